What follows belongs to an exercise in optimizing a design on an open flow for small area and a short achievable clock period; a production flow would make more cautious choices.
RTL that was checked went through simulation tests only; none was proved equivalent to the original.
Runs are listed by start time; runs that overlapped did not see each other's results, and the first one shown may already differ from the original design.
Some runs may be left out. An edit can pass the tests and still lose a function that they never use.
Only the layout flow was run in runs 2 to 5, 8 to 10, 17, 19 to 21, 34 to 37, 40, 41, 43, 44, 47, 50 and 51; the RTL was not checked for function there.
Power is estimated from default activity; no workload was simulated.

==> design/flow/design.v <==
`timescale 1ns / 1ps
module mod3_1(
input clk,
input reset_n,
input  signed [22:0]a,     
input  signed [22:0]b,     
input signed [16:0]c,     
output signed [39:0]y
    );
    reg signed [22:0] a1;
    reg signed [22:0] b1;
    reg signed [16:0] c1;
    reg signed [23:0] sum;
    reg signed [39:0]result;
    always@(posedge clk)
    begin
             if(!reset_n)
             begin
             a1<=0;
             b1<=0;
             c1<=0;
             sum <= 0;
             result <=0;
             end
             else begin
             a1<=a;
             b1<=b;
             c1<=c;
             sum <= a1-b1;
            result <= sum * c1;
             end
    end
  assign y = result;
endmodule
==> design/flow/run.sh <==
#!/bin/bash
# synth_recipe.tcl (not shown) runs the flow's synth.tcl, then flattens the netlist and writes it again
# the make line also repeats each setting of config.mk as NAME=value (left out here)
make -C /OpenROAD-flow-scripts/flow DESIGN_CONFIG=/design/flow/config.mk WORK_HOME=/design/flow/orfs CLKGATE_MAP_FILE= SYNTH_SCRIPT=/design/flow/synth_recipe.tcl finish
==> design/flow/config.mk <==
export PLATFORM = sky130hd
export DESIGN_NAME = mod3_1
export DESIGN_NICKNAME = mod3_1
export VERILOG_FILES = /design/flow/design.v
export SDC_FILE = /design/flow/constraint.sdc
export NUM_CORES = 4
export LEC_CHECK = 0
export CAP_MARGIN = 20
export CORE_MARGIN = 2
export CORE_UTILIZATION = 40
export SLEW_MARGIN = 20
==> design/flow/constraint.sdc <==
create_clock -name core_clock -period 7.0 [get_ports {clk}]
set_input_delay 1.4000 -clock core_clock [delete_from_list [all_inputs] [get_ports {clk}]]
set_output_delay 1.4000 -clock core_clock [all_outputs]
set_load 0.01 [all_outputs]
==> flow_summary.yaml, run 1 <==
run_status:
  status: "timing/DRC/antenna clean"
run:
  maxCapViolCount: 0
synth:
  synth_edf_count: 0
  yosysUniqueCellTypes: 59
  avgSynthCellArea_um2: 9.31
  ys_ff_latch: 127
  netlist_area_um2: 18500
  synthTopCellsByCount: "inv_1, fa_1, and2_1"
  synth_area_leaders: "fa_1, dfxtp_1, inv_1"
  synth.most_common_cell: "inv_1"
  synth_async_sr_flop_share: 0
  yosysWarningCount: 1
  ys.flop_type: "dfxtp_1"
  syn_nets: 2573
  syn_inst: 1992
  synth_top_area_frac: 0.428
  yosys.area.top_type: "fa_1"
  yosysSeqAreaShare: 0.137
route:
  wl_um: 46000
  drcViolationCount: 0
  post_drt_via_cell_ratio: 4.87
  drt-wirelength-per-cell_um: 17.0
  first_pass_iters: 5
  first_iter_violations: 668
  via_count: 13200
  final_antenna_net_count: 0
global_routing:
  grt_pass1_wl_um: 77400
  grt_max_degree: 79
  first_global_vias: 14900
  antenna_found_initial: 0
  grt_remaining_overflow: 0
  grt_usage: 0.209
power_and_ir_drop:
  p_clk_frac: 0.139
  p_switching_mw: 3.27
  switching_share: 0.484
  peakVddDrop_mv: 0.282
  p_int_mw: 3.49
  p_leak_nw: 10.4
  combPwrFrac: 0.714
  pwr_density_cell_nw_per_um2: 320
  seqPwrFrac: 0.148
hold_path:
  hp-class: "reg2reg"
floorplan:
  io_pins: 105
  die_x_um: 219
  floorplan.die_area_um2: 48100
  row_count: 78
  start_util: 0.407
  core_um2: 45600
  fp.dieH_um: 219
clocking:
  h-tree-depth: 4
  cts_tree: "yes"
  clock-sinks: 127
  cts.clk_slew.worst_paths_ps: 80
  clock_latency_ps: 470
  clk_root_buffer_cell: "clkbuf_16"
  ctsLongestPathBuffers: 2
  cts_buffers: 17
place:
  dp_hpwl_um: 38100
  gp_congestion: 0.885
  dpl.cell_count: 2680
  portBuffers: 104
  preCtsSetupSlack_ps: -313
sta:
  hold_viol: 0
  final_max_slew_viol_count: 0
  fin_ws_ps: 347
  rsz0062_at_grt: "false"
  timing.fmax_mhz: 150
  layout_min_cycle_time_ps: 6650
  finalSetupTns_ps: 0
  slew_headroom: 0.441
  period_share: 0.950
  max_slew.worst_pin.slew_ps: 837
  setup-violations-final: 0
  skew_ps: 23.5
cells_and_area:
  synthToLayoutAreaGrowth_pct: 14.1
  layout.cells.non_filler: 2712
  diodes: 0
  num-fill-cells: 4358
  drive_gt1_frac: 0.0554
  nets: 2680
setup_path:
  crit_type: "reg2reg"
  critPathRequiredTime_ps: 7360
  endpoint_kind: "flop"
  critPathArrivalTime_ps: 7010
  start_kind: "flop"
  cp_max_fo: 20
what timing repair did:
action | in CTS | in global routing
pin swaps | 0 | 0
hold buffers | 0 | 0
hold endpoints to repair | 0 | 0
buffers inserted | 0 | 0
endpoints found under the setup margin | 5 | 8
gates resized for setup | 7 | 12
cell type report:
type | count | area (um2) | area share
clock buffer | 17 | 425 | 0.0201
clock inverter | 15 | 191 | 0.00905
inverter | 443 | 1660 | 0.0787
multi-input combinational | 1350 | 14100 | 0.666
sequential | 127 | 2560 | 0.121
tap | 600 | 751 | 0.0355
timing repair buffer | 160 | 1480 | 0.0700
power by group through the flow:
stage | clock network, mW | registers (mW) | logic, mW
after floorplan | 0 | 0.974 | 3.36
after global placement | 0 | 1.01 | 4.70
after detailed placement | 0 | 1.01 | 4.82
after CTS | 0.965 | 0.998 | 4.85
after global routing | 0.990 | 1.01 | 5.54
final | 0.938 | 0.999 | 4.83
per-stage QoR:
stage          total power [mW]  area [um2]   util  hold WS (ps)
4_1_cts                    6.81       21100  0.464           533
3_3_place_gp               5.72       20500  0.450           518
3_5_place_dp               5.83       20500  0.450           517
6_report                   6.76       21200  0.464           524
2_1_floorplan              4.33       18500      -           478
5_1_grt                    7.54       21200  0.464           561
path summary, 6_finish.rpt:
path	from	endpoint	slack, ps	cells after the start
worst max-delay path	c1[5]	result[37]	350	22
worst min-delay path	b1[0]	sum[0]	520	2
worst max register to register	c1[5]	result[37]	350	22
worst min register to register	b1[0]	sum[0]	520	2
layer usage:
| layer | track usage | up-vias | share of wire |
|---|---|---|---|
| met2 | 0.358 | 338 | 0.48 |
| met5 | 0 | - | 0 |
| met1 | 0.267 | 6696 | 0.44 |
| met3 | 0.0292 | 79 | 0.044 |
| li1 | - | 6094 | - |
| met4 | 0.0797 | 0 | 0.036 |
sequential cells by signal (all words and copies together), names as in the netlist:
register / flops
a1: 23
b1: 23
c1: 17
result: 40
sum: 24
worst max-delay path: stages, from the launching register on:
cell       delay, ps
dfxtp_2          450
buf_4            210
and2_1           160
fa_1             540
inv_1             50
fa_1             450
fa_1             590
inv_1             70
fa_1             460
fa_1             520
inv_1             50
fa_1             470
inv_1             40
ha_1             390
nand4_1          190
nor3_4           330
nand4_1          320
nand3_2          260
a21oi_2          120
a21oi_2          250
and2_1           190
o21ai_1           60
a2111oi_1        340
cell usage in the layout, fill, tap and decap left out, types with 4 or more instances in the layout:
| master | Yosys | routed |
|---|---|---|
| buf_4 | 0 | 54 |
| o211ai_1 | 4 | 4 |
| fa_1 | 396 | 396 |
| dfxtp_2 | 0 | 14 |
| and3_1 | 8 | 8 |
| o21bai_1 | 4 | 4 |
| inv_1 | 441 | 441 |
| nand2_1 | 230 | 230 |
| and2_1 | 249 | 249 |
| nor2_1 | 83 | 83 |
| clkbuf_16 | 0 | 17 |
| dfxtp_1 | 127 | 113 |
| clkinv_8 | 0 | 4 |
| o21a_1 | 15 | 15 |
| ha_1 | 120 | 120 |
| inv_8 | 0 | 4 |
| o21ai_1 | 5 | 5 |
| xnor2_1 | 32 | 32 |
| or3_1 | 5 | 5 |
| a31oi_1 | 4 | 4 |
| nand4_1 | 5 | 5 |
| nand2b_1 | 14 | 14 |
| a21oi_1 | 35 | 34 |
| xor2_1 | 19 | 19 |
| nor2b_1 | 7 | 7 |
| nor3_1 | 21 | 20 |
| a21o_1 | 15 | 15 |
| clkdlybuf4s50_1 | 0 | 103 |
| o21ai_0 | 28 | 28 |
| a211oi_1 | 5 | 5 |
cell families (layout without fill, tap and decap cells):
group           count (synthesis)  in the layout  synth area share
buf+inv                       515            635             0.104
mux                             1              1          0.000540
simple gates                  638            638             0.173
compound gates                144            144            0.0526
flops                         127            127             0.137
fa+ha+maj                     516            516             0.509
xor+xnor                       51             51            0.0241
--- run 2: outline of the changes from run 1 ---
design/flow/design.v: 34 -> 1846 lines; modules unchanged: 0
  mod3_1: edited, 33 -> 1846 lines, shown in part
  code outside the modules changed too, not shown
==> module mod3_1, changes in run 2, first 48 of 1878 lines <==
@@ -1,33 +1,1846 @@
 module mod3_1(
-input clk,
-input reset_n,
-input  signed [22:0]a,     
-input  signed [22:0]b,     
-input signed [16:0]c,     
-output signed [39:0]y
-    );
-    reg signed [22:0] a1;
-    reg signed [22:0] b1;
-    reg signed [16:0] c1;
-    reg signed [23:0] sum;
-    reg signed [39:0]result;
-    always@(posedge clk)
-    begin
-             if(!reset_n)
-             begin
-             a1<=0;
-             b1<=0;
-             c1<=0;
-             sum <= 0;
-             result <=0;
-             end
-             else begin
-             a1<=a;
-             b1<=b;
-             c1<=c;
-             sum <= a1-b1;
-            result <= sum * c1;
-             end
-    end
-  assign y = result;
+  input clk,
+  input reset_n,
+  input signed [22:0] a,
+  input signed [22:0] b,
+  input signed [16:0] c,
+  output signed [39:0] y
+);
+  reg [23:0] d1, d2;
+  reg r1q, f1q;
+  reg [16:0] c1;
+  reg [39:0] r0;
+  reg [39:0] r1;
+  wire kill = ~reset_n | f1q;
+  wire [8:0] one_w, two_w, neg_w;
+  assign one_w[0] = c1[0] ^ 1'b0;
==> run 2 against run 1 <==
Against the previous run: global-route usage up 3.0 points; final cell count increased by 3.7%; utilization is 1.4 points lower; sequential power increased by about 20%; synthesized cell count grew 15%; sequential share of layout area up 2.9 points; largest cell class unchanged.
==> flow_summary.yaml, run 2 <==
clocking:
  cts.clk_slew.worst_paths_ps: 60
  clock-sinks: 145
  cts_buffers: 17
  hold_buffers: 0
  h-tree-depth: 4
  ctsLongestPathBuffers: 2
  clock_latency_ps: 470
  cts_tree: "yes"
  cts_setup_buffers: 0
  clk_root_buffer_cell: "clkbuf_16"
  cts_resized: 0
place:
  gp_congestion: 0.940
  preCtsSetupSlack_ps: 1790
  portBuffers: 104
  dp_hpwl_um: 38200
synth:
  synth_area_leaders: "fa_1, dfxtp_1, a21oi_1"
  yosysSeqAreaShare: 0.165
  netlist_area_um2: 17600
  yosysWarningCount: 1
  synth_top_area_frac: 0.185
  synth_edf_count: 0
  synth_async_sr_flop_share: 0
  ys.flop_type: "dfxtp_1"
  yosysUniqueCellTypes: 66
  syn_inst: 2287
  yosys.area.top_type: "fa_1"
  synthTopCellsByCount: "a21oi_1, clkbuf_1, inv_1"
  syn_nets: 2618
  synth.most_common_cell: "a21oi_1"
  ys_ff_latch: 145
  avgSynthCellArea_um2: 7.68
hold_path:
  hp-class: "reg2reg"
route:
  first_pass_iters: 6
  drcViolationCount: 0
  via_count: 16500
  final_antenna_net_count: 0
  drt-wirelength-per-cell_um: 19.0
  first_iter_violations: 1958
  post_drt_via_cell_ratio: 5.88
  wl_um: 53500
cells_and_area:
  final_common_cell: "a21oi_1"
  largest_reg_flops: 40
  nets: 2546
  diodes: 0
  top_regs: "r0 (40), r1 (38)"
  final-seq-area_um2: 2920
  synthToLayoutAreaGrowth_pct: 10.9
  layout_common_cells: "a21oi_1, inv_1, nor2_1, fa_1, nand2_1"
  fin_util: 0.450
  top_register: "r0"
  num-fill-cells: 4322
  drive_gt1_frac: 0.0548
  multi_input_area_um2: 13000
setup_path:
  critical_path.cell_chain: "buf_4, clkinv_1, o311a_1, o22ai_1, fa_1, fa_1, fa_1, fa_1, inv_1, ha_1, ha_1, and2_1"
  crit_family: "adder cells"
  critPathRequiredTime_ps: 7350
  slowest_delay_ps: 780
  path_common_cell: "fa_1"
  crit_type: "reg2reg"
  critPathArrivalTime_ps: 5700
  cp_max_fo: 45
  start_kind: "flop"
  endpoint_kind: "flop"
  path_buf_inv: 3
  crit_slowest_cell: "clkinv_1"
  reg2reg_slack_ps: 1660
sta:
  finalSetupTns_ps: 0
  fin_ws_ps: 1660
  layout_min_cycle_time_ps: 5340
  skew_ps: 16.7
  timing.fmax_mhz: 187
  rsz0062_at_grt: "false"
  holdWs_ps: 325
  max_slew.worst_pin.slew_ps: 1160
  slew_headroom: 0.227
  setup-violations-final: 0
  final_max_slew_viol_count: 0
  period_share: 0.763
  hold_viol: 0
floorplan:
  fp.dieH_um: 214
  start_util: 0.406
  row_count: 76
  io_pins: 105
  core_um2: 43300
  floorplan.die_area_um2: 45600
  die_x_um: 214
power_and_ir_drop:
  p_leak_nw: 8.08
  peakVddDrop_mv: 0.195
  pwr_density_cell_nw_per_um2: 396
run:
  maxCapViolCount: 0
global_routing:
  grt_max_degree: 77
  grt_pass1_wl_um: 84800
  grt_remaining_overflow: 0
  first_global_vias: 15100
  grt_usage: 0.239
  antenna_found_initial: 0
run_status:
  status: "timing/DRC/antenna clean"
run 2: logic make-up after synthesis:
group,Yosys count,share of synthesized area
AO/OA/AOI/OAI,766,0.273
XOR/XNOR,87,0.0434
adder cells (fa/ha/maj),296,0.276
buffers and inverters,451,0.0965
flip-flops,145,0.165
multiplexers,17,0.00975
AND/OR/NAND/NOR,525,0.137
run 2: final timing paths:
| path | from | to | cells after the start |
|---|---|---|---|
| max reg2reg | c1[4] | r0[26] | 12 |
| max | c1[4] | r0[26] | 12 |
| min | d1[17] | d2[17] | 0 |
| min reg2reg | d1[17] | d2[17] | 0 |
run 2: metrics by stage:
stage	cell area [um2]	power, mW	instances
6_report	19500	7.72	2813
5_1_grt	19500	8.93	2813
4_1_cts	19500	7.84	2813
3_5_place_dp	18900	6.78	2781
3_3_place_gp	18900	6.70	2781
2_1_floorplan	17600	5.14	2287
run 2: cell type report:
| type | instances | area share |
|---|---|---|
| Multi-Input combinational cell | 1691 | 0.667 |
| Sequential cell | 145 | 0.150 |
| Timing Repair Buffer | 160 | 0.0756 |
| Inverter | 200 | 0.0385 |
| Tap cell | 585 | 0.0376 |
| Clock buffer | 17 | 0.0218 |
| Clock inverter | 15 | 0.0101 |
run 2: worst register-to-register path: cells and delay by family, from the launching register on:
family / cells / cell delay [ps]
AO/OA/AOI/OAI: 2 / 910
adder cells (fa/ha/maj): 6 / 2630
buffers and inverters: 3 / 1240
AND/OR/NAND/NOR: 1 / 130
flip-flops: 1 / 310
run 2: metal layers:
layer	part of all wire	GRT usage	vias to the layer above	wire length, um
met3	0.099	0.0464	93	5300
li1	-	-	7741	-
met4	0.032	0.0979	0	1700
met1	0.43	0.336	7789	23300
met2	0.43	0.359	910	23200
met5	0	0	-	0
run 2: power breakdown:
| part | leakage [nW] | switching (mW) | internal, mW |
|---|---|---|---|
| sequential | 1.20 | 0.198 | 1.01 |
| clock | 0.301 | 0.400 | 0.571 |
| combinational | 6.58 | 3.05 | 2.50 |
| total | 8.08 | 3.65 | 4.07 |
==> run 3, diff against run 2 <==
--- a/design/flow/design.v
+++ b/design/flow/design.v
@@ -9,8 +9,7 @@
   reg [23:0] d1, d2;
   reg r1q, f1q;
   reg [16:0] c1;
-  reg [39:0] r0;
-  reg [39:0] r1;
+  reg [39:0] res;
   wire kill = ~reset_n | f1q;
   wire [8:0] one_w, two_w, neg_w;
   assign one_w[0] = c1[0] ^ 1'b0;
@@ -1511,210 +1510,212 @@
   assign co629 = s626 & co623;
   assign s630 = ci233 ^ co627;
   assign co631 = ci233 & co627;
-  wire [39:0] r0_d, r1_d;
-  assign r0_d[0] = (pp1 ^ neg0) & ~kill;
-  assign r1_d[0] = (pp1 & neg0) & ~kill;
-  assign r0_d[1] = (pp2) & ~kill;
+  wire [39:0] r0_d, r1_d, prod;
+  assign r0_d[0] = pp1;
+  assign r1_d[0] = neg0;
+  assign r0_d[1] = pp2;
   assign r1_d[1] = 1'b0;
-  assign r0_d[2] = (pp26 ^ s234) & ~kill;
-  assign r1_d[2] = (pp26 & s234) & ~kill;
-  assign r0_d[3] = (co235 ^ s236) & ~kill;
-  assign r1_d[3] = (co235 & s236) & ~kill;
-  assign r0_d[4] = (s238 ^ s240) & ~kill;
-  assign r1_d[4] = (s238 & s240) & ~kill;
-  assign r0_d[5] = (s242 ^ s244) & ~kill;
-  assign r1_d[5] = (s242 & s244) & ~kill;
-  assign r0_d[6] = (s248 ^ s250) & ~kill;
-  assign r1_d[6] = (s248 & s250) & ~kill;
-  assign r0_d[7] = (s254 ^ s256) & ~kill;
-  assign r1_d[7] = (s254 & s256) & ~kill;
-  assign r0_d[8] = (co257 ^ s264) & ~kill;
-  assign r1_d[8] = (co257 & s264) & ~kill;
-  assign r0_d[9] = (s270 ^ s272) & ~kill;
-  assign r1_d[9] = (s270 & s272) & ~kill;
-  assign r0_d[10] = (s280 ^ s282) & ~kill;
-  assign r1_d[10] = (s280 & s282) & ~kill;
-  assign r0_d[11] = (co283 ^ s292) & ~kill;
-  assign r1_d[11] = (co283 & s292) & ~kill;
-  assign r0_d[12] = (co293 ^ s304) & ~kill;
-  assign r1_d[12] = (co293 & s304) & ~kill;
-  assign r0_d[13] = (s314 ^ s316) & ~kill;
-  assign r1_d[13] = (s314 & s316) & ~kill;
-  assign r0_d[14] = (co317 ^ s330) & ~kill;
-  assign r1_d[14] = (co317 & s330) & ~kill;
-  assign r0_d[15] = (co331 ^ s344) & ~kill;
-  assign r1_d[15] = (co331 & s344) & ~kill;
-  assign r0_d[16] = (co345 ^ s360) & ~kill;
-  assign r1_d[16] = (co345 & s360) & ~kill;
-  assign r0_d[17] = (co361 ^ s376) & ~kill;
-  assign r1_d[17] = (co361 & s376) & ~kill;
-  assign r0_d[18] = (co377 ^ s392) & ~kill;
-  assign r1_d[18] = (co377 & s392) & ~kill;
-  assign r0_d[19] = (co393 ^ s408) & ~kill;
-  assign r1_d[19] = (co393 & s408) & ~kill;
-  assign r0_d[20] = (co409 ^ s424) & ~kill;
-  assign r1_d[20] = (co409 & s424) & ~kill;
-  assign r0_d[21] = (co425 ^ s440) & ~kill;
-  assign r1_d[21] = (co425 & s440) & ~kill;
-  assign r0_d[22] = (co441 ^ s456) & ~kill;
-  assign r1_d[22] = (co441 & s456) & ~kill;
-  assign r0_d[23] = (co457 ^ s472) & ~kill;
-  assign r1_d[23] = (co457 & s472) & ~kill;
-  assign r0_d[24] = (co473 ^ s488) & ~kill;
-  assign r1_d[24] = (co473 & s488) & ~kill;
-  assign r0_d[25] = (co489 ^ s504) & ~kill;
-  assign r1_d[25] = (co489 & s504) & ~kill;
-  assign r0_d[26] = (co505 ^ s520) & ~kill;
-  assign r1_d[26] = (co505 & s520) & ~kill;
-  assign r0_d[27] = (co521 ^ s534) & ~kill;
-  assign r1_d[27] = (co521 & s534) & ~kill;
-  assign r0_d[28] = (co535 ^ s548) & ~kill;
-  assign r1_d[28] = (co535 & s548) & ~kill;
-  assign r0_d[29] = (co549 ^ s560) & ~kill;
-  assign r1_d[29] = (co549 & s560) & ~kill;
-  assign r0_d[30] = (co561 ^ s572) & ~kill;
-  assign r1_d[30] = (co561 & s572) & ~kill;
-  assign r0_d[31] = (co573 ^ s582) & ~kill;
-  assign r1_d[31] = (co573 & s582) & ~kill;
-  assign r0_d[32] = (co583 ^ s592) & ~kill;
-  assign r1_d[32] = (co583 & s592) & ~kill;
-  assign r0_d[33] = (co593 ^ s600) & ~kill;
-  assign r1_d[33] = (co593 & s600) & ~kill;
-  assign r0_d[34] = (co601 ^ s608) & ~kill;
-  assign r1_d[34] = (co601 & s608) & ~kill;
-  assign r0_d[35] = (co609 ^ s614) & ~kill;
-  assign r1_d[35] = (co609 & s614) & ~kill;
-  assign r0_d[36] = (co615 ^ s620) & ~kill;
-  assign r1_d[36] = (co615 & s620) & ~kill;
-  assign r0_d[37] = (co621 ^ s624) & ~kill;
-  assign r1_d[37] = (co621 & s624) & ~kill;
-  assign r0_d[38] = (co625 ^ s628) & ~kill;
-  assign r1_d[38] = (co625 & s628) & ~kill;
-  assign r0_d[39] = (co629 ^ s630) & ~kill;
-  assign r1_d[39] = (co629 & s630) & ~kill;
-  wire [39:0] sum;
-  assign pg632 = r1[1] | (r0[1] & r1[0]);
-  assign pp633 = r0[1] & r0[0];
-  assign pg634 = r1[3] | (r0[3] & r1[2]);
-  assign pp635 = r0[3] & r0[2];
-  assign pg636 = r1[5] | (r0[5] & r1[4]);
-  assign pp637 = r0[5] & r0[4];
-  assign pg638 = r1[7] | (r0[7] & r1[6]);
-  assign pp639 = r0[7] & r0[6];
-  assign pg640 = r1[9] | (r0[9] & r1[8]);
-  assign pp641 = r0[9] & r0[8];
-  assign pg642 = r1[11] | (r0[11] & r1[10]);
-  assign pp643 = r0[11] & r0[10];
-  assign pg644 = r1[13] | (r0[13] & r1[12]);
-  assign pp645 = r0[13] & r0[12];
-  assign pg646 = r1[15] | (r0[15] & r1[14]);
-  assign pp647 = r0[15] & r0[14];
-  assign pg648 = r1[17] | (r0[17] & r1[16]);
-  assign pp649 = r0[17] & r0[16];
-  assign pg650 = r1[19] | (r0[19] & r1[18]);
-  assign pp651 = r0[19] & r0[18];
-  assign pg652 = r1[21] | (r0[21] & r1[20]);
-  assign pp653 = r0[21] & r0[20];
-  assign pg654 = r1[23] | (r0[23] & r1[22]);
-  assign pp655 = r0[23] & r0[22];
-  assign pg656 = r1[25] | (r0[25] & r1[24]);
-  assign pp657 = r0[25] & r0[24];
-  assign pg658 = r1[27] | (r0[27] & r1[26]);
-  assign pp659 = r0[27] & r0[26];
-  assign pg660 = r1[29] | (r0[29] & r1[28]);
-  assign pp661 = r0[29] & r0[28];
-  assign pg662 = r1[31] | (r0[31] & r1[30]);
-  assign pp663 = r0[31] & r0[30];
-  assign pg664 = r1[33] | (r0[33] & r1[32]);
-  assign pp665 = r0[33] & r0[32];
-  assign pg666 = r1[35] | (r0[35] & r1[34]);
-  assign pp667 = r0[35] & r0[34];
-  assign pg668 = r1[37] | (r0[37] & r1[36]);
-  assign pp669 = r0[37] & r0[36];
-  assign pg670 = r1[39] | (r0[39] & r1[38]);
-  assign pp671 = r0[39] & r0[38];
-  assign pg672 = r1[2] | (r0[2] & pg632);
-  assign pp673 = r0[2] & pp633;
+  assign r0_d[2] = pp26;
+  assign r1_d[2] = s234;
+  assign r0_d[3] = co235;
+  assign r1_d[3] = s236;
+  assign r0_d[4] = s238;
+  assign r1_d[4] = s240;
+  assign r0_d[5] = s242;
+  assign r1_d[5] = s244;
+  assign r0_d[6] = s248;
+  assign r1_d[6] = s250;
+  assign r0_d[7] = s254;
+  assign r1_d[7] = s256;
+  assign r0_d[8] = co257;
+  assign r1_d[8] = s264;
+  assign r0_d[9] = s270;
+  assign r1_d[9] = s272;
+  assign r0_d[10] = s280;
+  assign r1_d[10] = s282;
+  assign r0_d[11] = co283;
+  assign r1_d[11] = s292;
+  assign r0_d[12] = co293;
+  assign r1_d[12] = s304;
+  assign r0_d[13] = s314;
+  assign r1_d[13] = s316;
+  assign r0_d[14] = co317;
+  assign r1_d[14] = s330;
+  assign r0_d[15] = co331;
+  assign r1_d[15] = s344;
+  assign r0_d[16] = co345;
+  assign r1_d[16] = s360;
+  assign r0_d[17] = co361;
+  assign r1_d[17] = s376;
+  assign r0_d[18] = co377;
+  assign r1_d[18] = s392;
+  assign r0_d[19] = co393;
+  assign r1_d[19] = s408;
+  assign r0_d[20] = co409;
+  assign r1_d[20] = s424;
+  assign r0_d[21] = co425;
+  assign r1_d[21] = s440;
+  assign r0_d[22] = co441;
+  assign r1_d[22] = s456;
+  assign r0_d[23] = co457;
+  assign r1_d[23] = s472;
+  assign r0_d[24] = co473;
+  assign r1_d[24] = s488;
+  assign r0_d[25] = co489;
+  assign r1_d[25] = s504;
+  assign r0_d[26] = co505;
+  assign r1_d[26] = s520;
+  assign r0_d[27] = co521;
+  assign r1_d[27] = s534;
+  assign r0_d[28] = co535;
+  assign r1_d[28] = s548;
+  assign r0_d[29] = co549;
+  assign r1_d[29] = s560;
+  assign r0_d[30] = co561;
+  assign r1_d[30] = s572;
+  assign r0_d[31] = co573;
+  assign r1_d[31] = s582;
+  assign r0_d[32] = co583;
+  assign r1_d[32] = s592;
+  assign r0_d[33] = co593;
+  assign r1_d[33] = s600;
+  assign r0_d[34] = co601;
+  assign r1_d[34] = s608;
+  assign r0_d[35] = co609;
+  assign r1_d[35] = s614;
+  assign r0_d[36] = co615;
+  assign r1_d[36] = s620;
+  assign r0_d[37] = co621;
+  assign r1_d[37] = s624;
+  assign r0_d[38] = co625;
+  assign r1_d[38] = s628;
+  assign r0_d[39] = co629;
+  assign r1_d[39] = s630;
+  wire [39:0] fp, fg;
+  assign fp = r0_d ^ r1_d;
+  assign fg = r0_d & r1_d;
+  assign pg632 = fg[1] | (fp[1] & fg[0]);
+  assign pp633 = fp[1] & fp[0];
+  assign pg634 = fg[3] | (fp[3] & fg[2]);
+  assign pp635 = fp[3] & fp[2];
+  assign pg636 = fg[5] | (fp[5] & fg[4]);
+  assign pp637 = fp[5] & fp[4];
+  assign pg638 = fg[7] | (fp[7] & fg[6]);
+  assign pp639 = fp[7] & fp[6];
+  assign pg640 = fg[9] | (fp[9] & fg[8]);
+  assign pp641 = fp[9] & fp[8];
+  assign pg642 = fg[11] | (fp[11] & fg[10]);
+  assign pp643 = fp[11] & fp[10];
+  assign pg644 = fg[13] | (fp[13] & fg[12]);
+  assign pp645 = fp[13] & fp[12];
+  assign pg646 = fg[15] | (fp[15] & fg[14]);
+  assign pp647 = fp[15] & fp[14];
+  assign pg648 = fg[17] | (fp[17] & fg[16]);
+  assign pp649 = fp[17] & fp[16];
+  assign pg650 = fg[19] | (fp[19] & fg[18]);
+  assign pp651 = fp[19] & fp[18];
+  assign pg652 = fg[21] | (fp[21] & fg[20]);
+  assign pp653 = fp[21] & fp[20];
+  assign pg654 = fg[23] | (fp[23] & fg[22]);
+  assign pp655 = fp[23] & fp[22];
+  assign pg656 = fg[25] | (fp[25] & fg[24]);
+  assign pp657 = fp[25] & fp[24];
+  assign pg658 = fg[27] | (fp[27] & fg[26]);
+  assign pp659 = fp[27] & fp[26];
+  assign pg660 = fg[29] | (fp[29] & fg[28]);
+  assign pp661 = fp[29] & fp[28];
+  assign pg662 = fg[31] | (fp[31] & fg[30]);
+  assign pp663 = fp[31] & fp[30];
+  assign pg664 = fg[33] | (fp[33] & fg[32]);
+  assign pp665 = fp[33] & fp[32];
+  assign pg666 = fg[35] | (fp[35] & fg[34]);
+  assign pp667 = fp[35] & fp[34];
+  assign pg668 = fg[37] | (fp[37] & fg[36]);
+  assign pp669 = fp[37] & fp[36];
+  assign pg670 = fg[39] | (fp[39] & fg[38]);
+  assign pp671 = fp[39] & fp[38];
+  assign pg672 = fg[2] | (fp[2] & pg632);
+  assign pp673 = fp[2] & pp633;
   assign pg674 = pg634 | (pp635 & pg632);
   assign pp675 = pp635 & pp633;
-  assign pg676 = r1[6] | (r0[6] & pg636);
-  assign pp677 = r0[6] & pp637;
+  assign pg676 = fg[6] | (fp[6] & pg636);
+  assign pp677 = fp[6] & pp637;
   assign pg678 = pg638 | (pp639 & pg636);
   assign pp679 = pp639 & pp637;
-  assign pg680 = r1[10] | (r0[10] & pg640);
-  assign pp681 = r0[10] & pp641;
+  assign pg680 = fg[10] | (fp[10] & pg640);
+  assign pp681 = fp[10] & pp641;
   assign pg682 = pg642 | (pp643 & pg640);
   assign pp683 = pp643 & pp641;
-  assign pg684 = r1[14] | (r0[14] & pg644);
-  assign pp685 = r0[14] & pp645;
+  assign pg684 = fg[14] | (fp[14] & pg644);
+  assign pp685 = fp[14] & pp645;
   assign pg686 = pg646 | (pp647 & pg644);
   assign pp687 = pp647 & pp645;
-  assign pg688 = r1[18] | (r0[18] & pg648);
-  assign pp689 = r0[18] & pp649;
+  assign pg688 = fg[18] | (fp[18] & pg648);
+  assign pp689 = fp[18] & pp649;
   assign pg690 = pg650 | (pp651 & pg648);
   assign pp691 = pp651 & pp649;
-  assign pg692 = r1[22] | (r0[22] & pg652);
-  assign pp693 = r0[22] & pp653;
+  assign pg692 = fg[22] | (fp[22] & pg652);
+  assign pp693 = fp[22] & pp653;
   assign pg694 = pg654 | (pp655 & pg652);
   assign pp695 = pp655 & pp653;
-  assign pg696 = r1[26] | (r0[26] & pg656);
-  assign pp697 = r0[26] & pp657;
+  assign pg696 = fg[26] | (fp[26] & pg656);
+  assign pp697 = fp[26] & pp657;
   assign pg698 = pg658 | (pp659 & pg656);
   assign pp699 = pp659 & pp657;
-  assign pg700 = r1[30] | (r0[30] & pg660);
-  assign pp701 = r0[30] & pp661;
+  assign pg700 = fg[30] | (fp[30] & pg660);
+  assign pp701 = fp[30] & pp661;
   assign pg702 = pg662 | (pp663 & pg660);
   assign pp703 = pp663 & pp661;
-  assign pg704 = r1[34] | (r0[34] & pg664);
-  assign pp705 = r0[34] & pp665;
+  assign pg704 = fg[34] | (fp[34] & pg664);
+  assign pp705 = fp[34] & pp665;
   assign pg706 = pg666 | (pp667 & pg664);
   assign pp707 = pp667 & pp665;
-  assign pg708 = r1[38] | (r0[38] & pg668);
-  assign pp709 = r0[38] & pp669;
+  assign pg708 = fg[38] | (fp[38] & pg668);
+  assign pp709 = fp[38] & pp669;
   assign pg710 = pg670 | (pp671 & pg668);
   assign pp711 = pp671 & pp669;
-  assign pg712 = r1[4] | (r0[4] & pg674);
-  assign pp713 = r0[4] & pp675;
+  assign pg712 = fg[4] | (fp[4] & pg674);
+  assign pp713 = fp[4] & pp675;
   assign pg714 = pg636 | (pp637 & pg674);
   assign pp715 = pp637 & pp675;
   assign pg716 = pg676 | (pp677 & pg674);
   assign pp717 = pp677 & pp675;
   assign pg718 = pg678 | (pp679 & pg674);
   assign pp719 = pp679 & pp675;
-  assign pg720 = r1[12] | (r0[12] & pg682);
-  assign pp721 = r0[12] & pp683;
+  assign pg720 = fg[12] | (fp[12] & pg682);
+  assign pp721 = fp[12] & pp683;
   assign pg722 = pg644 | (pp645 & pg682);
   assign pp723 = pp645 & pp683;
   assign pg724 = pg684 | (pp685 & pg682);
   assign pp725 = pp685 & pp683;
   assign pg726 = pg686 | (pp687 & pg682);
   assign pp727 = pp687 & pp683;
-  assign pg728 = r1[20] | (r0[20] & pg690);
-  assign pp729 = r0[20] & pp691;
+  assign pg728 = fg[20] | (fp[20] & pg690);
+  assign pp729 = fp[20] & pp691;
   assign pg730 = pg652 | (pp653 & pg690);
   assign pp731 = pp653 & pp691;
   assign pg732 = pg692 | (pp693 & pg690);
   assign pp733 = pp693 & pp691;
   assign pg734 = pg694 | (pp695 & pg690);
   assign pp735 = pp695 & pp691;
-  assign pg736 = r1[28] | (r0[28] & pg698);
-  assign pp737 = r0[28] & pp699;
+  assign pg736 = fg[28] | (fp[28] & pg698);
+  assign pp737 = fp[28] & pp699;
   assign pg738 = pg660 | (pp661 & pg698);
   assign pp739 = pp661 & pp699;
   assign pg740 = pg700 | (pp701 & pg698);
   assign pp741 = pp701 & pp699;
   assign pg742 = pg702 | (pp703 & pg698);
   assign pp743 = pp703 & pp699;
-  assign pg744 = r1[36] | (r0[36] & pg706);
-  assign pp745 = r0[36] & pp707;
+  assign pg744 = fg[36] | (fp[36] & pg706);
+  assign pp745 = fp[36] & pp707;
   assign pg746 = pg668 | (pp669 & pg706);
   assign pp747 = pp669 & pp707;
   assign pg748 = pg708 | (pp709 & pg706);
   assign pp749 = pp709 & pp707;
   assign pg750 = pg710 | (pp711 & pg706);
   assign pp751 = pp711 & pp707;
-  assign pg752 = r1[8] | (r0[8] & pg718);
-  assign pp753 = r0[8] & pp719;
+  assign pg752 = fg[8] | (fp[8] & pg718);
+  assign pp753 = fp[8] & pp719;
   assign pg754 = pg640 | (pp641 & pg718);
   assign pp755 = pp641 & pp719;
   assign pg756 = pg680 | (pp681 & pg718);
@@ -1729,8 +1730,8 @@
   assign pp765 = pp725 & pp719;
   assign pg766 = pg726 | (pp727 & pg718);
   assign pp767 = pp727 & pp719;
-  assign pg768 = r1[24] | (r0[24] & pg734);
-  assign pp769 = r0[24] & pp735;
+  assign pg768 = fg[24] | (fp[24] & pg734);
+  assign pp769 = fp[24] & pp735;
   assign pg770 = pg656 | (pp657 & pg734);
   assign pp771 = pp657 & pp735;
   assign pg772 = pg696 | (pp697 & pg734);
@@ -1745,8 +1746,8 @@
   assign pp781 = pp741 & pp735;
   assign pg782 = pg742 | (pp743 & pg734);
   assign pp783 = pp743 & pp735;
-  assign pg784 = r1[16] | (r0[16] & pg766);
-  assign pp785 = r0[16] & pp767;
+  assign pg784 = fg[16] | (fp[16] & pg766);
+  assign pp785 = fp[16] & pp767;
   assign pg786 = pg648 | (pp649 & pg766);
   assign pp787 = pp649 & pp767;
   assign pg788 = pg688 | (pp689 & pg766);
@@ -1777,8 +1778,8 @@
   assign pp813 = pp781 & pp767;
   assign pg814 = pg782 | (pp783 & pg766);
   assign pp815 = pp783 & pp767;
-  assign pg816 = r1[32] | (r0[32] & pg814);
-  assign pp817 = r0[32] & pp815;
+  assign pg816 = fg[32] | (fp[32] & pg814);
+  assign pp817 = fp[32] & pp815;
   assign pg818 = pg664 | (pp665 & pg814);
   assign pp819 = pp665 & pp815;
   assign pg820 = pg704 | (pp705 & pg814);
@@ -1793,54 +1794,53 @@
   assign pp829 = pp749 & pp815;
   assign pg830 = pg750 | (pp751 & pg814);
   assign pp831 = pp751 & pp815;
-  assign sum[0] = r0[0];
-  assign sum[1] = r0[1] ^ r1[0];
-  assign sum[2] = r0[2] ^ pg632;
-  assign sum[3] = r0[3] ^ pg672;
-  assign sum[4] = r0[4] ^ pg674;
-  assign sum[5] = r0[5] ^ pg712;
-  assign sum[6] = r0[6] ^ pg714;
-  assign sum[7] = r0[7] ^ pg716;
-  assign sum[8] = r0[8] ^ pg718;
-  assign sum[9] = r0[9] ^ pg752;
-  assign sum[10] = r0[10] ^ pg754;
-  assign sum[11] = r0[11] ^ pg756;
-  assign sum[12] = r0[12] ^ pg758;
-  assign sum[13] = r0[13] ^ pg760;
-  assign sum[14] = r0[14] ^ pg762;
-  assign sum[15] = r0[15] ^ pg764;
-  assign sum[16] = r0[16] ^ pg766;
-  assign sum[17] = r0[17] ^ pg784;
-  assign sum[18] = r0[18] ^ pg786;
-  assign sum[19] = r0[19] ^ pg788;
-  assign sum[20] = r0[20] ^ pg790;
-  assign sum[21] = r0[21] ^ pg792;
-  assign sum[22] = r0[22] ^ pg794;
-  assign sum[23] = r0[23] ^ pg796;
-  assign sum[24] = r0[24] ^ pg798;
-  assign sum[25] = r0[25] ^ pg800;
-  assign sum[26] = r0[26] ^ pg802;
-  assign sum[27] = r0[27] ^ pg804;
-  assign sum[28] = r0[28] ^ pg806;
-  assign sum[29] = r0[29] ^ pg808;
-  assign sum[30] = r0[30] ^ pg810;
-  assign sum[31] = r0[31] ^ pg812;
-  assign sum[32] = r0[32] ^ pg814;
-  assign sum[33] = r0[33] ^ pg816;
-  assign sum[34] = r0[34] ^ pg818;
-  assign sum[35] = r0[35] ^ pg820;
-  assign sum[36] = r0[36] ^ pg822;
-  assign sum[37] = r0[37] ^ pg824;
-  assign sum[38] = r0[38] ^ pg826;
-  assign sum[39] = r0[39] ^ pg828;
-  assign y = sum;
+  assign prod[0] = fp[0];
+  assign prod[1] = fp[1] ^ fg[0];
+  assign prod[2] = fp[2] ^ pg632;
+  assign prod[3] = fp[3] ^ pg672;
+  assign prod[4] = fp[4] ^ pg674;
+  assign prod[5] = fp[5] ^ pg712;
+  assign prod[6] = fp[6] ^ pg714;
+  assign prod[7] = fp[7] ^ pg716;
+  assign prod[8] = fp[8] ^ pg718;
+  assign prod[9] = fp[9] ^ pg752;
+  assign prod[10] = fp[10] ^ pg754;
+  assign prod[11] = fp[11] ^ pg756;
+  assign prod[12] = fp[12] ^ pg758;
+  assign prod[13] = fp[13] ^ pg760;
+  assign prod[14] = fp[14] ^ pg762;
+  assign prod[15] = fp[15] ^ pg764;
+  assign prod[16] = fp[16] ^ pg766;
+  assign prod[17] = fp[17] ^ pg784;
+  assign prod[18] = fp[18] ^ pg786;
+  assign prod[19] = fp[19] ^ pg788;
+  assign prod[20] = fp[20] ^ pg790;
+  assign prod[21] = fp[21] ^ pg792;
+  assign prod[22] = fp[22] ^ pg794;
+  assign prod[23] = fp[23] ^ pg796;
+  assign prod[24] = fp[24] ^ pg798;
+  assign prod[25] = fp[25] ^ pg800;
+  assign prod[26] = fp[26] ^ pg802;
+  assign prod[27] = fp[27] ^ pg804;
+  assign prod[28] = fp[28] ^ pg806;
+  assign prod[29] = fp[29] ^ pg808;
+  assign prod[30] = fp[30] ^ pg810;
+  assign prod[31] = fp[31] ^ pg812;
+  assign prod[32] = fp[32] ^ pg814;
+  assign prod[33] = fp[33] ^ pg816;
+  assign prod[34] = fp[34] ^ pg818;
+  assign prod[35] = fp[35] ^ pg820;
+  assign prod[36] = fp[36] ^ pg822;
+  assign prod[37] = fp[37] ^ pg824;
+  assign prod[38] = fp[38] ^ pg826;
+  assign prod[39] = fp[39] ^ pg828;
+  assign y = res;
   always @(posedge clk) begin
     d1 <= {a[22], a} - {b[22], b};
     r1q <= ~reset_n;
     d2 <= d1;
     f1q <= ~reset_n | r1q;
     c1 <= c;
-    r0 <= r0_d;
-    r1 <= r1_d;
+    res <= prod & {40{~kill}};
   end
 endmodule
==> run 3 against run 2 <==
Against the previous run: fmax shrank 17%; final cell count shrank 2.6%; largest cell class unchanged; die area shrank 5.0%; area after synthesis shrank 5.0%; flip-flop and latch count shrank 38; critical path depth grew 11; utilization shrank 0.17 points; worst setup slack lost 1100 ps; synthesized cell count shrank 1.5%; register-to-register slack lost 1100 ps; worst hold slack lost 15 ps; via count shrank 6.8%.
==> flow_summary.yaml, run 3 <==
route:
  drt-wirelength-per-cell_um: 17.4
  final_antenna_net_count: 0
  drcViolationCount: 0
  via_count: 15400
  post_drt_via_cell_ratio: 5.63
  wl_um: 47700
  first_pass_iters: 8
  first_iter_violations: 1680
global_routing:
  grt_max_degree: 112
  grt_usage: 0.221
  antenna_found_initial: 0
  grt_pass1_wl_um: 77300
  grt_remaining_overflow: 0
  first_global_vias: 14400
synth:
  syn_inst: 2252
  avgSynthCellArea_um2: 7.41
  yosysUniqueCellTypes: 62
  netlist_area_um2: 16700
  ys_ff_latch: 107
  synthTopCellsByCount: "inv_1, nor2_1, a21oi_1"
  synth_edf_count: 0
  yosysWarningCount: 1
  yosys.area.top_type: "fa_1"
  yosysSeqAreaShare: 0.128
  syn_nets: 2583
  synth_async_sr_flop_share: 0
  ys.flop_type: "dfxtp_1"
  synth.most_common_cell: "inv_1"
  synth_area_leaders: "fa_1, dfxtp_1, ha_1"
  synth_top_area_frac: 0.200
cells_and_area:
  largest_reg_flops: 40
  synthToLayoutAreaGrowth_pct: 10.3
  top_register: "res"
  final_common_cell: "inv_1"
  top_regs: "res (40), d1 (24), d2 (24)"
  nets: 2533
  diodes: 0
  drive_gt1_frac: 0.0548
  layout_common_cells: "inv_1, nor2_1, a21oi_1, nand2_1, fa_1"
sta:
  slew_headroom: 0.260
  rsz0062_at_grt: "false"
  timing.fmax_mhz: 155
  finalSetupTns_ps: 0
  hold_viol: 0
  period_share: 0.922
  layout_min_cycle_time_ps: 6460
  setup-violations-final: 0
  max_slew.worst_pin.slew_ps: 1110
  final_max_slew_viol_count: 0
  skew_ps: 21.4
clocking:
  cts_tree: "yes"
  cts_setup_buffers: 0
  h-tree-depth: 3
  cts_resized: 0
  cts_buffers: 9
  cts.clk_slew.worst_paths_ps: 100
  clock-sinks: 107
  ctsLongestPathBuffers: 2
  hold_buffers: 0
  clock_latency_ps: 410
  clk_root_buffer_cell: "clkbuf_16"
setup_path:
  cp_max_fo: 22
  start_kind: "flop"
  endpoint_kind: "flop"
  critPathArrivalTime_ps: 6810
  crit_type: "reg2reg"
  critPathRequiredTime_ps: 7360
run:
  maxCapViolCount: 0
floorplan:
  row_count: 74
  fp.dieH_um: 208
  core_um2: 41000
  start_util: 0.407
  die_x_um: 208
  io_pins: 105
  floorplan.die_area_um2: 43400
place:
  gp_congestion: 0.875
  portBuffers: 104
  dp_hpwl_um: 36600
hold_path:
  hp-class: "reg2reg"
run_status:
  status: "timing/DRC/antenna clean"
==> run 3: cell type report <==
cell class	instances	area, um2
Multi-Input combinational cell	1634	12600
Timing Repair Buffer	181	1640
Fill cell	4134	22600
Clock buffer	9	225
Clock inverter	7	68.8
Sequential cell	107	2160
Tap cell	532	666
Inverter	269	1010
==> run 3: worst paths after layout <==
check,from,depth (start not counted),end,slack (ps)
hold reg to reg,d1[19],0,d2[19],310
setup / recovery,c1[9],23,res[38],540
hold / removal,d1[19],0,d2[19],310
setup reg to reg,c1[9],23,res[38],540
==> run 3: cells by family (layout without fill, tap and decap cells) <==
group,count (synthesis),in the layout,synth area share
XOR/XNOR,67,67,0.0352
flip-flops,107,107,0.128
AND/OR/NAND/NOR,542,542,0.138
multiplexers,44,44,0.0269
buffers and inverters,511,466,0.115
adder cells (fa/ha/maj),314,314,0.303
AO/OA/AOI/OAI,667,667,0.253
==> run 3: metal layers <==
layer | vias up | global-route usage | routed length (um)
met5 | - | 0 | 0
met3 | 46 | 0.0409 | 4580
li1 | 7486 | - | -
met2 | 649 | 0.333 | 20600
met1 | 7228 | 0.320 | 21800
met4 | 0 | 0.0615 | 670
==> run 3: critical path: stages, from the launching register on <==
cell      delay, ps
dfxtp_2         440
buf_4           260
nand2_1         390
o22ai_1         160
nor2_1          140
nor2_1           40
a221oi_1        410
fa_1            520
fa_1            460
fa_1            560
inv_1            60
fa_1            520
inv_1            40
ha_1            290
ha_1            360
a21o_1          170
a21o_1          170
a21oi_1         190
o21ai_0         170
a21oi_1         190
o21a_2          250
o31ai_2         110
or4_1           410
nand3_1          90
==> run 3: per-stage QoR <==
step	hold WS (ps)	util	instance area [um2]	cells	worst slack (ps)
floorplan	310	-	16700	2252	1050
global placement	314	0.442	18100	2723	700
detailed placement	312	0.442	18100	2723	616
CTS	313	0.449	18400	2739	582
global route	334	0.449	18400	2739	89.9
finish	310	0.449	18400	2739	545
Power of run 3 is left out: the tool's default activity adds up to more than one toggle a clock period on the data nets, which glitch-free logic cannot reach.
==> run 4, diff against run 3 <==
==> design/flow/design.v: back to that of run 2 <==
--- a/design/flow/config.mk
+++ b/design/flow/config.mk
@@ -5,6 +5,7 @@
 export SDC_FILE = /design/flow/constraint.sdc
 export NUM_CORES = 4
 export LEC_CHECK = 0
+export ABC_AREA = 1
 export CAP_MARGIN = 20
 export CORE_MARGIN = 2
 export CORE_UTILIZATION = 40
==> run 4 against run 3 <==
Against the previous run: still clean; critical path depth is 8 lower; worst hold slack better by 2.5 ps; clock skew down 9.5 ps; worst setup slack better by 1000 ps; synthesized cell count shrank 17%; final area is 7.3% lower; flip-flop and latch count grew 38; clock-buffer cell count up 10; area after synthesis down 9.8%; sequential share of layout area grew 5.3 points; utilization up 0.77 points; critical endpoint is now r0[26]; largest cell class unchanged.
==> flow_summary.yaml, run 4 <==
global_routing:
  grt_pass1_wl_um: 63900
  grt_max_degree: 55
  grt_remaining_overflow: 0
  first_global_vias: 12300
  grt_usage: 0.209
  antenna_found_initial: 0
synth:
  synth_area_leaders: "fa_1, dfxtp_1, xor2_1"
  avgSynthCellArea_um2: 8.07
  yosysUniqueCellTypes: 38
  yosysWarningCount: 1
  yosys.area.top_type: "fa_1"
  synthTopCellsByCount: "inv_1, nand2_1, xor2_1"
  synth_edf_count: 0
  syn_inst: 1864
  synth.most_common_cell: "inv_1"
  syn_nets: 2195
  ys_ff_latch: 145
  netlist_area_um2: 15000
  yosysSeqAreaShare: 0.193
  synth_top_area_frac: 0.216
  ys.flop_type: "dfxtp_1"
  synth_async_sr_flop_share: 0
sta:
  timing.fmax_mhz: 185
  final_max_slew_viol_count: 0
  hold_viol: 0
  finalSetupTns_ps: 0
  skew_ps: 11.9
  setup-violations-final: 0
  layout_min_cycle_time_ps: 5420
  period_share: 0.774
  slew_headroom: 0.194
  rsz0062_at_grt: "false"
  max_slew.worst_pin.slew_ps: 1210
clocking:
  ctsLongestPathBuffers: 2
  h-tree-depth: 4
  cts_buffers: 17
  clk_root_buffer_cell: "clkbuf_16"
  cts.clk_slew.worst_paths_ps: 70
  clock-sinks: 145
  clock_latency_ps: 440
  cts_tree: "yes"
  hold_buffers: 0
  cts_setup_buffers: 0
  cts_resized: 0
cells_and_area:
  largest_reg_flops: 40
  top_regs: "r0 (40), r1 (38)"
  synthToLayoutAreaGrowth_pct: 13.4
  final_common_cell: "inv_1"
  drive_gt1_frac: 0.0565
  layout.cells.non_filler: 2441
  fin_util: 0.456
  layout_common_cells: "inv_1, nand2_1, xor2_1, o22ai_1, fa_1"
  nets: 2248
  fin_area_um2: 17100
  diodes: 0
  top_register: "r0"
setup_path:
  endpoint_kind: "flop"
  critPathArrivalTime_ps: 5740
  crit_type: "reg2reg"
  reg2reg_slack_ps: 1580
  critPathRequiredTime_ps: 7320
  start_kind: "flop"
  cp_max_fo: 20
place:
  dpl-instance-area_um2: 16400
  dp_hpwl_um: 30100
  gp_congestion: 0.934
  portBuffers: 104
  dpl.cell_count: 2409
floorplan:
  io_pins: 105
  row_count: 71
  floorplan.die_area_um2: 39200
  fp.dieH_um: 198
  core_um2: 37400
  start_util: 0.402
  die_x_um: 198
route:
  first_pass_iters: 5
  drcViolationCount: 0
  via_count: 12200
  drt-wirelength-per-cell_um: 16.2
  first_iter_violations: 906
  wl_um: 39600
  final_antenna_net_count: 0
  post_drt_via_cell_ratio: 4.98
hold_path:
  hp-class: "reg2reg"
run_status:
  status: "timing/DRC/antenna clean"
run:
  maxCapViolCount: 0
==> run 4: cell count changes after synthesis, moves of 35 or more <==
cell      previous run  this run
a21oi_1            211        53
maj3_1              48         0
a22oi_1             55         0
o21ai_0            109        44
xor2_1              28       210
buf_2                0        45
a221oi_1            65         1
nor2_1             226       140
nor2b_1             35         0
dfxtp_1            107       145
o22ai_1            103       182
mux2i_1             37         0
inv_1              267       364
clkbuf_1           200        31
==> run 4: through the flow <==
step,worst slack (ps),hold WS [ps]
finish,1580,313
global route,1290,321
CTS,1610,315
detailed placement,1610,312
global placement,1670,310
floorplan,2850,310
==> run 4: per-layer routing <==
layer	wire [um]	GRT usage	vias up
li1	-	-	5955
met1	17700	0.279	5663
met2	17700	0.333	454
met3	2910	0.0365	90
met4	1320	0.0880	0
met5	0	0	-
==> run 4: final timing paths <==
kind / start / to / cells past startpoint
max: c1[15] / r0[26] / 15
min: d1[23] / d2[23] / 0
max reg2reg: c1[15] / r0[26] / 15
min reg2reg: d1[23] / d2[23] / 0
==> run 4: area by class of cell <==
type | count | area [um2]
Fill cell | 3748 | 20300
Multi-Input combinational cell | 1251 | 10300
Sequential cell | 145 | 2900
Clock inverter | 13 | 175
Timing Repair Buffer | 127 | 1210
Inverter | 375 | 1410
Tap cell | 511 | 639
Clock buffer | 19 | 443
==> run 4: cells by family (layout without fill, tap and decap cells) <==
family,after synthesis,after routing,share of synthesized area
buf+inv,468,534,0.124
compound gates,312,312,0.126
xor+xnor,225,225,0.131
flops,145,145,0.193
fa+ha+maj,266,266,0.302
simple gates,448,448,0.124
==> run 4: worst max-delay path, stage by stage (launching register included) <==
cell and delay [ps]:
dfxtp_1 970, inv_2 320, o21ai_2 510, buf_4 290
o22ai_1 100, xor2_1 200, fa_1 560, inv_1 60
fa_1 500, fa_1 520, fa_1 550, inv_1 40
ha_1 290, ha_1 290, inv_1 60, nor2_1 40
Power of run 4 is not shown: the default activity estimate is doubtful for this run.
## Run 5: large edit since run 4, in outline
design/flow/design.v: 1846 -> 1736 lines; modules unchanged: 0
  mod3_1: edited, 1846 -> 1736 lines, shown in part
==> module mod3_1, changes in run 5, first 68 of 594 lines <==
@@ -11,6 +11,7 @@
   reg [16:0] c1;
   reg [39:0] r0;
   reg [39:0] r1;
+  reg kq;
   wire kill = ~reset_n | f1q;
   wire [8:0] one_w, two_w, neg_w;
   assign one_w[0] = c1[0] ^ 1'b0;
@@ -824,62 +825,6 @@
   wire pp773;
   wire pg774;
   wire pp775;
-  wire pg776;
-  wire pp777;
-  wire pg778;
-  wire pp779;
-  wire pg780;
-  wire pp781;
-  wire pg782;
-  wire pp783;
-  wire pg784;
-  wire pp785;
-  wire pg786;
-  wire pp787;
-  wire pg788;
-  wire pp789;
-  wire pg790;
-  wire pp791;
-  wire pg792;
-  wire pp793;
-  wire pg794;
-  wire pp795;
-  wire pg796;
-  wire pp797;
-  wire pg798;
-  wire pp799;
-  wire pg800;
-  wire pp801;
-  wire pg802;
-  wire pp803;
-  wire pg804;
-  wire pp805;
-  wire pg806;
-  wire pp807;
-  wire pg808;
-  wire pp809;
-  wire pg810;
-  wire pp811;
-  wire pg812;
-  wire pp813;
-  wire pg814;
-  wire pp815;
-  wire pg816;
-  wire pp817;
-  wire pg818;
-  wire pp819;
-  wire pg820;
-  wire pp821;
-  wire pg822;
-  wire pp823;
-  wire pg824;
-  wire pp825;
-  wire pg826;
-  wire pp827;
-  wire pg828;
-  wire pp829;
-  wire pg830;
-  wire pp831;
==> run 5 against run 4 <==
Against the previous run: clock-buffer cell count decreased by 2; die area fell by 2.2%; clock skew down 1.5 ps; worst hold slack better by 14 ps; critical path type unchanged; highest routed layer unchanged.
==> flow_summary.yaml, run 5 <==
place:
  gp_congestion: 0.941
  preCtsSetupSlack_ps: 1790
  dp_hpwl_um: 29100
  portBuffers: 104
cells_and_area:
  drive_gt1_frac: 0.0861
  diodes: 0
  top_register: "r0"
  largest_reg_flops: 40
  nets: 2074
  top_regs: "r0 (40), r1 (38)"
  layout_common_cells: "inv_1, xor2_1, nand2_1, fa_1, o22ai_1"
  synthToLayoutAreaGrowth_pct: 13.2
  final_common_cell: "inv_1"
  num-fill-cells: 3540
global_routing:
  grt_usage: 0.205
  grt_max_degree: 41
  grt_pass1_wl_um: 61400
  antenna_found_initial: 0
  first_global_vias: 11700
  grt_remaining_overflow: 0
route:
  via_count: 11500
  first_pass_iters: 6
  drcViolationCount: 0
  final_antenna_net_count: 0
  post_drt_via_cell_ratio: 5.21
  wl_um: 38300
  first_iter_violations: 766
  drt-wirelength-per-cell_um: 17.3
setup_path:
  critPathArrivalTime_ps: 5310
  crit_slowest_cell: "o21ai_2"
  cp_max_fo: 15
  start_kind: "flop"
  critical_path.cell_chain: "buf_8, inv_2, o21ai_2, buf_4, o22ai_2, xor2_1, fa_1, inv_1, fa_1, inv_1, fa_1, fa_1, inv_1, ha_1, ha_1"
  path_common_cell: "fa_1"
  critPathLaunch: "c1[15]"
  crit_type: "reg2reg"
  endpoint_kind: "flop"
  critPathRequiredTime_ps: 7320
  crit_family: "adder cells"
  slowest_delay_ps: 790
  path_buf_inv: 6
  rr_startpoint: "c1[15]"
clocking:
  clk_root_buffer_cell: "clkbuf_16"
  hold_buffers: 0
  cts.clk_slew.worst_paths_ps: 70
  cts_resized: 0
  cts_tree: "yes"
  h-tree-depth: 4
  clock_latency_ps: 440
  cts_setup_buffers: 0
  clock-sinks: 146
  cts_buffers: 17
  ctsLongestPathBuffers: 2
sta:
  timing.fmax_mhz: 200
  setup-violations-final: 0
  hold_viol: 0
  slew_headroom: 0.263
  skew_ps: 10.4
  max_slew.worst_pin.slew_ps: 1110
  period_share: 0.713
  final_max_slew_viol_count: 0
  fin_ws_ps: 2010
  rsz0062_at_grt: "false"
  layout_min_cycle_time_ps: 4990
  finalSetupTns_ps: 0
synth:
  syn_nets: 2017
  synth_async_sr_flop_share: 0
  synthTopCellsByCount: "inv_1, xor2_1, nand2_1"
  avgSynthCellArea_um2: 8.80
  synth.most_common_cell: "inv_1"
  synth_area_leaders: "fa_1, dfxtp_1, xor2_1"
  yosysWarningCount: 1
  yosysSeqAreaShare: 0.199
  syn_inst: 1672
  netlist_area_um2: 14700
  ys.flop_type: "dfxtp_1"
  synth_edf_count: 0
  yosys.area.top_type: "fa_1"
  synth_top_area_frac: 0.220
  yosysUniqueCellTypes: 41
  ys_ff_latch: 146
run:
  maxCapViolCount: 0
floorplan:
  io_pins: 105
  row_count: 70
  fp.dieH_um: 196
  floorplan.die_area_um2: 38300
  die_x_um: 196
  core_um2: 36400
  start_util: 0.404
hold_path:
  hp-class: "reg2reg"
  worstHoldStart: "d1[0]"
run_status:
  status: "timing/DRC/antenna clean"
==> run 5: path summary, 6_finish.rpt <==
| check | to | slack, ps | cells past startpoint |
|---|---|---|---|
| hold / removal | d2[0] | 330 | 0 |
| setup reg to reg | r0[29] | 2010 | 15 |
| setup / recovery | r0[29] | 2010 | 15 |
| hold reg to reg | d2[0] | 330 | 0 |
==> run 5: worst reg2reg max path: stages (launching register included) <==
cell and delay [ps]:
dfxtp_1 650, buf_8 240, inv_2 60, o21ai_2 790
buf_4 360, o22ai_2 100, xor2_1 190, fa_1 500
inv_1 50, fa_1 350, inv_1 80, fa_1 420
fa_1 490, inv_1 40, ha_1 280, ha_1 270
==> run 5: kinds of logic (layout without fill, tap and decap cells) <==
family,count (synthesis),count (layout),share of synthesized area
buf+inv,384,454,0.107
simple gates,348,348,0.104
compound gates,303,303,0.144
fa+ha+maj,280,280,0.321
xor+xnor,211,211,0.126
flops,146,146,0.199
==> run 5: routing by layer <==
metal	routed length (um)	global-route usage	vias to the layer above	share of wire
li1	-	-	5502	-
met1	16100	0.263	5444	0.42
met2	17800	0.336	489	0.46
met3	3120	0.0425	84	0.081
met4	1310	0.0873	0	0.034
met5	0	0	-	0
==> run 5: final cells by class <==
cell class	instances	area [um2]	share of cell area
Tap cell	468	586	0.0352
Clock buffer	17	425	0.0255
Inverter	297	1110	0.0669
Sequential cell	146	2920	0.176
Timing Repair Buffer	125	1210	0.0724
Multi-Input combinational cell	1142	10200	0.613
Clock inverter	15	189	0.0113
==> run 5: stage by stage <==
| stage | hold slack, ps | std cells | utilization | area, um2 |
|---|---|---|---|---|
| floorplan | 310 | 1672 | - | 14700 |
| global placement | 311 | 2177 | 0.440 | 16000 |
| detailed placement | 312 | 2177 | 0.440 | 16000 |
| CTS | 327 | 2209 | 0.457 | 16600 |
| global route | 330 | 2210 | 0.457 | 16700 |
| finish | 327 | 2210 | 0.457 | 16700 |
Power of run 5 is not shown: the default activity estimate is doubtful for this run.
## Run 6: large edit since run 5, in outline
design/flow/design.v: 1736 -> 1681 lines; modules unchanged: 0
  mod3_1: edited, 1736 -> 1681 lines, shown in part
==> module mod3_1, changes in run 6, first 28 of 1478 lines <==
@@ -8,12 +8,13 @@
 );
   reg [23:0] d1, d2;
   reg r1q, f1q;
-  reg [16:0] c1;
+  reg [8:0] one_q, two_q, neg_q;
   reg [39:0] r0;
   reg [39:0] r1;
   reg kq;
   wire kill = ~reset_n | f1q;
   wire [8:0] one_w, two_w, neg_w;
+  wire [16:0] c1 = c;
   assign one_w[0] = c1[0] ^ 1'b0;
   assign two_w[0] = (c1[1] & ~c1[0] & ~1'b0) | (~c1[1] & c1[0] & 1'b0);
   assign neg_w[0] = c1[1];
@@ -41,15 +42,16 @@
   assign one_w[8] = c1[16] ^ c1[15];
   assign two_w[8] = (c1[16] & ~c1[16] & ~c1[15]) | (~c1[16] & c1[16] & c1[15]);
   assign neg_w[8] = c1[16];
-  wire one0 = one_w[0], two0 = two_w[0], neg0 = neg_w[0];
-  wire one1 = one_w[1], two1 = two_w[1], neg1 = neg_w[1];
-  wire one2 = one_w[2], two2 = two_w[2], neg2 = neg_w[2];
-  wire one3 = one_w[3], two3 = two_w[3], neg3 = neg_w[3];
-  wire one4 = one_w[4], two4 = two_w[4], neg4 = neg_w[4];
-  wire one5 = one_w[5], two5 = two_w[5], neg5 = neg_w[5];
-  wire one6 = one_w[6], two6 = two_w[6], neg6 = neg_w[6];
-  wire one7 = one_w[7], two7 = two_w[7], neg7 = neg_w[7];
-  wire one8 = one_w[8], two8 = two_w[8], neg8 = neg_w[8];
==> run 6 against run 5 <==
Against the previous run: register-to-register slack better by 980 ps; fmax up 11%; via count up 12%; final cell count up 14%; non-clock buffer count down 12; area after synthesis up 6.0%; utilization about the same; wire length up 17%; first-iteration DRC count up 14%; flip-flop and latch count up 10; clock skew up 7.3 ps; global-route usage up 1.8 points; critical endpoint is now y[33].
==> flow_summary.yaml, run 6 <==
run_status:
  status: "timing/DRC/antenna clean"
setup_path:
  cp_max_fo: 5
  reg2reg_slack_ps: 2990
  r2r_cells: 10
  crit_type: "reg2out"
  critPathLaunch: "r0[21]"
  crit_family: "simple AND/OR/NAND/NOR gates"
  r2r-end: "r1[17]"
  crit_slowest_cell: "clkdlybuf4s50_1"
  critPathArrivalTime_ps: 3110
  path_buf_inv: 1
  slowest_delay_ps: 540
  rr_startpoint: "one_q[0]"
  endpoint_kind: "output pin"
  critical_path.cell_chain: "ha_1, nand2_1, nor2_1, nand2_1, nor2_1, nand4_1, nand4_1, nand2_1, nor2_1, clkdlybuf4s50_1"
  start_kind: "flop"
  critPathRequiredTime_ps: 5600
hold_path:
  worstHoldStart: "d1[17]"
  holdPathEnd: "d2[17]"
  whs_path_depth: 0
  hp-class: "reg2reg"
clocking:
  clk_root_buffer_cell: "clkbuf_16"
  cts_setup_buffers: 0
  clock-sinks: 156
  cts_buffers: 17
  ctsLongestPathBuffers: 2
  cts_resized: 0
  cts.clk_slew.worst_paths_ps: 70
  hold_buffers: 0
  h-tree-depth: 4
  clock_latency_ps: 450
  cts_tree: "yes"
floorplan:
  io_pins: 105
  core_um2: 38600
  fp.dieH_um: 201
  start_util: 0.404
  die_x_um: 201
  floorplan.die_area_um2: 40600
  row_count: 72
sta:
  period_share: 0.645
  max_slew.worst_pin.slew_ps: 1090
  hold_viol: 0
  skew_ps: 17.7
  timing.fmax_mhz: 222
  final_max_slew_viol_count: 0
  slew_headroom: 0.274
  layout_min_cycle_time_ps: 4510
  rsz0062_at_grt: "false"
  finalSetupTns_ps: 0
  holdWs_ps: 322
  setup-violations-final: 0
route:
  via_count: 12800
  wl_um: 44800
  post_drt_via_cell_ratio: 5.11
  route.met2.wl_um: 19900
  first_pass_iters: 5
  first_iter_violations: 870
  final_antenna_net_count: 0
  drcViolationCount: 0
  drt-wirelength-per-cell_um: 17.8
  topRoutingLayerUsed: "met4"
  wl_met3_um: 3590
  m1WireLength_um: 19500
global_routing:
  grt_max_degree: 37
  antenna_found_initial: 0
  grt_usage: 0.223
  first_global_vias: 13100
  grt_pass1_wl_um: 70700
  grt_remaining_overflow: 0
cells_and_area:
  diodes: 0
  top_register: "r0"
  synthToLayoutAreaGrowth_pct: 13.1
  drive_gt1_frac: 0.0426
  top_regs: "r0 (40), r1 (39)"
  final_common_cell: "inv_1"
  largest_reg_flops: 40
  nets: 2318
  layout_common_cells: "inv_1, nand2_1, xor2_1, o22ai_1, fa_1"
place:
  dp_hpwl_um: 34100
  gp_congestion: 0.926
  portBuffers: 104
run:
  maxCapViolCount: 0
synth:
  synth_area_leaders: "fa_1, dfxtp_1, xor2_1"
  avgSynthCellArea_um2: 8.07
  netlist_area_um2: 15600
  synth.most_common_cell: "inv_1"
  ys.flop_type: "dfxtp_1"
  ys_ff_latch: 156
  synth_edf_count: 0
  yosysSeqAreaShare: 0.200
  yosys.area.top_type: "fa_1"
  yosysUniqueCellTypes: 38
  synthTopCellsByCount: "inv_1, nand2_1, xor2_1"
  synth_top_area_frac: 0.221
  yosysWarningCount: 1
  syn_inst: 1931
  syn_nets: 2267
  synth_async_sr_flop_share: 0
run 6: cell count changes after synthesis, moves of 36 or more:
cell,previous run,this run
clkbuf_1,22,58
o22ai_1,146,184
inv_1,284,380
nor2_1,65,111
nor3_1,43,7
o22ai_2,37,0
nand2_1,173,288
run 6: worst reg2reg max path: cells and delay by family, from the launching register on:
family	cells	cell delay, ps
fa+ha+maj	5	2410
compound gates	1	230
xor+xnor	1	190
flops	1	310
buf+inv	3	760
run 6: worst max-delay path by stage:
stage	endpoint	slack, ps	depth (start not counted)
2_1_floorplan	r1[17]	3550	11
3_3_place_gp	d1[22]	2850	16
3_5_place_dp	d1[22]	2810	16
4_1_cts	y[33]	2460	10
5_1_grt	y[33]	2390	10
6_report	y[33]	2490	10
run 6: metrics by stage:
stage                     cell area [um2]  setup slack, ps   util  instances
after global placement              17000             2850  0.441       2480
after global routing                17600             2390  0.457       2512
after detailed placement            17000             2810  0.441       2480
final                               17600             2490  0.457       2512
after floorplan                     15600             3550      -       1931
after CTS                           17600             2460  0.457       2511
run 6: kinds of logic after synthesis:
group	share of synthesized area
flops	0.200
mux	0.00506
fa+ha+maj	0.300
xor+xnor	0.135
simple gates	0.128
buf+inv	0.116
compound gates	0.115
run 6: metal layers:
layer | GRT usage | up-vias
met5 | 0 | -
met4 | 0.103 | 0
met1 | 0.290 | 6029
li1 | - | 6148
met2 | 0.355 | 561
met3 | 0.0460 | 107
run 6: area by class of cell:
type | count | area, um2
fillers | 3931 | 20900
well taps | 518 | 648
flip-flops and latches | 156 | 3120
multi-input cells | 1303 | 10700
inverters | 391 | 1470
clock buffers | 18 | 439
repair buffers | 113 | 1130
clock inverters | 13 | 155
Power of run 6 is not shown: the default activity estimate is doubtful for this run.
==> run 7, diff against run 6 <==
--- a/design/flow/config.mk
+++ b/design/flow/config.mk
@@ -9,4 +9,5 @@
 export CAP_MARGIN = 20
 export CORE_MARGIN = 2
 export CORE_UTILIZATION = 40
+export SETUP_SLACK_MARGIN = 2.5
 export SLEW_MARGIN = 20
==> run 7 against run 6 <==
Against the previous run: still clean on timing, DRC and antenna; fmax up 4.3%; via count up 0.60%; worst hold slack about the same; highest routed layer unchanged.
==> flow_summary.yaml, run 7 <==
hold_path:
  whs_path_depth: 0
  hp-class: "reg2reg"
  holdPathEnd: "d2[11]"
  worstHoldStart: "d1[11]"
setup_path:
  start_kind: "flop"
  r2r_cells: 10
  r2r-end: "r1[17]"
  critPathRequiredTime_ps: 5600
  cp_max_fo: 5
  rr_startpoint: "one_q[0]"
  critPathArrivalTime_ps: 2930
  crit_type: "reg2out"
  endpoint_kind: "output pin"
  reg2reg_slack_ps: 2980
synth:
  ys.flop_type: "dfxtp_1"
  syn_nets: 2267
  synth_top_area_frac: 0.221
  ys_ff_latch: 156
  avgSynthCellArea_um2: 8.07
  synth_async_sr_flop_share: 0
  yosysUniqueCellTypes: 38
  synth.most_common_cell: "inv_1"
  synth_area_leaders: "fa_1, dfxtp_1, xor2_1"
  yosys.area.top_type: "fa_1"
  yosysWarningCount: 1
  yosysSeqAreaShare: 0.200
  netlist_area_um2: 15600
  synth_edf_count: 0
  syn_inst: 1931
  synthTopCellsByCount: "inv_1, nand2_1, xor2_1"
cells_and_area:
  layout_common_cells: "inv_1, nand2_1, xor2_1, o22ai_1, fa_1"
  nets: 2319
  final_common_cell: "inv_1"
  synthToLayoutAreaGrowth_pct: 13.1
  top_register: "r0"
  diodes: 0
  largest_reg_flops: 40
  drive_gt1_frac: 0.0436
  num-fill-cells: 3932
  top_regs: "r0 (40), r1 (39)"
route:
  via_count: 12900
  drcViolationCount: 0
  first_pass_iters: 5
  post_drt_via_cell_ratio: 5.14
  final_antenna_net_count: 0
  drt-wirelength-per-cell_um: 17.8
  wl_um: 44800
  first_iter_violations: 887
global_routing:
  first_global_vias: 13100
  grt_pass1_wl_um: 70700
  grt_usage: 0.223
  grt_remaining_overflow: 0
  antenna_found_initial: 0
  grt_max_degree: 37
sta:
  holdWs_ps: 323
  skew_ps: 17.9
  setup-violations-final: 0
  finalSetupTns_ps: 0
  period_share: 0.618
  rsz0062_at_grt: "false"
  hold_viol: 0
  layout_min_cycle_time_ps: 4330
  final_max_slew_viol_count: 0
  max_slew.worst_pin.slew_ps: 1080
  timing.fmax_mhz: 231
  slew_headroom: 0.278
floorplan:
  die_x_um: 201
  row_count: 72
  io_pins: 105
  floorplan.die_area_um2: 40600
  core_um2: 38600
  start_util: 0.404
  fp.dieH_um: 201
run:
  maxCapViolCount: 0
place:
  gp_congestion: 0.926
  portBuffers: 104
  dp_hpwl_um: 34100
clocking:
  clock-sinks: 156
  cts.clk_slew.worst_paths_ps: 60
  h-tree-depth: 4
  clock_latency_ps: 450
  cts_tree: "yes"
  cts_buffers: 17
  clk_root_buffer_cell: "clkbuf_16"
  ctsLongestPathBuffers: 2
run_status:
  status: "timing/DRC/antenna clean"
[run 7: cell counts after synthesis]
Identical to the previous run, type by type.
[run 7: final cells by class]
cell class / instances / area [um2] / share of cell area
clock inverters: 13 / 155 / 0.00880
inverters: 391 / 1470 / 0.0832
flip-flops and latches: 156 / 3120 / 0.177
well taps: 518 / 648 / 0.0367
repair buffers: 114 / 1130 / 0.0643
multi-input cells: 1303 / 10700 / 0.605
clock buffers: 18 / 439 / 0.0249
[run 7: layer usage]
| layer | up-vias | global-route usage | wire (um) |
|---|---|---|---|
| met5 | - | 0 | 0 |
| met4 | 0 | 0.103 | 1810 |
| met3 | 110 | 0.0460 | 3710 |
| met2 | 584 | 0.355 | 19800 |
| met1 | 6080 | 0.290 | 19500 |
| li1 | 6148 | - | - |
[run 7: critical path, stage by stage, from the launching register on]
cell and delay, ps:
dfxtp_1 300, ha_1 380, nand2_1 120, nor2_1 210, nand2_1 150, nor2_1 270
nand4_1 120, buf_4 180, nand4_1 80, nand2_1 50, nor2_1 80, clkdlybuf4s50_1 540
[run 7: cell families (layout without fill, tap and decap cells)]
logic type	count (synthesis)	after routing	share of synthesized area
adder cells (fa/ha/maj)	271	271	0.300
XOR/XNOR	241	241	0.135
multiplexers	7	7	0.00506
AND/OR/NAND/NOR	478	478	0.128
flip-flops	156	156	0.200
AO/OA/AOI/OAI	306	306	0.115
buffers and inverters	472	536	0.116
[run 7: what timing repair did]
action	CTS	global route
gates resized for setup	0	1
pin swaps	1	0
hold endpoints to repair	0	0
hold buffers	0	0
buffers inserted	1	0
endpoints found under the setup margin	1	1
[run 7: through the flow]
step	instances	util	instance area [um2]	worst slack [ps]
after floorplan	1931	-	15600	3550
after global placement	2480	0.441	17000	2850
after detailed placement	2480	0.441	17000	2810
after CTS	2512	0.457	17600	2590
after global routing	2513	0.457	17600	2510
final	2513	0.457	17600	2670
[run 7: worst max path at each step]
| stage | from | endpoint | slack [ps] |
|---|---|---|---|
| final | r0[29] | y[33] | 2670 |
| after global routing | r1[9] | y[34] | 2510 |
| after CTS | r0[21] | y[33] | 2590 |
| after detailed placement | a[0] | d1[22] | 2810 |
| after global placement | a[0] | d1[22] | 2850 |
| after floorplan | d2[15] | r1[17] | 3550 |
Power of run 7 is not shown: the default activity estimate is doubtful for this run.
## Run 8: large edit since run 7, in outline
design/flow/design.v: 1681 -> 1681 lines; modules unchanged: 0
  mod3_1: edited, 1681 -> 1681 lines, not shown
removed: design/flow/run.sh
==> design/flow/flow/run.sh (new file) <==
#!/bin/bash
# Layout flow: the standard layout (standard.sh) with two changes:
#  1. synthesis runs Yosys's synth with -noabc, so the generic "abc -fast" pass does not
#     restructure the design's adder cells before extract_fa; everything else in the
#     synthesis script (synth_recipe.tcl and ORFS synth.tcl) is unchanged.
#  2. the port buffers that place inserts are sky130_fd_sc_hd__buf_1 (buffer_ports
#     -buffer_cell) instead of the cell buffer_ports picks by default.
set -euo pipefail
work=$PWD
sed 's/synth -nofsm -noshare {\*}\$args/synth -nofsm -noshare -noabc {*}$args/' \
  synth_recipe.tcl > flow_synth.tcl
grep -q -- '-noabc' flow_synth.tcl
bash standard.sh "SYNTH_SCRIPT=$work/flow_synth.tcl" \
  "BUFFER_PORTS_ARGS=-buffer_cell ${PORT_BUF:-sky130_fd_sc_hd__buf_1}" finish \
  > flow_make.log 2>&1
==> design/flow/standard.sh (new file) <==
#!/bin/bash
# synth_recipe.tcl (not shown) runs the flow's synth.tcl, then flattens the netlist and writes it again
# the make line also repeats each setting of config.mk as NAME=value (left out here)
make -C /OpenROAD-flow-scripts/flow DESIGN_CONFIG=/design/flow/config.mk WORK_HOME=/design/flow/orfs CLKGATE_MAP_FILE= SYNTH_SCRIPT=/design/flow/synth_recipe.tcl "${@:-finish}"
--- a/design/flow/config.mk
+++ b/design/flow/config.mk
@@ -9,5 +9,4 @@
 export CAP_MARGIN = 20
 export CORE_MARGIN = 2
 export CORE_UTILIZATION = 40
-export SETUP_SLACK_MARGIN = 2.5
 export SLEW_MARGIN = 20
==> run 8 against run 7 <==
Against the previous run: still clean on timing, DRC and antenna; wire length is 11% lower; final area is 8.5% lower; critical path depth is 2 lower; die area is 3.7% lower; clock-buffer cell count is 1 higher; critical endpoint unchanged; worst hold slack worse by 2.3 ps; flip-flop and latch count stayed put; first-iteration DRC count is 20% higher; worst setup slack better by 390 ps.
==> flow_summary.yaml, run 8 <==
global_routing:
  first_global_vias: 12000
  grt_remaining_overflow: 0
  antenna_found_initial: 0
  grt_pass1_wl_um: 64100
  grt_usage: 0.209
  grt_max_degree: 32
synth:
  synth_edf_count: 0
  synth.most_common_cell: "nand2_1"
  synth_async_sr_flop_share: 0
  synth_top_area_frac: 0.231
  ys_ff_latch: 156
  synthTopCellsByCount: "nand2_1, xor2_1, inv_1"
  yosysSeqAreaShare: 0.208
  syn_nets: 2124
  avgSynthCellArea_um2: 8.39
  synth_area_leaders: "fa_1, dfxtp_1, xor2_1"
  yosys.area.top_type: "fa_1"
  syn_inst: 1788
  ys.flop_type: "dfxtp_1"
  yosysUniqueCellTypes: 33
  netlist_area_um2: 15000
  yosysWarningCount: 1
hold_path:
  worstHoldStart: "d1n[7]"
  hp-class: "reg2reg"
  holdPathEnd: "d2n[7]"
  whs_path_depth: 0
clocking:
  ctsLongestPathBuffers: 2
  cts_resized: 0
  cts.clk_slew.worst_paths_ps: 70
  h-tree-depth: 4
  clock-sinks: 156
  hold_buffers: 0
  clock_latency_ps: 440
  cts_tree: "yes"
  clk_root_buffer_cell: "clkbuf_16"
  cts_setup_buffers: 0
  cts_buffers: 17
cells_and_area:
  final-seq-area_um2: 3120
  num-fill-cells: 3664
  top_regs: "r0 (40), r1 (39)"
  drive_gt1_frac: 0.0381
  top_register: "r0"
  nets: 2135
  multi_input_area_um2: 10600
  final_common_cell: "nand2_1"
  diodes: 0
  synthToLayoutAreaGrowth_pct: 7.60
  layout_common_cells: "nand2_1, xor2_1, inv_1, o22ai_1, fa_1"
  largest_reg_flops: 40
setup_path:
  endpoint_kind: "output pin"
  start_kind: "flop"
  cp_max_fo: 5
  reg2reg_slack_ps: 3230
  critPathRequiredTime_ps: 5600
  rr_startpoint: "twon_q[1]"
  r2r_cells: 7
  critPathArrivalTime_ps: 2540
  r2r-end: "r1[19]"
  crit_type: "reg2out"
sta:
  setup-violations-final: 0
  max_slew.worst_pin.slew_ps: 1170
  hold_viol: 0
  period_share: 0.562
  timing.fmax_mhz: 254
  slew_headroom: 0.221
  layout_min_cycle_time_ps: 3940
  final_max_slew_viol_count: 0
  finalSetupTns_ps: 0
  rsz0062_at_grt: "false"
  skew_ps: 16.0
route:
  first_iter_violations: 1061
  first_pass_iters: 5
  via_count: 11900
  post_drt_via_cell_ratio: 5.23
  final_antenna_net_count: 0
  drcViolationCount: 0
  wl_um: 39900
  drt-wirelength-per-cell_um: 17.5
place:
  gp_congestion: 0.905
  dp_hpwl_um: 30000
  portBuffers: 104
floorplan:
  die_x_um: 198
  fp.dieH_um: 198
  floorplan.die_area_um2: 39100
  start_util: 0.408
  row_count: 70
  io_pins: 105
  core_um2: 36800
run_status:
  status: "timing/DRC/antenna clean"
run:
  maxCapViolCount: 0
[run 8: worst max-delay path, stage by stage (launching register included)]
cell     delay (ps)
dfxtp_1         300
ha_1            360
nand2_1         150
nor2_2          200
nor3b_1         300
nand4_1         250
nand4_1         160
nand2_1          50
nor2_1          150
buf_1           180
[run 8: worst max path at each step]
| stage | start | cells after the start | to | slack (ps) |
|---|---|---|---|---|
| floorplan | d2n[21] | 11 | r1[26] | 3660 |
| global placement | a[0] | 16 | d1n[21] | 3230 |
| detailed placement | a[0] | 16 | d1n[21] | 3210 |
| CTS | r0[8] | 9 | y[33] | 3060 |
| global route | r0[24] | 10 | y[33] | 2880 |
| finish | r0[7] | 9 | y[33] | 3060 |
[run 8: stage by stage]
stage               hold WS [ps]  instance area, um2  instances  setup slack, ps  utilization
global placement             312               15600       2248             3230        0.423
floorplan                    310               15000       1788             3660            -
detailed placement           312               15600       2248             3210        0.423
finish                       320               16100       2277             3060        0.439
global route                 329               16100       2277             2880        0.439
CTS                          325               16100       2277             3060        0.439
[run 8: area by class of cell]
class,count,share of cell area
multi-input combinational,1289,0.655
timing repair buffer,113,0.0284
clock inverter,10,0.00884
tap,468,0.0363
clock buffer,19,0.0268
sequential,156,0.193
inverter,222,0.0516
[run 8: logic make-up after synthesis]
| family | Yosys count | synth area share |
|---|---|---|
| adder cells (fa/ha/maj) | 271 | 0.313 |
| multiplexers | 2 | 0.00150 |
| AND/OR/NAND/NOR | 466 | 0.128 |
| XOR/XNOR | 238 | 0.139 |
| buffers and inverters | 343 | 0.0875 |
| flip-flops | 156 | 0.208 |
| AO/OA/AOI/OAI | 312 | 0.123 |
[run 8: routing by layer]
layer,GRT usage,part of all wire,vias up
li1,-,-,5749
met1,0.292,0.45,5579
met2,0.319,0.43,518
met3,0.0514,0.095,57
met4,0.0638,0.019,0
met5,0,0,-
Power of run 8 is not shown: the default activity estimate is doubtful for this run.
--- run 9: outline of the changes from run 8 ---
design/flow/design.v: 1681 -> 2168 lines; modules unchanged: 0
  mod3_1: edited, 1681 -> 2168 lines, shown in part
==> module mod3_1, changes in run 9, first 68 of 1147 lines <==
@@ -9,8 +9,8 @@
   reg [23:0] d1n, d2n;
   reg r1q, f1q;
   reg [8:0] one_q, two_q, neg_q, onen_q, twon_q;
-  reg [39:0] r0;
-  reg [39:0] r1;
+  reg [39:0] h0;
+  reg [39:0] h1;
   reg kq;
   wire kill = ~reset_n | f1q;
   wire [8:0] one_w, two_w, neg_w;
@@ -683,86 +683,86 @@
   wire co629;
   wire s630;
   wire co631;
-  wire sp632;
-  wire sg633;
-  wire sp634;
-  wire sg635;
-  wire sp636;
-  wire sg637;
-  wire sp638;
-  wire sg639;
-  wire sp640;
-  wire sg641;
-  wire sp642;
-  wire sg643;
-  wire sp644;
-  wire sg645;
-  wire sp646;
-  wire sg647;
-  wire sp648;
-  wire sg649;
-  wire sp650;
-  wire sg651;
-  wire sp652;
-  wire sg653;
-  wire sp654;
-  wire sg655;
-  wire sp656;
-  wire sg657;
-  wire sp658;
-  wire sg659;
-  wire sp660;
-  wire sg661;
-  wire sp662;
-  wire sg663;
-  wire sp664;
-  wire sg665;
-  wire sp666;
-  wire sg667;
-  wire sp668;
-  wire sg669;
-  wire sp670;
-  wire sg671;
-  wire sp672;
-  wire sg673;
-  wire sp674;
-  wire sg675;
-  wire sp676;
-  wire sg677;
-  wire sp678;
-  wire sg679;
-  wire pg680;
-  wire pp681;
-  wire pg682;
-  wire pp683;
-  wire pg684;
==> run 9 against run 8 <==
Against the previous run: via count shrank 18%; register-to-register slack improved by 150 ps; clock skew fell by 3.9 ps; first-iteration DRC count fell by 36%; global-route usage down 1.5 points; sequential share of layout area is 1.5 points higher; clock-buffer cell count fell by 2; die area shrank 8.0%; fmax down 15%; worst setup slack lost 720 ps; non-clock buffer count increased by 9; critical path depth is 10 higher.
==> flow_summary.yaml, run 9 <==
global_routing:
  grt_remaining_overflow: 0
  antenna_found_initial: 0
  grt_use_met3: 0.0480
  grt_pass1_wl_um: 55000
  grt_use_met2: 0.318
  grt_busiest_layer: "met2"
  met1_usage: 0.254
  grt_max_degree: 41
  first_global_vias: 10400
  grt_usage: 0.194
synth:
  yosysWarningCount: 1
  syn_nets: 1753
  syn_inst: 1399
  ys.flop_type: "dfxtp_1"
  yosysSeqAreaShare: 0.227
  synth_top_area_frac: 0.279
  avgSynthCellArea_um2: 9.84
  synthTopCellsByCount: "xor2_1, fa_1, o22ai_1"
  yosys.area.top_type: "fa_1"
  ys_ff_latch: 156
  synth_edf_count: 0
  netlist_area_um2: 13800
  yosysUniqueCellTypes: 31
  synth_area_leaders: "fa_1, dfxtp_1, xor2_1"
  synth_async_sr_flop_share: 0
  synth.most_common_cell: "xor2_1"
cells_and_area:
  fin_util: 0.445
  nets: 1773
  drive_gt1_frac: 0.0573
  top_regs: "h0 (40), h1 (39)"
  layout.cells.non_filler: 1880
  fin_area_um2: 15000
  layout_common_cells: "xor2_1, fa_1, o22ai_1, dfxtp_1, inv_1"
  num-fill-cells: 3277
  synthToLayoutAreaGrowth_pct: 8.84
  final_common_cell: "xor2_1"
  largest_reg_flops: 40
  top_register: "h0"
  diodes: 0
hold_path:
  worstHoldStart: "d1n[2]"
  whs_path_depth: 0
  hp-class: "reg2reg"
  holdPathEnd: "d2n[2]"
setup_path:
  path_buf_inv: 1
  slowest_delay_ps: 370
  crit_type: "reg2out"
  cp_max_fo: 5
  start_kind: "flop"
  r2r_cells: 7
  reg2reg_slack_ps: 3380
  r2r-end: "h1[31]"
  critical_path.cell_chain: "ha_1, ha_1, nand3_1, nand3_2, nand2_2, nand2_2, nand2_1, nand2_4, nand2_2, nand2_2, nand2_2, nand2_2, nand2_1, nand2_1, fa_1, xor2_1, nor2_1, nor3b_1, buf_1"
  endpoint_kind: "output pin"
  critPathArrivalTime_ps: 3260
  critPathRequiredTime_ps: 5600
  crit_slowest_cell: "fa_1"
  rr_startpoint: "twon_q[5]"
  path_common_cell: "nand2_2"
  crit_family: "simple AND/OR/NAND/NOR gates"
route:
  first_pass_iters: 5
  final_antenna_net_count: 0
  drt-wirelength-per-cell_um: 17.7
  post_drt_via_cell_ratio: 5.18
  drcViolationCount: 0
  via_count: 9734
  wl_um: 33300
  first_iter_violations: 684
floorplan:
  fp.dieH_um: 190
  row_count: 67
  floorplan.die_area_um2: 35900
  die_x_um: 190
  start_util: 0.409
  io_pins: 105
  core_um2: 33700
clocking:
  ctsLongestPathBuffers: 2
  clk_root_buffer_cell: "clkbuf_16"
  hold_buffers: 0
  cts_setup_buffers: 0
  clock-sinks: 156
  cts_tree: "yes"
  h-tree-depth: 4
  cts_buffers: 17
  clock_latency_ps: 440
  cts.clk_slew.worst_paths_ps: 70
  cts_resized: 0
place:
  dp_hpwl_um: 23400
  preCtsSetupSlack_ps: 2740
  gp_congestion: 0.856
  portBuffers: 104
  dpl-instance-area_um2: 14400
  dpl.cell_count: 1848
sta:
  slew_headroom: 0.215
  fin_ws_ps: 2340
  skew_ps: 12.1
  layout_min_cycle_time_ps: 4660
  max_slew.worst_pin.slew_ps: 1180
  timing.fmax_mhz: 215
  rsz0062_at_grt: "false"
  hold_viol: 0
  final_max_slew_viol_count: 0
  period_share: 0.665
  finalSetupTns_ps: 0
  holdWs_ps: 323
  setup-violations-final: 0
power_and_ir_drop:
  power_mw: 7.48
  pwr_density_cell_nw_per_um2: 499
  p_leak_nw: 6.65
  peakVddDrop_mv: 0.209
run:
  maxCapViolCount: 0
run_status:
  status: "timing/DRC/antenna clean"
==> run 9: cell type report <==
class | count | area [um2] | area share
sequential | 156 | 3130 | 0.209
clock buffer | 17 | 425 | 0.0284
tap | 448 | 561 | 0.0374
inverter | 129 | 484 | 0.0323
clock inverter | 15 | 195 | 0.0130
multi-input combinational | 993 | 9670 | 0.645
timing repair buffer | 122 | 526 | 0.0351
==> run 9: worst max path at each step <==
stage               slack [ps]  cells past startpoint  endpoint  startpoint
finish                    2340                     19     y[39]       h0[0]
detailed placement        2740                     19     y[39]       h0[0]
global route              2040                     19     y[39]       h0[0]
CTS                       2270                     19     y[39]       h0[0]
floorplan                 3190                     18     y[39]       h0[0]
global placement          2800                     19     y[39]       h0[0]
==> run 9: logic make-up after synthesis <==
logic type,count (synthesis),share of synthesized area
buffers and inverters,250,0.0709
and+or+nand+nor,211,0.0645
AOI/OAI and AO/OA,232,0.104
muxes,2,0.00164
DFF,156,0.227
adders and majority gates,289,0.367
xor gates and xnor gates,259,0.165
==> run 9: power breakdown <==
part	total [mW]	switching (mW)	leakage (nW)	internal, mW
logic	4.82	2.60	5.04	2.22
clock network	0.968	0.423	0.294	0.545
registers	1.68	0.370	1.31	1.31
==> run 9: layer usage <==
layer | part of all wire | vias to the layer above
met1 | 0.44 | 4742
met5 | 0 | -
li1 | - | 4566
met4 | 0.016 | 0
met2 | 0.47 | 382
met3 | 0.077 | 44
## Run 10: large edit since run 9, in outline
design/flow/design.v: 2168 -> 1801 lines; modules unchanged: 0
  mod3_1: edited, 2168 -> 1801 lines, shown in part
==> module mod3_1, changes in run 10, first 68 of 1307 lines <==
@@ -9,8 +9,10 @@
   reg [23:0] d1n, d2n;
   reg r1q, f1q;
   reg [8:0] one_q, two_q, neg_q, onen_q, twon_q;
-  reg [39:0] h0;
-  reg [39:0] h1;
+  reg [7:0] ylo;
+  reg cyq;
+  reg [31:0] h0;
+  reg [31:0] h1;
   reg kq;
   wire kill = ~reset_n | f1q;
   wire [8:0] one_w, two_w, neg_w;
@@ -699,336 +701,152 @@
   wire fg645;
   wire fp646;
   wire fg647;
-  wire fp648;
-  wire fg649;
-  wire fp650;
-  wire fg651;
-  wire fp652;
-  wire fg653;
-  wire fp654;
-  wire fg655;
-  wire fp656;
-  wire fg657;
-  wire fp658;
-  wire fg659;
-  wire fp660;
-  wire fg661;
-  wire fp662;
-  wire fg663;
-  wire fp664;
-  wire fg665;
-  wire fp666;
-  wire fg667;
-  wire fp668;
-  wire fg669;
-  wire fp670;
-  wire fg671;
-  wire fp672;
-  wire fg673;
-  wire fp674;
-  wire fg675;
-  wire fp676;
-  wire fg677;
-  wire fp678;
-  wire fg679;
-  wire fp680;
-  wire fg681;
-  wire fp682;
-  wire fg683;
-  wire fp684;
-  wire fg685;
-  wire fp686;
-  wire fg687;
-  wire fp688;
-  wire fg689;
-  wire fp690;
-  wire fg691;
-  wire fp692;
-  wire fg693;
-  wire fp694;
-  wire fg695;
-  wire fp696;
-  wire fg697;
-  wire fp698;
==> run 10 against run 9 <==
Against the previous run: worst hold slack about the same; final area increased by 5.6%; utilization is 0.95 points lower; non-clock buffer count decreased by 9; clock-buffer cell count did not move; fmax up 12%; via count is 17% higher; sequential share of layout area is 1.8 points lower; register-to-register slack got worse by 140 ps; largest cell class unchanged; highest routed layer unchanged.
==> flow_summary.yaml, run 10 <==
clocking:
  hold_buffers: 0
  cts_buffers: 17
  cts.clk_slew.worst_paths_ps: 70
  clock-sinks: 150
  cts_resized: 0
  ctsLongestPathBuffers: 2
  clk_root_buffer_cell: "clkbuf_16"
  cts_tree: "yes"
  h-tree-depth: 4
  cts_setup_buffers: 0
  clock_latency_ps: 440
global_routing:
  grt_pass1_wl_um: 61800
  grt_max_degree: 30
  grt_remaining_overflow: 0
  grt_usage: 0.204
  antenna_found_initial: 0
  first_global_vias: 11400
cells_and_area:
  nets: 2046
  synthToLayoutAreaGrowth_pct: 8.02
  final_common_cell: "nand2_1"
  layout_common_cells: "nand2_1, xor2_1, inv_1, o22ai_1, fa_1"
  drive_gt1_frac: 0.0489
  diodes: 0
  top_regs: "h0 (32), h1 (32)"
  num-fill-cells: 3582
run_status:
  status: "timing/DRC/antenna clean"
synth:
  avgSynthCellArea_um2: 8.64
  yosysUniqueCellTypes: 30
  synthTopCellsByCount: "nand2_1, xor2_1, inv_1"
  synth.most_common_cell: "nand2_1"
  synth_top_area_frac: 0.242
  syn_inst: 1695
  yosysWarningCount: 1
  netlist_area_um2: 14600
  ys_ff_latch: 150
  synth_area_leaders: "fa_1, dfxtp_1, xor2_1"
  ys.flop_type: "dfxtp_1"
  yosys.area.top_type: "fa_1"
  yosysSeqAreaShare: 0.205
  syn_nets: 2035
  synth_edf_count: 0
  synth_async_sr_flop_share: 0
hold_path:
  hp-class: "reg2reg"
route:
  drcViolationCount: 0
  wl_um: 37800
  final_antenna_net_count: 0
  drt-wirelength-per-cell_um: 17.3
  first_pass_iters: 5
  post_drt_via_cell_ratio: 5.21
  via_count: 11400
  first_iter_violations: 1029
sta:
  period_share: 0.595
  final_max_slew_viol_count: 0
  rsz0062_at_grt: "false"
  hold_viol: 0
  skew_ps: 9.55
  layout_min_cycle_time_ps: 4170
  max_slew.worst_pin.slew_ps: 1200
  finalSetupTns_ps: 0
  slew_headroom: 0.199
  setup-violations-final: 0
  timing.fmax_mhz: 240
  holdWs_ps: 323
place:
  dp_hpwl_um: 28300
  portBuffers: 104
  gp_congestion: 0.909
run:
  maxCapViolCount: 0
setup_path:
  start_kind: "flop"
  crit_type: "reg2out"
  critPathRequiredTime_ps: 5600
  critPathArrivalTime_ps: 2770
  endpoint_kind: "output pin"
  cp_max_fo: 4
floorplan:
  start_util: 0.403
  floorplan.die_area_um2: 38200
  core_um2: 36300
  die_x_um: 195
  io_pins: 105
  row_count: 70
  fp.dieH_um: 195
[run 10: final cells by class]
type                       instances  area (um2)  share of cell area
multi-input combinational       1224       10400               0.656
sequential                       150        3010               0.190
inverter                         200         751              0.0474
tap                              468         586              0.0370
timing repair buffer             113         458              0.0289
clock buffer                      17         425              0.0269
clock inverter                    15         216              0.0137
[run 10: cells by family after synthesis]
family,synth area share
AND/OR/NAND/NOR,0.120
buffers and inverters,0.0864
AO/OA/AOI/OAI,0.114
adder cells (fa/ha/maj),0.326
XOR/XNOR,0.148
flip-flops,0.205
multiplexers,0.000769
[run 10: worst paths after layout]
check / startpoint / endpoint / slack, ps / depth (start not counted)
hold reg to reg: d1n[10] / d2n[10] / 320 / 0
setup reg to reg: twon_q[2] / h1[18] / 3240 / 9
hold / removal: d1n[10] / d2n[10] / 320 / 0
setup / recovery: cyq / y[28] / 2830 / 12
[run 10: metrics by stage]
stage / utilization / area, um2 / cells / setup slack [ps]
after floorplan: - / 14600 / 1695 / 3620
after global placement: 0.418 / 15200 / 2155 / 3300
after detailed placement: 0.418 / 15200 / 2155 / 3270
after CTS: 0.435 / 15800 / 2187 / 2790
after global routing: 0.435 / 15800 / 2187 / 2570
final: 0.435 / 15800 / 2187 / 2830
[run 10: routing by layer]
metal / global-route usage / wire length (um) / up-vias / share of wire
li1: - / - / 5448 / -
met1: 0.295 / 17600 / 5438 / 0.47
met2: 0.312 / 16500 / 469 / 0.44
met3: 0.0380 / 3220 / 37 / 0.085
met4: 0.0568 / 490 / 0 / 0.013
met5: 0 / 0 / - / 0
[run 10: critical path, stage by stage (launching register included)]
cell	delay [ps]
dfxtp_1	310
fa_1	490
fa_1	470
nand3_1	120
nand3_1	150
nand3_1	110
nand3_1	150
nand2_1	100
nand2_1	70
nand2_1	60
nand2_1	50
nor2_1	110
buf_1	160
Power of run 10 is not shown: the default activity estimate is doubtful for this run.
--- run 11: outline of the changes from run 10 ---
design/flow/design.v: 1801 -> 1845 lines; modules unchanged: 0
  mod3_1: edited, 1801 -> 1845 lines, shown in part
==> module mod3_1, changes in run 11, first 54 of 786 lines <==
@@ -9,10 +9,10 @@
   reg [23:0] d1n, d2n;
   reg r1q, f1q;
   reg [8:0] one_q, two_q, neg_q, onen_q, twon_q;
-  reg [7:0] ylo;
+  reg [11:0] ylo;
   reg cyq;
-  reg [31:0] h0;
-  reg [31:0] h1;
+  reg [27:0] h0;
+  reg [27:0] h1;
   reg kq;
   wire kill = ~reset_n | f1q;
   wire [8:0] one_w, two_w, neg_w;
@@ -701,14 +701,14 @@
   wire fg645;
   wire fp646;
   wire fg647;
-  wire pg648;
-  wire pp649;
-  wire pg650;
-  wire pp651;
-  wire pg652;
-  wire pp653;
-  wire pg654;
-  wire pp655;
+  wire fp648;
+  wire fg649;
+  wire fp650;
+  wire fg651;
+  wire fp652;
+  wire fg653;
+  wire fp654;
+  wire fg655;
   wire pg656;
   wire pp657;
   wire pg658;
@@ -725,30 +725,30 @@
   wire pp669;
   wire pg670;
   wire pp671;
-  wire sp675;
-  wire sg676;
-  wire sp677;
-  wire sg678;
-  wire sp679;
-  wire sg680;
-  wire sp681;
-  wire sg682;
-  wire sp683;
-  wire sg684;
-  wire sp685;
-  wire sg686;
-  wire sp687;
--- a/design/flow/config.mk
+++ b/design/flow/config.mk
@@ -9,4 +9,5 @@
 export CAP_MARGIN = 20
 export CORE_MARGIN = 2
 export CORE_UTILIZATION = 40
+export SETUP_SLACK_MARGIN = 4.0
 export SLEW_MARGIN = 20
==> run 11 against run 10 <==
Against the previous run: still clean on timing, DRC and antenna; area after synthesis decreased by 1.6%; register-to-register slack improved by 490 ps; clock skew increased by 4.7 ps; synthesized cell count decreased by 1.8%; sequential share of layout area decreased by 2.8 points.
==> flow_summary.yaml, run 11 <==
run_status:
  status: "timing/DRC/antenna clean"
floorplan:
  die_x_um: 194
  start_util: 0.405
  core_um2: 35600
  row_count: 69
  io_pins: 105
  fp.dieH_um: 194
  floorplan.die_area_um2: 37600
setup_path:
  path_buf_inv: 3
  crit_family: "adder cells"
  critPathRequiredTime_ps: 5600
  cp_max_fo: 3
  crit_slowest_cell: "fa_2"
  slowest_delay_ps: 400
  critical_path.cell_chain: "fa_2, buf_4, buf_6, nand3_2, nand3_4, a21oi_2, nand2_1, nand2_1, nor2_1, buf_2"
  start_kind: "flop"
  critPathArrivalTime_ps: 2130
  path_common_cell: "nand2_1"
  endpoint_kind: "output pin"
  crit_type: "reg2out"
place:
  dpl-instance-area_um2: 15100
  portBuffers: 104
  dp_hpwl_um: 27500
  gp_congestion: 0.906
synth:
  synth_async_sr_flop_share: 0
  synthTopCellsByCount: "nand2_1, xor2_1, inv_1"
  avgSynthCellArea_um2: 8.67
  ys.flop_type: "dfxtp_1"
  syn_inst: 1664
  syn_nets: 2005
  yosys.area.top_type: "fa_1"
  yosysUniqueCellTypes: 28
  synth_top_area_frac: 0.246
  synth.most_common_cell: "nand2_1"
  synth_edf_count: 0
  synth_area_leaders: "fa_1, dfxtp_1, xor2_1"
  netlist_area_um2: 14400
  yosysSeqAreaShare: 0.203
  ys_ff_latch: 146
  yosysWarningCount: 1
clocking:
  ctsLongestPathBuffers: 2
  cts_tree: "yes"
  h-tree-depth: 4
  clk_root_buffer_cell: "clkbuf_16"
  cts.clk_slew.worst_paths_ps: 70
  clock_latency_ps: 450
  cts_buffers: 17
  clock-sinks: 146
cells_and_area:
  num-fill-cells: 3094
  synthToLayoutAreaGrowth_pct: 33.9
  top_regs: "h0 (28), h1 (28)"
  fin_area_um2: 19300
  final_common_cell: "xor2_1"
  nets: 2175
  multi_input_area_um2: 12100
  final-seq-area_um2: 3130
  layout_common_cells: "xor2_1, inv_1, nand2_1, o22ai_1, buf_4"
  fin_util: 0.543
  drive_gt1_frac: 0.363
  diodes: 0
sta:
  period_share: 0.504
  setup-violations-final: 0
  slew_headroom: 0.677
  skew_ps: 14.3
  holdWs_ps: 320
  layout_min_cycle_time_ps: 3530
  max_slew.worst_pin.slew_ps: 485
  hold_viol: 0
  finalSetupTns_ps: 0
  rsz0062_at_grt: "true"
  timing.fmax_mhz: 283
  final_max_slew_viol_count: 0
global_routing:
  grt_usage: 0.223
  antenna_found_initial: 0
  grt_remaining_overflow: 0
  first_global_vias: 12500
  grt_pass1_wl_um: 66600
  grt_max_degree: 27
route:
  wl_um: 46000
  first_iter_violations: 1085
  first_pass_iters: 7
  drcViolationCount: 0
  post_drt_via_cell_ratio: 5.46
  via_count: 12600
  final_antenna_net_count: 0
  drt-wirelength-per-cell_um: 19.9
run:
  maxCapViolCount: 0
hold_path:
  hp-class: "reg2reg"
[run 11: final cells by class]
class                           count  share of cell area
Inverter                          191              0.0381
Tap cell                          461              0.0299
Multi-Input combinational cell   1206               0.625
Timing Repair inverter              1            0.000389
Clock inverter                     15             0.00972
Timing Repair Buffer              271               0.113
Clock buffer                       17              0.0220
Sequential cell                   146               0.162
[run 11: layer usage]
layer,vias to the layer above,track usage,wire length [um],part of all wire
li1,5663,-,-,-
met1,6014,0.294,18300,0.40
met2,726,0.354,21000,0.46
met3,193,0.0477,4130,0.090
met4,0,0.0962,2540,0.055
met5,-,0,0,0
[run 11: stage by stage]
step	setup slack (ps)	std cells
floorplan	3800	1664
global placement	3280	2118
detailed placement	3260	2118
CTS	3520	2244
global route	3380	2308
finish	3470	2308
[run 11: logic make-up (layout without fill, tap and decap cells)]
family          count (synthesis)  in the layout  share of synthesized area
mux                             2              2                    0.00156
simple gates                  418            418                      0.119
xor+xnor                      244            244                      0.148
flops                         146            146                      0.203
compound gates                266            266                      0.110
fa+ha+maj                     276            276                      0.332
buf+inv                       312            495                     0.0867
[run 11: what timing repair did]
action,4_1_cts,5_1_grt
pin swaps,81,127
gates cloned,5,2
buffers inserted,89,62
hold buffers,0,0
gates resized for setup,338,263
endpoints found under the setup margin,95,79
[run 11: worst paths after layout]
check             startpoint      to  slack (ps)  depth (start not counted)
setup / recovery       h1[0]   y[29]        3470                         10
setup reg to reg   twon_q[1]  h1[12]        3730                          9
hold reg to reg       d1n[1]  d2n[1]         320                          0
hold / removal        d1n[1]  d2n[1]         320                          0
Power of run 11 is not shown: the default activity estimate is doubtful for this run.
==> run 12, diff against run 11 <==
--- a/design/flow/config.mk
+++ b/design/flow/config.mk
@@ -9,5 +9,4 @@
 export CAP_MARGIN = 20
 export CORE_MARGIN = 2
 export CORE_UTILIZATION = 40
-export SETUP_SLACK_MARGIN = 4.0
-export SLEW_MARGIN = 20
+export SLEW_MARGIN = 70
==> run 12 against run 11 <==
Against the previous run: die area stayed put; clock skew is 3.1 ps lower; wire length fell by 21%; sequential share of layout area rose by 3.0 points; still clean; critical path depth rose by 1; largest cell class unchanged; highest routed layer unchanged; critical path type unchanged; synthesized cell count did not move; via count shrank 11%.
==> flow_summary.yaml, run 12 <==
run_status:
  status: "timing/DRC/antenna clean"
synth:
  ys_ff_latch: 146
  yosysUniqueCellTypes: 28
  yosysWarningCount: 1
  netlist_area_um2: 14400
  synth_top_area_frac: 0.246
  ys.flop_type: "dfxtp_1"
  syn_inst: 1664
  avgSynthCellArea_um2: 8.67
  synth.most_common_cell: "nand2_1"
  syn_nets: 2005
  yosys.area.top_type: "fa_1"
  yosysSeqAreaShare: 0.203
  synth_async_sr_flop_share: 0
  synth_area_leaders: "fa_1, dfxtp_1, xor2_1"
  synth_edf_count: 0
  synthTopCellsByCount: "nand2_1, xor2_1, inv_1"
cells_and_area:
  fin_area_um2: 15800
  final_common_cell: "nand2_1"
  drive_gt1_frac: 0.0715
  top_regs: "h0 (28), h1 (28)"
  diodes: 0
  layout_common_cells: "nand2_1, xor2_1, inv_1, o22ai_1, fa_1"
  num-fill-cells: 3481
  synthToLayoutAreaGrowth_pct: 9.52
  nets: 2021
clocking:
  cts_tree: "yes"
  cts.clk_slew.worst_paths_ps: 70
  clock-sinks: 146
  cts_setup_buffers: 0
  clk_root_buffer_cell: "clkbuf_16"
  clock_latency_ps: 440
  ctsLongestPathBuffers: 2
  cts_buffers: 17
  cts_resized: 0
  hold_buffers: 0
  h-tree-depth: 4
global_routing:
  grt_remaining_overflow: 0
  first_global_vias: 11300
  antenna_found_initial: 0
  grt_max_degree: 27
  grt_pass1_wl_um: 59900
  grt_usage: 0.198
sta:
  timing.fmax_mhz: 269
  layout_min_cycle_time_ps: 3720
  final_max_slew_viol_count: 0
  skew_ps: 11.1
  hold_viol: 0
  finalSetupTns_ps: 0
  rsz0062_at_grt: "false"
  period_share: 0.531
  max_slew.worst_pin.slew_ps: 436
  setup-violations-final: 0
  holdWs_ps: 320
  slew_headroom: 0.707
  fin_ws_ps: 3280
route:
  via_count: 11200
  final_antenna_net_count: 0
  drcViolationCount: 0
  wl_um: 36400
  post_drt_via_cell_ratio: 5.21
  first_pass_iters: 5
  first_iter_violations: 1050
  drt-wirelength-per-cell_um: 16.9
floorplan:
  start_util: 0.405
  die_x_um: 194
  io_pins: 105
  row_count: 69
  fp.dieH_um: 194
  core_um2: 35600
  floorplan.die_area_um2: 37600
setup_path:
  critPathRequiredTime_ps: 5600
  critPathArrivalTime_ps: 2320
  start_kind: "flop"
  cp_max_fo: 5
  crit_type: "reg2out"
  endpoint_kind: "output pin"
hold_path:
  hp-class: "reg2reg"
place:
  preCtsSetupSlack_ps: 3300
  portBuffers: 104
  dpl-instance-area_um2: 15100
  gp_congestion: 0.889
  dp_hpwl_um: 27600
run:
  maxCapViolCount: 0
[run 12: cell types whose count changed in the layout (fill, tap and decap cells not counted), moves of 26 or more]
cell	change
ha_1	+36
ha_4	-32
nand2_1	+68
fa_2	-74
buf_4	-103
nor2_1	+27
o22ai_1	+56
o22ai_2	-40
buf_6	-26
fa_1	+74
dfxtp_1	+38
buf_2	-27
nand2_2	-51
buf_1	+30
[run 12: logic make-up after synthesis]
kind of cell	count (synthesis)	synth area share
AO/OA/AOI/OAI	266	0.110
XOR/XNOR	244	0.148
adder cells (fa/ha/maj)	276	0.332
buffers and inverters	312	0.0867
flip-flops	146	0.203
multiplexers	2	0.00156
AND/OR/NAND/NOR	418	0.119
[run 12: layout make-up]
cell class	count	area (um2)	share of cell area
Clock inverter	10	106	0.00673
Inverter	191	718	0.0455
Timing Repair Buffer	118	587	0.0372
Multi-Input combinational cell	1206	10300	0.649
Clock buffer	22	518	0.0328
Sequential cell	146	3030	0.192
Tap cell	461	577	0.0365
[run 12: per-layer routing]
layer / GRT usage / wire [um] / vias up
met1: 0.276 / 16800 / 5344
met5: 0 / 0 / -
met2: 0.312 / 16400 / 467
met3: 0.0390 / 2630 / 50
met4: 0.0567 / 589 / 0
li1: - / - / 5360
[run 12: worst paths after layout]
check / start / endpoint / slack (ps) / cells after the start
min: d1n[9] / d2n[9] / 320 / 0
min reg2reg: d1n[9] / d2n[9] / 320 / 0
max: cyq / y[33] / 3280 / 11
max reg2reg: d2n[6] / ylo[9] / 3610 / 10
[run 12: stage by stage]
| step | cells | util |
|---|---|---|
| global placement | 2118 | 0.420 |
| finish | 2154 | 0.444 |
| global route | 2154 | 0.444 |
| floorplan | 1664 | - |
| detailed placement | 2122 | 0.425 |
| CTS | 2154 | 0.443 |
[run 12: worst max-delay path, cell delays in order, from the launching register on]
cell,delay [ps]
dfxtp_1,370
fa_1,510
nand3_1,110
nand3_2,130
nand2_1,110
nand2_1,90
nand2_1,70
nand3_1,120
nand2_1,80
nand2_1,50
nor2_1,90
buf_1,160
Power of run 12 is not shown: the default activity estimate is doubtful for this run.
==> run 13, diff against run 12 <==
--- a/design/flow/config.mk
+++ b/design/flow/config.mk
@@ -9,4 +9,4 @@
 export CAP_MARGIN = 20
 export CORE_MARGIN = 2
 export CORE_UTILIZATION = 40
-export SLEW_MARGIN = 70
+export SLEW_MARGIN = 20
==> run 13 against run 12 <==
Against the previous run: sequential share of layout area decreased by 0.40 points; still clean; synthesized cell count unchanged; critical path depth decreased by 1; worst hold slack got worse by 5.6 ps; flip-flop and latch count unchanged; clock-buffer cell count decreased by 4; utilization decreased by 0.65 points; global-route usage decreased by 0.17 points; worst setup slack got worse by 36 ps; final cell count decreased by 0.19%; first-iteration DRC count decreased by 9.8%; critical path type is now reg2reg.
==> flow_summary.yaml, run 13 <==
run_status:
  status: "timing/DRC/antenna clean"
clocking:
  cts_buffers: 17
  cts.clk_slew.worst_paths_ps: 70
  h-tree-depth: 4
  cts_setup_buffers: 0
  ctsLongestPathBuffers: 2
  hold_buffers: 0
  clock-sinks: 146
  clk_root_buffer_cell: "clkbuf_16"
  cts_resized: 0
  cts_tree: "yes"
  clock_latency_ps: 450
cells_and_area:
  drive_gt1_frac: 0.0456
  top_regs: "h0 (28), h1 (28)"
  num-fill-cells: 3573
  layout_common_cells: "nand2_1, xor2_1, inv_1, o22ai_1, fa_1"
  final_common_cell: "nand2_1"
  diodes: 0
  synthToLayoutAreaGrowth_pct: 7.91
  nets: 2018
global_routing:
  grt_usage: 0.196
  antenna_found_initial: 0
  grt_max_degree: 27
  first_global_vias: 11100
  grt_remaining_overflow: 0
  grt_pass1_wl_um: 59100
route:
  post_drt_via_cell_ratio: 5.15
  drt-wirelength-per-cell_um: 16.9
  drcViolationCount: 0
  wl_um: 36300
  via_count: 11100
  first_pass_iters: 5
  first_iter_violations: 947
  final_antenna_net_count: 0
sta:
  skew_ps: 18.3
  final_max_slew_viol_count: 0
  max_slew.worst_pin.slew_ps: 1160
  period_share: 0.536
  hold_viol: 0
  timing.fmax_mhz: 267
  finalSetupTns_ps: 0
  setup-violations-final: 0
  rsz0062_at_grt: "false"
  layout_min_cycle_time_ps: 3750
  fin_ws_ps: 3250
  slew_headroom: 0.226
synth:
  syn_inst: 1664
  netlist_area_um2: 14400
  yosys.area.top_type: "fa_1"
  yosysWarningCount: 1
  synthTopCellsByCount: "nand2_1, xor2_1, inv_1"
  synth_top_area_frac: 0.246
  synth_async_sr_flop_share: 0
  synth_edf_count: 0
  ys_ff_latch: 146
  ys.flop_type: "dfxtp_1"
  synth_area_leaders: "fa_1, dfxtp_1, xor2_1"
  yosysSeqAreaShare: 0.203
  synth.most_common_cell: "nand2_1"
  syn_nets: 2005
  yosysUniqueCellTypes: 28
  avgSynthCellArea_um2: 8.67
place:
  preCtsSetupSlack_ps: 3280
  dp_hpwl_um: 27400
  gp_congestion: 0.889
  portBuffers: 104
setup_path:
  rr_startpoint: "twon_q[0]"
  path_common_cell: "fa_1"
  r2r_cells: 10
  r2r-end: "ylo[9]"
  path_depth: 10
  crit_end: "ylo[9]"
  endpoint_kind: "flop"
  critPathLaunch: "twon_q[0]"
  critPathRequiredTime_ps: 7320
  path_buf_inv: 0
  crit_family: "adder cells"
  start_kind: "flop"
  crit_type: "reg2reg"
  slowest_delay_ps: 880
  critPathArrivalTime_ps: 4080
  crit_slowest_cell: "dfxtp_1"
  critical_path.cell_chain: "o22ai_1, xor2_1, ha_1, fa_1, fa_1, ha_1, a21oi_1, nand3_1, fa_1, xor2_1"
  reg2reg_slack_ps: 3250
  cp_max_fo: 24
floorplan:
  floorplan.die_area_um2: 37600
  fp.dieH_um: 194
  die_x_um: 194
  io_pins: 105
  start_util: 0.405
  core_um2: 35600
  row_count: 69
hold_path:
  hp-class: "reg2reg"
run:
  maxCapViolCount: 0
## run 13: kinds of logic after synthesis
kind of cell	after synthesis	share of synthesized area
compound gates	266	0.110
xor+xnor	244	0.148
fa+ha+maj	276	0.332
buf+inv	312	0.0867
flops	146	0.203
mux	2	0.00156
simple gates	418	0.119
## run 13: stage by stage
stage                     instance area [um2]  utilization  std cells  hold slack [ps]
final                                   15600        0.437       2150              314
after global routing                    15600        0.437       2150              317
after CTS                               15500        0.437       2149              318
after detailed placement                14900        0.420       2118              312
after global placement                  14900        0.420       2118              313
after floorplan                         14400            -       1664              310
## run 13: layout make-up
cell class | count | area (um2) | area share
clock buffers | 18 | 439 | 0.0282
clock inverters | 13 | 175 | 0.0113
inverters | 191 | 717 | 0.0461
multi-input cells | 1206 | 10200 | 0.658
flip-flops and latches | 146 | 2930 | 0.188
well taps | 461 | 577 | 0.0371
repair buffers | 115 | 480 | 0.0309
## run 13: metal layers
metal / global-route usage / routed length, um / up-vias
met2: 0.303 / 16100 / 428
met3: 0.0409 / 2660 / 48
met4: 0.0595 / 602 / 0
met1: 0.276 / 16900 / 5233
met5: 0 / 0 / -
li1: - / - / 5353
## run 13: worst min-delay path by stage
stage	startpoint	end	slack (ps)	depth (start not counted)
after CTS	d1n[6]	d2n[6]	320	0
after detailed placement	d1n[15]	d2n[15]	310	0
after global routing	d1n[6]	d2n[6]	320	0
after floorplan	d1n[0]	d2n[0]	310	0
after global placement	d1n[9]	d2n[9]	310	0
final	d1n[6]	d2n[6]	310	0
## run 13: worst reg2reg max path, delay by kind of cell, from the launching register on
family,cells,cell delay (ps)
AO/OA/AOI/OAI,2,350
adder cells (fa/ha/maj),5,1900
XOR/XNOR,2,340
flip-flops,1,880
AND/OR/NAND/NOR,1,160
Power of run 13 is not shown: the default activity estimate is doubtful for this run.
==> run 14, diff against run 13 <==
==> design/flow/flow/run.sh (replaced) <==
#!/bin/bash
# Layout flow: the standard layout (standard.sh, ORFS make) with these changes:
#  1. synthesis runs Yosys's synth with -noabc, so the generic "abc -fast" pass does not
#     restructure the adder logic before extract_fa; the rest of synth_recipe.tcl and of ORFS's
#     synth.tcl is unchanged (same registers and names).
#  2. the final ABC mapping uses flow/abc.script (area mapping, no buffering or gate sizing;
#     OpenROAD's repair steps buffer and size the netlist after placement instead).
#  3. the port buffers that placement inserts are sky130_fd_sc_hd__buf_1.
# Each tool's output goes to ORFS's own logs (orfs/logs/...), and make's output to flow_make.log.
set -euo pipefail
work=$PWD
sed 's/synth -nofsm -noshare {\*}\$args/synth -nofsm -noshare -noabc {*}$args/' \
  synth_recipe.tcl > flow_synth.tcl
grep -q -- '-noabc' flow_synth.tcl
# ORFS scripts, with the ABC area script replaced
rm -rf flow_scripts
cp -r "$FLOW_HOME/scripts" flow_scripts
cp flow/abc.script flow_scripts/abc_area.script
bash standard.sh "SYNTH_SCRIPT=$work/flow_synth.tcl" "SCRIPTS_DIR=$work/flow_scripts" \
  "BUFFER_PORTS_ARGS=-buffer_cell sky130_fd_sc_hd__buf_1" finish \
  > flow_make.log 2>&1
==> design/flow/flow/abc.script (new file) <==
strash
dch
map -a
topo
==> run 14 against run 13 <==
Against the previous run: critical endpoint is now y[38]; first-iteration DRC count down 13%; global-route usage increased by 2.1 points; still clean; worst setup slack got worse by 570 ps; final cell count decreased by 10%; utilization up 2.0 points; critical path depth is 2 higher; clock skew decreased by 9.4 ps; synthesized cell count is 20% lower.
==> flow_summary.yaml, run 14 <==
run_status:
  status: "timing/DRC/antenna clean"
route:
  final_antenna_net_count: 0
  first_iter_violations: 820
  via_count: 10500
  drcViolationCount: 0
  wl_um: 35400
  first_pass_iters: 7
  post_drt_via_cell_ratio: 5.46
  drt-wirelength-per-cell_um: 18.4
clocking:
  cts_resized: 0
  cts_buffers: 17
  cts_setup_buffers: 0
  cts.clk_slew.worst_paths_ps: 60
  cts_tree: "yes"
  ctsLongestPathBuffers: 2
  hold_buffers: 0
  clock-sinks: 146
  h-tree-depth: 4
  clock_latency_ps: 440
  clk_root_buffer_cell: "clkbuf_16"
floorplan:
  fp.dieH_um: 186
  die_x_um: 186
  row_count: 66
  start_util: 0.406
  core_um2: 32500
  io_pins: 105
  floorplan.die_area_um2: 34400
sta:
  final_max_slew_viol_count: 0
  setup-violations-final: 0
  layout_min_cycle_time_ps: 4320
  skew_ps: 8.87
  timing.fmax_mhz: 231
  slew_headroom: 0.186
  period_share: 0.617
  finalSetupTns_ps: 0
  rsz0062_at_grt: "false"
  hold_viol: 0
  max_slew.worst_pin.slew_ps: 1220
place:
  portBuffers: 104
  dp_hpwl_um: 24900
  gp_congestion: 0.897
synth:
  synth.most_common_cell: "xor2_1"
  synth_top_area_frac: 0.269
  synthTopCellsByCount: "xor2_1, o22ai_1, fa_1"
  avgSynthCellArea_um2: 9.87
  synth_area_leaders: "fa_1, dfxtp_1, xor2_1"
  synth_async_sr_flop_share: 0
  yosys.area.top_type: "fa_1"
  syn_inst: 1335
  ys.flop_type: "dfxtp_1"
  yosysUniqueCellTypes: 28
  ys_ff_latch: 146
  syn_nets: 1676
  synth_edf_count: 0
  yosysWarningCount: 1
  netlist_area_um2: 13200
  yosysSeqAreaShare: 0.222
setup_path:
  crit_type: "reg2out"
  crit_slowest_cell: "ha_1"
  critPathArrivalTime_ps: 2920
  critical_path.cell_chain: "ha_1, a21oi_1, and2_2, nor3_1, nor2_1, clkinv_1, a21oi_1, clkinv_1, a41oi_1, o21ai_0, a21oi_1, buf_1"
  slowest_delay_ps: 350
  critPathRequiredTime_ps: 5600
  endpoint_kind: "output pin"
  path_common_cell: "a21oi_1"
  cp_max_fo: 5
  start_kind: "flop"
cells_and_area:
  nets: 1811
  diodes: 0
  final-seq-area_um2: 2930
  layout_common_cells: "xor2_1, o22ai_1, fa_1, dfxtp_1, clkinv_1"
  num-fill-cells: 3147
  final_common_cell: "xor2_1"
  top_regs: "h0 (28), h1 (28)"
  drive_gt1_frac: 0.0398
  synthToLayoutAreaGrowth_pct: 12.6
  multi_input_area_um2: 9760
global_routing:
  first_global_vias: 10900
  grt_max_degree: 27
  grt_pass1_wl_um: 58200
  antenna_found_initial: 0
  grt_remaining_overflow: 0
  grt_usage: 0.217
hold_path:
  hp-class: "reg2reg"
run:
  maxCapViolCount: 0
[run 14: cell types whose count changed after synthesis, moves of 37 or more]
cell      previous run  this run
inv_1              191         0
nand2_1            241        62
clkinv_1             0       133
buf_2               60         0
clkbuf_1            60         0
o21ai_0             19        56
[run 14: worst paths after layout]
kind | start | to | slack, ps | cells after the start
max | h0[1] | y[38] | 2680 | 12
min | d1n[4] | d2n[4] | 330 | 0
max reg2reg | twon_q[0] | ylo[8] | 2950 | 9
min reg2reg | d1n[4] | d2n[4] | 330 | 0
[run 14: cell type report]
class | instances | area share
timing repair buffer | 116 | 0.0324
tap | 442 | 0.0373
clock inverter | 12 | 0.0114
multi-input combinational | 1056 | 0.657
clock buffer | 20 | 0.0308
inverter | 133 | 0.0336
sequential | 146 | 0.197
[run 14: logic make-up after synthesis]
logic type               after synthesis  synth area share
buffers and inverters                133            0.0379
flip-flops                           146             0.222
adder cells (fa/ha/maj)              276             0.363
XOR/XNOR                             248             0.165
AND/OR/NAND/NOR                      179            0.0551
multiplexers                           2           0.00171
AO/OA/AOI/OAI                        351             0.156
[run 14: metal layers]
metal	global-route usage	wire length, um	vias to the layer above
met5	0	0	-
met4	0.0670	486	0
met3	0.0558	3130	43
met2	0.335	15700	464
met1	0.299	16100	5115
li1	-	-	4882
[run 14: metrics by stage]
| stage | instances | hold WS (ps) | worst slack [ps] | util | instance area [um2] |
|---|---|---|---|---|---|
| floorplan | 1335 | 310 | 3150 | - | 13200 |
| detailed placement | 1893 | 312 | 2450 | 0.438 | 14200 |
| global placement | 1893 | 312 | 2480 | 0.438 | 14200 |
| global route | 1925 | 332 | 2340 | 0.457 | 14800 |
| CTS | 1925 | 326 | 2690 | 0.457 | 14800 |
| finish | 1925 | 326 | 2680 | 0.457 | 14800 |
[run 14: worst max-delay path: cells and delay by family, from the launching register on]
kind                       cells  cell delay, ps
AOI/OAI and AO/OA              5             890
buffers and inverters          3             520
DFF                            1             300
adders and majority gates      1             350
and+or+nand+nor                3             430
Power of run 14 is not shown: the default activity estimate is doubtful for this run.
==> run 15, diff against run 14 <==
==> design/flow/flow/abc.script (replaced) <==
strash
dch
map -B 0.9
topo
==> run 15 against run 14 <==
Against the previous run: fmax is 10% higher; wire length is 2.0% higher; non-clock buffer count is 1 higher; via count is 5.8% higher; still clean; critical path depth is 2 lower; critical endpoint is now ylo[9]; critical path type is now reg2reg.
==> flow_summary.yaml, run 15 <==
run_status:
  status: "timing/DRC/antenna clean"
synth:
  syn_inst: 1543
  yosysSeqAreaShare: 0.212
  yosysWarningCount: 1
  yosysUniqueCellTypes: 22
  synth-adder-area-share: 0.346
  synth_mux_area_frac: 0.00163
  ys.flop_type: "dfxtp_1"
  synth_top_area_frac: 0.256
  synth_compound_area_frac: 0.115
  avgSynthCellArea_um2: 8.95
  synth_top_family_by_area: "adder cells"
  synth_async_sr_flop_share: 0
  synth_area_leaders: "fa_1, dfxtp_1, xor2_1"
  synthTopCellsByCount: "nand2_1, xor2_1, clkinv_1"
  syn_nets: 1884
  ys_ff_latch: 146
  yosys.area.top_type: "fa_1"
  netlist_area_um2: 13800
  synthXorXnorAreaFrac: 0.155
  synth-simple-area-share: 0.119
  synth.most_common_cell: "nand2_1"
  synth_edf_count: 0
global_routing:
  grt_remaining_overflow: 0
  grt_usage: 0.209
  grt_max_degree: 27
  antenna_found_initial: 0
  grt_pass1_wl_um: 59800
  first_global_vias: 11300
floorplan:
  core_um2: 34300
  fp.dieH_um: 190
  io_pins: 105
  die_x_um: 190
  floorplan.die_area_um2: 36000
  start_util: 0.403
  row_count: 68
sta:
  slew_headroom: 0.199
  finalSetupTns_ps: 0
  rsz0062_at_grt: "false"
  timing.fmax_mhz: 255
  skew_ps: 14.9
  fin_ws_ps: 3080
  period_share: 0.560
  hold_viol: 0
  final_max_slew_viol_count: 0
  holdWs_ps: 326
  setup-violations-final: 0
  max_slew.worst_pin.slew_ps: 1200
  layout_min_cycle_time_ps: 3920
place:
  dpl-instance-area_um2: 14900
  dp_hpwl_um: 26800
  preCtsSetupSlack_ps: 3080
  portBuffers: 104
  gp_congestion: 0.889
route:
  via_count: 11100
  post_drt_via_cell_ratio: 5.18
  wl_um: 36100
  drcViolationCount: 0
  drt-wirelength-per-cell_um: 16.8
  final_antenna_net_count: 0
  first_pass_iters: 5
  first_iter_violations: 857
clocking:
  h-tree-depth: 4
  clk_root_buffer_cell: "clkbuf_16"
  clock-sinks: 146
  cts_resized: 0
  cts.clk_slew.worst_paths_ps: 60
  cts_setup_buffers: 0
  hold_buffers: 0
  clock_latency_ps: 430
  cts_tree: "yes"
  ctsLongestPathBuffers: 2
  cts_buffers: 17
setup_path:
  critPathRequiredTime_ps: 7310
  cp_max_fo: 24
  critPathArrivalTime_ps: 4230
  endpoint_kind: "flop"
  crit_type: "reg2reg"
  r2r_cells: 10
  start_kind: "flop"
cells_and_area:
  diodes: 0
  fin_area_um2: 15500
  layout_common_cells: "nand2_1, xor2_1, clkinv_1, o22ai_1, fa_1"
  top_regs: "h0 (28), h1 (28)"
  synthToLayoutAreaGrowth_pct: 12.0
  final_common_cell: "nand2_1"
  nets: 2020
  drive_gt1_frac: 0.0367
hold_path:
  whs_path_depth: 0
  hp-class: "reg2reg"
run:
  maxCapViolCount: 0
## run 15: cell count changes in the layout (fill, tap and decap cells not counted), moves of 4 or more
| cell | before | now |
|---|---|---|
| a21o_2 | 2 | 6 |
| a21oi_1 | 87 | 52 |
| a41oi_1 | 4 | 0 |
| clkinv_1 | 133 | 191 |
| nand2_1 | 62 | 247 |
| nand3_1 | 13 | 29 |
| nor2_1 | 89 | 127 |
| o21ai_0 | 56 | 19 |
| o31ai_1 | 4 | 0 |
| or2_2 | 4 | 8 |
| xor2_1 | 239 | 232 |
## run 15: routing by layer
layer / share of wire / up-vias / global-route usage
met5: 0 / - / 0
met4: 0.011 / 0 / 0.0519
met3: 0.080 / 28 / 0.0465
met2: 0.45 / 394 / 0.331
met1: 0.46 / 5339 / 0.289
li1: - / 5355 / -
## run 15: logic make-up (layout without fill, tap and decap cells)
logic type | count (synthesis) | after routing
xor gates and xnor gates | 244 | 244
adders and majority gates | 276 | 276
DFF | 146 | 146
buffers and inverters | 191 | 339
AOI/OAI and AO/OA | 266 | 266
muxes | 2 | 2
and+or+nand+nor | 418 | 418
## run 15: layout make-up
type / count / area [um2]
Sequential cell: 146 / 2930
Timing Repair Buffer: 117 / 503
Fill cell: 3369 / 18800
Inverter: 191 / 717
Clock inverter: 11 / 129
Multi-Input combinational cell: 1206 / 10200
Tap cell: 455 / 569
Clock buffer: 20 / 457
## run 15: worst paths after layout
path,endpoint,startpoint,slack (ps)
worst max-delay path,ylo[9],twon_q[0],3080
worst min-delay path,d2n[22],d1n[22],330
worst max register to register,ylo[9],twon_q[0],3080
worst min register to register,d2n[22],d1n[22],330
## run 15: stage by stage
step,cells,utilization
floorplan,1543,-
global placement,2113,0.433
detailed placement,2113,0.433
CTS,2144,0.450
global route,2146,0.451
finish,2146,0.451
## run 15: critical path, cell delays in order (launching register included)
cell     delay (ps)
dfxtp_1         980
o22ai_1         190
xor2_1          200
ha_1            230
fa_1            510
fa_1            420
ha_1            350
a21oi_1         160
nand3_1         200
fa_1            420
xor2_1          150
Power of run 15 is not shown: the default activity estimate is doubtful for this run.
==> run 16, diff against run 15 <==
--- a/design/flow/config.mk
+++ b/design/flow/config.mk
@@ -9,4 +9,4 @@
 export CAP_MARGIN = 20
 export CORE_MARGIN = 2
 export CORE_UTILIZATION = 40
-export SLEW_MARGIN = 20
+export SLEW_MARGIN = 70
==> run 16 against run 15 <==
Against the previous run: first-iteration DRC count down 17%; global-route usage down 0.053 points; final cell count unchanged; sequential share of layout area up 0.51 points; utilization up 0.29 points; final area up 0.65%; critical path depth up 1; flip-flop and latch count unchanged; fmax up 2.4%.
==> flow_summary.yaml, run 16 <==
run_status:
  status: "timing/DRC/antenna clean"
setup_path:
  reg2reg_slack_ps: 3570
  critPathArrivalTime_ps: 2430
  r2r_cells: 10
  endpoint_kind: "output pin"
  r2r-end: "ylo[9]"
  start_kind: "flop"
  rr_startpoint: "d2n[5]"
  cp_max_fo: 5
  crit_type: "reg2out"
  critPathRequiredTime_ps: 5600
floorplan:
  io_pins: 105
  core_um2: 34300
  fp.dieH_um: 190
  start_util: 0.403
  die_x_um: 190
  floorplan.die_area_um2: 36000
  row_count: 68
synth:
  yosys.area.top_type: "fa_1"
  synth_top_area_frac: 0.256
  synth.most_common_cell: "nand2_1"
  ys.flop_type: "dfxtp_1"
  ys_ff_latch: 146
  synthXorXnorAreaFrac: 0.155
  syn_inst: 1543
  syn_nets: 1884
  synth_async_sr_flop_share: 0
  avgSynthCellArea_um2: 8.95
  netlist_area_um2: 13800
  synth_area_leaders: "fa_1, dfxtp_1, xor2_1"
  synth-adder-area-share: 0.346
  yosysSeqAreaShare: 0.212
  synth_edf_count: 0
  synth_compound_area_frac: 0.115
  yosysUniqueCellTypes: 22
  synth_mux_area_frac: 0.00163
  synth_top_family_by_area: "adder cells"
  yosysWarningCount: 1
  synth-simple-area-share: 0.119
  synthTopCellsByCount: "nand2_1, xor2_1, clkinv_1"
place:
  dp_hpwl_um: 27000
  gp_congestion: 0.889
  preCtsSetupSlack_ps: 3080
  portBuffers: 104
  dpl-instance-area_um2: 15000
cells_and_area:
  top_regs: "h0 (28), h1 (28)"
  num-fill-cells: 3330
  final_common_cell: "nand2_1"
  diodes: 0
  synthToLayoutAreaGrowth_pct: 12.7
  nets: 2019
  layout_common_cells: "nand2_1, xor2_1, clkinv_1, o22ai_1, fa_1"
  final-seq-area_um2: 3020
  drive_gt1_frac: 0.0597
  fin_area_um2: 15600
  multi_input_area_um2: 10200
route:
  drt-wirelength-per-cell_um: 16.8
  drcViolationCount: 0
  first_pass_iters: 5
  via_count: 11200
  wl_um: 36000
  final_antenna_net_count: 0
  post_drt_via_cell_ratio: 5.20
  first_iter_violations: 715
global_routing:
  grt_pass1_wl_um: 59600
  grt_use_met2: 0.331
  antenna_found_initial: 0
  grt_max_degree: 27
  first_global_vias: 11400
  grt_busiest_layer: "met2"
  grt_use_met3: 0.0494
  met1_usage: 0.288
  grt_remaining_overflow: 0
  grt_usage: 0.208
sta:
  skew_ps: 6.71
  holdWs_ps: 324
  period_share: 0.547
  max_slew.worst_pin.slew_ps: 452
  rsz0062_at_grt: "false"
  fin_ws_ps: 3170
  layout_min_cycle_time_ps: 3830
  hold_viol: 0
  slew_headroom: 0.698
  final_max_slew_viol_count: 0
  timing.fmax_mhz: 261
  finalSetupTns_ps: 0
  setup-violations-final: 0
clocking:
  clk_root_buffer_cell: "clkbuf_16"
  cts_resized: 0
  h-tree-depth: 4
  clock_latency_ps: 430
  cts.clk_slew.worst_paths_ps: 60
  hold_buffers: 0
  ctsLongestPathBuffers: 2
  cts_tree: "yes"
  clock-sinks: 146
  cts_buffers: 17
  cts_setup_buffers: 0
hold_path:
  holdPathEnd: "d2n[3]"
  hp-class: "reg2reg"
  whs_path_depth: 0
  worstHoldStart: "d1n[3]"
run:
  maxCapViolCount: 0
run 16: layer usage:
layer | share of wire | up-vias
met4 | 0.011 | 0
met3 | 0.076 | 33
met1 | 0.46 | 5403
met5 | 0 | -
met2 | 0.45 | 376
li1 | - | 5357
run 16: how the worst max path moves through the flow:
stage	start	to	slack, ps	cells past startpoint
6_report	cyq	y[33]	3170	11
5_1_grt	cyq	y[31]	2890	11
4_1_cts	cyq	y[31]	3110	11
3_5_place_dp	a[0]	d1n[19]	3080	14
3_3_place_gp	a[0]	d1n[19]	3130	14
2_1_floorplan	neg_q[4]	h1[19]	3360	7
run 16: kinds of logic after synthesis:
logic type	count (synthesis)
compound gates	266
buf+inv	191
mux	2
simple gates	418
xor+xnor	244
flops	146
fa+ha+maj	276
run 16: area by class of cell:
| type | instances | area share |
|---|---|---|
| Multi-Input combinational cell | 1206 | 0.653 |
| Sequential cell | 146 | 0.194 |
| Inverter | 191 | 0.0461 |
| Tap cell | 455 | 0.0365 |
| Timing Repair Buffer | 116 | 0.0341 |
| Clock buffer | 18 | 0.0276 |
| Clock inverter | 14 | 0.00835 |
run 16: stage by stage:
step	instances	utilization
2_1_floorplan	1543	-
3_3_place_gp	2113	0.433
3_5_place_dp	2114	0.437
4_1_cts	2146	0.454
5_1_grt	2146	0.454
6_report	2146	0.454
run 16: worst max-delay path, stage by stage (launching register included):
cell	delay, ps
dfxtp_1	360
fa_1	500
nand3_1	90
nand3_1	160
nand2_1	150
nand2_1	110
nand2_1	70
nand3_1	120
nand2_1	90
nand2_1	50
nor2_1	130
buf_1	160
Power of run 16 is not shown: the default activity estimate is doubtful for this run.
==> run 17, diff against run 16 <==
--- a/design/flow/design.v
+++ b/design/flow/design.v
@@ -13,7 +13,6 @@
   reg cyq;
   reg [27:0] h0;
   reg [27:0] h1;
-  reg kq;
   wire kill = ~reset_n | f1q;
   wire [8:0] one_w, two_w, neg_w;
   wire [16:0] c1 = c;
@@ -1713,75 +1712,75 @@
   assign pg694 = pg678 | (pp679 & pg686);
   assign pp695 = pp679 & pp687;
   wire [11:0] ylo_d;
-  assign ylo_d[0] = fp632;
-  assign ylo_d[1] = fp634 ^ fg633;
-  assign ylo_d[2] = fp636 ^ pg656;
-  assign ylo_d[3] = fp638 ^ pg668;
-  assign ylo_d[4] = fp640 ^ pg670;
-  assign ylo_d[5] = fp642 ^ pg680;
-  assign ylo_d[6] = fp644 ^ pg682;
-  assign ylo_d[7] = fp646 ^ pg684;
-  assign ylo_d[8] = fp648 ^ pg686;
-  assign ylo_d[9] = fp650 ^ pg688;
-  assign ylo_d[10] = fp652 ^ pg690;
-  assign ylo_d[11] = fp654 ^ pg692;
+  assign ylo_d[0] = (fp632) & ~kill;
+  assign ylo_d[1] = (fp634 ^ fg633) & ~kill;
+  assign ylo_d[2] = (fp636 ^ pg656) & ~kill;
+  assign ylo_d[3] = (fp638 ^ pg668) & ~kill;
+  assign ylo_d[4] = (fp640 ^ pg670) & ~kill;
+  assign ylo_d[5] = (fp642 ^ pg680) & ~kill;
+  assign ylo_d[6] = (fp644 ^ pg682) & ~kill;
+  assign ylo_d[7] = (fp646 ^ pg684) & ~kill;
+  assign ylo_d[8] = (fp648 ^ pg686) & ~kill;
+  assign ylo_d[9] = (fp650 ^ pg688) & ~kill;
+  assign ylo_d[10] = (fp652 ^ pg690) & ~kill;
+  assign ylo_d[11] = (fp654 ^ pg692) & ~kill;
   wire [27:0] h0_d, h1_d;
-  assign h0_d[0] = co575;
-  assign h1_d[0] = s576;
-  assign h0_d[1] = co577;
-  assign h1_d[1] = s578;
-  assign h0_d[2] = co579;
-  assign h1_d[2] = s580;
-  assign h0_d[3] = co581;
-  assign h1_d[3] = s582;
-  assign h0_d[4] = co583;
-  assign h1_d[4] = s584;
-  assign h0_d[5] = co585;
-  assign h1_d[5] = s586;
-  assign h0_d[6] = co587;
-  assign h1_d[6] = s588;
-  assign h0_d[7] = co589;
-  assign h1_d[7] = s590;
-  assign h0_d[8] = co591;
-  assign h1_d[8] = s592;
-  assign h0_d[9] = co593;
-  assign h1_d[9] = s594;
-  assign h0_d[10] = co595;
-  assign h1_d[10] = s596;
-  assign h0_d[11] = co597;
-  assign h1_d[11] = s598;
-  assign h0_d[12] = co599;
-  assign h1_d[12] = s600;
-  assign h0_d[13] = co601;
-  assign h1_d[13] = s602;
-  assign h0_d[14] = co603;
-  assign h1_d[14] = s604;
-  assign h0_d[15] = co605;
-  assign h1_d[15] = s606;
-  assign h0_d[16] = co607;
-  assign h1_d[16] = s608;
-  assign h0_d[17] = co609;
-  assign h1_d[17] = s610;
-  assign h0_d[18] = co611;
-  assign h1_d[18] = s612;
-  assign h0_d[19] = co613;
-  assign h1_d[19] = s614;
-  assign h0_d[20] = co615;
-  assign h1_d[20] = s616;
-  assign h0_d[21] = co617;
-  assign h1_d[21] = s618;
-  assign h0_d[22] = co619;
-  assign h1_d[22] = s620;
-  assign h0_d[23] = co621;
-  assign h1_d[23] = s622;
-  assign h0_d[24] = co623;
-  assign h1_d[24] = s624;
-  assign h0_d[25] = co625;
-  assign h1_d[25] = s626;
-  assign h0_d[26] = co627;
-  assign h1_d[26] = s628;
-  assign h0_d[27] = co629;
-  assign h1_d[27] = s630;
+  assign h0_d[0] = (co575) & ~kill;
+  assign h1_d[0] = (s576) & ~kill;
+  assign h0_d[1] = (co577) & ~kill;
+  assign h1_d[1] = (s578) & ~kill;
+  assign h0_d[2] = (co579) & ~kill;
+  assign h1_d[2] = (s580) & ~kill;
+  assign h0_d[3] = (co581) & ~kill;
+  assign h1_d[3] = (s582) & ~kill;
+  assign h0_d[4] = (co583) & ~kill;
+  assign h1_d[4] = (s584) & ~kill;
+  assign h0_d[5] = (co585) & ~kill;
+  assign h1_d[5] = (s586) & ~kill;
+  assign h0_d[6] = (co587) & ~kill;
+  assign h1_d[6] = (s588) & ~kill;
+  assign h0_d[7] = (co589) & ~kill;
+  assign h1_d[7] = (s590) & ~kill;
+  assign h0_d[8] = (co591) & ~kill;
+  assign h1_d[8] = (s592) & ~kill;
+  assign h0_d[9] = (co593) & ~kill;
+  assign h1_d[9] = (s594) & ~kill;
+  assign h0_d[10] = (co595) & ~kill;
+  assign h1_d[10] = (s596) & ~kill;
+  assign h0_d[11] = (co597) & ~kill;
+  assign h1_d[11] = (s598) & ~kill;
+  assign h0_d[12] = (co599) & ~kill;
+  assign h1_d[12] = (s600) & ~kill;
+  assign h0_d[13] = (co601) & ~kill;
+  assign h1_d[13] = (s602) & ~kill;
+  assign h0_d[14] = (co603) & ~kill;
+  assign h1_d[14] = (s604) & ~kill;
+  assign h0_d[15] = (co605) & ~kill;
+  assign h1_d[15] = (s606) & ~kill;
+  assign h0_d[16] = (co607) & ~kill;
+  assign h1_d[16] = (s608) & ~kill;
+  assign h0_d[17] = (co609) & ~kill;
+  assign h1_d[17] = (s610) & ~kill;
+  assign h0_d[18] = (co611) & ~kill;
+  assign h1_d[18] = (s612) & ~kill;
+  assign h0_d[19] = (co613) & ~kill;
+  assign h1_d[19] = (s614) & ~kill;
+  assign h0_d[20] = (co615) & ~kill;
+  assign h1_d[20] = (s616) & ~kill;
+  assign h0_d[21] = (co617) & ~kill;
+  assign h1_d[21] = (s618) & ~kill;
+  assign h0_d[22] = (co619) & ~kill;
+  assign h1_d[22] = (s620) & ~kill;
+  assign h0_d[23] = (co621) & ~kill;
+  assign h1_d[23] = (s622) & ~kill;
+  assign h0_d[24] = (co623) & ~kill;
+  assign h1_d[24] = (s624) & ~kill;
+  assign h0_d[25] = (co625) & ~kill;
+  assign h1_d[25] = (s626) & ~kill;
+  assign h0_d[26] = (co627) & ~kill;
+  assign h1_d[26] = (s628) & ~kill;
+  assign h0_d[27] = (co629) & ~kill;
+  assign h1_d[27] = (s630) & ~kill;
   wire [29:0] ax696, bx697, sm698;
   assign ax696 = {1'b0, h0[27], h0[26], h0[25], h0[24], h0[23], h0[22], h0[21], h0[20], h0[19], h0[18], h0[17], h0[16], h0[15], h0[14], h0[13], h0[12], h0[11], h0[10], h0[9], h0[8], h0[7], h0[6], h0[5], h0[4], h0[3], h0[2], h0[1], h0[0], 1'b1};
   assign bx697 = {1'b0, h1[27], h1[26], h1[25], h1[24], h1[23], h1[22], h1[21], h1[20], h1[19], h1[18], h1[17], h1[16], h1[15], h1[14], h1[13], h1[12], h1[11], h1[10], h1[9], h1[8], h1[7], h1[6], h1[5], h1[4], h1[3], h1[2], h1[1], h1[0], cyq};
@@ -1827,7 +1826,7 @@
   assign sum[37] = sm698[26];
   assign sum[38] = sm698[27];
   assign sum[39] = sm698[28];
-  assign y = sum & {40{~kq}};
+  assign y = sum;
   always @(posedge clk) begin
     d1n <= ~dsub;
     r1q <= ~reset_n;
@@ -1837,9 +1836,8 @@
     twon_q <= ~two_w;
     neg_q <= neg_w;
     ylo <= ylo_d;
-    cyq <= pg694;
+    cyq <= (pg694) & ~kill;
     h0 <= h0_d;
     h1 <= h1_d;
-    kq <= kill;
   end
 endmodule
==> design/flow/flow/run.sh (replaced) <==
#!/bin/bash
# Layout flow: the standard layout (standard.sh) with two changes:
#  1. synthesis runs Yosys's synth with -noabc, so the generic "abc -fast" pass does not
#     restructure the design's adder cells before extract_fa; everything else in the
#     synthesis script (synth_recipe.tcl and ORFS synth.tcl) is unchanged.
#  2. the port buffers that place inserts are sky130_fd_sc_hd__buf_1 (buffer_ports
#     -buffer_cell) instead of the cell buffer_ports picks by default.
set -euo pipefail
work=$PWD
sed 's/synth -nofsm -noshare {\*}\$args/synth -nofsm -noshare -noabc {*}$args/' \
  synth_recipe.tcl > flow_synth.tcl
grep -q -- '-noabc' flow_synth.tcl
bash standard.sh "SYNTH_SCRIPT=$work/flow_synth.tcl" \
  "BUFFER_PORTS_ARGS=-buffer_cell ${PORT_BUF:-sky130_fd_sc_hd__buf_1}" finish \
  > flow_make.log 2>&1
removed: design/flow/flow/abc.script
==> run 17 against run 16 <==
Against the previous run: still clean on timing, DRC and antenna; final cell count up 3.4%; first-iteration DRC count up 26%; clock skew up 6.7 ps; critical endpoint is now y[39]; largest cell class unchanged.
==> flow_summary.yaml, run 17 <==
sta:
  setup-violations-final: 0
  final_max_slew_viol_count: 0
  hold_viol: 0
  period_share: 0.543
  finalSetupTns_ps: 0
  timing.fmax_mhz: 263
  layout_min_cycle_time_ps: 3800
  slew_headroom: 0.710
  skew_ps: 13.4
  rsz0062_at_grt: "false"
  max_slew.worst_pin.slew_ps: 433
global_routing:
  grt_max_degree: 65
  antenna_found_initial: 0
  grt_pass1_wl_um: 60300
  first_global_vias: 11500
  grt_remaining_overflow: 0
  grt_usage: 0.198
clocking:
  cts_resized: 0
  ctsLongestPathBuffers: 2
  hold_buffers: 0
  cts.clk_slew.worst_paths_ps: 60
  h-tree-depth: 4
  cts_setup_buffers: 0
  cts_tree: "yes"
  cts_buffers: 17
  clk_root_buffer_cell: "clkbuf_16"
  clock_latency_ps: 440
  clock-sinks: 145
synth:
  synth_async_sr_flop_share: 0
  synth_area_leaders: "fa_1, dfxtp_1, xor2_1"
  yosysUniqueCellTypes: 30
  ys_ff_latch: 145
  synthTopCellsByCount: "xor2_1, inv_1, nand2_1"
  syn_inst: 1726
  yosysWarningCount: 1
  synth_edf_count: 0
  avgSynthCellArea_um2: 8.51
  yosys.area.top_type: "fa_1"
  syn_nets: 2067
  ys.flop_type: "dfxtp_1"
  synth_top_area_frac: 0.241
  yosysSeqAreaShare: 0.198
  netlist_area_um2: 14700
  synth.most_common_cell: "xor2_1"
hold_path:
  whs_path_depth: 0
  holdPathEnd: "d2n[0]"
  hp-class: "reg2reg"
  worstHoldStart: "d1n[0]"
run:
  maxCapViolCount: 0
setup_path:
  r2r_cells: 12
  crit_type: "reg2out"
  critPathRequiredTime_ps: 5600
  cp_max_fo: 4
  r2r-end: "ylo[8]"
  reg2reg_slack_ps: 3490
  critPathArrivalTime_ps: 2400
  rr_startpoint: "d2n[5]"
  start_kind: "flop"
  endpoint_kind: "output pin"
route:
  first_iter_violations: 902
  post_drt_via_cell_ratio: 5.06
  drcViolationCount: 0
  final_antenna_net_count: 0
  via_count: 11200
  drt-wirelength-per-cell_um: 16.7
  first_pass_iters: 5
  wl_um: 37100
floorplan:
  io_pins: 105
  floorplan.die_area_um2: 38300
  row_count: 70
  fp.dieH_um: 196
  core_um2: 36300
  start_util: 0.404
  die_x_um: 196
power_and_ir_drop:
  pwr_density_cell_nw_per_um2: 456
  power_mw: 7.30
  p_leak_nw: 7.65
  peakVddDrop_mv: 0.200
cells_and_area:
  drive_gt1_frac: 0.0662
  nets: 2080
  final-seq-area_um2: 3000
  layout.cells.non_filler: 2220
  layout_common_cells: "xor2_1, inv_1, nand2_1, o22ai_1, fa_1"
  multi_input_area_um2: 10400
  top_regs: "h0 (28), h1 (28)"
  num-fill-cells: 3613
  synthToLayoutAreaGrowth_pct: 8.98
  final_common_cell: "xor2_1"
  diodes: 0
  fin_util: 0.440
place:
  gp_congestion: 0.871
  portBuffers: 104
  dp_hpwl_um: 28100
  dpl.cell_count: 2187
run_status:
  status: "timing/DRC/antenna clean"
[run 17: cell types whose count changed in the layout (fill, tap and decap cells not counted), sizes merged, moves of 4 or more]
cell / change
nand4: +4
nand3: +7
a21oi: -5
clkinv: -194
xor2: +10
nand2: -13
o21bai: +5
inv: +232
clkbuf: +4
nor2: +14
o21ai: -7
[run 17: worst max path at each step]
stage / start / end / slack, ps / cells after the start
global placement: twon_q[1] / ylo[8] / 3230 / 11
global route: cyq / y[39] / 2970 / 9
finish: cyq / y[39] / 3200 / 9
detailed placement: a[0] / d1n[19] / 3270 / 15
floorplan: onen_q[0] / ylo[8] / 3510 / 14
CTS: cyq / y[39] / 3120 / 9
[run 17: where the power goes]
| group | internal, mW | leakage (nW) | switching (mW) | total (mW) |
|---|---|---|---|---|
| Combinational | 2.23 | 6.15 | 2.83 | 5.06 |
| Clock | 0.568 | 0.289 | 0.371 | 0.939 |
| Sequential | 1.01 | 1.21 | 0.285 | 1.30 |
| Total | 3.81 | 7.65 | 3.48 | 7.30 |
[run 17: cell families after synthesis]
kind of cell,after synthesis,share of synthesized area
adder cells (fa/ha/maj),276,0.326
flip-flops,145,0.198
XOR/XNOR,255,0.152
buffers and inverters,358,0.0966
multiplexers,3,0.00230
AND/OR/NAND/NOR,433,0.121
AO/OA/AOI/OAI,256,0.105
[run 17: cell type report]
cell class | count | share of cell area
timing repair buffer | 117 | 0.0342
inverter | 235 | 0.0556
clock buffer | 22 | 0.0303
multi-input combinational | 1223 | 0.648
sequential | 145 | 0.188
tap | 468 | 0.0366
clock inverter | 10 | 0.00766
[run 17: critical path, cell delays in order (launching register included)]
cell and delay (ps):
dfxtp_1 380, fa_1 510, nand3_1 110, nand3_1 180
nand3_1 120, nand3_1 190, nand2_1 150, nand3_1 80
nand2_1 80, buf_1 160
[run 17: layer usage]
layer  vias up  share of wire  global-route usage
met1      5304           0.47               0.277
li1       5487              -                   -
met5         -              0                   0
met2       400           0.44               0.309
met4         0          0.019              0.0633
met3        42          0.067              0.0377
[run 17: metrics by stage]
stage / hold slack, ps / area, um2 / worst slack [ps]
2_1_floorplan: 310 / 14700 / 3510
3_3_place_gp: 311 / 15200 / 3230
3_5_place_dp: 312 / 15300 / 3270
4_1_cts: 325 / 16000 / 3120
5_1_grt: 329 / 16000 / 2970
6_report: 323 / 16000 / 3200
==> run 18, diff against run 17 <==
==> design/flow/design.v: back to that of run 11 <==
--- a/design/flow/config.mk
+++ b/design/flow/config.mk
@@ -9,4 +9,5 @@
 export CAP_MARGIN = 20
 export CORE_MARGIN = 2
 export CORE_UTILIZATION = 40
+export CTS_BUF_LIST = sky130_fd_sc_hd__clkbuf_8
 export SLEW_MARGIN = 70
==> run 18 against run 17 <==
Against the previous run: flip-flop and latch count up 1; clock-buffer cell count down 4; final cell count down 3.0%; critical path type unchanged; non-clock buffer count up 1; largest cell class unchanged; worst hold slack worse by 3.5 ps; via count down 0.57%; area after synthesis down 1.8%; synthesized cell count down 3.6%.
==> flow_summary.yaml, run 18 <==
floorplan:
  die_x_um: 194
  io_pins: 105
  core_um2: 35600
  floorplan.die_area_um2: 37600
  fp.dieH_um: 194
  start_util: 0.405
  row_count: 69
place:
  dpl.cell_count: 2122
  gp_congestion: 0.889
  portBuffers: 104
  dp_hpwl_um: 27600
  dpl-instance-area_um2: 15100
  preCtsSetupSlack_ps: 3300
global_routing:
  grt_pass1_wl_um: 59600
  first_global_vias: 11300
  antenna_found_initial: 0
  grt_max_degree: 27
  grt_usage: 0.197
  grt_remaining_overflow: 0
synth:
  synth_async_sr_flop_share: 0
  netlist_area_um2: 14400
  synth_top_area_frac: 0.246
  yosysWarningCount: 1
  ys_ff_latch: 146
  synth.most_common_cell: "nand2_1"
  yosysSeqAreaShare: 0.203
  syn_nets: 2005
  syn_inst: 1664
  yosysUniqueCellTypes: 28
  synth_edf_count: 0
  synthTopCellsByCount: "nand2_1, xor2_1, inv_1"
  synth_area_leaders: "fa_1, dfxtp_1, xor2_1"
  avgSynthCellArea_um2: 8.67
  ys.flop_type: "dfxtp_1"
  yosys.area.top_type: "fa_1"
route:
  post_drt_via_cell_ratio: 5.19
  first_pass_iters: 5
  via_count: 11200
  drt-wirelength-per-cell_um: 16.9
  first_iter_violations: 991
  drcViolationCount: 0
  final_antenna_net_count: 0
  wl_um: 36300
clocking:
  ctsLongestPathBuffers: 2
  cts_setup_buffers: 0
  cts_resized: 0
  clk_root_buffer_cell: "clkbuf_8"
  cts_buffers: 17
  hold_buffers: 0
  cts_tree: "yes"
  clock_latency_ps: 460
  cts.clk_slew.worst_paths_ps: 90
  h-tree-depth: 4
  clock-sinks: 146
sta:
  setup-violations-final: 0
  rsz0062_at_grt: "false"
  layout_min_cycle_time_ps: 3750
  finalSetupTns_ps: 0
  slew_headroom: 0.709
  final_max_slew_viol_count: 0
  period_share: 0.536
  skew_ps: 12.6
  fin_ws_ps: 3250
  timing.fmax_mhz: 267
  max_slew.worst_pin.slew_ps: 433
  hold_viol: 0
setup_path:
  critPathArrivalTime_ps: 2350
  critical_path.cell_chain: "fa_1, nand3_1, nand3_2, nand2_1, nand2_1, nand2_1, nand3_1, nand2_1, nand2_1, nor2_1, buf_1"
  start_kind: "flop"
  path_buf_inv: 1
  endpoint_kind: "output pin"
  slowest_delay_ps: 510
  path_common_cell: "nand2_1"
  crit_slowest_cell: "fa_1"
  crit_family: "simple AND/OR/NAND/NOR gates"
  cp_max_fo: 5
  crit_type: "reg2out"
  critPathRequiredTime_ps: 5600
run:
  maxCapViolCount: 0
cells_and_area:
  drive_gt1_frac: 0.0715
  nets: 2021
  synthToLayoutAreaGrowth_pct: 8.31
  final_common_cell: "nand2_1"
  layout.cells.non_filler: 2154
  fin_area_um2: 15600
  top_regs: "h0 (28), h1 (28)"
  layout_common_cells: "nand2_1, xor2_1, inv_1, o22ai_1, fa_1"
  diodes: 0
run_status:
  status: "timing/DRC/antenna clean"
hold_path:
  hp-class: "reg2reg"
run 18: through the flow:
stage / hold slack (ps) / util
after CTS: 319 / 0.438
after global routing: 327 / 0.439
final: 320 / 0.439
after detailed placement: 312 / 0.425
after floorplan: 310 / -
after global placement: 313 / 0.420
run 18: cells by family (layout without fill, tap and decap cells):
logic type               count (synthesis)  count (layout)  share of synthesized area
XOR/XNOR                               244             244                      0.148
flip-flops                             146             146                      0.203
multiplexers                             2               2                    0.00156
AND/OR/NAND/NOR                        418             418                      0.119
adder cells (fa/ha/maj)                276             276                      0.332
AO/OA/AOI/OAI                          266             266                      0.110
buffers and inverters                  312             341                     0.0867
run 18: per-layer routing:
metal	vias up	track usage	routed length [um]
met5	-	0	0
met4	0	0.0589	616
met3	62	0.0381	2720
met2	450	0.309	16400
met1	5296	0.276	16600
li1	5361	-	-
run 18: final timing paths:
path | start | slack (ps) | to | cells past startpoint
min reg2reg | d1n[11] | 320 | d2n[11] | 0
max reg2reg | d2n[8] | 3600 | ylo[11] | 12
max | cyq | 3250 | y[33] | 11
min | d1n[11] | 320 | d2n[11] | 0
run 18: final cells by class:
cell class                 count  area, um2
sequential                   146       3030
tap                          461        577
inverter                     191        718
clock buffer                  18        248
fill                        3502      20000
timing repair buffer         118        587
clock inverter                14        200
multi-input combinational   1206      10300
Power of run 18 is not shown: the default activity estimate is doubtful for this run.
--- run 19: outline of the changes from run 18 ---
design/flow/design.v: 1845 -> 1843 lines; modules unchanged: 0
  mod3_1: edited, 1845 -> 1843 lines, not shown
==> run 19 against run 18 <==
Against the previous run: still clean on timing, DRC and antenna; critical path depth is 1 lower; synthesized cell count up 1.9%; final cell count is 1.2% higher; wire length increased by 1.3%; non-clock buffer count decreased by 5; fmax decreased by 1.5%; via count increased by 0.44%; critical path type unchanged.
==> flow_summary.yaml, run 19 <==
power_and_ir_drop:
  p_clk_frac: 0.083
  p_int_mw: 3.76
  pwr_density_cell_nw_per_um2: 481
  switching_share: 0.501
  peakVddDrop_mv: 0.246
  p_switching_mw: 3.79
  combPwrFrac: 0.748
  seqPwrFrac: 0.170
  p_leak_nw: 7.37
floorplan:
  row_count: 69
  die_x_um: 195
  fp.dieH_um: 195
  core_um2: 35700
  io_pins: 105
  floorplan.die_area_um2: 38100
  start_util: 0.409
route:
  drcViolationCount: 0
  first_iter_violations: 1010
  final_antenna_net_count: 0
  wl_um: 36800
  first_pass_iters: 5
  post_drt_via_cell_ratio: 5.15
  via_count: 11200
  drt-wirelength-per-cell_um: 16.9
sta:
  rsz0062_at_grt: "false"
  skew_ps: 16.3
  layout_min_cycle_time_ps: 3810
  setup-violations-final: 0
  timing.fmax_mhz: 263
  finalSetupTns_ps: 0
  final_max_slew_viol_count: 0
  period_share: 0.544
  holdWs_ps: 325
  slew_headroom: 0.705
  hold_viol: 0
  max_slew.worst_pin.slew_ps: 443
  fin_ws_ps: 3190
clocking:
  cts_resized: 0
  clock-sinks: 144
  cts.clk_slew.worst_paths_ps: 90
  h-tree-depth: 4
  ctsLongestPathBuffers: 2
  clock_latency_ps: 470
  cts_tree: "yes"
  cts_buffers: 17
  clk_root_buffer_cell: "clkbuf_8"
  cts_setup_buffers: 0
  hold_buffers: 0
synth:
  ys.flop_type: "dfxtp_1"
  avgSynthCellArea_um2: 8.62
  synth.most_common_cell: "xor2_1"
  synth_async_sr_flop_share: 0
  yosysSeqAreaShare: 0.197
  ys_ff_latch: 144
  synthTopCellsByCount: "xor2_1, inv_1, nand2_1"
  netlist_area_um2: 14600
  synth_edf_count: 0
  yosys.area.top_type: "fa_1"
  syn_nets: 2035
  synth_top_area_frac: 0.244
  yosysUniqueCellTypes: 35
  yosysWarningCount: 1
  synth_area_leaders: "fa_1, dfxtp_1, xor2_1"
  syn_inst: 1695
setup_path:
  critical_path.cell_chain: "ha_1, fa_1, nand2_1, nand3_1, nand3_2, nand2_2, nand3_1, nand4_1, nand2_1, buf_1"
  rr_startpoint: "neg_q[8]"
  crit_slowest_cell: "fa_1"
  start_kind: "flop"
  crit_type: "reg2out"
  critPathArrivalTime_ps: 2410
  cp_max_fo: 4
  slowest_delay_ps: 500
  critPathLaunch: "h0[0]"
  crit_family: "adder cells"
  critPathRequiredTime_ps: 5600
  endpoint_kind: "output pin"
  path_buf_inv: 1
global_routing:
  first_global_vias: 11700
  antenna_found_initial: 0
  grt_pass1_wl_um: 60500
  grt_usage: 0.199
  grt_max_degree: 64
  grt_remaining_overflow: 0
cells_and_area:
  diodes: 0
  layout_common_cells: "xor2_1, inv_1, nand2_1, o22ai_1, fa_1"
  top_regs: "h0 (28), h1 (28)"
  final_common_cell: "xor2_1"
  fin_area_um2: 15700
  nets: 2045
  synthToLayoutAreaGrowth_pct: 7.40
  fin_util: 0.439
  drive_gt1_frac: 0.0774
place:
  gp_congestion: 0.894
  dpl-instance-area_um2: 15300
  dp_hpwl_um: 27200
  preCtsSetupSlack_ps: 3320
  portBuffers: 104
hold_path:
  hp-class: "reg2reg"
  worstHoldStart: "d1n[0]"
run:
  maxCapViolCount: 0
run_status:
  status: "timing/DRC/antenna clean"
## run 19: cell types whose count changed in the layout (fill, tap and decap cells not counted), moves of 8 or more
cell	previous run	this run
nand2_1	241	211
inv_1	191	220
xor2_1	231	247
o21ai_0	19	6
dfxtp_4	24	32
nand2_2	6	14
nor2_1	118	126
## run 19: final timing paths
check,endpoint,slack (ps),depth (start not counted)
max,y[36],3190,10
min,d2n[0],330,0
max reg2reg,h1[14],3320,11
min reg2reg,d2n[0],330,0
## run 19: cell type report
class,count,area [um2]
clock inverter,15,129
tap,461,577
sequential,144,3020
multi-input combinational,1203,10400
fill,3617,20100
clock buffer,17,234
inverter,226,856
timing repair buffer,113,517
## run 19: logic make-up after synthesis
| kind of cell | synth area share |
|---|---|
| xor gates and xnor gates | 0.152 |
| buffers and inverters | 0.0945 |
| muxes | 0.00308 |
| AOI/OAI and AO/OA | 0.105 |
| adders and majority gates | 0.327 |
| DFF | 0.197 |
| and+or+nand+nor | 0.121 |
## run 19: power by group through the flow
| stage | combinational, mW | clock [mW] | sequential (mW) |
|---|---|---|---|
| after floorplan | 4.51 | 0 | 1.03 |
| after global placement | 5.54 | 0 | 1.28 |
| after detailed placement | 5.64 | 0 | 1.28 |
| after CTS | 5.70 | 0.650 | 1.27 |
| after global routing | 6.68 | 0.684 | 1.30 |
| final | 5.64 | 0.623 | 1.28 |
## run 19: stage by stage
stage               power [mW]  cells
CTS                       7.61   2179
finish                    7.55   2179
floorplan                 5.54   1695
global route              8.67   2179
detailed placement        6.93   2147
global placement          6.81   2145
## run 19: routing by layer
metal / track usage / wire [um] / vias up
met2: 0.316 / 16100 / 510
li1: - / - / 5401
met3: 0.0482 / 3660 / 50
met4: 0.0622 / 604 / 0
met5: 0 / 0 / -
met1: 0.268 / 16400 / 5257
## Run 20: large edit since run 19, in outline
design/flow/design.v: 1843 -> 1817 lines; modules unchanged: 0
  mod3_1: edited, 1843 -> 1817 lines, shown in part
==> module mod3_1, changes in run 20, first 68 of 1608 lines <==
@@ -9,9 +9,9 @@
   reg [23:0] d1n, d2n;
   reg r1q, f1q;
   reg [8:0] one_q, two_q, neg_q, onen_q, twon_q;
-  reg [11:0] ylo;
-  reg [27:0] h0;
-  reg [27:0] h1;
+  reg [9:0] ylo;
+  reg [29:0] h0;
+  reg [29:0] h1;
   wire kill = ~reset_n | f1q;
   wire [8:0] one_w, two_w, neg_w;
   wire [16:0] c1 = c;
@@ -325,91 +325,91 @@
   wire co271;
   wire s272;
   wire co273;
-  wire s274;
-  wire co275;
-  wire s276;
-  wire co277;
-  wire s278;
-  wire co279;
-  wire s280;
-  wire co281;
-  wire s282;
-  wire co283;
-  wire s284;
-  wire co285;
-  wire s286;
-  wire co287;
-  wire s288;
-  wire co289;
-  wire s290;
-  wire co291;
-  wire s292;
-  wire co293;
-  wire fp294;
-  wire fg295;
-  wire fp296;
-  wire fg297;
-  wire fp298;
-  wire fg299;
-  wire fp300;
-  wire fg301;
-  wire fp302;
-  wire fg303;
-  wire fp304;
-  wire fg305;
-  wire fp306;
-  wire fg307;
-  wire fp308;
-  wire fg309;
-  wire fp310;
-  wire fg311;
-  wire fp312;
-  wire fg313;
-  wire fp314;
-  wire fg315;
-  wire fp316;
-  wire fg317;
+  wire fp274;
+  wire fg275;
+  wire fp276;
+  wire fg277;
+  wire fp278;
+  wire fg279;
+  wire fp280;
==> run 20 against run 19 <==
Against the previous run: sequential power hardly changed; sequential share of layout area down 0.093 points; clock power up 4.2%; largest cell class unchanged; critical path type unchanged; worst setup slack worse by 26 ps; power up 0.21%; register-to-register slack worse by 100 ps; final area is 1.4% higher; first-iteration DRC count grew 2.3%; via count up 0.97%; die area rose by 0.98%; final cell count increased by 2.5%.
==> flow_summary.yaml, run 20 <==
run_status:
  status: "timing/DRC/antenna clean"
sta:
  skew_ps: 13.7
  max_slew.worst_pin.slew_ps: 447
  final_max_slew_viol_count: 0
  layout_min_cycle_time_ps: 3830
  setup-violations-final: 0
  timing.fmax_mhz: 261
  finalSetupTns_ps: 0
  fin_ws_ps: 3170
  hold_viol: 0
  period_share: 0.548
  rsz0062_at_grt: "false"
  slew_headroom: 0.702
  holdWs_ps: 324
cells_and_area:
  final_common_cell: "xor2_1"
  diodes: 0
  synthToLayoutAreaGrowth_pct: 7.80
  num-fill-cells: 3593
  layout.cells.non_filler: 2234
  fin_util: 0.436
  fin_area_um2: 15900
  top_regs: "h0 (30), h1 (30)"
  layout_common_cells: "xor2_1, inv_1, nand2_1, o22ai_1, fa_1"
  drive_gt1_frac: 0.0691
  nets: 2093
synth:
  synth_area_leaders: "fa_1, dfxtp_1, xor2_1"
  yosys.area.top_type: "fa_1"
  ys_ff_latch: 146
  avgSynthCellArea_um2: 8.47
  syn_nets: 2081
  yosysSeqAreaShare: 0.198
  yosysWarningCount: 1
  ys.flop_type: "dfxtp_1"
  synth.most_common_cell: "xor2_1"
  synthTopCellsByCount: "xor2_1, inv_1, nand2_1"
  netlist_area_um2: 14700
  synth_top_area_frac: 0.242
  synth_async_sr_flop_share: 0
  yosysUniqueCellTypes: 34
  synth_edf_count: 0
  syn_inst: 1741
global_routing:
  grt_pass1_wl_um: 58900
  first_global_vias: 11300
  antenna_found_initial: 0
  grt_usage: 0.192
  grt_max_degree: 69
  grt_remaining_overflow: 0
route:
  drt-wirelength-per-cell_um: 16.2
  final_antenna_net_count: 0
  via_count: 11300
  post_drt_via_cell_ratio: 5.07
  wl_um: 36200
  first_iter_violations: 1033
  first_pass_iters: 5
  drcViolationCount: 0
setup_path:
  crit_type: "reg2out"
  cp_max_fo: 4
  critPathArrivalTime_ps: 2430
  endpoint_kind: "output pin"
  start_kind: "flop"
  critPathRequiredTime_ps: 5600
place:
  dpl.cell_count: 2200
  gp_congestion: 0.919
  preCtsSetupSlack_ps: 3250
  dp_hpwl_um: 27500
  dpl-instance-area_um2: 15400
  portBuffers: 104
power_and_ir_drop:
  p_leak_nw: 7.59
  peakVddDrop_mv: 0.253
  power_mw: 7.57
  pwr_density_cell_nw_per_um2: 476
floorplan:
  fp.dieH_um: 196
  io_pins: 105
  floorplan.die_area_um2: 38400
  core_um2: 36400
  start_util: 0.405
  row_count: 70
  die_x_um: 196
clocking:
  cts_setup_buffers: 0
  clock-sinks: 146
  cts_resized: 0
  hold_buffers: 0
  h-tree-depth: 4
  clock_latency_ps: 480
  cts_tree: "yes"
  ctsLongestPathBuffers: 2
  cts_buffers: 17
  cts.clk_slew.worst_paths_ps: 90
  clk_root_buffer_cell: "clkbuf_8"
run:
  maxCapViolCount: 0
hold_path:
  hp-class: "reg2reg"
## run 20: cell types whose count changed after synthesis, sizes merged, moves of 3 or more
cell,delta
or2,-4
a21oi,-4
nand4,-3
nand3,+5
clkbuf,-6
mux2,-3
nor2,+12
buf,+7
o21ai,+6
nand2,+19
o21bai,-5
inv,+20
## run 20: power by group
part / switching, mW / internal (mW)
Clock: 0.377 / 0.273
Combinational: 3.09 / 2.53
Sequential: 0.288 / 1.01
## run 20: per-layer routing
layer / vias to the layer above / wire [um] / GRT usage
met1: 5318 / 16600 / 0.266
met3: 45 / 2710 / 0.0401
li1: 5521 / - / -
met2: 443 / 16400 / 0.302
met5: - / 0 / 0
met4: 0 / 561 / 0.0589
## run 20: logic make-up after synthesis
| logic type | count (synthesis) | share of synthesized area |
|---|---|---|
| mux | 1 | 0.000763 |
| buf+inv | 369 | 0.0992 |
| fa+ha+maj | 275 | 0.324 |
| simple gates | 445 | 0.124 |
| flops | 146 | 0.198 |
| compound gates | 250 | 0.102 |
| xor+xnor | 255 | 0.151 |
## run 20: final cells by class
cell class | count | area, um2 | share of cell area
clock buffer | 18 | 248 | 0.0156
clock inverter | 14 | 139 | 0.00874
inverter | 246 | 931 | 0.0586
multi-input combinational | 1226 | 10400 | 0.653
sequential | 146 | 3040 | 0.191
tap | 468 | 586 | 0.0368
timing repair buffer | 116 | 567 | 0.0357
## run 20: path summary, 6_finish.rpt
path | from | end | slack (ps) | cells past startpoint
max | h0[0] | y[38] | 3170 | 10
min | d1n[21] | d2n[21] | 320 | 0
max reg2reg | neg_q[8] | h1[17] | 3220 | 11
min reg2reg | d1n[21] | d2n[21] | 320 | 0
## run 20: critical path: stages, from the launching register on
cell     delay [ps]
dfxtp_1         310
ha_1            290
fa_1            470
nand3_1         120
nand3_2         120
nand3_1         110
nand3_2         120
nand2_1         120
nand3_1          80
nand2_1          80
buf_1           150
## Run 21: large edit since run 20, in outline
design/flow/design.v: 1817 -> 2279 lines; modules unchanged: 0
  mod3_1: edited, 1817 -> 2279 lines, shown in part
==> module mod3_1, changes in run 21, first 67 of 2970 lines <==
@@ -9,9 +9,11 @@
   reg [23:0] d1n, d2n;
   reg r1q, f1q;
   reg [8:0] one_q, two_q, neg_q, onen_q, twon_q;
-  reg [9:0] ylo;
-  reg [29:0] h0;
-  reg [29:0] h1;
+  reg [11:0] ylo;
+  reg cyq;
+  reg [27:0] h0;
+  reg [27:0] h1;
+  reg kq;
   wire kill = ~reset_n | f1q;
   wire [8:0] one_w, two_w, neg_w;
   wire [16:0] c1 = c;
@@ -325,537 +327,769 @@
   wire co271;
   wire s272;
   wire co273;
-  wire fp274;
-  wire fg275;
-  wire fp276;
-  wire fg277;
-  wire fp278;
-  wire fg279;
-  wire fp280;
-  wire fg281;
-  wire fp282;
-  wire fg283;
-  wire fp284;
-  wire fg285;
-  wire fp286;
-  wire fg287;
-  wire fp288;
-  wire fg289;
-  wire fp290;
-  wire fg291;
-  wire fp292;
-  wire fg293;
-  wire pg294;
-  wire pp295;
-  wire pg296;
-  wire pp297;
-  wire pg298;
-  wire pp299;
-  wire pg300;
-  wire pp301;
-  wire pg302;
-  wire pp303;
-  wire pg304;
-  wire pp305;
-  wire pg306;
-  wire pp307;
-  wire pg308;
-  wire pp309;
-  wire pg310;
-  wire pp311;
-  wire pg312;
-  wire pp313;
-  wire pg314;
-  wire pp315;
-  wire pg316;
-  wire pp317;
-  wire pg318;
-  wire pp319;
-  wire pg320;
-  wire pp321;
==> run 21 against run 20 <==
Against the previous run: still clean on timing, DRC and antenna; flip-flop and latch count fell by 1; fmax is 2.7% lower; utilization rose by 0.31 points; synthesized cell count decreased by 4.8%; non-clock buffer count increased by 3; first-iteration DRC count is 26% lower; register-to-register slack improved by 220 ps; final cell count shrank 3.8%; sequential share of layout area increased by 0.094 points; die area is 1.9% lower; worst setup slack worse by 110 ps; highest routed layer unchanged.
==> flow_summary.yaml, run 21 <==
sta:
  final_max_slew_viol_count: 0
  rsz0062_at_grt: "false"
  finalSetupTns_ps: 0
  skew_ps: 13.9
  layout_min_cycle_time_ps: 3940
  max_slew.worst_pin.slew_ps: 433
  period_share: 0.563
  slew_headroom: 0.711
  timing.fmax_mhz: 254
  hold_viol: 0
  setup-violations-final: 0
clocking:
  cts_tree: "yes"
  cts.clk_slew.worst_paths_ps: 90
  clock_latency_ps: 470
  cts_setup_buffers: 0
  clock-sinks: 145
  cts_resized: 0
  cts_buffers: 17
  ctsLongestPathBuffers: 2
  hold_buffers: 0
  h-tree-depth: 4
  clk_root_buffer_cell: "clkbuf_8"
cells_and_area:
  nets: 2017
  diodes: 0
  synthToLayoutAreaGrowth_pct: 8.12
  top_regs: "h0 (28), h1 (27)"
  fin_util: 0.439
  largest_reg_flops: 28
  top_register: "h0"
  fin_area_um2: 15600
  final_common_cell: "xor2_1"
  layout_common_cells: "xor2_1, nand2_1, inv_1, o22ai_1, fa_1"
  drive_gt1_frac: 0.0841
  num-fill-cells: 3533
place:
  dpl-instance-area_um2: 15100
  dp_hpwl_um: 27000
  portBuffers: 104
  gp_congestion: 0.881
synth:
  synth_async_sr_flop_share: 0
  netlist_area_um2: 14500
  ys.flop_type: "dfxtp_1"
  syn_inst: 1658
  synth.most_common_cell: "xor2_1"
  syn_nets: 2000
  avgSynthCellArea_um2: 8.72
  yosys.area.top_type: "fa_1"
  yosysWarningCount: 1
  synth_area_leaders: "fa_1, dfxtp_1, xor2_1"
  yosysSeqAreaShare: 0.201
  ys_ff_latch: 145
  synth_top_area_frac: 0.244
  synthTopCellsByCount: "xor2_1, nand2_1, inv_1"
  yosysUniqueCellTypes: 35
  synth_edf_count: 0
setup_path:
  critical_path.cell_chain: "ha_1, inv_1, nand2_1, ha_1, inv_1, nand2_1, nand2_1, nand2_2, nand2_1, nand2_2, nand2_1, nand3_1, nand2_1, nand2_1, nor2_1, buf_1"
  crit_slowest_cell: "dfxtp_1"
  critPathRequiredTime_ps: 5600
  slowest_delay_ps: 310
  critPathArrivalTime_ps: 2540
  start_kind: "flop"
  cp_max_fo: 6
  endpoint_kind: "output pin"
  crit_type: "reg2out"
  path_common_cell: "nand2_1"
run:
  maxCapViolCount: 0
route:
  first_pass_iters: 5
  via_count: 11100
  drcViolationCount: 0
  final_antenna_net_count: 0
  drt-wirelength-per-cell_um: 16.5
  first_iter_violations: 761
  post_drt_via_cell_ratio: 5.15
  wl_um: 35500
global_routing:
  grt_max_degree: 27
  grt_pass1_wl_um: 58200
  first_global_vias: 11200
  grt_usage: 0.191
  antenna_found_initial: 0
  grt_remaining_overflow: 0
floorplan:
  core_um2: 35600
  io_pins: 105
  fp.dieH_um: 194
  start_util: 0.406
  floorplan.die_area_um2: 37700
  die_x_um: 194
  row_count: 69
run_status:
  status: "timing/DRC/antenna clean"
hold_path:
  hp-class: "reg2reg"
[run 21: per-stage QoR]
step	hold slack, ps	setup WS, ps	instances
final	322	3060	2149
after global routing	327	2720	2149
after CTS	325	2980	2148
after detailed placement	313	3270	2116
after global placement	311	3180	2114
after floorplan	310	3510	1658
[run 21: final timing paths]
path	start	end	slack, ps	cells after the start
worst min register to register	d1n[21]	d2n[21]	320	0
worst min-delay path	d1n[21]	d2n[21]	320	0
worst max register to register	d2n[21]	h0[14]	3440	10
worst max-delay path	cyq	y[36]	3060	16
[run 21: area by class of cell]
type	count	area, um2	share of cell area
clock buffers	17	234	0.0150
well taps	461	577	0.0369
multi-input cells	1193	10300	0.659
inverters	199	747	0.0478
flip-flops and latches	145	3010	0.192
repair buffers	119	578	0.0370
clock inverters	15	195	0.0125
[run 21: critical path: cells and delay by family (launching register included)]
| kind | cells | cell delay, ps |
|---|---|---|
| adders and majority gates | 2 | 400 |
| DFF | 1 | 310 |
| and+or+nand+nor | 11 | 1080 |
| buffers and inverters | 3 | 270 |
[run 21: cells by family (layout without fill, tap and decap cells)]
family          count (synthesis)  in the layout  share of synthesized area
simple gates                  400            400                      0.118
mux                             2              2                    0.00156
compound gates                270            270                      0.112
buf+inv                       320            350                     0.0883
xor+xnor                      244            244                      0.148
flops                         145            145                      0.201
fa+ha+maj                     277            277                      0.331
[run 21: routing by layer]
| layer | share of wire | vias to the layer above | track usage |
|---|---|---|---|
| met1 | 0.47 | 5334 | 0.265 |
| met2 | 0.45 | 372 | 0.304 |
| met3 | 0.066 | 37 | 0.0405 |
| met5 | 0 | - | 0 |
| li1 | - | 5322 | - |
| met4 | 0.013 | 0 | 0.0452 |
Power of run 21 is not shown: the default activity estimate is doubtful for this run.
==> run 22, diff against run 21 <==
==> design/flow/design.v: back to that of run 11 <==
--- a/design/flow/config.mk
+++ b/design/flow/config.mk
@@ -10,4 +10,5 @@
 export CORE_MARGIN = 2
 export CORE_UTILIZATION = 40
 export CTS_BUF_LIST = sky130_fd_sc_hd__clkbuf_8
+export SETUP_SLACK_MARGIN = 3.4
 export SLEW_MARGIN = 70
==> run 22 against run 21 <==
Against the previous run: wire length grew 4.1%; fmax grew 11%; worst hold slack lost 4.1 ps; clock-buffer cell count grew 1; register-to-register slack gained 170 ps; die area shrank 0.26%; worst setup slack gained 400 ps.
==> flow_summary.yaml, run 22 <==
floorplan:
  io_pins: 105
  fp.dieH_um: 194
  row_count: 69
  die_x_um: 194
  start_util: 0.405
  core_um2: 35600
  floorplan.die_area_um2: 37600
synth:
  syn_nets: 2005
  synthTopCellsByCount: "nand2_1, xor2_1, inv_1"
  yosys.area.top_type: "fa_1"
  syn_inst: 1664
  synth_async_sr_flop_share: 0
  synth_edf_count: 0
  avgSynthCellArea_um2: 8.67
  synth_top_area_frac: 0.246
  netlist_area_um2: 14400
  synth.most_common_cell: "nand2_1"
  yosysWarningCount: 1
  yosysSeqAreaShare: 0.203
  synth_area_leaders: "fa_1, dfxtp_1, xor2_1"
  ys_ff_latch: 146
  ys.flop_type: "dfxtp_1"
  yosysUniqueCellTypes: 28
global_routing:
  grt_remaining_overflow: 0
  grt_usage: 0.197
  grt_pass1_wl_um: 59800
  grt_max_degree: 27
  antenna_found_initial: 0
  first_global_vias: 11300
clocking:
  ctsLongestPathBuffers: 2
  hold_buffers: 0
  h-tree-depth: 4
  clock_latency_ps: 460
  clock-sinks: 146
  cts.clk_slew.worst_paths_ps: 90
  cts_tree: "yes"
  cts_buffers: 17
  clk_root_buffer_cell: "clkbuf_8"
setup_path:
  crit_family: "simple AND/OR/NAND/NOR gates"
  critPathArrivalTime_ps: 2140
  path_buf_inv: 1
  endpoint_kind: "output pin"
  crit_type: "reg2out"
  slowest_delay_ps: 340
  cp_max_fo: 5
  crit_slowest_cell: "dfxtp_2"
  critPathRequiredTime_ps: 5600
  start_kind: "flop"
  path_common_cell: "nand2_1"
  critical_path.cell_chain: "ha_1, nand3_1, nand3_4, nand2_2, nand2_2, nand2_1, nand3_2, nand2_1, nand2_1, nor2_1, buf_2"
cells_and_area:
  diodes: 0
  layout.cells.non_filler: 2162
  synthToLayoutAreaGrowth_pct: 13.1
  top_regs: "h0 (28), h1 (28)"
  final_common_cell: "xor2_1"
  drive_gt1_frac: 0.142
  nets: 2029
  num-fill-cells: 3446
  fin_util: 0.459
  layout_common_cells: "xor2_1, nand2_1, inv_1, o22ai_1, fa_1"
place:
  dpl.cell_count: 2122
  dp_hpwl_um: 27600
  portBuffers: 104
  gp_congestion: 0.889
run:
  maxCapViolCount: 0
route:
  drt-wirelength-per-cell_um: 17.1
  via_count: 11300
  final_antenna_net_count: 0
  wl_um: 37000
  first_iter_violations: 938
  post_drt_via_cell_ratio: 5.24
  drcViolationCount: 0
  first_pass_iters: 7
sta:
  layout_min_cycle_time_ps: 3540
  holdWs_ps: 318
  timing.fmax_mhz: 283
  period_share: 0.505
  skew_ps: 14.0
  slew_headroom: 0.703
  hold_viol: 0
  finalSetupTns_ps: 0
  setup-violations-final: 0
  rsz0062_at_grt: "true"
  max_slew.worst_pin.slew_ps: 442
  final_max_slew_viol_count: 0
run_status:
  status: "timing/DRC/antenna clean"
hold_path:
  hp-class: "reg2reg"
run 22: cell types whose count changed in the layout (fill, tap and decap cells not counted), sizes merged, moves of 2 or more:
cell    before  now
inv        208  196
o21a         5    2
clkbuf      17   22
ha         101   99
nor2       120  127
buf        119  122
nand3       25   29
nand2      240  247
clkinv       1    4
run 22: metrics by stage:
step           setup WS [ps]  cell area, um2
6_report                3460           16300
5_1_grt                 3330           16300
4_1_cts                 3380           15800
3_5_place_dp            3300           15100
3_3_place_gp            3340           14900
2_1_floorplan           3650           14400
run 22: final timing paths:
check	from	to	slack, ps	cells after the start
setup / recovery	h0[0]	y[32]	3460	11
hold / removal	d1n[11]	d2n[11]	320	0
setup reg to reg	d2n[8]	ylo[11]	3610	12
hold reg to reg	d1n[11]	d2n[11]	320	0
run 22: area by class of cell:
class | instances | area [um2] | share of cell area
clock buffer | 18 | 248 | 0.0152
inverter | 191 | 718 | 0.0440
multi-input combinational | 1206 | 10900 | 0.665
clock inverter | 14 | 200 | 0.0123
tap | 461 | 577 | 0.0354
sequential | 146 | 3050 | 0.187
timing repair buffer | 126 | 666 | 0.0408
run 22: cells by family (layout without fill, tap and decap cells):
logic type                 count (synthesis)  count (layout)  share of synthesized area
muxes                                      2               2                    0.00156
DFF                                      146             146                      0.203
and+or+nand+nor                          418             418                      0.119
adders and majority gates                276             276                      0.332
xor gates and xnor gates                 244             244                      0.148
AOI/OAI and AO/OA                        266             266                      0.110
buffers and inverters                    312             349                     0.0867
run 22: metal layers:
| layer | vias up | part of all wire | global-route usage |
|---|---|---|---|
| met5 | - | 0 | 0 |
| met4 | 0 | 0.017 | 0.0589 |
| met3 | 65 | 0.074 | 0.0381 |
| met2 | 461 | 0.46 | 0.309 |
| met1 | 5435 | 0.45 | 0.277 |
| li1 | 5375 | - | - |
run 22: worst register-to-register path: stages, from the launching register on:
cell     delay, ps
dfxtp_2        600
o22ai_1        180
xor2_1         190
fa_1           440
fa_1           560
fa_1           410
ha_1           330
a21oi_1        230
nor2_1          70
nor2_1         120
nand2_1         70
nand2_1         50
nand2_1         40
run 22: timing repair:
item / in CTS / in global routing
resized for setup: 46 / 105
buffers inserted: 2 / 6
endpoints found under the setup margin: 21 / 21
pin swaps: 3 / 16
Power of run 22 is not shown: the default activity estimate is doubtful for this run.
==> run 23, diff against run 22 <==
--- a/design/flow/config.mk
+++ b/design/flow/config.mk
@@ -10,5 +10,5 @@
 export CORE_MARGIN = 2
 export CORE_UTILIZATION = 40
 export CTS_BUF_LIST = sky130_fd_sc_hd__clkbuf_8
-export SETUP_SLACK_MARGIN = 3.4
+export SETUP_SLACK_MARGIN = 3.6
 export SLEW_MARGIN = 70
==> run 23 against run 22 <==
Against the previous run: still clean; wire length increased by 1.2%; synthesized cell count did not move; sequential share of layout area down 0.29 points; final cell count grew 0.88%; non-clock buffer count increased by 19; clock skew hardly changed; die area did not move; flip-flop and latch count unchanged; critical path depth is the same; critical path type unchanged; highest routed layer unchanged.
==> flow_summary.yaml, run 23 <==
sta:
  rsz0062_at_grt: "true"
  max_slew.worst_pin.slew_ps: 442
  hold_viol: 0
  skew_ps: 13.8
  final_max_slew_viol_count: 0
  slew_headroom: 0.703
  layout_min_cycle_time_ps: 3490
  period_share: 0.499
  finalSetupTns_ps: 0
  setup-violations-final: 0
  timing.fmax_mhz: 286
synth:
  ys.flop_type: "dfxtp_1"
  synth_compound_area_frac: 0.110
  yosysUniqueCellTypes: 28
  synth_top_family_by_area: "adder cells"
  synth-simple-area-share: 0.119
  yosys.area.top_type: "fa_1"
  yosysWarningCount: 1
  syn_inst: 1664
  avgSynthCellArea_um2: 8.67
  synthTopCellsByCount: "nand2_1, xor2_1, inv_1"
  ys_ff_latch: 146
  synth_edf_count: 0
  syn_nets: 2005
  synth_mux_area_frac: 0.00156
  synth.most_common_cell: "nand2_1"
  netlist_area_um2: 14400
  synth-adder-area-share: 0.332
  synthXorXnorAreaFrac: 0.148
  synth_top_area_frac: 0.246
  synth_area_leaders: "fa_1, dfxtp_1, xor2_1"
  yosysSeqAreaShare: 0.203
  synth_async_sr_flop_share: 0
cells_and_area:
  layout_common_cells: "xor2_1, nand2_1, inv_1, o22ai_1, fa_1"
  nets: 2048
  final_common_cell: "xor2_1"
  top_regs: "h0 (28), h1 (28)"
  diodes: 0
  synthToLayoutAreaGrowth_pct: 16.3
  num-fill-cells: 3407
  drive_gt1_frac: 0.190
floorplan:
  die_x_um: 194
  row_count: 69
  io_pins: 105
  fp.dieH_um: 194
  floorplan.die_area_um2: 37600
  start_util: 0.405
  core_um2: 35600
clocking:
  clk_root_buffer_cell: "clkbuf_8"
  clock_latency_ps: 470
  clock-sinks: 146
  cts_tree: "yes"
  ctsLongestPathBuffers: 2
  cts.clk_slew.worst_paths_ps: 90
  h-tree-depth: 4
  hold_buffers: 0
  cts_buffers: 17
place:
  gp_congestion: 0.889
  portBuffers: 104
  dp_hpwl_um: 27600
hold_path:
  hp-class: "reg2reg"
global_routing:
  antenna_found_initial: 0
  grt_pass1_wl_um: 60800
  first_global_vias: 11500
  grt_max_degree: 27
  grt_remaining_overflow: 0
  grt_usage: 0.201
setup_path:
  reg2reg_slack_ps: 3710
  r2r-end: "ylo[9]"
  critPathArrivalTime_ps: 2090
  r2r_cells: 10
  start_kind: "flop"
  critPathRequiredTime_ps: 5600
  crit_type: "reg2out"
  endpoint_kind: "output pin"
  critPathLaunch: "h0[0]"
  cp_max_fo: 4
  rr_startpoint: "twon_q[0]"
  crit_end: "y[35]"
route:
  first_iter_violations: 953
  via_count: 11500
  wl_um: 37400
  drcViolationCount: 0
  final_antenna_net_count: 0
  post_drt_via_cell_ratio: 5.25
  first_pass_iters: 5
  drt-wirelength-per-cell_um: 17.2
run_status:
  status: "timing/DRC/antenna clean"
run:
  maxCapViolCount: 0
## run 23: what timing repair did
item / CTS / global route
pin swaps: 28 / 32
gates resized for setup: 181 / 76
setup buffers: 14 / 13
setup endpoints to repair: 27 / 33
## run 23: cell families (layout without fill, tap and decap cells)
group,after synthesis,in the layout
adders and majority gates,276,276
buffers and inverters,312,368
and+or+nand+nor,418,418
AOI/OAI and AO/OA,266,266
DFF,146,146
muxes,2,2
xor gates and xnor gates,244,244
## run 23: through the flow
step | cells | worst slack [ps] | hold slack [ps] | instance area, um2 | utilization
2_1_floorplan | 1664 | 3650 | 310 | 14400 | -
3_3_place_gp | 2118 | 3340 | 313 | 14900 | 0.420
3_5_place_dp | 2122 | 3300 | 312 | 15100 | 0.425
4_1_cts | 2168 | 3460 | 319 | 16400 | 0.460
5_1_grt | 2181 | 3350 | 327 | 16800 | 0.471
6_report | 2181 | 3510 | 318 | 16800 | 0.471
## run 23: final cells by class
class | count | area, um2 | area share
Inverter | 191 | 718 | 0.0428
Tap cell | 461 | 577 | 0.0344
Timing Repair Buffer | 145 | 832 | 0.0496
Clock inverter | 14 | 200 | 0.0119
Clock buffer | 18 | 248 | 0.0148
Sequential cell | 146 | 3090 | 0.184
Multi-Input combinational cell | 1206 | 11100 | 0.662
## run 23: routing by layer
metal | up-vias | track usage | wire (um)
met3 | 59 | 0.0377 | 2480
met4 | 0 | 0.0589 | 566
met1 | 5524 | 0.280 | 17000
li1 | 5409 | - | -
met5 | - | 0 | 0
met2 | 463 | 0.317 | 17300
## run 23: how the worst min path moves through the flow
stage             from       to  cells after the start
2_1_floorplan   d1n[0]   d2n[0]                      0
3_3_place_gp    d1n[9]   d2n[9]                      0
3_5_place_dp   d1n[15]  d2n[15]                      0
4_1_cts         d1n[9]   d2n[9]                      0
5_1_grt        d1n[11]  d2n[11]                      0
6_report       d1n[11]  d2n[11]                      0
## run 23: worst max-delay path, cell delays in order (launching register included)
cell,delay [ps]
dfxtp_2,340
fa_2,410
nand3_2,90
nand3_4,110
nand2_2,110
nand2_4,80
nand2_2,70
nand3_2,80
nand2_1,70
nand2_1,40
nor2_1,100
buf_2,140
Power of run 23 is not shown: the default activity estimate is doubtful for this run.
==> run 24, diff against run 23 <==
--- a/design/flow/config.mk
+++ b/design/flow/config.mk
@@ -10,5 +10,5 @@
 export CORE_MARGIN = 2
 export CORE_UTILIZATION = 40
 export CTS_BUF_LIST = sky130_fd_sc_hd__clkbuf_8
-export SETUP_SLACK_MARGIN = 3.6
+export SETUP_SLACK_MARGIN = 3.8
 export SLEW_MARGIN = 70
==> run 24 against run 23 <==
Against the previous run: synthesized cell count unchanged; sequential share of layout area decreased by 0.25 points; clock skew decreased by 3.4 ps; utilization increased by 1.1 points; final cell count increased by 1.3%; wire length increased by 2.9%; via count increased by 1.3%; non-clock buffer count increased by 29.
==> flow_summary.yaml, run 24 <==
route:
  final_antenna_net_count: 0
  first_pass_iters: 5
  drcViolationCount: 0
  first_iter_violations: 1044
  via_count: 11600
  drt-wirelength-per-cell_um: 17.4
  post_drt_via_cell_ratio: 5.25
  wl_um: 38500
cells_and_area:
  drive_gt1_frac: 0.227
  top_regs: "h0 (28), h1 (28)"
  multi_input_area_um2: 11200
  num-fill-cells: 3373
  nets: 2077
  synthToLayoutAreaGrowth_pct: 19.1
  final_common_cell: "xor2_1"
  layout_common_cells: "xor2_1, nand2_1, inv_1, o22ai_1, fa_1"
  diodes: 0
  final-seq-area_um2: 3120
synth:
  synth_top_area_frac: 0.246
  syn_nets: 2005
  yosysWarningCount: 1
  syn_inst: 1664
  avgSynthCellArea_um2: 8.67
  synth_async_sr_flop_share: 0
  ys_ff_latch: 146
  synth_area_leaders: "fa_1, dfxtp_1, xor2_1"
  ys.flop_type: "dfxtp_1"
  synth.most_common_cell: "nand2_1"
  yosys.area.top_type: "fa_1"
  yosysSeqAreaShare: 0.203
  synth_edf_count: 0
  yosysUniqueCellTypes: 28
  synthTopCellsByCount: "nand2_1, xor2_1, inv_1"
  netlist_area_um2: 14400
floorplan:
  core_um2: 35600
  start_util: 0.405
  io_pins: 105
  die_x_um: 194
  fp.dieH_um: 194
  floorplan.die_area_um2: 37600
  row_count: 69
clocking:
  ctsLongestPathBuffers: 2
  cts_tree: "yes"
  clock-sinks: 146
  clk_root_buffer_cell: "clkbuf_8"
  h-tree-depth: 4
  cts.clk_slew.worst_paths_ps: 90
  hold_buffers: 0
  clock_latency_ps: 480
  cts_buffers: 17
run_status:
  status: "timing/DRC/antenna clean"
sta:
  max_slew.worst_pin.slew_ps: 435
  rsz0062_at_grt: "true"
  skew_ps: 10.5
  finalSetupTns_ps: 0
  slew_headroom: 0.709
  hold_viol: 0
  layout_min_cycle_time_ps: 3510
  final_max_slew_viol_count: 0
  period_share: 0.501
  timing.fmax_mhz: 285
  setup-violations-final: 0
setup_path:
  crit_type: "reg2out"
  critPathRequiredTime_ps: 5600
  critical_path.cell_chain: "ha_4, nand2_2, inv_1, a21oi_2, nor2_1, nor2_1, nand3_2, nand2_1, nand2_1, nor2_2, buf_2"
  start_kind: "flop"
  crit_slowest_cell: "dfxtp_1"
  path_buf_inv: 2
  endpoint_kind: "output pin"
  cp_max_fo: 5
  slowest_delay_ps: 370
  critPathArrivalTime_ps: 2110
  crit_family: "simple AND/OR/NAND/NOR gates"
place:
  portBuffers: 104
  dp_hpwl_um: 27500
  gp_congestion: 0.879
global_routing:
  grt_max_degree: 27
  grt_remaining_overflow: 0
  antenna_found_initial: 0
  grt_usage: 0.202
  grt_pass1_wl_um: 61400
  first_global_vias: 11700
hold_path:
  hp-class: "reg2reg"
run:
  maxCapViolCount: 0
[run 24: cell counts after synthesis]
No cell type changed its count.
[run 24: worst paths after layout]
check             startpoint      end  slack (ps)  cells past startpoint
setup / recovery      h0[14]    y[32]        3490                     11
hold / removal       d1n[11]  d2n[11]         320                      0
setup reg to reg   twon_q[0]    h1[5]        3850                      7
hold reg to reg      d1n[11]  d2n[11]         320                      0
[run 24: area by class of cell]
type,instances,share of cell area
Tap cell,461,0.0336
Multi-Input combinational cell,1206,0.652
Clock inverter,14,0.0131
Sequential cell,146,0.181
Inverter,191,0.0426
Timing Repair Buffer,174,0.0633
Clock buffer,18,0.0144
[run 24: layer usage]
layer,GRT usage,wire length (um)
met1,0.283,17400
met2,0.318,17400
met3,0.0357,2810
met4,0.0668,917
met5,0,0
[run 24: per-stage QoR]
step	hold slack, ps	utilization	instance area [um2]	instances	worst slack [ps]
floorplan	310	-	14500	1664	3770
global placement	312	0.420	14900	2116	3280
detailed placement	312	0.425	15100	2119	3240
CTS	324	0.467	16600	2180	3460
global route	330	0.483	17200	2210	3340
finish	323	0.483	17200	2210	3490
[run 24: what timing repair did]
item | 4_1_cts | 5_1_grt
buffers inserted | 29 | 30
gates cloned | 0 | 0
pin swaps | 39 | 36
setup endpoints to repair | 53 | 52
resized for setup | 210 | 88
[run 24: cells by family after synthesis]
logic type / after synthesis / synth area share
compound gates: 266 / 0.110
xor+xnor: 244 / 0.148
fa+ha+maj: 276 / 0.332
buf+inv: 312 / 0.0867
flops: 146 / 0.203
mux: 2 / 0.00156
simple gates: 418 / 0.119
Power of run 24 is not shown: the default activity estimate is doubtful for this run.
==> run 25, diff against run 24 <==
--- a/design/flow/config.mk
+++ b/design/flow/config.mk
@@ -8,7 +8,8 @@
 export ABC_AREA = 1
 export CAP_MARGIN = 20
 export CORE_MARGIN = 2
-export CORE_UTILIZATION = 40
+export CORE_UTILIZATION = 55
 export CTS_BUF_LIST = sky130_fd_sc_hd__clkbuf_8
-export SETUP_SLACK_MARGIN = 3.8
+export PLACE_DENSITY = 0.75
+export SETUP_SLACK_MARGIN = 3.4
 export SLEW_MARGIN = 70
==> run 25 against run 24 <==
Against the previous run: still clean; worst setup slack got worse by 33 ps; final area down 7.1%; via count decreased by 0.90%; clock-buffer cell count fell by 1; global-route usage up 5.8 points; final cell count fell by 8.1%; worst hold slack lost 2.2 ps; critical path type unchanged; critical endpoint is now y[36].
==> flow_summary.yaml, run 25 <==
cells_and_area:
  diodes: 0
  final_common_cell: "xor2_1"
  synthToLayoutAreaGrowth_pct: 10.6
  top_regs: "h0 (28), h1 (28)"
  layout_common_cells: "xor2_1, nand2_1, inv_1, o22ai_1, fa_1"
  nets: 2024
  drive_gt1_frac: 0.131
place:
  portBuffers: 104
  gp_congestion: 0.931
  dp_hpwl_um: 26100
synth:
  yosysWarningCount: 1
  synth_top_area_frac: 0.246
  synth_async_sr_flop_share: 0
  synthTopCellsByCount: "nand2_1, xor2_1, inv_1"
  yosys.area.top_type: "fa_1"
  synth_area_leaders: "fa_1, dfxtp_1, xor2_1"
  synth.most_common_cell: "nand2_1"
  ys_ff_latch: 146
  syn_inst: 1664
  ys.flop_type: "dfxtp_1"
  synth_edf_count: 0
  syn_nets: 2005
  avgSynthCellArea_um2: 8.67
  netlist_area_um2: 14400
  yosysUniqueCellTypes: 28
  yosysSeqAreaShare: 0.203
route:
  final_antenna_net_count: 0
  topRoutingLayerUsed: "met4"
  via_count: 11500
  wl_met3_um: 2740
  route.met2.wl_um: 16800
  post_drt_via_cell_ratio: 5.66
  first_iter_violations: 1143
  wl_um: 35900
  drcViolationCount: 0
  drt-wirelength-per-cell_um: 17.7
  first_pass_iters: 5
  m1WireLength_um: 15400
floorplan:
  start_util: 0.556
  core_um2: 25900
  fp.dieH_um: 166
  floorplan.die_area_um2: 27500
  io_pins: 105
  die_x_um: 166
  row_count: 59
global_routing:
  grt_remaining_overflow: 0
  grt_pass1_wl_um: 58200
  antenna_found_initial: 0
  grt_max_degree: 27
  first_global_vias: 11600
  grt_usage: 0.261
setup_path:
  critical_path.cell_chain: "ha_4, nand2_1, nor2_1, nand3_1, nand3_4, nand2_1, nand3_1, nand2_1, nor2_1, clkbuf_2"
  crit_slowest_cell: "dfxtp_1"
  crit_family: "simple AND/OR/NAND/NOR gates"
  path_buf_inv: 1
  slowest_delay_ps: 340
  crit_type: "reg2out"
  endpoint_kind: "output pin"
  cp_max_fo: 6
  path_common_cell: "nand2_1"
  critPathArrivalTime_ps: 2140
  start_kind: "flop"
  critPathRequiredTime_ps: 5600
sta:
  setup-violations-final: 0
  rsz0062_at_grt: "true"
  finalSetupTns_ps: 0
  period_share: 0.506
  slew_headroom: 0.699
  skew_ps: 18.0
  final_max_slew_viol_count: 0
  timing.fmax_mhz: 283
  layout_min_cycle_time_ps: 3540
  max_slew.worst_pin.slew_ps: 452
  hold_viol: 0
clocking:
  h-tree-depth: 4
  cts_tree: "yes"
  clock_latency_ps: 470
  clock-sinks: 146
  ctsLongestPathBuffers: 2
  cts_buffers: 17
  clk_root_buffer_cell: "clkbuf_8"
  cts.clk_slew.worst_paths_ps: 80
run:
  maxCapViolCount: 0
hold_path:
  hp-class: "reg2reg"
run_status:
  status: "timing/DRC/antenna clean"
==> run 25: final cells by class <==
type                       count  area [um2]
multi-input combinational   1206       10800
fill                        2234        9960
sequential                   146        3040
inverter                     191         718
timing repair buffer         121         608
tap                          335         419
clock buffer                  17         234
clock inverter                15         145
==> run 25: final timing paths <==
| check | endpoint | slack (ps) | cells after the start | startpoint |
|---|---|---|---|---|
| worst max-delay path | y[36] | 3460 | 10 | h0[2] |
| worst min-delay path | d2n[2] | 320 | 0 | d1n[2] |
| worst max register to register | cyq | 3610 | 9 | d2n[10] |
| worst min register to register | d2n[2] | 320 | 0 | d1n[2] |
==> run 25: repair_timing <==
item | 4_1_cts | 5_1_grt
setup buffers | 1 | 2
hold buffers | 0 | 0
pin swaps | 2 | 11
resized for setup | 28 | 105
endpoints found under the setup margin | 16 | 24
==> run 25: per-stage QoR <==
step | cell area (um2) | worst slack (ps) | utilization | hold WS (ps) | std cells
4_1_cts | 15500 | 3400 | 0.597 | 323 | 2029
3_5_place_dp | 14900 | 3280 | 0.577 | 312 | 1996
5_1_grt | 16000 | 3330 | 0.616 | 331 | 2031
3_3_place_gp | 14800 | 3350 | 0.570 | 310 | 1992
2_1_floorplan | 14400 | 3650 | - | 310 | 1664
6_report | 16000 | 3460 | 0.616 | 321 | 2031
==> run 25: per-layer routing <==
layer  GRT usage  vias to the layer above
met5           0                        -
met4       0.103                        0
met3      0.0372                       89
met2       0.426                      538
met1       0.351                     5513
li1            -                     5360
==> run 25: cell families after synthesis <==
logic type,count (synthesis),synth area share
AOI/OAI and AO/OA,266,0.110
and+or+nand+nor,418,0.119
xor gates and xnor gates,244,0.148
muxes,2,0.00156
DFF,146,0.203
buffers and inverters,312,0.0867
adders and majority gates,276,0.332
==> run 25: worst register-to-register path: stages (launching register included) <==
cell and delay, ps:
dfxtp_2 600, o22ai_1 180, xor2_1 260, ha_1 290
fa_1 400, fa_1 530, fa_1 430, ha_1 340
a21oi_1 140, nand2_1 100
Power of run 25 is not shown: the default activity estimate is doubtful for this run.
==> run 26, diff against run 25 <==
--- a/design/flow/config.mk
+++ b/design/flow/config.mk
@@ -8,8 +8,7 @@
 export ABC_AREA = 1
 export CAP_MARGIN = 20
 export CORE_MARGIN = 2
-export CORE_UTILIZATION = 55
+export CORE_UTILIZATION = 85
 export CTS_BUF_LIST = sky130_fd_sc_hd__clkbuf_8
-export PLACE_DENSITY = 0.75
 export SETUP_SLACK_MARGIN = 3.4
 export SLEW_MARGIN = 70
==> run 26 against run 25 <==
Against the previous run: the run now fails in global routing; synthesized cell count unchanged; area after synthesis unchanged.
==> flow_summary.yaml, run 26 <==
run_status:
  status: "stopped before the end"
  stop_stage: "global routing"
  tool.error: "[ERROR GRT-0232] Routing congestion too high. Check the congestion heatmap in the GUI."
place:
  dp_hpwl_um: 30200
  portBuffers: 104
  gp_congestion: 0.948
synth:
  synth.most_common_cell: "nand2_1"
  synth-simple-area-share: 0.119
  yosysSeqAreaShare: 0.203
  synthTopCellsByCount: "nand2_1, xor2_1, inv_1"
  synth_async_sr_flop_share: 0
  syn_nets: 2005
  synth_edf_count: 0
  syn_inst: 1664
  yosysUniqueCellTypes: 28
  yosys.area.top_type: "fa_1"
  synth_top_area_frac: 0.246
  synth-adder-area-share: 0.332
  synthXorXnorAreaFrac: 0.148
  synth_mux_area_frac: 0.00156
  ys.flop_type: "dfxtp_1"
  synth_compound_area_frac: 0.110
  ys_ff_latch: 146
  yosysWarningCount: 1
  netlist_area_um2: 14400
  avgSynthCellArea_um2: 8.67
  synth_area_leaders: "fa_1, dfxtp_1, xor2_1"
  synth_top_family_by_area: "adder cells"
clocking:
  cts_buffers: 17
  hold_buffers: 0
  h-tree-depth: 4
  clock-sinks: 146
  clk_root_buffer_cell: "clkbuf_8"
  ctsLongestPathBuffers: 2
global_routing:
  grt_max_degree: 27
  grt_usage: 0.818
  grt_remaining_overflow: 178
floorplan:
  fp.dieH_um: 134
  row_count: 47
  die_x_um: 134
  start_util: 0.869
  io_pins: 105
sta:
  endpoint_type: "primary output"
  postGrtWorstEndpoint: "y[31]"
run 26: cell counts after synthesis:
No cell type changed its count.
run 26: per-layer routing:
| metal | GRT overflow | track usage |
|---|---|---|
| met5 | 0 | 0.167 |
| met4 | 59 | 0.894 |
| met3 | 5 | 0.659 |
| met2 | 111 | 0.989 |
| met1 | 3 | 0.798 |
run 26: logic make-up after synthesis:
family / after synthesis
buffers and inverters: 312
XOR/XNOR: 244
multiplexers: 2
AO/OA/AOI/OAI: 266
adder cells (fa/ha/maj): 276
flip-flops: 146
AND/OR/NAND/NOR: 418
run 26: how the worst max path moves through the flow:
stage | start | endpoint | slack (ps) | depth (start not counted)
floorplan | onen_q[0] | ylo[11] | 3650 | 14
global placement | twon_q[0] | ylo[11] | 3400 | 12
detailed placement | a[0] | d1n[21] | 3220 | 15
CTS | h0[6] | y[35] | 3380 | 13
run 26: timing repair:
| item | 4_1_cts |
|---|---|
| gates resized for setup | 23 |
| setup endpoints to repair | 17 |
| pin swaps | 1 |
| endpoints found under the hold margin | 0 |
| buffers inserted | 2 |
run 26: through the flow:
stage	util	instances	setup WS, ps	cell area [um2]
3_3_place_gp	0.883	1878	3400	14600
3_5_place_dp	0.890	1880	3220	14800
4_1_cts	0.919	1914	3380	15200
2_1_floorplan	-	1664	3650	14400
==> run 27, diff against run 26 <==
--- a/design/flow/config.mk
+++ b/design/flow/config.mk
@@ -8,7 +8,7 @@
 export ABC_AREA = 1
 export CAP_MARGIN = 20
 export CORE_MARGIN = 2
-export CORE_UTILIZATION = 85
+export CORE_UTILIZATION = 75
 export CTS_BUF_LIST = sky130_fd_sc_hd__clkbuf_8
 export SETUP_SLACK_MARGIN = 3.4
 export SLEW_MARGIN = 70
==> run 27 against run 26 <==
Against the previous run: synthesized cell count is the same; the run now finishes clean; area after synthesis stayed put.
==> flow_summary.yaml, run 27 <==
floorplan:
  io_pins: 105
  fp.dieH_um: 143
  start_util: 0.768
  core_um2: 18800
  floorplan.die_area_um2: 20400
  row_count: 50
  die_x_um: 143
synth:
  ys_ff_latch: 146
  avgSynthCellArea_um2: 8.67
  synthTopCellsByCount: "nand2_1, xor2_1, inv_1"
  yosys.area.top_type: "fa_1"
  synth_edf_count: 0
  yosysSeqAreaShare: 0.203
  netlist_area_um2: 14400
  synth_top_area_frac: 0.246
  ys.flop_type: "dfxtp_1"
  yosysWarningCount: 1
  syn_nets: 2005
  synth.most_common_cell: "nand2_1"
  yosysUniqueCellTypes: 28
  syn_inst: 1664
  synth_area_leaders: "fa_1, dfxtp_1, xor2_1"
  synth_async_sr_flop_share: 0
setup_path:
  crit_type: "reg2out"
  critPathRequiredTime_ps: 5600
  rr_startpoint: "d2n[15]"
  critPathArrivalTime_ps: 2220
  critPathLaunch: "cyq"
  crit_end: "y[35]"
  start_kind: "flop"
  crit_slowest_cell: "fa_2"
  path_buf_inv: 1
  r2r-end: "h1[6]"
  reg2reg_slack_ps: 3570
  crit_family: "simple AND/OR/NAND/NOR gates"
  endpoint_kind: "output pin"
  critical_path.cell_chain: "fa_2, nand3_2, nand3_4, nand2_4, nand2_4, nand2_2, nand3_2, nand2_1, nand2_1, nor2_1, buf_2"
  cp_max_fo: 5
  slowest_delay_ps: 400
  path_depth: 11
  r2r_cells: 7
sta:
  timing.fmax_mhz: 276
  final_max_slew_viol_count: 0
  setup-violations-final: 0
  slew_headroom: 0.692
  rsz0062_at_grt: "true"
  period_share: 0.517
  finalSetupTns_ps: 0
  skew_ps: 30.4
  fin_ws_ps: 3380
  layout_min_cycle_time_ps: 3620
  max_slew.worst_pin.slew_ps: 462
  hold_viol: 0
global_routing:
  grt_pass1_wl_um: 59800
  first_global_vias: 11800
  grt_usage: 0.381
  antenna_found_initial: 1
  grt_max_degree: 27
  grt_remaining_overflow: 0
route:
  wl_um: 39100
  post_drt_via_cell_ratio: 6.28
  drt-wirelength-per-cell_um: 20.3
  first_pass_iters: 9
  drcViolationCount: 0
  via_count: 12100
  final_antenna_net_count: 0
  first_iter_violations: 1617
cells_and_area:
  synthToLayoutAreaGrowth_pct: 9.96
  diodes: 0
  fin_area_um2: 15900
  top_regs: "h0 (28), h1 (28)"
  layout_common_cells: "xor2_1, nand2_1, inv_1, o22ai_1, fa_1"
  final_common_cell: "xor2_1"
  final-seq-area_um2: 3040
  num-fill-cells: 1105
  nets: 2021
  drive_gt1_frac: 0.129
  layout.cells.non_filler: 1927
  multi_input_area_um2: 10800
hold_path:
  worstHoldStart: "d1n[14]"
  hp-class: "reg2reg"
clocking:
  clock-sinks: 146
  cts_tree: "yes"
  clock_latency_ps: 490
  cts.clk_slew.worst_paths_ps: 110
  hold_buffers: 0
  h-tree-depth: 4
  ctsLongestPathBuffers: 2
  cts_buffers: 17
  clk_root_buffer_cell: "clkbuf_8"
run:
  maxCapViolCount: 0
place:
  portBuffers: 104
  preCtsSetupSlack_ps: 3310
  dpl.cell_count: 1892
  dpl-instance-area_um2: 14800
  gp_congestion: 0.947
  dp_hpwl_um: 26800
run_status:
  status: "timing/DRC/antenna clean"
## run 27: cell counts after synthesis
No cell type changed its count.
## run 27: layout make-up
| type | instances | area share |
|---|---|---|
| tap | 234 | 0.0185 |
| clock buffer | 18 | 0.0156 |
| inverter | 191 | 0.0452 |
| timing repair buffer | 118 | 0.0352 |
| clock inverter | 14 | 0.0113 |
| multi-input combinational | 1206 | 0.683 |
| sequential | 146 | 0.191 |
## run 27: logic make-up (layout without fill, tap and decap cells)
group | count (synthesis) | count (layout) | synth area share
compound gates | 266 | 266 | 0.110
buf+inv | 312 | 341 | 0.0867
simple gates | 418 | 418 | 0.119
xor+xnor | 244 | 244 | 0.148
fa+ha+maj | 276 | 276 | 0.332
mux | 2 | 2 | 0.00156
flops | 146 | 146 | 0.203
## run 27: how the worst min path moves through the flow
stage | end | slack (ps) | depth (start not counted)
floorplan | d2n[0] | 310 | 0
CTS | d2n[17] | 320 | 0
global route | d2n[14] | 320 | 0
detailed placement | d2n[15] | 310 | 0
global placement | d2n[16] | 310 | 0
finish | d2n[14] | 320 | 0
## run 27: per-stage QoR
stage,util,hold WS (ps)
detailed placement,0.787,312
finish,0.845,319
floorplan,-,310
CTS,0.815,322
global route,0.845,322
global placement,0.780,310
## run 27: repair_timing
item,in CTS,in global routing
setup buffers,1,2
resized for setup,18,124
endpoints found under the hold margin,0,0
gates cloned,0,0
endpoints found under the setup margin,14,23
pin swaps,1,19
## run 27: routing by layer
metal | GRT usage | wire (um) | vias up
met4 | 0.146 | 1820 | 2
met1 | 0.492 | 14400 | 5660
met2 | 0.628 | 18100 | 884
met5 | 0 | 13 | -
met3 | 0.0892 | 4660 | 182
li1 | - | - | 5364
Power of run 27 is not shown: the default activity estimate is doubtful for this run.
==> run 28, diff against run 27 <==
--- a/design/flow/config.mk
+++ b/design/flow/config.mk
@@ -8,7 +8,7 @@
 export ABC_AREA = 1
 export CAP_MARGIN = 20
 export CORE_MARGIN = 2
-export CORE_UTILIZATION = 75
+export CORE_UTILIZATION = 65
 export CTS_BUF_LIST = sky130_fd_sc_hd__clkbuf_8
 export SETUP_SLACK_MARGIN = 3.4
 export SLEW_MARGIN = 70
==> run 28 against run 27 <==
Against the previous run: still clean on timing, DRC and antenna; wire length decreased by 9.9%; global-route usage is 7.1 points lower; worst hold slack better by 1.6 ps; sequential share of layout area up 0.073 points; highest routed layer is now met4.
==> flow_summary.yaml, run 28 <==
run_status:
  status: "timing/DRC/antenna clean"
floorplan:
  fp.dieH_um: 153
  start_util: 0.661
  core_um2: 21800
  io_pins: 105
  row_count: 54
  die_x_um: 153
  floorplan.die_area_um2: 23400
synth:
  syn_inst: 1664
  yosysWarningCount: 1
  synthXorXnorAreaFrac: 0.148
  synthTopCellsByCount: "nand2_1, xor2_1, inv_1"
  synth_top_family_by_area: "adder cells"
  avgSynthCellArea_um2: 8.67
  synth-simple-area-share: 0.119
  synth_async_sr_flop_share: 0
  synth_top_area_frac: 0.246
  ys_ff_latch: 146
  synth_compound_area_frac: 0.110
  synth_area_leaders: "fa_1, dfxtp_1, xor2_1"
  yosysUniqueCellTypes: 28
  syn_nets: 2005
  synth_edf_count: 0
  yosys.area.top_type: "fa_1"
  synth_mux_area_frac: 0.00156
  synth-adder-area-share: 0.332
  ys.flop_type: "dfxtp_1"
  yosysSeqAreaShare: 0.203
  synth.most_common_cell: "nand2_1"
  netlist_area_um2: 14400
global_routing:
  grt_pass1_wl_um: 58000
  grt_remaining_overflow: 0
  first_global_vias: 11500
  grt_use_met2: 0.491
  antenna_found_initial: 0
  grt_max_degree: 27
  grt_busiest_layer: "met2"
  grt_usage: 0.310
  met1_usage: 0.431
  grt_use_met3: 0.0621
clocking:
  ctsLongestPathBuffers: 2
  clock-sinks: 146
  hold_buffers: 0
  cts_tree: "yes"
  clk_root_buffer_cell: "clkbuf_8"
  h-tree-depth: 4
  cts_buffers: 17
  cts.clk_slew.worst_paths_ps: 100
  clock_latency_ps: 460
cells_and_area:
  layout_common_cells: "xor2_1, nand2_1, inv_1, o22ai_1, fa_1"
  top_regs: "h0 (28), h1 (28)"
  final_common_cell: "xor2_1"
  diodes: 0
  nets: 2021
  final-seq-area_um2: 3030
  synthToLayoutAreaGrowth_pct: 9.41
  drive_gt1_frac: 0.127
  multi_input_area_um2: 10700
  num-fill-cells: 1731
route:
  via_count: 11400
  first_iter_violations: 942
  post_drt_via_cell_ratio: 5.77
  wl_um: 35200
  final_antenna_net_count: 0
  first_pass_iters: 5
  drt-wirelength-per-cell_um: 17.8
  drcViolationCount: 0
sta:
  setup-violations-final: 0
  layout_min_cycle_time_ps: 3510
  final_max_slew_viol_count: 0
  hold_viol: 0
  max_slew.worst_pin.slew_ps: 446
  rsz0062_at_grt: "true"
  finalSetupTns_ps: 0
  period_share: 0.502
  timing.fmax_mhz: 285
  skew_ps: 26.9
  slew_headroom: 0.703
setup_path:
  crit_type: "reg2out"
  start_kind: "flop"
  critPathArrivalTime_ps: 2110
  critPathRequiredTime_ps: 5600
  endpoint_kind: "output pin"
  cp_max_fo: 5
place:
  portBuffers: 104
  dp_hpwl_um: 26000
  gp_congestion: 0.911
run:
  maxCapViolCount: 0
hold_path:
  hp-class: "reg2reg"
run 28: worst paths after layout:
kind | from | slack (ps) | end | cells after the start
max | h1[0] | 3490 | y[33] | 11
min | d1n[9] | 320 | d2n[9] | 0
max reg2reg | d2n[6] | 3560 | ylo[9] | 10
min reg2reg | d1n[9] | 320 | d2n[9] | 0
run 28: area by class of cell:
type | instances | area share
clock buffer | 18 | 0.0157
clock inverter | 14 | 0.00872
inverter | 191 | 0.0455
multi-input combinational | 1206 | 0.681
sequential | 146 | 0.192
tap | 280 | 0.0222
timing repair buffer | 118 | 0.0346
run 28: timing repair:
item                                    CTS  global route
resized for setup                        11           113
gates cloned                              0             0
setup buffers                             1             1
pin swaps                                 1             7
endpoints found under the setup margin   11            24
endpoints found under the hold margin     0             0
run 28: cells by family (layout without fill, tap and decap cells):
family	after synthesis	in the layout
adder cells (fa/ha/maj)	276	276
flip-flops	146	146
AND/OR/NAND/NOR	418	418
AO/OA/AOI/OAI	266	266
multiplexers	2	2
XOR/XNOR	244	244
buffers and inverters	312	341
run 28: metal layers:
layer | up-vias | share of wire
met5 | - | 0
met4 | 0 | 0.027
met3 | 90 | 0.095
met2 | 559 | 0.45
met1 | 5379 | 0.42
li1 | 5348 | -
run 28: critical path: stages, from the launching register on:
cell and delay [ps]:
dfxtp_2 340, fa_2 410, nand3_2 90, nand3_4 110, nand2_2 80, nand2_1 90, nand2_1 90, nand3_2 100
nand2_1 70, nand2_1 50, nor2_1 90, buf_2 130
run 28: per-stage QoR:
step | std cells | worst slack (ps) | hold slack, ps | instance area, um2 | util
after floorplan | 1664 | 3650 | 310 | 14400 | -
final | 1973 | 3490 | 321 | 15800 | 0.723
after global routing | 1973 | 3330 | 324 | 15800 | 0.723
after CTS | 1971 | 3390 | 322 | 15300 | 0.699
after detailed placement | 1938 | 3340 | 312 | 14800 | 0.679
after global placement | 1938 | 3370 | 310 | 14700 | 0.674
Power of run 28 is not shown: the default activity estimate is doubtful for this run.
==> run 29, diff against run 28 <==
==> design/flow/flow/run.sh (replaced) <==
#!/bin/bash
# Layout flow: the standard layout (standard.sh, ORFS make) with these changes:
#  1. synthesis runs Yosys's synth with -noabc, so the generic "abc -fast" pass does not
#     restructure the adder logic before extract_fa; the rest of synth_recipe.tcl and of ORFS's
#     synth.tcl is unchanged (same registers and names).
#  2. the final ABC mapping uses flow/abc.script (area mapping, no buffering or gate sizing;
#     OpenROAD's repair steps buffer and size the netlist after placement instead).
#  3. the port buffers that placement inserts are sky130_fd_sc_hd__buf_1.
# Each tool's output goes to ORFS's own logs (orfs/logs/...), and make's output to flow_make.log.
set -euo pipefail
work=$PWD
sed 's/synth -nofsm -noshare {\*}\$args/synth -nofsm -noshare -noabc {*}$args/' \
  synth_recipe.tcl > flow_synth.tcl
grep -q -- '-noabc' flow_synth.tcl
# ORFS scripts, with the ABC area script replaced
rm -rf flow_scripts
cp -r "$FLOW_HOME/scripts" flow_scripts
cp flow/abc.script flow_scripts/abc_area.script
bash standard.sh "SYNTH_SCRIPT=$work/flow_synth.tcl" "SCRIPTS_DIR=$work/flow_scripts" \
  "BUFFER_PORTS_ARGS=-buffer_cell sky130_fd_sc_hd__buf_1" finish \
  > flow_make.log 2>&1
==> design/flow/flow/abc.script (new file) <==
strash
dch
map -B 0.9
topo
stime -c
buffer -c
dnsize -c
==> run 29 against run 28 <==
Against the previous run: wire length grew 0.48%; first-iteration DRC count grew 38%; critical endpoint is now y[35]; worst hold slack gained 2.7 ps; die area shrank 0.91%; sequential share of layout area shrank 0.13 points; fmax shrank 1.3%; still clean on timing, DRC and antenna; final area grew 0.53%; highest routed layer unchanged; synthesized cell count is the same; clock skew grew 7.4 ps; global-route usage shrank 0.45 points; via count shrank 0.63%.
==> flow_summary.yaml, run 29 <==
run_status:
  status: "timing/DRC/antenna clean"
setup_path:
  critPathArrivalTime_ps: 2160
  slowest_delay_ps: 400
  start_kind: "flop"
  critical_path.cell_chain: "fa_2, nand3_2, nand3_4, nand2_2, nand2_4, nand2_1, nand3_2, nand2_1, nand2_1, nor2_1, buf_2"
  crit_slowest_cell: "fa_2"
  critPathRequiredTime_ps: 5600
  cp_max_fo: 4
  crit_type: "reg2out"
  endpoint_kind: "output pin"
  rr_startpoint: "d2n[5]"
  critPathLaunch: "cyq"
  path_common_cell: "nand2_1"
clocking:
  cts.clk_slew.worst_paths_ps: 110
  cts_tree: "yes"
  cts_buffers: 17
  h-tree-depth: 4
  clock-sinks: 146
  clk_root_buffer_cell: "clkbuf_8"
  clock_latency_ps: 480
  hold_buffers: 0
  ctsLongestPathBuffers: 2
cells_and_area:
  multi_input_area_um2: 10800
  layout_common_cells: "xor2_1, nand2_1, inv_1, o22ai_1, fa_1"
  num-fill-cells: 1692
  final-seq-area_um2: 3030
  final_common_cell: "xor2_1"
  top_regs: "h0 (28), h1 (28)"
  synthToLayoutAreaGrowth_pct: 11.0
  nets: 2026
  drive_gt1_frac: 0.128
  diodes: 0
  layout.cells.non_filler: 1978
global_routing:
  antenna_found_initial: 0
  first_global_vias: 11100
  grt_remaining_overflow: 0
  grt_max_degree: 27
  grt_usage: 0.305
  grt_pass1_wl_um: 56700
sta:
  period_share: 0.508
  hold_viol: 0
  slew_headroom: 0.700
  setup-violations-final: 0
  skew_ps: 34.3
  rsz0062_at_grt: "true"
  timing.fmax_mhz: 281
  max_slew.worst_pin.slew_ps: 450
  final_max_slew_viol_count: 0
  layout_min_cycle_time_ps: 3560
  finalSetupTns_ps: 0
hold_path:
  worstHoldStart: "d1n[21]"
  hp-class: "reg2reg"
route:
  via_count: 11300
  drt-wirelength-per-cell_um: 17.9
  wl_um: 35400
  final_antenna_net_count: 0
  post_drt_via_cell_ratio: 5.71
  first_iter_violations: 1303
  first_pass_iters: 6
  drcViolationCount: 0
floorplan:
  die_x_um: 152
  row_count: 54
  io_pins: 105
  core_um2: 21700
  floorplan.die_area_um2: 23200
  fp.dieH_um: 152
  start_util: 0.659
synth:
  yosys.area.top_type: "fa_1"
  synthTopCellsByCount: "nand2_1, xor2_1, inv_1"
  synth.most_common_cell: "nand2_1"
  yosysUniqueCellTypes: 25
  avgSynthCellArea_um2: 8.58
  ys_ff_latch: 146
  yosysWarningCount: 1
  synth_async_sr_flop_share: 0
  synth_area_leaders: "fa_1, dfxtp_1, xor2_1"
  yosysSeqAreaShare: 0.205
  netlist_area_um2: 14300
  syn_nets: 2005
  syn_inst: 1664
  synth_top_area_frac: 0.248
  synth_edf_count: 0
  ys.flop_type: "dfxtp_1"
place:
  gp_congestion: 0.871
  portBuffers: 104
  dp_hpwl_um: 25600
  dpl.cell_count: 1940
run:
  maxCapViolCount: 0
==> run 29: changes by cell type in the layout (fill, tap and decap cells not counted), sizes merged <==
cell and delta:
buf +3, bufinv +1, clkbuf +1, clkinv +2, clkinvlp +2, inv -4
==> run 29: critical path: cells and delay by family, from the launching register on <==
kind	cells	cell delay [ps]
AND/OR/NAND/NOR	9	770
adder cells (fa/ha/maj)	1	400
flip-flops	1	370
buffers and inverters	1	130
==> run 29: cell families after synthesis <==
family / share of synthesized area
flops: 0.205
compound gates: 0.111
simple gates: 0.115
buf+inv: 0.0836
fa+ha+maj: 0.335
xor+xnor: 0.150
mux: 0.00158
==> run 29: area by class of cell <==
type,count,share of cell area
Tap cell,280,0.0221
Inverter,191,0.0453
Sequential cell,146,0.191
Clock inverter,15,0.0109
Clock buffer,17,0.0148
Multi-Input combinational cell,1206,0.680
Timing Repair Buffer,123,0.0364
==> run 29: repair_timing <==
item,4_1_cts,5_1_grt
endpoints found under the setup margin,21,20
setup buffers,1,5
resized for setup,28,123
gates cloned,0,0
pin swaps,2,13
==> run 29: metal layers <==
metal	part of all wire	GRT usage	vias to the layer above
met2	0.45	0.484	533
met3	0.090	0.0631	65
met1	0.44	0.423	5341
met5	0	0	-
met4	0.021	0.0988	0
li1	-	-	5365
==> run 29: path summary, 6_finish.rpt <==
check | cells past startpoint | slack (ps) | to
worst max register to register | 10 | 3540 | ylo[9]
worst max-delay path | 11 | 3440 | y[35]
worst min register to register | 0 | 320 | d2n[21]
worst min-delay path | 0 | 320 | d2n[21]
==> run 29: stage by stage <==
step	instance area (um2)	hold slack (ps)	setup slack (ps)	utilization
4_1_cts	15300	328	3380	0.705
3_3_place_gp	14600	311	3370	0.675
3_5_place_dp	14700	312	3320	0.679
2_1_floorplan	14300	310	3590	-
6_report	15900	323	3440	0.731
5_1_grt	15900	328	3310	0.731
Power of run 29 is not shown: the default activity estimate is doubtful for this run.
==> run 30, diff against run 29 <==
==> design/flow/flow/run.sh (replaced) <==
#!/bin/bash
# Layout flow: the standard layout (standard.sh, ORFS make) with these changes:
#  1. synthesis runs Yosys's synth with -noabc, so the generic "abc -fast" pass does not
#     restructure the adder logic before extract_fa; the rest of synth_recipe.tcl is unchanged
#     (same registers and names).
#  2. a copy of ORFS's scripts is used in which synth.tcl extracts only full adders
#     (extract_fa -fa): half adders are left to ABC as plain gates.
#  3. the port buffers that placement inserts are sky130_fd_sc_hd__buf_1.
# Each tool's output goes to ORFS's own logs (orfs/logs/...), and make's output to flow_make.log.
set -euo pipefail
work=$PWD
sed 's/synth -nofsm -noshare {\*}\$args/synth -nofsm -noshare -noabc {*}$args/' \
  synth_recipe.tcl > flow_synth.tcl
grep -q -- '-noabc' flow_synth.tcl
rm -rf flow_scripts
cp -r "$FLOW_HOME/scripts" flow_scripts
sed -i 's/^  extract_fa {\*}\[dont_use_extract_fa_args\]$/  extract_fa -fa/' flow_scripts/synth.tcl
grep -q '^  extract_fa -fa$' flow_scripts/synth.tcl
bash standard.sh "SYNTH_SCRIPT=$work/flow_synth.tcl" "SCRIPTS_DIR=$work/flow_scripts" \
  "BUFFER_PORTS_ARGS=-buffer_cell sky130_fd_sc_hd__buf_1" finish \
  > flow_make.log 2>&1
--- a/design/flow/config.mk
+++ b/design/flow/config.mk
@@ -10,5 +10,4 @@
 export CORE_MARGIN = 2
 export CORE_UTILIZATION = 65
 export CTS_BUF_LIST = sky130_fd_sc_hd__clkbuf_8
-export SETUP_SLACK_MARGIN = 3.4
 export SLEW_MARGIN = 70
removed: design/flow/flow/abc.script
==> run 30 against run 29 <==
Against the previous run: global-route usage grew 2.8 points; final cell count grew 3.2%; synthesized cell count up 4.3%; critical path depth up 3; first-iteration DRC count shrank 20%; area after synthesis is 0.88% lower; final area fell by 5.0%; die area is 0.85% lower; register-to-register slack worse by 70 ps; worst setup slack worse by 600 ps; flip-flop and latch count did not move; worst hold slack improved by 2.1 ps; critical endpoint is now y[36].
==> flow_summary.yaml, run 30 <==
sta:
  final_max_slew_viol_count: 0
  period_share: 0.593
  slew_headroom: 0.693
  rsz0062_at_grt: "false"
  setup-violations-final: 0
  timing.fmax_mhz: 241
  skew_ps: 18.2
  layout_min_cycle_time_ps: 4150
  finalSetupTns_ps: 0
  max_slew.worst_pin.slew_ps: 459
  hold_viol: 0
cells_and_area:
  synthToLayoutAreaGrowth_pct: 6.38
  layout.cells.non_filler: 2042
  nets: 1996
  top_regs: "h0 (28), h1 (28)"
  layout_common_cells: "xor2_1, nand2_1, nor2_1, o22ai_1, fa_1"
  num-fill-cells: 1728
  final_common_cell: "xor2_1"
  diodes: 0
  drive_gt1_frac: 0.0826
synth:
  synthTopCellsByCount: "xor2_1, nand2_1, nor2_1"
  avgSynthCellArea_um2: 8.16
  syn_inst: 1735
  yosys.area.top_type: "fa_1"
  syn_nets: 1977
  synth.most_common_cell: "xor2_1"
  ys_ff_latch: 146
  yosysUniqueCellTypes: 44
  synth_edf_count: 0
  yosysSeqAreaShare: 0.206
  netlist_area_um2: 14200
  synth_top_area_frac: 0.250
  synth_area_leaders: "fa_1, dfxtp_1, xor2_1"
  ys.flop_type: "dfxtp_1"
  synth_async_sr_flop_share: 0
  yosysWarningCount: 1
run_status:
  status: "timing/DRC/antenna clean"
global_routing:
  first_global_vias: 11700
  grt_usage: 0.333
  antenna_found_initial: 0
  grt_max_degree: 26
  grt_pass1_wl_um: 58700
  grt_remaining_overflow: 0
route:
  drt-wirelength-per-cell_um: 17.8
  via_count: 12000
  first_iter_violations: 1047
  wl_um: 36300
  post_drt_via_cell_ratio: 5.87
  drcViolationCount: 0
  final_antenna_net_count: 0
  first_pass_iters: 6
setup_path:
  crit_family: "simple AND/OR/NAND/NOR gates"
  endpoint_kind: "output pin"
  path_buf_inv: 4
  crit_type: "reg2out"
  start_kind: "flop"
  critical_path.cell_chain: "nand2_1, inv_1, nor2_1, inv_1, nor2_1, nand2_1, nor3_1, nand2_1, clkinv_1, nand2_1, nand4_1, nand2_1, nor2_1, buf_1"
  crit_slowest_cell: "nor3_1"
  critPathRequiredTime_ps: 5600
  cp_max_fo: 3
  slowest_delay_ps: 350
  critPathArrivalTime_ps: 2750
  path_common_cell: "nand2_1"
clocking:
  h-tree-depth: 4
  clk_root_buffer_cell: "clkbuf_8"
  ctsLongestPathBuffers: 2
  cts_setup_buffers: 0
  hold_buffers: 0
  clock-sinks: 146
  cts_buffers: 17
  clock_latency_ps: 470
  cts_resized: 0
  cts.clk_slew.worst_paths_ps: 100
  cts_tree: "yes"
run:
  maxCapViolCount: 0
floorplan:
  floorplan.die_area_um2: 23000
  fp.dieH_um: 152
  core_um2: 21200
  die_x_um: 152
  io_pins: 105
  start_util: 0.667
  row_count: 53
place:
  dp_hpwl_um: 27500
  dpl.cell_count: 2009
  portBuffers: 104
  gp_congestion: 0.930
power_and_ir_drop:
  pwr_density_cell_nw_per_um2: 501
  peakVddDrop_mv: 0.225
  p_leak_nw: 6.72
hold_path:
  hp-class: "reg2reg"
## run 30: cell count changes after synthesis, moves of 10 or more
cell and delta:
clkbuf_1 -10, o21ai_0 +22, inv_2 +12, xor2_1 +27, nand3_1 +12, nor2_1 +76, nand2_1 -27, a21oi_1 +26
xnor2_1 +12, inv_1 -40, ha_1 -99
## run 30: final timing paths
path	to	slack, ps	cells after the start	startpoint
worst max-delay path	y[36]	2850	14	h1[16]
worst min-delay path	d2n[18]	330	0	d1n[18]
worst max register to register	h1[14]	3470	9	neg_q[2]
worst min register to register	d2n[18]	330	0	d1n[18]
## run 30: layout make-up
class                           instances  area [um2]  share of cell area
Clock buffer                           17         234              0.0155
Clock inverter                         15         139             0.00922
Inverter                              169         637              0.0423
Multi-Input combinational cell       1306       10200               0.677
Sequential cell                       146        3030               0.201
Tap cell                              275         344              0.0228
Timing Repair Buffer                  114         485              0.0322
## run 30: report_power, final
part	total (mW)	switching (mW)	internal, mW
combinational	5.30	3.13	2.17
clock	0.648	0.386	0.262
sequential	1.61	0.368	1.24
## run 30: per-stage QoR
step	total power [mW]	area, um2	utilization	hold slack (ps)	setup slack (ps)
2_1_floorplan	5.51	14200	-	310	3360
3_3_place_gp	6.71	14500	0.683	311	3230
3_5_place_dp	6.90	14600	0.689	312	3220
4_1_cts	7.56	15000	0.707	326	2940
5_1_grt	8.53	15100	0.710	334	2690
6_report	7.55	15100	0.710	326	2850
## run 30: logic make-up after synthesis
family	count (synthesis)	share of synthesized area
and+or+nand+nor	516	0.151
AOI/OAI and AO/OA	326	0.135
xor gates and xnor gates	285	0.177
buffers and inverters	283	0.0779
adders and majority gates	177	0.250
DFF	146	0.206
muxes	2	0.00159
## run 30: metal layers
metal,routed length [um],share of wire,track usage,up-vias
li1,-,-,-,5597
met4,1550,0.043,0.152,0
met2,16500,0.45,0.526,618
met1,15100,0.41,0.440,5663
met3,3200,0.088,0.0734,115
met5,0,0,0,-
==> run 31, diff against run 30 <==
--- a/design/flow/config.mk
+++ b/design/flow/config.mk
@@ -10,4 +10,5 @@
 export CORE_MARGIN = 2
 export CORE_UTILIZATION = 65
 export CTS_BUF_LIST = sky130_fd_sc_hd__clkbuf_8
+export SETUP_SLACK_MARGIN = 3.4
 export SLEW_MARGIN = 70
==> run 31 against run 30 <==
Against the previous run: worst setup slack gained 570 ps; final cell count up 1.6%; clock skew increased by 1.6 ps; critical path depth is 2 lower; fmax increased by 16%; die area unchanged; synthesized cell count unchanged; wire length is 4.8% higher; sequential share of layout area decreased by 0.94 points.
==> flow_summary.yaml, run 31 <==
synth:
  ys_ff_latch: 146
  syn_inst: 1735
  synth_top_area_frac: 0.250
  synthTopCellsByCount: "xor2_1, nand2_1, nor2_1"
  yosysSeqAreaShare: 0.206
  syn_nets: 1977
  netlist_area_um2: 14200
  synth_area_leaders: "fa_1, dfxtp_1, xor2_1"
  yosysWarningCount: 1
  synth.most_common_cell: "xor2_1"
  yosys.area.top_type: "fa_1"
  synth_async_sr_flop_share: 0
  avgSynthCellArea_um2: 8.16
  ys.flop_type: "dfxtp_1"
  yosysUniqueCellTypes: 44
  synth_edf_count: 0
sta:
  timing.fmax_mhz: 279
  max_slew.worst_pin.slew_ps: 469
  finalSetupTns_ps: 0
  layout_min_cycle_time_ps: 3590
  setup-violations-final: 0
  rsz0062_at_grt: "true"
  period_share: 0.512
  hold_viol: 0
  skew_ps: 19.9
  final_max_slew_viol_count: 0
  slew_headroom: 0.688
cells_and_area:
  diodes: 0
  top_regs: "h0 (28), h1 (28)"
  nets: 2028
  layout_common_cells: "xor2_1, o22ai_1, fa_1, nand2_1, nor2_1"
  num-fill-cells: 1619
  drive_gt1_frac: 0.205
  final_common_cell: "xor2_1"
  synthToLayoutAreaGrowth_pct: 14.2
floorplan:
  io_pins: 105
  die_x_um: 152
  start_util: 0.667
  core_um2: 21200
  floorplan.die_area_um2: 23000
  fp.dieH_um: 152
  row_count: 53
clocking:
  clk_root_buffer_cell: "clkbuf_8"
  h-tree-depth: 4
  cts_buffers: 17
  clock_latency_ps: 470
  ctsLongestPathBuffers: 2
  cts_tree: "yes"
  cts.clk_slew.worst_paths_ps: 100
  clock-sinks: 146
setup_path:
  slowest_delay_ps: 350
  path_common_cell: "nor2_4"
  reg2reg_slack_ps: 3510
  critPathRequiredTime_ps: 5600
  crit_family: "simple AND/OR/NAND/NOR gates"
  r2r-end: "h1[5]"
  start_kind: "flop"
  rr_startpoint: "neg_q[8]"
  critical_path.cell_chain: "nand2_2, inv_2, nor2_4, inv_4, nor2_4, nand2_4, o21ai_2, a21oi_1, nand3_1, nand2_1, nor2_1, buf_2"
  crit_type: "reg2out"
  crit_slowest_cell: "dfxtp_2"
  path_buf_inv: 3
  endpoint_kind: "output pin"
  cp_max_fo: 3
  r2r_cells: 7
  critPathArrivalTime_ps: 2190
hold_path:
  whs_path_depth: 0
  worstHoldStart: "d1n[1]"
  holdPathEnd: "d2n[1]"
  hp-class: "reg2reg"
global_routing:
  first_global_vias: 11800
  antenna_found_initial: 0
  grt_pass1_wl_um: 59900
  grt_max_degree: 26
  grt_usage: 0.339
  grt_remaining_overflow: 0
route:
  first_pass_iters: 6
  post_drt_via_cell_ratio: 5.95
  drcViolationCount: 0
  via_count: 12300
  final_antenna_net_count: 0
  first_iter_violations: 1209
  wl_met3_um: 3490
  route.met2.wl_um: 18100
  topRoutingLayerUsed: "met4"
  drt-wirelength-per-cell_um: 18.4
  m1WireLength_um: 15000
  wl_um: 38100
run:
  maxCapViolCount: 0
place:
  dp_hpwl_um: 27900
  gp_congestion: 0.939
  portBuffers: 104
run_status:
  status: "timing/DRC/antenna clean"
## run 31: worst max path at each step
stage / startpoint / endpoint / slack (ps) / cells past startpoint
6_report: h0[16] / y[38] / 3410 / 12
3_5_place_dp: b[0] / d1n[22] / 3210 / 13
2_1_floorplan: onen_q[2] / ylo[8] / 3430 / 17
4_1_cts: h1[3] / y[29] / 3390 / 13
3_3_place_gp: twon_q[2] / ylo[8] / 3230 / 14
5_1_grt: h0[14] / y[27] / 3260 / 8
## run 31: layer usage
metal  track usage  up-vias
li1              -     5679
met1         0.452     5841
met2         0.548      685
met3        0.0560      130
met4         0.152        0
met5             0        -
## run 31: cell families (layout without fill, tap and decap cells)
family | count (synthesis) | count (layout) | share of synthesized area
compound gates | 326 | 326 | 0.135
xor+xnor | 285 | 285 | 0.177
fa+ha+maj | 177 | 177 | 0.250
buf+inv | 283 | 347 | 0.0779
flops | 146 | 146 | 0.206
mux | 2 | 2 | 0.00159
simple gates | 516 | 516 | 0.151
## run 31: timing repair
action,CTS,global route
pin swaps,28,51
cloned,0,0
hold buffers,0,0
resized for setup,107,182
setup endpoints to repair,21,30
buffers inserted,11,23
## run 31: final cells by class
| type | instances | area, um2 | share of cell area |
|---|---|---|---|
| multi-input cells | 1306 | 11000 | 0.678 |
| flip-flops and latches | 146 | 3100 | 0.192 |
| repair buffers | 146 | 746 | 0.0461 |
| inverters | 169 | 653 | 0.0404 |
| well taps | 275 | 344 | 0.0213 |
| clock buffers | 17 | 234 | 0.0145 |
| clock inverters | 15 | 121 | 0.00750 |
## run 31: through the flow
step | hold slack, ps | std cells | setup slack [ps] | util | instance area [um2]
5_1_grt | 335 | 2074 | 3260 | 0.762 | 16200
4_1_cts | 329 | 2051 | 3390 | 0.724 | 15400
6_report | 324 | 2074 | 3410 | 0.762 | 16200
3_5_place_dp | 312 | 2008 | 3210 | 0.688 | 14600
3_3_place_gp | 310 | 2008 | 3230 | 0.683 | 14500
2_1_floorplan | 310 | 1735 | 3430 | - | 14200
Power of run 31 is not shown: the default activity estimate is doubtful for this run.
==> run 32, diff against run 31 <==
==> design/flow/flow/run.sh (replaced) <==
#!/bin/bash
# Layout flow: the standard layout (standard.sh) with two changes:
#  1. synthesis runs Yosys's synth with -noabc, so the generic "abc -fast" pass does not
#     restructure the design's adder cells before extract_fa; everything else in the
#     synthesis script (synth_recipe.tcl and ORFS synth.tcl) is unchanged.
#  2. the port buffers that place inserts are sky130_fd_sc_hd__buf_1 (buffer_ports
#     -buffer_cell) instead of the cell buffer_ports picks by default.
set -euo pipefail
work=$PWD
sed 's/synth -nofsm -noshare {\*}\$args/synth -nofsm -noshare -noabc {*}$args/' \
  synth_recipe.tcl > flow_synth.tcl
grep -q -- '-noabc' flow_synth.tcl
bash standard.sh "SYNTH_SCRIPT=$work/flow_synth.tcl" \
  "BUFFER_PORTS_ARGS=-buffer_cell ${PORT_BUF:-sky130_fd_sc_hd__buf_1}" finish \
  > flow_make.log 2>&1
--- a/design/flow/config.mk
+++ b/design/flow/config.mk
@@ -10,5 +10,6 @@
 export CORE_MARGIN = 2
 export CORE_UTILIZATION = 65
 export CTS_BUF_LIST = sky130_fd_sc_hd__clkbuf_8
+export PLACE_DENSITY = 0.8
 export SETUP_SLACK_MARGIN = 3.4
 export SLEW_MARGIN = 70
==> run 32 against run 31 <==
Against the previous run: final cell count shrank 4.8%; flip-flop and latch count is the same; utilization decreased by 3.7 points; critical path depth is 3 lower; first-iteration DRC count rose by 9.5%; die area increased by 1.8%; fmax increased by 0.65%; global-route usage shrank 3.2 points; worst setup slack better by 23 ps; critical path type unchanged; critical endpoint is now y[34]; highest routed layer unchanged.
==> flow_summary.yaml, run 32 <==
setup_path:
  critPathLaunch: "h0[21]"
  r2r-end: "ylo[9]"
  reg2reg_slack_ps: 3650
  start_kind: "flop"
  cp_max_fo: 5
  slowest_delay_ps: 360
  r2r_cells: 10
  endpoint_kind: "output pin"
  crit_slowest_cell: "dfxtp_1"
  rr_startpoint: "d2n[6]"
  critPathArrivalTime_ps: 2160
  critical_path.cell_chain: "ha_2, a21oi_1, nand2_1, a21oi_1, nand3_2, nand2_1, nand2_1, nor2_1, clkbuf_2"
  path_common_cell: "nand2_1"
  crit_type: "reg2out"
  critPathRequiredTime_ps: 5600
floorplan:
  fp.dieH_um: 153
  row_count: 54
  core_um2: 21800
  io_pins: 105
  start_util: 0.661
  floorplan.die_area_um2: 23400
  die_x_um: 153
route:
  drcViolationCount: 0
  first_iter_violations: 1324
  post_drt_via_cell_ratio: 5.88
  via_count: 11600
  wl_um: 36200
  final_antenna_net_count: 0
  drt-wirelength-per-cell_um: 18.3
  first_pass_iters: 6
synth:
  yosysSeqAreaShare: 0.203
  synth_top_family_by_area: "adder cells"
  synthXorXnorAreaFrac: 0.148
  synth_edf_count: 0
  synth.most_common_cell: "nand2_1"
  syn_nets: 2005
  ys_ff_latch: 146
  synth-adder-area-share: 0.332
  syn_inst: 1664
  synthTopCellsByCount: "nand2_1, xor2_1, inv_1"
  netlist_area_um2: 14400
  yosys.area.top_type: "fa_1"
  synth_area_leaders: "fa_1, dfxtp_1, xor2_1"
  yosysWarningCount: 1
  avgSynthCellArea_um2: 8.67
  ys.flop_type: "dfxtp_1"
  synth_compound_area_frac: 0.110
  synth_async_sr_flop_share: 0
  synth_mux_area_frac: 0.00156
  synth-simple-area-share: 0.119
  synth_top_area_frac: 0.246
  yosysUniqueCellTypes: 28
sta:
  timing.fmax_mhz: 281
  period_share: 0.509
  rsz0062_at_grt: "true"
  setup-violations-final: 0
  fin_ws_ps: 3440
  finalSetupTns_ps: 0
  slew_headroom: 0.707
  hold_viol: 0
  max_slew.worst_pin.slew_ps: 440
  layout_min_cycle_time_ps: 3560
  final_max_slew_viol_count: 0
  holdWs_ps: 320
  skew_ps: 18.9
cells_and_area:
  final_common_cell: "xor2_1"
  layout_common_cells: "xor2_1, nand2_1, inv_1, o22ai_1, fa_1"
  top_regs: "h0 (28), h1 (28)"
  drive_gt1_frac: 0.128
  diodes: 0
  synthToLayoutAreaGrowth_pct: 9.68
  nets: 2022
place:
  portBuffers: 104
  gp_congestion: 0.958
  dp_hpwl_um: 25400
  preCtsSetupSlack_ps: 3330
clocking:
  clock-sinks: 146
  h-tree-depth: 4
  cts_tree: "yes"
  cts_buffers: 17
  ctsLongestPathBuffers: 2
  cts.clk_slew.worst_paths_ps: 90
  clk_root_buffer_cell: "clkbuf_8"
  hold_buffers: 0
  clock_latency_ps: 480
hold_path:
  worstHoldStart: "d1n[3]"
  whs_path_depth: 0
  holdPathEnd: "d2n[3]"
  hp-class: "reg2reg"
global_routing:
  grt_max_degree: 27
  grt_usage: 0.308
  grt_remaining_overflow: 0
  first_global_vias: 11500
  antenna_found_initial: 0
  grt_pass1_wl_um: 57800
run:
  maxCapViolCount: 0
run_status:
  status: "timing/DRC/antenna clean"
## run 32: changes by cell type after synthesis, sizes merged, moves of 26 or more
cell	delta
ha	+99
nor2	-84
buf	+33
o21ai	-31
inv	+28
xor2	-28
a21oi	-26
clkbuf	-26
## run 32: cells by family after synthesis
family | after synthesis
AO/OA/AOI/OAI | 266
flip-flops | 146
buffers and inverters | 312
XOR/XNOR | 244
adder cells (fa/ha/maj) | 276
multiplexers | 2
AND/OR/NAND/NOR | 418
## run 32: what timing repair did
item,4_1_cts,5_1_grt
resized for setup,26,91
hold endpoints to repair,0,0
endpoints found under the setup margin,16,20
buffers inserted,2,2
pin swaps,7,7
## run 32: stage by stage
stage / std cells / util / cell area, um2
final: 1974 / 0.725 / 15800
after global routing: 1974 / 0.725 / 15800
after CTS: 1972 / 0.706 / 15400
after detailed placement: 1938 / 0.680 / 14800
after global placement: 1937 / 0.674 / 14700
after floorplan: 1664 / - / 14400
## run 32: layout make-up
type	instances	area, um2
clock buffers	17	234
clock inverters	15	188
fillers	1609	6010
inverters	191	718
multi-input cells	1206	10700
flip-flops and latches	146	3030
well taps	280	350
repair buffers	119	561
## run 32: worst max-delay path by stage
stage	endpoint	slack, ps	cells past startpoint
after floorplan	ylo[11]	3650	14
after global placement	d1n[19]	3400	14
after detailed placement	d1n[19]	3330	14
after CTS	y[29]	3380	11
after global routing	y[36]	3330	10
final	y[34]	3440	9
## run 32: worst max-delay path, delay by kind of cell, from the launching register on
kind / cells / cell delay (ps)
flip-flops: 1 / 360
AND/OR/NAND/NOR: 5 / 430
AO/OA/AOI/OAI: 2 / 440
adder cells (fa/ha/maj): 1 / 320
buffers and inverters: 1 / 130
## run 32: routing by layer
layer / up-vias / part of all wire / GRT usage
li1: 5362 / - / -
met1: 5515 / 0.40 / 0.413
met5: - / 0 / 0
met3: 78 / 0.097 / 0.0576
met4: 0 / 0.023 / 0.111
met2: 654 / 0.48 / 0.502
Power of run 32 is not shown: the default activity estimate is doubtful for this run.
==> run 33, diff against run 32 <==
--- a/design/flow/config.mk
+++ b/design/flow/config.mk
@@ -10,6 +10,5 @@
 export CORE_MARGIN = 2
 export CORE_UTILIZATION = 65
 export CTS_BUF_LIST = sky130_fd_sc_hd__clkbuf_8
-export PLACE_DENSITY = 0.8
-export SETUP_SLACK_MARGIN = 3.4
+export SETUP_SLACK_MARGIN = 3.3
 export SLEW_MARGIN = 70
==> run 33 against run 32 <==
Against the previous run: via count fell by 2.5%; final area fell by 2.3%; worst hold slack improved by 1.6 ps; highest routed layer unchanged; die area did not move; critical endpoint is now y[33]; sequential share of layout area rose by 0.38 points.
==> flow_summary.yaml, run 33 <==
run_status:
  status: "timing/DRC/antenna clean"
sta:
  setup-violations-final: 0
  slew_headroom: 0.709
  timing.fmax_mhz: 279
  rsz0062_at_grt: "true"
  finalSetupTns_ps: 0
  period_share: 0.512
  layout_min_cycle_time_ps: 3590
  final_max_slew_viol_count: 0
  skew_ps: 27.9
  max_slew.worst_pin.slew_ps: 436
  hold_viol: 0
setup_path:
  critPathLaunch: "h0[0]"
  rr_startpoint: "d2n[7]"
  crit_type: "reg2out"
  start_kind: "flop"
  reg2reg_slack_ps: 3580
  r2r-end: "ylo[11]"
  cp_max_fo: 5
  critPathArrivalTime_ps: 2190
  critPathRequiredTime_ps: 5600
  r2r_cells: 12
  endpoint_kind: "output pin"
synth:
  syn_inst: 1664
  synth_top_area_frac: 0.246
  synthTopCellsByCount: "nand2_1, xor2_1, inv_1"
  ys_ff_latch: 146
  netlist_area_um2: 14400
  avgSynthCellArea_um2: 8.67
  synth_area_leaders: "fa_1, dfxtp_1, xor2_1"
  synth_edf_count: 0
  ys.flop_type: "dfxtp_1"
  syn_nets: 2005
  yosysUniqueCellTypes: 28
  yosysWarningCount: 1
  synth.most_common_cell: "nand2_1"
  yosysSeqAreaShare: 0.203
  synth_async_sr_flop_share: 0
  yosys.area.top_type: "fa_1"
clocking:
  cts_tree: "yes"
  h-tree-depth: 4
  ctsLongestPathBuffers: 2
  clock-sinks: 146
  cts.clk_slew.worst_paths_ps: 90
  cts_buffers: 17
  clock_latency_ps: 460
  clk_root_buffer_cell: "clkbuf_8"
place:
  dp_hpwl_um: 26000
  gp_congestion: 0.911
  portBuffers: 104
cells_and_area:
  final_common_cell: "nand2_1"
  synthToLayoutAreaGrowth_pct: 7.17
  nets: 2021
  layout_common_cells: "nand2_1, xor2_1, inv_1, o22ai_1, fa_1"
  top_regs: "h0 (28), h1 (28)"
  num-fill-cells: 1798
  diodes: 0
  drive_gt1_frac: 0.102
route:
  drcViolationCount: 0
  first_pass_iters: 6
  drt-wirelength-per-cell_um: 17.6
  first_iter_violations: 880
  post_drt_via_cell_ratio: 5.74
  wl_um: 34800
  via_count: 11300
  final_antenna_net_count: 0
hold_path:
  hp-class: "reg2reg"
  worstHoldStart: "d1n[17]"
  holdPathEnd: "d2n[17]"
  whs_path_depth: 0
global_routing:
  grt_max_degree: 27
  antenna_found_initial: 0
  grt_remaining_overflow: 0
  grt_pass1_wl_um: 57900
  grt_usage: 0.309
  first_global_vias: 11500
floorplan:
  row_count: 54
  floorplan.die_area_um2: 23400
  io_pins: 105
  die_x_um: 153
  fp.dieH_um: 153
  core_um2: 21800
  start_util: 0.661
run:
  maxCapViolCount: 0
[run 33: per-stage QoR]
stage          area [um2]  setup slack, ps  hold slack (ps)  std cells  utilization
6_report            15500             3410              321       1973        0.708
4_1_cts             15200             3310              322       1970        0.697
3_5_place_dp        14800             3340              312       1938        0.679
2_1_floorplan       14400             3650              310       1664            -
3_3_place_gp        14700             3370              310       1938        0.674
5_1_grt             15500             3270              324       1973        0.708
[run 33: worst max path at each step]
stage,depth (start not counted),end,slack (ps)
floorplan,14,ylo[11],3650
global placement,12,ylo[11],3370
detailed placement,14,d1n[19],3340
CTS,11,y[33],3310
global route,10,y[38],3270
finish,11,y[33],3410
[run 33: repair_timing]
action                     4_1_cts  5_1_grt
pin swaps                        1        1
buffers inserted                 0        2
hold buffers                     0        0
gates resized for setup          1       54
setup endpoints to repair        6       18
[run 33: logic make-up (layout without fill, tap and decap cells)]
kind of cell,after synthesis,count (layout),share of synthesized area
flip-flops,146,146,0.203
buffers and inverters,312,341,0.0867
AO/OA/AOI/OAI,266,266,0.110
XOR/XNOR,244,244,0.148
adder cells (fa/ha/maj),276,276,0.332
AND/OR/NAND/NOR,418,418,0.119
multiplexers,2,2,0.00156
[run 33: metal layers]
metal,global-route usage,wire (um),part of all wire,up-vias
li1,-,-,-,5345
met4,0.0966,854,0.025,0
met5,0,0,0,-
met3,0.0618,3170,0.091,72
met2,0.491,15800,0.45,539
met1,0.430,15000,0.43,5361
[run 33: critical path, cell delays in order (launching register included)]
cell	delay, ps
dfxtp_2	340
fa_2	420
nand3_2	90
nand3_4	100
nand2_1	100
nand2_1	90
nand2_1	80
nand3_1	130
nand2_1	90
nand2_1	50
nor2_1	90
buf_1	150
[run 33: cell type report]
| class | instances | area [um2] | area share |
|---|---|---|---|
| sequential | 146 | 3020 | 0.196 |
| inverter | 191 | 718 | 0.0465 |
| clock inverter | 14 | 138 | 0.00891 |
| multi-input combinational | 1206 | 10400 | 0.676 |
| tap | 280 | 350 | 0.0227 |
| clock buffer | 18 | 248 | 0.0160 |
| timing repair buffer | 118 | 534 | 0.0346 |
Power of run 33 is not shown: the default activity estimate is doubtful for this run.
--- run 34: outline of the changes from run 33 ---
design/flow/design.v: 1845 -> 2445 lines; modules unchanged: 0
  mod3_1: edited, 1845 -> 2445 lines, shown in part
==> module mod3_1, changes in run 34, first 59 of 1228 lines <==
@@ -749,128 +749,430 @@
   wire pp693;
   wire pg694;
   wire pp695;
-  wire sp699;
-  wire sg700;
-  wire sp701;
-  wire sg702;
-  wire sp703;
-  wire sg704;
-  wire sp705;
-  wire sg706;
-  wire sp707;
-  wire sg708;
-  wire sp709;
-  wire sg710;
-  wire sp711;
-  wire sg712;
-  wire sp713;
-  wire sg714;
-  wire sp715;
-  wire sg716;
-  wire sp717;
-  wire sg718;
-  wire sp719;
-  wire sg720;
-  wire sp721;
-  wire sg722;
-  wire sp723;
-  wire sg724;
-  wire sp725;
-  wire sg726;
-  wire sp727;
-  wire sg728;
-  wire sp729;
-  wire sg730;
-  wire sp731;
-  wire sg732;
-  wire sp733;
-  wire sg734;
-  wire sp735;
-  wire sg736;
-  wire sp737;
-  wire sg738;
-  wire sp739;
-  wire sg740;
-  wire sp741;
-  wire sg742;
-  wire sp743;
-  wire sg744;
-  wire sp745;
-  wire sg746;
-  wire pg747;
-  wire pp748;
-  wire pg749;
-  wire pp750;
-  wire pg751;
-  wire pp752;
-  wire pg753;
--- a/design/flow/config.mk
+++ b/design/flow/config.mk
@@ -10,5 +10,4 @@
 export CORE_MARGIN = 2
 export CORE_UTILIZATION = 65
 export CTS_BUF_LIST = sky130_fd_sc_hd__clkbuf_8
-export SETUP_SLACK_MARGIN = 3.3
 export SLEW_MARGIN = 70
==> run 34 against run 33 <==
Against the previous run: clock skew fell by 5.4 ps; worst hold slack improved by 1.3 ps; global-route usage decreased by 0.98 points; wire length fell by 1.0%; synthesized cell count shrank 1.9%; die area decreased by 0.25%; register-to-register slack worse by 40 ps; fmax fell by 5.8%.
==> flow_summary.yaml, run 34 <==
global_routing:
  grt_pass1_wl_um: 56200
  grt_remaining_overflow: 0
  antenna_found_initial: 0
  grt_usage: 0.299
  grt_max_degree: 27
  first_global_vias: 11000
synth:
  ys_ff_latch: 146
  yosys.area.top_type: "fa_1"
  synthTopCellsByCount: "xor2_1, nand2_1, o22ai_1"
  syn_nets: 1974
  yosysSeqAreaShare: 0.203
  yosysWarningCount: 1
  synth_area_leaders: "fa_1, dfxtp_1, xor2_1"
  syn_inst: 1633
  synth_top_area_frac: 0.246
  ys.flop_type: "dfxtp_1"
  avgSynthCellArea_um2: 8.81
  synth_edf_count: 0
  netlist_area_um2: 14400
  synth.most_common_cell: "xor2_1"
  synth_async_sr_flop_share: 0
  yosysUniqueCellTypes: 41
route:
  first_pass_iters: 5
  via_count: 11100
  drcViolationCount: 0
  final_antenna_net_count: 0
  first_iter_violations: 911
  drt-wirelength-per-cell_um: 17.7
  post_drt_via_cell_ratio: 5.74
  wl_um: 34500
sta:
  slew_headroom: 0.705
  rsz0062_at_grt: "false"
  final_max_slew_viol_count: 0
  max_slew.worst_pin.slew_ps: 443
  holdWs_ps: 323
  timing.fmax_mhz: 263
  finalSetupTns_ps: 0
  layout_min_cycle_time_ps: 3800
  setup-violations-final: 0
  hold_viol: 0
  skew_ps: 22.5
  fin_ws_ps: 3200
  period_share: 0.544
cells_and_area:
  layout_common_cells: "xor2_1, nand2_1, o22ai_1, fa_1, inv_1"
  drive_gt1_frac: 0.0789
  final_common_cell: "xor2_1"
  top_regs: "h0 (28), h1 (28)"
  num-fill-cells: 1769
  synthToLayoutAreaGrowth_pct: 6.34
  nets: 1989
  diodes: 0
clocking:
  cts_resized: 0
  cts.clk_slew.worst_paths_ps: 110
  cts_buffers: 17
  hold_buffers: 0
  clock_latency_ps: 480
  clock-sinks: 146
  clk_root_buffer_cell: "clkbuf_8"
  ctsLongestPathBuffers: 2
  h-tree-depth: 4
  cts_setup_buffers: 0
  cts_tree: "yes"
place:
  portBuffers: 104
  preCtsSetupSlack_ps: 3210
  gp_congestion: 0.928
  dp_hpwl_um: 25900
setup_path:
  critPathRequiredTime_ps: 5600
  crit_type: "reg2out"
  start_kind: "flop"
  endpoint_kind: "output pin"
  critPathArrivalTime_ps: 2400
  cp_max_fo: 6
floorplan:
  core_um2: 21800
  die_x_um: 153
  floorplan.die_area_um2: 23300
  start_util: 0.661
  fp.dieH_um: 153
  row_count: 54
  io_pins: 105
run:
  maxCapViolCount: 0
run_status:
  status: "timing/DRC/antenna clean"
hold_path:
  hp-class: "reg2reg"
## run 34: per-stage QoR
stage	instances	instance area [um2]	util
final	1941	15300	0.703
after global routing	1941	15300	0.703
after CTS	1941	15300	0.701
after detailed placement	1909	14800	0.682
after global placement	1908	14700	0.677
after floorplan	1633	14400	-
## run 34: path summary, 6_finish.rpt
path | depth (start not counted) | from | end | slack [ps]
worst max-delay path | 10 | h0[1] | y[35] | 3200
worst max register to register | 12 | d2n[8] | ylo[11] | 3540
worst min-delay path | 0 | d1n[22] | d2n[22] | 320
worst min register to register | 0 | d1n[22] | d2n[22] | 320
## run 34: cell families after synthesis
kind of cell	after synthesis	synth area share
AND/OR/NAND/NOR	393	0.118
flip-flops	146	0.203
AO/OA/AOI/OAI	276	0.116
buffers and inverters	294	0.0792
adder cells (fa/ha/maj)	276	0.332
multiplexers	1	0.000783
XOR/XNOR	247	0.150
## run 34: routing by layer
metal / GRT usage / part of all wire / vias up
met3: 0.0501 / 0.085 / 68
met1: 0.418 / 0.44 / 5234
met4: 0.101 / 0.024 / 0
met2: 0.477 / 0.46 / 519
met5: 0 / 0 / -
li1: - / - / 5311
## run 34: final cells by class
cell class                      instances  area, um2  area share
Clock buffer                           17        234      0.0153
Multi-Input combinational cell       1193      10300       0.676
Tap cell                              280        350      0.0229
Clock inverter                         15        180      0.0118
Inverter                              173        649      0.0425
Timing Repair Buffer                  117        531      0.0347
Sequential cell                       146       3010       0.197
## run 34: critical path, cell delays in order (launching register included)
cell     delay (ps)
dfxtp_1         320
ha_1            430
nand2_2          90
nor2_1          300
nand3_1         140
nand3_2         140
nand4_1         120
nand3_1         100
nand2_1          50
nor2_1          100
buf_1           150
Power of run 34 is not shown: the default activity estimate is doubtful for this run.
==> run 35, diff against run 34 <==
--- a/design/flow/config.mk
+++ b/design/flow/config.mk
@@ -10,4 +10,5 @@
 export CORE_MARGIN = 2
 export CORE_UTILIZATION = 65
 export CTS_BUF_LIST = sky130_fd_sc_hd__clkbuf_8
+export SETUP_SLACK_MARGIN = 3.4
 export SLEW_MARGIN = 70
==> run 35 against run 34 <==
Against the previous run: flip-flop and latch count did not move; worst hold slack worse by 0.61 ps; final area increased by 5.6%; fmax is 6.1% higher; die area unchanged; synthesized cell count unchanged; final cell count up 0.72%; utilization rose by 3.9 points; clock-buffer cell count unchanged; clock skew increased by 2.4 ps.
==> flow_summary.yaml, run 35 <==
setup_path:
  path_common_cell: "nand2_1"
  crit_slowest_cell: "dfxtp_2"
  slowest_delay_ps: 340
  critPathRequiredTime_ps: 5600
  path_buf_inv: 2
  critPathArrivalTime_ps: 2190
  crit_type: "reg2out"
  crit_family: "simple AND/OR/NAND/NOR gates"
  endpoint_kind: "output pin"
  cp_max_fo: 4
  reg2reg_slack_ps: 3660
  start_kind: "flop"
  critical_path.cell_chain: "ha_4, nand2_2, inv_1, nand2_1, nand2_1, nor2_1, nand2_1, nand3_4, nand2_2, nand3_1, nand2_1, nor2_1, clkbuf_2"
global_routing:
  grt_busiest_layer: "met2"
  first_global_vias: 11200
  grt_use_met2: 0.489
  met1_usage: 0.424
  grt_max_degree: 27
  grt_pass1_wl_um: 57300
  grt_usage: 0.305
  antenna_found_initial: 0
  grt_use_met3: 0.0503
  grt_remaining_overflow: 0
sta:
  fin_ws_ps: 3410
  skew_ps: 24.9
  timing.fmax_mhz: 279
  hold_viol: 0
  period_share: 0.512
  setup-violations-final: 0
  max_slew.worst_pin.slew_ps: 444
  rsz0062_at_grt: "true"
  final_max_slew_viol_count: 0
  slew_headroom: 0.704
  holdWs_ps: 322
  finalSetupTns_ps: 0
  layout_min_cycle_time_ps: 3590
synth:
  syn_nets: 1974
  yosysUniqueCellTypes: 41
  yosysWarningCount: 1
  synth.most_common_cell: "xor2_1"
  synth_async_sr_flop_share: 0
  synthTopCellsByCount: "xor2_1, nand2_1, o22ai_1"
  synth_top_area_frac: 0.246
  yosysSeqAreaShare: 0.203
  ys_ff_latch: 146
  netlist_area_um2: 14400
  synth_edf_count: 0
  avgSynthCellArea_um2: 8.81
  yosys.area.top_type: "fa_1"
  ys.flop_type: "dfxtp_1"
  syn_inst: 1633
  synth_area_leaders: "fa_1, dfxtp_1, xor2_1"
clocking:
  clk_root_buffer_cell: "clkbuf_8"
  cts_buffers: 17
  clock-sinks: 146
  hold_buffers: 0
  cts_tree: "yes"
  cts.clk_slew.worst_paths_ps: 110
  h-tree-depth: 4
  clock_latency_ps: 470
  ctsLongestPathBuffers: 2
place:
  dp_hpwl_um: 25900
  dpl-instance-area_um2: 14800
  gp_congestion: 0.928
  portBuffers: 104
  preCtsSetupSlack_ps: 3210
cells_and_area:
  layout_common_cells: "xor2_1, o22ai_1, fa_1, nand2_1, inv_1"
  fin_area_um2: 16100
  diodes: 0
  nets: 2003
  final_common_cell: "xor2_1"
  top_regs: "h0 (28), h1 (28)"
  synthToLayoutAreaGrowth_pct: 12.2
  drive_gt1_frac: 0.167
run_status:
  status: "timing/DRC/antenna clean"
floorplan:
  die_x_um: 153
  io_pins: 105
  core_um2: 21800
  floorplan.die_area_um2: 23300
  start_util: 0.661
  fp.dieH_um: 153
  row_count: 54
route:
  drcViolationCount: 0
  first_iter_violations: 1034
  final_antenna_net_count: 0
  wl_um: 35800
  post_drt_via_cell_ratio: 5.81
  via_count: 11400
  drt-wirelength-per-cell_um: 18.3
  first_pass_iters: 5
run:
  maxCapViolCount: 0
hold_path:
  hp-class: "reg2reg"
run 35: final timing paths:
| check | cells after the start | start | endpoint |
|---|---|---|---|
| worst max register to register | 7 | d2n[21] | h1[12] |
| worst min register to register | 0 | d1n[22] | d2n[22] |
| worst min-delay path | 0 | d1n[22] | d2n[22] |
| worst max-delay path | 13 | h1[8] | y[38] |
run 35: kinds of logic (layout without fill, tap and decap cells):
logic type                 after synthesis  after routing  share of synthesized area
AOI/OAI and AO/OA                      276            276                      0.116
xor gates and xnor gates               247            247                      0.150
and+or+nand+nor                        393            393                      0.118
buffers and inverters                  294            336                     0.0792
DFF                                    146            146                      0.203
muxes                                    1              1                   0.000783
adders and majority gates              276            276                      0.332
run 35: final cells by class:
| type | instances | area, um2 |
|---|---|---|
| repair buffers | 131 | 664 |
| well taps | 280 | 350 |
| clock inverters | 15 | 180 |
| fillers | 1637 | 5610 |
| flip-flops and latches | 146 | 3060 |
| clock buffers | 17 | 234 |
| inverters | 173 | 652 |
| multi-input cells | 1193 | 11000 |
run 35: worst register-to-register path, cell delays in order (launching register included):
cell and delay (ps):
dfxtp_2 620, o22ai_1 190, xor2_1 180, ha_1 320
fa_1 470, fa_1 410, fa_1 580, fa_1 430
run 35: timing repair:
action	CTS	global route
resized for setup	55	126
endpoints found under the setup margin	18	20
cloned	0	0
setup buffers	0	14
pin swaps	6	48
run 35: metal layers:
layer | vias up | part of all wire
met3 | 72 | 0.077
li1 | 5332 | -
met4 | 0 | 0.026
met1 | 5436 | 0.44
met5 | - | 0
met2 | 527 | 0.46
run 35: through the flow:
| stage | instances | util |
|---|---|---|
| CTS | 1941 | 0.717 |
| detailed placement | 1909 | 0.682 |
| floorplan | 1633 | - |
| global placement | 1908 | 0.677 |
| global route | 1955 | 0.742 |
| finish | 1955 | 0.742 |
Power of run 35 is not shown: the default activity estimate is doubtful for this run.
==> run 36: too many edits to list; what changed since run 35 <==
design/flow/design.v: 2445 -> 1819 lines; modules unchanged: 0
  mod3_1: edited, 2445 -> 1819 lines, shown in part
==> module mod3_1, changes in run 36, first 67 of 1498 lines <==
@@ -9,10 +9,10 @@
   reg [23:0] d1n, d2n;
   reg r1q, f1q;
   reg [8:0] one_q, two_q, neg_q, onen_q, twon_q;
-  reg [11:0] ylo;
+  reg [9:0] ylo;
   reg cyq;
-  reg [27:0] h0;
-  reg [27:0] h1;
+  reg [29:0] h0;
+  reg [29:0] h1;
   reg kq;
   wire kill = ~reset_n | f1q;
   wire [8:0] one_w, two_w, neg_w;
@@ -705,10 +705,10 @@
   wire fg649;
   wire fp650;
   wire fg651;
-  wire fp652;
-  wire fg653;
-  wire fp654;
-  wire fg655;
+  wire pg652;
+  wire pp653;
+  wire pg654;
+  wire pp655;
   wire pg656;
   wire pp657;
   wire pg658;
@@ -735,444 +735,128 @@
   wire pp679;
   wire pg680;
   wire pp681;
-  wire pg682;
-  wire pp683;
-  wire pg684;
-  wire pp685;
-  wire pg686;
-  wire pp687;
-  wire pg688;
-  wire pp689;
-  wire pg690;
-  wire pp691;
-  wire pg692;
-  wire pp693;
-  wire pg694;
-  wire pp695;
-  wire fp696;
-  wire fg697;
-  wire fp698;
-  wire fg699;
-  wire fp700;
-  wire fg701;
-  wire fp702;
-  wire fg703;
-  wire fp704;
-  wire fg705;
-  wire fp706;
-  wire fg707;
-  wire fp708;
-  wire fg709;
-  wire fp710;
-  wire fg711;
-  wire fp712;
-  wire fg713;
-  wire fp714;
-  wire fg715;
==> run 36 against run 35 <==
Against the previous run: wire length increased by 2.0%; highest routed layer is now met5; final cell count grew 2.0%; clock-buffer cell count unchanged; clock skew is 0.56 ps higher; still clean on timing, DRC and antenna; worst hold slack worse by 1.5 ps; final area increased by 1.1%; die area grew 0.66%; register-to-register slack improved by 30 ps; synthesized cell count up 2.1%; worst setup slack better by 15 ps.
==> flow_summary.yaml, run 36 <==
sta:
  fin_ws_ps: 3430
  rsz0062_at_grt: "true"
  setup-violations-final: 0
  hold_viol: 0
  max_slew.worst_pin.slew_ps: 438
  slew_headroom: 0.708
  final_max_slew_viol_count: 0
  skew_ps: 25.5
  period_share: 0.510
  layout_min_cycle_time_ps: 3570
  timing.fmax_mhz: 280
  finalSetupTns_ps: 0
place:
  preCtsSetupSlack_ps: 3310
  portBuffers: 104
  dpl-instance-area_um2: 14900
  gp_congestion: 0.914
  dp_hpwl_um: 25800
global_routing:
  grt_max_degree: 29
  first_global_vias: 11700
  grt_pass1_wl_um: 58500
  grt_usage: 0.309
  antenna_found_initial: 0
  grt_remaining_overflow: 0
hold_path:
  holdPathEnd: "d2n[19]"
  hp-class: "reg2reg"
  worstHoldStart: "d1n[19]"
  whs_path_depth: 0
synth:
  yosysSeqAreaShare: 0.205
  synth_top_area_frac: 0.245
  synth_edf_count: 0
  synth_area_leaders: "fa_1, dfxtp_1, xor2_1"
  netlist_area_um2: 14500
  syn_nets: 2009
  yosysUniqueCellTypes: 35
  synth_async_sr_flop_share: 0
  ys_ff_latch: 148
  ys.flop_type: "dfxtp_1"
  avgSynthCellArea_um2: 8.68
  synthTopCellsByCount: "nand2_1, xor2_1, inv_1"
  yosysWarningCount: 1
  synth.most_common_cell: "nand2_1"
  syn_inst: 1668
  yosys.area.top_type: "fa_1"
route:
  first_pass_iters: 6
  first_iter_violations: 1118
  post_drt_via_cell_ratio: 5.81
  wl_um: 36600
  drcViolationCount: 0
  final_antenna_net_count: 0
  drt-wirelength-per-cell_um: 18.3
  via_count: 11600
floorplan:
  core_um2: 21800
  io_pins: 105
  die_x_um: 153
  floorplan.die_area_um2: 23500
  start_util: 0.663
  row_count: 54
  fp.dieH_um: 153
setup_path:
  endpoint_kind: "output pin"
  r2r-end: "h1[16]"
  reg2reg_slack_ps: 3690
  r2r_cells: 9
  critPathRequiredTime_ps: 5600
  critPathArrivalTime_ps: 2170
  rr_startpoint: "d2n[18]"
  crit_type: "reg2out"
  cp_max_fo: 4
  start_kind: "flop"
clocking:
  clock-sinks: 148
  cts_buffers: 17
  clock_latency_ps: 470
  h-tree-depth: 4
  cts_tree: "yes"
  ctsLongestPathBuffers: 2
  cts.clk_slew.worst_paths_ps: 110
  clk_root_buffer_cell: "clkbuf_8"
  hold_buffers: 0
run_status:
  status: "timing/DRC/antenna clean"
run:
  maxCapViolCount: 0
cells_and_area:
  nets: 2042
  final_common_cell: "xor2_1"
  drive_gt1_frac: 0.163
  fin_area_um2: 16300
  fin_util: 0.748
  synthToLayoutAreaGrowth_pct: 12.7
  layout_common_cells: "xor2_1, nand2_1, o22ai_1, inv_1, fa_1"
  top_regs: "h0 (30), h1 (30)"
  diodes: 0
run 36: metrics by stage:
step	std cells	hold WS (ps)
after CTS	1977	328
after global routing	1994	330
final	1994	321
after floorplan	1668	310
after detailed placement	1941	312
after global placement	1941	311
run 36: critical path, cell delays in order (launching register included):
cell,delay [ps]
dfxtp_4,370
fa_2,430
nand3_2,100
nand3_4,100
nand3_4,90
nand3_4,90
buf_4,150
a21oi_1,200
buf_1,170
run 36: cell families (layout without fill, tap and decap cells):
logic type	count (synthesis)	count (layout)	synth area share
AOI/OAI and AO/OA	281	281	0.116
xor gates and xnor gates	248	248	0.150
adders and majority gates	276	276	0.330
buffers and inverters	308	354	0.0843
DFF	148	148	0.205
muxes	1	1	0.000778
and+or+nand+nor	406	406	0.115
run 36: area by class of cell:
| cell class | instances | area (um2) |
|---|---|---|
| Fill cell | 1632 | 5500 |
| Clock inverter | 15 | 184 |
| Clock buffer | 17 | 234 |
| Multi-Input combinational cell | 1212 | 11100 |
| Inverter | 188 | 713 |
| Sequential cell | 148 | 3090 |
| Tap cell | 280 | 350 |
| Timing Repair Buffer | 134 | 682 |
run 36: how the worst max path moves through the flow:
stage / slack, ps / start / endpoint / cells past startpoint
2_1_floorplan: 3640 / a[0] / d1n[19] / 13
3_3_place_gp: 3330 / a[0] / d1n[19] / 14
3_5_place_dp: 3310 / a[0] / d1n[19] / 14
4_1_cts: 3380 / h1[0] / y[29] / 11
5_1_grt: 3320 / h0[5] / y[35] / 11
6_report: 3430 / h0[0] / y[21] / 8
run 36: what timing repair did:
| item | CTS | global route |
|---|---|---|
| pin swaps | 5 | 43 |
| gates resized for setup | 49 | 148 |
| endpoints found under the setup margin | 19 | 20 |
| setup buffers | 4 | 16 |
| cloned | 0 | 0 |
run 36: layer usage:
metal  wire length [um]  global-route usage
met1              15600               0.408
met2              16900               0.507
met3               3290              0.0771
met4                746              0.0904
met5                 49              0.0166
Power of run 36 is not shown: the default activity estimate is doubtful for this run.
--- run 37: outline of the changes from run 36 ---
design/flow/design.v: 1819 -> 1871 lines; modules unchanged: 0
  mod3_1: edited, 1819 -> 1871 lines, shown in part
==> module mod3_1, changes in run 37, first 67 of 814 lines <==
@@ -9,10 +9,10 @@
   reg [23:0] d1n, d2n;
   reg r1q, f1q;
   reg [8:0] one_q, two_q, neg_q, onen_q, twon_q;
-  reg [9:0] ylo;
+  reg [13:0] ylo;
   reg cyq;
-  reg [29:0] h0;
-  reg [29:0] h1;
+  reg [25:0] h0;
+  reg [25:0] h1;
   reg kq;
   wire kill = ~reset_n | f1q;
   wire [8:0] one_w, two_w, neg_w;
@@ -705,14 +705,14 @@
   wire fg649;
   wire fp650;
   wire fg651;
-  wire pg652;
-  wire pp653;
-  wire pg654;
-  wire pp655;
-  wire pg656;
-  wire pp657;
-  wire pg658;
-  wire pp659;
+  wire fp652;
+  wire fg653;
+  wire fp654;
+  wire fg655;
+  wire fp656;
+  wire fg657;
+  wire fp658;
+  wire fg659;
   wire pg660;
   wire pp661;
   wire pg662;
@@ -735,34 +735,34 @@
   wire pp679;
   wire pg680;
   wire pp681;
-  wire sp685;
-  wire sg686;
-  wire sp687;
-  wire sg688;
-  wire sp689;
-  wire sg690;
-  wire sp691;
-  wire sg692;
-  wire sp693;
-  wire sg694;
-  wire sp695;
-  wire sg696;
-  wire sp697;
-  wire sg698;
-  wire sp699;
-  wire sg700;
-  wire sp701;
-  wire sg702;
-  wire sp703;
-  wire sg704;
-  wire sp705;
-  wire sg706;
-  wire sp707;
-  wire sg708;
-  wire sp709;
-  wire sg710;
==> run 37 against run 36 <==
Against the previous run: still clean on timing, DRC and antenna; fmax is 0.82% higher; via count is 1.6% lower; wire length is 5.8% lower; final cell count is 1.4% lower; first-iteration DRC count is 18% lower; utilization is 1.6 points lower; synthesized cell count is 1.1% lower; critical path depth is 2 higher; sequential share of layout area is 0.054 points lower.
==> flow_summary.yaml, run 37 <==
setup_path:
  critPathArrivalTime_ps: 2140
  r2r-end: "ylo[13]"
  reg2reg_slack_ps: 3520
  cp_max_fo: 3
  critPathRequiredTime_ps: 5600
  crit_type: "reg2out"
  r2r_cells: 13
  start_kind: "flop"
  endpoint_kind: "output pin"
  rr_startpoint: "neg_q[0]"
global_routing:
  antenna_found_initial: 0
  grt_remaining_overflow: 0
  grt_usage: 0.300
  grt_pass1_wl_um: 56400
  grt_max_degree: 27
  first_global_vias: 11200
floorplan:
  core_um2: 21800
  die_x_um: 152
  start_util: 0.659
  floorplan.die_area_um2: 23200
  row_count: 54
  fp.dieH_um: 152
  io_pins: 105
run_status:
  status: "timing/DRC/antenna clean"
sta:
  layout_min_cycle_time_ps: 3540
  period_share: 0.506
  skew_ps: 16.2
  hold_viol: 0
  slew_headroom: 0.703
  fin_ws_ps: 3460
  finalSetupTns_ps: 0
  rsz0062_at_grt: "true"
  setup-violations-final: 0
  final_max_slew_viol_count: 0
  max_slew.worst_pin.slew_ps: 446
  timing.fmax_mhz: 282
clocking:
  clk_root_buffer_cell: "clkbuf_8"
  cts.clk_slew.worst_paths_ps: 100
  clock-sinks: 144
  clock_latency_ps: 470
  hold_buffers: 0
  ctsLongestPathBuffers: 2
  cts_tree: "yes"
  h-tree-depth: 4
  cts_buffers: 17
synth:
  synth_top_area_frac: 0.247
  netlist_area_um2: 14300
  avgSynthCellArea_um2: 8.68
  ys_ff_latch: 144
  yosys.area.top_type: "fa_1"
  synth_async_sr_flop_share: 0
  yosysWarningCount: 1
  synth_area_leaders: "fa_1, dfxtp_1, xor2_1"
  syn_nets: 1991
  synth_edf_count: 0
  yosysSeqAreaShare: 0.201
  ys.flop_type: "dfxtp_1"
  synth.most_common_cell: "xor2_1"
  synthTopCellsByCount: "xor2_1, nand2_1, o22ai_1"
  yosysUniqueCellTypes: 37
  syn_inst: 1650
place:
  gp_congestion: 0.902
  preCtsSetupSlack_ps: 3310
  dpl.cell_count: 1927
  dp_hpwl_um: 25800
  portBuffers: 104
  dpl-instance-area_um2: 14800
route:
  drcViolationCount: 0
  post_drt_via_cell_ratio: 5.79
  wl_um: 34500
  first_pass_iters: 6
  via_count: 11400
  first_iter_violations: 914
  route.met2.wl_um: 15800
  m1WireLength_um: 15000
  topRoutingLayerUsed: "met4"
  final_antenna_net_count: 0
  wl_met3_um: 2850
  drt-wirelength-per-cell_um: 17.5
cells_and_area:
  final_common_cell: "xor2_1"
  synthToLayoutAreaGrowth_pct: 11.2
  top_regs: "h0 (26), h1 (26)"
  drive_gt1_frac: 0.138
  layout.cells.non_filler: 1967
  nets: 2015
  layout_common_cells: "xor2_1, nand2_1, o22ai_1, inv_1, fa_1"
  num-fill-cells: 1682
  fin_area_um2: 15900
  diodes: 0
hold_path:
  worstHoldStart: "d1n[15]"
  whs_path_depth: 0
  hp-class: "reg2reg"
  holdPathEnd: "d2n[15]"
run:
  maxCapViolCount: 0
-- run 37: stage by stage --
stage,util,hold WS (ps)
3_3_place_gp,0.673,310
5_1_grt,0.732,335
6_report,0.732,331
4_1_cts,0.704,332
3_5_place_dp,0.679,312
2_1_floorplan,-,310
-- run 37: layout make-up --
type | instances | area, um2 | share of cell area
Clock buffer | 17 | 234 | 0.0147
Timing Repair Buffer | 126 | 653 | 0.0410
Sequential cell | 144 | 3010 | 0.189
Clock inverter | 15 | 204 | 0.0128
Tap cell | 280 | 350 | 0.0220
Inverter | 185 | 694 | 0.0436
Multi-Input combinational cell | 1200 | 10800 | 0.677
-- run 37: kinds of logic (layout without fill, tap and decap cells) --
| group | after synthesis | in the layout | synth area share |
|---|---|---|---|
| simple gates | 401 | 401 | 0.115 |
| fa+ha+maj | 276 | 276 | 0.334 |
| compound gates | 275 | 275 | 0.114 |
| buf+inv | 306 | 343 | 0.0838 |
| flops | 144 | 144 | 0.201 |
| mux | 1 | 1 | 0.000786 |
| xor+xnor | 247 | 247 | 0.151 |
-- run 37: timing repair --
action                     4_1_cts  5_1_grt
pin swaps                        1       11
setup endpoints to repair       14       25
gates resized for setup         21      133
setup buffers                    1        6
-- run 37: worst max-delay path, cell delays in order (launching register included) --
cell	delay [ps]
dfxtp_4	360
fa_2	440
nand2_2	110
nand3_2	90
and2_4	160
nand2_2	60
nand3_2	80
nand2_1	70
nand2_1	40
nor2_1	120
buf_2	140
-- run 37: worst max-delay path by stage --
| stage | endpoint | from | depth (start not counted) | slack [ps] |
|---|---|---|---|---|
| detailed placement | d1n[19] | a[0] | 14 | 3310 |
| floorplan | ylo[13] | onen_q[0] | 15 | 3400 |
| global route | y[33] | cyq | 10 | 3340 |
| global placement | ylo[13] | twon_q[0] | 13 | 3180 |
| finish | y[33] | cyq | 10 | 3460 |
| CTS | y[29] | h1[0] | 11 | 3370 |
-- run 37: routing by layer --
layer,track usage,vias to the layer above
met1,0.419,5434
li1,-,5352
met3,0.0577,69
met4,0.0847,0
met2,0.480,536
met5,0,-
Power of run 37 is not shown: the default activity estimate is doubtful for this run.
==> run 38, diff against run 37 <==
==> design/flow/design.v: back to that of run 11 <==
--- a/design/flow/config.mk
+++ b/design/flow/config.mk
@@ -9,6 +9,8 @@
 export CAP_MARGIN = 20
 export CORE_MARGIN = 2
 export CORE_UTILIZATION = 65
-export CTS_BUF_LIST = sky130_fd_sc_hd__clkbuf_8
+export CTS_BUF_LIST = sky130_fd_sc_hd__clkbuf_16
+export CTS_CLUSTER_DIAMETER = 80
+export CTS_CLUSTER_SIZE = 40
 export SETUP_SLACK_MARGIN = 3.4
 export SLEW_MARGIN = 70
==> run 38 against run 37 <==
Against the previous run: clock skew up 4.5 ps; non-clock buffer count fell by 10; wire length rose by 3.9%; critical path type unchanged; largest cell class unchanged; highest routed layer unchanged.
==> flow_summary.yaml, run 38 <==
setup_path:
  cp_max_fo: 5
  crit_type: "reg2out"
  start_kind: "flop"
  critPathArrivalTime_ps: 2120
  critPathRequiredTime_ps: 5600
  endpoint_kind: "output pin"
cells_and_area:
  fin_area_um2: 15900
  layout_common_cells: "xor2_1, nand2_1, inv_1, o22ai_1, fa_1"
  diodes: 0
  drive_gt1_frac: 0.118
  nets: 2019
  final_common_cell: "xor2_1"
  synthToLayoutAreaGrowth_pct: 10.5
  top_regs: "h0 (28), h1 (28)"
sta:
  rsz0062_at_grt: "true"
  slew_headroom: 0.700
  layout_min_cycle_time_ps: 3520
  hold_viol: 0
  period_share: 0.503
  max_slew.worst_pin.slew_ps: 450
  final_max_slew_viol_count: 0
  skew_ps: 20.7
  setup-violations-final: 0
  finalSetupTns_ps: 0
  timing.fmax_mhz: 284
global_routing:
  grt_remaining_overflow: 0
  antenna_found_initial: 0
  grt_pass1_wl_um: 58800
  first_global_vias: 11600
  grt_max_degree: 27
  grt_usage: 0.315
route:
  drcViolationCount: 0
  post_drt_via_cell_ratio: 5.80
  first_pass_iters: 6
  final_antenna_net_count: 0
  drt-wirelength-per-cell_um: 18.2
  first_iter_violations: 997
  wl_um: 35800
  via_count: 11400
clocking:
  h-tree-depth: 4
  clock_latency_ps: 440
  cts_buffers: 17
  cts.clk_slew.worst_paths_ps: 70
  clk_root_buffer_cell: "clkbuf_16"
  cts_tree: "yes"
  clock-sinks: 146
  ctsLongestPathBuffers: 2
floorplan:
  io_pins: 105
  row_count: 54
  start_util: 0.661
  floorplan.die_area_um2: 23400
  core_um2: 21800
  die_x_um: 153
  fp.dieH_um: 153
synth:
  synth.most_common_cell: "nand2_1"
  syn_inst: 1664
  avgSynthCellArea_um2: 8.67
  synth_async_sr_flop_share: 0
  ys.flop_type: "dfxtp_1"
  yosysSeqAreaShare: 0.203
  synth_edf_count: 0
  yosys.area.top_type: "fa_1"
  yosysUniqueCellTypes: 28
  yosysWarningCount: 1
  synth_area_leaders: "fa_1, dfxtp_1, xor2_1"
  netlist_area_um2: 14400
  synth_top_area_frac: 0.246
  syn_nets: 2005
  synthTopCellsByCount: "nand2_1, xor2_1, inv_1"
  ys_ff_latch: 146
place:
  dpl-instance-area_um2: 14800
  portBuffers: 104
  dp_hpwl_um: 26000
  gp_congestion: 0.911
run:
  maxCapViolCount: 0
run_status:
  status: "timing/DRC/antenna clean"
hold_path:
  hp-class: "reg2reg"
run 38: final timing paths:
path | startpoint | endpoint | slack [ps] | depth (start not counted)
worst max-delay path | h0[0] | y[33] | 3480 | 11
worst min-delay path | d1n[23] | d2n[23] | 320 | 0
worst max register to register | d2n[6] | ylo[9] | 3530 | 10
worst min register to register | d1n[23] | d2n[23] | 320 | 0
run 38: what timing repair did:
item                                    4_1_cts  5_1_grt
setup buffers                                 1        0
resized for setup                             5      109
endpoints found under the setup margin       10       23
hold buffers                                  0        0
pin swaps                                     1        5
cloned                                        0        0
run 38: stage by stage:
stage	cells	hold WS, ps	worst slack [ps]	util
2_1_floorplan	1664	310	3650	-
3_3_place_gp	1938	310	3370	0.674
3_5_place_dp	1938	312	3340	0.679
4_1_cts	1971	322	3400	0.706
5_1_grt	1971	321	3380	0.730
6_report	1971	321	3480	0.730
run 38: final cells by class:
| type | count | area [um2] |
|---|---|---|
| Tap cell | 280 | 350 |
| Fill cell | 1707 | 5900 |
| Multi-Input combinational cell | 1206 | 10700 |
| Sequential cell | 146 | 3030 |
| Clock buffer | 17 | 425 |
| Timing Repair Buffer | 116 | 526 |
| Clock inverter | 15 | 141 |
| Inverter | 191 | 718 |
run 38: metal layers:
metal / vias to the layer above / global-route usage / part of all wire
li1: 5355 / - / -
met1: 5427 / 0.437 / 0.42
met2: 575 / 0.502 / 0.47
met3: 75 / 0.0615 / 0.093
met4: 0 / 0.0996 / 0.022
met5: - / 0 / 0
run 38: worst max-delay path, stage by stage, from the launching register on:
cell and delay [ps]:
dfxtp_2 330, fa_2 400, nand3_2 90, nand3_4 100, nand2_1 100, nand2_1 90
nand2_1 80, nand3_1 130, nand2_1 90, nand2_1 50, nor2_1 80, buf_2 130
run 38: cells by family (layout without fill, tap and decap cells):
logic type      count (synthesis)  count (layout)  share of synthesized area
buf+inv                       312             339                     0.0867
simple gates                  418             418                      0.119
fa+ha+maj                     276             276                      0.332
xor+xnor                      244             244                      0.148
compound gates                266             266                      0.110
mux                             2               2                    0.00156
flops                         146             146                      0.203
Power of run 38 is not shown: the default activity estimate is doubtful for this run.
==> run 39, diff against run 38 <==
--- a/design/flow/config.mk
+++ b/design/flow/config.mk
@@ -9,8 +9,8 @@
 export CAP_MARGIN = 20
 export CORE_MARGIN = 2
 export CORE_UTILIZATION = 65
-export CTS_BUF_LIST = sky130_fd_sc_hd__clkbuf_16
-export CTS_CLUSTER_DIAMETER = 80
-export CTS_CLUSTER_SIZE = 40
+export CTS_BUF_LIST = sky130_fd_sc_hd__clkbuf_8
+export CTS_CLUSTER_DIAMETER = 60
+export CTS_CLUSTER_SIZE = 30
 export SETUP_SLACK_MARGIN = 3.4
 export SLEW_MARGIN = 70
==> run 39 against run 38 <==
Against the previous run: fmax increased by 0.28%; area after synthesis unchanged; still clean; critical endpoint unchanged; flip-flop and latch count unchanged; critical path depth unchanged; worst setup slack improved by 9.7 ps; sequential share of layout area grew 0.20 points; non-clock buffer count grew 2; synthesized cell count is the same.
==> flow_summary.yaml, run 39 <==
place:
  gp_congestion: 0.911
  dp_hpwl_um: 26000
  portBuffers: 104
route:
  first_pass_iters: 5
  post_drt_via_cell_ratio: 5.77
  final_antenna_net_count: 0
  via_count: 11400
  first_iter_violations: 942
  wl_um: 35200
  drt-wirelength-per-cell_um: 17.8
  drcViolationCount: 0
global_routing:
  grt_remaining_overflow: 0
  first_global_vias: 11500
  grt_pass1_wl_um: 58000
  grt_usage: 0.310
  antenna_found_initial: 0
  grt_max_degree: 27
clocking:
  ctsLongestPathBuffers: 2
  cts.clk_slew.worst_paths_ps: 100
  cts_tree: "yes"
  hold_buffers: 0
  cts_buffers: 17
  clock_latency_ps: 460
  clk_root_buffer_cell: "clkbuf_8"
  h-tree-depth: 4
  clock-sinks: 146
synth:
  yosysWarningCount: 1
  synth_top_area_frac: 0.246
  netlist_area_um2: 14400
  synthXorXnorAreaFrac: 0.148
  synth.most_common_cell: "nand2_1"
  syn_inst: 1664
  synth_top_family_by_area: "adder cells"
  synth_compound_area_frac: 0.110
  ys.flop_type: "dfxtp_1"
  yosys.area.top_type: "fa_1"
  synthTopCellsByCount: "nand2_1, xor2_1, inv_1"
  synth-simple-area-share: 0.119
  yosysUniqueCellTypes: 28
  ys_ff_latch: 146
  syn_nets: 2005
  synth-adder-area-share: 0.332
  yosysSeqAreaShare: 0.203
  synth_area_leaders: "fa_1, dfxtp_1, xor2_1"
  synth_mux_area_frac: 0.00156
  avgSynthCellArea_um2: 8.67
  synth_async_sr_flop_share: 0
  synth_edf_count: 0
floorplan:
  row_count: 54
  start_util: 0.661
  die_x_um: 153
  core_um2: 21800
  fp.dieH_um: 153
  floorplan.die_area_um2: 23400
  io_pins: 105
cells_and_area:
  multi_input_area_um2: 10700
  synthToLayoutAreaGrowth_pct: 9.41
  drive_gt1_frac: 0.127
  final_common_cell: "xor2_1"
  nets: 2021
  top_regs: "h0 (28), h1 (28)"
  final-seq-area_um2: 3030
  diodes: 0
  layout_common_cells: "xor2_1, nand2_1, inv_1, o22ai_1, fa_1"
  num-fill-cells: 1731
sta:
  final_max_slew_viol_count: 0
  rsz0062_at_grt: "true"
  finalSetupTns_ps: 0
  setup-violations-final: 0
  hold_viol: 0
  skew_ps: 26.9
  period_share: 0.502
  max_slew.worst_pin.slew_ps: 446
  layout_min_cycle_time_ps: 3510
  timing.fmax_mhz: 285
  slew_headroom: 0.703
setup_path:
  start_kind: "flop"
  endpoint_kind: "output pin"
  critPathArrivalTime_ps: 2110
  cp_max_fo: 5
  crit_type: "reg2out"
  r2r_cells: 10
  critPathRequiredTime_ps: 5600
run_status:
  status: "timing/DRC/antenna clean"
hold_path:
  whs_path_depth: 0
  hp-class: "reg2reg"
run:
  maxCapViolCount: 0
[run 39: cell count changes in the layout (fill, tap and decap cells not counted), sizes merged]
cell    change
clkinv      -1
clkbuf      +1
buf         +2
[run 39: final timing paths]
kind / start / end / slack (ps)
worst max-delay path: h1[0] / y[33] / 3490
worst min-delay path: d1n[9] / d2n[9] / 320
worst max register to register: d2n[6] / ylo[9] / 3560
worst min register to register: d1n[9] / d2n[9] / 320
[run 39: per-stage QoR]
step	std cells	hold slack, ps	setup slack, ps	util	cell area, um2
2_1_floorplan	1664	310	3650	-	14400
4_1_cts	1971	322	3390	0.699	15300
3_5_place_dp	1938	312	3340	0.679	14800
3_3_place_gp	1938	310	3370	0.674	14700
5_1_grt	1973	324	3330	0.723	15800
6_report	1973	321	3490	0.723	15800
[run 39: cell families after synthesis]
kind of cell	count (synthesis)
AOI/OAI and AO/OA	266
xor gates and xnor gates	244
adders and majority gates	276
buffers and inverters	312
DFF	146
muxes	2
and+or+nand+nor	418
[run 39: layout make-up]
| type | count | share of cell area |
|---|---|---|
| flip-flops and latches | 146 | 0.192 |
| multi-input cells | 1206 | 0.681 |
| clock buffers | 18 | 0.0157 |
| clock inverters | 14 | 0.00872 |
| well taps | 280 | 0.0222 |
| repair buffers | 118 | 0.0346 |
| inverters | 191 | 0.0455 |
[run 39: critical path, cell delays in order (launching register included)]
cell,delay (ps)
dfxtp_2,340
fa_2,410
nand3_2,90
nand3_4,110
nand2_2,80
nand2_1,90
nand2_1,90
nand3_2,100
nand2_1,70
nand2_1,50
nor2_1,90
buf_2,130
[run 39: routing by layer]
layer  wire length, um  up-vias  GRT usage
li1                  -     5348          -
met1             15000     5379      0.431
met2             15900      559      0.491
met3              3350       90     0.0621
met4               964        0      0.100
met5                 0        -          0
[run 39: what timing repair did]
item,4_1_cts,5_1_grt
setup endpoints to repair,11,24
setup buffers,1,1
resized for setup,11,113
pin swaps,1,7
Power of run 39 is not shown: the default activity estimate is doubtful for this run.
--- run 40: outline of the changes from run 39 ---
design/flow/design.v: 1845 -> 1834 lines; modules unchanged: 0
  mod3_1: edited, 1845 -> 1834 lines, shown in part
==> module mod3_1, changes in run 40, first 48 of 1865 lines <==
@@ -54,6 +54,7 @@
   wire one7 = ~onen_q[7], two7 = ~twon_q[7], neg7 = neg_q[7];
   wire one8 = ~onen_q[8], two8 = ~twon_q[8], neg8 = neg_q[8];
   wire [23:0] dsub;
+  reg [23:0] r8q;
   wire pp1;
   wire pp2;
   wire pp3;
@@ -254,67 +255,67 @@
   wire pp198;
   wire pp199;
   wire pp200;
-  wire pp201;
-  wire pp202;
-  wire pp203;
-  wire pp204;
-  wire pp205;
-  wire pp206;
-  wire pp207;
-  wire pp208;
-  wire pp209;
-  wire pp210;
-  wire pp211;
-  wire pp212;
-  wire pp213;
-  wire pp214;
-  wire pp215;
-  wire pp216;
-  wire pp217;
-  wire pp218;
-  wire pp219;
-  wire pp220;
-  wire pp221;
-  wire pp222;
-  wire pp223;
-  wire pp224;
-  wire ci225;
-  wire ci226;
-  wire ci227;
-  wire ci228;
-  wire ci229;
-  wire ci230;
-  wire ci231;
-  wire ci232;
-  wire ci233;
-  wire s234;
-  wire co235;
-  wire s236;
--- a/design/flow/config.mk
+++ b/design/flow/config.mk
@@ -10,7 +10,5 @@
 export CORE_MARGIN = 2
 export CORE_UTILIZATION = 65
 export CTS_BUF_LIST = sky130_fd_sc_hd__clkbuf_8
-export CTS_CLUSTER_DIAMETER = 60
-export CTS_CLUSTER_SIZE = 30
 export SETUP_SLACK_MARGIN = 3.4
 export SLEW_MARGIN = 70
==> run 40 against run 39 <==
Against the previous run: register-to-register slack gained 130 ps; critical endpoint is now y[25]; utilization is 0.58 points higher; via count increased by 2.6%; non-clock buffer count grew 4; worst hold slack improved by 35 ps; final area up 3.9%; fmax is 0.12% lower; sequential share of layout area is 1.9 points higher; die area increased by 2.4%; worst setup slack got worse by 4.2 ps.
==> flow_summary.yaml, run 40 <==
run_status:
  status: "timing/DRC/antenna clean"
clocking:
  clock-sinks: 168
  cts_tree: "yes"
  ctsLongestPathBuffers: 2
  cts_buffers: 17
  clk_root_buffer_cell: "clkbuf_8"
  h-tree-depth: 4
  cts.clk_slew.worst_paths_ps: 110
  hold_buffers: 0
  clock_latency_ps: 480
global_routing:
  antenna_found_initial: 0
  grt_use_met3: 0.0633
  grt_remaining_overflow: 0
  grt_usage: 0.296
  grt_pass1_wl_um: 56100
  grt_busiest_layer: "met2"
  grt_max_degree: 27
  first_global_vias: 11300
  met1_usage: 0.393
  grt_use_met2: 0.488
setup_path:
  endpoint_kind: "output pin"
  crit_slowest_cell: "dfxtp_4"
  start_kind: "flop"
  rr_startpoint: "d2n[5]"
  critPathArrivalTime_ps: 2120
  critPathLaunch: "cyq"
  cp_max_fo: 4
  critPathRequiredTime_ps: 5600
  slowest_delay_ps: 390
  critical_path.cell_chain: "fa_2, nand3_2, nand3_4, nand2_2, nand2_4, inv_1, o21bai_1, and2_1, nor2_2, buf_2"
  crit_type: "reg2out"
cells_and_area:
  diodes: 0
  top_regs: "h0 (28), h1 (28)"
  nets: 2070
  num-fill-cells: 1753
  drive_gt1_frac: 0.138
  synthToLayoutAreaGrowth_pct: 11.0
  final_common_cell: "nand2_1"
  layout_common_cells: "nand2_1, xor2_1, inv_1, o22ai_1, fa_1"
synth:
  syn_inst: 1731
  yosysUniqueCellTypes: 37
  synth_area_leaders: "fa_1, dfxtp_1, xor2_1"
  avgSynthCellArea_um2: 8.54
  synthTopCellsByCount: "nand2_1, xor2_1, inv_1"
  yosysWarningCount: 1
  synth_edf_count: 0
  ys_ff_latch: 168
  netlist_area_um2: 14800
  synth_top_area_frac: 0.240
  syn_nets: 2048
  synth_async_sr_flop_share: 0
  yosys.area.top_type: "fa_1"
  ys.flop_type: "dfxtp_1"
  yosysSeqAreaShare: 0.228
  synth.most_common_cell: "nand2_1"
floorplan:
  start_util: 0.657
  io_pins: 105
  die_x_um: 155
  floorplan.die_area_um2: 24000
  row_count: 55
  core_um2: 22500
  fp.dieH_um: 155
place:
  portBuffers: 104
  gp_congestion: 0.897
  dp_hpwl_um: 26600
route:
  drcViolationCount: 0
  final_antenna_net_count: 0
  post_drt_via_cell_ratio: 5.69
  first_pass_iters: 5
  drt-wirelength-per-cell_um: 17.1
  wl_um: 35100
  first_iter_violations: 941
  via_count: 11700
sta:
  setup-violations-final: 0
  rsz0062_at_grt: "true"
  period_share: 0.502
  hold_viol: 0
  max_slew.worst_pin.slew_ps: 440
  finalSetupTns_ps: 0
  timing.fmax_mhz: 284
  final_max_slew_viol_count: 0
  layout_min_cycle_time_ps: 3520
  slew_headroom: 0.707
  skew_ps: 21.4
hold_path:
  hp-class: "reg2reg"
  worstHoldStart: "d1n[22]"
run:
  maxCapViolCount: 0
## run 40: changes by cell type after synthesis, sizes merged, moves of 12 or more
cell    delta
o21ai     +15
buf       -30
ha        -24
inv       +15
clkbuf    +28
xor2      -12
nand2     +27
dfxtp     +22
## run 40: worst paths after layout
| check | end | slack (ps) | cells after the start |
|---|---|---|---|
| setup / recovery | y[25] | 3480 | 10 |
| hold / removal | d2n[22] | 360 | 0 |
| setup reg to reg | ylo[9] | 3690 | 10 |
| hold reg to reg | d2n[22] | 360 | 0 |
## run 40: logic make-up after synthesis
family / count (synthesis) / synth area share
buf+inv: 325 / 0.0854
simple gates: 462 / 0.129
xor+xnor: 231 / 0.137
compound gates: 292 / 0.117
flops: 168 / 0.228
mux: 1 / 0.000762
fa+ha+maj: 252 / 0.303
## run 40: final cells by class
cell class | instances | area (um2) | share of cell area
Timing Repair Buffer | 122 | 554 | 0.0338
Tap cell | 285 | 357 | 0.0217
Sequential cell | 168 | 3460 | 0.211
Clock inverter | 15 | 175 | 0.0107
Clock buffer | 17 | 234 | 0.0143
Inverter | 206 | 774 | 0.0472
Multi-Input combinational cell | 1238 | 10800 | 0.661
## run 40: layer usage
metal | up-vias | part of all wire | wire length, um
li1 | 5575 | - | -
met1 | 5526 | 0.43 | 15200
met2 | 507 | 0.47 | 16400
met3 | 68 | 0.077 | 2710
met4 | 0 | 0.024 | 854
met5 | - | 0 | 0
## run 40: through the flow
stage / utilization / worst slack (ps) / hold WS, ps / instance area, um2 / cells
2_1_floorplan: - / 3610 / 331 / 14800 / 1731
3_3_place_gp: 0.672 / 3390 / 337 / 15100 / 2013
3_5_place_dp: 0.676 / 3330 / 340 / 15200 / 2013
4_1_cts: 0.706 / 3380 / 357 / 15900 / 2047
5_1_grt: 0.729 / 3360 / 361 / 16400 / 2051
6_report: 0.729 / 3480 / 355 / 16400 / 2051
## run 40: repair_timing
action / CTS / global route
setup endpoints to repair: 22 / 16
setup buffers: 2 / 4
gates resized for setup: 58 / 111
gates cloned: 0 / 0
pin swaps: 2 / 16
## run 40: worst max-delay path, delay by kind of cell, from the launching register on
| family | cells | cell delay (ps) |
|---|---|---|
| AO/OA/AOI/OAI | 1 | 70 |
| flip-flops | 1 | 390 |
| buffers and inverters | 2 | 190 |
| AND/OR/NAND/NOR | 6 | 620 |
| adder cells (fa/ha/maj) | 1 | 370 |
Power of run 40 is not shown: the default activity estimate is doubtful for this run.
==> run 41, diff against run 40 <==
--- a/design/flow/design.v
+++ b/design/flow/design.v
@@ -13,7 +13,6 @@
   reg cyq;
   reg [27:0] h0;
   reg [27:0] h1;
-  reg kq;
   wire kill = ~reset_n | f1q;
   wire [8:0] one_w, two_w, neg_w;
   wire [16:0] c1 = c;
@@ -1701,75 +1700,75 @@
   assign pg674 = pg658 | (pp659 & pg666);
   assign pp675 = pp659 & pp667;
   wire [11:0] ylo_d;
-  assign ylo_d[0] = fp612;
-  assign ylo_d[1] = fp614 ^ fg613;
-  assign ylo_d[2] = fp616 ^ pg636;
-  assign ylo_d[3] = fp618 ^ pg648;
-  assign ylo_d[4] = fp620 ^ pg650;
-  assign ylo_d[5] = fp622 ^ pg660;
-  assign ylo_d[6] = fp624 ^ pg662;
-  assign ylo_d[7] = fp626 ^ pg664;
-  assign ylo_d[8] = fp628 ^ pg666;
-  assign ylo_d[9] = fp630 ^ pg668;
-  assign ylo_d[10] = fp632 ^ pg670;
-  assign ylo_d[11] = fp634 ^ pg672;
+  assign ylo_d[0] = (fp612) & ~kill;
+  assign ylo_d[1] = (fp614 ^ fg613) & ~kill;
+  assign ylo_d[2] = (fp616 ^ pg636) & ~kill;
+  assign ylo_d[3] = (fp618 ^ pg648) & ~kill;
+  assign ylo_d[4] = (fp620 ^ pg650) & ~kill;
+  assign ylo_d[5] = (fp622 ^ pg660) & ~kill;
+  assign ylo_d[6] = (fp624 ^ pg662) & ~kill;
+  assign ylo_d[7] = (fp626 ^ pg664) & ~kill;
+  assign ylo_d[8] = (fp628 ^ pg666) & ~kill;
+  assign ylo_d[9] = (fp630 ^ pg668) & ~kill;
+  assign ylo_d[10] = (fp632 ^ pg670) & ~kill;
+  assign ylo_d[11] = (fp634 ^ pg672) & ~kill;
   wire [27:0] h0_d, h1_d;
-  assign h0_d[0] = co557;
-  assign h1_d[0] = s558;
-  assign h0_d[1] = co559;
-  assign h1_d[1] = s560;
-  assign h0_d[2] = co561;
-  assign h1_d[2] = s562;
-  assign h0_d[3] = co563;
-  assign h1_d[3] = s564;
-  assign h0_d[4] = co565;
-  assign h1_d[4] = s566;
-  assign h0_d[5] = co567;
-  assign h1_d[5] = s568;
-  assign h0_d[6] = co569;
-  assign h1_d[6] = s570;
-  assign h0_d[7] = co571;
-  assign h1_d[7] = s572;
-  assign h0_d[8] = co573;
-  assign h1_d[8] = s574;
-  assign h0_d[9] = co575;
-  assign h1_d[9] = s576;
-  assign h0_d[10] = co577;
-  assign h1_d[10] = s578;
-  assign h0_d[11] = co579;
-  assign h1_d[11] = s580;
-  assign h0_d[12] = co581;
-  assign h1_d[12] = s582;
-  assign h0_d[13] = co583;
-  assign h1_d[13] = s584;
-  assign h0_d[14] = co585;
-  assign h1_d[14] = s586;
-  assign h0_d[15] = co587;
-  assign h1_d[15] = s588;
-  assign h0_d[16] = co589;
-  assign h1_d[16] = s590;
-  assign h0_d[17] = co591;
-  assign h1_d[17] = s592;
-  assign h0_d[18] = co593;
-  assign h1_d[18] = s594;
-  assign h0_d[19] = co595;
-  assign h1_d[19] = s596;
-  assign h0_d[20] = co597;
-  assign h1_d[20] = s598;
-  assign h0_d[21] = co599;
-  assign h1_d[21] = s600;
-  assign h0_d[22] = co601;
-  assign h1_d[22] = s602;
-  assign h0_d[23] = co603;
-  assign h1_d[23] = s604;
-  assign h0_d[24] = co605;
-  assign h1_d[24] = s606;
-  assign h0_d[25] = co607;
-  assign h1_d[25] = s608;
-  assign h0_d[26] = co609;
-  assign h1_d[26] = s610;
-  assign h0_d[27] = co611;
-  assign h1_d[27] = ci261;
+  assign h0_d[0] = (co557) & ~kill;
+  assign h1_d[0] = (s558) & ~kill;
+  assign h0_d[1] = (co559) & ~kill;
+  assign h1_d[1] = (s560) & ~kill;
+  assign h0_d[2] = (co561) & ~kill;
+  assign h1_d[2] = (s562) & ~kill;
+  assign h0_d[3] = (co563) & ~kill;
+  assign h1_d[3] = (s564) & ~kill;
+  assign h0_d[4] = (co565) & ~kill;
+  assign h1_d[4] = (s566) & ~kill;
+  assign h0_d[5] = (co567) & ~kill;
+  assign h1_d[5] = (s568) & ~kill;
+  assign h0_d[6] = (co569) & ~kill;
+  assign h1_d[6] = (s570) & ~kill;
+  assign h0_d[7] = (co571) & ~kill;
+  assign h1_d[7] = (s572) & ~kill;
+  assign h0_d[8] = (co573) & ~kill;
+  assign h1_d[8] = (s574) & ~kill;
+  assign h0_d[9] = (co575) & ~kill;
+  assign h1_d[9] = (s576) & ~kill;
+  assign h0_d[10] = (co577) & ~kill;
+  assign h1_d[10] = (s578) & ~kill;
+  assign h0_d[11] = (co579) & ~kill;
+  assign h1_d[11] = (s580) & ~kill;
+  assign h0_d[12] = (co581) & ~kill;
+  assign h1_d[12] = (s582) & ~kill;
+  assign h0_d[13] = (co583) & ~kill;
+  assign h1_d[13] = (s584) & ~kill;
+  assign h0_d[14] = (co585) & ~kill;
+  assign h1_d[14] = (s586) & ~kill;
+  assign h0_d[15] = (co587) & ~kill;
+  assign h1_d[15] = (s588) & ~kill;
+  assign h0_d[16] = (co589) & ~kill;
+  assign h1_d[16] = (s590) & ~kill;
+  assign h0_d[17] = (co591) & ~kill;
+  assign h1_d[17] = (s592) & ~kill;
+  assign h0_d[18] = (co593) & ~kill;
+  assign h1_d[18] = (s594) & ~kill;
+  assign h0_d[19] = (co595) & ~kill;
+  assign h1_d[19] = (s596) & ~kill;
+  assign h0_d[20] = (co597) & ~kill;
+  assign h1_d[20] = (s598) & ~kill;
+  assign h0_d[21] = (co599) & ~kill;
+  assign h1_d[21] = (s600) & ~kill;
+  assign h0_d[22] = (co601) & ~kill;
+  assign h1_d[22] = (s602) & ~kill;
+  assign h0_d[23] = (co603) & ~kill;
+  assign h1_d[23] = (s604) & ~kill;
+  assign h0_d[24] = (co605) & ~kill;
+  assign h1_d[24] = (s606) & ~kill;
+  assign h0_d[25] = (co607) & ~kill;
+  assign h1_d[25] = (s608) & ~kill;
+  assign h0_d[26] = (co609) & ~kill;
+  assign h1_d[26] = (s610) & ~kill;
+  assign h0_d[27] = (co611) & ~kill;
+  assign h1_d[27] = (ci261) & ~kill;
   wire [29:0] ax676, bx677, sm678;
   assign ax676 = {1'b0, h0[27], h0[26], h0[25], h0[24], h0[23], h0[22], h0[21], h0[20], h0[19], h0[18], h0[17], h0[16], h0[15], h0[14], h0[13], h0[12], h0[11], h0[10], h0[9], h0[8], h0[7], h0[6], h0[5], h0[4], h0[3], h0[2], h0[1], h0[0], 1'b1};
   assign bx677 = {1'b0, h1[27], h1[26], h1[25], h1[24], h1[23], h1[22], h1[21], h1[20], h1[19], h1[18], h1[17], h1[16], h1[15], h1[14], h1[13], h1[12], h1[11], h1[10], h1[9], h1[8], h1[7], h1[6], h1[5], h1[4], h1[3], h1[2], h1[1], h1[0], cyq};
@@ -1815,7 +1814,7 @@
   assign sum[37] = sm678[26];
   assign sum[38] = sm678[27];
   assign sum[39] = sm678[28];
-  assign y = sum & {40{~kq}};
+  assign y = sum;
   always @(posedge clk) begin
     d1n <= ~dsub;
     r1q <= ~reset_n;
@@ -1826,9 +1825,8 @@
     neg_q <= neg_w;
     r8q <= r8_d;
     ylo <= ylo_d;
-    cyq <= pg674;
+    cyq <= (pg674) & ~kill;
     h0 <= h0_d;
     h1 <= h1_d;
-    kq <= kill;
   end
 endmodule
==> run 41 against run 40 <==
Against the previous run: non-clock buffer count decreased by 2; register-to-register slack got worse by 120 ps; global-route usage decreased by 0.14 points; still clean on timing, DRC and antenna; critical path type unchanged; die area increased by 1.9%; clock-buffer cell count increased by 1.
==> flow_summary.yaml, run 41 <==
run_status:
  status: "timing/DRC/antenna clean"
clocking:
  cts_tree: "yes"
  cts.clk_slew.worst_paths_ps: 100
  clk_root_buffer_cell: "clkbuf_8"
  hold_buffers: 0
  clock_latency_ps: 470
  cts_buffers: 17
  h-tree-depth: 4
  clock-sinks: 167
  ctsLongestPathBuffers: 2
cells_and_area:
  num-fill-cells: 1795
  final_common_cell: "nand2_1"
  diodes: 0
  top_regs: "h0 (28), h1 (28)"
  drive_gt1_frac: 0.0981
  synthToLayoutAreaGrowth_pct: 9.04
  nets: 2139
  layout_common_cells: "nand2_1, inv_1, xor2_1, o22ai_1, fa_1"
  fin_util: 0.724
power_and_ir_drop:
  p_switching_mw: 3.39
  combPwrFrac: 0.683
  seqPwrFrac: 0.210
  peakVddDrop_mv: 0.314
  switching_share: 0.482
  p_clk_frac: 0.107
  p_int_mw: 3.64
  power_mw: 7.03
  p_leak_nw: 7.80
  pwr_density_cell_nw_per_um2: 428
synth:
  syn_nets: 2123
  ys_ff_latch: 167
  ys.flop_type: "dfxtp_1"
  yosys.area.top_type: "fa_1"
  syn_inst: 1806
  avgSynthCellArea_um2: 8.34
  synth_area_leaders: "fa_1, dfxtp_1, xor2_1"
  synth_edf_count: 0
  netlist_area_um2: 15100
  yosysSeqAreaShare: 0.222
  synth_top_area_frac: 0.235
  synth.most_common_cell: "nand2_1"
  synthTopCellsByCount: "nand2_1, inv_1, xor2_1"
  yosysWarningCount: 1
  yosysUniqueCellTypes: 36
  synth_async_sr_flop_share: 0
hold_path:
  whs_path_depth: 0
  hp-class: "reg2reg"
  worstHoldStart: "d1n[23]"
  holdPathEnd: "d2n[23]"
global_routing:
  met1_usage: 0.411
  grt_use_met2: 0.477
  first_global_vias: 11400
  grt_usage: 0.295
  grt_max_degree: 66
  grt_pass1_wl_um: 56600
  grt_remaining_overflow: 0
  grt_busiest_layer: "met2"
  antenna_found_initial: 0
  grt_use_met3: 0.0476
setup_path:
  critPathArrivalTime_ps: 2120
  rr_startpoint: "d2n[8]"
  reg2reg_slack_ps: 3570
  start_kind: "flop"
  r2r-end: "ylo[11]"
  endpoint_kind: "output pin"
  critPathRequiredTime_ps: 5600
  cp_max_fo: 4
  r2r_cells: 11
  crit_type: "reg2out"
sta:
  timing.fmax_mhz: 284
  setup-violations-final: 0
  layout_min_cycle_time_ps: 3520
  hold_viol: 0
  slew_headroom: 0.706
  holdWs_ps: 367
  final_max_slew_viol_count: 0
  finalSetupTns_ps: 0
  period_share: 0.503
  skew_ps: 17.5
  rsz0062_at_grt: "true"
  fin_ws_ps: 3480
  max_slew.worst_pin.slew_ps: 441
floorplan:
  core_um2: 22700
  floorplan.die_area_um2: 24400
  row_count: 55
  start_util: 0.664
  fp.dieH_um: 156
  io_pins: 105
  die_x_um: 156
route:
  drt-wirelength-per-cell_um: 16.8
  post_drt_via_cell_ratio: 5.63
  first_pass_iters: 7
  first_iter_violations: 1044
  final_antenna_net_count: 0
  via_count: 11900
  wl_um: 35600
  drcViolationCount: 0
place:
  portBuffers: 104
  dp_hpwl_um: 26800
  gp_congestion: 0.915
  preCtsSetupSlack_ps: 3380
run:
  maxCapViolCount: 0
run 41: cell count changes after synthesis, moves of 6 or more:
| cell | delta |
|---|---|
| inv_1 | +42 |
| nand2_1 | +12 |
| nor2_1 | +11 |
| o21ai_0 | -10 |
| nand3_1 | +9 |
| clkbuf_1 | -6 |
| xor2_1 | +6 |
run 41: layout make-up:
cell class	count	area, um2	share of cell area
clock buffer	18	248	0.0151
clock inverter	14	199	0.0121
inverter	249	942	0.0573
multi-input combinational	1267	10700	0.652
sequential	167	3430	0.209
tap	285	357	0.0217
timing repair buffer	120	537	0.0327
run 41: worst max-delay path by stage:
stage	from	end	slack, ps	cells past startpoint
floorplan	d2n[6]	ylo[8]	3420	14
global route	h0[0]	y[34]	3370	12
finish	cyq	y[27]	3480	9
CTS	h0[7]	y[29]	3350	9
detailed placement	a[0]	d1n[19]	3380	15
global placement	twon_q[0]	ylo[8]	3180	12
run 41: through the flow:
| step | instances | cell area (um2) |
|---|---|---|
| 2_1_floorplan | 1806 | 15100 |
| 3_3_place_gp | 2084 | 15400 |
| 3_5_place_dp | 2084 | 15500 |
| 4_1_cts | 2116 | 16000 |
| 5_1_grt | 2120 | 16400 |
| 6_report | 2120 | 16400 |
run 41: critical path, cell delays in order, from the launching register on:
cell and delay (ps):
dfxtp_2 370, fa_2 420, nand3_1 110, nand3_2 120
nand2_1 100, nand2_2 100, nand2_1 80, nand3b_1 80
xor2_1 140, buf_2 130
run 41: cell families after synthesis:
group                      synth area share
and+or+nand+nor                       0.134
buffers and inverters                0.0960
AOI/OAI and AO/OA                     0.109
adders and majority gates             0.297
xor gates and xnor gates              0.141
DFF                                   0.222
muxes                              0.000747
run 41: layer usage:
metal	wire [um]	vias to the layer above	share of wire
met2	16300	528	0.46
met3	2810	59	0.079
li1	-	5743	-
met1	15800	5605	0.44
met4	648	0	0.018
met5	0	-	0
run 41: timing repair:
action	4_1_cts	5_1_grt
buffers inserted	0	4
pin swaps	1	7
endpoints found under the setup margin	20	21
resized for setup	24	78
endpoints found under the hold margin	0	0
run 41: power by group through the flow:
stage,logic [mW],registers (mW),clock network (mW)
final,4.80,1.48,0.751
after global routing,5.54,1.51,0.801
after CTS,4.68,1.44,0.764
after detailed placement,4.60,1.46,0
after global placement,4.48,1.45,0
after floorplan,3.72,1.24,0
## Run 42: large edit since run 41, in outline
design/flow/design.v: 1832 -> 2333 lines; modules unchanged: 0
  mod3_1: edited, 1832 -> 2333 lines, shown in part
==> module mod3_1, changes in run 42, first 49 of 2515 lines <==
@@ -13,6 +13,7 @@
   reg cyq;
   reg [27:0] h0;
   reg [27:0] h1;
+  reg kq;
   wire kill = ~reset_n | f1q;
   wire [8:0] one_w, two_w, neg_w;
   wire [16:0] c1 = c;
@@ -53,7 +54,6 @@
   wire one7 = ~onen_q[7], two7 = ~twon_q[7], neg7 = neg_q[7];
   wire one8 = ~onen_q[8], two8 = ~twon_q[8], neg8 = neg_q[8];
   wire [23:0] dsub;
-  reg [23:0] r8q;
   wire pp1;
   wire pp2;
   wire pp3;
@@ -254,67 +254,67 @@
   wire pp198;
   wire pp199;
   wire pp200;
-  wire ia201;
-  wire ia202;
-  wire ia203;
-  wire ia204;
-  wire ia205;
-  wire ia206;
-  wire ia207;
-  wire ia208;
-  wire ia209;
-  wire ia210;
-  wire ia211;
-  wire ia212;
-  wire ia213;
-  wire ia214;
-  wire ia215;
-  wire ia216;
-  wire ia217;
-  wire ia218;
-  wire ia219;
-  wire ia220;
-  wire ia221;
-  wire ia222;
-  wire ia223;
-  wire ia224;
-  wire ia225;
-  wire ia226;
-  wire ia227;
-  wire ia228;
-  wire ia229;
--- a/design/flow/config.mk
+++ b/design/flow/config.mk
@@ -10,5 +10,4 @@
 export CORE_MARGIN = 2
 export CORE_UTILIZATION = 65
 export CTS_BUF_LIST = sky130_fd_sc_hd__clkbuf_8
-export SETUP_SLACK_MARGIN = 3.4
 export SLEW_MARGIN = 70
==> run 42 against run 41 <==
Against the previous run: largest cell class unchanged; clock-buffer cell count down 1; clock skew up 5.2 ps; critical endpoint is now y[38]; final area fell by 7.6%; still clean; area after synthesis is 5.3% lower; critical path type unchanged; first-iteration DRC count is 3.4% lower; utilization down 2.3 points.
==> flow_summary.yaml, run 42 <==
hold_path:
  worstHoldStart: "d1n[6]"
  whs_path_depth: 0
  holdPathEnd: "d2n[6]"
  hp-class: "reg2reg"
setup_path:
  cp_max_fo: 5
  start_kind: "flop"
  reg2reg_slack_ps: 3420
  critPathRequiredTime_ps: 5600
  r2r-end: "h0[14]"
  crit_type: "reg2out"
  critPathArrivalTime_ps: 2240
  endpoint_kind: "output pin"
  rr_startpoint: "d2n[18]"
  r2r_cells: 10
synth:
  netlist_area_um2: 14300
  synth-adder-area-share: 0.334
  synth_top_area_frac: 0.247
  yosysUniqueCellTypes: 41
  ys_ff_latch: 145
  ys.flop_type: "dfxtp_1"
  synth_area_leaders: "fa_1, dfxtp_1, xor2_1"
  synth_top_family_by_area: "adder cells"
  synth_mux_area_frac: 0.00158
  avgSynthCellArea_um2: 8.91
  synth.most_common_cell: "xor2_1"
  yosysWarningCount: 1
  yosysSeqAreaShare: 0.203
  syn_inst: 1603
  synth_async_sr_flop_share: 0
  synth-simple-area-share: 0.107
  synth_compound_area_frac: 0.123
  syn_nets: 1944
  synthTopCellsByCount: "xor2_1, o22ai_1, fa_1"
  yosys.area.top_type: "fa_1"
  synth_edf_count: 0
  synthXorXnorAreaFrac: 0.151
cells_and_area:
  diodes: 0
  final_common_cell: "xor2_1"
  multi_input_area_um2: 10300
  drive_gt1_frac: 0.0902
  largest_reg_flops: 28
  synthToLayoutAreaGrowth_pct: 6.41
  top_regs: "h0 (28), h1 (27)"
  nets: 1957
  final-seq-area_um2: 3010
  num-fill-cells: 1762
  layout_common_cells: "xor2_1, o22ai_1, fa_1, nand2_1, inv_1"
  top_register: "h0"
clocking:
  hold_buffers: 0
  cts.clk_slew.worst_paths_ps: 90
  clock_latency_ps: 470
  cts_buffers: 17
  cts_tree: "yes"
  ctsLongestPathBuffers: 2
  cts_resized: 0
  h-tree-depth: 4
  cts_setup_buffers: 0
  clk_root_buffer_cell: "clkbuf_8"
  clock-sinks: 145
floorplan:
  fp.dieH_um: 152
  die_x_um: 152
  row_count: 54
  io_pins: 105
  start_util: 0.658
  floorplan.die_area_um2: 23200
  core_um2: 21700
global_routing:
  antenna_found_initial: 0
  grt_pass1_wl_um: 56800
  grt_usage: 0.304
  grt_max_degree: 27
  grt_remaining_overflow: 0
  first_global_vias: 11100
sta:
  layout_min_cycle_time_ps: 3640
  final_max_slew_viol_count: 0
  hold_viol: 0
  skew_ps: 22.7
  timing.fmax_mhz: 275
  max_slew.worst_pin.slew_ps: 441
  rsz0062_at_grt: "false"
  finalSetupTns_ps: 0
  slew_headroom: 0.706
  period_share: 0.520
  setup-violations-final: 0
run:
  maxCapViolCount: 0
route:
  post_drt_via_cell_ratio: 5.77
  wl_um: 34400
  drcViolationCount: 0
  final_antenna_net_count: 0
  via_count: 11000
  first_pass_iters: 6
  drt-wirelength-per-cell_um: 18.0
  first_iter_violations: 1009
run_status:
  status: "timing/DRC/antenna clean"
place:
  portBuffers: 104
  gp_congestion: 0.882
  dp_hpwl_um: 25600
[run 42: how the worst max path moves through the flow]
stage / slack [ps] / from / end
final: 3360 / h0[13] / y[38]
after global routing: 3160 / h0[16] / y[38]
after CTS: 3290 / h0[13] / y[38]
after detailed placement: 3240 / a[0] / d1n[19]
after global placement: 3200 / onen_q[2] / h0[14]
after floorplan: 3450 / d2n[16] / h0[7]
[run 42: critical path, stage by stage, from the launching register on]
cell,delay [ps]
dfxtp_1,390
nand2_2,150
inv_1,50
nand2_1,60
nand2_1,60
nand2_1,70
nand2_1,70
a21oi_1,250
nand3_1,280
nand2_1,120
nand2_1,50
nor2_1,90
buf_1,150
[run 42: final cells by class]
| type | count | share of cell area |
|---|---|---|
| tap | 280 | 0.0231 |
| inverter | 169 | 0.0418 |
| timing repair buffer | 114 | 0.0334 |
| multi-input combinational | 1169 | 0.676 |
| clock buffer | 17 | 0.0154 |
| clock inverter | 15 | 0.0123 |
| sequential | 145 | 0.198 |
[run 42: routing by layer]
metal  track usage  part of all wire  vias up
li1              -                 -     5211
met1         0.425              0.44     5184
met2         0.468              0.44      548
met3        0.0754             0.092       73
met4        0.0992             0.022        0
met5             0                 0        -
[run 42: cell families after synthesis]
logic type / Yosys count
simple gates: 356
compound gates: 289
buf+inv: 289
fa+ha+maj: 276
xor+xnor: 246
flops: 145
mux: 2
[run 42: stage by stage]
stage	instances	utilization	worst slack (ps)	hold WS, ps	area, um2
4_1_cts	1909	0.698	3290	322	15100
2_1_floorplan	1603	-	3450	310	14300
3_5_place_dp	1877	0.678	3240	312	14700
6_report	1909	0.700	3360	324	15200
3_3_place_gp	1876	0.673	3200	310	14600
5_1_grt	1909	0.700	3160	331	15200
Power of run 42 is not shown: the default activity estimate is doubtful for this run.
==> run 43: too many edits to list; what changed since run 42 <==
design/flow/design.v: 2333 -> 2322 lines; modules unchanged: 0
  mod3_1: edited, 2333 -> 2322 lines, shown in part
==> module mod3_1, changes in run 43, first 53 of 2283 lines <==
@@ -54,6 +54,7 @@
   wire one7 = ~onen_q[7], two7 = ~twon_q[7], neg7 = neg_q[7];
   wire one8 = ~onen_q[8], two8 = ~twon_q[8], neg8 = neg_q[8];
   wire [23:0] dsub;
+  reg [23:0] r8q;
   wire pp1;
   wire pp2;
   wire pp3;
@@ -254,67 +255,67 @@
   wire pp198;
   wire pp199;
   wire pp200;
-  wire pp201;
-  wire pp202;
-  wire pp203;
-  wire pp204;
-  wire pp205;
-  wire pp206;
-  wire pp207;
-  wire pp208;
-  wire pp209;
-  wire pp210;
-  wire pp211;
-  wire pp212;
-  wire pp213;
-  wire pp214;
-  wire pp215;
-  wire pp216;
-  wire pp217;
-  wire pp218;
-  wire pp219;
-  wire pp220;
-  wire pp221;
-  wire pp222;
-  wire pp223;
-  wire pp224;
-  wire ci225;
-  wire ci226;
-  wire ci227;
-  wire ci228;
-  wire ci229;
-  wire ci230;
-  wire ci231;
-  wire ci232;
-  wire ci233;
-  wire s234;
-  wire co235;
-  wire s236;
-  wire co237;
-  wire s238;
-  wire co239;
-  wire s240;
-  wire co241;
--- a/design/flow/config.mk
+++ b/design/flow/config.mk
@@ -10,4 +10,5 @@
 export CORE_MARGIN = 2
 export CORE_UTILIZATION = 65
 export CTS_BUF_LIST = sky130_fd_sc_hd__clkbuf_8
+export SETUP_SLACK_MARGIN = 3.4
 export SLEW_MARGIN = 70
==> run 43 against run 42 <==
Against the previous run: global-route usage grew 1.2 points; clock-buffer cell count unchanged; critical path depth decreased by 3; final cell count is 5.1% higher; wire length is 4.9% higher; flip-flop and latch count increased by 22; area after synthesis rose by 2.9%.
==> flow_summary.yaml, run 43 <==
cells_and_area:
  layout_common_cells: "nand2_1, xor2_1, o22ai_1, inv_1, fa_1"
  drive_gt1_frac: 0.0895
  fin_util: 0.700
  largest_reg_flops: 28
  nets: 2025
  synthToLayoutAreaGrowth_pct: 6.86
  multi_input_area_um2: 10200
  diodes: 0
  top_regs: "h0 (28), h1 (27)"
  top_register: "h0"
  final-seq-area_um2: 3460
  num-fill-cells: 1873
  final_common_cell: "nand2_1"
clocking:
  clock-sinks: 167
  cts_tree: "yes"
  ctsLongestPathBuffers: 2
  cts_setup_buffers: 0
  clk_root_buffer_cell: "clkbuf_8"
  clock_latency_ps: 480
  cts_buffers: 17
  hold_buffers: 0
  cts.clk_slew.worst_paths_ps: 110
  h-tree-depth: 4
  cts_resized: 2
synth:
  ys.flop_type: "dfxtp_1"
  synthXorXnorAreaFrac: 0.136
  synth_mux_area_frac: 0.00307
  syn_nets: 2008
  synth-simple-area-share: 0.125
  synthTopCellsByCount: "nand2_1, xor2_1, inv_1, o22ai_1, fa_1"
  yosysSeqAreaShare: 0.228
  synth-adder-area-share: 0.304
  yosysUniqueCellTypes: 40
  synth_async_sr_flop_share: 0
  netlist_area_um2: 14700
  yosysWarningCount: 1
  synth_edf_count: 0
  synth.most_common_cell: "nand2_1"
  avgSynthCellArea_um2: 8.69
  yosys.area.top_type: "fa_1"
  ys_ff_latch: 167
  syn_inst: 1691
  synth_compound_area_frac: 0.122
  synth_top_family_by_area: "adder cells"
  synth_top_area_frac: 0.240
  synth_area_leaders: "fa_1, dfxtp_1, xor2_1"
sta:
  skew_ps: 26.6
  rsz0062_at_grt: "true"
  max_slew.worst_pin.slew_ps: 446
  layout_min_cycle_time_ps: 3480
  slew_headroom: 0.703
  period_share: 0.498
  setup-violations-final: 0
  hold_viol: 0
  final_max_slew_viol_count: 0
  timing.fmax_mhz: 287
  finalSetupTns_ps: 0
global_routing:
  antenna_found_initial: 1
  first_global_vias: 11800
  grt_pass1_wl_um: 59500
  grt_max_degree: 27
  grt_usage: 0.316
  grt_remaining_overflow: 0
setup_path:
  slowest_delay_ps: 440
  crit_slowest_cell: "dfxtp_1"
  crit_family: "simple AND/OR/NAND/NOR gates"
  path_common_cell: "nand2_1"
  critPathRequiredTime_ps: 5600
  crit_type: "reg2out"
  path_buf_inv: 1
  endpoint_kind: "output pin"
  critPathArrivalTime_ps: 2080
  cp_max_fo: 4
  start_kind: "flop"
  critical_path.cell_chain: "nand2_1, nor2_1, nand2_1, nor2_4, nand3_1, nand4_1, nand2_1, nor2_1, buf_1"
power_and_ir_drop:
  p_int_mw: 4.14
  pwr_density_cell_nw_per_um2: 508
  combPwrFrac: 0.669
  seqPwrFrac: 0.236
  p_clk_frac: 0.094
  p_switching_mw: 3.84
  peakVddDrop_mv: 0.380
  switching_share: 0.481
  p_leak_nw: 7.17
floorplan:
  fp.dieH_um: 154
  core_um2: 22400
  floorplan.die_area_um2: 23800
  die_x_um: 154
  start_util: 0.655
  io_pins: 105
  row_count: 55
run:
  maxCapViolCount: 0
place:
  dp_hpwl_um: 26900
  gp_congestion: 0.910
  portBuffers: 104
route:
  first_pass_iters: 8
  drt-wirelength-per-cell_um: 18.0
  drcViolationCount: 0
  wl_um: 36000
  via_count: 11600
  post_drt_via_cell_ratio: 5.79
  first_iter_violations: 1081
  final_antenna_net_count: 0
run_status:
  status: "timing/DRC/antenna clean"
hold_path:
  hp-class: "reg2reg"
==> run 43: changes by cell type in the layout (fill, tap and decap cells not counted), moves of 12 or more <==
cell | before | now
inv_1 | 161 | 183
a21oi_1 | 56 | 74
ha_1 | 100 | 76
dfxtp_2 | 19 | 34
nand2_1 | 172 | 228
xor2_1 | 231 | 219
==> run 43: routing by layer <==
metal  vias up  GRT usage  routed length [um]
met2       603      0.514               16300
li1       5494          -                   -
met3        91     0.0686                3640
met1      5418      0.421               15100
met5         -          0                   0
met4         0      0.110                 958
==> run 43: worst paths after layout <==
| kind | startpoint | slack (ps) | endpoint | depth (start not counted) |
|---|---|---|---|---|
| max | h0[16] | 3520 | y[38] | 9 |
| min | d1n[11] | 350 | d2n[11] | 0 |
| max reg2reg | neg_q[1] | 3530 | h0[14] | 9 |
| min reg2reg | d1n[11] | 350 | d2n[11] | 0 |
==> run 43: logic make-up (layout without fill, tap and decap cells) <==
group                      count (synthesis)  count (layout)
AOI/OAI and AO/OA                        303             303
xor gates and xnor gates                 229             229
adders and majority gates                252             252
buffers and inverters                    307             337
DFF                                      167             167
muxes                                      4               4
and+or+nand+nor                          429             429
==> run 43: stage by stage <==
step,std cells,total power [mW],hold WS [ps],setup slack [ps],area (um2)
after floorplan,1691,5.66,331,3590,14700
after global routing,2006,8.94,364,3380,15700
final,2006,7.97,355,3520,15700
after detailed placement,1974,7.14,338,3300,15200
after global placement,1972,6.84,336,3300,15000
after CTS,2006,7.95,352,3410,15600
==> run 43: power groups by stage <==
| stage | clock network, mW | registers (mW) | logic, mW |
|---|---|---|---|
| 2_1_floorplan | 0 | 1.59 | 4.07 |
| 3_3_place_gp | 0 | 1.86 | 4.97 |
| 3_5_place_dp | 0 | 1.87 | 5.27 |
| 4_1_cts | 0.764 | 1.85 | 5.34 |
| 5_1_grt | 0.802 | 1.92 | 6.22 |
| 6_report | 0.752 | 1.88 | 5.34 |
==> run 43: layout make-up <==
cell class	count	area share
Multi-Input combinational cell	1217	0.650
Sequential cell	167	0.220
Inverter	187	0.0447
Timing Repair Buffer	118	0.0353
Tap cell	285	0.0227
Clock buffer	17	0.0149
Clock inverter	15	0.0124
==> run 44, diff against run 43 <==
--- a/design/flow/config.mk
+++ b/design/flow/config.mk
@@ -10,5 +10,5 @@
 export CORE_MARGIN = 2
 export CORE_UTILIZATION = 65
 export CTS_BUF_LIST = sky130_fd_sc_hd__clkbuf_8
-export SETUP_SLACK_MARGIN = 3.4
+export SETUP_SLACK_MARGIN = 3.6
 export SLEW_MARGIN = 70
==> run 44 against run 43 <==
Against the previous run: clock skew grew 1.4 ps; clock-buffer cell count is the same; wire length grew 1.6%; area after synthesis is the same; first-iteration DRC count shrank 4.4%; final cell count grew 0.75%; synthesized cell count is the same; via count grew 0.90%; register-to-register slack gained 90 ps; combinational power grew 2%; worst setup slack gained 100 ps; critical path type is now reg2reg; critical endpoint is now h0[1]; largest power group unchanged.
==> flow_summary.yaml, run 44 <==
floorplan:
  fp.dieH_um: 154
  start_util: 0.655
  row_count: 55
  core_um2: 22400
  io_pins: 105
  floorplan.die_area_um2: 23800
  die_x_um: 154
clocking:
  cts.clk_slew.worst_paths_ps: 100
  ctsLongestPathBuffers: 2
  clock_latency_ps: 490
  clock-sinks: 167
  cts_tree: "yes"
  clk_root_buffer_cell: "clkbuf_8"
  hold_buffers: 0
  h-tree-depth: 4
  cts_buffers: 17
synth:
  synth_top_area_frac: 0.240
  yosysSeqAreaShare: 0.228
  syn_inst: 1691
  yosysWarningCount: 1
  ys_ff_latch: 167
  yosys.area.top_type: "fa_1"
  syn_nets: 2008
  synthTopCellsByCount: "nand2_1, xor2_1, inv_1, o22ai_1, fa_1"
  ys.flop_type: "dfxtp_1"
  netlist_area_um2: 14700
  yosysUniqueCellTypes: 40
  synth_area_leaders: "fa_1, dfxtp_1, xor2_1"
  synth_async_sr_flop_share: 0
  synth.most_common_cell: "nand2_1"
  avgSynthCellArea_um2: 8.69
  synth_edf_count: 0
sta:
  hold_viol: 0
  finalSetupTns_ps: 0
  slew_headroom: 0.705
  period_share: 0.483
  skew_ps: 28.1
  fin_ws_ps: 3620
  max_slew.worst_pin.slew_ps: 443
  rsz0062_at_grt: "true"
  final_max_slew_viol_count: 0
  timing.fmax_mhz: 296
  layout_min_cycle_time_ps: 3380
  setup-violations-final: 0
setup_path:
  start_kind: "flop"
  endpoint_kind: "flop"
  cp_max_fo: 16
  crit_type: "reg2reg"
  critPathArrivalTime_ps: 3760
  critPathRequiredTime_ps: 7370
place:
  gp_congestion: 0.927
  dp_hpwl_um: 26800
  portBuffers: 104
  preCtsSetupSlack_ps: 3330
cells_and_area:
  diodes: 0
  top_register: "h0"
  final_common_cell: "xor2_1"
  fin_util: 0.719
  num-fill-cells: 1770
  final-seq-area_um2: 3570
  top_regs: "h0 (28), h1 (27)"
  multi_input_area_um2: 10400
  nets: 2040
  largest_reg_flops: 28
  drive_gt1_frac: 0.143
  layout_common_cells: "xor2_1, nand2_1, o22ai_1, inv_1, fa_1"
  synthToLayoutAreaGrowth_pct: 9.75
global_routing:
  grt_max_degree: 26
  first_global_vias: 11500
  grt_remaining_overflow: 0
  grt_pass1_wl_um: 58800
  grt_usage: 0.314
  antenna_found_initial: 0
hold_path:
  hp-class: "reg2reg"
route:
  first_pass_iters: 7
  final_antenna_net_count: 0
  via_count: 11700
  post_drt_via_cell_ratio: 5.79
  wl_um: 36600
  first_iter_violations: 1033
  drcViolationCount: 0
  drt-wirelength-per-cell_um: 18.1
power_and_ir_drop:
  p_leak_nw: 7.34
  pwr_density_cell_nw_per_um2: 506
  peakVddDrop_mv: 0.347
run:
  maxCapViolCount: 0
run_status:
  status: "timing/DRC/antenna clean"
run 44: cell counts after synthesis:
No cell type changed its count.
run 44: worst paths after layout:
check	endpoint	slack [ps]	cells past startpoint	startpoint
worst max-delay path	h0[1]	3620	7	d2n[10]
worst min-delay path	d2n[11]	350	0	d1n[11]
worst max register to register	h0[1]	3620	7	d2n[10]
worst min register to register	d2n[11]	350	0	d1n[11]
run 44: area by class of cell:
cell class	count	area share
Sequential cell	167	0.221
Multi-Input combinational cell	1217	0.644
Clock buffer	17	0.0145
Timing Repair Buffer	133	0.0415
Clock inverter	15	0.0129
Inverter	187	0.0435
Tap cell	285	0.0221
run 44: where the power goes:
part	switching (mW)	internal [mW]	leakage (nW)	total (mW)
clock	0.423	0.340	0.218	0.763
sequential	0.471	1.46	1.42	1.94
combinational	3.00	2.46	5.70	5.46
total	3.89	4.27	7.34	8.16
run 44: routing by layer:
layer  share of wire  global-route usage  up-vias
met5               0                   0        -
met4           0.024               0.104        0
met3           0.097              0.0703       83
met2            0.45               0.498      632
met1            0.43               0.431     5478
li1                -                   -     5518
run 44: what timing repair did:
action,in CTS,in global routing
setup buffers,2,17
gates cloned,0,0
gates resized for setup,36,123
pin swaps,0,27
setup endpoints to repair,40,48
run 44: logic make-up after synthesis:
logic type | count (synthesis) | share of synthesized area
AOI/OAI and AO/OA | 303 | 0.122
xor gates and xnor gates | 229 | 0.136
adders and majority gates | 252 | 0.304
buffers and inverters | 307 | 0.0810
DFF | 167 | 0.228
muxes | 4 | 0.00307
and+or+nand+nor | 429 | 0.125
run 44: worst max-delay path, stage by stage (launching register included):
cell and delay (ps):
dfxtp_2 610, o22ai_1 190, xor2_1 310, fa_1 510
fa_1 450, fa_1 530, fa_1 410, ha_1 280
run 44: through the flow:
step                total power [mW]  cells  hold slack [ps]  instance area (um2)
floorplan                       5.66   1691              331                14700
global placement                6.83   1969              335                15000
detailed placement              7.12   1969              338                15100
CTS                             7.99   2003              352                15600
global route                    9.18   2021              359                16100
finish                          8.16   2021              351                16100
==> run 45, diff against run 44 <==
==> design/flow/design.v: back to that of run 42 <==
--- a/design/flow/config.mk
+++ b/design/flow/config.mk
@@ -10,5 +10,5 @@
 export CORE_MARGIN = 2
 export CORE_UTILIZATION = 65
 export CTS_BUF_LIST = sky130_fd_sc_hd__clkbuf_8
-export SETUP_SLACK_MARGIN = 3.6
+export SETUP_SLACK_MARGIN = 3.4
 export SLEW_MARGIN = 70
==> run 45 against run 44 <==
Against the previous run: flip-flop and latch count shrank 22; clock-buffer cell count is the same; critical endpoint is now h0[17]; utilization shrank 1.4 points; first-iteration DRC count grew 1.5%.
==> flow_summary.yaml, run 45 <==
sta:
  setup-violations-final: 0
  skew_ps: 22.4
  period_share: 0.495
  holdWs_ps: 321
  max_slew.worst_pin.slew_ps: 438
  layout_min_cycle_time_ps: 3460
  slew_headroom: 0.708
  rsz0062_at_grt: "true"
  timing.fmax_mhz: 289
  hold_viol: 0
  final_max_slew_viol_count: 0
  finalSetupTns_ps: 0
cells_and_area:
  largest_reg_flops: 28
  diodes: 0
  final_common_cell: "xor2_1"
  fin_area_um2: 15300
  drive_gt1_frac: 0.106
  top_regs: "h0 (28), h1 (27)"
  top_register: "h0"
  final-seq-area_um2: 3060
  multi_input_area_um2: 10300
  num-fill-cells: 1746
  layout_common_cells: "xor2_1, o22ai_1, fa_1, nand2_1, inv_1"
  layout.cells.non_filler: 1910
  nets: 1958
  synthToLayoutAreaGrowth_pct: 7.12
synth:
  synth_area_leaders: "fa_1, dfxtp_1, xor2_1"
  netlist_area_um2: 14300
  synth.most_common_cell: "xor2_1"
  synth_top_area_frac: 0.247
  synth_edf_count: 0
  synthTopCellsByCount: "xor2_1, o22ai_1, fa_1"
  syn_nets: 1944
  avgSynthCellArea_um2: 8.91
  yosysWarningCount: 1
  synth_async_sr_flop_share: 0
  ys_ff_latch: 145
  yosysUniqueCellTypes: 41
  syn_inst: 1603
  yosys.area.top_type: "fa_1"
  yosysSeqAreaShare: 0.203
  ys.flop_type: "dfxtp_1"
global_routing:
  antenna_found_initial: 0
  grt_max_degree: 27
  grt_remaining_overflow: 0
  grt_pass1_wl_um: 56900
  grt_usage: 0.304
  first_global_vias: 11100
floorplan:
  fp.dieH_um: 152
  io_pins: 105
  row_count: 54
  die_x_um: 152
  core_um2: 21700
  floorplan.die_area_um2: 23200
  start_util: 0.658
route:
  via_count: 11100
  final_antenna_net_count: 0
  drt-wirelength-per-cell_um: 18.2
  first_pass_iters: 7
  wl_um: 34700
  first_iter_violations: 1049
  drcViolationCount: 0
  post_drt_via_cell_ratio: 5.80
clocking:
  ctsLongestPathBuffers: 2
  clock-sinks: 145
  cts_tree: "yes"
  cts.clk_slew.worst_paths_ps: 110
  clock_latency_ps: 470
  hold_buffers: 0
  cts_buffers: 17
  clk_root_buffer_cell: "clkbuf_8"
  h-tree-depth: 4
place:
  dpl.cell_count: 1877
  dp_hpwl_um: 25600
  dpl-instance-area_um2: 14700
  portBuffers: 104
  gp_congestion: 0.882
setup_path:
  critPathArrivalTime_ps: 3810
  critPathRequiredTime_ps: 7350
  critical_path.cell_chain: "buf_6, inv_1, xor2_1, fa_1, inv_1, fa_1, fa_1, fa_1, ha_1"
  cp_max_fo: 24
  endpoint_kind: "flop"
  start_kind: "flop"
  crit_type: "reg2reg"
  slowest_delay_ps: 560
  path_common_cell: "fa_1"
  crit_slowest_cell: "fa_1"
  path_buf_inv: 3
  crit_family: "adder cells"
run_status:
  status: "timing/DRC/antenna clean"
run:
  maxCapViolCount: 0
hold_path:
  hp-class: "reg2reg"
## run 45: final timing paths
kind              slack, ps  cells after the start  endpoint     start
setup / recovery       3540                      9    h0[17]  neg_q[4]
hold / removal          320                      0    d2n[6]    d1n[6]
setup reg to reg       3540                      9    h0[17]  neg_q[4]
hold reg to reg         320                      0    d2n[6]    d1n[6]
## run 45: cell type report
cell class,instances,share of cell area
multi-input cells,1169,0.674
flip-flops and latches,145,0.200
inverters,169,0.0416
repair buffers,115,0.0340
well taps,280,0.0229
clock buffers,17,0.0153
clock inverters,15,0.0122
## run 45: repair_timing
item	4_1_cts	5_1_grt
gates resized for setup	2	36
setup endpoints to repair	1	24
pin swaps	0	2
setup buffers	0	1
endpoints found under the hold margin	0	0
## run 45: logic make-up after synthesis
logic type,Yosys count,synth area share
AO/OA/AOI/OAI,289,0.123
XOR/XNOR,246,0.151
adder cells (fa/ha/maj),276,0.334
buffers and inverters,289,0.0788
flip-flops,145,0.203
multiplexers,2,0.00158
AND/OR/NAND/NOR,356,0.107
## run 45: per-layer routing
| metal | global-route usage | part of all wire | vias to the layer above |
|---|---|---|---|
| met5 | 0 | 0 | - |
| met4 | 0.0992 | 0.022 | 0 |
| met3 | 0.0754 | 0.095 | 67 |
| met2 | 0.470 | 0.44 | 527 |
| met1 | 0.425 | 0.44 | 5266 |
| li1 | - | - | 5217 |
## run 45: worst register-to-register path, cell delays in order, from the launching register on
cell and delay (ps):
dfxtp_1 360, buf_6 310, inv_1 170, xor2_1 210, fa_1 560, inv_1 70
fa_1 430, fa_1 550, fa_1 420, ha_1 270
## run 45: stage by stage
| step | setup WS [ps] | util |
|---|---|---|
| 6_report | 3540 | 0.705 |
| 5_1_grt | 3370 | 0.705 |
| 4_1_cts | 3430 | 0.698 |
| 3_5_place_dp | 3240 | 0.678 |
| 3_3_place_gp | 3200 | 0.673 |
| 2_1_floorplan | 3450 | - |
Power of run 45 is not shown: the default activity estimate is doubtful for this run.
==> run 46, diff against run 45 <==
--- a/design/flow/config.mk
+++ b/design/flow/config.mk
@@ -10,5 +10,5 @@
 export CORE_MARGIN = 2
 export CORE_UTILIZATION = 65
 export CTS_BUF_LIST = sky130_fd_sc_hd__clkbuf_8
-export SETUP_SLACK_MARGIN = 3.4
+export SETUP_SLACK_MARGIN = 3.6
 export SLEW_MARGIN = 70
==> run 46 against run 45 <==
Against the previous run: clock-buffer cell count unchanged; first-iteration DRC count up 13%; highest routed layer unchanged; critical path depth down 1; largest cell class unchanged; still clean.
==> flow_summary.yaml, run 46 <==
floorplan:
  core_um2: 21700
  row_count: 54
  start_util: 0.658
  floorplan.die_area_um2: 23200
  fp.dieH_um: 152
  die_x_um: 152
  io_pins: 105
route:
  wl_um: 36900
  via_count: 11500
  final_antenna_net_count: 0
  post_drt_via_cell_ratio: 5.85
  first_pass_iters: 6
  drcViolationCount: 0
  drt-wirelength-per-cell_um: 18.8
  first_iter_violations: 1189
clocking:
  hold_buffers: 0
  h-tree-depth: 4
  clock_latency_ps: 470
  clk_root_buffer_cell: "clkbuf_8"
  cts_buffers: 17
  clock-sinks: 145
  cts_tree: "yes"
  cts.clk_slew.worst_paths_ps: 100
  ctsLongestPathBuffers: 2
cells_and_area:
  diodes: 0
  num-fill-cells: 1670
  drive_gt1_frac: 0.191
  largest_reg_flops: 28
  top_regs: "h0 (28), h1 (27)"
  nets: 2009
  layout_common_cells: "xor2_1, o22ai_1, fa_1, inv_1, nand2_1"
  multi_input_area_um2: 10700
  final-seq-area_um2: 3120
  top_register: "h0"
  fin_util: 0.746
  final_common_cell: "xor2_1"
  synthToLayoutAreaGrowth_pct: 13.4
synth:
  synth_async_sr_flop_share: 0
  avgSynthCellArea_um2: 8.91
  ys.flop_type: "dfxtp_1"
  syn_inst: 1603
  syn_nets: 1944
  ys_ff_latch: 145
  synth.most_common_cell: "xor2_1"
  synth_top_area_frac: 0.247
  synthTopCellsByCount: "xor2_1, o22ai_1, fa_1"
  netlist_area_um2: 14300
  synth_edf_count: 0
  yosysWarningCount: 1
  synth_area_leaders: "fa_1, dfxtp_1, xor2_1"
  yosysUniqueCellTypes: 41
  yosysSeqAreaShare: 0.203
  yosys.area.top_type: "fa_1"
setup_path:
  critPathLaunch: "d2n[14]"
  critPathArrivalTime_ps: 3730
  crit_slowest_cell: "fa_1"
  slowest_delay_ps: 570
  reg2reg_slack_ps: 3620
  path_common_cell: "fa_1"
  critPathRequiredTime_ps: 7350
  critical_path.cell_chain: "buf_2, o22ai_1, xor2_1, fa_1, fa_1, fa_1, fa_2, ha_1"
  crit_type: "reg2reg"
  r2r_cells: 8
  rr_startpoint: "d2n[14]"
  crit_family: "adder cells"
  endpoint_kind: "flop"
  path_buf_inv: 1
  r2r-end: "h0[16]"
  start_kind: "flop"
  cp_max_fo: 6
hold_path:
  whs_path_depth: 0
  holdPathEnd: "d2n[14]"
  hp-class: "reg2reg"
  worstHoldStart: "d1n[14]"
place:
  gp_congestion: 0.926
  portBuffers: 104
  dp_hpwl_um: 25700
  preCtsSetupSlack_ps: 3270
run:
  maxCapViolCount: 0
sta:
  period_share: 0.483
  layout_min_cycle_time_ps: 3380
  hold_viol: 0
  skew_ps: 22.6
  timing.fmax_mhz: 296
  final_max_slew_viol_count: 0
  finalSetupTns_ps: 0
  fin_ws_ps: 3620
  slew_headroom: 0.738
  rsz0062_at_grt: "true"
  max_slew.worst_pin.slew_ps: 393
  setup-violations-final: 0
global_routing:
  grt_max_degree: 27
  antenna_found_initial: 0
  grt_usage: 0.310
  grt_pass1_wl_um: 57500
  first_global_vias: 11500
  grt_remaining_overflow: 0
run_status:
  status: "timing/DRC/antenna clean"
## run 46: what timing repair did
item                       in CTS  in global routing
pin swaps                       0                 36
setup endpoints to repair      41                 41
setup buffers                   4                 48
resized for setup              36                174
## run 46: cell type report
type                    count  area share
repair buffers            166      0.0623
clock buffers              17      0.0145
flip-flops and latches    145       0.193
well taps                 280      0.0216
inverters                 169      0.0393
clock inverters            15      0.0112
multi-input cells        1169       0.658
## run 46: worst max-delay path by stage
| stage | slack (ps) | to | cells after the start |
|---|---|---|---|
| finish | 3620 | h0[16] | 8 |
| global route | 3490 | h0[14] | 10 |
| CTS | 3530 | y[38] | 9 |
| detailed placement | 3270 | d1n[19] | 14 |
| global placement | 3180 | h0[14] | 8 |
| floorplan | 3600 | d1n[19] | 13 |
## run 46: metal layers
metal	wire length, um	vias up	global-route usage	share of wire
met5	0	-	0	0
met4	1320	0	0.117	0.036
met3	4130	118	0.0762	0.11
met2	16300	640	0.478	0.44
met1	15200	5398	0.425	0.41
li1	-	5325	-	-
## run 46: cells by family (layout without fill, tap and decap cells)
logic type                 after synthesis  count (layout)  share of synthesized area
adders and majority gates              276             276                      0.334
AOI/OAI and AO/OA                      289             289                      0.123
xor gates and xnor gates               246             246                      0.151
buffers and inverters                  289             367                     0.0788
DFF                                    145             145                      0.203
muxes                                    2               2                    0.00158
and+or+nand+nor                        356             356                      0.107
## run 46: through the flow
stage | hold slack (ps) | instance area [um2] | instances
after CTS | 323 | 15200 | 1913
after global routing | 331 | 16200 | 1961
final | 323 | 16200 | 1961
after global placement | 311 | 14600 | 1877
after detailed placement | 312 | 14700 | 1877
after floorplan | 310 | 14300 | 1603
## run 46: worst register-to-register path: cells and delay by family, from the launching register on
| kind | cells | cell delay [ps] |
|---|---|---|
| compound gates | 1 | 130 |
| buf+inv | 1 | 240 |
| xor+xnor | 1 | 180 |
| flops | 1 | 450 |
| fa+ha+maj | 5 | 2260 |
Power of run 46 is not shown: the default activity estimate is doubtful for this run.
--- run 47: outline of the changes from run 46 ---
design/flow/design.v: 2333 -> 2343 lines; modules unchanged: 0
  mod3_1: edited, 2333 -> 2343 lines, not shown
--- a/design/flow/config.mk
+++ b/design/flow/config.mk
@@ -10,5 +10,5 @@
 export CORE_MARGIN = 2
 export CORE_UTILIZATION = 65
 export CTS_BUF_LIST = sky130_fd_sc_hd__clkbuf_8
-export SETUP_SLACK_MARGIN = 3.6
+export SETUP_SLACK_MARGIN = 3.4
 export SLEW_MARGIN = 70
==> run 47 against run 46 <==
Against the previous run: worst hold slack lost 8.7 ps; flip-flop and latch count is 9 higher; wire length down 4.4%; largest cell class unchanged; still clean; critical endpoint is now h0[14].
==> flow_summary.yaml, run 47 <==
run_status:
  status: "timing/DRC/antenna clean"
setup_path:
  crit_type: "reg2reg"
  critPathArrivalTime_ps: 3810
  start_kind: "flop"
  crit_slowest_cell: "fa_1"
  reg2reg_slack_ps: 3540
  endpoint_kind: "flop"
  critical_path.cell_chain: "o22ai_1, xor2_1, ha_1, inv_1, fa_1, inv_1, fa_1, fa_1, fa_1, ha_1"
  cp_max_fo: 24
  slowest_delay_ps: 540
  critPathRequiredTime_ps: 7350
  path_common_cell: "fa_1"
sta:
  slew_headroom: 0.699
  hold_viol: 0
  final_max_slew_viol_count: 0
  skew_ps: 22.4
  rsz0062_at_grt: "false"
  layout_min_cycle_time_ps: 3460
  finalSetupTns_ps: 0
  max_slew.worst_pin.slew_ps: 451
  setup-violations-final: 0
  timing.fmax_mhz: 289
  period_share: 0.495
floorplan:
  row_count: 54
  core_um2: 21800
  io_pins: 105
  start_util: 0.663
  fp.dieH_um: 153
  floorplan.die_area_um2: 23500
  die_x_um: 153
synth:
  synthTopCellsByCount: "nand2_1, xor2_1, inv_1"
  yosys.area.top_type: "fa_1"
  ys_ff_latch: 154
  syn_inst: 1660
  netlist_area_um2: 14500
  yosysWarningCount: 1
  avgSynthCellArea_um2: 8.71
  synth_async_sr_flop_share: 0
  synth_top_area_frac: 0.244
  ys.flop_type: "dfxtp_1"
  yosysSeqAreaShare: 0.213
  syn_nets: 2001
  synth_area_leaders: "fa_1, dfxtp_1, xor2_1"
  synth_edf_count: 0
  yosysUniqueCellTypes: 34
hold_path:
  hp-class: "reg2reg"
global_routing:
  grt_pass1_wl_um: 58200
  grt_usage: 0.312
  antenna_found_initial: 0
  grt_max_degree: 26
  first_global_vias: 11200
  grt_remaining_overflow: 0
route:
  via_count: 11400
  post_drt_via_cell_ratio: 5.80
  drt-wirelength-per-cell_um: 17.9
  first_iter_violations: 1025
  first_pass_iters: 5
  final_antenna_net_count: 0
  wl_um: 35300
  drcViolationCount: 0
clocking:
  clock-sinks: 154
  cts.clk_slew.worst_paths_ps: 110
  h-tree-depth: 4
  cts_buffers: 17
  clock_latency_ps: 470
  cts_tree: "yes"
  ctsLongestPathBuffers: 2
  clk_root_buffer_cell: "clkbuf_8"
cells_and_area:
  final_common_cell: "xor2_1"
  top_regs: "h0 (28), h1 (27)"
  synthToLayoutAreaGrowth_pct: 6.30
  diodes: 0
  largest_reg_flops: 28
  drive_gt1_frac: 0.0795
  top_register: "h0"
  nets: 2014
  layout_common_cells: "xor2_1, nand2_1, inv_1, o22ai_1, fa_1"
run:
  maxCapViolCount: 0
place:
  gp_congestion: 0.937
  dp_hpwl_um: 27100
  portBuffers: 104
[run 47: changes by cell type in the layout (fill, tap and decap cells not counted), sizes merged, moves of 6 or more]
cell / previous run / this run
buf: 158 / 104
nand2: 195 / 245
inv: 176 / 207
a21oi: 62 / 53
dfxtp: 145 / 154
clkbuf: 25 / 18
xnor2: 13 / 7
xor2: 233 / 239
[run 47: area by class of cell]
class	count	area (um2)
Multi-Input combinational cell	1195	10200
Fill cell	1802	6450
Sequential cell	154	3250
Inverter	200	753
Timing Repair Buffer	105	403
Tap cell	280	350
Clock buffer	17	234
Clock inverter	15	178
[run 47: worst max-delay path: cells and delay by family (launching register included)]
kind	cells	cell delay [ps]
buffers and inverters	2	100
flip-flops	1	530
adder cells (fa/ha/maj)	6	2390
AO/OA/AOI/OAI	1	130
XOR/XNOR	1	160
[run 47: what timing repair did]
action                                  in CTS  in global routing
buffers inserted                             0                  0
gates resized for setup                      0                 30
hold buffers                                 0                  0
endpoints found under the setup margin       0                 23
[run 47: routing by layer]
metal  part of all wire  vias to the layer above  track usage
li1                   -                     5341            -
met1               0.43                     5392        0.444
met2               0.44                      616        0.473
met3               0.11                       62       0.0794
met4              0.018                        0       0.0922
met5                  0                        -            0
[run 47: worst paths after layout]
check	startpoint	end	cells after the start
max	twon_q[3]	h0[14]	10
min	d1n[9]	d2n[9]	0
max reg2reg	twon_q[3]	h0[14]	10
min reg2reg	d1n[9]	d2n[9]	0
[run 47: through the flow]
step	cell area (um2)	std cells	hold slack, ps	util	setup slack [ps]
after detailed placement	14900	1933	312	0.681	3230
after floorplan	14500	1660	310	-	3450
final	15400	1966	315	0.705	3540
after global placement	14800	1933	310	0.676	3220
after CTS	15300	1965	322	0.700	3430
after global routing	15400	1966	321	0.705	3400
[run 47: kinds of logic (layout without fill, tap and decap cells)]
kind of cell,Yosys count,in the layout,synth area share
simple gates,409,409,0.115
buf+inv,311,337,0.0834
fa+ha+maj,276,276,0.330
compound gates,264,264,0.109
xor+xnor,246,246,0.149
flops,154,154,0.213
Power of run 47 is not shown: the default activity estimate is doubtful for this run.
==> run 48, diff against run 47 <==
==> design/flow/design.v: back to that of run 42 <==
--- a/design/flow/config.mk
+++ b/design/flow/config.mk
@@ -11,4 +11,4 @@
 export CORE_UTILIZATION = 65
 export CTS_BUF_LIST = sky130_fd_sc_hd__clkbuf_8
 export SETUP_SLACK_MARGIN = 3.4
-export SLEW_MARGIN = 70
+export SLEW_MARGIN = 20
==> run 48 against run 47 <==
Against the previous run: register-to-register slack worse by 50 ps; die area down 1.3%; clock-buffer cell count unchanged; critical endpoint is now h0[6]; flip-flop and latch count down 9; area after synthesis down 1.3%; synthesized cell count down 3.4%; still clean; non-clock buffer count up 8; fmax down 1.3%; utilization down 0.46 points; critical path depth down 2; clock skew up 3.5 ps.
==> flow_summary.yaml, run 48 <==
sta:
  final_max_slew_viol_count: 0
  timing.fmax_mhz: 285
  hold_viol: 0
  layout_min_cycle_time_ps: 3510
  slew_headroom: 0.602
  setup-violations-final: 0
  max_slew.worst_pin.slew_ps: 597
  finalSetupTns_ps: 0
  period_share: 0.501
  skew_ps: 25.9
  rsz0062_at_grt: "true"
hold_path:
  worstHoldStart: "d1n[19]"
  holdPathEnd: "d2n[19]"
  hp-class: "reg2reg"
  whs_path_depth: 0
synth:
  syn_nets: 1944
  yosys.area.top_type: "fa_1"
  synth_async_sr_flop_share: 0
  syn_inst: 1603
  yosysWarningCount: 1
  avgSynthCellArea_um2: 8.91
  ys_ff_latch: 145
  ys.flop_type: "dfxtp_1"
  synthTopCellsByCount: "xor2_1, o22ai_1, fa_1"
  yosysUniqueCellTypes: 41
  synth_edf_count: 0
  synth_top_area_frac: 0.247
  netlist_area_um2: 14300
  yosysSeqAreaShare: 0.203
  synth_area_leaders: "fa_1, dfxtp_1, xor2_1"
  synth.most_common_cell: "xor2_1"
setup_path:
  r2r_cells: 8
  crit_type: "reg2reg"
  rr_startpoint: "d2n[15]"
  cp_max_fo: 17
  r2r-end: "h0[6]"
  endpoint_kind: "flop"
  critPathLaunch: "d2n[15]"
  reg2reg_slack_ps: 3490
  start_kind: "flop"
  critPathArrivalTime_ps: 3850
  critPathRequiredTime_ps: 7340
clocking:
  h-tree-depth: 4
  cts_tree: "yes"
  ctsLongestPathBuffers: 2
  clock-sinks: 145
  cts_setup_buffers: 0
  cts.clk_slew.worst_paths_ps: 110
  clock_latency_ps: 470
  cts_buffers: 17
  clk_root_buffer_cell: "clkbuf_8"
global_routing:
  grt_max_degree: 27
  grt_remaining_overflow: 0
  first_global_vias: 11200
  grt_pass1_wl_um: 56600
  grt_usage: 0.304
  antenna_found_initial: 0
floorplan:
  die_x_um: 152
  row_count: 54
  fp.dieH_um: 152
  io_pins: 105
  start_util: 0.658
  core_um2: 21700
  floorplan.die_area_um2: 23200
route:
  first_pass_iters: 5
  post_drt_via_cell_ratio: 5.79
  drt-wirelength-per-cell_um: 18.0
  wl_um: 34400
  final_antenna_net_count: 0
  drcViolationCount: 0
  via_count: 11000
  first_iter_violations: 1013
cells_and_area:
  synthToLayoutAreaGrowth_pct: 6.35
  final_common_cell: "xor2_1"
  top_regs: "h0 (28), h1 (27)"
  drive_gt1_frac: 0.0995
  final-seq-area_um2: 3030
  nets: 1956
  largest_reg_flops: 28
  layout.cells.non_filler: 1908
  layout_common_cells: "xor2_1, o22ai_1, fa_1, nand2_1, inv_1"
  diodes: 0
  num-fill-cells: 1760
  multi_input_area_um2: 10300
  top_register: "h0"
place:
  gp_congestion: 0.882
  dpl.cell_count: 1876
  dp_hpwl_um: 25600
  portBuffers: 104
run_status:
  status: "timing/DRC/antenna clean"
run:
  maxCapViolCount: 0
-- run 48: cell types whose count changed in the layout (fill, tap and decap cells not counted), sizes merged, moves of 8 or more --
cell   before  now
nand2     245  195
inv       207  174
a21oi      53   62
dfxtp     154  145
buf       104  112
-- run 48: layout make-up --
cell class | instances | area share
timing repair buffer | 113 | 0.0307
clock buffer | 17 | 0.0154
sequential | 145 | 0.200
tap | 280 | 0.0231
multi-input combinational | 1169 | 0.677
clock inverter | 15 | 0.0123
inverter | 169 | 0.0419
-- run 48: layer usage --
layer,wire (um),part of all wire,vias up,track usage
met2,15300,0.45,523,0.472
li1,-,-,5214,-
met1,15200,0.44,5244,0.425
met5,0,0,-,0
met3,3100,0.090,64,0.0651
met4,755,0.022,0,0.104
-- run 48: metrics by stage --
step           worst slack [ps]  hold slack (ps)  area [um2]  utilization
6_report                   3490              321       15200        0.700
3_3_place_gp               3200              310       14600        0.673
4_1_cts                    3410              326       15100        0.695
2_1_floorplan              3450              310       14300            -
5_1_grt                    3390              323       15200        0.700
3_5_place_dp               3140              312       14600        0.673
-- run 48: worst max-delay path by stage --
stage / cells past startpoint / to
floorplan: 10 / h0[7]
global placement: 10 / h0[14]
detailed placement: 8 / h0[10]
CTS: 7 / h0[6]
global route: 12 / cyq
finish: 8 / h0[6]
-- run 48: worst max-delay path: stages, from the launching register on --
cell and delay (ps):
dfxtp_2 630, o22ai_1 190, xor2_1 170, ha_1 310
fa_1 420, fa_1 460, fa_1 530, fa_1 410
ha_1 270
-- run 48: cells by family (layout without fill, tap and decap cells) --
group / Yosys count / in the layout / share of synthesized area
DFF: 145 / 145 / 0.203
xor gates and xnor gates: 246 / 246 / 0.151
AOI/OAI and AO/OA: 289 / 289 / 0.123
muxes: 2 / 2 / 0.00158
adders and majority gates: 276 / 276 / 0.334
buffers and inverters: 289 / 314 / 0.0788
and+or+nand+nor: 356 / 356 / 0.107
-- run 48: timing repair --
| item | CTS | global route |
|---|---|---|
| hold buffers | 0 | 0 |
| setup endpoints to repair | 60 | 32 |
| resized for setup | 39 | 50 |
| pin swaps | 0 | 2 |
Power of run 48 is not shown: the default activity estimate is doubtful for this run.
==> run 49, diff against run 48 <==
--- a/design/flow/config.mk
+++ b/design/flow/config.mk
@@ -11,4 +11,4 @@
 export CORE_UTILIZATION = 65
 export CTS_BUF_LIST = sky130_fd_sc_hd__clkbuf_8
 export SETUP_SLACK_MARGIN = 3.4
-export SLEW_MARGIN = 20
+export SLEW_MARGIN = 40
==> run 49 against run 48 <==
Against the previous run: register-to-register slack hardly changed; final cell count hardly changed; fmax is 0.32% higher; highest routed layer unchanged.
==> flow_summary.yaml, run 49 <==
run_status:
  status: "timing/DRC/antenna clean"
clocking:
  cts_tree: "yes"
  clock_latency_ps: 480
  cts.clk_slew.worst_paths_ps: 110
  clk_root_buffer_cell: "clkbuf_8"
  cts_buffers: 17
  hold_buffers: 0
  h-tree-depth: 4
  ctsLongestPathBuffers: 2
  clock-sinks: 145
synth:
  ys_ff_latch: 145
  yosysUniqueCellTypes: 41
  avgSynthCellArea_um2: 8.91
  synth.most_common_cell: "xor2_1"
  ys.flop_type: "dfxtp_1"
  synth_edf_count: 0
  syn_nets: 1944
  netlist_area_um2: 14300
  synth_top_area_frac: 0.247
  syn_inst: 1603
  synthTopCellsByCount: "xor2_1, o22ai_1, fa_1"
  synth_async_sr_flop_share: 0
  yosysSeqAreaShare: 0.203
  synth_area_leaders: "fa_1, dfxtp_1, xor2_1"
  yosysWarningCount: 1
  yosys.area.top_type: "fa_1"
setup_path:
  critPathArrivalTime_ps: 3850
  slowest_delay_ps: 760
  path_common_cell: "fa_1"
  crit_type: "reg2reg"
  cp_max_fo: 25
  critical_path.cell_chain: "o22ai_1, xor2_1, fa_1, fa_1, fa_1, fa_1, ha_1"
  crit_slowest_cell: "dfxtp_2"
  endpoint_kind: "flop"
  start_kind: "flop"
  critPathRequiredTime_ps: 7350
sta:
  layout_min_cycle_time_ps: 3500
  final_max_slew_viol_count: 0
  slew_headroom: 0.571
  setup-violations-final: 0
  timing.fmax_mhz: 286
  max_slew.worst_pin.slew_ps: 644
  period_share: 0.500
  finalSetupTns_ps: 0
  hold_viol: 0
  skew_ps: 23.1
  rsz0062_at_grt: "false"
route:
  first_iter_violations: 962
  post_drt_via_cell_ratio: 5.80
  final_antenna_net_count: 0
  first_pass_iters: 5
  via_count: 11100
  wl_um: 34700
  drt-wirelength-per-cell_um: 18.2
  drcViolationCount: 0
floorplan:
  floorplan.die_area_um2: 23200
  row_count: 54
  core_um2: 21700
  die_x_um: 152
  start_util: 0.658
  fp.dieH_um: 152
  io_pins: 105
cells_and_area:
  final_common_cell: "xor2_1"
  top_regs: "h0 (28), h1 (27)"
  synthToLayoutAreaGrowth_pct: 6.44
  largest_reg_flops: 28
  drive_gt1_frac: 0.102
  top_register: "h0"
  diodes: 0
  layout_common_cells: "xor2_1, o22ai_1, fa_1, nand2_1, inv_1"
  nets: 1957
global_routing:
  grt_usage: 0.307
  grt_pass1_wl_um: 57200
  grt_max_degree: 27
  first_global_vias: 11300
  grt_remaining_overflow: 0
  antenna_found_initial: 0
place:
  gp_congestion: 0.882
  dp_hpwl_um: 25600
  portBuffers: 104
hold_path:
  hp-class: "reg2reg"
run:
  maxCapViolCount: 0
## run 49: cell counts after synthesis
Identical to the previous run, type by type.
## run 49: area by class of cell
class | count | area, um2
Clock buffer | 17 | 234
Clock inverter | 15 | 186
Fill cell | 1766 | 6490
Inverter | 169 | 636
Multi-Input combinational cell | 1169 | 10300
Sequential cell | 145 | 3030
Tap cell | 280 | 350
Timing Repair Buffer | 114 | 474
## run 49: per-layer routing
metal,track usage,up-vias,wire (um)
li1,-,5210,-
met1,0.431,5261,15300
met2,0.479,540,15600
met3,0.0671,58,3200
met4,0.0979,0,657
met5,0,-,0
## run 49: logic make-up (layout without fill, tap and decap cells)
family | Yosys count | in the layout | synth area share
muxes | 2 | 2 | 0.00158
adders and majority gates | 276 | 276 | 0.334
DFF | 145 | 145 | 0.203
buffers and inverters | 289 | 315 | 0.0788
AOI/OAI and AO/OA | 289 | 289 | 0.123
and+or+nand+nor | 356 | 356 | 0.107
xor gates and xnor gates | 246 | 246 | 0.151
## run 49: what timing repair did
action / CTS / global route
hold endpoints to repair: 0 / 0
gates resized for setup: 29 / 52
setup endpoints to repair: 56 / 40
buffers inserted: 0 / 1
pin swaps: 0 / 3
## run 49: critical path, delay by kind of cell (launching register included)
family                     cells  cell delay [ps]
DFF                            1              760
xor gates and xnor gates       1              190
adders and majority gates      5             2240
AOI/OAI and AO/OA              1              170
## run 49: path summary, 6_finish.rpt
check,cells past startpoint,end,slack [ps],start
max reg2reg,7,h0[9],3500,onen_q[6]
min reg2reg,0,d2n[17],320,d1n[17]
min,0,d2n[17],320,d1n[17]
max,7,h0[9],3500,onen_q[6]
## run 49: per-stage QoR
stage / setup WS, ps / utilization / cell area, um2 / cells / hold slack, ps
after floorplan: 3450 / - / 14300 / 1603 / 310
after detailed placement: 3140 / 0.673 / 14600 / 1876 / 312
final: 3500 / 0.701 / 15200 / 1909 / 321
after global routing: 3400 / 0.701 / 15200 / 1909 / 327
after global placement: 3200 / 0.673 / 14600 / 1876 / 310
after CTS: 3410 / 0.695 / 15100 / 1908 / 322
Power of run 49 is not shown: the default activity estimate is doubtful for this run.
--- run 50: outline of the changes from run 49 ---
design/flow/design.v: 2333 -> 2381 lines; modules unchanged: 0
  mod3_1: edited, 2333 -> 2381 lines, shown in part
==> module mod3_1, changes in run 50, first 59 of 1099 lines <==
@@ -749,30 +749,30 @@
   wire pp693;
   wire pg694;
   wire pp695;
-  wire pg696;
-  wire pp697;
-  wire pg698;
-  wire pp699;
-  wire pg700;
-  wire pp701;
-  wire pg702;
-  wire pp703;
-  wire pg704;
-  wire pp705;
-  wire pg706;
-  wire pp707;
-  wire pg708;
-  wire pp709;
-  wire pg710;
-  wire pp711;
-  wire pg712;
-  wire pp713;
-  wire pg714;
-  wire pp715;
-  wire pg716;
-  wire pp717;
-  wire pg718;
-  wire pp719;
+  wire ep696;
+  wire eg697;
+  wire ep698;
+  wire eg699;
+  wire ep700;
+  wire eg701;
+  wire ep702;
+  wire eg703;
+  wire ep704;
+  wire eg705;
+  wire ep706;
+  wire eg707;
+  wire ep708;
+  wire eg709;
+  wire ep710;
+  wire eg711;
+  wire ep712;
+  wire eg713;
+  wire ep714;
+  wire eg715;
+  wire ep716;
+  wire eg717;
+  wire ep718;
+  wire eg719;
   wire pg720;
   wire pp721;
   wire pg722;
@@ -967,58 +967,58 @@
   wire pp911;
   wire pg912;
   wire pp913;
--- a/design/flow/config.mk
+++ b/design/flow/config.mk
@@ -11,4 +11,4 @@
 export CORE_UTILIZATION = 65
 export CTS_BUF_LIST = sky130_fd_sc_hd__clkbuf_8
 export SETUP_SLACK_MARGIN = 3.4
-export SLEW_MARGIN = 40
+export SLEW_MARGIN = 70
==> run 50 against run 49 <==
Against the previous run: sequential share of layout area down 0.74 points; final area up 4.1%; synthesized cell count up 1.4%; highest routed layer unchanged; register-to-register slack worse by 30 ps; still clean on timing, DRC and antenna; largest cell class unchanged; worst setup slack worse by 53 ps; clock-buffer cell count unchanged; worst hold slack worse by 5.0 ps; critical path type is now reg2out.
==> flow_summary.yaml, run 50 <==
sta:
  slew_headroom: 0.710
  skew_ps: 26.6
  finalSetupTns_ps: 0
  rsz0062_at_grt: "true"
  period_share: 0.507
  setup-violations-final: 0
  final_max_slew_viol_count: 0
  max_slew.worst_pin.slew_ps: 435
  layout_min_cycle_time_ps: 3550
  hold_viol: 0
  timing.fmax_mhz: 282
floorplan:
  io_pins: 105
  core_um2: 21700
  fp.dieH_um: 152
  start_util: 0.659
  die_x_um: 152
  row_count: 54
  floorplan.die_area_um2: 23200
hold_path:
  hp-class: "reg2reg"
synth:
  synth.most_common_cell: "xor2_1"
  ys.flop_type: "dfxtp_1"
  synth_edf_count: 0
  synthTopCellsByCount: "xor2_1, nand2_1, o22ai_1"
  synth_async_sr_flop_share: 0
  synth_area_leaders: "fa_1, dfxtp_1, xor2_1"
  yosysSeqAreaShare: 0.203
  syn_nets: 1966
  avgSynthCellArea_um2: 8.80
  netlist_area_um2: 14300
  yosys.area.top_type: "fa_1"
  ys_ff_latch: 145
  yosysWarningCount: 1
  syn_inst: 1625
  synth_top_area_frac: 0.246
  yosysUniqueCellTypes: 37
route:
  final_antenna_net_count: 0
  wl_um: 36600
  drcViolationCount: 0
  first_iter_violations: 922
  via_count: 11400
  post_drt_via_cell_ratio: 5.87
  drt-wirelength-per-cell_um: 18.8
  first_pass_iters: 5
clocking:
  clk_root_buffer_cell: "clkbuf_8"
  cts.clk_slew.worst_paths_ps: 110
  ctsLongestPathBuffers: 2
  cts_buffers: 17
  cts_tree: "yes"
  clock-sinks: 145
  clock_latency_ps: 470
  h-tree-depth: 4
global_routing:
  grt_remaining_overflow: 0
  first_global_vias: 11200
  antenna_found_initial: 0
  grt_pass1_wl_um: 58200
  grt_usage: 0.314
  grt_max_degree: 27
setup_path:
  slowest_delay_ps: 350
  start_kind: "flop"
  critPathArrivalTime_ps: 2150
  path_common_cell: "nand3_1"
  reg2reg_slack_ps: 3470
  critPathRequiredTime_ps: 5600
  crit_slowest_cell: "dfxtp_2"
  endpoint_kind: "output pin"
  cp_max_fo: 4
  critical_path.cell_chain: "ha_4, nand2_4, nor2_4, inv_2, nor3_2, nand3_1, nand3_1, nand2_1, nor2_2, buf_2"
  crit_type: "reg2out"
place:
  portBuffers: 104
  dp_hpwl_um: 25700
  dpl.cell_count: 1905
  gp_congestion: 0.920
cells_and_area:
  drive_gt1_frac: 0.140
  top_register: "h0"
  final_common_cell: "xor2_1"
  num-fill-cells: 1680
  layout_common_cells: "xor2_1, o22ai_1, nand2_1, fa_1, inv_1"
  nets: 1998
  layout.cells.non_filler: 1950
  synthToLayoutAreaGrowth_pct: 10.6
  largest_reg_flops: 28
  diodes: 0
  top_regs: "h0 (28), h1 (27)"
run:
  maxCapViolCount: 0
run_status:
  status: "timing/DRC/antenna clean"
run 50: changes by cell type in the layout (fill, tap and decap cells not counted), moves of 5 or more:
| cell | delta |
|---|---|
| nor2_2 | +5 |
| buf_6 | +5 |
| nor2_1 | -9 |
| a21oi_1 | -5 |
| buf_1 | -7 |
| ha_1 | -12 |
| buf_4 | +12 |
| nand2_1 | +7 |
| nor2_4 | +8 |
| ha_4 | +12 |
| nand2_4 | +9 |
run 50: critical path, delay by kind of cell (launching register included):
family,cells,cell delay [ps]
adder cells (fa/ha/maj),1,290
buffers and inverters,2,210
flip-flops,1,350
AND/OR/NAND/NOR,7,830
run 50: layout make-up:
| type | instances | area [um2] | area share |
|---|---|---|---|
| tap | 280 | 350 | 0.0221 |
| multi-input combinational | 1183 | 10700 | 0.673 |
| timing repair buffer | 134 | 698 | 0.0441 |
| inverter | 176 | 666 | 0.0421 |
| clock buffer | 17 | 234 | 0.0148 |
| clock inverter | 15 | 186 | 0.0118 |
| sequential | 145 | 3030 | 0.192 |
run 50: metal layers:
layer,vias to the layer above,track usage,wire length [um]
met2,602,0.503,16600
met3,99,0.0637,3410
met4,0,0.105,1120
met1,5428,0.431,15500
li1,5320,-,-
met5,-,0,0
run 50: path summary, 6_finish.rpt:
check	cells after the start	start	endpoint
hold / removal	0	d1n[0]	d2n[0]
setup reg to reg	8	d2n[20]	h0[9]
setup / recovery	10	h0[16]	y[36]
hold reg to reg	0	d1n[0]	d2n[0]
run 50: logic make-up after synthesis:
family,Yosys count,synth area share
simple gates,376,0.111
buf+inv,297,0.0808
compound gates,283,0.119
fa+ha+maj,276,0.334
xor+xnor,246,0.151
flops,145,0.203
mux,2,0.00157
run 50: metrics by stage:
step	instance area [um2]	util	hold slack (ps)	setup WS, ps
floorplan	14300	-	310	3450
global placement	14700	0.677	310	3200
detailed placement	14800	0.680	312	3210
CTS	15300	0.707	319	3410
global route	15800	0.729	323	3320
finish	15800	0.729	316	3450
run 50: what timing repair did:
| item | in CTS | in global routing |
|---|---|---|
| hold buffers | 0 | 0 |
| pin swaps | 1 | 31 |
| setup buffers | 0 | 11 |
| gates resized for setup | 28 | 101 |
| setup endpoints to repair | 9 | 24 |
Power of run 50 is not shown: the default activity estimate is doubtful for this run.
--- run 51: outline of the changes from run 50 ---
design/flow/design.v: 2381 -> 2401 lines; modules unchanged: 0
  mod3_1: edited, 2381 -> 2401 lines, shown in part
==> module mod3_1, changes in run 51, first 73 of 861 lines <==
@@ -773,16 +773,16 @@
   wire eg717;
   wire ep718;
   wire eg719;
-  wire pg720;
-  wire pp721;
-  wire pg722;
-  wire pp723;
-  wire pg724;
-  wire pp725;
-  wire pg726;
-  wire pp727;
-  wire pg728;
-  wire pp729;
+  wire ep720;
+  wire eg721;
+  wire ep722;
+  wire eg723;
+  wire ep724;
+  wire eg725;
+  wire ep726;
+  wire eg727;
+  wire ep728;
+  wire eg729;
   wire pg730;
   wire pp731;
   wire pg732;
@@ -991,16 +991,16 @@
   wire pp935;
   wire pg936;
   wire pp937;
-  wire cc938;
-  wire cc939;
-  wire cc940;
-  wire cc941;
-  wire cc942;
-  wire cc943;
-  wire cc944;
-  wire cc945;
-  wire cc946;
-  wire cc947;
+  wire pg938;
+  wire pp939;
+  wire pg940;
+  wire pp941;
+  wire pg942;
+  wire pp943;
+  wire pg944;
+  wire pp945;
+  wire pg946;
+  wire pp947;
   wire cc948;
   wire cc949;
   wire cc950;
@@ -1019,16 +1019,16 @@
   wire cc963;
   wire cc964;
   wire cc965;
-  wire sp966;
-  wire sg967;
-  wire sp968;
-  wire sg969;
-  wire sp970;
-  wire sg971;
-  wire sp972;
-  wire sg973;
-  wire sp974;
-  wire sg975;
+  wire cc966;
+  wire cc967;
+  wire cc968;
+  wire cc969;
+  wire cc970;
==> run 51 against run 50 <==
Against the previous run: die area fell by 0.22%; wire length down 3.2%; final cell count stayed put; critical path type unchanged; still clean; critical endpoint unchanged; largest cell class unchanged; final area hardly changed; utilization is essentially flat; critical path depth fell by 1.
==> flow_summary.yaml, run 51 <==
sta:
  slew_headroom: 0.713
  fin_ws_ps: 3480
  skew_ps: 29.3
  max_slew.worst_pin.slew_ps: 431
  finalSetupTns_ps: 0
  timing.fmax_mhz: 284
  layout_min_cycle_time_ps: 3520
  rsz0062_at_grt: "true"
  setup-violations-final: 0
  period_share: 0.502
  hold_viol: 0
  final_max_slew_viol_count: 0
setup_path:
  endpoint_kind: "output pin"
  critPathArrivalTime_ps: 2120
  cp_max_fo: 4
  r2r-end: "h0[4]"
  r2r_cells: 7
  start_kind: "flop"
  critPathRequiredTime_ps: 5600
  rr_startpoint: "neg_q[2]"
  crit_type: "reg2out"
  reg2reg_slack_ps: 3630
cells_and_area:
  final_common_cell: "xor2_1"
  synthToLayoutAreaGrowth_pct: 10.9
  layout_common_cells: "xor2_1, o22ai_1, nand2_1, fa_1, inv_1"
  largest_reg_flops: 28
  diodes: 0
  top_register: "h0"
  nets: 1998
  num-fill-cells: 1646
  drive_gt1_frac: 0.151
  top_regs: "h0 (28), h1 (27)"
  fin_area_um2: 15800
clocking:
  clk_root_buffer_cell: "clkbuf_8"
  cts.clk_slew.worst_paths_ps: 110
  cts_buffers: 17
  clock_latency_ps: 470
  h-tree-depth: 4
  clock-sinks: 145
  ctsLongestPathBuffers: 2
  cts_tree: "yes"
  hold_buffers: 0
synth:
  synth_edf_count: 0
  yosysWarningCount: 1
  synth.most_common_cell: "xor2_1"
  yosysSeqAreaShare: 0.203
  synth_area_leaders: "fa_1, dfxtp_1, xor2_1"
  yosysUniqueCellTypes: 35
  syn_inst: 1627
  netlist_area_um2: 14300
  yosys.area.top_type: "fa_1"
  synth_top_area_frac: 0.247
  ys.flop_type: "dfxtp_1"
  ys_ff_latch: 145
  syn_nets: 1968
  synthTopCellsByCount: "xor2_1, nand2_1, o22ai_1"
  avgSynthCellArea_um2: 8.77
  synth_async_sr_flop_share: 0
place:
  gp_congestion: 0.968
  dpl-instance-area_um2: 14700
  preCtsSetupSlack_ps: 3320
  portBuffers: 104
  dp_hpwl_um: 25700
route:
  drcViolationCount: 0
  wl_um: 35400
  first_iter_violations: 1003
  final_antenna_net_count: 0
  first_pass_iters: 5
  post_drt_via_cell_ratio: 5.77
  via_count: 11300
  drt-wirelength-per-cell_um: 18.2
floorplan:
  io_pins: 105
  core_um2: 21700
  row_count: 54
  die_x_um: 152
  floorplan.die_area_um2: 23200
  start_util: 0.658
  fp.dieH_um: 152
global_routing:
  first_global_vias: 11400
  antenna_found_initial: 0
  grt_usage: 0.313
  grt_remaining_overflow: 0
  grt_max_degree: 27
  grt_pass1_wl_um: 58000
run_status:
  status: "timing/DRC/antenna clean"
hold_path:
  worstHoldStart: "d1n[0]"
  hp-class: "reg2reg"
  holdPathEnd: "d2n[0]"
  whs_path_depth: 0
run:
  maxCapViolCount: 0
-- run 51: changes by cell type in the layout (fill, tap and decap cells not counted), moves of 4 or more --
cell	previous run	this run
dfxtp_4	26	17
buf_1	96	90
dfxtp_1	93	81
a21oi_1	47	43
buf_2	4	11
nand2_1	176	180
ha_4	12	17
inv_1	164	168
dfxtp_2	26	47
ha_1	88	83
a21oi_2	13	17
-- run 51: layout make-up --
cell class / instances / area, um2 / area share
clock buffers: 17 / 234 / 0.0148
clock inverters: 15 / 181 / 0.0115
inverters: 177 / 669 / 0.0423
multi-input cells: 1184 / 10700 / 0.677
flip-flops and latches: 145 / 3030 / 0.191
well taps: 280 / 350 / 0.0221
repair buffers: 132 / 644 / 0.0407
-- run 51: kinds of logic after synthesis --
kind of cell / share of synthesized area
multiplexers: 0.00158
XOR/XNOR: 0.150
AND/OR/NAND/NOR: 0.110
adder cells (fa/ha/maj): 0.335
buffers and inverters: 0.0809
AO/OA/AOI/OAI: 0.120
flip-flops: 0.203
-- run 51: per-stage QoR --
| step | util | instances | hold slack [ps] |
|---|---|---|---|
| 6_report | 0.730 | 1950 | 325 |
| 5_1_grt | 0.730 | 1950 | 337 |
| 4_1_cts | 0.709 | 1936 | 327 |
| 3_5_place_dp | 0.678 | 1904 | 312 |
| 3_3_place_gp | 0.674 | 1904 | 310 |
| 2_1_floorplan | - | 1627 | 310 |
-- run 51: worst max path at each step --
| stage | start | to | slack [ps] |
|---|---|---|---|
| floorplan | d2n[7] | cyq | 3560 |
| global placement | onen_q[1] | cyq | 3340 |
| detailed placement | a[0] | d1n[19] | 3320 |
| CTS | h0[13] | y[38] | 3400 |
| global route | h1[18] | y[34] | 3350 |
| finish | h1[5] | y[36] | 3480 |
-- run 51: what timing repair did --
| item | in CTS | in global routing |
|---|---|---|
| setup buffers | 0 | 14 |
| endpoints found under the setup margin | 17 | 19 |
| pin swaps | 6 | 45 |
| gates resized for setup | 48 | 106 |
-- run 51: critical path, cell delays in order (launching register included) --
cell and delay, ps:
dfxtp_2 340, ha_4 300, nand2_4 80, nor2_4 130, nand4_1 100, nand3_2 160
nand3_2 110, a21oi_1 230, nor2_2 50, buf_2 130
-- run 51: per-layer routing --
metal	vias to the layer above	share of wire	global-route usage
li1	5320	-	-
met1	5302	0.43	0.419
met2	540	0.46	0.513
met3	99	0.081	0.0611
met4	0	0.031	0.107
met5	-	0	0
Power of run 51 is not shown: the default activity estimate is doubtful for this run.

[separate check: timing with driven ports]
The flow's constraints put no driver on any port. The routed layouts listed below were extracted and timed again, unchanged, in two steps. Step 1 sets driving cells, clkbuf_16 on the clock port and buf_2 on the other inputs (assumed; they add their load-dependent delay and slew). Step 2 adds t to the input delays and takes it off the output delays; t is the mean of the earliest and latest rising clock arrival at the registers after step 1. Input paths then give back, and output paths get back, about the clock's delay inside the block. Slacks: ideal ports / drivers / drivers and shift; pairs: ideal ports / drivers.
run | shift t [ns] | slack for setup (ns) | hold slack, ns | worst register clock-pin slew, ns
run 1 | 0.506 | 0.347 / 0.347 / 0.347 | 0.524 / 0.524 / 0.524 | 0.08 / 0.08
run 2 | 0.518 | 1.658 / 1.658 / 1.658 | 0.325 / 0.325 / 0.325 | 0.07 / 0.07
run 3 | 0.448 | 0.545 / 0.545 / 0.545 | 0.310 / 0.310 / 0.310 | 0.10 / 0.10
run 4 | 0.487 | 1.580 / 1.580 / 1.580 | 0.313 / 0.313 / 0.313 | 0.07 / 0.07
run 5 | 0.489 | 2.009 / 2.009 / 2.009 | 0.327 / 0.327 / 0.327 | 0.07 / 0.07
run 6 | 0.491 | 2.486 / 2.435 / 2.852 | 0.322 / 0.322 / 0.322 | 0.08 / 0.08
run 7 | 0.492 | 2.674 / 2.621 / 2.853 | 0.323 / 0.323 / 0.323 | 0.08 / 0.08
run 8 | 0.477 | 3.063 / 3.017 / 3.234 | 0.320 / 0.320 / 0.320 | 0.07 / 0.07
run 9 | 0.479 | 2.343 / 2.295 / 2.774 | 0.323 / 0.323 / 0.323 | 0.07 / 0.07
run 10 | 0.483 | 2.833 / 2.785 / 3.243 | 0.323 / 0.323 / 0.323 | 0.07 / 0.07
run 11 | 0.492 | 3.472 / 3.422 / 3.614 | 0.320 / 0.320 / 0.320 | 0.07 / 0.07
run 12 | 0.476 | 3.285 / 3.238 / 3.344 | 0.320 / 0.320 / 0.320 | 0.07 / 0.07
run 13 | 0.483 | 3.248 / 3.223 / 3.248 | 0.314 / 0.314 / 0.314 | 0.07 / 0.07
run 14 | 0.479 | 2.680 / 2.632 / 2.622 | 0.326 / 0.326 / 0.326 | 0.07 / 0.07
run 15 | 0.469 | 3.080 / 3.080 / 3.080 | 0.326 / 0.326 / 0.326 | 0.06 / 0.06
run 16 | 0.472 | 3.171 / 3.123 / 3.165 | 0.324 / 0.324 / 0.324 | 0.06 / 0.06
run 17 | 0.482 | 3.202 / 3.153 / 3.317 | 0.323 / 0.323 / 0.323 | 0.07 / 0.07
run 18 | 0.502 | 3.251 / 3.209 / 3.343 | 0.320 / 0.320 / 0.320 | 0.09 / 0.09
run 19 | 0.509 | 3.193 / 3.147 / 3.319 | 0.325 / 0.325 / 0.325 | 0.10 / 0.10
run 20 | 0.517 | 3.166 / 3.122 / 3.224 | 0.324 / 0.324 / 0.324 | 0.10 / 0.10
run 21 | 0.506 | 3.061 / 3.018 / 3.311 | 0.322 / 0.322 / 0.322 | 0.09 / 0.09
run 22 | 0.500 | 3.463 / 3.420 / 3.343 | 0.318 / 0.318 / 0.318 | 0.09 / 0.09
run 23 | 0.501 | 3.507 / 3.464 / 3.345 | 0.318 / 0.318 / 0.318 | 0.09 / 0.09
run 24 | 0.521 | 3.494 / 3.446 / 3.457 | 0.323 / 0.323 / 0.323 | 0.09 / 0.09
run 25 | 0.503 | 3.461 / 3.421 / 3.319 | 0.321 / 0.321 / 0.321 | 0.09 / 0.09
run 27 | 0.526 | 3.379 / 3.330 / 3.336 | 0.319 / 0.319 / 0.319 | 0.11 / 0.11
run 28 | 0.490 | 3.488 / 3.445 / 3.362 | 0.321 / 0.321 / 0.321 | 0.11 / 0.11
run 29 | 0.507 | 3.442 / 3.396 / 3.334 | 0.323 / 0.323 / 0.323 | 0.12 / 0.12
run 30 | 0.512 | 2.847 / 2.801 / 3.245 | 0.326 / 0.326 / 0.326 | 0.10 / 0.10
run 31 | 0.512 | 3.414 / 3.366 / 3.221 | 0.324 / 0.324 / 0.324 | 0.10 / 0.10
run 32 | 0.506 | 3.437 / 3.398 / 3.355 | 0.320 / 0.320 / 0.320 | 0.10 / 0.10
run 33 | 0.490 | 3.415 / 3.373 / 3.372 | 0.321 / 0.321 / 0.321 | 0.11 / 0.11
run 34 | 0.514 | 3.195 / 3.149 / 3.264 | 0.323 / 0.323 / 0.323 | 0.11 / 0.11
run 35 | 0.502 | 3.413 / 3.367 / 3.265 | 0.322 / 0.322 / 0.322 | 0.11 / 0.11
run 36 | 0.495 | 3.428 / 3.385 / 3.343 | 0.321 / 0.321 / 0.321 | 0.11 / 0.11
run 37 | 0.498 | 3.457 / 3.416 / 3.339 | 0.331 / 0.331 / 0.331 | 0.11 / 0.11
run 38 | 0.476 | 3.478 / 3.430 / 3.359 | 0.321 / 0.321 / 0.321 | 0.08 / 0.08
run 39 | 0.490 | 3.488 / 3.445 / 3.362 | 0.321 / 0.321 / 0.321 | 0.11 / 0.11
run 40 | 0.513 | 3.484 / 3.437 / 3.349 | 0.355 / 0.355 / 0.355 | 0.12 / 0.12
run 41 | 0.501 | 3.476 / 3.433 / 3.419 | 0.367 / 0.367 / 0.367 | 0.10 / 0.10
run 42 | 0.507 | 3.362 / 3.316 / 3.285 | 0.324 / 0.324 / 0.324 | 0.11 / 0.11
run 43 | 0.506 | 3.515 / 3.474 / 3.315 | 0.355 / 0.355 / 0.355 | 0.12 / 0.12
run 44 | 0.520 | 3.617 / 3.617 / 3.362 | 0.351 / 0.351 / 0.351 | 0.12 / 0.12
run 45 | 0.505 | 3.536 / 3.536 / 3.282 | 0.321 / 0.321 / 0.321 | 0.11 / 0.11
run 46 | 0.508 | 3.619 / 3.614 / 3.325 | 0.323 / 0.323 / 0.323 | 0.11 / 0.11
run 47 | 0.511 | 3.538 / 3.538 / 3.281 | 0.315 / 0.315 / 0.315 | 0.11 / 0.11
run 48 | 0.504 | 3.491 / 3.491 / 3.275 | 0.321 / 0.321 / 0.321 | 0.12 / 0.12
run 49 | 0.512 | 3.502 / 3.502 / 3.277 | 0.321 / 0.321 / 0.321 | 0.11 / 0.11
run 50 | 0.500 | 3.450 / 3.407 / 3.269 | 0.316 / 0.316 / 0.316 | 0.11 / 0.11
run 51 | 0.506 | 3.483 / 3.437 / 3.342 | 0.325 / 0.325 / 0.325 | 0.12 / 0.12
After both steps every run listed still meets setup and hold. The setup slack of run 46, which loses most, moves by -0.005 ns with the drivers and by -0.294 ns with both steps.
